What follows belongs to an exercise in optimizing a design on an open flow for small area; a production flow would make more cautious choices.
Only simulation tests tie the RTL to the original design; equivalence was not proved.
Order is by start time. A run may have started before the one above it ended, and the first run may already hold edits.
Some runs may be left out. An edit can pass the tests and still lose a function that they never use.
The flow treats the clock pin as an ideal source. Dropping or thinning the clock tree relies on that and would not hold on a real chip.
No activity file was given, so power comes from the tool's default toggle rates.

==> flow/design.v <==
module LIT
#(
parameter LIT_IN = 9,
parameter LIT_OUT = 16
)
(
input [LIT_IN - 1 : 0] LIT_in,
input clk,
input rst,
output reg [LIT_OUT - 1: 0] LIT_out
);
parameter const0_6     = 9'b0_10011001;
parameter const0_64444 = 9'b0_10100100;
parameter const0_68889 = 9'b0_10110000;
parameter const0_73333 = 9'b0_10111011;
parameter const0_77778 = 9'b0_11000111;
parameter const0_82222 = 9'b0_11010010;
parameter const0_86667 = 9'b0_11011101;
parameter const0_91111 = 9'b0_11101001;
parameter const0_95556 = 9'b0_11110100;
parameter const1       = 9'b1_00000000;
parameter const0_36     = 19'b000_0101110000101000;
parameter const0_180625 = 19'b000_0010111000111101;
parameter const0_520625 = 19'b000_1000010101000111;
parameter const0_284375 = 19'b000_0100100011001100;
parameter const0_75375  = 19'b000_1100000011110101;
parameter const0_957    = 19'b000_1111010011111101;
parameter const0_445    = 19'b000_0111000111101011;
parameter const1_09125  = 19'b001_0001011101011100;
parameter const0_6925   = 19'b000_1011000101000111;
parameter const1_57875  = 19'b001_1001010000101000;
parameter const1_0725   = 19'b001_0001001010001111;
parameter const2_285625 = 19'b010_0100100100011110;
parameter const1_65375  = 19'b001_1010011101011100;
parameter const3_3075   = 19'b011_0100111010111000;
parameter const2_540625 = 19'b010_1000101001100110;
parameter const4_786875 = 19'b100_1100100101110000;
parameter const3_89     = 19'b011_1110001111010111;
parameter const6_94     = 19'b110_1111000010100011;
parameter const5_949375 = 19'b101_1111001100001010;
reg [18:0] mult_r;
reg [18:0] sub_r;
wire [16:0] before_sft;
wire [16:0] after_sft;
wire [15:0] after_sft_16b;
wire [27:0] mult_28b;
wire [18:0] mult_19b;
wire [18:0] sub_result;
wire [15:0] sub_result_16b;
assign before_sft = {LIT_in,{8{1'd0}}};
assign after_sft = (before_sft >> 4);
assign after_sft_16b = after_sft[15:0];
assign mult_28b = LIT_in * mult_r;
assign mult_19b = mult_28b[26:8];
assign sub_result = mult_19b - sub_r;
assign sub_result_16b = sub_result[15:0];
always@(*)begin
    if(LIT_in < const0_64444)begin
        mult_r = const0_36;
        sub_r = const0_180625;
    end
    else if(LIT_in < const0_68889)begin
        mult_r = const0_520625;
        sub_r = const0_284375;
    end
    else if(LIT_in < const0_73333)begin
        mult_r = const0_75375;
        sub_r = const0_445;
    end
    else if(LIT_in < const0_77778)begin
        mult_r = const1_09125;
        sub_r = const0_6925;
    end
    else if(LIT_in < const0_82222)begin
        mult_r = const1_57875;
        sub_r = const1_0725;
    end
    else if(LIT_in < const0_86667)begin
        mult_r = const2_285625;
        sub_r = const1_65375;
    end
    else if(LIT_in < const0_91111)begin
        mult_r = const3_3075;
        sub_r = const2_540625;
    end
    else if(LIT_in < const0_95556)begin
        mult_r = const4_786875;
        sub_r = const3_89;
    end
    else begin
        mult_r = const6_94;
        sub_r = const5_949375;
    end
end
always@(posedge clk or posedge rst)begin
    if(rst) LIT_out <= 'd0;
    else LIT_out <= (LIT_in < const0_6)? after_sft_16b : sub_result_16b;
end
endmodule
==> flow/run.sh <==
#!/bin/bash
# synth_recipe.tcl (not shown) runs the flow's synth.tcl, then flattens the netlist and writes it again
# the make line also repeats each setting of config.mk as NAME=value (left out here)
make -C /OpenROAD-flow-scripts/flow DESIGN_CONFIG=/design/flow/config.mk WORK_HOME=/design/flow/orfs CLKGATE_MAP_FILE= SYNTH_SCRIPT=/design/flow/synth_recipe.tcl finish
==> flow/config.mk <==
export PLATFORM = sky130hd
export DESIGN_NAME = LIT
export DESIGN_NICKNAME = LIT
export VERILOG_FILES = /design/flow/design.v
export SDC_FILE = /design/flow/constraint.sdc
export NUM_CORES = 4
export LEC_CHECK = 0
export CAP_MARGIN = 20
export CORE_MARGIN = 2
export CORE_UTILIZATION = 40
export SLEW_MARGIN = 20
==> flow/constraint.sdc <==
create_clock -name core_clock -period 11.0 [get_ports {clk}]
set_input_delay 2.2000 -clock core_clock [delete_from_list [all_inputs] [get_ports {clk}]]
set_output_delay 2.2000 -clock core_clock [all_outputs]
set_load 0.01 [all_outputs]
==> flow_summary.toml, run 1 <==
[cts]
clk_pin_slew_ns = 0.05
clock_path_buffers = 2
root_buffer = "clkbuf_16"
cts_setup_buffers = 0
clock-sinks = 16
cts_made_buffers = 3
htreeDepth = 1
cts_tree = "done"
cts.repair.resized = 0
postCtsHoldBufs = 0

[timing]
timing.slew.headroom = 0.306
min_period_ns = 10.40
max_freq_mhz = 96.1
setup_tns_ns = 0
period_share = 0.946
worst-slew-pin-transition_ns = 1.04
rsz0062_at_grt = "no"
finalSetupViolCount = 0
hold_viol = 0
report.final.slew_viol_count = 0

[floorplan]
core-area_sq_um = 15300
dieArea_sq_um = 16800
row_count = 45
io_pins = 27
initial_core_util = 0.412
die_y_um = 130
fp.dieW_um = 130

[detailed_routing]
routed_via_density = 5.12
wire_per_inst_um = 16.3
wl_um = 16200
route.detailed.drc = 0
drt_iter0_drc = 339
num_vias = 5107
drtPass1Iterations = 5
drtAntennaViolNets = 0

[cells_and_area]
layout_commonest_cell = "inv_1"
seqCellArea_sq_um = 400
layout_common_cells = "141 x inv_1, 115 x fa_1, 97 x nand2_1"
nets = 961
fillers = 1552
diodes = 0
multiInputGateArea_sq_um = 5240
largest_register = "LIT_out"
reg_top3 = "LIT_out (16)"
drive_gt1_frac = 0.0559
syn2layout_area_growth_pct = 10.2
largest_reg_flops = 16

[yosys]
synth_edf_count = 0
synthArstFlopShare = 1.00
yosysSeqAreaShare = 0.0635
syn_area_sq_um = 6310
synthCells = 765
ys_types = 66
yosysWarnings = 1
synthFlopType = "dfrtp_1"
syn_area_per_cell_sq_um = 8.25
synth_seq_cells = 16

[worst_setup_path]
crit_slowest_cell = "clkdlybuf4s50_1"
cp_common_cell = "fa_1"
cp.arrival_ns = 10.59
end_kind = "register"
worstSetupPathType = "primary input to register"
critPathMaxStageDelay_ns = 0.75
critPathBufInv = 4
start_kind = "primary input"
critPathTopFamily = "compound AO/OA/AOI/OAI gates"
cp_max_fo = 13
critPathRequiredTime_ns = 11.19

[place]
dp_hpwl_um = 13300
gp_congestion = 0.884
io_buffers = 26

[global_route]
grt_overflow = 0
grt_pass1_vias = 5203
grt_first_pass_wirelength_um = 27000
antenna_found_initial = 0
grt_max_degree = 33
grt.total_usage = 0.209

[worst_hold_path]
min_path_type = "primary input to asynchronous set/reset pin"

[run]
cap_viol_max_count = 0

[status]
status = "timing/DRC/antenna clean"
[final cells by class]
type,count,share of cell area
Clock buffer,3,0.0108
Multi-Input combinational cell,577,0.753
Tap cell,211,0.0380
Inverter,142,0.0766
Timing Repair Buffer,49,0.0641
Sequential cell,16,0.0576
[synthesized netlist by cell type, types with 4 or more instances]
library cell  count  area, sq um
a31oi_1           5         31.3
nand2_1          97          364
a21oi_1          29          145
nor2b_1           9         56.3
dfrtp_1          16          400
ha_1             46          576
o21ai_0          24          120
xnor2_1          17          149
fa_1            115         2300
nor2_1           52          195
xor2_1            9         78.8
o21a_1            9         67.6
inv_1           141          529
clkbuf_1         27          101
nor3_1           11         55.1
nand3_1           5         25.0
buf_2             7         35.0
or2_2             4         25.0
and2_1           74          463
[layer usage]
layer | wire length [um] | track usage | up-vias | share of wire
met1 | 7150 | 0.285 | 2525 | 0.44
met4 | 496 | 0.0620 | 0 | 0.031
met2 | 7930 | 0.357 | 132 | 0.49
li1 | - | - | 2416 | -
met3 | 660 | 0.0182 | 34 | 0.041
met5 | 0 | 0 | - | 0
[worst max-delay path by stage]
| stage | startpoint | endpoint | slack (ns) | cells past startpoint |
|---|---|---|---|---|
| floorplan | LIT_in[7] | LIT_out[15] | 2.00 | 35 |
| global placement | LIT_in[2] | LIT_out[15] | 0.33 | 31 |
| detailed placement | LIT_in[2] | LIT_out[15] | 0.42 | 31 |
| CTS | LIT_in[2] | LIT_out[15] | 0.64 | 31 |
| global route | LIT_in[4] | LIT_out[15] | 0.17 | 34 |
| finish | LIT_in[2] | LIT_out[15] | 0.60 | 31 |
[through the flow]
stage / instances / setup slack (ns) / utilization / hold slack, ns / instance area [sq um]
after global placement: 995 / 0.330 / 0.449 / 2.60 / 6880
final: 998 / 0.597 / 0.454 / 2.32 / 6950
after CTS: 998 / 0.637 / 0.454 / 2.34 / 6950
after detailed placement: 995 / 0.419 / 0.449 / 2.60 / 6880
after global routing: 998 / 0.169 / 0.454 / 2.40 / 6950
after floorplan: 772 / 2.00 / - / 2.11 / 6340
[kinds of logic (layout without fill, tap and decap cells)]
group / count (synthesis) / after routing / share of synthesized area
DFF: 16 / 16 / 0.0635
and+or+nand+nor: 272 / 272 / 0.212
adders and majority gates: 161 / 161 / 0.456
AOI/OAI and AO/OA: 110 / 110 / 0.121
xor gates and xnor gates: 26 / 26 / 0.0361
buffers and inverters: 179 / 194 / 0.111
other: 1 / 8 / 0.000594
Power of run 1 is left out: the tool's default activity adds up to more than one toggle a clock period on the data nets, which glitch-free logic cannot reach.
==> run 2, diff against run 1 <==
==> flow/design.v (replaced) <==
module LIT(input [8:0] LIT_in, input clk, input rst, output [15:0] LIT_out);
reg [15:0] y;
reg [8:0] x;
always @(posedge clk or posedge rst) if (rst) x <= 9'd0; else x <= LIT_in;
always @(*) begin
 case (x)
  9'd0: y = 16'h0000;
  9'd1: y = 16'h0010;
  9'd2: y = 16'h0020;
  9'd3: y = 16'h0030;
  9'd4: y = 16'h0040;
  9'd5: y = 16'h0050;
  9'd6: y = 16'h0060;
  9'd7: y = 16'h0070;
  9'd8: y = 16'h0080;
  9'd9: y = 16'h0090;
  9'd10: y = 16'h00a0;
  9'd11: y = 16'h00b0;
  9'd12: y = 16'h00c0;
  9'd13: y = 16'h00d0;
  9'd14: y = 16'h00e0;
  9'd15: y = 16'h00f0;
  9'd16: y = 16'h0100;
  9'd17: y = 16'h0110;
  9'd18: y = 16'h0120;
  9'd19: y = 16'h0130;
  9'd20: y = 16'h0140;
  9'd21: y = 16'h0150;
  9'd22: y = 16'h0160;
  9'd23: y = 16'h0170;
  9'd24: y = 16'h0180;
  9'd25: y = 16'h0190;
  9'd26: y = 16'h01a0;
  9'd27: y = 16'h01b0;
  9'd28: y = 16'h01c0;
  9'd29: y = 16'h01d0;
  9'd30: y = 16'h01e0;
  9'd31: y = 16'h01f0;
  9'd32: y = 16'h0200;
  9'd33: y = 16'h0210;
  9'd34: y = 16'h0220;
  9'd35: y = 16'h0230;
  9'd36: y = 16'h0240;
  9'd37: y = 16'h0250;
  9'd38: y = 16'h0260;
  9'd39: y = 16'h0270;
  9'd40: y = 16'h0280;
  9'd41: y = 16'h0290;
  9'd42: y = 16'h02a0;
  9'd43: y = 16'h02b0;
  9'd44: y = 16'h02c0;
  9'd45: y = 16'h02d0;
  9'd46: y = 16'h02e0;
  9'd47: y = 16'h02f0;
  9'd48: y = 16'h0300;
  9'd49: y = 16'h0310;
  9'd50: y = 16'h0320;
  9'd51: y = 16'h0330;
  9'd52: y = 16'h0340;
  9'd53: y = 16'h0350;
  9'd54: y = 16'h0360;
  9'd55: y = 16'h0370;
  9'd56: y = 16'h0380;
  9'd57: y = 16'h0390;
  9'd58: y = 16'h03a0;
  9'd59: y = 16'h03b0;
  9'd60: y = 16'h03c0;
  9'd61: y = 16'h03d0;
  9'd62: y = 16'h03e0;
  9'd63: y = 16'h03f0;
  9'd64: y = 16'h0400;
  9'd65: y = 16'h0410;
  9'd66: y = 16'h0420;
  9'd67: y = 16'h0430;
  9'd68: y = 16'h0440;
  9'd69: y = 16'h0450;
  9'd70: y = 16'h0460;
  9'd71: y = 16'h0470;
  9'd72: y = 16'h0480;
  9'd73: y = 16'h0490;
  9'd74: y = 16'h04a0;
  9'd75: y = 16'h04b0;
  9'd76: y = 16'h04c0;
  9'd77: y = 16'h04d0;
  9'd78: y = 16'h04e0;
  9'd79: y = 16'h04f0;
  9'd80: y = 16'h0500;
  9'd81: y = 16'h0510;
  9'd82: y = 16'h0520;
  9'd83: y = 16'h0530;
  9'd84: y = 16'h0540;
  9'd85: y = 16'h0550;
  9'd86: y = 16'h0560;
  9'd87: y = 16'h0570;
  9'd88: y = 16'h0580;
  9'd89: y = 16'h0590;
  9'd90: y = 16'h05a0;
  9'd91: y = 16'h05b0;
  9'd92: y = 16'h05c0;
  9'd93: y = 16'h05d0;
  9'd94: y = 16'h05e0;
  9'd95: y = 16'h05f0;
  9'd96: y = 16'h0600;
  9'd97: y = 16'h0610;
  9'd98: y = 16'h0620;
  9'd99: y = 16'h0630;
  9'd100: y = 16'h0640;
  9'd101: y = 16'h0650;
  9'd102: y = 16'h0660;
  9'd103: y = 16'h0670;
  9'd104: y = 16'h0680;
  9'd105: y = 16'h0690;
  9'd106: y = 16'h06a0;
  9'd107: y = 16'h06b0;
  9'd108: y = 16'h06c0;
  9'd109: y = 16'h06d0;
  9'd110: y = 16'h06e0;
  9'd111: y = 16'h06f0;
  9'd112: y = 16'h0700;
  9'd113: y = 16'h0710;
  9'd114: y = 16'h0720;
  9'd115: y = 16'h0730;
  9'd116: y = 16'h0740;
  9'd117: y = 16'h0750;
  9'd118: y = 16'h0760;
  9'd119: y = 16'h0770;
  9'd120: y = 16'h0780;
  9'd121: y = 16'h0790;
  9'd122: y = 16'h07a0;
  9'd123: y = 16'h07b0;
  9'd124: y = 16'h07c0;
  9'd125: y = 16'h07d0;
  9'd126: y = 16'h07e0;
  9'd127: y = 16'h07f0;
  9'd128: y = 16'h0800;
  9'd129: y = 16'h0810;
  9'd130: y = 16'h0820;
  9'd131: y = 16'h0830;
  9'd132: y = 16'h0840;
  9'd133: y = 16'h0850;
  9'd134: y = 16'h0860;
  9'd135: y = 16'h0870;
  9'd136: y = 16'h0880;
  9'd137: y = 16'h0890;
  9'd138: y = 16'h08a0;
  9'd139: y = 16'h08b0;
  9'd140: y = 16'h08c0;
  9'd141: y = 16'h08d0;
  9'd142: y = 16'h08e0;
  9'd143: y = 16'h08f0;
  9'd144: y = 16'h0900;
  9'd145: y = 16'h0910;
  9'd146: y = 16'h0920;
  9'd147: y = 16'h0930;
  9'd148: y = 16'h0940;
  9'd149: y = 16'h0950;
  9'd150: y = 16'h0960;
  9'd151: y = 16'h0970;
  9'd152: y = 16'h0980;
  9'd153: y = 16'h08d6;
  9'd154: y = 16'h0933;
  9'd155: y = 16'h098f;
  9'd156: y = 16'h09eb;
  9'd157: y = 16'h0a47;
  9'd158: y = 16'h0aa3;
  9'd159: y = 16'h0aff;
  9'd160: y = 16'h0b5c;
  9'd161: y = 16'h0bb8;
  9'd162: y = 16'h0c14;
  9'd163: y = 16'h0c70;
  9'd164: y = 16'h0c95;
  9'd165: y = 16'h0d1a;
  9'd166: y = 16'h0da0;
  9'd167: y = 16'h0e25;
  9'd168: y = 16'h0eaa;
  9'd169: y = 16'h0f2f;
  9'd170: y = 16'h0fb5;
  9'd171: y = 16'h103a;
  9'd172: y = 16'h10bf;
  9'd173: y = 16'h1144;
  9'd174: y = 16'h11ca;
  9'd175: y = 16'h124f;
  9'd176: y = 16'h12bd;
  9'd177: y = 16'h137e;
  9'd178: y = 16'h143f;
  9'd179: y = 16'h1500;
  9'd180: y = 16'h15c1;
  9'd181: y = 16'h1682;
  9'd182: y = 16'h1743;
  9'd183: y = 16'h1804;
  9'd184: y = 16'h18c5;
  9'd185: y = 16'h1986;
  9'd186: y = 16'h1a47;
  9'd187: y = 16'h1ac9;
  9'd188: y = 16'h1be0;
  9'd189: y = 16'h1cf7;
  9'd190: y = 16'h1e0f;
  9'd191: y = 16'h1f26;
  9'd192: y = 16'h203e;
  9'd193: y = 16'h2155;
  9'd194: y = 16'h226c;
  9'd195: y = 16'h2384;
  9'd196: y = 16'h249b;
  9'd197: y = 16'h25b2;
  9'd198: y = 16'h26ca;
  9'd199: y = 16'h279c;
  9'd200: y = 16'h2930;
  9'd201: y = 16'h2ac4;
  9'd202: y = 16'h2c58;
  9'd203: y = 16'h2dec;
  9'd204: y = 16'h2f80;
  9'd205: y = 16'h3115;
  9'd206: y = 16'h32a9;
  9'd207: y = 16'h343d;
  9'd208: y = 16'h35d1;
  9'd209: y = 16'h3765;
  9'd210: y = 16'h389e;
  9'd211: y = 16'h3ae7;
  9'd212: y = 16'h3d30;
  9'd213: y = 16'h3f79;
  9'd214: y = 16'h41c3;
  9'd215: y = 16'h440c;
  9'd216: y = 16'h4655;
  9'd217: y = 16'h489e;
  9'd218: y = 16'h4ae7;
  9'd219: y = 16'h4d30;
  9'd220: y = 16'h4f79;
  9'd221: y = 16'h508e;
  9'd222: y = 16'h53dd;
  9'd223: y = 16'h572c;
  9'd224: y = 16'h5a7b;
  9'd225: y = 16'h5dc9;
  9'd226: y = 16'h6118;
  9'd227: y = 16'h6467;
  9'd228: y = 16'h67b5;
  9'd229: y = 16'h6b04;
  9'd230: y = 16'h6e53;
  9'd231: y = 16'h71a2;
  9'd232: y = 16'h74f0;
  9'd233: y = 16'h777f;
  9'd234: y = 16'h7c49;
  9'd235: y = 16'h8112;
  9'd236: y = 16'h85dc;
  9'd237: y = 16'h8aa5;
  9'd238: y = 16'h8f6f;
  9'd239: y = 16'h9438;
  9'd240: y = 16'h9902;
  9'd241: y = 16'h9dcb;
  9'd242: y = 16'ha294;
  9'd243: y = 16'ha75e;
  9'd244: y = 16'haa51;
  9'd245: y = 16'hb141;
  9'd246: y = 16'hb832;
  9'd247: y = 16'hbf23;
  9'd248: y = 16'hc613;
  9'd249: y = 16'hcd04;
  9'd250: y = 16'hd3f5;
  9'd251: y = 16'hdae5;
  9'd252: y = 16'he1d6;
  9'd253: y = 16'he8c7;
  9'd254: y = 16'hefb7;
  9'd255: y = 16'hf6a8;
  9'd256: y = 16'hfd99;
  default: y = 16'hxxxx;
 endcase
end
assign LIT_out = y;
endmodule
==> run 2 against run 1 <==
  * The run now fails in 1_2_yosys
==> flow_summary.toml, run 2 <==
[status]
status = "aborted with a tool error"
failed_stage = "1_2_yosys"
error = "ERROR: TCL interpreter returned an error: Source files actually used in the design:"

[yosys]
yosysWarnings = 1
==> run 3, diff against run 2 <==
==> flow/design.v (replaced) <==
module LIT
#(
parameter LIT_IN = 9,
parameter LIT_OUT = 16
)
(
input [LIT_IN - 1 : 0] LIT_in,
input clk,
input rst,
output [LIT_OUT - 1: 0] LIT_out
);
reg [8:0] x_r;
always@(posedge clk or posedge rst)begin
    if(rst) x_r <= 9'd0;
    else x_r <= LIT_in;
end
LIT_rom u_rom (
    .pi0(x_r[8]), .pi1(x_r[7]), .pi2(x_r[6]), .pi3(x_r[5]), .pi4(x_r[4]),
    .pi5(x_r[3]), .pi6(x_r[2]), .pi7(x_r[1]), .pi8(x_r[0]),
    .po00(LIT_out[15]),
    .po01(LIT_out[14]),
    .po02(LIT_out[13]),
    .po03(LIT_out[12]),
    .po04(LIT_out[11]),
    .po05(LIT_out[10]),
    .po06(LIT_out[9]),
    .po07(LIT_out[8]),
    .po08(LIT_out[7]),
    .po09(LIT_out[6]),
    .po10(LIT_out[5]),
    .po11(LIT_out[4]),
    .po12(LIT_out[3]),
    .po13(LIT_out[2]),
    .po14(LIT_out[1]),
    .po15(LIT_out[0])
);
endmodule
module LIT_rom ( 
    pi0, pi1, pi2, pi3, pi4, pi5, pi6, pi7, pi8,
    po00, po01, po02, po03, po04, po05, po06, po07, po08, po09, po10, po11,
    po12, po13, po14, po15  );
  input  pi0, pi1, pi2, pi3, pi4, pi5, pi6, pi7, pi8;
  output po00, po01, po02, po03, po04, po05, po06, po07, po08, po09, po10,
    po11, po12, po13, po14, po15;
  wire new_n26, new_n27, new_n28, new_n29, new_n30, new_n31, new_n32,
    new_n33, new_n34, new_n35, new_n36, new_n37, new_n39, new_n40, new_n41,
    new_n42, new_n43, new_n44, new_n45, new_n46, new_n47, new_n49, new_n50,
    new_n51, new_n52, new_n53, new_n54, new_n55, new_n57, new_n58, new_n59,
    new_n60, new_n61, new_n62, new_n63, new_n64, new_n65, new_n66, new_n67,
    new_n68, new_n69, new_n70, new_n71, new_n72, new_n73, new_n74, new_n75,
    new_n76, new_n77, new_n78, new_n79, new_n80, new_n81, new_n82, new_n83,
    new_n84, new_n85, new_n86, new_n87, new_n88, new_n89, new_n91, new_n92,
    new_n93, new_n94, new_n95, new_n96, new_n97, new_n98, new_n99,
    new_n100, new_n101, new_n102, new_n103, new_n104, new_n105, new_n106,
    new_n107, new_n108, new_n109, new_n110, new_n111, new_n112, new_n113,
    new_n114, new_n115, new_n116, new_n117, new_n118, new_n119, new_n120,
    new_n121, new_n122, new_n123, new_n124, new_n125, new_n126, new_n127,
    new_n128, new_n129, new_n130, new_n131, new_n133, new_n134, new_n135,
    new_n136, new_n137, new_n138, new_n139, new_n140, new_n141, new_n142,
    new_n143, new_n144, new_n145, new_n146, new_n147, new_n148, new_n149,
    new_n150, new_n151, new_n152, new_n153, new_n154, new_n155, new_n156,
    new_n157, new_n158, new_n159, new_n160, new_n161, new_n162, new_n163,
    new_n164, new_n165, new_n166, new_n168, new_n169, new_n170, new_n171,
    new_n172, new_n173, new_n174, new_n175, new_n176, new_n177, new_n178,
    new_n179, new_n180, new_n181, new_n182, new_n183, new_n184, new_n185,
    new_n186, new_n187, new_n188, new_n189, new_n190, new_n191, new_n192,
    new_n193, new_n194, new_n195, new_n196, new_n197, new_n198, new_n199,
    new_n201, new_n202, new_n203, new_n204, new_n205, new_n206, new_n207,
    new_n208, new_n209, new_n210, new_n211, new_n212, new_n213, new_n214,
    new_n215, new_n216, new_n217, new_n218, new_n219, new_n220, new_n221,
    new_n222, new_n223, new_n224, new_n225, new_n226, new_n227, new_n228,
    new_n229, new_n230, new_n231, new_n232, new_n233, new_n234, new_n235,
    new_n236, new_n237, new_n238, new_n239, new_n240, new_n241, new_n242,
    new_n243, new_n244, new_n245, new_n246, new_n247, new_n248, new_n249,
    new_n250, new_n251, new_n252, new_n253, new_n255, new_n256, new_n257,
    new_n258, new_n259, new_n260, new_n261, new_n262, new_n263, new_n264,
    new_n265, new_n266, new_n267, new_n268, new_n269, new_n270, new_n271,
    new_n272, new_n273, new_n274, new_n275, new_n276, new_n277, new_n278,
    new_n279, new_n280, new_n281, new_n282, new_n283, new_n284, new_n285,
    new_n286, new_n287, new_n288, new_n289, new_n290, new_n291, new_n292,
    new_n294, new_n295, new_n296, new_n297, new_n298, new_n299, new_n300,
    new_n301, new_n302, new_n303, new_n304, new_n305, new_n306, new_n307,
    new_n308, new_n309, new_n310, new_n311, new_n312, new_n313, new_n314,
    new_n315, new_n316, new_n317, new_n318, new_n319, new_n320, new_n321,
    new_n322, new_n323, new_n324, new_n325, new_n326, new_n327, new_n328,
    new_n329, new_n330, new_n331, new_n332, new_n333, new_n335, new_n336,
    new_n337, new_n338, new_n339, new_n340, new_n341, new_n342, new_n343,
    new_n344, new_n345, new_n346, new_n347, new_n348, new_n349, new_n350,
    new_n351, new_n352, new_n353, new_n354, new_n355, new_n356, new_n357,
    new_n358, new_n359, new_n360, new_n361, new_n362, new_n363, new_n364,
    new_n365, new_n366, new_n367, new_n368, new_n369, new_n370, new_n371,
    new_n372, new_n373, new_n374, new_n376, new_n377, new_n378, new_n379,
    new_n380, new_n381, new_n382, new_n383, new_n384, new_n385, new_n386,
    new_n387, new_n388, new_n389, new_n390, new_n391, new_n392, new_n393,
    new_n394, new_n395, new_n396, new_n397, new_n398, new_n399, new_n400,
    new_n401, new_n402, new_n403, new_n404, new_n405, new_n406, new_n407,
    new_n408, new_n409, new_n410, new_n411, new_n412, new_n413, new_n414,
    new_n416, new_n417, new_n418, new_n419, new_n420, new_n421, new_n422,
    new_n423, new_n424, new_n425, new_n426, new_n427, new_n428, new_n429,
    new_n430, new_n431, new_n432, new_n433, new_n434, new_n435, new_n436,
    new_n437, new_n438, new_n439, new_n440, new_n441, new_n442, new_n443,
    new_n444, new_n445, new_n446, new_n447, new_n448, new_n450, new_n451,
    new_n452, new_n453, new_n454, new_n455, new_n456, new_n457, new_n458,
    new_n459, new_n460, new_n461, new_n462, new_n463, new_n464, new_n465,
    new_n466, new_n467, new_n468, new_n469, new_n470, new_n472, new_n473,
    new_n474, new_n475, new_n476, new_n477, new_n478, new_n479, new_n480,
    new_n481, new_n482, new_n483, new_n484, new_n485, new_n486, new_n487,
    new_n488, new_n489, new_n490, new_n492, new_n493, new_n494, new_n495,
    new_n496, new_n497, new_n498, new_n499, new_n500, new_n501, new_n502,
    new_n503, new_n504, new_n505, new_n506, new_n507, new_n508, new_n509,
    new_n510, new_n511, new_n512, new_n513, new_n514, new_n515, new_n516,
    new_n517, new_n518;
  assign new_n26 = ~pi4 & pi5;
  assign new_n27 = pi3 & new_n26;
  assign new_n28 = ~pi5 & pi6;
  assign new_n29 = ~pi6 & ~pi7;
  assign new_n30 = ~pi6 & ~pi8;
  assign new_n31 = ~new_n29 & ~new_n30;
  assign new_n32 = ~new_n28 & new_n31;
  assign new_n33 = new_n27 & new_n32;
  assign new_n34 = pi3 & pi4;
  assign new_n35 = ~new_n33 & ~new_n34;
  assign new_n36 = pi1 & pi2;
  assign new_n37 = ~new_n35 & new_n36;
  assign po00 = pi0 | new_n37;
  assign new_n39 = ~new_n33 & new_n36;
  assign new_n40 = pi4 & pi5;
  assign new_n41 = ~pi3 & pi7;
  assign new_n42 = pi4 & pi6;
  assign new_n43 = new_n41 & new_n42;
  assign new_n44 = ~new_n40 & ~new_n43;
  assign new_n45 = pi3 & ~pi4;
  assign new_n46 = new_n44 & ~new_n45;
  assign new_n47 = new_n39 & ~new_n46;
  assign po01 = pi0 | new_n47;
  assign new_n49 = pi3 & ~pi5;
  assign new_n50 = pi3 & pi6;
  assign new_n51 = ~new_n49 & ~new_n50;
  assign new_n52 = ~new_n44 & new_n51;
  assign new_n53 = new_n29 & new_n49;
  assign new_n54 = ~new_n52 & ~new_n53;
  assign new_n55 = new_n39 & new_n54;
  assign po02 = pi0 | new_n55;
  assign new_n57 = pi4 & pi8;
  assign new_n58 = ~new_n30 & ~new_n57;
  assign new_n59 = pi3 & pi7;
  assign new_n60 = pi5 & new_n59;
  assign new_n61 = ~new_n58 & new_n60;
  assign new_n62 = ~pi3 & ~pi4;
  assign new_n63 = ~pi6 & ~new_n62;
  assign new_n64 = ~pi7 & ~new_n40;
  assign new_n65 = new_n63 & new_n64;
  assign new_n66 = ~pi6 & pi7;
  assign new_n67 = ~pi7 & ~pi8;
  assign new_n68 = ~new_n66 & ~new_n67;
  assign new_n69 = pi4 & ~pi5;
  assign new_n70 = pi7 & pi8;
  assign new_n71 = ~new_n69 & ~new_n70;
  assign new_n72 = new_n68 & ~new_n71;
  assign new_n73 = ~new_n65 & ~new_n72;
  assign new_n74 = ~new_n61 & new_n73;
  assign new_n75 = ~pi7 & pi8;
  assign new_n76 = pi7 & ~pi8;
  assign new_n77 = ~new_n75 & ~new_n76;
  assign new_n78 = pi5 & pi6;
  assign new_n79 = ~pi3 & new_n78;
  assign new_n80 = ~new_n77 & new_n79;
  assign new_n81 = ~pi3 & new_n69;
  assign new_n82 = pi2 & ~new_n81;
  assign new_n83 = ~new_n80 & new_n82;
  assign new_n84 = new_n74 & new_n83;
  assign new_n85 = ~pi2 & new_n35;
  assign new_n86 = new_n28 & new_n41;
  assign new_n87 = pi1 & ~new_n86;
  assign new_n88 = ~new_n85 & new_n87;
  assign new_n89 = ~new_n84 & new_n88;
  assign po03 = pi0 | new_n89;
  assign new_n91 = new_n42 & new_n49;
  assign new_n92 = new_n70 & new_n91;
  assign new_n93 = ~pi5 & ~pi7;
  assign new_n94 = new_n42 & new_n93;
  assign new_n95 = pi2 & ~new_n53;
  assign new_n96 = ~new_n94 & new_n95;
  assign new_n97 = new_n50 & ~new_n77;
  assign new_n98 = pi7 & new_n30;
  assign new_n99 = new_n26 & new_n98;
  assign new_n100 = ~new_n97 & ~new_n99;
  assign new_n101 = ~pi6 & pi8;
  assign new_n102 = new_n40 & new_n101;
  assign new_n103 = ~pi3 & pi4;
  assign new_n104 = new_n66 & new_n103;
  assign new_n105 = ~new_n102 & ~new_n104;
  assign new_n106 = ~pi6 & new_n26;
  assign new_n107 = ~pi3 & new_n106;
  assign new_n108 = new_n105 & ~new_n107;
  assign new_n109 = new_n100 & new_n108;
  assign new_n110 = new_n96 & new_n109;
  assign new_n111 = pi8 & new_n28;
  assign new_n112 = pi2 & ~new_n111;
  assign new_n113 = ~new_n40 & ~new_n112;
  assign new_n114 = ~new_n35 & new_n113;
  assign new_n115 = ~new_n110 & ~new_n114;
  assign new_n116 = ~new_n92 & ~new_n115;
  assign new_n117 = pi1 & ~new_n116;
  assign new_n118 = pi6 & ~pi7;
  assign new_n119 = pi5 & pi8;
  assign new_n120 = new_n32 & ~new_n119;
  assign new_n121 = ~new_n69 & ~new_n106;
  assign new_n122 = new_n75 & ~new_n121;
  assign new_n123 = ~new_n26 & ~new_n69;
  assign new_n124 = ~new_n57 & ~new_n93;
  assign new_n125 = new_n123 & new_n124;
  assign new_n126 = ~new_n122 & ~new_n125;
  assign new_n127 = ~new_n120 & new_n126;
  assign new_n128 = new_n36 & new_n51;
  assign new_n129 = ~new_n127 & new_n128;
  assign new_n130 = new_n118 & new_n129;
  assign new_n131 = ~pi0 & ~new_n130;
  assign po04 = new_n117 | ~new_n131;
  assign new_n133 = pi1 & pi3;
  assign new_n134 = ~new_n92 & new_n133;
  assign new_n135 = new_n54 & new_n134;
  assign new_n136 = ~pi2 & ~new_n135;
  assign new_n137 = pi6 & pi7;
  assign new_n138 = new_n69 & new_n137;
  assign new_n139 = new_n118 & new_n119;
  assign new_n140 = ~new_n138 & ~new_n139;
  assign new_n141 = new_n29 & new_n62;
  assign new_n142 = new_n34 & new_n118;
  assign new_n143 = ~new_n141 & ~new_n142;
  assign new_n144 = new_n140 & new_n143;
  assign new_n145 = ~pi3 & pi5;
  assign new_n146 = ~new_n49 & new_n66;
  assign new_n147 = ~new_n145 & new_n146;
  assign new_n148 = ~new_n77 & new_n145;
  assign new_n149 = pi6 & pi8;
  assign new_n150 = ~new_n30 & ~new_n149;
  assign new_n151 = new_n49 & ~new_n150;
  assign new_n152 = ~new_n148 & ~new_n151;
  assign new_n153 = ~new_n147 & new_n152;
  assign new_n154 = new_n144 & new_n153;
  assign new_n155 = ~pi2 & ~new_n77;
  assign new_n156 = new_n42 & new_n70;
  assign new_n157 = ~pi2 & ~pi5;
  assign new_n158 = pi1 & ~new_n157;
  assign new_n159 = ~new_n156 & new_n158;
  assign new_n160 = ~new_n99 & new_n159;
  assign new_n161 = ~new_n155 & new_n160;
  assign new_n162 = ~new_n154 & new_n161;
  assign new_n163 = ~pi2 & pi6;
  assign new_n164 = new_n26 & new_n163;
  assign new_n165 = ~new_n162 & ~new_n164;
  assign new_n166 = ~new_n136 & new_n165;
  assign po05 = pi0 | new_n166;
  assign new_n168 = ~new_n74 & ~new_n156;
  assign new_n169 = ~pi2 & ~new_n168;
  assign new_n170 = pi2 & ~new_n98;
  assign new_n171 = ~pi4 & new_n149;
  assign new_n172 = ~new_n70 & ~new_n171;
  assign new_n173 = new_n170 & new_n172;
  assign new_n174 = pi2 & pi7;
  assign new_n175 = ~pi4 & new_n174;
  assign new_n176 = ~new_n173 & ~new_n175;
  assign new_n177 = ~new_n169 & new_n176;
  assign new_n178 = pi4 & new_n29;
  assign new_n179 = new_n93 & ~new_n178;
  assign new_n180 = pi2 & ~pi8;
  assign new_n181 = new_n179 & new_n180;
  assign new_n182 = pi1 & ~new_n181;
  assign new_n183 = ~new_n177 & new_n182;
  assign new_n184 = pi3 & ~new_n183;
  assign new_n185 = ~new_n129 & ~new_n184;
  assign new_n186 = ~pi0 & ~new_n185;
  assign new_n187 = ~pi4 & ~new_n180;
  assign new_n188 = pi7 & ~new_n187;
  assign new_n189 = ~pi2 & pi3;
  assign new_n190 = new_n57 & new_n189;
  assign new_n191 = ~pi2 & pi4;
  assign new_n192 = ~pi3 & ~pi8;
  assign new_n193 = new_n191 & ~new_n192;
  assign new_n194 = ~new_n190 & new_n193;
  assign new_n195 = ~new_n188 & ~new_n194;
  assign new_n196 = ~pi0 & pi1;
  assign new_n197 = pi6 & ~new_n69;
  assign new_n198 = new_n196 & new_n197;
  assign new_n199 = ~new_n195 & new_n198;
  assign po06 = new_n186 | new_n199;
  assign new_n201 = ~pi2 & ~pi3;
  assign new_n202 = ~new_n163 & ~new_n201;
  assign new_n203 = ~new_n68 & ~new_n202;
  assign new_n204 = pi1 & ~new_n203;
  assign new_n205 = ~pi4 & ~new_n204;
  assign new_n206 = ~new_n66 & ~new_n118;
  assign new_n207 = pi5 & new_n206;
  assign new_n208 = ~new_n57 & new_n163;
  assign new_n209 = pi3 & ~new_n208;
  assign new_n210 = ~new_n207 & new_n209;
  assign new_n211 = pi3 & ~new_n191;
  assign new_n212 = ~new_n77 & new_n211;
  assign new_n213 = new_n69 & ~new_n174;
  assign new_n214 = ~new_n190 & ~new_n213;
  assign new_n215 = ~new_n212 & new_n214;
  assign new_n216 = ~new_n210 & ~new_n215;
  assign new_n217 = ~pi4 & ~pi8;
  assign new_n218 = ~new_n206 & new_n217;
  assign new_n219 = ~new_n178 & ~new_n218;
  assign new_n220 = pi2 & ~pi5;
  assign new_n221 = pi3 & new_n220;
  assign new_n222 = ~new_n219 & new_n221;
  assign new_n223 = new_n45 & new_n66;
  assign new_n224 = ~pi5 & pi8;
  assign new_n225 = ~new_n103 & new_n224;
  assign new_n226 = new_n202 & new_n225;
  assign new_n227 = ~new_n223 & new_n226;
  assign new_n228 = ~new_n222 & ~new_n227;
  assign new_n229 = ~new_n216 & new_n228;
  assign new_n230 = ~pi3 & ~pi7;
  assign new_n231 = ~pi8 & ~new_n50;
  assign new_n232 = ~new_n230 & new_n231;
  assign new_n233 = pi5 & ~new_n232;
  assign new_n234 = ~pi4 & ~new_n233;
  assign new_n235 = ~pi4 & ~new_n50;
  assign new_n236 = ~new_n206 & new_n235;
  assign new_n237 = ~pi8 & ~new_n49;
  assign new_n238 = new_n40 & new_n41;
  assign new_n239 = ~new_n237 & ~new_n238;
  assign new_n240 = ~new_n236 & new_n239;
  assign new_n241 = pi2 & ~new_n240;
  assign new_n242 = ~new_n234 & new_n241;
  assign new_n243 = new_n30 & new_n103;
  assign new_n244 = ~new_n178 & ~new_n243;
  assign new_n245 = new_n242 & new_n244;
  assign new_n246 = new_n229 & ~new_n245;
  assign new_n247 = ~pi4 & ~pi5;
  assign new_n248 = new_n67 & new_n247;
  assign new_n249 = ~new_n99 & ~new_n248;
  assign new_n250 = ~pi2 & ~new_n249;
  assign new_n251 = new_n204 & ~new_n250;
  assign new_n252 = new_n246 & new_n251;
  assign new_n253 = ~new_n205 & ~new_n252;
  assign po07 = pi0 | new_n253;
  assign new_n255 = pi4 & new_n155;
  assign new_n256 = ~new_n206 & new_n255;
  assign new_n257 = new_n136 & new_n256;
  assign new_n258 = ~pi3 & ~new_n105;
  assign new_n259 = new_n78 & new_n103;
  assign new_n260 = ~new_n258 & ~new_n259;
  assign new_n261 = new_n246 & ~new_n260;
  assign new_n262 = pi2 & ~pi7;
  assign new_n263 = new_n50 & new_n262;
  assign new_n264 = ~new_n136 & ~new_n263;
  assign new_n265 = ~new_n261 & new_n264;
  assign new_n266 = ~new_n257 & ~new_n265;
  assign new_n267 = new_n62 & new_n101;
  assign new_n268 = pi1 & ~new_n267;
  assign new_n269 = ~new_n266 & new_n268;
  assign new_n270 = pi5 & ~new_n269;
  assign new_n271 = ~new_n30 & ~new_n171;
  assign new_n272 = ~pi5 & ~new_n271;
  assign new_n273 = ~new_n40 & ~new_n272;
  assign new_n274 = new_n174 & ~new_n273;
  assign new_n275 = ~pi5 & new_n101;
  assign new_n276 = new_n211 & ~new_n275;
  assign new_n277 = ~new_n59 & ~new_n276;
  assign new_n278 = ~new_n174 & new_n217;
  assign new_n279 = ~new_n277 & ~new_n278;
  assign new_n280 = ~new_n274 & new_n279;
  assign new_n281 = new_n42 & ~new_n76;
  assign new_n282 = new_n36 & ~new_n119;
  assign new_n283 = ~new_n281 & new_n282;
  assign new_n284 = ~new_n133 & ~new_n283;
  assign new_n285 = ~pi5 & ~new_n75;
  assign new_n286 = ~pi6 & ~new_n211;
  assign new_n287 = ~new_n285 & new_n286;
  assign new_n288 = new_n30 & new_n247;
  assign new_n289 = ~new_n287 & ~new_n288;
  assign new_n290 = ~new_n284 & new_n289;
  assign new_n291 = ~new_n280 & new_n290;
  assign new_n292 = ~pi0 & ~new_n291;
  assign po08 = new_n270 | ~new_n292;
  assign new_n294 = pi4 & ~pi7;
  assign new_n295 = ~new_n242 & ~new_n294;
  assign new_n296 = new_n40 & ~new_n41;
  assign new_n297 = ~new_n195 & new_n296;
  assign new_n298 = pi2 & pi8;
  assign new_n299 = pi3 & new_n75;
  assign new_n300 = ~new_n298 & ~new_n299;
  assign new_n301 = new_n69 & ~new_n300;
  assign new_n302 = pi3 & new_n77;
  assign new_n303 = new_n247 & new_n302;
  assign new_n304 = ~new_n301 & ~new_n303;
  assign new_n305 = ~new_n297 & new_n304;
  assign new_n306 = pi3 & new_n305;
  assign new_n307 = ~new_n295 & new_n306;
  assign new_n308 = pi1 & ~new_n307;
  assign new_n309 = ~pi6 & ~new_n305;
  assign new_n310 = pi5 & ~new_n67;
  assign new_n311 = new_n45 & ~new_n310;
  assign new_n312 = new_n40 & new_n76;
  assign new_n313 = new_n163 & ~new_n190;
  assign new_n314 = ~new_n312 & new_n313;
  assign new_n315 = ~new_n311 & new_n314;
  assign new_n316 = ~new_n63 & ~new_n77;
  assign new_n317 = ~pi5 & ~new_n29;
  assign new_n318 = ~new_n316 & new_n317;
  assign new_n319 = ~new_n103 & new_n137;
  assign new_n320 = ~new_n247 & new_n319;
  assign new_n321 = pi2 & ~new_n320;
  assign new_n322 = ~pi4 & pi6;
  assign new_n323 = ~new_n40 & ~new_n322;
  assign new_n324 = pi8 & ~new_n323;
  assign new_n325 = new_n217 & new_n230;
  assign new_n326 = ~new_n324 & ~new_n325;
  assign new_n327 = new_n321 & new_n326;
  assign new_n328 = ~new_n318 & new_n327;
  assign new_n329 = ~new_n315 & ~new_n328;
  assign new_n330 = ~new_n309 & new_n329;
  assign new_n331 = new_n308 & new_n330;
  assign new_n332 = ~pi6 & ~new_n308;
  assign new_n333 = ~pi0 & ~new_n332;
  assign po09 = ~new_n331 & new_n333;
  assign new_n335 = ~new_n28 & new_n57;
  assign new_n336 = pi2 & ~new_n106;
  assign new_n337 = ~new_n335 & new_n336;
  assign new_n338 = ~new_n30 & ~new_n102;
  assign new_n339 = ~new_n337 & new_n338;
  assign new_n340 = new_n35 & new_n339;
  assign new_n341 = pi1 & ~new_n340;
  assign new_n342 = pi7 & ~new_n341;
  assign new_n343 = new_n40 & new_n66;
  assign new_n344 = new_n29 & new_n217;
  assign new_n345 = ~new_n343 & ~new_n344;
  assign new_n346 = ~new_n303 & new_n345;
  assign new_n347 = ~new_n118 & ~new_n288;
  assign new_n348 = ~pi3 & ~new_n347;
  assign new_n349 = ~pi7 & ~new_n34;
  assign new_n350 = ~new_n247 & new_n349;
  assign new_n351 = pi8 & new_n350;
  assign new_n352 = new_n321 & ~new_n351;
  assign new_n353 = ~new_n348 & new_n352;
  assign new_n354 = new_n346 & new_n353;
  assign new_n355 = ~pi8 & new_n322;
  assign new_n356 = ~new_n119 & ~new_n355;
  assign new_n357 = ~pi3 & ~new_n356;
  assign new_n358 = pi1 & ~new_n357;
  assign new_n359 = ~new_n174 & ~new_n358;
  assign new_n360 = ~new_n57 & ~new_n67;
  assign new_n361 = new_n78 & ~new_n360;
  assign new_n362 = ~pi7 & new_n275;
  assign new_n363 = ~pi5 & ~pi6;
  assign new_n364 = pi4 & ~pi8;
  assign new_n365 = new_n363 & new_n364;
  assign new_n366 = new_n189 & ~new_n365;
  assign new_n367 = ~new_n362 & new_n366;
  assign new_n368 = ~new_n106 & new_n367;
  assign new_n369 = ~pi2 & new_n230;
  assign new_n370 = ~new_n368 & ~new_n369;
  assign new_n371 = ~new_n361 & ~new_n370;
  assign new_n372 = ~new_n359 & ~new_n371;
  assign new_n373 = ~new_n354 & new_n372;
  assign new_n374 = ~new_n342 & ~new_n373;
  assign po10 = ~pi0 & ~new_n374;
  assign new_n376 = new_n27 & new_n174;
  assign new_n377 = ~new_n40 & new_n201;
  assign new_n378 = pi1 & ~new_n377;
  assign new_n379 = ~new_n376 & new_n378;
  assign new_n380 = ~new_n26 & ~new_n262;
  assign new_n381 = ~pi8 & ~new_n380;
  assign new_n382 = ~new_n155 & ~new_n381;
  assign new_n383 = ~pi6 & ~new_n382;
  assign new_n384 = pi6 & ~pi8;
  assign new_n385 = ~new_n26 & ~new_n384;
  assign new_n386 = pi2 & new_n40;
  assign new_n387 = ~new_n385 & new_n386;
  assign new_n388 = new_n70 & new_n163;
  assign new_n389 = ~new_n365 & ~new_n388;
  assign new_n390 = ~new_n179 & new_n389;
  assign new_n391 = ~new_n387 & new_n390;
  assign new_n392 = ~new_n383 & new_n391;
  assign new_n393 = ~new_n221 & ~new_n367;
  assign new_n394 = ~new_n392 & new_n393;
  assign new_n395 = new_n229 & new_n298;
  assign new_n396 = new_n66 & ~new_n191;
  assign new_n397 = ~new_n218 & ~new_n396;
  assign new_n398 = ~pi4 & new_n93;
  assign new_n399 = ~new_n298 & new_n398;
  assign new_n400 = pi2 & ~new_n385;
  assign new_n401 = pi4 & new_n139;
  assign new_n402 = ~new_n400 & ~new_n401;
  assign new_n403 = ~new_n399 & new_n402;
  assign new_n404 = new_n397 & new_n403;
  assign new_n405 = pi3 & ~new_n404;
  assign new_n406 = ~new_n395 & new_n405;
  assign new_n407 = ~new_n394 & ~new_n406;
  assign new_n408 = new_n379 & ~new_n407;
  assign new_n409 = pi2 & new_n102;
  assign new_n410 = ~new_n171 & ~new_n409;
  assign new_n411 = ~pi3 & ~new_n410;
  assign new_n412 = pi8 & ~new_n379;
  assign new_n413 = ~pi0 & ~new_n412;
  assign new_n414 = ~new_n411 & new_n413;
  assign po11 = new_n408 | ~new_n414;
  assign new_n416 = pi2 & ~new_n363;
  assign new_n417 = ~new_n150 & new_n416;
  assign new_n418 = new_n64 & ~new_n417;
  assign new_n419 = ~pi2 & ~new_n364;
  assign new_n420 = new_n356 & new_n419;
  assign new_n421 = pi7 & ~new_n420;
  assign new_n422 = ~new_n418 & ~new_n421;
  assign new_n423 = new_n101 & new_n175;
  assign new_n424 = new_n133 & ~new_n139;
  assign new_n425 = ~new_n423 & new_n424;
  assign new_n426 = ~pi2 & ~new_n57;
  assign new_n427 = ~new_n163 & ~new_n364;
  assign new_n428 = ~new_n426 & ~new_n427;
  assign new_n429 = pi6 & new_n285;
  assign new_n430 = ~new_n428 & ~new_n429;
  assign new_n431 = new_n425 & new_n430;
  assign new_n432 = ~new_n422 & new_n431;
  assign new_n433 = ~new_n187 & ~new_n213;
  assign new_n434 = ~new_n298 & ~new_n433;
  assign new_n435 = pi1 & ~pi3;
  assign new_n436 = ~new_n434 & new_n435;
  assign new_n437 = pi5 & ~pi7;
  assign new_n438 = ~new_n75 & ~new_n437;
  assign new_n439 = ~pi4 & ~new_n438;
  assign new_n440 = ~new_n155 & ~new_n275;
  assign new_n441 = ~new_n439 & new_n440;
  assign new_n442 = new_n436 & new_n441;
  assign new_n443 = ~new_n432 & ~new_n442;
  assign new_n444 = pi2 & new_n343;
  assign new_n445 = ~new_n78 & ~new_n363;
  assign new_n446 = new_n364 & new_n445;
  assign new_n447 = ~new_n444 & ~new_n446;
  assign new_n448 = ~new_n443 & new_n447;
  assign po12 = pi0 | new_n448;
  assign new_n450 = pi4 & new_n66;
  assign new_n451 = ~new_n120 & ~new_n450;
  assign new_n452 = pi2 & ~new_n451;
  assign new_n453 = ~pi2 & ~new_n219;
  assign new_n454 = ~pi7 & ~new_n356;
  assign new_n455 = ~new_n312 & ~new_n388;
  assign new_n456 = new_n30 & new_n157;
  assign new_n457 = new_n262 & new_n322;
  assign new_n458 = ~new_n456 & ~new_n457;
  assign new_n459 = new_n455 & new_n458;
  assign new_n460 = ~new_n454 & new_n459;
  assign new_n461 = ~new_n453 & new_n460;
  assign new_n462 = ~new_n452 & new_n461;
  assign new_n463 = new_n133 & ~new_n462;
  assign new_n464 = new_n166 & ~new_n462;
  assign new_n465 = ~new_n70 & ~new_n119;
  assign new_n466 = ~new_n363 & new_n465;
  assign new_n467 = ~new_n386 & new_n466;
  assign new_n468 = new_n436 & ~new_n467;
  assign new_n469 = ~new_n464 & new_n468;
  assign new_n470 = ~new_n463 & ~new_n469;
  assign po13 = ~pi0 & ~new_n470;
  assign new_n472 = new_n163 & ~new_n437;
  assign new_n473 = ~new_n285 & new_n472;
  assign new_n474 = new_n26 & ~new_n76;
  assign new_n475 = ~new_n149 & ~new_n180;
  assign new_n476 = new_n474 & new_n475;
  assign new_n477 = ~new_n473 & ~new_n476;
  assign new_n478 = ~new_n255 & new_n477;
  assign new_n479 = pi3 & ~new_n478;
  assign new_n480 = new_n49 & new_n118;
  assign new_n481 = ~new_n145 & ~new_n480;
  assign new_n482 = new_n170 & new_n481;
  assign new_n483 = pi8 & ~new_n49;
  assign new_n484 = ~new_n118 & new_n483;
  assign new_n485 = ~pi4 & new_n299;
  assign new_n486 = ~new_n350 & ~new_n485;
  assign new_n487 = ~new_n484 & new_n486;
  assign new_n488 = new_n482 & new_n487;
  assign new_n489 = ~new_n479 & ~new_n488;
  assign new_n490 = ~new_n261 & new_n489;
  assign po14 = new_n196 & ~new_n490;
  assign new_n492 = new_n363 & new_n395;
  assign new_n493 = ~new_n118 & ~new_n201;
  assign new_n494 = new_n364 & new_n493;
  assign new_n495 = ~new_n259 & ~new_n343;
  assign new_n496 = ~new_n401 & new_n495;
  assign new_n497 = ~new_n494 & new_n496;
  assign new_n498 = ~pi3 & new_n298;
  assign new_n499 = ~pi3 & ~new_n66;
  assign new_n500 = new_n220 & ~new_n499;
  assign new_n501 = ~new_n498 & ~new_n500;
  assign new_n502 = ~new_n497 & new_n501;
  assign new_n503 = ~new_n272 & new_n427;
  assign new_n504 = ~new_n302 & ~new_n503;
  assign new_n505 = pi4 & ~new_n224;
  assign new_n506 = pi3 & ~new_n70;
  assign new_n507 = ~new_n93 & ~new_n163;
  assign new_n508 = ~new_n79 & new_n507;
  assign new_n509 = ~new_n506 & new_n508;
  assign new_n510 = ~new_n505 & ~new_n509;
  assign new_n511 = ~new_n91 & ~new_n510;
  assign new_n512 = ~new_n208 & ~new_n220;
  assign new_n513 = ~new_n310 & new_n512;
  assign new_n514 = ~new_n511 & ~new_n513;
  assign new_n515 = ~new_n504 & new_n514;
  assign new_n516 = ~new_n502 & ~new_n515;
  assign new_n517 = ~new_n492 & new_n516;
  assign new_n518 = pi1 & ~new_n517;
  assign po15 = pi0 | new_n518;
endmodule
--- a/flow/config.mk
+++ b/flow/config.mk
@@ -5,6 +5,7 @@
 export SDC_FILE = /design/flow/constraint.sdc
 export NUM_CORES = 4
 export LEC_CHECK = 0
+export ABC_AREA = 1
 export CAP_MARGIN = 20
 export CORE_MARGIN = 2
 export CORE_UTILIZATION = 40
==> run 3 against run 2 <==
  * The run now finishes clean
==> flow_summary.toml, run 3 <==
[status]
status = "timing/DRC/antenna clean"

[floorplan]
io_pins = 27
row_count = 28
die_y_um = 82.3
core-area_sq_um = 5920
dieArea_sq_um = 6770
initial_core_util = 0.414
fp.dieW_um = 82.3

[cells_and_area]
syn2layout_area_growth_pct = 7.55
fin_cells = 508
drive_gt1_frac = 0.0693
diodes = 0
reg_top3 = "x_r (9)"
fillers = 677
largest_reg_flops = 9
largest_register = "x_r"
layout_common_cells = "133 x nand2_1, 38 x inv_1, 36 x nor2_1"
layout_commonest_cell = "nand2_1"
seqCellArea_sq_um = 225
multiInputGateArea_sq_um = 1810
nets = 467

[global_route]
grt_first_pass_wirelength_um = 16600
grt_pass1_vias = 3029
grt_max_degree = 23
grt_overflow = 0
antenna_found_initial = 0
grt.total_usage = 0.334

[worst_setup_path]
cp_max_fo = 15
worstSetupPathType = "register to primary output"
start_kind = "register"
crit_path_start = "x_r[0]"
cp.arrival_ns = 3.77
critPathRequiredTime_ns = 8.80
end_kind = "primary output"

[timing]
worst-slew-pin-transition_ns = 0.942
rsz0062_at_grt = "no"
setup_ws_ns = 5.03
max_freq_mhz = 168
period_share = 0.543
min_period_ns = 5.97
finalSetupViolCount = 0
hold_viol = 0
setup_tns_ns = 0
report.final.slew_viol_count = 0
timing.slew.headroom = 0.372

[run]
cap_viol_max_count = 0

[power_and_ir_drop]
p_leak_nw = 1.30
peakVddDrop_mv = 0.0833
powerDensity_nw_per_um2 = 70.6

[yosys]
ys_types = 37
yosysSeqAreaShare = 0.0919
synthTopCellsByArea = "nand2_1 20%, ha_1 11%, dfrtp_1 9.2%"
yosys.area.top_type_share = 0.204
synthCells = 432
synth_edf_count = 0
synth_seq_cells = 9
synthArstFlopShare = 1.00
synth_most_common_cell = "nand2_1"
synthFlopType = "dfrtp_1"
yosysWarnings = 1
syn_area_sq_um = 2450
syn_area_per_cell_sq_um = 5.67
yosys.area.top_type = "nand2_1"
ys_top_cells_by_count = "133 x nand2_1, 38 x inv_1, 36 x nor2_1, 31 x o21ai_0, 29 x nand3_1"

[cts]
root_buffer = "clkbuf_8"
cts_made_buffers = 3
postCtsHoldBufs = 0
cts_tree = "done"
htreeDepth = 1
clock_path_buffers = 2
clk_pin_slew_ns = 0.04
cts.repair.resized = 0
cts_setup_buffers = 0
clock-sinks = 9

[place]
pre_cts_ws_ns = 5.45
dp_hpwl_um = 8080
gp_congestion = 1.04
io_buffers = 26
dp.cells = 504

[detailed_routing]
route.detailed.drc = 0
drtPass1Iterations = 6
wl_um = 10800
wire_per_inst_um = 21.3
drtAntennaViolNets = 0
num_vias = 3220
routed_via_density = 6.34
drt_iter0_drc = 645

[worst_hold_path]
min_path_type = "primary input to asynchronous set/reset pin"
[run 3: worst max-delay path: stages, from the launching register on]
cell and delay [ns]:
dfrtp_1 0.79, inv_1 0.54, ha_1 0.59, nor3_1 0.38
or2_1 0.16, inv_1 0.04, nand2_1 0.08, nor2_1 0.04
nand2_1 0.07, nand2_1 0.06, nand2_1 0.08, nand2_1 0.05
nor2_1 0.11, clkdlybuf4s50_1 0.54
[run 3: how the worst max path moves through the flow]
| stage | endpoint | slack [ns] | cells past startpoint |
|---|---|---|---|
| global route | LIT_out[6] | 4.82 | 13 |
| CTS | LIT_out[6] | 5.19 | 13 |
| finish | LIT_out[6] | 5.03 | 13 |
| global placement | LIT_out[6] | 5.31 | 9 |
| detailed placement | LIT_out[6] | 5.45 | 13 |
| floorplan | LIT_out[11] | 6.87 | 11 |
[run 3: power breakdown]
| group | switching (mW) | internal (mW) | total (mW) |
|---|---|---|---|
| logic | 0.0694 | 0.0370 | 0.106 |
| clock network | 0.0118 | 0.0251 | 0.0369 |
| registers | 0.00792 | 0.0348 | 0.0427 |
[run 3: area by class of cell]
cell class	instances	share of cell area
clock buffer	4	0.0171
inverter	49	0.0698
timing repair buffer	28	0.104
sequential	9	0.0854
tap	75	0.0356
multi-input combinational	343	0.688
[run 3: layer usage]
layer / routed length, um / track usage
met5: 0 / 0
met4: 983 / 0.258
met3: 1390 / 0.0478
met2: 4400 / 0.492
met1: 4060 / 0.435
[run 3: metrics by stage]
stage               cell area [sq um]  hold slack (ns)  total power [mW]  utilization
finish                           2640             2.22             0.186        0.445
global route                     2640             2.25             0.198        0.445
CTS                              2640             2.22             0.182        0.445
detailed placement               2590             2.47             0.144        0.438
global placement                 2590             2.47             0.148        0.438
floorplan                        2450             2.03             0.114            -
[run 3: cells by family after synthesis]
group,synth area share
compound gates,0.211
flops,0.0919
buf+inv,0.168
fa+ha+maj,0.112
simple gates,0.417
==> run 4, diff against run 3 <==
==> flow/design.v (replaced) <==
module LIT
#(
parameter LIT_IN = 9,
parameter LIT_OUT = 16
)
(
input [LIT_IN - 1 : 0] LIT_in,
input clk,
input rst,
output [LIT_OUT - 1: 0] LIT_out
);
reg [8:0] x_r;
always@(posedge clk or posedge rst)begin
    if(rst) x_r <= 9'd0;
    else x_r <= LIT_in;
end
LIT_rom u_rom (
    .pi0(x_r[8]), .pi1(x_r[7]), .pi2(x_r[6]), .pi3(x_r[5]), .pi4(x_r[4]),
    .pi5(x_r[3]), .pi6(x_r[2]), .pi7(x_r[1]), .pi8(x_r[0]),
    .po00(LIT_out[15]),
    .po01(LIT_out[14]),
    .po02(LIT_out[13]),
    .po03(LIT_out[12]),
    .po04(LIT_out[11]),
    .po05(LIT_out[10]),
    .po06(LIT_out[9]),
    .po07(LIT_out[8]),
    .po08(LIT_out[7]),
    .po09(LIT_out[6]),
    .po10(LIT_out[5]),
    .po11(LIT_out[4]),
    .po12(LIT_out[3]),
    .po13(LIT_out[2]),
    .po14(LIT_out[1]),
    .po15(LIT_out[0])
);
endmodule
module LIT_rom ( 
    pi0, pi1, pi2, pi3, pi4, pi5, pi6, pi7, pi8,
    po00, po01, po02, po03, po04, po05, po06, po07, po08, po09, po10, po11,
    po12, po13, po14, po15  );
  input  pi0, pi1, pi2, pi3, pi4, pi5, pi6, pi7, pi8;
  output po00, po01, po02, po03, po04, po05, po06, po07, po08, po09, po10,
    po11, po12, po13, po14, po15;
  wire new_n26, new_n27, new_n28, new_n29, new_n30, new_n31, new_n32,
    new_n33, new_n34, new_n35, new_n36, new_n37, new_n38, new_n40, new_n41,
    new_n42, new_n44, new_n45, new_n46, new_n47, new_n48, new_n49, new_n50,
    new_n51, new_n52, new_n54, new_n55, new_n56, new_n57, new_n58, new_n59,
    new_n60, new_n61, new_n62, new_n63, new_n64, new_n65, new_n66, new_n67,
    new_n68, new_n69, new_n70, new_n71, new_n72, new_n73, new_n74, new_n75,
    new_n76, new_n77, new_n78, new_n79, new_n80, new_n81, new_n82, new_n83,
    new_n84, new_n85, new_n86, new_n87, new_n88, new_n89, new_n90, new_n91,
    new_n92, new_n93, new_n94, new_n95, new_n96, new_n97, new_n98, new_n99,
    new_n100, new_n101, new_n102, new_n103, new_n104, new_n105, new_n106,
    new_n107, new_n108, new_n109, new_n110, new_n111, new_n112, new_n113,
    new_n114, new_n115, new_n116, new_n117, new_n118, new_n119, new_n120,
    new_n122, new_n123, new_n124, new_n125, new_n126, new_n127, new_n128,
    new_n129, new_n130, new_n131, new_n132, new_n133, new_n134, new_n135,
    new_n136, new_n137, new_n138, new_n139, new_n140, new_n141, new_n142,
    new_n143, new_n144, new_n146, new_n147, new_n148, new_n149, new_n150,
    new_n151, new_n152, new_n153, new_n154, new_n155, new_n156, new_n157,
    new_n158, new_n159, new_n160, new_n161, new_n162, new_n163, new_n164,
    new_n165, new_n166, new_n167, new_n168, new_n169, new_n170, new_n171,
    new_n172, new_n173, new_n174, new_n175, new_n176, new_n177, new_n178,
    new_n179, new_n180, new_n181, new_n182, new_n183, new_n184, new_n185,
    new_n186, new_n187, new_n188, new_n189, new_n190, new_n192, new_n193,
    new_n194, new_n195, new_n196, new_n197, new_n198, new_n199, new_n200,
    new_n201, new_n202, new_n203, new_n204, new_n205, new_n206, new_n207,
    new_n208, new_n209, new_n210, new_n211, new_n212, new_n213, new_n214,
    new_n215, new_n216, new_n217, new_n218, new_n219, new_n220, new_n221,
    new_n222, new_n223, new_n224, new_n225, new_n226, new_n227, new_n228,
    new_n229, new_n230, new_n231, new_n232, new_n233, new_n234, new_n235,
    new_n236, new_n237, new_n238, new_n239, new_n240, new_n241, new_n242,
    new_n243, new_n244, new_n245, new_n246, new_n247, new_n248, new_n249,
    new_n250, new_n252, new_n253, new_n254, new_n255, new_n256, new_n257,
    new_n258, new_n259, new_n260, new_n262, new_n263, new_n264, new_n265,
    new_n266, new_n267, new_n268, new_n269, new_n270, new_n271, new_n272,
    new_n273, new_n274, new_n275, new_n276, new_n277, new_n278, new_n279,
    new_n280, new_n281, new_n282, new_n283, new_n284, new_n285, new_n286,
    new_n287, new_n288, new_n289, new_n290, new_n291, new_n292, new_n293,
    new_n294, new_n295, new_n296, new_n297, new_n298, new_n299, new_n300,
    new_n302, new_n303, new_n304, new_n305, new_n306, new_n307, new_n308,
    new_n309, new_n310, new_n311, new_n312, new_n313, new_n314, new_n315,
    new_n316, new_n317, new_n318, new_n319, new_n320, new_n321, new_n322,
    new_n323, new_n324, new_n325, new_n326, new_n327, new_n328, new_n329,
    new_n330, new_n331, new_n332, new_n333, new_n334, new_n336, new_n337,
    new_n338, new_n339, new_n340, new_n341, new_n342, new_n343, new_n344,
    new_n345, new_n346, new_n347, new_n348, new_n349, new_n350, new_n351,
    new_n352, new_n354, new_n355, new_n356, new_n357, new_n358, new_n359,
    new_n360, new_n361, new_n362, new_n363, new_n364, new_n365, new_n366,
    new_n367, new_n368, new_n369, new_n370, new_n371, new_n372, new_n373,
    new_n374, new_n375, new_n376, new_n377, new_n378, new_n379, new_n380,
    new_n381, new_n382, new_n383, new_n384, new_n385, new_n386, new_n387,
    new_n388, new_n389, new_n391, new_n392, new_n393, new_n394, new_n395,
    new_n396, new_n397, new_n398, new_n399, new_n400, new_n401, new_n402,
    new_n403, new_n404, new_n405, new_n406, new_n407, new_n408, new_n409,
    new_n410, new_n411, new_n412, new_n413, new_n414, new_n415, new_n417,
    new_n418, new_n419, new_n420, new_n421, new_n422, new_n423, new_n424,
    new_n425, new_n426, new_n427, new_n428, new_n429, new_n430, new_n431,
    new_n432, new_n433, new_n434, new_n435, new_n436, new_n437, new_n439,
    new_n440, new_n441, new_n442, new_n443, new_n444, new_n445, new_n446,
    new_n447, new_n448, new_n449, new_n450, new_n451, new_n452, new_n453,
    new_n454, new_n455, new_n456, new_n457, new_n458, new_n459, new_n460,
    new_n461, new_n462, new_n463, new_n464, new_n465, new_n467, new_n468,
    new_n469, new_n470, new_n471, new_n472, new_n473, new_n474, new_n475,
    new_n476, new_n477, new_n478, new_n479, new_n480, new_n481, new_n482,
    new_n483, new_n484, new_n485, new_n486, new_n487, new_n488, new_n489;
  assign new_n26 = pi1 & pi2;
  assign new_n27 = pi6 & pi7;
  assign new_n28 = ~pi5 & ~new_n27;
  assign new_n29 = pi4 & ~new_n28;
  assign new_n30 = ~pi3 & ~new_n29;
  assign new_n31 = pi3 & pi4;
  assign new_n32 = ~new_n30 & ~new_n31;
  assign new_n33 = pi7 & pi8;
  assign new_n34 = ~pi6 & ~new_n33;
  assign new_n35 = pi5 & ~new_n34;
  assign new_n36 = new_n32 & ~new_n35;
  assign new_n37 = pi3 & ~new_n36;
  assign new_n38 = new_n26 & new_n37;
  assign po00 = pi0 | new_n38;
  assign new_n40 = pi4 & pi5;
  assign new_n41 = ~new_n36 & ~new_n40;
  assign new_n42 = new_n26 & ~new_n41;
  assign po01 = pi0 | new_n42;
  assign new_n44 = new_n26 & ~new_n32;
  assign new_n45 = ~po01 & ~new_n44;
  assign new_n46 = ~pi3 & new_n29;
  assign new_n47 = ~pi5 & pi7;
  assign new_n48 = ~pi4 & pi5;
  assign new_n49 = pi3 & ~pi6;
  assign new_n50 = ~new_n48 & new_n49;
  assign new_n51 = ~new_n47 & new_n50;
  assign new_n52 = ~new_n46 & ~new_n51;
  assign po02 = ~new_n45 & new_n52;
  assign new_n54 = ~pi3 & pi5;
  assign new_n55 = ~pi4 & ~pi5;
  assign new_n56 = pi5 & pi8;
  assign new_n57 = ~pi7 & ~new_n56;
  assign new_n58 = pi6 & ~new_n57;
  assign new_n59 = ~new_n55 & ~new_n58;
  assign new_n60 = pi6 & new_n40;
  assign new_n61 = ~pi2 & ~new_n48;
  assign new_n62 = ~pi7 & new_n61;
  assign new_n63 = ~pi5 & pi8;
  assign new_n64 = pi2 & ~pi5;
  assign new_n65 = ~new_n33 & ~new_n64;
  assign new_n66 = ~new_n63 & ~new_n65;
  assign new_n67 = ~new_n62 & ~new_n66;
  assign new_n68 = new_n60 & ~new_n67;
  assign new_n69 = ~new_n60 & ~new_n64;
  assign new_n70 = ~pi4 & ~pi6;
  assign new_n71 = pi2 & pi7;
  assign new_n72 = ~new_n70 & new_n71;
  assign new_n73 = new_n69 & new_n72;
  assign new_n74 = ~new_n68 & ~new_n73;
  assign new_n75 = ~pi2 & ~pi3;
  assign new_n76 = pi2 & ~pi8;
  assign new_n77 = ~new_n54 & new_n76;
  assign new_n78 = ~new_n75 & ~new_n77;
  assign new_n79 = new_n74 & new_n78;
  assign new_n80 = pi3 & pi6;
  assign new_n81 = ~pi7 & ~pi8;
  assign new_n82 = ~new_n33 & ~new_n81;
  assign new_n83 = new_n80 & new_n82;
  assign new_n84 = ~pi6 & ~pi7;
  assign new_n85 = new_n56 & new_n84;
  assign new_n86 = ~new_n83 & ~new_n85;
  assign new_n87 = new_n79 & new_n86;
  assign new_n88 = ~pi2 & ~new_n87;
  assign new_n89 = ~new_n59 & ~new_n88;
  assign new_n90 = new_n54 & ~new_n89;
  assign new_n91 = ~pi6 & pi7;
  assign new_n92 = pi7 & new_n40;
  assign new_n93 = ~pi4 & ~pi8;
  assign new_n94 = pi2 & new_n93;
  assign new_n95 = ~new_n92 & ~new_n94;
  assign new_n96 = new_n80 & ~new_n95;
  assign new_n97 = pi4 & pi8;
  assign new_n98 = pi5 & ~new_n97;
  assign new_n99 = ~pi2 & new_n80;
  assign new_n100 = pi7 & new_n97;
  assign new_n101 = new_n99 & ~new_n100;
  assign new_n102 = ~new_n98 & new_n101;
  assign new_n103 = ~new_n96 & ~new_n102;
  assign new_n104 = ~new_n91 & new_n103;
  assign new_n105 = ~pi8 & ~new_n104;
  assign new_n106 = pi3 & ~new_n105;
  assign new_n107 = ~new_n54 & ~new_n106;
  assign new_n108 = new_n89 & new_n107;
  assign new_n109 = ~new_n90 & ~new_n108;
  assign new_n110 = ~pi2 & ~new_n37;
  assign new_n111 = ~new_n34 & ~new_n97;
  assign new_n112 = ~pi7 & new_n40;
  assign new_n113 = ~new_n47 & ~new_n112;
  assign new_n114 = ~new_n111 & new_n113;
  assign new_n115 = pi2 & pi3;
  assign new_n116 = ~new_n27 & new_n115;
  assign new_n117 = ~new_n114 & new_n116;
  assign new_n118 = pi1 & ~new_n117;
  assign new_n119 = ~new_n110 & new_n118;
  assign new_n120 = new_n109 & new_n119;
  assign po03 = pi0 | new_n120;
  assign new_n122 = ~pi0 & ~pi1;
  assign new_n123 = ~pi4 & pi8;
  assign new_n124 = pi4 & ~pi8;
  assign new_n125 = ~new_n123 & ~new_n124;
  assign new_n126 = pi6 & new_n125;
  assign new_n127 = pi2 & ~pi7;
  assign new_n128 = pi5 & ~new_n127;
  assign new_n129 = new_n125 & new_n128;
  assign new_n130 = pi3 & ~pi5;
  assign new_n131 = new_n127 & new_n130;
  assign new_n132 = ~new_n129 & ~new_n131;
  assign new_n133 = ~new_n126 & ~new_n132;
  assign new_n134 = pi2 & pi4;
  assign new_n135 = new_n84 & new_n134;
  assign new_n136 = ~new_n89 & ~new_n135;
  assign new_n137 = pi3 & new_n136;
  assign new_n138 = ~pi5 & new_n31;
  assign new_n139 = new_n86 & ~new_n138;
  assign new_n140 = ~new_n136 & new_n139;
  assign new_n141 = ~new_n137 & ~new_n140;
  assign new_n142 = ~new_n133 & ~new_n141;
  assign new_n143 = ~pi2 & ~new_n41;
  assign new_n144 = new_n142 & ~new_n143;
  assign po04 = ~new_n122 & ~new_n144;
  assign new_n146 = ~pi2 & new_n122;
  assign new_n147 = pi4 & new_n91;
  assign new_n148 = pi3 & ~pi7;
  assign new_n149 = pi2 & ~new_n148;
  assign new_n150 = ~pi3 & pi6;
  assign new_n151 = ~pi4 & ~new_n150;
  assign new_n152 = new_n149 & new_n151;
  assign new_n153 = ~new_n147 & ~new_n152;
  assign new_n154 = ~pi5 & ~new_n153;
  assign new_n155 = ~new_n63 & ~new_n93;
  assign new_n156 = new_n82 & new_n155;
  assign new_n157 = ~new_n49 & new_n149;
  assign new_n158 = ~new_n156 & new_n157;
  assign new_n159 = ~new_n154 & new_n158;
  assign new_n160 = ~pi8 & ~new_n153;
  assign new_n161 = new_n56 & new_n142;
  assign new_n162 = ~new_n160 & ~new_n161;
  assign new_n163 = ~new_n59 & ~new_n162;
  assign new_n164 = ~pi2 & pi3;
  assign new_n165 = ~new_n34 & new_n164;
  assign new_n166 = ~new_n27 & ~new_n84;
  assign new_n167 = new_n130 & new_n166;
  assign new_n168 = ~new_n165 & ~new_n167;
  assign new_n169 = ~new_n87 & ~new_n168;
  assign new_n170 = ~new_n76 & ~new_n84;
  assign new_n171 = new_n128 & ~new_n170;
  assign new_n172 = new_n168 & ~new_n171;
  assign new_n173 = new_n87 & new_n172;
  assign new_n174 = ~new_n169 & ~new_n173;
  assign new_n175 = ~new_n105 & new_n109;
  assign new_n176 = new_n174 & ~new_n175;
  assign new_n177 = ~new_n105 & ~new_n174;
  assign new_n178 = ~pi4 & ~new_n177;
  assign new_n179 = ~new_n176 & new_n178;
  assign new_n180 = ~new_n163 & new_n179;
  assign new_n181 = new_n84 & ~new_n162;
  assign new_n182 = new_n27 & new_n110;
  assign new_n183 = ~new_n181 & ~new_n182;
  assign new_n184 = ~new_n180 & new_n183;
  assign new_n185 = new_n159 & new_n184;
  assign new_n186 = new_n49 & ~new_n92;
  assign new_n187 = new_n67 & new_n186;
  assign new_n188 = pi1 & new_n103;
  assign new_n189 = ~new_n187 & new_n188;
  assign new_n190 = ~new_n185 & new_n189;
  assign po05 = ~new_n146 & ~new_n190;
  assign new_n192 = pi5 & ~pi6;
  assign new_n193 = new_n124 & new_n192;
  assign new_n194 = ~pi3 & new_n33;
  assign new_n195 = new_n64 & new_n194;
  assign new_n196 = new_n127 & new_n192;
  assign new_n197 = ~pi6 & new_n164;
  assign new_n198 = ~pi7 & new_n56;
  assign new_n199 = ~new_n197 & ~new_n198;
  assign new_n200 = ~new_n196 & new_n199;
  assign new_n201 = ~new_n195 & new_n200;
  assign new_n202 = ~pi2 & pi8;
  assign new_n203 = ~new_n76 & ~new_n202;
  assign new_n204 = ~pi6 & new_n81;
  assign new_n205 = new_n130 & ~new_n204;
  assign new_n206 = ~new_n203 & new_n205;
  assign new_n207 = pi7 & ~pi8;
  assign new_n208 = ~pi3 & ~pi6;
  assign new_n209 = pi2 & new_n208;
  assign new_n210 = ~pi2 & pi6;
  assign new_n211 = pi5 & new_n210;
  assign new_n212 = ~new_n209 & ~new_n211;
  assign new_n213 = new_n207 & ~new_n212;
  assign new_n214 = ~pi2 & new_n150;
  assign new_n215 = ~new_n115 & ~new_n214;
  assign new_n216 = new_n56 & ~new_n215;
  assign new_n217 = ~new_n213 & ~new_n216;
  assign new_n218 = ~new_n206 & new_n217;
  assign new_n219 = new_n201 & new_n218;
  assign new_n220 = ~new_n93 & new_n219;
  assign new_n221 = new_n131 & ~new_n220;
  assign new_n222 = ~new_n86 & new_n134;
  assign new_n223 = pi8 & new_n134;
  assign new_n224 = new_n86 & ~new_n223;
  assign new_n225 = new_n52 & ~new_n224;
  assign new_n226 = ~new_n222 & new_n225;
  assign new_n227 = pi6 & ~new_n56;
  assign new_n228 = new_n54 & new_n227;
  assign new_n229 = ~pi4 & ~new_n54;
  assign new_n230 = ~new_n115 & new_n229;
  assign new_n231 = pi4 & new_n49;
  assign new_n232 = ~new_n60 & ~new_n231;
  assign new_n233 = ~new_n230 & new_n232;
  assign new_n234 = ~new_n127 & ~new_n233;
  assign new_n235 = ~new_n228 & ~new_n234;
  assign new_n236 = ~new_n226 & new_n235;
  assign new_n237 = ~new_n221 & new_n236;
  assign new_n238 = ~new_n193 & new_n237;
  assign new_n239 = ~new_n33 & ~new_n124;
  assign new_n240 = new_n80 & ~new_n239;
  assign new_n241 = ~pi3 & pi8;
  assign new_n242 = ~new_n27 & ~new_n241;
  assign new_n243 = pi4 & ~new_n242;
  assign new_n244 = ~pi2 & ~new_n243;
  assign new_n245 = ~new_n240 & new_n244;
  assign new_n246 = pi1 & ~new_n245;
  assign new_n247 = ~new_n238 & new_n246;
  assign new_n248 = pi1 & ~new_n114;
  assign new_n249 = pi3 & ~new_n248;
  assign new_n250 = ~new_n246 & new_n249;
  assign po06 = new_n247 | new_n250;
  assign new_n252 = ~pi4 & ~new_n174;
  assign new_n253 = pi8 & new_n49;
  assign new_n254 = ~new_n111 & new_n253;
  assign new_n255 = ~new_n252 & ~new_n254;
  assign new_n256 = ~new_n92 & ~new_n255;
  assign new_n257 = pi1 & new_n256;
  assign new_n258 = ~pi4 & ~po00;
  assign new_n259 = pi1 & ~new_n219;
  assign new_n260 = ~new_n258 & ~new_n259;
  assign po07 = new_n257 | new_n260;
  assign new_n262 = ~pi5 & new_n122;
  assign new_n263 = ~pi3 & ~pi4;
  assign new_n264 = ~new_n81 & ~new_n263;
  assign new_n265 = ~new_n84 & ~new_n264;
  assign new_n266 = new_n27 & new_n123;
  assign new_n267 = ~pi3 & new_n124;
  assign new_n268 = ~new_n266 & ~new_n267;
  assign new_n269 = ~new_n265 & new_n268;
  assign new_n270 = ~new_n254 & new_n269;
  assign new_n271 = ~new_n75 & new_n270;
  assign new_n272 = new_n136 & new_n271;
  assign new_n273 = ~new_n136 & ~new_n270;
  assign new_n274 = ~pi5 & ~new_n273;
  assign new_n275 = ~new_n272 & new_n274;
  assign new_n276 = pi6 & ~pi7;
  assign new_n277 = new_n270 & new_n276;
  assign new_n278 = ~new_n89 & new_n277;
  assign new_n279 = ~new_n275 & ~new_n278;
  assign new_n280 = ~new_n99 & new_n279;
  assign new_n281 = new_n162 & ~new_n280;
  assign new_n282 = ~new_n134 & ~new_n162;
  assign new_n283 = ~pi4 & ~pi7;
  assign new_n284 = ~pi5 & ~new_n80;
  assign new_n285 = ~new_n283 & new_n284;
  assign new_n286 = pi6 & new_n55;
  assign new_n287 = ~new_n285 & new_n286;
  assign new_n288 = ~new_n46 & ~new_n287;
  assign new_n289 = pi2 & ~new_n288;
  assign new_n290 = ~new_n135 & ~new_n289;
  assign new_n291 = ~pi3 & new_n82;
  assign new_n292 = pi5 & ~new_n291;
  assign new_n293 = ~new_n290 & new_n292;
  assign new_n294 = ~new_n282 & ~new_n293;
  assign new_n295 = ~new_n281 & new_n294;
  assign new_n296 = pi4 & ~pi7;
  assign new_n297 = ~new_n93 & ~new_n296;
  assign new_n298 = new_n99 & ~new_n297;
  assign new_n299 = pi1 & ~new_n298;
  assign new_n300 = ~new_n295 & new_n299;
  assign po08 = ~new_n262 & ~new_n300;
  assign new_n302 = ~pi2 & new_n130;
  assign new_n303 = ~new_n81 & ~new_n302;
  assign new_n304 = ~new_n124 & ~new_n303;
  assign new_n305 = ~new_n92 & ~new_n304;
  assign new_n306 = pi1 & ~new_n305;
  assign new_n307 = ~new_n54 & ~new_n297;
  assign new_n308 = ~new_n267 & new_n307;
  assign new_n309 = new_n26 & ~new_n308;
  assign new_n310 = pi6 & ~new_n309;
  assign new_n311 = ~new_n306 & new_n310;
  assign new_n312 = new_n54 & new_n62;
  assign new_n313 = ~pi2 & ~new_n148;
  assign new_n314 = ~pi6 & ~new_n40;
  assign new_n315 = ~new_n313 & new_n314;
  assign new_n316 = ~new_n214 & ~new_n315;
  assign new_n317 = ~new_n312 & new_n316;
  assign new_n318 = ~pi3 & new_n93;
  assign new_n319 = ~new_n127 & new_n318;
  assign new_n320 = ~pi4 & ~new_n127;
  assign new_n321 = pi8 & ~new_n320;
  assign new_n322 = ~new_n319 & ~new_n321;
  assign new_n323 = ~new_n185 & new_n322;
  assign new_n324 = ~new_n317 & ~new_n323;
  assign new_n325 = ~new_n55 & new_n76;
  assign new_n326 = new_n32 & new_n325;
  assign new_n327 = pi4 & ~new_n128;
  assign new_n328 = pi8 & new_n148;
  assign new_n329 = new_n50 & ~new_n328;
  assign new_n330 = ~new_n327 & new_n329;
  assign new_n331 = new_n109 & new_n330;
  assign new_n332 = ~new_n326 & ~new_n331;
  assign new_n333 = ~new_n324 & new_n332;
  assign new_n334 = pi1 & ~new_n333;
  assign po09 = new_n311 | new_n334;
  assign new_n336 = pi4 & ~new_n82;
  assign new_n337 = new_n75 & ~new_n336;
  assign new_n338 = pi1 & ~new_n337;
  assign new_n339 = ~pi7 & ~new_n338;
  assign new_n340 = new_n159 & new_n166;
  assign new_n341 = ~new_n33 & new_n302;
  assign new_n342 = pi3 & new_n27;
  assign new_n343 = ~new_n341 & ~new_n342;
  assign new_n344 = ~new_n340 & new_n343;
  assign new_n345 = ~new_n93 & ~new_n344;
  assign new_n346 = ~new_n210 & new_n345;
  assign new_n347 = ~pi5 & new_n208;
  assign new_n348 = new_n125 & new_n347;
  assign new_n349 = new_n338 & ~new_n348;
  assign new_n350 = new_n74 & new_n349;
  assign new_n351 = ~new_n346 & new_n350;
  assign new_n352 = new_n184 & new_n351;
  assign po10 = ~new_n339 & ~new_n352;
  assign new_n354 = pi3 & ~new_n171;
  assign new_n355 = ~new_n220 & new_n354;
  assign new_n356 = ~new_n134 & ~new_n241;
  assign new_n357 = ~new_n355 & new_n356;
  assign new_n358 = ~new_n208 & ~new_n342;
  assign new_n359 = new_n79 & ~new_n358;
  assign new_n360 = ~new_n49 & ~new_n71;
  assign new_n361 = new_n33 & ~new_n150;
  assign new_n362 = ~new_n360 & new_n361;
  assign new_n363 = new_n206 & new_n362;
  assign new_n364 = ~new_n83 & ~new_n363;
  assign new_n365 = new_n41 & ~new_n364;
  assign new_n366 = new_n40 & new_n150;
  assign new_n367 = ~new_n55 & ~new_n91;
  assign new_n368 = ~new_n366 & new_n367;
  assign new_n369 = new_n40 & ~new_n368;
  assign new_n370 = ~new_n27 & new_n369;
  assign new_n371 = ~new_n27 & ~new_n148;
  assign new_n372 = new_n134 & ~new_n371;
  assign new_n373 = ~new_n370 & ~new_n372;
  assign new_n374 = ~new_n365 & new_n373;
  assign new_n375 = ~new_n359 & new_n374;
  assign new_n376 = ~new_n357 & new_n375;
  assign new_n377 = ~new_n48 & new_n209;
  assign new_n378 = ~new_n76 & ~new_n377;
  assign new_n379 = new_n48 & ~new_n209;
  assign new_n380 = ~new_n285 & ~new_n379;
  assign new_n381 = ~new_n378 & new_n380;
  assign new_n382 = pi1 & ~new_n381;
  assign new_n383 = ~new_n376 & new_n382;
  assign new_n384 = pi4 & ~new_n109;
  assign new_n385 = ~new_n162 & new_n384;
  assign new_n386 = new_n383 & ~new_n385;
  assign new_n387 = ~pi8 & new_n122;
  assign new_n388 = ~new_n383 & new_n385;
  assign new_n389 = ~new_n387 & ~new_n388;
  assign po11 = ~new_n386 & new_n389;
  assign new_n391 = ~pi3 & ~new_n340;
  assign new_n392 = new_n324 & ~new_n391;
  assign new_n393 = ~new_n203 & ~new_n252;
  assign new_n394 = ~pi3 & new_n296;
  assign new_n395 = ~new_n27 & ~new_n394;
  assign new_n396 = ~new_n345 & new_n395;
  assign new_n397 = ~new_n219 & ~new_n396;
  assign new_n398 = ~new_n393 & new_n397;
  assign new_n399 = ~new_n130 & ~new_n368;
  assign new_n400 = pi3 & ~pi8;
  assign new_n401 = ~pi7 & ~new_n400;
  assign new_n402 = new_n48 & ~new_n401;
  assign new_n403 = ~new_n70 & ~new_n402;
  assign new_n404 = ~new_n399 & new_n403;
  assign new_n405 = new_n91 & new_n203;
  assign new_n406 = ~new_n63 & ~new_n193;
  assign new_n407 = ~new_n196 & new_n406;
  assign new_n408 = ~new_n405 & new_n407;
  assign new_n409 = ~new_n404 & new_n408;
  assign new_n410 = new_n404 & ~new_n408;
  assign new_n411 = new_n340 & new_n410;
  assign new_n412 = ~new_n409 & ~new_n411;
  assign new_n413 = ~new_n398 & new_n412;
  assign new_n414 = ~new_n392 & new_n413;
  assign new_n415 = ~pi0 & ~new_n338;
  assign po12 = ~new_n414 & ~new_n415;
  assign new_n417 = ~new_n142 & new_n252;
  assign new_n418 = pi2 & pi5;
  assign new_n419 = ~new_n82 & ~new_n296;
  assign new_n420 = ~new_n418 & ~new_n419;
  assign new_n421 = new_n80 & ~new_n420;
  assign new_n422 = ~new_n56 & ~new_n421;
  assign new_n423 = ~new_n123 & ~new_n422;
  assign new_n424 = ~new_n142 & ~new_n423;
  assign new_n425 = ~new_n362 & ~new_n424;
  assign new_n426 = ~new_n417 & ~new_n425;
  assign new_n427 = ~pi2 & ~pi6;
  assign new_n428 = ~new_n123 & new_n427;
  assign new_n429 = ~new_n92 & ~new_n428;
  assign new_n430 = new_n422 & new_n429;
  assign new_n431 = pi1 & ~new_n430;
  assign new_n432 = ~new_n426 & new_n431;
  assign new_n433 = new_n238 & new_n279;
  assign new_n434 = ~new_n208 & ~new_n297;
  assign new_n435 = new_n26 & ~new_n342;
  assign new_n436 = ~new_n434 & new_n435;
  assign new_n437 = ~new_n433 & new_n436;
  assign po13 = new_n432 | new_n437;
  assign new_n439 = ~new_n192 & ~new_n227;
  assign new_n440 = new_n252 & new_n439;
  assign new_n441 = pi3 & new_n283;
  assign new_n442 = new_n237 & new_n441;
  assign new_n443 = pi6 & new_n131;
  assign new_n444 = ~new_n61 & ~new_n394;
  assign new_n445 = ~new_n328 & ~new_n444;
  assign new_n446 = ~new_n443 & ~new_n445;
  assign new_n447 = new_n31 & new_n207;
  assign new_n448 = ~new_n446 & ~new_n447;
  assign new_n449 = ~new_n56 & new_n209;
  assign new_n450 = ~new_n164 & ~new_n449;
  assign new_n451 = pi4 & ~new_n450;
  assign new_n452 = ~new_n70 & new_n216;
  assign new_n453 = ~pi6 & new_n207;
  assign new_n454 = ~new_n54 & ~new_n194;
  assign new_n455 = ~new_n453 & new_n454;
  assign new_n456 = ~new_n452 & new_n455;
  assign new_n457 = ~new_n451 & ~new_n456;
  assign new_n458 = ~new_n448 & ~new_n457;
  assign new_n459 = ~new_n442 & new_n458;
  assign new_n460 = ~new_n440 & new_n459;
  assign new_n461 = new_n75 & ~new_n84;
  assign new_n462 = ~pi8 & ~new_n461;
  assign new_n463 = new_n40 & new_n360;
  assign new_n464 = ~new_n462 & new_n463;
  assign new_n465 = ~new_n460 & ~new_n464;
  assign po14 = pi1 & ~new_n465;
  assign new_n467 = ~new_n150 & ~new_n256;
  assign new_n468 = ~new_n114 & ~new_n467;
  assign new_n469 = pi4 & ~pi6;
  assign new_n470 = pi5 & ~new_n469;
  assign new_n471 = new_n82 & new_n470;
  assign new_n472 = ~pi4 & new_n210;
  assign new_n473 = new_n64 & ~new_n207;
  assign new_n474 = ~new_n472 & ~new_n473;
  assign new_n475 = ~new_n471 & new_n474;
  assign new_n476 = ~new_n31 & ~new_n263;
  assign new_n477 = ~pi6 & ~new_n476;
  assign new_n478 = ~new_n256 & new_n477;
  assign new_n479 = ~new_n475 & ~new_n478;
  assign new_n480 = ~new_n468 & new_n479;
  assign new_n481 = pi3 & ~new_n124;
  assign new_n482 = new_n69 & ~new_n481;
  assign new_n483 = new_n142 & new_n482;
  assign new_n484 = ~pi8 & new_n289;
  assign new_n485 = pi1 & ~new_n369;
  assign new_n486 = ~new_n289 & ~new_n485;
  assign new_n487 = ~new_n484 & ~new_n486;
  assign new_n488 = ~new_n483 & new_n487;
  assign new_n489 = ~new_n480 & new_n488;
  assign po15 = ~new_n122 & ~new_n489;
endmodule
==> flow/flow/run.sh (new file) <==
#!/bin/bash
# Own layout flow: the standard layout (standard.sh), except that the final
# ABC technology mapping in synthesis uses flow/abc.script (area-only mapping,
# no delay-driven buffering/upsizing) instead of ORFS's abc_area.script,
# and the two make settings below.
# Everything else (registers, flattening, renaming, floorplan to finish) is
# the standard flow. Each tool's output goes to a log file in the work folder.
set -euo pipefail
W=$(pwd)
F=$W/flow
# Synthesis script: the standard flow's own, with the abc command redirected to our script.
{
  printf 'proc abc {args} {\n'
  printf '  set i [lsearch -exact $args -script]\n'
  printf '  if {$i >= 0} { set args [lreplace $args [expr {$i + 1}] [expr {$i + 1}] %s] }\n' "$F/abc.script"
  printf '  yosys abc {*}$args\n'
  printf '}\n'
  # the coarse synth pass skips its quick abc run: the design is already an
  # optimised gate network, and the one abc call below maps it
  sed -e 's/yosys synth -nofsm -noshare /yosys synth -nofsm -noshare -noabc /' "$W/synth_recipe.tcl"
} > "$W/own_synth.tcl"
# Also: no adder extraction (it turns plain XOR/AND logic into half-adder
# cells), and port buffers of the smallest buffer cell.
sed -e "s#SYNTH_SCRIPT=[^ ]*#SYNTH_SCRIPT=$W/own_synth.tcl ADDER_MAP_FILE= 'BUFFER_PORTS_ARGS=-buffer_cell sky130_fd_sc_hd__buf_1'#" \
  "$W/standard.sh" > "$W/own_standard.sh"
grep -q "SYNTH_SCRIPT=$W/own_synth.tcl" "$W/own_standard.sh"
grep -q -- "-noshare -noabc" "$W/own_synth.tcl"
bash "$W/own_standard.sh" finish > "$W/own_flow_make.log" 2>&1
test -f "$W/out/final.def"
==> flow/flow/abc.script (new file) <==
strash
dch
amap
==> flow/standard.sh (new file) <==
#!/bin/bash
# synth_recipe.tcl (not shown) runs the flow's synth.tcl, then flattens the netlist and writes it again
# the make line also repeats each setting of config.mk as NAME=value (left out here)
make -C /OpenROAD-flow-scripts/flow DESIGN_CONFIG=/design/flow/config.mk WORK_HOME=/design/flow/orfs CLKGATE_MAP_FILE= SYNTH_SCRIPT=/design/flow/synth_recipe.tcl "${@:-finish}"
--- a/flow/config.mk
+++ b/flow/config.mk
@@ -5,8 +5,8 @@
 export SDC_FILE = /design/flow/constraint.sdc
 export NUM_CORES = 4
 export LEC_CHECK = 0
-export ABC_AREA = 1
 export CAP_MARGIN = 20
 export CORE_MARGIN = 2
 export CORE_UTILIZATION = 40
+export CTS_BUF_LIST = sky130_fd_sc_hd__clkbuf_2
 export SLEW_MARGIN = 20
removed: flow/run.sh
==> run 4 against run 3 <==
  * Still clean on timing, DRC and antenna
  * Non-clock buffer count increased by 2
  * Setup slack got worse by 2.4 ns
  * Total power decreased by 14%
  * Critical endpoint is now LIT_out[3]
==> flow_summary.toml, run 4 <==
[status]
status = "timing/DRC/antenna clean"

[timing]
report.final.slew_viol_count = 0
min_period_ns = 8.35
setup_ws_ns = 2.65
rsz0062_at_grt = "no"
setup_tns_ns = 0
finalSetupViolCount = 0
period_share = 0.759
hold_viol = 0
timing.slew.headroom = 0.438
max_freq_mhz = 120
holdWs_ns = 1.83
worst-slew-pin-transition_ns = 0.840

[cells_and_area]
layout_common_cells = "98 x nor2_1, 46 x clkinv_1, 26 x buf_1"
layout_commonest_cell = "nor2_1"
final_area_sq_um = 1940
drive_gt1_frac = 0.0236
largest_register = "x_r"
fin_cells = 391
fillers = 511
largest_reg_flops = 9
nets = 351
reg_top3 = "x_r (9)"
diodes = 0
syn2layout_area_growth_pct = 5.02

[worst_setup_path]
crit_chain = "clkinv_1 -> nor2_1 -> clkinv_1 -> nor2_1 -> nor2_1 -> a32o_1 -> a211o_1 -> nor2_1 -> o21ai_0 -> clkinv_1 -> nor2_1 -> a21oi_1 -> o21ai_0 -> o22ai_1 -> clkinv_1 -> o221ai_1 -> nor2_1 -> o21a_1 -> o21a_1 -> o32a_1 -> buf_1"
cp_common_cell = "nor2_1"
crit_slowest_cell = "dfrtp_1"
critPathBufInv = 5
critPathMaxStageDelay_ns = 0.85
end_kind = "primary output"
worstSetupPathType = "register to primary output"
start_kind = "register"
cp.arrival_ns = 6.15
critPathTopFamily = "compound AO/OA/AOI/OAI gates"
cp_max_fo = 21
critPathRequiredTime_ns = 8.80

[yosys]
synthCells = 321
synth_fa_ha_area_frac = 0
yosys.area_share.simple = 0.306
muxShareOfSynthArea = 0
ys_top_cells_by_count = "98 x nor2_1, 46 x clkinv_1, 24 x o21ai_0, 18 x a21oi_1"
syn_area_per_cell_sq_um = 5.75
synth_compound_area_frac = 0.413
synth_edf_count = 0
yosysSeqAreaShare = 0.122
syn_area_sq_um = 1850
yosys.area.top_type = "nor2_1"
synthTopCellsByArea = "nor2_1 20%, dfrtp_1 12%, clkinv_1 9.4%"
ys_types = 37
yosysWarnings = 1
yosys.area.top_type_share = 0.199
synthFlopType = "dfrtp_1"
synth_seq_cells = 9
synth_most_common_cell = "nor2_1"
synthArstFlopShare = 1.00
synth_top_family_by_area = "compound AO/OA/AOI/OAI gates"
synthXorXnorAreaFrac = 0

[global_route]
grt.total_usage = 0.346
grt_pass1_vias = 2473
grt_overflow = 0
grt_max_degree = 22
grt_first_pass_wirelength_um = 13700
antenna_found_initial = 0

[cts]
cts_tree = "done"
root_buffer = "clkbuf_2"
clock_path_buffers = 2
clock-sinks = 9
cts.repair.resized = 0
htreeDepth = 1
cts_setup_buffers = 0
postCtsHoldBufs = 0
cts_made_buffers = 3
clk_pin_slew_ns = 0.08

[worst_hold_path]
min_path_type = "primary input to asynchronous set/reset pin"

[floorplan]
core-area_sq_um = 4410
die_y_um = 71.9
row_count = 24
io_pins = 27
initial_core_util = 0.418
dieArea_sq_um = 5170
fp.dieW_um = 71.9

[detailed_routing]
drtPass1Iterations = 6
route.detailed.drc = 0
drt_iter0_drc = 491
routed_via_density = 6.99
wl_um = 8820
drtAntennaViolNets = 0
wire_per_inst_um = 22.5
num_vias = 2735

[place]
dp_hpwl_um = 6720
dpl-instance-area_sq_um = 1920
dp.cells = 387
io_buffers = 26
gp_congestion = 1.12
pre_cts_ws_ns = 3.23

[power_and_ir_drop]
powerDensity_nw_per_um2 = 82.3
peakVddDrop_mv = 0.0660
p_leak_nw = 0.651

[run]
cap_viol_max_count = 0
run 4: layer usage:
metal / wire, um / GRT usage
met1: 3170 / 0.464
met2: 3650 / 0.509
met3: 1290 / 0.0667
met4: 703 / 0.220
met5: 0 / 0
run 4: worst max path at each step:
stage,slack (ns),cells past startpoint,start,end
after global placement,2.90,21,x_r[4],LIT_out[3]
after global routing,2.35,21,x_r[4],LIT_out[3]
after floorplan,4.62,21,x_r[4],LIT_out[3]
after detailed placement,3.23,21,x_r[4],LIT_out[3]
final,2.65,21,x_r[4],LIT_out[3]
after CTS,2.94,21,x_r[4],LIT_out[3]
run 4: cells by family (layout without fill, tap and decap cells):
| family | Yosys count | after routing |
|---|---|---|
| and+or+nand+nor | 140 | 140 |
| AOI/OAI and AO/OA | 110 | 110 |
| DFF | 9 | 9 |
| buffers and inverters | 62 | 80 |
run 4: layout make-up:
type | count | area [sq um] | share of cell area
inverters | 46 | 173 | 0.0891
multi-input cells | 250 | 1330 | 0.685
flip-flops and latches | 9 | 225 | 0.116
repair buffers | 30 | 128 | 0.0658
well taps | 52 | 65.1 | 0.0336
clock buffers | 4 | 20.0 | 0.0103
run 4: per-stage QoR:
stage	power [mW]	utilization
floorplan	0.112	-
global placement	0.138	0.435
detailed placement	0.135	0.435
CTS	0.155	0.439
global route	0.169	0.439
finish	0.159	0.439
run 4: power by group:
group          internal (mW)  total, mW  switching (mW)
Combinational         0.0306     0.0998          0.0692
Sequential            0.0347     0.0397         0.00505
Clock                0.00967     0.0199          0.0103
Total                 0.0749      0.159          0.0845
==> run 5, diff against run 4 <==
==> flow/design.v (replaced) <==
module LIT
#(
parameter LIT_IN = 9,
parameter LIT_OUT = 16
)
(
input [LIT_IN - 1 : 0] LIT_in,
input clk,
input rst,
output [LIT_OUT - 1: 0] LIT_out
);
reg [8:0] x_r;
always@(posedge clk or posedge rst)begin
    if(rst) x_r <= 9'd0;
    else x_r <= LIT_in;
end
  wire new_n26, new_n27, new_n28, new_n29, new_n30, new_n31, new_n32,
    new_n33, new_n34, new_n35, new_n37, new_n38, new_n39, new_n40, new_n41,
    new_n42, new_n43, new_n44, new_n46, new_n47, new_n48, new_n49, new_n50,
    new_n51, new_n52, new_n53, new_n55, new_n56, new_n57, new_n58, new_n59,
    new_n60, new_n61, new_n62, new_n63, new_n64, new_n65, new_n66, new_n67,
    new_n68, new_n69, new_n70, new_n71, new_n72, new_n73, new_n74, new_n75,
    new_n76, new_n77, new_n78, new_n79, new_n80, new_n81, new_n82, new_n83,
    new_n84, new_n85, new_n86, new_n87, new_n88, new_n89, new_n90, new_n91,
    new_n92, new_n93, new_n94, new_n95, new_n96, new_n97, new_n98, new_n99,
    new_n100, new_n101, new_n102, new_n103, new_n104, new_n105, new_n106,
    new_n107, new_n108, new_n109, new_n110, new_n111, new_n112, new_n113,
    new_n114, new_n115, new_n116, new_n118, new_n119, new_n120, new_n121,
    new_n122, new_n123, new_n124, new_n125, new_n126, new_n127, new_n128,
    new_n129, new_n130, new_n131, new_n132, new_n133, new_n134, new_n135,
    new_n136, new_n137, new_n138, new_n139, new_n140, new_n141, new_n142,
    new_n143, new_n144, new_n145, new_n146, new_n147, new_n148, new_n149,
    new_n150, new_n151, new_n152, new_n153, new_n154, new_n155, new_n156,
    new_n157, new_n159, new_n160, new_n161, new_n162, new_n163, new_n164,
    new_n165, new_n166, new_n167, new_n168, new_n169, new_n170, new_n171,
    new_n172, new_n173, new_n174, new_n175, new_n176, new_n177, new_n178,
    new_n179, new_n180, new_n181, new_n182, new_n183, new_n184, new_n185,
    new_n186, new_n187, new_n188, new_n189, new_n190, new_n191, new_n192,
    new_n193, new_n194, new_n195, new_n196, new_n197, new_n198, new_n199,
    new_n200, new_n201, new_n202, new_n203, new_n204, new_n205, new_n206,
    new_n207, new_n208, new_n209, new_n210, new_n211, new_n212, new_n213,
    new_n214, new_n215, new_n217, new_n218, new_n219, new_n220, new_n221,
    new_n222, new_n223, new_n224, new_n225, new_n226, new_n227, new_n228,
    new_n229, new_n230, new_n231, new_n232, new_n233, new_n234, new_n235,
    new_n237, new_n238, new_n239, new_n240, new_n241, new_n242, new_n243,
    new_n244, new_n245, new_n246, new_n247, new_n248, new_n249, new_n250,
    new_n251, new_n252, new_n253, new_n254, new_n255, new_n256, new_n257,
    new_n258, new_n259, new_n260, new_n261, new_n262, new_n263, new_n264,
    new_n265, new_n266, new_n267, new_n268, new_n269, new_n270, new_n271,
    new_n273, new_n274, new_n275, new_n276, new_n277, new_n278, new_n279,
    new_n280, new_n281, new_n282, new_n283, new_n284, new_n285, new_n286,
    new_n287, new_n288, new_n289, new_n290, new_n291, new_n292, new_n293,
    new_n294, new_n295, new_n296, new_n297, new_n299, new_n300, new_n301,
    new_n302, new_n303, new_n304, new_n305, new_n306, new_n307, new_n308,
    new_n309, new_n310, new_n311, new_n312, new_n313, new_n314, new_n315,
    new_n316, new_n317, new_n318, new_n319, new_n320, new_n321, new_n322,
    new_n323, new_n324, new_n325, new_n326, new_n327, new_n328, new_n330,
    new_n331, new_n332, new_n333, new_n334, new_n335, new_n336, new_n337,
    new_n338, new_n339, new_n340, new_n341, new_n342, new_n343, new_n344,
    new_n345, new_n346, new_n347, new_n348, new_n349, new_n350, new_n351,
    new_n352, new_n353, new_n354, new_n355, new_n356, new_n357, new_n358,
    new_n359, new_n360, new_n361, new_n362, new_n363, new_n364, new_n365,
    new_n367, new_n368, new_n369, new_n370, new_n371, new_n372, new_n373,
    new_n374, new_n375, new_n376, new_n377, new_n378, new_n379, new_n380,
    new_n381, new_n382, new_n383, new_n384, new_n385, new_n386, new_n387,
    new_n388, new_n389, new_n390, new_n391, new_n392, new_n393, new_n394,
    new_n395, new_n396, new_n397, new_n398, new_n400, new_n401, new_n402,
    new_n403, new_n404, new_n405, new_n406, new_n407, new_n408, new_n409,
    new_n410, new_n411, new_n412, new_n413, new_n414, new_n415, new_n416,
    new_n417, new_n418, new_n419, new_n420, new_n421, new_n422, new_n424,
    new_n425, new_n426, new_n427, new_n428, new_n429, new_n430, new_n431,
    new_n432, new_n433, new_n434, new_n435, new_n436, new_n437, new_n438,
    new_n439, new_n440, new_n441, new_n442, new_n443, new_n444, new_n446,
    new_n447, new_n448, new_n449, new_n450, new_n451, new_n452, new_n453,
    new_n454, new_n455, new_n456, new_n457, new_n458, new_n459, new_n460,
    new_n461, new_n462, new_n463, new_n464, new_n465, new_n466, new_n468,
    new_n469, new_n470, new_n471, new_n472, new_n473, new_n474, new_n475,
    new_n476, new_n477, new_n478, new_n479, new_n480, new_n481, new_n482,
    new_n483;
  assign new_n26 = x_r[5] & x_r[4];
  assign new_n27 = x_r[5] & ~x_r[4];
  assign new_n28 = x_r[3] & new_n27;
  assign new_n29 = ~x_r[2] & ~x_r[0];
  assign new_n30 = ~x_r[2] & ~x_r[1];
  assign new_n31 = ~new_n29 & ~new_n30;
  assign new_n32 = new_n28 & new_n31;
  assign new_n33 = ~new_n26 & ~new_n32;
  assign new_n34 = x_r[7] & x_r[6];
  assign new_n35 = ~new_n33 & new_n34;
  assign LIT_out[15] = x_r[8] | new_n35;
  assign new_n37 = x_r[4] & x_r[2];
  assign new_n38 = ~x_r[5] & x_r[1];
  assign new_n39 = new_n37 & new_n38;
  assign new_n40 = x_r[4] & x_r[3];
  assign new_n41 = ~new_n39 & ~new_n40;
  assign new_n42 = new_n27 & ~new_n32;
  assign new_n43 = new_n41 & ~new_n42;
  assign new_n44 = new_n34 & ~new_n43;
  assign LIT_out[14] = x_r[8] | new_n44;
  assign new_n46 = x_r[5] & x_r[2];
  assign new_n47 = ~new_n41 & ~new_n46;
  assign new_n48 = x_r[5] & ~x_r[1];
  assign new_n49 = ~x_r[3] & ~x_r[2];
  assign new_n50 = new_n48 & new_n49;
  assign new_n51 = ~new_n32 & ~new_n50;
  assign new_n52 = ~new_n47 & new_n51;
  assign new_n53 = new_n34 & new_n52;
  assign LIT_out[13] = x_r[8] | new_n53;
  assign new_n55 = x_r[1] & ~x_r[0];
  assign new_n56 = x_r[6] & x_r[3];
  assign new_n57 = new_n55 & ~new_n56;
  assign new_n58 = ~new_n30 & new_n40;
  assign new_n59 = ~new_n57 & new_n58;
  assign new_n60 = x_r[2] & ~x_r[0];
  assign new_n61 = ~x_r[2] & x_r[0];
  assign new_n62 = ~new_n60 & ~new_n61;
  assign new_n63 = x_r[6] & ~x_r[5];
  assign new_n64 = ~new_n62 & new_n63;
  assign new_n65 = ~new_n59 & ~new_n64;
  assign new_n66 = x_r[5] & ~x_r[2];
  assign new_n67 = x_r[3] & ~new_n66;
  assign new_n68 = x_r[4] & ~x_r[2];
  assign new_n69 = x_r[4] & ~x_r[1];
  assign new_n70 = ~new_n68 & ~new_n69;
  assign new_n71 = ~new_n67 & ~new_n70;
  assign new_n72 = ~new_n65 & new_n71;
  assign new_n73 = x_r[6] & ~x_r[3];
  assign new_n74 = ~new_n55 & ~new_n73;
  assign new_n75 = ~new_n57 & new_n66;
  assign new_n76 = ~new_n74 & new_n75;
  assign new_n77 = ~x_r[4] & ~new_n76;
  assign new_n78 = x_r[3] & x_r[2];
  assign new_n79 = x_r[0] & ~new_n56;
  assign new_n80 = ~new_n78 & ~new_n79;
  assign new_n81 = ~x_r[6] & x_r[5];
  assign new_n82 = new_n80 & new_n81;
  assign new_n83 = ~x_r[1] & x_r[0];
  assign new_n84 = new_n73 & new_n83;
  assign new_n85 = x_r[4] & ~new_n84;
  assign new_n86 = ~new_n82 & new_n85;
  assign new_n87 = ~new_n77 & ~new_n86;
  assign new_n88 = ~new_n72 & ~new_n87;
  assign new_n89 = ~x_r[6] & ~new_n33;
  assign new_n90 = x_r[3] & x_r[0];
  assign new_n91 = x_r[2] & ~x_r[1];
  assign new_n92 = ~new_n90 & new_n91;
  assign new_n93 = x_r[4] & new_n90;
  assign new_n94 = ~x_r[2] & new_n93;
  assign new_n95 = x_r[6] & ~new_n94;
  assign new_n96 = ~new_n92 & new_n95;
  assign new_n97 = ~new_n55 & ~new_n83;
  assign new_n98 = new_n46 & ~new_n97;
  assign new_n99 = x_r[2] & ~new_n98;
  assign new_n100 = ~x_r[4] & ~x_r[1];
  assign new_n101 = new_n66 & new_n100;
  assign new_n102 = x_r[4] & ~x_r[3];
  assign new_n103 = ~x_r[2] & x_r[1];
  assign new_n104 = x_r[5] & new_n103;
  assign new_n105 = new_n102 & ~new_n104;
  assign new_n106 = ~new_n101 & ~new_n105;
  assign new_n107 = ~new_n99 & new_n106;
  assign new_n108 = new_n96 & ~new_n107;
  assign new_n109 = ~new_n89 & ~new_n108;
  assign new_n110 = ~x_r[5] & ~x_r[3];
  assign new_n111 = x_r[2] & new_n110;
  assign new_n112 = ~new_n109 & ~new_n111;
  assign new_n113 = new_n88 & ~new_n112;
  assign new_n114 = new_n49 & new_n109;
  assign new_n115 = ~new_n113 & ~new_n114;
  assign new_n116 = x_r[7] & new_n115;
  assign LIT_out[12] = x_r[8] | new_n116;
  assign new_n118 = x_r[1] & x_r[0];
  assign new_n119 = ~x_r[6] & new_n102;
  assign new_n120 = new_n118 & new_n119;
  assign new_n121 = ~x_r[4] & x_r[2];
  assign new_n122 = ~new_n68 & ~new_n121;
  assign new_n123 = ~x_r[4] & ~x_r[0];
  assign new_n124 = new_n46 & new_n123;
  assign new_n125 = new_n73 & ~new_n124;
  assign new_n126 = ~new_n122 & new_n125;
  assign new_n127 = ~new_n120 & ~new_n126;
  assign new_n128 = x_r[2] & ~new_n127;
  assign new_n129 = ~new_n91 & ~new_n103;
  assign new_n130 = ~x_r[6] & x_r[0];
  assign new_n131 = x_r[3] & ~new_n123;
  assign new_n132 = ~new_n130 & new_n131;
  assign new_n133 = ~new_n129 & new_n132;
  assign new_n134 = ~x_r[3] & ~x_r[0];
  assign new_n135 = x_r[6] & ~new_n121;
  assign new_n136 = new_n134 & new_n135;
  assign new_n137 = x_r[5] & ~new_n136;
  assign new_n138 = ~new_n133 & new_n137;
  assign new_n139 = ~new_n128 & new_n138;
  assign new_n140 = new_n43 & ~new_n96;
  assign new_n141 = new_n139 & new_n140;
  assign new_n142 = ~x_r[5] & x_r[3];
  assign new_n143 = new_n92 & new_n142;
  assign new_n144 = new_n37 & new_n41;
  assign new_n145 = ~x_r[4] & ~x_r[2];
  assign new_n146 = x_r[3] & new_n145;
  assign new_n147 = x_r[5] & ~new_n55;
  assign new_n148 = new_n146 & ~new_n147;
  assign new_n149 = ~new_n50 & ~new_n98;
  assign new_n150 = ~new_n148 & new_n149;
  assign new_n151 = ~new_n144 & new_n150;
  assign new_n152 = ~new_n143 & new_n151;
  assign new_n153 = new_n38 & new_n68;
  assign new_n154 = new_n95 & ~new_n153;
  assign new_n155 = new_n152 & new_n154;
  assign new_n156 = ~x_r[8] & ~x_r[7];
  assign new_n157 = ~new_n155 & ~new_n156;
  assign LIT_out[11] = ~new_n141 & new_n157;
  assign new_n159 = ~x_r[1] & new_n90;
  assign new_n160 = ~x_r[6] & x_r[2];
  assign new_n161 = ~x_r[1] & new_n134;
  assign new_n162 = new_n160 & new_n161;
  assign new_n163 = ~new_n60 & new_n69;
  assign new_n164 = ~x_r[6] & ~x_r[3];
  assign new_n165 = x_r[6] & ~x_r[0];
  assign new_n166 = ~new_n164 & ~new_n165;
  assign new_n167 = new_n163 & new_n166;
  assign new_n168 = x_r[6] & x_r[1];
  assign new_n169 = new_n145 & new_n168;
  assign new_n170 = ~new_n120 & ~new_n169;
  assign new_n171 = ~new_n167 & new_n170;
  assign new_n172 = x_r[1] & ~new_n102;
  assign new_n173 = ~x_r[3] & ~x_r[1];
  assign new_n174 = ~new_n68 & new_n165;
  assign new_n175 = ~new_n173 & new_n174;
  assign new_n176 = ~new_n172 & new_n175;
  assign new_n177 = ~x_r[6] & x_r[1];
  assign new_n178 = x_r[6] & ~x_r[1];
  assign new_n179 = ~new_n123 & new_n178;
  assign new_n180 = ~new_n177 & ~new_n179;
  assign new_n181 = new_n49 & ~new_n180;
  assign new_n182 = new_n118 & new_n160;
  assign new_n183 = ~new_n118 & ~new_n160;
  assign new_n184 = ~x_r[4] & ~new_n183;
  assign new_n185 = ~new_n182 & new_n184;
  assign new_n186 = ~new_n181 & ~new_n185;
  assign new_n187 = ~new_n176 & new_n186;
  assign new_n188 = new_n171 & new_n187;
  assign new_n189 = ~new_n162 & new_n188;
  assign new_n190 = new_n56 & new_n121;
  assign new_n191 = x_r[4] & new_n142;
  assign new_n192 = x_r[3] & ~x_r[2];
  assign new_n193 = ~new_n46 & ~new_n192;
  assign new_n194 = x_r[6] & x_r[4];
  assign new_n195 = ~new_n193 & new_n194;
  assign new_n196 = ~new_n191 & ~new_n195;
  assign new_n197 = ~new_n56 & ~new_n196;
  assign new_n198 = ~new_n190 & ~new_n197;
  assign new_n199 = new_n189 & ~new_n198;
  assign new_n200 = ~new_n49 & new_n55;
  assign new_n201 = ~new_n164 & new_n200;
  assign new_n202 = ~new_n43 & new_n201;
  assign new_n203 = ~new_n199 & ~new_n202;
  assign new_n204 = ~new_n145 & new_n178;
  assign new_n205 = ~new_n49 & new_n168;
  assign new_n206 = ~new_n204 & ~new_n205;
  assign new_n207 = ~x_r[5] & ~new_n206;
  assign new_n208 = new_n203 & new_n207;
  assign new_n209 = ~new_n159 & new_n208;
  assign new_n210 = x_r[7] & ~new_n139;
  assign new_n211 = ~new_n209 & new_n210;
  assign new_n212 = new_n53 & new_n141;
  assign new_n213 = new_n52 & ~new_n156;
  assign new_n214 = ~x_r[6] & ~new_n213;
  assign new_n215 = ~new_n212 & ~new_n214;
  assign LIT_out[10] = ~new_n211 & new_n215;
  assign new_n217 = ~x_r[4] & x_r[1];
  assign new_n218 = new_n73 & new_n217;
  assign new_n219 = ~new_n88 & ~new_n134;
  assign new_n220 = ~new_n218 & ~new_n219;
  assign new_n221 = ~new_n83 & new_n208;
  assign new_n222 = ~new_n65 & ~new_n221;
  assign new_n223 = ~new_n130 & new_n222;
  assign new_n224 = new_n37 & ~new_n223;
  assign new_n225 = ~new_n145 & new_n165;
  assign new_n226 = ~new_n224 & ~new_n225;
  assign new_n227 = x_r[3] & ~new_n226;
  assign new_n228 = new_n220 & ~new_n227;
  assign new_n229 = x_r[7] & ~x_r[5];
  assign new_n230 = ~new_n228 & new_n229;
  assign new_n231 = x_r[7] & ~new_n189;
  assign new_n232 = x_r[5] & ~new_n231;
  assign new_n233 = new_n34 & new_n189;
  assign new_n234 = new_n222 & new_n233;
  assign new_n235 = ~new_n232 & ~new_n234;
  assign LIT_out[9] = new_n230 | ~new_n235;
  assign new_n237 = ~x_r[4] & new_n156;
  assign new_n238 = new_n81 & ~new_n152;
  assign new_n239 = x_r[5] & new_n151;
  assign new_n240 = new_n134 & ~new_n239;
  assign new_n241 = new_n48 & ~new_n92;
  assign new_n242 = x_r[6] & ~new_n241;
  assign new_n243 = ~new_n240 & new_n242;
  assign new_n244 = ~new_n238 & ~new_n243;
  assign new_n245 = new_n90 & new_n129;
  assign new_n246 = new_n77 & ~new_n245;
  assign new_n247 = ~new_n244 & new_n246;
  assign new_n248 = ~x_r[5] & new_n55;
  assign new_n249 = new_n247 & ~new_n248;
  assign new_n250 = new_n66 & new_n83;
  assign new_n251 = x_r[7] & ~new_n250;
  assign new_n252 = ~new_n249 & new_n251;
  assign new_n253 = ~new_n237 & ~new_n252;
  assign new_n254 = new_n165 & new_n222;
  assign new_n255 = ~x_r[6] & ~new_n217;
  assign new_n256 = ~new_n66 & new_n255;
  assign new_n257 = ~new_n165 & ~new_n222;
  assign new_n258 = ~new_n256 & ~new_n257;
  assign new_n259 = ~new_n254 & new_n258;
  assign new_n260 = x_r[1] & new_n259;
  assign new_n261 = ~new_n168 & ~new_n203;
  assign new_n262 = ~new_n226 & new_n261;
  assign new_n263 = ~new_n260 & ~new_n262;
  assign new_n264 = ~x_r[6] & ~new_n78;
  assign new_n265 = ~new_n115 & new_n264;
  assign new_n266 = new_n115 & ~new_n264;
  assign new_n267 = new_n62 & ~new_n266;
  assign new_n268 = ~new_n265 & new_n267;
  assign new_n269 = x_r[4] & ~new_n159;
  assign new_n270 = ~new_n268 & new_n269;
  assign new_n271 = new_n263 & new_n270;
  assign LIT_out[8] = new_n253 | new_n271;
  assign new_n273 = ~x_r[3] & new_n156;
  assign new_n274 = ~new_n160 & ~new_n173;
  assign new_n275 = new_n222 & new_n274;
  assign new_n276 = x_r[4] & ~new_n129;
  assign new_n277 = new_n142 & ~new_n276;
  assign new_n278 = ~new_n124 & ~new_n277;
  assign new_n279 = ~new_n96 & ~new_n278;
  assign new_n280 = x_r[0] & new_n49;
  assign new_n281 = ~new_n49 & ~new_n78;
  assign new_n282 = new_n123 & new_n281;
  assign new_n283 = ~x_r[6] & x_r[4];
  assign new_n284 = new_n48 & ~new_n283;
  assign new_n285 = ~new_n282 & new_n284;
  assign new_n286 = new_n280 & ~new_n285;
  assign new_n287 = ~new_n48 & ~new_n126;
  assign new_n288 = ~new_n280 & new_n285;
  assign new_n289 = ~new_n287 & ~new_n288;
  assign new_n290 = ~new_n286 & new_n289;
  assign new_n291 = x_r[7] & ~new_n290;
  assign new_n292 = ~new_n279 & new_n291;
  assign new_n293 = ~new_n275 & new_n292;
  assign new_n294 = ~new_n273 & ~new_n293;
  assign new_n295 = x_r[3] & new_n109;
  assign new_n296 = ~new_n152 & new_n295;
  assign new_n297 = ~new_n259 & new_n296;
  assign LIT_out[7] = new_n294 | new_n297;
  assign new_n299 = ~x_r[7] & ~x_r[2];
  assign new_n300 = ~new_n83 & ~new_n208;
  assign new_n301 = ~new_n147 & new_n300;
  assign new_n302 = ~x_r[2] & ~new_n255;
  assign new_n303 = new_n52 & new_n302;
  assign new_n304 = ~new_n301 & new_n303;
  assign new_n305 = x_r[4] & new_n46;
  assign new_n306 = new_n26 & ~new_n281;
  assign new_n307 = ~new_n191 & ~new_n306;
  assign new_n308 = ~x_r[0] & ~new_n199;
  assign new_n309 = ~new_n307 & ~new_n308;
  assign new_n310 = ~new_n305 & ~new_n309;
  assign new_n311 = new_n102 & new_n160;
  assign new_n312 = ~new_n26 & ~new_n256;
  assign new_n313 = ~new_n52 & new_n312;
  assign new_n314 = ~new_n311 & ~new_n313;
  assign new_n315 = ~x_r[1] & new_n314;
  assign new_n316 = ~new_n310 & new_n315;
  assign new_n317 = ~new_n220 & ~new_n247;
  assign new_n318 = ~x_r[0] & ~new_n314;
  assign new_n319 = x_r[5] & ~new_n90;
  assign new_n320 = ~x_r[5] & x_r[0];
  assign new_n321 = x_r[4] & ~new_n320;
  assign new_n322 = ~new_n319 & ~new_n321;
  assign new_n323 = new_n160 & new_n322;
  assign new_n324 = x_r[7] & ~new_n323;
  assign new_n325 = ~new_n318 & new_n324;
  assign new_n326 = ~new_n317 & new_n325;
  assign new_n327 = ~new_n316 & new_n326;
  assign new_n328 = ~new_n304 & new_n327;
  assign LIT_out[6] = ~new_n299 & ~new_n328;
  assign new_n330 = ~new_n52 & new_n199;
  assign new_n331 = ~new_n81 & ~new_n330;
  assign new_n332 = x_r[7] & ~new_n331;
  assign new_n333 = new_n72 & ~new_n332;
  assign new_n334 = ~x_r[1] & new_n189;
  assign new_n335 = x_r[1] & ~new_n188;
  assign new_n336 = ~new_n334 & ~new_n335;
  assign new_n337 = ~new_n66 & new_n134;
  assign new_n338 = new_n206 & new_n337;
  assign new_n339 = ~new_n336 & new_n338;
  assign new_n340 = new_n61 & new_n334;
  assign new_n341 = new_n29 & new_n141;
  assign new_n342 = ~x_r[5] & ~new_n90;
  assign new_n343 = ~new_n146 & ~new_n342;
  assign new_n344 = ~x_r[6] & ~new_n343;
  assign new_n345 = ~new_n27 & ~new_n68;
  assign new_n346 = new_n90 & new_n345;
  assign new_n347 = x_r[7] & ~new_n190;
  assign new_n348 = ~new_n195 & new_n347;
  assign new_n349 = ~new_n346 & new_n348;
  assign new_n350 = ~new_n344 & new_n349;
  assign new_n351 = ~new_n165 & ~new_n217;
  assign new_n352 = ~new_n55 & ~new_n351;
  assign new_n353 = ~new_n43 & new_n352;
  assign new_n354 = ~x_r[1] & ~x_r[0];
  assign new_n355 = new_n67 & new_n354;
  assign new_n356 = new_n91 & new_n320;
  assign new_n357 = ~new_n355 & ~new_n356;
  assign new_n358 = ~new_n353 & new_n357;
  assign new_n359 = new_n350 & new_n358;
  assign new_n360 = ~new_n341 & new_n359;
  assign new_n361 = ~new_n340 & new_n360;
  assign new_n362 = ~new_n339 & new_n361;
  assign new_n363 = ~new_n333 & new_n362;
  assign new_n364 = ~x_r[1] & ~new_n350;
  assign new_n365 = ~new_n332 & new_n364;
  assign LIT_out[5] = ~new_n363 & ~new_n365;
  assign new_n367 = ~new_n78 & ~new_n96;
  assign new_n368 = ~new_n199 & new_n367;
  assign new_n369 = ~new_n121 & ~new_n368;
  assign new_n370 = new_n320 & ~new_n369;
  assign new_n371 = ~x_r[0] & new_n156;
  assign new_n372 = new_n62 & new_n199;
  assign new_n373 = new_n100 & ~new_n192;
  assign new_n374 = ~new_n322 & new_n373;
  assign new_n375 = new_n159 & new_n305;
  assign new_n376 = ~x_r[3] & ~new_n118;
  assign new_n377 = ~new_n217 & ~new_n376;
  assign new_n378 = new_n66 & ~new_n377;
  assign new_n379 = ~new_n375 & ~new_n378;
  assign new_n380 = ~new_n374 & new_n379;
  assign new_n381 = ~new_n372 & new_n380;
  assign new_n382 = ~x_r[6] & ~new_n381;
  assign new_n383 = ~x_r[3] & new_n26;
  assign new_n384 = ~new_n28 & ~new_n100;
  assign new_n385 = ~new_n383 & new_n384;
  assign new_n386 = new_n155 & ~new_n385;
  assign new_n387 = ~x_r[5] & x_r[4];
  assign new_n388 = ~new_n27 & ~new_n387;
  assign new_n389 = new_n193 & new_n388;
  assign new_n390 = new_n38 & ~new_n145;
  assign new_n391 = new_n281 & new_n390;
  assign new_n392 = ~new_n28 & new_n165;
  assign new_n393 = ~new_n391 & new_n392;
  assign new_n394 = ~new_n389 & new_n393;
  assign new_n395 = x_r[7] & ~new_n394;
  assign new_n396 = ~new_n386 & new_n395;
  assign new_n397 = ~new_n382 & new_n396;
  assign new_n398 = ~new_n371 & ~new_n397;
  assign LIT_out[4] = new_n370 | new_n398;
  assign new_n400 = new_n78 & ~new_n263;
  assign new_n401 = ~x_r[6] & new_n211;
  assign new_n402 = new_n189 & new_n320;
  assign new_n403 = new_n33 & ~new_n402;
  assign new_n404 = new_n56 & ~new_n217;
  assign new_n405 = ~new_n37 & ~new_n69;
  assign new_n406 = ~new_n160 & new_n405;
  assign new_n407 = ~new_n404 & new_n406;
  assign new_n408 = ~x_r[0] & ~new_n407;
  assign new_n409 = new_n46 & new_n407;
  assign new_n410 = ~new_n280 & ~new_n409;
  assign new_n411 = ~new_n408 & new_n410;
  assign new_n412 = new_n403 & new_n411;
  assign new_n413 = ~new_n401 & new_n412;
  assign new_n414 = new_n73 & new_n309;
  assign new_n415 = ~new_n52 & ~new_n80;
  assign new_n416 = ~new_n341 & ~new_n415;
  assign new_n417 = ~new_n159 & ~new_n416;
  assign new_n418 = ~new_n414 & ~new_n417;
  assign new_n419 = ~new_n413 & new_n418;
  assign new_n420 = ~new_n400 & new_n419;
  assign new_n421 = new_n177 & new_n403;
  assign new_n422 = ~new_n156 & ~new_n421;
  assign LIT_out[3] = ~new_n420 & new_n422;
  assign new_n424 = new_n93 & new_n211;
  assign new_n425 = ~new_n101 & ~new_n204;
  assign new_n426 = ~new_n205 & ~new_n247;
  assign new_n427 = new_n425 & ~new_n426;
  assign new_n428 = ~new_n247 & ~new_n425;
  assign new_n429 = new_n37 & ~new_n118;
  assign new_n430 = new_n130 & new_n406;
  assign new_n431 = ~new_n429 & ~new_n430;
  assign new_n432 = ~new_n428 & new_n431;
  assign new_n433 = ~new_n427 & new_n432;
  assign new_n434 = x_r[5] & new_n189;
  assign new_n435 = new_n55 & new_n434;
  assign new_n436 = x_r[4] & ~new_n434;
  assign new_n437 = ~new_n83 & ~new_n436;
  assign new_n438 = ~new_n435 & new_n437;
  assign new_n439 = x_r[3] & ~new_n438;
  assign new_n440 = ~new_n320 & ~new_n439;
  assign new_n441 = ~new_n433 & new_n440;
  assign new_n442 = ~x_r[5] & ~new_n96;
  assign new_n443 = x_r[7] & ~new_n442;
  assign new_n444 = ~new_n441 & new_n443;
  assign LIT_out[2] = new_n424 | new_n444;
  assign new_n446 = new_n56 & ~new_n113;
  assign new_n447 = new_n26 & ~new_n55;
  assign new_n448 = ~new_n113 & ~new_n447;
  assign new_n449 = ~new_n40 & ~new_n49;
  assign new_n450 = new_n178 & ~new_n449;
  assign new_n451 = ~new_n205 & ~new_n450;
  assign new_n452 = ~new_n448 & new_n451;
  assign new_n453 = ~new_n446 & ~new_n452;
  assign new_n454 = new_n300 & new_n453;
  assign new_n455 = new_n113 & new_n376;
  assign new_n456 = new_n208 & new_n455;
  assign new_n457 = ~new_n56 & ~new_n164;
  assign new_n458 = x_r[1] & ~new_n457;
  assign new_n459 = new_n309 & ~new_n458;
  assign new_n460 = new_n146 & ~new_n165;
  assign new_n461 = new_n130 & new_n281;
  assign new_n462 = ~new_n460 & ~new_n461;
  assign new_n463 = new_n48 & ~new_n462;
  assign new_n464 = ~new_n459 & ~new_n463;
  assign new_n465 = ~new_n456 & new_n464;
  assign new_n466 = ~new_n454 & new_n465;
  assign LIT_out[1] = x_r[7] & ~new_n466;
  assign new_n468 = ~x_r[1] & new_n293;
  assign new_n469 = new_n46 & new_n159;
  assign new_n470 = ~new_n161 & ~new_n469;
  assign new_n471 = ~new_n468 & new_n470;
  assign new_n472 = ~new_n222 & new_n291;
  assign new_n473 = new_n228 & new_n472;
  assign new_n474 = ~new_n471 & ~new_n473;
  assign new_n475 = ~new_n160 & new_n300;
  assign new_n476 = ~x_r[5] & ~new_n56;
  assign new_n477 = ~x_r[4] & ~new_n476;
  assign new_n478 = ~new_n475 & new_n477;
  assign new_n479 = ~new_n72 & ~new_n478;
  assign new_n480 = new_n152 & ~new_n479;
  assign new_n481 = ~new_n87 & new_n203;
  assign new_n482 = ~new_n480 & new_n481;
  assign new_n483 = ~new_n474 & new_n482;
  assign LIT_out[0] = ~new_n156 & ~new_n483;
endmodule
--- a/flow/flow/run.sh
+++ b/flow/flow/run.sh
@@ -20,8 +20,10 @@
   sed -e 's/yosys synth -nofsm -noshare /yosys synth -nofsm -noshare -noabc /' "$W/synth_recipe.tcl"
 } > "$W/own_synth.tcl"
 # Also: no adder extraction (it turns plain XOR/AND logic into half-adder
-# cells), and port buffers of the smallest buffer cell.
-sed -e "s#SYNTH_SCRIPT=[^ ]*#SYNTH_SCRIPT=$W/own_synth.tcl ADDER_MAP_FILE= 'BUFFER_PORTS_ARGS=-buffer_cell sky130_fd_sc_hd__buf_1'#" \
+# cells), port buffers of the smallest buffer cell, and a clock tree of
+# clkbuf_2 cells without dummy loads (9 flip-flops only).
+CTS='-sink_clustering_enable -repair_clock_nets -root_buf sky130_fd_sc_hd__clkbuf_2 -tree_buf sky130_fd_sc_hd__clkbuf_2 -buf_list sky130_fd_sc_hd__clkbuf_2 -dont_use_dummy_load'
+sed -e "s#SYNTH_SCRIPT=[^ ]*#SYNTH_SCRIPT=$W/own_synth.tcl ADDER_MAP_FILE= 'BUFFER_PORTS_ARGS=-buffer_cell sky130_fd_sc_hd__buf_1' 'CTS_ARGS=$CTS'#" \
   "$W/standard.sh" > "$W/own_standard.sh"
 grep -q "SYNTH_SCRIPT=$W/own_synth.tcl" "$W/own_standard.sh"
 grep -q -- "-noshare -noabc" "$W/own_synth.tcl"
--- a/flow/config.mk
+++ b/flow/config.mk
@@ -8,5 +8,5 @@
 export CAP_MARGIN = 20
 export CORE_MARGIN = 2
 export CORE_UTILIZATION = 40
-export CTS_BUF_LIST = sky130_fd_sc_hd__clkbuf_2
+export GPL_TIMING_DRIVEN = 0
 export SLEW_MARGIN = 20
==> run 5 against run 4 <==
  * Via count is 1.8% lower
  * Utilization is 2.3 points higher
  * Sequential power increased by 5%
  * Flip-flop and latch count unchanged
  * First-iteration DRC count rose by 23%
  * Area after synthesis is 7.9% lower
  * Routed wire length is 7.0% lower
  * Synthesized cell count is 6.5% lower
  * Hold slack improved by 0.012 ns
  * Critical endpoint unchanged
  * Largest cell class unchanged
  * Largest power group unchanged
==> flow_summary.toml, run 5 <==
[worst_setup_path]
critPathRequiredTime_ns = 8.80
cp.arrival_ns = 6.34
crit_chain = "clkinv_1 -> nor2_1 -> clkinv_1 -> nor4_1 -> a31oi_1 -> o21ai_0 -> nor4_1 -> o21ai_0 -> o21bai_1 -> o41ai_1 -> or3_1 -> o21ai_0 -> clkinv_1 -> a221oi_1 -> a21oi_1 -> nor2_1 -> o221a_1 -> buf_1"
worstSetupPathType = "register to primary output"
critPathMaxStageDelay_ns = 0.79
crit_slowest_cell = "dfrtp_1"
end_kind = "primary output"
start_kind = "register"
cp_max_fo = 17

[yosys]
synthArstFlopShare = 1.00
yosys.area.top_type = "nor2_1"
syn_area_sq_um = 1700
synthTopCellsByArea = "nor2_1 19%, dfrtp_1 13%, clkinv_1 9.5%"
synth_edf_count = 0
synthCells = 300
synthFlopType = "dfrtp_1"
muxShareOfSynthArea = 0
ys_types = 38
yosysSeqAreaShare = 0.133
yosys.area_share.simple = 0.348
synth_fa_ha_area_frac = 0
yosys.area.top_type_share = 0.188
ys_top_cells_by_count = "85 x nor2_1, 43 x clkinv_1, 29 x o21ai_0, 21 x nand2_1, 17 x a21oi_1"
synth_top_family_by_area = "compound AO/OA/AOI/OAI gates"
synth_most_common_cell = "nor2_1"
synth_compound_area_frac = 0.425
synth_seq_cells = 9
syn_area_per_cell_sq_um = 5.66
yosysWarnings = 1
synthXorXnorAreaFrac = 0

[cells_and_area]
largest_register = "x_r"
syn2layout_area_growth_pct = 10.3
layout_commonest_cell = "nor2_1"
layout_common_cells = "85 x nor2_1, 43 x clkinv_1, 29 x o21ai_0"
diodes = 0
drive_gt1_frac = 0.00912
largest_reg_flops = 9
fin_cells = 379
reg_top3 = "x_r (9)"
nets = 342

[timing]
hold_viol = 0
setup_tns_ns = 0
max_freq_mhz = 117
period_share = 0.776
timing.slew.headroom = 0.269
report.final.slew_viol_count = 0
rsz0062_at_grt = "no"
finalSetupViolCount = 0
worst-slew-pin-transition_ns = 1.09
holdWs_ns = 1.84
min_period_ns = 8.54

[power_and_ir_drop]
p_leak_nw = 0.621
powerDensity_nw_per_um2 = 78.4
peakVddDrop_mv = 0.0519

[detailed_routing]
num_vias = 2685
drt_iter0_drc = 604
wire_per_inst_um = 21.6
wl_um = 8200
routed_via_density = 7.08
route.detailed.drc = 0
drtPass1Iterations = 7
drtAntennaViolNets = 0

[global_route]
grt_max_degree = 20
grt_pass1_vias = 2423
grt_overflow = 0
antenna_found_initial = 0
grt.total_usage = 0.330
grt_first_pass_wirelength_um = 12600

[cts]
cts_made_buffers = 3
clock-sinks = 9
root_buffer = "clkbuf_2"
cts_setup_buffers = 0
cts.repair.resized = 0
postCtsHoldBufs = 0
htreeDepth = 1
clock_path_buffers = 2
cts_tree = "done"
clk_pin_slew_ns = 0.07

[floorplan]
fp.dieW_um = 69.2
core-area_sq_um = 4060
dieArea_sq_um = 4790
initial_core_util = 0.419
die_y_um = 69.2
row_count = 23
io_pins = 27

[worst_hold_path]
min_path_type = "primary input to asynchronous set/reset pin"

[place]
io_buffers = 26
dp_hpwl_um = 6170
dp.cells = 376
gp_congestion = 1.08

[status]
status = "timing/DRC/antenna clean"

[run]
cap_viol_max_count = 0
[run 5: cell types whose count changed after synthesis, sizes merged, moves of 3 or more]
cell	delta
o32ai	-4
a211oi	+4
nand3	-4
nor2	-13
o21ai	+5
o221ai	-4
or2	+3
nand2	+5
o211ai	-3
nor4	+7
buf	-16
clkinv	-3
[run 5: path summary, 6_finish.rpt]
path,from,endpoint
setup / recovery,x_r[1],LIT_out[3]
hold / removal,rst,x_r[4]
max in group asynchronous,rst,x_r[8]
min in group core_clock,LIT_in[4],x_r[4]
[run 5: layout make-up]
cell class,instances,area [sq um]
fillers,443,2180
inverters,43,161
clock buffers,3,15.0
flip-flops and latches,9,225
repair buffers,26,97.6
well taps,50,62.6
multi-input cells,248,1310
[run 5: critical path, delay by kind of cell, from the launching register on]
| kind | cells | cell delay [ns] |
|---|---|---|
| AOI/OAI and AO/OA | 9 | 2.59 |
| buffers and inverters | 4 | 1.12 |
| DFF | 1 | 0.79 |
| and+or+nand+nor | 5 | 1.62 |
[run 5: logic make-up (layout without fill, tap and decap cells)]
| group | count (synthesis) | after routing |
|---|---|---|
| compound gates | 108 | 108 |
| buf+inv | 43 | 72 |
| simple gates | 140 | 140 |
| flops | 9 | 9 |
[run 5: report_power, final]
part / total (mW) / switching, mW / internal, mW
clock: 0.0167 / 0.00921 / 0.00744
sequential: 0.0416 / 0.00694 / 0.0346
combinational: 0.0887 / 0.0622 / 0.0265
total: 0.147 / 0.0784 / 0.0686
[run 5: metal layers]
layer  vias up  routed length [um]  track usage
li1       1169                   -            -
met1      1145                2890        0.419
met2       296                3230        0.481
met3        75                1400        0.100
met4         0                 682        0.216
met5         -                   0            0
[run 5: stage by stage]
stage | cell area (sq um) | power, mW | utilization | setup slack (ns)
after floorplan | 1700 | 0.0969 | - | 4.86
after global placement | 1860 | 0.128 | 0.458 | 2.81
after detailed placement | 1860 | 0.126 | 0.458 | 3.15
after CTS | 1870 | 0.143 | 0.462 | 2.85
after global routing | 1870 | 0.156 | 0.462 | 2.20
final | 1870 | 0.147 | 0.462 | 2.46
==> run 6: too many edits to list; what changed since run 5 <==
flow/design.v: 539 -> 539 lines; modules unchanged: 0
  LIT: edited, 539 -> 539 lines, shown in part
==> module LIT, changes in run 6, first 26 of 1011 lines <==
@@ -16,8 +16,8 @@
 end
   wire new_n26, new_n27, new_n28, new_n29, new_n30, new_n31, new_n32,
     new_n33, new_n34, new_n35, new_n37, new_n38, new_n39, new_n40, new_n41,
-    new_n42, new_n43, new_n44, new_n46, new_n47, new_n48, new_n49, new_n50,
-    new_n51, new_n52, new_n53, new_n55, new_n56, new_n57, new_n58, new_n59,
+    new_n42, new_n43, new_n44, new_n45, new_n47, new_n48, new_n49, new_n50,
+    new_n51, new_n52, new_n53, new_n54, new_n55, new_n57, new_n58, new_n59,
     new_n60, new_n61, new_n62, new_n63, new_n64, new_n65, new_n66, new_n67,
     new_n68, new_n69, new_n70, new_n71, new_n72, new_n73, new_n74, new_n75,
     new_n76, new_n77, new_n78, new_n79, new_n80, new_n81, new_n82, new_n83,
@@ -25,32 +25,32 @@
     new_n92, new_n93, new_n94, new_n95, new_n96, new_n97, new_n98, new_n99,
     new_n100, new_n101, new_n102, new_n103, new_n104, new_n105, new_n106,
     new_n107, new_n108, new_n109, new_n110, new_n111, new_n112, new_n113,
-    new_n114, new_n115, new_n116, new_n118, new_n119, new_n120, new_n121,
-    new_n122, new_n123, new_n124, new_n125, new_n126, new_n127, new_n128,
-    new_n129, new_n130, new_n131, new_n132, new_n133, new_n134, new_n135,
-    new_n136, new_n137, new_n138, new_n139, new_n140, new_n141, new_n142,
+    new_n114, new_n115, new_n116, new_n117, new_n118, new_n119, new_n120,
+    new_n121, new_n122, new_n123, new_n124, new_n125, new_n126, new_n127,
+    new_n128, new_n129, new_n130, new_n131, new_n132, new_n133, new_n134,
+    new_n135, new_n136, new_n137, new_n138, new_n139, new_n141, new_n142,
     new_n143, new_n144, new_n145, new_n146, new_n147, new_n148, new_n149,
     new_n150, new_n151, new_n152, new_n153, new_n154, new_n155, new_n156,
-    new_n157, new_n159, new_n160, new_n161, new_n162, new_n163, new_n164,
new, not shown: flow/flow/rom.v
==> flow/flow/run.sh (replaced) <==
#!/bin/bash
# Own layout flow: the standard layout (standard.sh) with these changes:
#  - synthesis maps with flow/abc.script (area-only amap, no delay-driven
#    buffering/upsizing), skips yosys's quick abc pass and ORFS's adder
#    extraction; the flip-flops come out exactly as in the standard synthesis;
#  - the logic that drives LIT_out in the synthesized netlist is then replaced
#    by flow/rom.v, a premapped cell netlist of the same and-inverter graph as
#    rtl/LIT.v (flow/subst.py; the flip-flops and their reset inverter stay);
#  - port buffers are buf_1, the clock tree uses clkbuf_2 without dummy loads.
# Each tool's output goes to a log file of its own in the work folder.
set -euo pipefail
W=$(pwd)
F=$W/flow
{
  printf 'proc abc {args} {\n'
  printf '  set i [lsearch -exact $args -script]\n'
  printf '  if {$i >= 0} { set args [lreplace $args [expr {$i + 1}] [expr {$i + 1}] %s] }\n' "$F/abc.script"
  printf '  yosys abc {*}$args\n'
  printf '}\n'
  sed -e 's/yosys synth -nofsm -noshare /yosys synth -nofsm -noshare -noabc /' "$W/synth_recipe.tcl"
} > "$W/own_synth.tcl"
CTS='-sink_clustering_enable -repair_clock_nets -root_buf sky130_fd_sc_hd__clkbuf_2 -tree_buf sky130_fd_sc_hd__clkbuf_2 -buf_list sky130_fd_sc_hd__clkbuf_2 -dont_use_dummy_load'
sed -e "s#SYNTH_SCRIPT=[^ ]*#SYNTH_SCRIPT=$W/own_synth.tcl ADDER_MAP_FILE= 'BUFFER_PORTS_ARGS=-buffer_cell sky130_fd_sc_hd__buf_1' 'CTS_ARGS=$CTS'#" \
  "$W/standard.sh" > "$W/own_standard.sh"
grep -q "SYNTH_SCRIPT=$W/own_synth.tcl" "$W/own_standard.sh"
grep -q -- "-noshare -noabc" "$W/own_synth.tcl"
bash "$W/own_standard.sh" synth > "$W/own_flow_synth.log" 2>&1
RES=$(ls -d "$W"/orfs/results/*/LIT/base)
cp "$RES/1_2_yosys.v" "$W/synth_before_subst.v"
if python3 "$F/subst.py" "$RES/1_2_yosys.v" "$F/rom.v" > "$W/own_flow_subst.log" 2>&1; then
  rm -f "$RES/1_synth.odb" "$RES/1_synth.sdc"
else
  cp "$W/synth_before_subst.v" "$RES/1_2_yosys.v"
fi
bash "$W/own_standard.sh" finish > "$W/own_flow_make.log" 2>&1
test -f "$W/out/final.def"
==> flow/flow/abc.script (replaced) <==
strash
dch
amap -m
==> flow/flow/subst.py (new file) <==
#!/usr/bin/env python3
"""Replace the combinational logic that drives LIT_out in the synthesized netlist
(ORFS results 1_2_yosys.v) by the premapped netlist rom.v, a cell-level mapping
of the same and-inverter graph that rtl/LIT.v holds. The flip-flops, their
names and cells, and the logic feeding them are kept as synthesis made them.
usage: subst.py NETLIST ROM  (rewrites NETLIST in place)"""
import re, sys

net_path, rom_path = sys.argv[1], sys.argv[2]
src = open(net_path).read()
OUTPINS = {'X', 'Y', 'Q', 'Q_N', 'HI', 'LO', 'SUM', 'COUT'}
CELL = re.compile(r'^\s*(sky130_fd_sc_hd__\w+)\s+(\\\S+\s|\S+)\s*\((.*?)\);\s*$', re.M | re.S)
PIN = re.compile(r'\.(\w+)\(\s*([^()]*?)\s*\)')

head = src[:src.index('module')]
mod = src[src.index('module'):src.rindex('endmodule')]
if re.search(r'^\s*assign\b', mod, re.M):
    sys.exit('netlist has assign statements')
cells = []
for m in CELL.finditer(mod):
    pins = {p: n.strip() for p, n in PIN.findall(m.group(3))}
    cells.append((m.group(1), m.group(2).strip(), pins))
decl_end = CELL.search(mod).start()
decls = mod[:decl_end]
ports = re.search(r'module\s+LIT\s*\(([^)]*)\);', decls).group(0)
port_decls = [l for l in decls.splitlines() if re.match(r'\s*(input|output)\b', l)]
port_wires = [l for l in decls.splitlines()
              if re.match(r'\s*wire\s*\[\d+:0\]\s*(LIT_in|LIT_out)\s*;', l) or re.match(r'\s*wire\s+(clk|rst)\s*;', l)]

driver = {}
for i, (t, n, pins) in enumerate(cells):
    for p, net in pins.items():
        if p in OUTPINS:
            driver[net] = i
flops = [i for i, (t, n, p) in enumerate(cells) if '__df' in t]
if len(flops) != 9:
    sys.exit('expected 9 flip-flops, found %d' % len(flops))
keep = set(flops)
todo = [net for i in flops for p, net in cells[i][2].items() if p not in OUTPINS]
while todo:
    net = todo.pop()
    i = driver.get(net)
    if i is not None and i not in keep:
        keep.add(i)
        todo += [nn for p, nn in cells[i][2].items() if p not in OUTPINS]
drop = [i for i in range(len(cells)) if i not in keep]
# every LIT_out bit must be driven by dropped logic, and the dropped logic may
# only drive dropped logic or LIT_out
for k in range(16):
    if driver.get('LIT_out[%d]' % k) not in drop:
        sys.exit('LIT_out[%d] not driven by the logic being replaced' % k)
dropped_out = {net for i in drop for p, net in cells[i][2].items() if p in OUTPINS}
for i in keep:
    for p, net in cells[i][2].items():
        if p not in OUTPINS and net in dropped_out:
            sys.exit('kept cell %s reads replaced net %s' % (cells[i][1], net))

qnet = {}
for i in flops:
    m = re.match(r'\\?x_r\[(\d)\]', cells[i][1])
    if not m:
        sys.exit('unexpected flip-flop name %s' % cells[i][1])
    qnet[int(m.group(1))] = cells[i][2]['Q']

rom = open(rom_path).read()
def rn(net):
    m = re.fullmatch(r'pi(\d+)', net)
    if m:
        return qnet[8 - int(m.group(1))]
    m = re.fullmatch(r'po(\d+)', net)
    if m:
        return 'LIT_out[%d]' % (15 - int(m.group(1)))
    if re.fullmatch(r'new_n\d+', net):
        return 'rom_' + net
    sys.exit('unexpected net %s in rom' % net)
body = rom[rom.index(');') + 2: rom.rindex('endmodule')]
if re.search(r'^\s*assign\b', body, re.M):
    sys.exit('rom has assign statements')
new = []
for t, n, conn in re.findall(r'^\s*(sky130_fd_sc_hd__\w+)\s+(\w+)\s*\((.*?)\);', body, re.M | re.S):
    new.append((t, 'rom_' + n, {p: rn(x.strip()) for p, x in PIN.findall(conn)}))
if not new:
    sys.exit('empty rom')

out = [c for i, c in enumerate(cells) if i in keep] + new
nets = set()
for t, n, pins in out:
    nets.update(pins.values())
def isport(net):
    return net in ('clk', 'rst') or re.fullmatch(r'(LIT_in|LIT_out)\[\d+\]', net)
lines = [head + ports] + port_decls + port_wires
for net in sorted(nets):
    if not isport(net):
        lines.append('  wire %s%s;' % (net, ' ' if net.startswith('\\') else ''))
for t, n, pins in out:
    conns = ',\n'.join('    .%s(%s%s)' % (p, x, ' ' if x.startswith('\\') else '') for p, x in pins.items())
    lines.append('  %s %s%s (\n%s\n  );' % (t, n, ' ' if n.startswith('\\') else '', conns))
lines.append('endmodule')
open(net_path, 'w').write('\n'.join(lines) + '\n')
print('subst: kept %d cells, replaced %d by %d' % (len(keep), len(drop), len(new)))
==> run 6 against run 5 <==
  * Still clean on timing, DRC and antenna
  * Count of clock-buffer cells in the layout did not move
  * First-iteration DRC count rose by 6.8%
  * Die area fell by 1.6%
  * Clock power barely moved
  * Largest power group unchanged
  * Critical path type unchanged
  * Non-clock buffer count rose by 1
  * Sequential share of layout area rose by 0.11 points
  * Design area fell by 0.87%
  * Routed wire length rose by 0.66%
==> flow_summary.toml, run 6 <==
[cells_and_area]
layout_commonest_cell = "nor2_1"
multiInputGateArea_sq_um = 1310
final_area_sq_um = 1860
drive_gt1_frac = 0.0154
layout_common_cells = "92 x nor2_1, 37 x clkinv_1, 26 x buf_1"
nets = 337
syn2layout_area_growth_pct = 11.2
largest_register = "x_r"
fillers = 449
reg_top3 = "x_r (9)"
largest_reg_flops = 9
diodes = 0
seqCellArea_sq_um = 225

[timing]
hold_viol = 0
rsz0062_at_grt = "no"
worst-slew-pin-transition_ns = 0.902
min_period_ns = 10.37
period_share = 0.942
report.final.slew_viol_count = 0
max_freq_mhz = 96.5
timing.slew.headroom = 0.383
setup_tns_ns = 0
finalSetupViolCount = 0

[floorplan]
core-area_sq_um = 4000
row_count = 23
dieArea_sq_um = 4710
die_y_um = 68.6
io_pins = 27
initial_core_util = 0.418
fp.dieW_um = 68.6

[worst_hold_path]
min_path_type = "primary input to asynchronous set/reset pin"

[cts]
cts_tree = "done"
cts.repair.resized = 0
clock_path_buffers = 2
postCtsHoldBufs = 0
cts_setup_buffers = 0
cts_made_buffers = 3
clock-sinks = 9
htreeDepth = 1
clk_pin_slew_ns = 0.09
root_buffer = "clkbuf_2"

[power_and_ir_drop]
peakVddDrop_mv = 0.0826
powerDensity_nw_per_um2 = 84.7
p_leak_nw = 0.634

[detailed_routing]
routed_via_density = 7.08
wire_per_inst_um = 22.1
num_vias = 2647
route.detailed.drc = 0
wl_um = 8260
drt_iter0_drc = 645
drtAntennaViolNets = 0
drtPass1Iterations = 6

[worst_setup_path]
end_kind = "primary output"
cp.arrival_ns = 8.17
worstSetupPathType = "register to primary output"
start_kind = "register"
critPathRequiredTime_ns = 8.80
cp_max_fo = 15

[status]
status = "timing/DRC/antenna clean"

[global_route]
antenna_found_initial = 0
grt_first_pass_wirelength_um = 12900
grt_max_degree = 20
grt_overflow = 0
grt_pass1_vias = 2474
grt.total_usage = 0.378

[place]
dp_hpwl_um = 6200
gp_congestion = 1.06
dpl-instance-area_sq_um = 1840
io_buffers = 26

[yosys]
syn_area_per_cell_sq_um = 5.68
syn_area_sq_um = 1670
synthCells = 294
yosysWarnings = 1

[run]
cap_viol_max_count = 0
run 6: cell count changes in the layout (fill, tap and decap cells not counted), sizes merged, moves of 4 or more:
cell / previous run / this run
nor2: 85 / 92
clkinv: 43 / 37
o21ai: 29 / 23
a211oi: 8 / 3
a31oi: 6 / 11
nor4: 10 / 5
o32ai: 1 / 6
o21a: 5 / 9
run 6: layout make-up:
class	instances	area share
Sequential cell	9	0.121
Multi-Input combinational cell	248	0.707
Inverter	37	0.0747
Tap cell	50	0.0337
Timing Repair Buffer	27	0.0552
Clock buffer	3	0.00808
run 6: final timing paths:
path | from | to | slack, ns | depth (start not counted)
min | rst | x_r[5] | 1.83 | 2
min in group core_clock | LIT_in[2] | x_r[2] | 2.05 | 1
max | x_r[1] | LIT_out[4] | 0.63 | 23
max in group asynchronous | rst | x_r[6] | 8.95 | 2
run 6: metal layers:
metal / vias up / share of wire / global-route usage
li1: 1154 / - / -
met1: 1122 / 0.36 / 0.474
met2: 288 / 0.41 / 0.567
met3: 83 / 0.14 / 0.0909
met4: 0 / 0.087 / 0.260
met5: - / 0 / 0
run 6: critical path: stages, from the launching register on:
cell	delay, ns
dfrtp_1	0.75
clkinv_1	0.58
nor2_1	0.45
nor2_1	0.12
clkinv_1	0.13
nor2_1	0.07
a221oi_1	0.64
clkinv_1	0.24
a21oi_1	0.51
o311ai_0	0.40
a22o_1	0.37
o32ai_1	0.36
o21a_1	0.24
a31oi_1	0.10
o41ai_2	0.15
buf_2	0.27
clkinv_1	0.16
o21ai_0	0.53
o32ai_1	0.23
a2111oi_0	0.75
o211ai_1	0.28
a31oi_1	0.27
o32a_1	0.16
buf_1	0.15
run 6: stage by stage:
stage / total power, mW / instances / util / setup WS [ns] / hold slack, ns
after floorplan: 0.103 / 294 / - / 3.68 / 1.99
after global placement: 0.138 / 370 / 0.458 / 0.320 / 2.09
after detailed placement: 0.136 / 371 / 0.461 / 1.40 / 2.09
after CTS: 0.153 / 374 / 0.464 / 1.11 / 1.82
after global routing: 0.167 / 374 / 0.464 / 0.387 / 1.83
final: 0.157 / 374 / 0.464 / 0.633 / 1.83
run 6: where the power goes:
part | switching, mW | internal, mW
combinational | 0.0681 | 0.0304
sequential | 0.00771 | 0.0346
clock | 0.00903 | 0.00741
total | 0.0849 | 0.0724
## Run 7: large edit since run 6, in outline
changed, not shown: flow/flow/rom.v
==> flow/design.v (replaced) <==
module LIT
#(
parameter LIT_IN = 9,
parameter LIT_OUT = 16
)
(
input [LIT_IN - 1 : 0] LIT_in,
input clk,
input rst,
output [LIT_OUT - 1: 0] LIT_out
);
reg [8:0] x_r;
always@(posedge clk or posedge rst)begin
    if(rst) x_r <= 9'd0;
    else x_r <= LIT_in;
end
  wire new_n26, new_n27, new_n28, new_n29, new_n30, new_n31, new_n32,
    new_n33, new_n35, new_n36, new_n37, new_n38, new_n39, new_n40, new_n41,
    new_n42, new_n43, new_n44, new_n46, new_n47, new_n48, new_n49, new_n50,
    new_n51, new_n52, new_n53, new_n54, new_n56, new_n57, new_n58, new_n59,
    new_n60, new_n61, new_n62, new_n63, new_n64, new_n65, new_n66, new_n67,
    new_n68, new_n69, new_n70, new_n71, new_n72, new_n73, new_n74, new_n75,
    new_n76, new_n77, new_n78, new_n79, new_n80, new_n81, new_n82, new_n83,
    new_n84, new_n85, new_n86, new_n87, new_n88, new_n89, new_n90, new_n91,
    new_n92, new_n93, new_n94, new_n95, new_n96, new_n98, new_n99,
    new_n100, new_n101, new_n102, new_n103, new_n104, new_n105, new_n106,
    new_n107, new_n108, new_n109, new_n110, new_n111, new_n112, new_n113,
    new_n114, new_n115, new_n116, new_n117, new_n118, new_n119, new_n120,
    new_n121, new_n122, new_n123, new_n124, new_n125, new_n126, new_n127,
    new_n128, new_n129, new_n130, new_n131, new_n132, new_n133, new_n134,
    new_n135, new_n136, new_n137, new_n138, new_n139, new_n140, new_n141,
    new_n142, new_n143, new_n144, new_n145, new_n146, new_n147, new_n148,
    new_n149, new_n150, new_n151, new_n152, new_n153, new_n154, new_n155,
    new_n156, new_n157, new_n158, new_n159, new_n160, new_n161, new_n162,
    new_n163, new_n164, new_n165, new_n166, new_n167, new_n168, new_n169,
    new_n170, new_n171, new_n172, new_n173, new_n174, new_n175, new_n176,
    new_n177, new_n178, new_n179, new_n180, new_n181, new_n182, new_n183,
    new_n184, new_n185, new_n186, new_n187, new_n188, new_n189, new_n190,
    new_n191, new_n192, new_n193, new_n195, new_n196, new_n197, new_n198,
    new_n199, new_n200, new_n201, new_n202, new_n203, new_n204, new_n205,
    new_n206, new_n207, new_n208, new_n209, new_n210, new_n211, new_n212,
    new_n213, new_n214, new_n215, new_n216, new_n217, new_n218, new_n219,
    new_n220, new_n221, new_n222, new_n223, new_n225, new_n226, new_n227,
    new_n228, new_n229, new_n230, new_n231, new_n232, new_n233, new_n234,
    new_n235, new_n236, new_n237, new_n238, new_n239, new_n240, new_n241,
    new_n242, new_n243, new_n244, new_n245, new_n246, new_n247, new_n248,
    new_n249, new_n250, new_n251, new_n252, new_n253, new_n254, new_n255,
    new_n256, new_n257, new_n258, new_n259, new_n260, new_n261, new_n262,
    new_n263, new_n264, new_n265, new_n267, new_n268, new_n269, new_n271,
    new_n272, new_n273, new_n274, new_n275, new_n276, new_n277, new_n278,
    new_n279, new_n280, new_n281, new_n282, new_n283, new_n285, new_n286,
    new_n287, new_n288, new_n289, new_n290, new_n291, new_n292, new_n293,
    new_n294, new_n295, new_n296, new_n297, new_n298, new_n299, new_n300,
    new_n301, new_n302, new_n303, new_n304, new_n305, new_n306, new_n307,
    new_n308, new_n309, new_n310, new_n311, new_n312, new_n313, new_n314,
    new_n315, new_n316, new_n317, new_n318, new_n319, new_n320, new_n321,
    new_n323, new_n324, new_n325, new_n326, new_n327, new_n328, new_n329,
    new_n330, new_n331, new_n332, new_n333, new_n334, new_n335, new_n336,
    new_n337, new_n338, new_n339, new_n340, new_n341, new_n342, new_n343,
    new_n344, new_n345, new_n346, new_n347, new_n348, new_n349, new_n350,
    new_n351, new_n352, new_n353, new_n354, new_n355, new_n357, new_n358,
    new_n359, new_n360, new_n361, new_n362, new_n363, new_n364, new_n365,
    new_n366, new_n367, new_n368, new_n369, new_n370, new_n371, new_n372,
    new_n373, new_n374, new_n375, new_n376, new_n377, new_n378, new_n379,
    new_n380, new_n381, new_n382, new_n383, new_n384, new_n385, new_n386,
    new_n387, new_n388, new_n389, new_n391, new_n392, new_n393, new_n394,
    new_n395, new_n396, new_n397, new_n398, new_n399, new_n400, new_n401,
    new_n402, new_n403, new_n404, new_n405, new_n406, new_n407, new_n408,
    new_n409, new_n410, new_n411, new_n412, new_n413, new_n414, new_n416,
    new_n417, new_n418, new_n419, new_n420, new_n421, new_n422, new_n423,
    new_n424, new_n425, new_n426, new_n427, new_n428, new_n429, new_n430,
    new_n431, new_n432, new_n433, new_n434, new_n436, new_n437, new_n438,
    new_n439, new_n440, new_n441, new_n442, new_n443, new_n444, new_n445,
    new_n446, new_n447, new_n448, new_n449, new_n450, new_n451, new_n452,
    new_n453, new_n454, new_n455, new_n456, new_n457, new_n459, new_n460,
    new_n461, new_n462, new_n463, new_n464, new_n465, new_n466, new_n467,
    new_n468, new_n469, new_n470, new_n471, new_n472, new_n473, new_n474,
    new_n475, new_n476, new_n477;
  assign new_n26 = x_r[1] & x_r[0];
  assign new_n27 = ~x_r[4] & ~x_r[2];
  assign new_n28 = ~new_n26 & new_n27;
  assign new_n29 = x_r[3] & ~new_n28;
  assign new_n30 = ~x_r[4] & ~new_n29;
  assign new_n31 = x_r[5] & ~new_n30;
  assign new_n32 = x_r[6] & new_n31;
  assign new_n33 = x_r[7] & new_n32;
  assign LIT_out[15] = x_r[8] | new_n33;
  assign new_n35 = x_r[7] & x_r[6];
  assign new_n36 = ~x_r[3] & ~x_r[2];
  assign new_n37 = x_r[4] & x_r[3];
  assign new_n38 = x_r[4] & x_r[1];
  assign new_n39 = ~new_n37 & ~new_n38;
  assign new_n40 = ~new_n36 & ~new_n39;
  assign new_n41 = ~x_r[5] & ~new_n40;
  assign new_n42 = new_n31 & ~new_n37;
  assign new_n43 = ~new_n41 & ~new_n42;
  assign new_n44 = new_n35 & new_n43;
  assign LIT_out[14] = x_r[8] | new_n44;
  assign new_n46 = ~x_r[3] & ~x_r[1];
  assign new_n47 = ~x_r[2] & new_n46;
  assign new_n48 = x_r[5] & ~new_n47;
  assign new_n49 = x_r[4] & x_r[2];
  assign new_n50 = new_n29 & ~new_n49;
  assign new_n51 = new_n48 & ~new_n50;
  assign new_n52 = ~new_n41 & ~new_n51;
  assign new_n53 = x_r[6] & ~new_n52;
  assign new_n54 = x_r[7] & new_n53;
  assign LIT_out[13] = x_r[8] | new_n54;
  assign new_n56 = x_r[3] & x_r[1];
  assign new_n57 = x_r[5] & x_r[2];
  assign new_n58 = ~new_n39 & new_n57;
  assign new_n59 = ~new_n56 & new_n58;
  assign new_n60 = x_r[6] & x_r[3];
  assign new_n61 = x_r[6] & new_n48;
  assign new_n62 = ~new_n60 & ~new_n61;
  assign new_n63 = ~new_n59 & ~new_n62;
  assign new_n64 = ~x_r[2] & new_n38;
  assign new_n65 = x_r[2] & x_r[0];
  assign new_n66 = x_r[2] & x_r[1];
  assign new_n67 = ~new_n65 & ~new_n66;
  assign new_n68 = ~new_n28 & new_n67;
  assign new_n69 = ~new_n64 & new_n68;
  assign new_n70 = x_r[6] & x_r[5];
  assign new_n71 = ~x_r[4] & x_r[3];
  assign new_n72 = ~new_n38 & ~new_n71;
  assign new_n73 = ~new_n49 & new_n72;
  assign new_n74 = ~new_n66 & ~new_n73;
  assign new_n75 = ~new_n65 & new_n74;
  assign new_n76 = x_r[6] & ~new_n75;
  assign new_n77 = ~new_n42 & ~new_n76;
  assign new_n78 = ~new_n70 & ~new_n77;
  assign new_n79 = x_r[1] & ~x_r[0];
  assign new_n80 = ~x_r[1] & x_r[0];
  assign new_n81 = ~new_n79 & ~new_n80;
  assign new_n82 = x_r[4] & x_r[0];
  assign new_n83 = x_r[2] & ~new_n82;
  assign new_n84 = ~new_n81 & new_n83;
  assign new_n85 = new_n61 & ~new_n84;
  assign new_n86 = ~new_n78 & ~new_n85;
  assign new_n87 = ~new_n69 & ~new_n86;
  assign new_n88 = ~new_n36 & new_n87;
  assign new_n89 = new_n63 & ~new_n88;
  assign new_n90 = ~x_r[6] & ~x_r[5];
  assign new_n91 = x_r[7] & ~new_n90;
  assign new_n92 = ~new_n30 & new_n91;
  assign new_n93 = ~LIT_out[14] & ~new_n92;
  assign new_n94 = LIT_out[14] & new_n92;
  assign new_n95 = ~new_n63 & new_n94;
  assign new_n96 = ~new_n93 & ~new_n95;
  assign LIT_out[12] = ~new_n89 & new_n96;
  assign new_n98 = ~x_r[8] & ~x_r[7];
  assign new_n99 = new_n41 & new_n49;
  assign new_n100 = x_r[3] & x_r[0];
  assign new_n101 = ~x_r[2] & new_n100;
  assign new_n102 = x_r[4] & new_n101;
  assign new_n103 = ~new_n99 & ~new_n102;
  assign new_n104 = ~x_r[3] & ~x_r[0];
  assign new_n105 = ~new_n46 & ~new_n57;
  assign new_n106 = ~new_n104 & ~new_n105;
  assign new_n107 = ~new_n100 & new_n106;
  assign new_n108 = x_r[3] & new_n38;
  assign new_n109 = ~x_r[5] & new_n108;
  assign new_n110 = ~x_r[5] & ~x_r[0];
  assign new_n111 = x_r[2] & new_n110;
  assign new_n112 = ~new_n47 & ~new_n111;
  assign new_n113 = x_r[4] & new_n112;
  assign new_n114 = ~x_r[5] & ~new_n56;
  assign new_n115 = ~new_n104 & new_n114;
  assign new_n116 = new_n46 & new_n57;
  assign new_n117 = ~new_n115 & ~new_n116;
  assign new_n118 = ~new_n101 & new_n117;
  assign new_n119 = ~x_r[4] & new_n118;
  assign new_n120 = ~new_n113 & ~new_n119;
  assign new_n121 = x_r[5] & ~x_r[1];
  assign new_n122 = ~x_r[5] & x_r[4];
  assign new_n123 = x_r[5] & ~x_r[4];
  assign new_n124 = ~new_n122 & ~new_n123;
  assign new_n125 = ~x_r[2] & ~new_n124;
  assign new_n126 = ~new_n121 & new_n125;
  assign new_n127 = new_n48 & new_n104;
  assign new_n128 = new_n126 & new_n127;
  assign new_n129 = ~new_n120 & ~new_n128;
  assign new_n130 = ~new_n109 & new_n129;
  assign new_n131 = ~new_n107 & new_n130;
  assign new_n132 = ~new_n27 & ~new_n100;
  assign new_n133 = new_n114 & ~new_n132;
  assign new_n134 = ~x_r[5] & x_r[1];
  assign new_n135 = ~new_n100 & new_n134;
  assign new_n136 = ~new_n30 & new_n135;
  assign new_n137 = ~x_r[4] & ~new_n36;
  assign new_n138 = ~x_r[0] & new_n137;
  assign new_n139 = ~x_r[2] & ~x_r[1];
  assign new_n140 = ~new_n66 & ~new_n139;
  assign new_n141 = x_r[3] & ~new_n140;
  assign new_n142 = ~new_n138 & ~new_n141;
  assign new_n143 = x_r[5] & new_n142;
  assign new_n144 = ~new_n136 & ~new_n143;
  assign new_n145 = ~new_n133 & new_n144;
  assign new_n146 = x_r[4] & ~x_r[0];
  assign new_n147 = ~new_n80 & ~new_n146;
  assign new_n148 = x_r[6] & ~x_r[2];
  assign new_n149 = x_r[3] & new_n148;
  assign new_n150 = ~new_n147 & new_n149;
  assign new_n151 = ~new_n82 & new_n150;
  assign new_n152 = ~new_n145 & new_n151;
  assign new_n153 = ~new_n131 & new_n152;
  assign new_n154 = ~x_r[3] & ~new_n27;
  assign new_n155 = ~new_n82 & ~new_n86;
  assign new_n156 = new_n154 & new_n155;
  assign new_n157 = ~new_n138 & ~new_n156;
  assign new_n158 = ~x_r[4] & ~x_r[1];
  assign new_n159 = new_n157 & ~new_n158;
  assign new_n160 = ~x_r[4] & x_r[1];
  assign new_n161 = ~new_n157 & ~new_n160;
  assign new_n162 = ~new_n49 & new_n161;
  assign new_n163 = ~new_n159 & ~new_n162;
  assign new_n164 = x_r[5] & new_n163;
  assign new_n165 = x_r[3] & x_r[2];
  assign new_n166 = ~new_n100 & ~new_n165;
  assign new_n167 = new_n122 & new_n166;
  assign new_n168 = ~x_r[6] & ~new_n167;
  assign new_n169 = ~new_n164 & new_n168;
  assign new_n170 = new_n81 & ~new_n134;
  assign new_n171 = new_n165 & new_n170;
  assign new_n172 = x_r[4] & new_n171;
  assign new_n173 = new_n169 & ~new_n172;
  assign new_n174 = new_n131 & ~new_n152;
  assign new_n175 = x_r[6] & new_n174;
  assign new_n176 = ~new_n173 & ~new_n175;
  assign new_n177 = ~new_n153 & new_n176;
  assign new_n178 = x_r[6] & ~x_r[1];
  assign new_n179 = x_r[6] & x_r[0];
  assign new_n180 = ~x_r[6] & ~x_r[0];
  assign new_n181 = ~new_n179 & ~new_n180;
  assign new_n182 = x_r[1] & ~new_n181;
  assign new_n183 = new_n147 & ~new_n182;
  assign new_n184 = ~new_n178 & ~new_n183;
  assign new_n185 = ~new_n164 & new_n184;
  assign new_n186 = new_n177 & ~new_n185;
  assign new_n187 = x_r[4] & new_n57;
  assign new_n188 = ~new_n164 & ~new_n187;
  assign new_n189 = ~new_n177 & new_n184;
  assign new_n190 = ~new_n188 & ~new_n189;
  assign new_n191 = ~new_n186 & new_n190;
  assign new_n192 = new_n103 & ~new_n191;
  assign new_n193 = ~new_n86 & new_n192;
  assign LIT_out[11] = ~new_n98 & ~new_n193;
  assign new_n195 = ~x_r[8] & ~x_r[6];
  assign new_n196 = ~x_r[2] & x_r[0];
  assign new_n197 = x_r[5] & new_n56;
  assign new_n198 = new_n196 & ~new_n197;
  assign new_n199 = ~new_n114 & new_n198;
  assign new_n200 = x_r[7] & ~new_n199;
  assign new_n201 = new_n66 & new_n82;
  assign new_n202 = new_n200 & ~new_n201;
  assign new_n203 = ~new_n145 & new_n202;
  assign new_n204 = ~new_n195 & ~new_n203;
  assign new_n205 = new_n70 & ~new_n139;
  assign new_n206 = ~new_n160 & new_n205;
  assign new_n207 = ~x_r[6] & x_r[4];
  assign new_n208 = ~new_n79 & new_n207;
  assign new_n209 = ~new_n65 & new_n208;
  assign new_n210 = x_r[4] & ~new_n66;
  assign new_n211 = ~new_n148 & ~new_n179;
  assign new_n212 = ~new_n196 & ~new_n211;
  assign new_n213 = ~new_n210 & ~new_n212;
  assign new_n214 = ~x_r[5] & new_n213;
  assign new_n215 = x_r[7] & ~new_n214;
  assign new_n216 = ~new_n209 & new_n215;
  assign new_n217 = ~new_n206 & new_n216;
  assign new_n218 = ~x_r[8] & ~x_r[3];
  assign new_n219 = ~new_n217 & ~new_n218;
  assign new_n220 = ~x_r[6] & new_n51;
  assign new_n221 = ~new_n191 & new_n220;
  assign new_n222 = ~new_n219 & new_n221;
  assign new_n223 = x_r[7] & new_n222;
  assign LIT_out[10] = new_n204 | new_n223;
  assign new_n225 = ~x_r[6] & new_n47;
  assign new_n226 = ~new_n108 & ~new_n225;
  assign new_n227 = x_r[7] & new_n226;
  assign new_n228 = x_r[5] & ~new_n227;
  assign new_n229 = ~x_r[4] & ~new_n138;
  assign new_n230 = x_r[5] & ~x_r[2];
  assign new_n231 = ~new_n229 & new_n230;
  assign new_n232 = new_n184 & new_n231;
  assign new_n233 = new_n57 & ~new_n184;
  assign new_n234 = ~new_n232 & ~new_n233;
  assign new_n235 = ~x_r[1] & ~new_n86;
  assign new_n236 = ~new_n234 & ~new_n235;
  assign new_n237 = ~new_n173 & new_n236;
  assign new_n238 = x_r[6] & ~x_r[3];
  assign new_n239 = ~new_n146 & ~new_n158;
  assign new_n240 = new_n238 & new_n239;
  assign new_n241 = new_n41 & new_n240;
  assign new_n242 = new_n39 & ~new_n158;
  assign new_n243 = new_n181 & ~new_n242;
  assign new_n244 = ~new_n38 & ~new_n181;
  assign new_n245 = ~new_n243 & ~new_n244;
  assign new_n246 = x_r[5] & new_n245;
  assign new_n247 = ~new_n108 & ~new_n246;
  assign new_n248 = x_r[4] & ~new_n110;
  assign new_n249 = ~x_r[6] & ~new_n248;
  assign new_n250 = x_r[0] & ~new_n90;
  assign new_n251 = ~new_n249 & ~new_n250;
  assign new_n252 = x_r[3] & ~new_n70;
  assign new_n253 = new_n251 & new_n252;
  assign new_n254 = new_n247 & ~new_n253;
  assign new_n255 = x_r[2] & ~new_n254;
  assign new_n256 = ~new_n241 & ~new_n255;
  assign new_n257 = ~new_n151 & new_n256;
  assign new_n258 = x_r[7] & ~new_n257;
  assign new_n259 = ~new_n237 & ~new_n258;
  assign new_n260 = ~new_n228 & new_n259;
  assign new_n261 = ~x_r[4] & ~new_n60;
  assign new_n262 = ~x_r[6] & x_r[2];
  assign new_n263 = new_n121 & ~new_n262;
  assign new_n264 = ~new_n179 & new_n263;
  assign new_n265 = new_n261 & new_n264;
  assign LIT_out[9] = ~new_n260 | new_n265;
  assign new_n267 = x_r[7] & new_n177;
  assign new_n268 = ~x_r[8] & ~x_r[4];
  assign new_n269 = ~new_n200 & ~new_n268;
  assign LIT_out[8] = new_n267 | new_n269;
  assign new_n271 = ~x_r[3] & x_r[0];
  assign new_n272 = ~x_r[2] & new_n271;
  assign new_n273 = ~new_n169 & new_n272;
  assign new_n274 = new_n169 & ~new_n272;
  assign new_n275 = ~new_n273 & ~new_n274;
  assign new_n276 = ~new_n121 & ~new_n134;
  assign new_n277 = ~new_n275 & ~new_n276;
  assign new_n278 = ~new_n157 & new_n254;
  assign new_n279 = new_n122 & ~new_n271;
  assign new_n280 = ~new_n81 & new_n279;
  assign new_n281 = ~new_n278 & ~new_n280;
  assign new_n282 = ~new_n277 & new_n281;
  assign new_n283 = new_n91 & ~new_n282;
  assign LIT_out[7] = new_n219 | new_n283;
  assign new_n285 = ~x_r[6] & ~new_n146;
  assign new_n286 = new_n277 & new_n285;
  assign new_n287 = new_n56 & ~new_n145;
  assign new_n288 = ~x_r[4] & new_n287;
  assign new_n289 = x_r[7] & ~new_n65;
  assign new_n290 = ~new_n127 & new_n289;
  assign new_n291 = ~new_n288 & new_n290;
  assign new_n292 = new_n78 & new_n146;
  assign new_n293 = ~x_r[4] & new_n271;
  assign new_n294 = ~new_n80 & ~new_n160;
  assign new_n295 = ~x_r[6] & ~x_r[3];
  assign new_n296 = ~new_n294 & ~new_n295;
  assign new_n297 = ~new_n293 & new_n296;
  assign new_n298 = ~new_n60 & new_n297;
  assign new_n299 = x_r[0] & new_n90;
  assign new_n300 = x_r[7] & ~new_n299;
  assign new_n301 = x_r[4] & new_n121;
  assign new_n302 = x_r[6] & new_n301;
  assign new_n303 = new_n300 & ~new_n302;
  assign new_n304 = ~new_n298 & new_n303;
  assign new_n305 = ~new_n292 & new_n304;
  assign new_n306 = x_r[5] & new_n305;
  assign new_n307 = new_n81 & ~new_n100;
  assign new_n308 = ~new_n122 & new_n307;
  assign new_n309 = x_r[6] & ~new_n103;
  assign new_n310 = ~x_r[6] & new_n103;
  assign new_n311 = ~new_n309 & ~new_n310;
  assign new_n312 = ~new_n308 & new_n311;
  assign new_n313 = ~new_n306 & ~new_n312;
  assign new_n314 = new_n291 & ~new_n313;
  assign new_n315 = ~new_n145 & ~new_n260;
  assign new_n316 = new_n38 & ~new_n315;
  assign new_n317 = new_n314 & ~new_n316;
  assign new_n318 = ~new_n286 & new_n317;
  assign new_n319 = ~new_n56 & new_n90;
  assign new_n320 = new_n305 & ~new_n319;
  assign new_n321 = x_r[2] & ~new_n320;
  assign LIT_out[6] = new_n318 | new_n321;
  assign new_n323 = x_r[7] & x_r[3];
  assign new_n324 = ~new_n111 & new_n323;
  assign new_n325 = new_n134 & ~new_n183;
  assign new_n326 = x_r[6] & new_n66;
  assign new_n327 = ~new_n325 & ~new_n326;
  assign new_n328 = new_n324 & new_n327;
  assign new_n329 = x_r[2] & new_n277;
  assign new_n330 = ~new_n27 & ~new_n329;
  assign new_n331 = x_r[6] & new_n158;
  assign new_n332 = ~x_r[3] & ~new_n331;
  assign new_n333 = ~new_n271 & ~new_n332;
  assign new_n334 = new_n26 & new_n123;
  assign new_n335 = ~new_n147 & new_n230;
  assign new_n336 = new_n66 & ~new_n123;
  assign new_n337 = ~x_r[6] & ~new_n66;
  assign new_n338 = ~x_r[2] & new_n146;
  assign new_n339 = ~new_n337 & ~new_n338;
  assign new_n340 = ~new_n336 & new_n339;
  assign new_n341 = ~new_n335 & ~new_n340;
  assign new_n342 = ~new_n70 & ~new_n341;
  assign new_n343 = ~new_n334 & ~new_n342;
  assign new_n344 = ~new_n333 & new_n343;
  assign new_n345 = new_n215 & ~new_n344;
  assign new_n346 = x_r[1] & ~new_n91;
  assign new_n347 = ~new_n71 & ~new_n187;
  assign new_n348 = x_r[6] & x_r[1];
  assign new_n349 = ~new_n347 & new_n348;
  assign new_n350 = ~new_n346 & ~new_n349;
  assign new_n351 = new_n345 & ~new_n350;
  assign new_n352 = ~new_n330 & ~new_n351;
  assign new_n353 = new_n328 & ~new_n352;
  assign new_n354 = ~new_n237 & new_n353;
  assign new_n355 = ~new_n345 & new_n350;
  assign LIT_out[5] = ~new_n354 & ~new_n355;
  assign new_n357 = ~new_n187 & new_n254;
  assign new_n358 = ~new_n27 & ~new_n254;
  assign new_n359 = ~new_n357 & ~new_n358;
  assign new_n360 = new_n86 & new_n359;
  assign new_n361 = ~new_n300 & ~new_n345;
  assign new_n362 = ~new_n46 & ~new_n348;
  assign new_n363 = new_n123 & ~new_n362;
  assign new_n364 = ~new_n126 & ~new_n363;
  assign new_n365 = ~new_n100 & ~new_n104;
  assign new_n366 = x_r[6] & new_n365;
  assign new_n367 = ~new_n207 & ~new_n366;
  assign new_n368 = ~new_n81 & ~new_n348;
  assign new_n369 = x_r[3] & new_n368;
  assign new_n370 = ~new_n367 & ~new_n369;
  assign new_n371 = ~new_n364 & ~new_n370;
  assign new_n372 = ~new_n361 & ~new_n371;
  assign new_n373 = new_n41 & new_n65;
  assign new_n374 = new_n372 & ~new_n373;
  assign new_n375 = ~new_n360 & new_n374;
  assign new_n376 = new_n36 & ~new_n160;
  assign new_n377 = new_n158 & new_n365;
  assign new_n378 = ~x_r[6] & new_n377;
  assign new_n379 = ~new_n376 & ~new_n378;
  assign new_n380 = ~new_n79 & ~new_n121;
  assign new_n381 = ~new_n70 & new_n380;
  assign new_n382 = ~new_n379 & ~new_n381;
  assign new_n383 = ~new_n60 & ~new_n178;
  assign new_n384 = ~new_n239 & ~new_n383;
  assign new_n385 = ~new_n382 & ~new_n384;
  assign new_n386 = ~new_n49 & new_n86;
  assign new_n387 = ~new_n385 & ~new_n386;
  assign new_n388 = new_n375 & ~new_n387;
  assign new_n389 = ~x_r[0] & new_n98;
  assign LIT_out[4] = ~new_n388 & ~new_n389;
  assign new_n391 = new_n79 & new_n90;
  assign new_n392 = x_r[1] & ~new_n57;
  assign new_n393 = new_n207 & ~new_n392;
  assign new_n394 = x_r[0] & new_n393;
  assign new_n395 = ~new_n146 & ~new_n272;
  assign new_n396 = ~new_n165 & ~new_n395;
  assign new_n397 = ~new_n57 & new_n348;
  assign new_n398 = ~new_n210 & new_n397;
  assign new_n399 = ~new_n42 & new_n398;
  assign new_n400 = new_n65 & new_n158;
  assign new_n401 = new_n100 & ~new_n348;
  assign new_n402 = ~new_n165 & ~new_n401;
  assign new_n403 = ~new_n41 & ~new_n402;
  assign new_n404 = ~new_n78 & ~new_n403;
  assign new_n405 = ~new_n301 & ~new_n404;
  assign new_n406 = ~new_n400 & new_n405;
  assign new_n407 = ~new_n399 & ~new_n406;
  assign new_n408 = ~new_n396 & ~new_n407;
  assign new_n409 = ~new_n394 & new_n408;
  assign new_n410 = ~new_n382 & ~new_n409;
  assign new_n411 = new_n70 & new_n146;
  assign new_n412 = ~new_n410 & ~new_n411;
  assign new_n413 = ~new_n391 & new_n412;
  assign new_n414 = x_r[7] & new_n413;
  assign LIT_out[3] = x_r[8] | new_n414;
  assign new_n416 = ~x_r[1] & new_n365;
  assign new_n417 = ~new_n238 & ~new_n416;
  assign new_n418 = ~new_n90 & new_n417;
  assign new_n419 = ~new_n26 & new_n418;
  assign new_n420 = new_n100 & ~new_n207;
  assign new_n421 = ~new_n100 & ~new_n148;
  assign new_n422 = ~new_n420 & ~new_n421;
  assign new_n423 = ~x_r[5] & new_n422;
  assign new_n424 = ~new_n419 & ~new_n423;
  assign new_n425 = new_n157 & ~new_n424;
  assign new_n426 = x_r[0] & ~new_n400;
  assign new_n427 = ~x_r[1] & new_n426;
  assign new_n428 = ~new_n191 & ~new_n427;
  assign new_n429 = x_r[6] & ~new_n428;
  assign new_n430 = ~x_r[3] & new_n429;
  assign new_n431 = x_r[0] & new_n399;
  assign new_n432 = new_n234 & ~new_n431;
  assign new_n433 = ~new_n430 & ~new_n432;
  assign new_n434 = ~new_n425 & ~new_n433;
  assign LIT_out[2] = x_r[7] & ~new_n434;
  assign new_n436 = new_n147 & ~new_n238;
  assign new_n437 = ~x_r[2] & ~new_n70;
  assign new_n438 = ~new_n434 & ~new_n437;
  assign new_n439 = ~new_n27 & ~new_n438;
  assign new_n440 = ~new_n170 & ~new_n439;
  assign new_n441 = ~new_n122 & ~new_n180;
  assign new_n442 = ~x_r[1] & ~new_n441;
  assign new_n443 = ~new_n440 & ~new_n442;
  assign new_n444 = new_n57 & new_n178;
  assign new_n445 = new_n443 & ~new_n444;
  assign new_n446 = ~new_n436 & new_n445;
  assign new_n447 = new_n91 & new_n446;
  assign new_n448 = ~new_n57 & new_n124;
  assign new_n449 = ~new_n66 & ~new_n158;
  assign new_n450 = ~new_n81 & ~new_n449;
  assign new_n451 = ~new_n262 & ~new_n450;
  assign new_n452 = new_n145 & ~new_n451;
  assign new_n453 = ~new_n173 & ~new_n452;
  assign new_n454 = ~new_n145 & new_n451;
  assign new_n455 = new_n453 & ~new_n454;
  assign new_n456 = ~new_n448 & ~new_n455;
  assign new_n457 = new_n323 & new_n456;
  assign LIT_out[1] = new_n447 | new_n457;
  assign new_n459 = ~x_r[4] & ~new_n432;
  assign new_n460 = new_n64 & ~new_n118;
  assign new_n461 = ~new_n459 & ~new_n460;
  assign new_n462 = ~new_n177 & ~new_n461;
  assign new_n463 = ~x_r[4] & new_n262;
  assign new_n464 = ~x_r[2] & ~new_n38;
  assign new_n465 = ~x_r[5] & new_n464;
  assign new_n466 = ~new_n463 & ~new_n465;
  assign new_n467 = ~new_n332 & new_n466;
  assign new_n468 = ~x_r[1] & ~new_n347;
  assign new_n469 = ~new_n90 & ~new_n468;
  assign new_n470 = x_r[0] & new_n469;
  assign new_n471 = ~x_r[0] & new_n468;
  assign new_n472 = ~new_n470 & ~new_n471;
  assign new_n473 = new_n467 & new_n472;
  assign new_n474 = ~new_n292 & ~new_n473;
  assign new_n475 = ~new_n462 & new_n474;
  assign new_n476 = ~new_n430 & new_n475;
  assign new_n477 = ~x_r[8] & new_n476;
  assign LIT_out[0] = ~new_n98 & ~new_n477;
endmodule
==> run 7 against run 6 <==
  * Still clean on timing, DRC and antenna
  * Flip-flop and latch count unchanged
  * Total power fell by 8.1%
  * Routed wire length down 8.4%
  * Die area fell by 2.9%
  * Global-route usage is 4.3 points lower
  * Design area down 3.4%
  * Utilization decreased by 0.94 points
  * First-iteration DRC count down 2.6%
  * Clock power about the same
  * Area after synthesis down 3.1%
  * Count of clock-buffer cells in the layout stayed put
  * Critical endpoint is now LIT_out[1]
  * Largest cell class unchanged
==> flow_summary.toml, run 7 <==
[status]
status = "timing/DRC/antenna clean"

[floorplan]
die_y_um = 67.6
dieArea_sq_um = 4570
core-area_sq_um = 3940
row_count = 23
io_pins = 27
fp.dieW_um = 67.6
initial_core_util = 0.411

[timing]
hold_viol = 0
timing.slew.headroom = 0.248
report.final.slew_viol_count = 0
max_freq_mhz = 105
setup_tns_ns = 0
min_period_ns = 9.51
worst-slew-pin-transition_ns = 1.11
finalSetupViolCount = 0
period_share = 0.865
rsz0062_at_grt = "no"

[cts]
htreeDepth = 1
cts_setup_buffers = 0
postCtsHoldBufs = 0
root_buffer = "clkbuf_2"
cts.repair.resized = 0
clk_pin_slew_ns = 0.08
cts_tree = "done"
clock_path_buffers = 2
clock-sinks = 9
cts_made_buffers = 3

[global_route]
antenna_found_initial = 0
grt_first_pass_wirelength_um = 11500
grt_max_degree = 26
grt_pass1_vias = 2262
grt_overflow = 0
grt.total_usage = 0.336

[cells_and_area]
layout_commonest_cell = "nor2_1"
nets = 329
largest_reg_flops = 9
reg_top3 = "x_r (9)"
layout_common_cells = "92 x nor2_1, 32 x clkinv_1, 26 x buf_1"
largest_register = "x_r"
drive_gt1_frac = 0.00949
fillers = 439
syn2layout_area_growth_pct = 10.8
diodes = 0

[detailed_routing]
drtAntennaViolNets = 0
routed_via_density = 7.17
route.detailed.drc = 0
drt_iter0_drc = 628
drtPass1Iterations = 6
wire_per_inst_um = 20.7
num_vias = 2623
wl_um = 7570

[worst_setup_path]
crit_slowest_cell = "clkinv_1"
crit_chain = "clkinv_1 -> nor2_1 -> clkinv_1 -> o21ai_0 -> nand2_1 -> a41oi_1 -> nor2_1 -> a221oi_1 -> a311o_1 -> a31oi_1 -> a311oi_1 -> o221ai_1 -> o31a_1 -> nor3_1 -> o22ai_1 -> o21a_1 -> nor2_1 -> o22ai_1 -> a2111oi_0 -> a41o_1 -> buf_1"
end_kind = "primary output"
critPathTopFamily = "compound AO/OA/AOI/OAI gates"
cp_common_cell = "nor2_1"
cp.arrival_ns = 7.31
critPathBufInv = 3
crit_path_start = "x_r[6]"
critPathMaxStageDelay_ns = 0.80
start_kind = "register"
critPathRequiredTime_ns = 8.80
cp_max_fo = 25
worstSetupPathType = "register to primary output"

[yosys]
syn_area_sq_um = 1620
syn_area_per_cell_sq_um = 5.64
yosysWarnings = 1
synthCells = 287

[power_and_ir_drop]
power_mw = 0.144
p_leak_nw = 0.600
peakVddDrop_mv = 0.0623
powerDensity_nw_per_um2 = 80.5

[place]
dp_hpwl_um = 5460
gp_congestion = 1.08
io_buffers = 26

[worst_hold_path]
min_path_type = "primary input to asynchronous set/reset pin"

[run]
cap_viol_max_count = 0
## run 7: stage by stage
step	cells	hold WS, ns	worst slack, ns	cell area, sq um	util
4_1_cts	366	1.83	1.94	1790	0.455
6_report	366	1.83	1.49	1790	0.455
3_3_place_gp	363	2.09	2.18	1780	0.451
3_5_place_dp	363	2.10	2.26	1780	0.451
5_1_grt	366	1.84	1.27	1790	0.455
2_1_floorplan	287	1.99	4.24	1620	-
## run 7: metal layers
| layer | GRT usage | wire (um) |
|---|---|---|
| met1 | 0.439 | 2620 |
| met5 | 0 | 0 |
| met4 | 0.217 | 708 |
| met3 | 0.0783 | 1250 |
| met2 | 0.489 | 2990 |
## run 7: final cells by class
cell class	instances	area (sq um)	area share
well taps	50	62.6	0.0349
multi-input cells	246	1270	0.710
clock buffers	3	15.0	0.00837
repair buffers	26	97.6	0.0544
inverters	32	120	0.0669
flip-flops and latches	9	225	0.126
## run 7: how the worst max path moves through the flow
stage	endpoint	slack [ns]	cells past startpoint
floorplan	LIT_out[1]	4.24	21
global placement	LIT_out[1]	2.18	21
detailed placement	LIT_out[1]	2.26	21
CTS	LIT_out[1]	1.94	21
global route	LIT_out[1]	1.27	21
finish	LIT_out[1]	1.49	21
## run 7: power by group
| part | internal, mW | switching [mW] | total [mW] |
|---|---|---|---|
| Clock | 0.00741 | 0.00896 | 0.0164 |
| Combinational | 0.0267 | 0.0588 | 0.0855 |
| Sequential | 0.0346 | 0.00799 | 0.0426 |
| Total | 0.0687 | 0.0758 | 0.144 |
==> run 8, diff against run 7 <==
--- a/flow/flow/run.sh
+++ b/flow/flow/run.sh
@@ -6,7 +6,8 @@
 #  - the logic that drives LIT_out in the synthesized netlist is then replaced
 #    by flow/rom.v, a premapped cell netlist of the same and-inverter graph as
 #    rtl/LIT.v (flow/subst.py; the flip-flops and their reset inverter stay);
-#  - port buffers are buf_1, the clock tree uses clkbuf_2 without dummy loads.
+#  - port buffers are buf_1; the clock tree is built with clkbuf_2 without
+#    dummy loads and then reduced to a single clkbuf_4 (flow/post_cts.tcl).
 # Each tool's output goes to a log file of its own in the work folder.
 set -euo pipefail
 W=$(pwd)
@@ -20,7 +21,7 @@
   sed -e 's/yosys synth -nofsm -noshare /yosys synth -nofsm -noshare -noabc /' "$W/synth_recipe.tcl"
 } > "$W/own_synth.tcl"
 CTS='-sink_clustering_enable -repair_clock_nets -root_buf sky130_fd_sc_hd__clkbuf_2 -tree_buf sky130_fd_sc_hd__clkbuf_2 -buf_list sky130_fd_sc_hd__clkbuf_2 -dont_use_dummy_load'
-sed -e "s#SYNTH_SCRIPT=[^ ]*#SYNTH_SCRIPT=$W/own_synth.tcl ADDER_MAP_FILE= 'BUFFER_PORTS_ARGS=-buffer_cell sky130_fd_sc_hd__buf_1' 'CTS_ARGS=$CTS'#" \
+sed -e "s#SYNTH_SCRIPT=[^ ]*#SYNTH_SCRIPT=$W/own_synth.tcl ADDER_MAP_FILE= 'BUFFER_PORTS_ARGS=-buffer_cell sky130_fd_sc_hd__buf_1' 'CTS_ARGS=$CTS' POST_CTS_TCL=$F/post_cts.tcl#" \
   "$W/standard.sh" > "$W/own_standard.sh"
 grep -q "SYNTH_SCRIPT=$W/own_synth.tcl" "$W/own_standard.sh"
 grep -q -- "-noshare -noabc" "$W/own_synth.tcl"
==> flow/flow/post_cts.tcl (new file) <==
# Sourced by ORFS's cts.tcl after clock tree synthesis (POST_CTS_TCL).
# With only 9 flip-flops the tree is one root buffer and two leaf buffers. The
# leaf buffers are removed and the root buffer, resized to clkbuf_4, drives all
# flip-flop clock pins itself: one buffer between the clock port and every
# register, so all registers' clocks arrive together.
set block [ord::get_db_block]
set clk_net [$block findNet clk]
set root ""
foreach it [$clk_net getITerms] {
  set inst [$it getInst]
  if { [string match "sky130_fd_sc_hd__clkbuf_*" [[$inst getMaster] getName]] } { set root $inst }
}
if { $root eq "" } { error "post_cts: no root clock buffer on net clk" }
set root_net [[$root findITerm X] getNet]
set leaves {}
foreach it [$root_net getITerms] {
  set inst [$it getInst]
  if { $inst ne $root && [string match "sky130_fd_sc_hd__clkbuf_*" [[$inst getMaster] getName]] } {
    lappend leaves $inst
  }
}
foreach leaf $leaves {
  set out_net [[$leaf findITerm X] getNet]
  foreach it [$out_net getITerms] {
    if { [$it getInst] ne $leaf } {
      $it disconnect
      $it connect $root_net
    }
  }
  odb::dbInst_destroy $leaf
  odb::dbNet_destroy $out_net
}
replace_cell [$root getName] sky130_fd_sc_hd__clkbuf_4
detailed_placement
puts "post_cts: removed [llength $leaves] leaf clock buffers, root [$root getName] is clkbuf_4"
==> run 8 against run 7 <==
  * Design area is 0.42% lower
  * Critical endpoint unchanged
  * Sequential power hardly changed
  * Count of clock-buffer cells in the layout shrank 2
  * Critical path type unchanged
  * Still clean
  * Highest routed layer unchanged
  * Cell count is 0.55% lower
  * Largest cell class unchanged
  * Flip-flop and latch count stayed put
==> flow_summary.toml, run 8 <==
[run]
cap_viol_max_count = 0

[cells_and_area]
largest_register = "x_r"
multiInputGateArea_sq_um = 1270
final_area_sq_um = 1790
reg_top3 = "x_r (9)"
fillers = 439
diodes = 0
syn2layout_area_growth_pct = 10.4
seqCellArea_sq_um = 225
nets = 327
layout_common_cells = "92 x nor2_1, 32 x clkinv_1, 26 x buf_1"
largest_reg_flops = 9
drive_gt1_frac = 0.00318
layout_commonest_cell = "nor2_1"

[global_route]
antenna_found_initial = 0
grt_pass1_vias = 2248
grt.total_usage = 0.337
grt_first_pass_wirelength_um = 11500
grt_overflow = 0
grt_max_degree = 26

[timing]
timing.slew.headroom = 0.282
max_freq_mhz = 106
report.final.slew_viol_count = 0
worst-slew-pin-transition_ns = 1.06
rsz0062_at_grt = "no"
period_share = 0.854
setup_tns_ns = 0
min_period_ns = 9.40
hold_viol = 0
finalSetupViolCount = 0

[worst_setup_path]
cp_max_fo = 25
worstSetupPathType = "register to primary output"
cp_common_cell = "nor2_1"
critPathTopFamily = "compound AO/OA/AOI/OAI gates"
critPathMaxStageDelay_ns = 0.78
start_kind = "register"
crit_chain = "clkinv_1 -> nor2_1 -> clkinv_1 -> o21ai_0 -> nand2_1 -> a41oi_1 -> nor2_1 -> a221oi_1 -> a311o_1 -> a31oi_1 -> a311oi_1 -> o221ai_1 -> o31a_1 -> nor3_1 -> o22ai_1 -> o21a_1 -> nor2_1 -> o22ai_1 -> a2111oi_0 -> a41o_1 -> buf_1"
critPathRequiredTime_ns = 8.80
critPathBufInv = 3
end_kind = "primary output"
crit_slowest_cell = "clkinv_1"
cp.arrival_ns = 7.20

[floorplan]
initial_core_util = 0.411
io_pins = 27
core-area_sq_um = 3940
row_count = 23
fp.dieW_um = 67.6
dieArea_sq_um = 4570
die_y_um = 67.6

[worst_hold_path]
min_path_type = "primary input to asynchronous set/reset pin"

[detailed_routing]
num_vias = 2599
routed_via_density = 7.14
wl_um = 7450
drt_iter0_drc = 613
drtPass1Iterations = 6
drtAntennaViolNets = 0
wire_per_inst_um = 20.5
route.detailed.drc = 0

[power_and_ir_drop]
p_leak_nw = 0.592
powerDensity_nw_per_um2 = 77.8
peakVddDrop_mv = 0.0746

[place]
io_buffers = 26
gp_congestion = 1.08
dp_hpwl_um = 5460
dpl-instance-area_sq_um = 1780

[cts]
clock-sinks = 9
clk_pin_slew_ns = 0.08

[yosys]
yosysWarnings = 1
synthCells = 287
syn_area_per_cell_sq_um = 5.64
syn_area_sq_um = 1620

[status]
status = "timing/DRC/antenna clean"
[run 8: area by class of cell]
class	instances	share of cell area
clock buffer	1	0.00420
inverter	32	0.0672
multi-input combinational	246	0.713
sequential	9	0.126
tap	50	0.0350
timing repair buffer	26	0.0546
[run 8: how the worst max path moves through the flow]
stage	startpoint	end	slack, ns	cells past startpoint
after floorplan	x_r[4]	LIT_out[1]	4.24	21
final	x_r[6]	LIT_out[1]	1.60	21
after detailed placement	x_r[6]	LIT_out[1]	2.26	21
after global placement	x_r[6]	LIT_out[1]	2.18	21
after global routing	x_r[6]	LIT_out[1]	1.36	21
[run 8: through the flow]
step	std cells	utilization	power, mW	hold slack [ns]	setup slack [ns]
3_5_place_dp	363	0.451	0.123	2.10	2.26
5_1_grt	364	0.453	0.147	1.93	1.36
3_3_place_gp	363	0.451	0.125	2.09	2.18
2_1_floorplan	287	-	0.0965	1.99	4.24
6_report	364	0.453	0.139	1.92	1.60
[run 8: metal layers]
layer | wire length (um) | share of wire | up-vias | global-route usage
met5 | 0 | 0 | - | 0
met4 | 674 | 0.090 | 0 | 0.202
met3 | 1230 | 0.17 | 94 | 0.0733
met2 | 2960 | 0.40 | 295 | 0.498
met1 | 2590 | 0.35 | 1080 | 0.446
li1 | - | - | 1130 | -
[run 8: power by group]
part | leakage (nW) | internal (mW) | switching (mW)
Combinational | 0.482 | 0.0267 | 0.0585
Clock | 0.00460 | 0.00435 | 0.00706
Sequential | 0.105 | 0.0346 | 0.00785
## Run 9: large edit since run 8, in outline
changed, not shown: flow/flow/rom.v
==> flow/design.v (replaced) <==
module LIT
#(
parameter LIT_IN = 9,
parameter LIT_OUT = 16
)
(
input [LIT_IN - 1 : 0] LIT_in,
input clk,
input rst,
output [LIT_OUT - 1: 0] LIT_out
);
reg [8:0] x_r;
always@(posedge clk or posedge rst)begin
    if(rst) x_r <= 9'd0;
    else x_r <= LIT_in;
end
  wire new_n26, new_n27, new_n28, new_n29, new_n30, new_n31, new_n32,
    new_n33, new_n35, new_n36, new_n37, new_n38, new_n39, new_n40, new_n41,
    new_n42, new_n43, new_n45, new_n46, new_n47, new_n48, new_n49, new_n50,
    new_n51, new_n52, new_n54, new_n55, new_n56, new_n57, new_n58, new_n59,
    new_n60, new_n61, new_n62, new_n63, new_n64, new_n65, new_n66, new_n67,
    new_n68, new_n69, new_n70, new_n71, new_n72, new_n73, new_n74, new_n75,
    new_n76, new_n77, new_n78, new_n79, new_n80, new_n81, new_n82, new_n83,
    new_n84, new_n85, new_n86, new_n87, new_n88, new_n89, new_n90, new_n91,
    new_n92, new_n93, new_n95, new_n96, new_n97, new_n98, new_n99,
    new_n100, new_n101, new_n102, new_n103, new_n104, new_n105, new_n106,
    new_n107, new_n108, new_n109, new_n110, new_n111, new_n112, new_n113,
    new_n114, new_n115, new_n116, new_n117, new_n118, new_n119, new_n120,
    new_n121, new_n122, new_n123, new_n124, new_n125, new_n126, new_n127,
    new_n128, new_n129, new_n130, new_n131, new_n132, new_n133, new_n134,
    new_n135, new_n136, new_n137, new_n138, new_n139, new_n140, new_n141,
    new_n142, new_n143, new_n144, new_n145, new_n146, new_n147, new_n148,
    new_n149, new_n150, new_n151, new_n152, new_n153, new_n154, new_n155,
    new_n156, new_n157, new_n158, new_n159, new_n160, new_n161, new_n162,
    new_n163, new_n164, new_n165, new_n166, new_n167, new_n168, new_n169,
    new_n170, new_n171, new_n172, new_n173, new_n174, new_n175, new_n176,
    new_n177, new_n178, new_n179, new_n180, new_n181, new_n182, new_n183,
    new_n184, new_n185, new_n186, new_n187, new_n188, new_n189, new_n191,
    new_n192, new_n193, new_n194, new_n195, new_n196, new_n197, new_n198,
    new_n199, new_n200, new_n201, new_n202, new_n203, new_n204, new_n205,
    new_n206, new_n207, new_n208, new_n209, new_n210, new_n211, new_n212,
    new_n213, new_n214, new_n215, new_n216, new_n217, new_n218, new_n219,
    new_n220, new_n221, new_n223, new_n224, new_n225, new_n226, new_n227,
    new_n228, new_n229, new_n230, new_n231, new_n232, new_n233, new_n234,
    new_n235, new_n236, new_n237, new_n238, new_n239, new_n240, new_n241,
    new_n242, new_n243, new_n244, new_n245, new_n246, new_n247, new_n248,
    new_n249, new_n250, new_n251, new_n252, new_n253, new_n254, new_n255,
    new_n256, new_n257, new_n258, new_n259, new_n260, new_n261, new_n262,
    new_n263, new_n264, new_n266, new_n267, new_n268, new_n270, new_n271,
    new_n272, new_n273, new_n274, new_n275, new_n276, new_n277, new_n278,
    new_n279, new_n280, new_n281, new_n283, new_n284, new_n285, new_n286,
    new_n287, new_n288, new_n289, new_n290, new_n291, new_n292, new_n293,
    new_n294, new_n295, new_n296, new_n297, new_n298, new_n299, new_n300,
    new_n301, new_n302, new_n303, new_n304, new_n305, new_n306, new_n307,
    new_n308, new_n309, new_n310, new_n311, new_n312, new_n313, new_n314,
    new_n315, new_n316, new_n317, new_n318, new_n319, new_n320, new_n321,
    new_n322, new_n324, new_n325, new_n326, new_n327, new_n328, new_n329,
    new_n330, new_n331, new_n332, new_n333, new_n334, new_n335, new_n336,
    new_n337, new_n338, new_n339, new_n340, new_n341, new_n342, new_n343,
    new_n344, new_n345, new_n346, new_n347, new_n348, new_n349, new_n350,
    new_n351, new_n352, new_n353, new_n354, new_n355, new_n356, new_n357,
    new_n359, new_n360, new_n361, new_n362, new_n363, new_n364, new_n365,
    new_n366, new_n367, new_n368, new_n369, new_n370, new_n371, new_n372,
    new_n373, new_n374, new_n375, new_n376, new_n377, new_n378, new_n379,
    new_n380, new_n381, new_n382, new_n383, new_n385, new_n386, new_n387,
    new_n388, new_n389, new_n390, new_n391, new_n392, new_n393, new_n394,
    new_n395, new_n396, new_n397, new_n398, new_n399, new_n400, new_n401,
    new_n402, new_n403, new_n404, new_n405, new_n406, new_n407, new_n409,
    new_n410, new_n411, new_n412, new_n413, new_n414, new_n415, new_n416,
    new_n417, new_n418, new_n419, new_n420, new_n421, new_n422, new_n423,
    new_n424, new_n425, new_n426, new_n427, new_n429, new_n430, new_n431,
    new_n432, new_n433, new_n434, new_n435, new_n436, new_n437, new_n438,
    new_n439, new_n440, new_n441, new_n442, new_n443, new_n444, new_n445,
    new_n446, new_n447, new_n449, new_n450, new_n451, new_n452, new_n453,
    new_n454, new_n455, new_n456, new_n457, new_n458, new_n459, new_n460,
    new_n461, new_n462, new_n463, new_n464, new_n465;
  assign new_n26 = x_r[7] & x_r[6];
  assign new_n27 = x_r[1] & x_r[0];
  assign new_n28 = ~x_r[4] & ~x_r[2];
  assign new_n29 = ~new_n27 & new_n28;
  assign new_n30 = ~x_r[4] & ~x_r[3];
  assign new_n31 = ~new_n29 & ~new_n30;
  assign new_n32 = x_r[5] & new_n31;
  assign new_n33 = new_n26 & new_n32;
  assign LIT_out[15] = x_r[8] | new_n33;
  assign new_n35 = ~x_r[3] & ~x_r[2];
  assign new_n36 = ~x_r[3] & ~x_r[1];
  assign new_n37 = x_r[4] & ~new_n36;
  assign new_n38 = ~new_n35 & new_n37;
  assign new_n39 = ~x_r[5] & ~new_n38;
  assign new_n40 = x_r[4] & x_r[3];
  assign new_n41 = new_n32 & ~new_n40;
  assign new_n42 = ~new_n39 & ~new_n41;
  assign new_n43 = new_n26 & new_n42;
  assign LIT_out[14] = x_r[8] | new_n43;
  assign new_n45 = ~x_r[2] & new_n36;
  assign new_n46 = x_r[5] & ~new_n45;
  assign new_n47 = x_r[4] & x_r[2];
  assign new_n48 = ~new_n29 & ~new_n47;
  assign new_n49 = x_r[3] & new_n48;
  assign new_n50 = new_n46 & ~new_n49;
  assign new_n51 = ~new_n39 & ~new_n50;
  assign new_n52 = new_n26 & ~new_n51;
  assign LIT_out[13] = x_r[8] | new_n52;
  assign new_n54 = ~x_r[3] & ~new_n46;
  assign new_n55 = x_r[5] & x_r[2];
  assign new_n56 = x_r[3] & x_r[1];
  assign new_n57 = new_n37 & ~new_n56;
  assign new_n58 = new_n55 & new_n57;
  assign new_n59 = x_r[6] & ~new_n58;
  assign new_n60 = ~new_n54 & new_n59;
  assign new_n61 = ~x_r[6] & ~x_r[5];
  assign new_n62 = x_r[7] & ~new_n61;
  assign new_n63 = new_n31 & new_n62;
  assign new_n64 = ~new_n60 & new_n63;
  assign new_n65 = LIT_out[14] & new_n64;
  assign new_n66 = x_r[6] & x_r[5];
  assign new_n67 = x_r[4] & ~x_r[2];
  assign new_n68 = x_r[1] & new_n67;
  assign new_n69 = ~x_r[1] & ~x_r[0];
  assign new_n70 = x_r[4] & x_r[1];
  assign new_n71 = ~x_r[2] & ~new_n70;
  assign new_n72 = ~new_n69 & ~new_n71;
  assign new_n73 = ~new_n67 & ~new_n72;
  assign new_n74 = ~new_n30 & new_n73;
  assign new_n75 = ~new_n68 & ~new_n74;
  assign new_n76 = x_r[6] & new_n75;
  assign new_n77 = ~new_n41 & ~new_n76;
  assign new_n78 = ~new_n66 & ~new_n77;
  assign new_n79 = ~new_n27 & ~new_n69;
  assign new_n80 = ~x_r[4] & ~x_r[1];
  assign new_n81 = x_r[2] & x_r[1];
  assign new_n82 = ~new_n80 & ~new_n81;
  assign new_n83 = new_n79 & ~new_n82;
  assign new_n84 = x_r[2] & new_n83;
  assign new_n85 = new_n46 & ~new_n84;
  assign new_n86 = x_r[6] & new_n85;
  assign new_n87 = ~new_n78 & ~new_n86;
  assign new_n88 = ~new_n29 & ~new_n72;
  assign new_n89 = ~new_n35 & ~new_n88;
  assign new_n90 = ~new_n87 & new_n89;
  assign new_n91 = new_n60 & ~new_n90;
  assign new_n92 = ~LIT_out[14] & ~new_n63;
  assign new_n93 = ~new_n91 & ~new_n92;
  assign LIT_out[12] = ~new_n65 & new_n93;
  assign new_n95 = ~x_r[8] & ~x_r[7];
  assign new_n96 = new_n39 & new_n47;
  assign new_n97 = x_r[3] & x_r[0];
  assign new_n98 = new_n67 & new_n97;
  assign new_n99 = ~new_n96 & ~new_n98;
  assign new_n100 = x_r[6] & ~x_r[1];
  assign new_n101 = ~x_r[4] & ~x_r[0];
  assign new_n102 = ~new_n27 & ~new_n101;
  assign new_n103 = ~x_r[6] & ~x_r[0];
  assign new_n104 = x_r[6] & x_r[0];
  assign new_n105 = ~new_n103 & ~new_n104;
  assign new_n106 = x_r[1] & ~new_n105;
  assign new_n107 = ~new_n102 & ~new_n106;
  assign new_n108 = ~new_n100 & ~new_n107;
  assign new_n109 = ~x_r[4] & ~new_n35;
  assign new_n110 = ~x_r[0] & new_n109;
  assign new_n111 = ~x_r[3] & ~x_r[0];
  assign new_n112 = ~new_n30 & ~new_n111;
  assign new_n113 = ~new_n28 & ~new_n112;
  assign new_n114 = ~new_n87 & new_n113;
  assign new_n115 = ~new_n110 & ~new_n114;
  assign new_n116 = ~new_n80 & ~new_n115;
  assign new_n117 = new_n80 & new_n115;
  assign new_n118 = ~new_n116 & ~new_n117;
  assign new_n119 = x_r[5] & ~new_n67;
  assign new_n120 = ~new_n118 & new_n119;
  assign new_n121 = ~x_r[5] & x_r[4];
  assign new_n122 = x_r[3] & x_r[2];
  assign new_n123 = ~new_n97 & ~new_n122;
  assign new_n124 = new_n121 & new_n123;
  assign new_n125 = ~x_r[6] & ~new_n124;
  assign new_n126 = ~new_n120 & new_n125;
  assign new_n127 = ~x_r[5] & x_r[1];
  assign new_n128 = ~new_n79 & ~new_n127;
  assign new_n129 = new_n122 & new_n128;
  assign new_n130 = x_r[4] & new_n129;
  assign new_n131 = new_n126 & ~new_n130;
  assign new_n132 = x_r[2] & ~x_r[0];
  assign new_n133 = ~new_n56 & ~new_n132;
  assign new_n134 = new_n121 & ~new_n133;
  assign new_n135 = ~new_n97 & ~new_n111;
  assign new_n136 = ~new_n67 & ~new_n135;
  assign new_n137 = ~new_n36 & ~new_n55;
  assign new_n138 = ~new_n136 & ~new_n137;
  assign new_n139 = new_n36 & new_n55;
  assign new_n140 = ~x_r[5] & ~new_n56;
  assign new_n141 = ~new_n111 & new_n140;
  assign new_n142 = ~x_r[2] & x_r[0];
  assign new_n143 = x_r[3] & new_n142;
  assign new_n144 = ~new_n141 & ~new_n143;
  assign new_n145 = ~new_n139 & new_n144;
  assign new_n146 = ~x_r[4] & ~new_n145;
  assign new_n147 = new_n46 & new_n111;
  assign new_n148 = x_r[5] & ~x_r[1];
  assign new_n149 = ~new_n119 & ~new_n121;
  assign new_n150 = ~x_r[2] & ~new_n149;
  assign new_n151 = ~new_n148 & new_n150;
  assign new_n152 = new_n147 & new_n151;
  assign new_n153 = ~new_n146 & ~new_n152;
  assign new_n154 = ~new_n138 & new_n153;
  assign new_n155 = ~new_n134 & new_n154;
  assign new_n156 = ~new_n97 & new_n127;
  assign new_n157 = new_n31 & new_n156;
  assign new_n158 = ~x_r[2] & ~x_r[1];
  assign new_n159 = ~new_n81 & ~new_n158;
  assign new_n160 = x_r[3] & ~new_n159;
  assign new_n161 = x_r[5] & ~new_n110;
  assign new_n162 = ~new_n160 & new_n161;
  assign new_n163 = ~new_n28 & ~new_n97;
  assign new_n164 = new_n140 & ~new_n163;
  assign new_n165 = ~new_n162 & ~new_n164;
  assign new_n166 = ~new_n157 & new_n165;
  assign new_n167 = x_r[4] & ~x_r[0];
  assign new_n168 = ~new_n80 & ~new_n167;
  assign new_n169 = x_r[6] & new_n135;
  assign new_n170 = ~new_n100 & ~new_n169;
  assign new_n171 = ~new_n168 & ~new_n170;
  assign new_n172 = ~new_n40 & ~new_n97;
  assign new_n173 = new_n171 & ~new_n172;
  assign new_n174 = ~x_r[2] & new_n173;
  assign new_n175 = ~new_n166 & new_n174;
  assign new_n176 = ~new_n155 & new_n175;
  assign new_n177 = new_n155 & ~new_n175;
  assign new_n178 = x_r[6] & new_n177;
  assign new_n179 = ~new_n176 & ~new_n178;
  assign new_n180 = ~new_n131 & new_n179;
  assign new_n181 = ~new_n120 & new_n180;
  assign new_n182 = new_n108 & ~new_n181;
  assign new_n183 = x_r[4] & new_n55;
  assign new_n184 = ~new_n120 & ~new_n183;
  assign new_n185 = ~new_n108 & new_n180;
  assign new_n186 = ~new_n184 & ~new_n185;
  assign new_n187 = ~new_n182 & new_n186;
  assign new_n188 = new_n99 & ~new_n187;
  assign new_n189 = ~new_n87 & new_n188;
  assign LIT_out[11] = ~new_n95 & ~new_n189;
  assign new_n191 = ~x_r[8] & ~x_r[6];
  assign new_n192 = x_r[5] & new_n56;
  assign new_n193 = new_n142 & ~new_n192;
  assign new_n194 = ~new_n140 & new_n193;
  assign new_n195 = x_r[7] & ~new_n194;
  assign new_n196 = x_r[2] & x_r[0];
  assign new_n197 = new_n70 & new_n196;
  assign new_n198 = new_n195 & ~new_n197;
  assign new_n199 = ~new_n166 & new_n198;
  assign new_n200 = ~new_n191 & ~new_n199;
  assign new_n201 = x_r[1] & ~x_r[0];
  assign new_n202 = ~x_r[6] & x_r[4];
  assign new_n203 = ~new_n201 & new_n202;
  assign new_n204 = ~new_n196 & new_n203;
  assign new_n205 = ~x_r[4] & x_r[1];
  assign new_n206 = new_n66 & ~new_n205;
  assign new_n207 = ~new_n158 & new_n206;
  assign new_n208 = ~new_n132 & ~new_n142;
  assign new_n209 = new_n26 & new_n208;
  assign new_n210 = x_r[4] & ~new_n81;
  assign new_n211 = ~x_r[5] & ~new_n210;
  assign new_n212 = x_r[7] & ~new_n211;
  assign new_n213 = ~new_n209 & ~new_n212;
  assign new_n214 = ~new_n207 & ~new_n213;
  assign new_n215 = ~new_n204 & new_n214;
  assign new_n216 = ~x_r[8] & ~x_r[3];
  assign new_n217 = ~new_n215 & ~new_n216;
  assign new_n218 = ~x_r[6] & new_n50;
  assign new_n219 = ~new_n187 & new_n218;
  assign new_n220 = ~new_n217 & new_n219;
  assign new_n221 = x_r[7] & new_n220;
  assign LIT_out[10] = new_n200 | new_n221;
  assign new_n223 = x_r[6] & ~x_r[3];
  assign new_n224 = new_n168 & new_n223;
  assign new_n225 = new_n39 & new_n224;
  assign new_n226 = ~new_n174 & ~new_n225;
  assign new_n227 = x_r[3] & new_n70;
  assign new_n228 = ~new_n80 & new_n105;
  assign new_n229 = ~new_n70 & ~new_n228;
  assign new_n230 = ~new_n36 & new_n105;
  assign new_n231 = x_r[4] & new_n230;
  assign new_n232 = ~new_n229 & ~new_n231;
  assign new_n233 = x_r[5] & new_n232;
  assign new_n234 = x_r[0] & new_n61;
  assign new_n235 = ~x_r[0] & ~new_n61;
  assign new_n236 = ~new_n234 & ~new_n235;
  assign new_n237 = ~x_r[6] & ~x_r[4];
  assign new_n238 = x_r[3] & ~new_n66;
  assign new_n239 = ~new_n237 & new_n238;
  assign new_n240 = ~new_n236 & new_n239;
  assign new_n241 = ~new_n233 & ~new_n240;
  assign new_n242 = ~new_n227 & new_n241;
  assign new_n243 = x_r[2] & ~new_n242;
  assign new_n244 = new_n226 & ~new_n243;
  assign new_n245 = x_r[7] & ~new_n244;
  assign new_n246 = ~new_n55 & ~new_n108;
  assign new_n247 = x_r[5] & ~x_r[2];
  assign new_n248 = ~x_r[4] & ~new_n110;
  assign new_n249 = new_n247 & ~new_n248;
  assign new_n250 = new_n108 & ~new_n249;
  assign new_n251 = ~new_n246 & ~new_n250;
  assign new_n252 = ~x_r[1] & ~new_n87;
  assign new_n253 = ~new_n131 & ~new_n252;
  assign new_n254 = new_n251 & new_n253;
  assign new_n255 = ~x_r[6] & new_n45;
  assign new_n256 = x_r[7] & ~new_n227;
  assign new_n257 = ~new_n255 & new_n256;
  assign new_n258 = x_r[5] & ~new_n257;
  assign new_n259 = ~new_n254 & ~new_n258;
  assign new_n260 = ~new_n245 & new_n259;
  assign new_n261 = x_r[5] & ~x_r[4];
  assign new_n262 = ~new_n100 & ~new_n158;
  assign new_n263 = ~new_n169 & ~new_n262;
  assign new_n264 = new_n261 & new_n263;
  assign LIT_out[9] = ~new_n260 | new_n264;
  assign new_n266 = ~x_r[8] & ~x_r[4];
  assign new_n267 = ~new_n195 & ~new_n266;
  assign new_n268 = x_r[7] & new_n180;
  assign LIT_out[8] = new_n267 | new_n268;
  assign new_n270 = ~x_r[3] & new_n142;
  assign new_n271 = new_n126 & ~new_n270;
  assign new_n272 = ~new_n126 & new_n270;
  assign new_n273 = ~new_n271 & ~new_n272;
  assign new_n274 = ~new_n127 & ~new_n148;
  assign new_n275 = ~new_n273 & ~new_n274;
  assign new_n276 = ~new_n115 & new_n242;
  assign new_n277 = new_n79 & new_n121;
  assign new_n278 = ~new_n36 & new_n277;
  assign new_n279 = ~new_n276 & ~new_n278;
  assign new_n280 = ~new_n275 & new_n279;
  assign new_n281 = new_n62 & ~new_n280;
  assign LIT_out[7] = new_n217 | new_n281;
  assign new_n283 = x_r[7] & ~new_n234;
  assign new_n284 = ~x_r[6] & x_r[3];
  assign new_n285 = ~new_n223 & ~new_n284;
  assign new_n286 = x_r[0] & new_n30;
  assign new_n287 = ~new_n285 & ~new_n286;
  assign new_n288 = ~new_n70 & new_n287;
  assign new_n289 = ~new_n69 & new_n288;
  assign new_n290 = new_n78 & new_n167;
  assign new_n291 = x_r[4] & new_n148;
  assign new_n292 = x_r[6] & new_n291;
  assign new_n293 = ~new_n290 & ~new_n292;
  assign new_n294 = ~new_n289 & new_n293;
  assign new_n295 = new_n283 & new_n294;
  assign new_n296 = ~new_n56 & new_n61;
  assign new_n297 = new_n295 & ~new_n296;
  assign new_n298 = x_r[2] & ~new_n297;
  assign new_n299 = x_r[5] & new_n295;
  assign new_n300 = ~new_n56 & ~new_n79;
  assign new_n301 = ~new_n121 & new_n300;
  assign new_n302 = ~x_r[6] & new_n99;
  assign new_n303 = x_r[6] & ~new_n99;
  assign new_n304 = ~new_n302 & ~new_n303;
  assign new_n305 = ~new_n301 & new_n304;
  assign new_n306 = ~new_n299 & ~new_n305;
  assign new_n307 = new_n56 & ~new_n166;
  assign new_n308 = ~x_r[4] & new_n307;
  assign new_n309 = x_r[7] & ~new_n308;
  assign new_n310 = x_r[6] & x_r[1];
  assign new_n311 = new_n79 & ~new_n310;
  assign new_n312 = x_r[3] & new_n311;
  assign new_n313 = ~new_n169 & ~new_n202;
  assign new_n314 = ~new_n312 & ~new_n313;
  assign new_n315 = new_n275 & ~new_n314;
  assign new_n316 = new_n309 & ~new_n315;
  assign new_n317 = ~new_n196 & new_n316;
  assign new_n318 = ~new_n147 & new_n317;
  assign new_n319 = ~new_n166 & ~new_n260;
  assign new_n320 = new_n70 & ~new_n319;
  assign new_n321 = new_n318 & ~new_n320;
  assign new_n322 = ~new_n306 & new_n321;
  assign LIT_out[6] = new_n298 | new_n322;
  assign new_n324 = x_r[7] & x_r[3];
  assign new_n325 = ~x_r[5] & new_n132;
  assign new_n326 = new_n324 & ~new_n325;
  assign new_n327 = x_r[6] & new_n81;
  assign new_n328 = new_n326 & ~new_n327;
  assign new_n329 = ~new_n107 & new_n127;
  assign new_n330 = new_n328 & ~new_n329;
  assign new_n331 = x_r[1] & ~new_n62;
  assign new_n332 = ~new_n30 & ~new_n67;
  assign new_n333 = ~new_n121 & new_n332;
  assign new_n334 = new_n310 & new_n333;
  assign new_n335 = ~new_n331 & ~new_n334;
  assign new_n336 = ~x_r[2] & new_n335;
  assign new_n337 = ~new_n275 & ~new_n336;
  assign new_n338 = ~new_n67 & ~new_n337;
  assign new_n339 = new_n330 & ~new_n338;
  assign new_n340 = ~new_n254 & new_n339;
  assign new_n341 = ~x_r[0] & new_n67;
  assign new_n342 = ~new_n81 & ~new_n341;
  assign new_n343 = x_r[6] & new_n342;
  assign new_n344 = new_n102 & new_n247;
  assign new_n345 = ~new_n343 & ~new_n344;
  assign new_n346 = ~new_n66 & ~new_n345;
  assign new_n347 = ~x_r[3] & x_r[0];
  assign new_n348 = x_r[6] & new_n80;
  assign new_n349 = ~x_r[3] & ~new_n348;
  assign new_n350 = ~new_n347 & ~new_n349;
  assign new_n351 = ~new_n66 & new_n81;
  assign new_n352 = ~new_n27 & ~new_n351;
  assign new_n353 = new_n261 & ~new_n352;
  assign new_n354 = ~new_n350 & ~new_n353;
  assign new_n355 = ~new_n346 & new_n354;
  assign new_n356 = ~new_n213 & ~new_n355;
  assign new_n357 = new_n335 & ~new_n356;
  assign LIT_out[5] = ~new_n340 & ~new_n357;
  assign new_n359 = new_n35 & ~new_n205;
  assign new_n360 = ~x_r[1] & new_n135;
  assign new_n361 = new_n237 & new_n360;
  assign new_n362 = ~new_n359 & ~new_n361;
  assign new_n363 = ~new_n148 & ~new_n201;
  assign new_n364 = ~new_n66 & new_n363;
  assign new_n365 = ~new_n362 & ~new_n364;
  assign new_n366 = ~new_n171 & ~new_n365;
  assign new_n367 = ~new_n47 & new_n87;
  assign new_n368 = ~new_n366 & ~new_n367;
  assign new_n369 = ~new_n36 & ~new_n310;
  assign new_n370 = new_n261 & ~new_n369;
  assign new_n371 = ~new_n151 & ~new_n370;
  assign new_n372 = ~new_n314 & ~new_n371;
  assign new_n373 = new_n39 & new_n196;
  assign new_n374 = ~new_n372 & ~new_n373;
  assign new_n375 = ~new_n283 & ~new_n356;
  assign new_n376 = ~new_n28 & ~new_n242;
  assign new_n377 = ~new_n183 & new_n242;
  assign new_n378 = ~new_n376 & ~new_n377;
  assign new_n379 = new_n87 & new_n378;
  assign new_n380 = ~new_n375 & ~new_n379;
  assign new_n381 = new_n374 & new_n380;
  assign new_n382 = ~new_n368 & new_n381;
  assign new_n383 = ~x_r[0] & new_n95;
  assign LIT_out[4] = ~new_n382 & ~new_n383;
  assign new_n385 = new_n66 & new_n167;
  assign new_n386 = x_r[7] & ~new_n385;
  assign new_n387 = new_n61 & new_n201;
  assign new_n388 = ~new_n167 & ~new_n270;
  assign new_n389 = ~new_n122 & ~new_n388;
  assign new_n390 = ~new_n55 & ~new_n67;
  assign new_n391 = new_n310 & new_n390;
  assign new_n392 = ~new_n41 & new_n391;
  assign new_n393 = new_n80 & new_n196;
  assign new_n394 = new_n97 & ~new_n310;
  assign new_n395 = ~new_n122 & ~new_n394;
  assign new_n396 = ~new_n39 & ~new_n395;
  assign new_n397 = ~new_n78 & ~new_n396;
  assign new_n398 = ~new_n393 & ~new_n397;
  assign new_n399 = ~new_n291 & new_n398;
  assign new_n400 = ~new_n392 & ~new_n399;
  assign new_n401 = new_n202 & ~new_n246;
  assign new_n402 = x_r[0] & new_n401;
  assign new_n403 = ~new_n400 & ~new_n402;
  assign new_n404 = ~new_n389 & new_n403;
  assign new_n405 = ~new_n365 & ~new_n404;
  assign new_n406 = ~new_n387 & ~new_n405;
  assign new_n407 = new_n386 & new_n406;
  assign LIT_out[3] = x_r[8] | new_n407;
  assign new_n409 = ~x_r[1] & x_r[0];
  assign new_n410 = ~new_n393 & new_n409;
  assign new_n411 = ~new_n187 & ~new_n410;
  assign new_n412 = ~x_r[3] & ~new_n411;
  assign new_n413 = x_r[6] & new_n412;
  assign new_n414 = x_r[0] & new_n392;
  assign new_n415 = ~new_n251 & ~new_n414;
  assign new_n416 = ~new_n413 & ~new_n415;
  assign new_n417 = ~x_r[2] & ~new_n66;
  assign new_n418 = x_r[6] & ~new_n97;
  assign new_n419 = new_n417 & new_n418;
  assign new_n420 = ~new_n27 & ~new_n61;
  assign new_n421 = ~new_n223 & new_n420;
  assign new_n422 = ~new_n360 & new_n421;
  assign new_n423 = new_n40 & new_n234;
  assign new_n424 = ~new_n422 & ~new_n423;
  assign new_n425 = ~new_n419 & new_n424;
  assign new_n426 = new_n115 & ~new_n425;
  assign new_n427 = ~new_n416 & ~new_n426;
  assign LIT_out[2] = x_r[7] & ~new_n427;
  assign new_n429 = ~x_r[6] & x_r[2];
  assign new_n430 = ~new_n83 & ~new_n429;
  assign new_n431 = new_n166 & ~new_n430;
  assign new_n432 = ~new_n166 & new_n430;
  assign new_n433 = ~new_n431 & ~new_n432;
  assign new_n434 = ~new_n131 & new_n433;
  assign new_n435 = ~new_n149 & ~new_n434;
  assign new_n436 = new_n324 & new_n435;
  assign new_n437 = ~new_n417 & ~new_n427;
  assign new_n438 = ~new_n28 & ~new_n437;
  assign new_n439 = ~new_n128 & ~new_n438;
  assign new_n440 = new_n55 & new_n100;
  assign new_n441 = ~new_n103 & ~new_n121;
  assign new_n442 = ~x_r[1] & ~new_n441;
  assign new_n443 = ~new_n102 & ~new_n223;
  assign new_n444 = ~new_n442 & ~new_n443;
  assign new_n445 = ~new_n440 & new_n444;
  assign new_n446 = new_n62 & new_n445;
  assign new_n447 = ~new_n439 & new_n446;
  assign LIT_out[1] = new_n436 | new_n447;
  assign new_n449 = ~x_r[1] & new_n333;
  assign new_n450 = x_r[0] & ~new_n61;
  assign new_n451 = ~new_n449 & new_n450;
  assign new_n452 = ~new_n71 & ~new_n237;
  assign new_n453 = ~new_n247 & ~new_n452;
  assign new_n454 = ~new_n349 & ~new_n453;
  assign new_n455 = ~new_n451 & new_n454;
  assign new_n456 = new_n69 & new_n333;
  assign new_n457 = new_n455 & ~new_n456;
  assign new_n458 = ~x_r[8] & ~new_n457;
  assign new_n459 = ~new_n290 & new_n458;
  assign new_n460 = new_n68 & ~new_n145;
  assign new_n461 = ~x_r[4] & ~new_n415;
  assign new_n462 = ~new_n460 & ~new_n461;
  assign new_n463 = ~new_n180 & ~new_n462;
  assign new_n464 = ~new_n413 & ~new_n463;
  assign new_n465 = new_n459 & new_n464;
  assign LIT_out[0] = ~new_n95 & ~new_n465;
endmodule
==> run 9 against run 8 <==
  * Still clean on timing, DRC and antenna
  * Global-route usage rose by 0.94 points
  * Critical path type unchanged
  * Sequential share of layout area rose by 0.12 points
  * Cell count rose by 0.55%
  * Total power rose by 1.0%
  * Hold slack got worse by 0.0035 ns
  * Area after synthesis fell by 1.0%
==> flow_summary.toml, run 9 <==
[status]
status = "timing/DRC/antenna clean"

[worst_setup_path]
worstSetupPathType = "register to primary output"
end_kind = "primary output"
start_kind = "register"
crit_chain = "clkinv_1 -> nor2_1 -> nor2_1 -> o21ai_0 -> nor2_1 -> o31ai_1 -> a21oi_1 -> nor2_1 -> a21oi_1 -> nor3_1 -> nor3_1 -> o21ai_0 -> o221ai_1 -> o21ai_0 -> o221ai_1 -> a211oi_1 -> nor2_1 -> a21oi_1 -> nor2_1 -> nor2_1 -> nor2_1 -> o21ai_0 -> buf_1"
cp_max_fo = 15
critPathRequiredTime_ns = 8.80
cp.arrival_ns = 6.55
critPathMaxStageDelay_ns = 0.69
cp_common_cell = "nor2_1"
crit_slowest_cell = "dfrtp_1"

[cells_and_area]
diodes = 0
largest_register = "x_r"
syn2layout_area_growth_pct = 10.5
nets = 329
layout_commonest_cell = "nor2_1"
reg_top3 = "x_r (9)"
drive_gt1_frac = 0.00316
layout_common_cells = "88 x nor2_1, 35 x clkinv_1, 26 x buf_1"
largest_reg_flops = 9

[timing]
holdWs_ns = 1.91
finalSetupViolCount = 0
setup_tns_ns = 0
setup_ws_ns = 2.25
period_share = 0.795
report.final.slew_viol_count = 0
hold_viol = 0
min_period_ns = 8.75
max_freq_mhz = 114
rsz0062_at_grt = "no"
timing.slew.headroom = 0.442
worst-slew-pin-transition_ns = 0.830

[detailed_routing]
wl_met2_um = 3110
m1WireLength_um = 2570
routed_via_density = 6.92
num_vias = 2531
route.detailed.drc = 0
wire_per_inst_um = 20.4
drtPass1Iterations = 6
wl_um = 7460
drt_iter0_drc = 532
routed.top_layer = "met4"
drtAntennaViolNets = 0
dr_wl_met3_um = 1160

[floorplan]
row_count = 23
die_y_um = 67.3
core-area_sq_um = 3910
fp.dieW_um = 67.3
initial_core_util = 0.410
dieArea_sq_um = 4530
io_pins = 27

[place]
io_buffers = 26
dp_hpwl_um = 5690
gp_congestion = 1.07
pre_cts_ws_ns = 2.82

[power_and_ir_drop]
p_leak_nw = 0.608
peakVddDrop_mv = 0.0604
powerDensity_nw_per_um2 = 79.3
power_mw = 0.140

[yosys]
synthCells = 289
syn_area_sq_um = 1600
syn_area_per_cell_sq_um = 5.55
yosysWarnings = 1

[worst_hold_path]
min_path_type = "primary input to asynchronous set/reset pin"

[global_route]
grt_pass1_vias = 2275
grt.total_usage = 0.347
antenna_found_initial = 0
grt_max_degree = 19
grt_first_pass_wirelength_um = 11500
grt_overflow = 0

[run]
cap_viol_max_count = 0

[cts]
clk_pin_slew_ns = 0.09
clock-sinks = 9
run 9: report_power, final:
part | switching, mW | internal [mW]
combinational | 0.0606 | 0.0266
clock | 0.00722 | 0.00435
sequential | 0.00698 | 0.0346
run 9: worst max-delay path by stage:
stage	from	end	slack (ns)	cells past startpoint
floorplan	x_r[4]	LIT_out[1]	4.73	21
global placement	x_r[4]	LIT_out[1]	2.68	22
detailed placement	x_r[4]	LIT_out[1]	2.82	22
global route	x_r[4]	LIT_out[1]	1.86	22
finish	x_r[0]	LIT_out[1]	2.25	23
run 9: area by class of cell:
cell class,instances,area [sq um]
repair buffers,26,97.6
fillers,440,2140
multi-input cells,245,1250
clock buffers,1,7.51
inverters,35,131
flip-flops and latches,9,225
well taps,50,62.6
run 9: per-layer routing:
metal / track usage / vias to the layer above
met5: 0 / -
met4: 0.222 / 0
met3: 0.0700 / 77
met2: 0.543 / 277
met1: 0.432 / 1064
li1: - / 1113
run 9: stage by stage:
| stage | instances | util | area [sq um] |
|---|---|---|---|
| after detailed placement | 365 | 0.450 | 1760 |
| after global routing | 366 | 0.452 | 1770 |
| after global placement | 365 | 0.450 | 1760 |
| after floorplan | 289 | - | 1600 |
| final | 366 | 0.452 | 1770 |
run 9: critical path, delay by kind of cell (launching register included):
family,cells,cell delay (ns)
AND/OR/NAND/NOR,10,1.77
flip-flops,1,0.69
AO/OA/AOI/OAI,11,3.21
buffers and inverters,2,0.72
==> run 10, diff against run 9 <==
==> flow/design.v (replaced) <==
module LIT
#(
parameter LIT_IN = 9,
parameter LIT_OUT = 16
)
(
input [LIT_IN - 1 : 0] LIT_in,
input clk,
input rst,
output [LIT_OUT - 1: 0] LIT_out
);
reg [8:0] x_r;
always@(posedge clk or posedge rst)begin
    if(rst) x_r <= 9'd0;
    else x_r <= LIT_in;
end
  wire new_n26, new_n27, new_n28, new_n29, new_n30, new_n31, new_n32,
    new_n33, new_n35, new_n36, new_n37, new_n38, new_n39, new_n40, new_n41,
    new_n42, new_n43, new_n45, new_n46, new_n47, new_n48, new_n49, new_n50,
    new_n51, new_n52, new_n53, new_n55, new_n56, new_n57, new_n58, new_n59,
    new_n60, new_n61, new_n62, new_n63, new_n64, new_n65, new_n66, new_n67,
    new_n68, new_n69, new_n70, new_n71, new_n72, new_n73, new_n74, new_n75,
    new_n76, new_n77, new_n78, new_n79, new_n80, new_n81, new_n82, new_n83,
    new_n84, new_n85, new_n86, new_n87, new_n88, new_n89, new_n90, new_n91,
    new_n92, new_n93, new_n94, new_n96, new_n97, new_n98, new_n99,
    new_n100, new_n101, new_n102, new_n103, new_n104, new_n105, new_n106,
    new_n107, new_n108, new_n109, new_n110, new_n111, new_n112, new_n113,
    new_n114, new_n115, new_n116, new_n117, new_n118, new_n119, new_n120,
    new_n121, new_n122, new_n123, new_n124, new_n125, new_n126, new_n127,
    new_n128, new_n129, new_n130, new_n131, new_n132, new_n133, new_n134,
    new_n135, new_n136, new_n137, new_n138, new_n139, new_n140, new_n141,
    new_n142, new_n143, new_n144, new_n145, new_n146, new_n147, new_n148,
    new_n149, new_n150, new_n151, new_n152, new_n153, new_n154, new_n155,
    new_n156, new_n157, new_n158, new_n159, new_n160, new_n161, new_n162,
    new_n163, new_n164, new_n165, new_n166, new_n167, new_n168, new_n169,
    new_n170, new_n171, new_n172, new_n173, new_n174, new_n175, new_n176,
    new_n177, new_n178, new_n179, new_n180, new_n181, new_n182, new_n183,
    new_n184, new_n185, new_n186, new_n187, new_n188, new_n190, new_n191,
    new_n192, new_n193, new_n194, new_n195, new_n196, new_n197, new_n198,
    new_n199, new_n200, new_n201, new_n202, new_n203, new_n204, new_n205,
    new_n206, new_n207, new_n208, new_n209, new_n210, new_n211, new_n212,
    new_n213, new_n214, new_n215, new_n216, new_n217, new_n218, new_n219,
    new_n220, new_n222, new_n223, new_n224, new_n225, new_n226, new_n227,
    new_n228, new_n229, new_n230, new_n231, new_n232, new_n233, new_n234,
    new_n235, new_n236, new_n237, new_n238, new_n239, new_n240, new_n241,
    new_n242, new_n243, new_n244, new_n245, new_n246, new_n247, new_n248,
    new_n249, new_n250, new_n251, new_n252, new_n253, new_n254, new_n255,
    new_n256, new_n257, new_n258, new_n259, new_n260, new_n261, new_n263,
    new_n264, new_n265, new_n267, new_n268, new_n269, new_n270, new_n271,
    new_n272, new_n273, new_n274, new_n275, new_n276, new_n277, new_n278,
    new_n280, new_n281, new_n282, new_n283, new_n284, new_n285, new_n286,
    new_n287, new_n288, new_n289, new_n290, new_n291, new_n292, new_n293,
    new_n294, new_n295, new_n296, new_n297, new_n298, new_n299, new_n300,
    new_n301, new_n302, new_n303, new_n304, new_n305, new_n306, new_n307,
    new_n308, new_n309, new_n310, new_n311, new_n312, new_n313, new_n314,
    new_n315, new_n316, new_n317, new_n318, new_n319, new_n320, new_n322,
    new_n323, new_n324, new_n325, new_n326, new_n327, new_n328, new_n329,
    new_n330, new_n331, new_n332, new_n333, new_n334, new_n335, new_n336,
    new_n337, new_n338, new_n339, new_n340, new_n341, new_n342, new_n343,
    new_n344, new_n345, new_n346, new_n347, new_n348, new_n349, new_n350,
    new_n351, new_n352, new_n353, new_n354, new_n356, new_n357, new_n358,
    new_n359, new_n360, new_n361, new_n362, new_n363, new_n364, new_n365,
    new_n366, new_n367, new_n368, new_n369, new_n370, new_n371, new_n372,
    new_n373, new_n374, new_n375, new_n376, new_n377, new_n378, new_n379,
    new_n380, new_n382, new_n383, new_n384, new_n385, new_n386, new_n387,
    new_n388, new_n389, new_n390, new_n391, new_n392, new_n393, new_n394,
    new_n395, new_n396, new_n397, new_n398, new_n399, new_n400, new_n401,
    new_n402, new_n403, new_n404, new_n406, new_n407, new_n408, new_n409,
    new_n410, new_n411, new_n412, new_n413, new_n414, new_n415, new_n416,
    new_n417, new_n418, new_n419, new_n420, new_n421, new_n422, new_n423,
    new_n425, new_n426, new_n427, new_n428, new_n429, new_n430, new_n431,
    new_n432, new_n433, new_n434, new_n435, new_n436, new_n437, new_n438,
    new_n439, new_n440, new_n441, new_n443, new_n444, new_n445, new_n446,
    new_n447, new_n448, new_n449, new_n450, new_n451, new_n452, new_n453,
    new_n454, new_n455, new_n456, new_n457, new_n458, new_n459;
  assign new_n26 = x_r[7] & x_r[6];
  assign new_n27 = x_r[1] & x_r[0];
  assign new_n28 = ~x_r[4] & ~x_r[2];
  assign new_n29 = ~new_n27 & new_n28;
  assign new_n30 = ~x_r[4] & ~x_r[3];
  assign new_n31 = ~new_n29 & ~new_n30;
  assign new_n32 = x_r[5] & new_n31;
  assign new_n33 = new_n26 & new_n32;
  assign LIT_out[15] = x_r[8] | new_n33;
  assign new_n35 = ~x_r[3] & ~x_r[2];
  assign new_n36 = x_r[4] & x_r[3];
  assign new_n37 = x_r[4] & x_r[1];
  assign new_n38 = ~new_n36 & ~new_n37;
  assign new_n39 = ~new_n35 & ~new_n38;
  assign new_n40 = ~x_r[5] & ~new_n39;
  assign new_n41 = new_n32 & ~new_n36;
  assign new_n42 = ~new_n40 & ~new_n41;
  assign new_n43 = new_n26 & new_n42;
  assign LIT_out[14] = x_r[8] | new_n43;
  assign new_n45 = ~x_r[3] & ~x_r[1];
  assign new_n46 = ~x_r[2] & new_n45;
  assign new_n47 = x_r[5] & ~new_n46;
  assign new_n48 = x_r[4] & x_r[2];
  assign new_n49 = ~new_n29 & ~new_n48;
  assign new_n50 = x_r[3] & new_n49;
  assign new_n51 = new_n47 & ~new_n50;
  assign new_n52 = ~new_n40 & ~new_n51;
  assign new_n53 = new_n26 & ~new_n52;
  assign LIT_out[13] = x_r[8] | new_n53;
  assign new_n55 = ~x_r[3] & ~new_n47;
  assign new_n56 = x_r[3] & x_r[1];
  assign new_n57 = x_r[5] & x_r[2];
  assign new_n58 = x_r[4] & new_n57;
  assign new_n59 = ~new_n56 & new_n58;
  assign new_n60 = ~new_n45 & new_n59;
  assign new_n61 = x_r[6] & ~new_n60;
  assign new_n62 = ~new_n55 & new_n61;
  assign new_n63 = ~x_r[6] & ~x_r[5];
  assign new_n64 = x_r[7] & ~new_n63;
  assign new_n65 = new_n31 & new_n64;
  assign new_n66 = ~new_n62 & new_n65;
  assign new_n67 = LIT_out[14] & new_n66;
  assign new_n68 = x_r[6] & x_r[5];
  assign new_n69 = ~x_r[2] & new_n37;
  assign new_n70 = ~x_r[1] & ~x_r[0];
  assign new_n71 = ~x_r[2] & ~new_n37;
  assign new_n72 = ~new_n70 & ~new_n71;
  assign new_n73 = x_r[4] & ~x_r[2];
  assign new_n74 = ~new_n72 & ~new_n73;
  assign new_n75 = ~new_n30 & new_n74;
  assign new_n76 = ~new_n69 & ~new_n75;
  assign new_n77 = x_r[6] & new_n76;
  assign new_n78 = ~new_n41 & ~new_n77;
  assign new_n79 = ~new_n68 & ~new_n78;
  assign new_n80 = ~new_n27 & ~new_n70;
  assign new_n81 = ~x_r[4] & ~x_r[1];
  assign new_n82 = x_r[2] & x_r[1];
  assign new_n83 = ~new_n81 & ~new_n82;
  assign new_n84 = new_n80 & ~new_n83;
  assign new_n85 = x_r[2] & new_n84;
  assign new_n86 = new_n47 & ~new_n85;
  assign new_n87 = x_r[6] & new_n86;
  assign new_n88 = ~new_n79 & ~new_n87;
  assign new_n89 = ~new_n29 & ~new_n72;
  assign new_n90 = ~new_n35 & ~new_n89;
  assign new_n91 = ~new_n88 & new_n90;
  assign new_n92 = new_n62 & ~new_n91;
  assign new_n93 = ~LIT_out[14] & ~new_n65;
  assign new_n94 = ~new_n92 & ~new_n93;
  assign LIT_out[12] = ~new_n67 & new_n94;
  assign new_n96 = ~x_r[8] & ~x_r[7];
  assign new_n97 = ~x_r[5] & x_r[4];
  assign new_n98 = x_r[2] & ~x_r[0];
  assign new_n99 = ~new_n56 & ~new_n98;
  assign new_n100 = new_n97 & ~new_n99;
  assign new_n101 = ~new_n45 & ~new_n57;
  assign new_n102 = x_r[3] & x_r[0];
  assign new_n103 = ~x_r[3] & ~x_r[0];
  assign new_n104 = ~new_n102 & ~new_n103;
  assign new_n105 = ~new_n73 & ~new_n104;
  assign new_n106 = ~new_n101 & ~new_n105;
  assign new_n107 = ~new_n100 & ~new_n106;
  assign new_n108 = ~x_r[5] & ~new_n56;
  assign new_n109 = ~new_n103 & new_n108;
  assign new_n110 = ~x_r[2] & x_r[0];
  assign new_n111 = x_r[3] & new_n110;
  assign new_n112 = new_n45 & new_n57;
  assign new_n113 = ~new_n111 & ~new_n112;
  assign new_n114 = ~new_n109 & new_n113;
  assign new_n115 = ~x_r[4] & ~new_n114;
  assign new_n116 = new_n47 & new_n103;
  assign new_n117 = x_r[5] & ~x_r[1];
  assign new_n118 = x_r[5] & ~new_n73;
  assign new_n119 = ~new_n97 & ~new_n118;
  assign new_n120 = ~x_r[2] & ~new_n119;
  assign new_n121 = ~new_n117 & new_n120;
  assign new_n122 = new_n116 & new_n121;
  assign new_n123 = ~new_n115 & ~new_n122;
  assign new_n124 = new_n107 & new_n123;
  assign new_n125 = ~x_r[5] & x_r[1];
  assign new_n126 = ~new_n102 & new_n125;
  assign new_n127 = new_n31 & new_n126;
  assign new_n128 = ~x_r[2] & ~x_r[1];
  assign new_n129 = ~new_n82 & ~new_n128;
  assign new_n130 = x_r[3] & ~new_n129;
  assign new_n131 = ~x_r[4] & ~x_r[0];
  assign new_n132 = ~new_n35 & new_n131;
  assign new_n133 = x_r[5] & ~new_n132;
  assign new_n134 = ~new_n130 & new_n133;
  assign new_n135 = ~new_n28 & ~new_n102;
  assign new_n136 = new_n108 & ~new_n135;
  assign new_n137 = ~new_n134 & ~new_n136;
  assign new_n138 = ~new_n127 & new_n137;
  assign new_n139 = x_r[6] & ~x_r[1];
  assign new_n140 = x_r[6] & new_n104;
  assign new_n141 = ~new_n139 & ~new_n140;
  assign new_n142 = x_r[4] & ~x_r[0];
  assign new_n143 = ~new_n81 & ~new_n142;
  assign new_n144 = ~new_n141 & ~new_n143;
  assign new_n145 = ~x_r[2] & ~new_n131;
  assign new_n146 = x_r[3] & new_n145;
  assign new_n147 = new_n144 & new_n146;
  assign new_n148 = ~new_n138 & new_n147;
  assign new_n149 = ~new_n124 & new_n148;
  assign new_n150 = ~new_n30 & ~new_n103;
  assign new_n151 = ~new_n28 & ~new_n150;
  assign new_n152 = ~new_n88 & new_n151;
  assign new_n153 = ~new_n132 & ~new_n152;
  assign new_n154 = new_n81 & ~new_n153;
  assign new_n155 = ~new_n81 & new_n153;
  assign new_n156 = ~new_n154 & ~new_n155;
  assign new_n157 = new_n118 & new_n156;
  assign new_n158 = x_r[3] & x_r[2];
  assign new_n159 = ~new_n102 & ~new_n158;
  assign new_n160 = new_n97 & new_n159;
  assign new_n161 = ~x_r[6] & ~new_n160;
  assign new_n162 = ~new_n157 & new_n161;
  assign new_n163 = ~new_n80 & ~new_n125;
  assign new_n164 = new_n158 & new_n163;
  assign new_n165 = x_r[4] & new_n164;
  assign new_n166 = new_n162 & ~new_n165;
  assign new_n167 = new_n124 & ~new_n148;
  assign new_n168 = x_r[6] & new_n167;
  assign new_n169 = ~new_n166 & ~new_n168;
  assign new_n170 = ~new_n149 & new_n169;
  assign new_n171 = ~new_n27 & ~new_n131;
  assign new_n172 = ~x_r[6] & ~x_r[0];
  assign new_n173 = x_r[6] & x_r[0];
  assign new_n174 = ~new_n172 & ~new_n173;
  assign new_n175 = x_r[1] & ~new_n174;
  assign new_n176 = ~new_n171 & ~new_n175;
  assign new_n177 = ~new_n139 & ~new_n176;
  assign new_n178 = ~new_n157 & new_n177;
  assign new_n179 = new_n170 & ~new_n178;
  assign new_n180 = ~new_n170 & new_n177;
  assign new_n181 = ~new_n179 & ~new_n180;
  assign new_n182 = ~new_n58 & ~new_n157;
  assign new_n183 = new_n181 & ~new_n182;
  assign new_n184 = new_n40 & new_n48;
  assign new_n185 = new_n73 & new_n102;
  assign new_n186 = ~new_n184 & ~new_n185;
  assign new_n187 = ~new_n88 & new_n186;
  assign new_n188 = ~new_n183 & new_n187;
  assign LIT_out[11] = ~new_n96 & ~new_n188;
  assign new_n190 = ~x_r[8] & ~x_r[6];
  assign new_n191 = x_r[5] & new_n56;
  assign new_n192 = new_n110 & ~new_n191;
  assign new_n193 = ~new_n108 & new_n192;
  assign new_n194 = x_r[7] & ~new_n193;
  assign new_n195 = x_r[2] & x_r[0];
  assign new_n196 = new_n37 & new_n195;
  assign new_n197 = new_n194 & ~new_n196;
  assign new_n198 = ~new_n138 & new_n197;
  assign new_n199 = ~new_n190 & ~new_n198;
  assign new_n200 = ~x_r[8] & ~x_r[3];
  assign new_n201 = x_r[4] & ~new_n82;
  assign new_n202 = x_r[6] & ~new_n110;
  assign new_n203 = ~new_n98 & new_n202;
  assign new_n204 = ~new_n201 & ~new_n203;
  assign new_n205 = ~x_r[5] & new_n204;
  assign new_n206 = x_r[7] & ~new_n205;
  assign new_n207 = ~x_r[6] & x_r[4];
  assign new_n208 = x_r[1] & ~x_r[0];
  assign new_n209 = new_n207 & ~new_n208;
  assign new_n210 = ~new_n195 & new_n209;
  assign new_n211 = new_n68 & ~new_n128;
  assign new_n212 = ~x_r[4] & x_r[1];
  assign new_n213 = new_n211 & ~new_n212;
  assign new_n214 = ~new_n210 & ~new_n213;
  assign new_n215 = new_n206 & new_n214;
  assign new_n216 = ~new_n200 & ~new_n215;
  assign new_n217 = x_r[7] & ~x_r[6];
  assign new_n218 = new_n51 & new_n217;
  assign new_n219 = ~new_n216 & new_n218;
  assign new_n220 = ~new_n183 & new_n219;
  assign LIT_out[10] = new_n199 | new_n220;
  assign new_n222 = ~x_r[6] & ~x_r[4];
  assign new_n223 = x_r[5] & ~new_n172;
  assign new_n224 = ~new_n222 & ~new_n223;
  assign new_n225 = x_r[3] & new_n224;
  assign new_n226 = ~x_r[5] & ~new_n174;
  assign new_n227 = new_n225 & ~new_n226;
  assign new_n228 = x_r[3] & new_n37;
  assign new_n229 = ~new_n38 & new_n174;
  assign new_n230 = ~new_n37 & ~new_n174;
  assign new_n231 = ~new_n229 & ~new_n230;
  assign new_n232 = ~new_n81 & new_n231;
  assign new_n233 = x_r[5] & new_n232;
  assign new_n234 = ~new_n228 & ~new_n233;
  assign new_n235 = ~new_n227 & new_n234;
  assign new_n236 = x_r[2] & ~new_n235;
  assign new_n237 = x_r[6] & ~x_r[3];
  assign new_n238 = new_n143 & new_n237;
  assign new_n239 = new_n40 & new_n238;
  assign new_n240 = ~new_n236 & ~new_n239;
  assign new_n241 = ~new_n147 & new_n240;
  assign new_n242 = x_r[7] & ~new_n241;
  assign new_n243 = ~x_r[4] & ~new_n132;
  assign new_n244 = ~x_r[2] & ~new_n243;
  assign new_n245 = x_r[5] & new_n244;
  assign new_n246 = new_n177 & ~new_n245;
  assign new_n247 = ~new_n57 & ~new_n177;
  assign new_n248 = ~new_n246 & ~new_n247;
  assign new_n249 = ~x_r[1] & ~new_n88;
  assign new_n250 = ~new_n166 & ~new_n249;
  assign new_n251 = new_n248 & new_n250;
  assign new_n252 = ~x_r[6] & new_n46;
  assign new_n253 = x_r[7] & ~new_n228;
  assign new_n254 = ~new_n252 & new_n253;
  assign new_n255 = x_r[5] & ~new_n254;
  assign new_n256 = ~new_n251 & ~new_n255;
  assign new_n257 = ~new_n242 & new_n256;
  assign new_n258 = x_r[5] & new_n81;
  assign new_n259 = ~x_r[6] & x_r[2];
  assign new_n260 = ~new_n140 & ~new_n259;
  assign new_n261 = new_n258 & new_n260;
  assign LIT_out[9] = ~new_n257 | new_n261;
  assign new_n263 = ~x_r[8] & ~x_r[4];
  assign new_n264 = ~new_n194 & ~new_n263;
  assign new_n265 = x_r[7] & new_n170;
  assign LIT_out[8] = new_n264 | new_n265;
  assign new_n267 = x_r[0] & new_n35;
  assign new_n268 = new_n162 & new_n267;
  assign new_n269 = ~new_n117 & ~new_n125;
  assign new_n270 = ~new_n162 & ~new_n267;
  assign new_n271 = ~new_n269 & ~new_n270;
  assign new_n272 = ~new_n268 & new_n271;
  assign new_n273 = ~new_n153 & new_n235;
  assign new_n274 = new_n80 & new_n97;
  assign new_n275 = ~new_n45 & new_n274;
  assign new_n276 = ~new_n273 & ~new_n275;
  assign new_n277 = ~new_n272 & new_n276;
  assign new_n278 = new_n64 & ~new_n277;
  assign LIT_out[7] = new_n216 | new_n278;
  assign new_n280 = new_n56 & ~new_n138;
  assign new_n281 = ~x_r[4] & new_n280;
  assign new_n282 = x_r[7] & ~new_n281;
  assign new_n283 = x_r[6] & x_r[1];
  assign new_n284 = new_n80 & ~new_n283;
  assign new_n285 = x_r[3] & new_n284;
  assign new_n286 = ~new_n140 & ~new_n207;
  assign new_n287 = ~new_n285 & ~new_n286;
  assign new_n288 = new_n272 & ~new_n287;
  assign new_n289 = new_n282 & ~new_n288;
  assign new_n290 = ~new_n195 & new_n289;
  assign new_n291 = ~new_n116 & new_n290;
  assign new_n292 = new_n79 & new_n142;
  assign new_n293 = ~x_r[6] & x_r[3];
  assign new_n294 = ~new_n237 & ~new_n293;
  assign new_n295 = x_r[0] & new_n30;
  assign new_n296 = ~new_n294 & ~new_n295;
  assign new_n297 = ~new_n70 & new_n296;
  assign new_n298 = ~new_n37 & new_n297;
  assign new_n299 = x_r[0] & new_n63;
  assign new_n300 = x_r[7] & ~new_n299;
  assign new_n301 = ~new_n298 & new_n300;
  assign new_n302 = ~new_n292 & new_n301;
  assign new_n303 = x_r[4] & new_n117;
  assign new_n304 = x_r[6] & new_n303;
  assign new_n305 = new_n302 & ~new_n304;
  assign new_n306 = x_r[5] & new_n305;
  assign new_n307 = ~new_n56 & ~new_n80;
  assign new_n308 = ~new_n97 & new_n307;
  assign new_n309 = ~x_r[6] & new_n186;
  assign new_n310 = x_r[6] & ~new_n186;
  assign new_n311 = ~new_n309 & ~new_n310;
  assign new_n312 = ~new_n308 & new_n311;
  assign new_n313 = ~new_n306 & ~new_n312;
  assign new_n314 = ~new_n138 & ~new_n257;
  assign new_n315 = new_n37 & ~new_n314;
  assign new_n316 = ~new_n313 & ~new_n315;
  assign new_n317 = new_n291 & new_n316;
  assign new_n318 = ~new_n56 & new_n63;
  assign new_n319 = new_n305 & ~new_n318;
  assign new_n320 = x_r[2] & ~new_n319;
  assign LIT_out[6] = new_n317 | new_n320;
  assign new_n322 = new_n131 & new_n139;
  assign new_n323 = x_r[5] & ~x_r[4];
  assign new_n324 = new_n27 & new_n323;
  assign new_n325 = ~new_n322 & ~new_n324;
  assign new_n326 = ~x_r[3] & new_n325;
  assign new_n327 = ~x_r[2] & new_n142;
  assign new_n328 = x_r[6] & ~new_n82;
  assign new_n329 = ~new_n327 & new_n328;
  assign new_n330 = x_r[5] & ~x_r[2];
  assign new_n331 = new_n171 & new_n330;
  assign new_n332 = new_n57 & new_n212;
  assign new_n333 = ~new_n331 & ~new_n332;
  assign new_n334 = ~new_n329 & new_n333;
  assign new_n335 = ~new_n68 & ~new_n334;
  assign new_n336 = new_n326 & ~new_n335;
  assign new_n337 = new_n206 & ~new_n336;
  assign new_n338 = x_r[1] & ~new_n64;
  assign new_n339 = ~new_n30 & ~new_n73;
  assign new_n340 = ~new_n97 & new_n339;
  assign new_n341 = new_n283 & new_n340;
  assign new_n342 = ~new_n338 & ~new_n341;
  assign new_n343 = ~new_n337 & new_n342;
  assign new_n344 = ~x_r[2] & new_n342;
  assign new_n345 = ~new_n100 & ~new_n344;
  assign new_n346 = ~new_n272 & new_n345;
  assign new_n347 = ~new_n73 & ~new_n346;
  assign new_n348 = x_r[7] & x_r[3];
  assign new_n349 = new_n125 & ~new_n176;
  assign new_n350 = x_r[6] & new_n82;
  assign new_n351 = ~new_n251 & ~new_n350;
  assign new_n352 = ~new_n349 & new_n351;
  assign new_n353 = new_n348 & new_n352;
  assign new_n354 = ~new_n347 & new_n353;
  assign LIT_out[5] = ~new_n343 & ~new_n354;
  assign new_n356 = ~new_n58 & new_n235;
  assign new_n357 = ~new_n28 & ~new_n235;
  assign new_n358 = ~new_n356 & ~new_n357;
  assign new_n359 = new_n88 & new_n358;
  assign new_n360 = ~new_n300 & ~new_n337;
  assign new_n361 = new_n40 & new_n195;
  assign new_n362 = ~new_n360 & ~new_n361;
  assign new_n363 = ~new_n48 & new_n88;
  assign new_n364 = new_n35 & ~new_n212;
  assign new_n365 = ~x_r[1] & new_n104;
  assign new_n366 = new_n222 & new_n365;
  assign new_n367 = ~new_n364 & ~new_n366;
  assign new_n368 = ~new_n117 & ~new_n208;
  assign new_n369 = ~new_n68 & new_n368;
  assign new_n370 = ~new_n367 & ~new_n369;
  assign new_n371 = ~new_n144 & ~new_n370;
  assign new_n372 = ~new_n363 & ~new_n371;
  assign new_n373 = ~new_n45 & ~new_n283;
  assign new_n374 = new_n323 & ~new_n373;
  assign new_n375 = ~new_n121 & ~new_n374;
  assign new_n376 = ~new_n287 & ~new_n375;
  assign new_n377 = ~new_n372 & ~new_n376;
  assign new_n378 = new_n362 & new_n377;
  assign new_n379 = ~new_n359 & new_n378;
  assign new_n380 = ~x_r[0] & new_n96;
  assign LIT_out[4] = ~new_n379 & ~new_n380;
  assign new_n382 = new_n68 & new_n142;
  assign new_n383 = x_r[7] & ~new_n382;
  assign new_n384 = new_n63 & new_n208;
  assign new_n385 = new_n207 & ~new_n247;
  assign new_n386 = x_r[0] & new_n385;
  assign new_n387 = new_n142 & ~new_n158;
  assign new_n388 = ~new_n386 & ~new_n387;
  assign new_n389 = ~new_n57 & ~new_n73;
  assign new_n390 = new_n283 & new_n389;
  assign new_n391 = ~new_n41 & new_n390;
  assign new_n392 = new_n81 & new_n195;
  assign new_n393 = new_n102 & ~new_n283;
  assign new_n394 = ~new_n158 & ~new_n393;
  assign new_n395 = ~new_n40 & ~new_n394;
  assign new_n396 = ~new_n79 & ~new_n395;
  assign new_n397 = ~new_n303 & ~new_n396;
  assign new_n398 = ~new_n392 & new_n397;
  assign new_n399 = ~new_n391 & ~new_n398;
  assign new_n400 = new_n388 & ~new_n399;
  assign new_n401 = ~new_n267 & new_n400;
  assign new_n402 = ~new_n370 & ~new_n401;
  assign new_n403 = ~new_n384 & ~new_n402;
  assign new_n404 = new_n383 & new_n403;
  assign LIT_out[3] = x_r[8] | new_n404;
  assign new_n406 = new_n36 & new_n299;
  assign new_n407 = ~new_n27 & ~new_n63;
  assign new_n408 = ~new_n237 & new_n407;
  assign new_n409 = ~new_n365 & new_n408;
  assign new_n410 = ~x_r[2] & ~new_n68;
  assign new_n411 = x_r[6] & ~new_n102;
  assign new_n412 = new_n410 & new_n411;
  assign new_n413 = ~new_n409 & ~new_n412;
  assign new_n414 = ~new_n406 & new_n413;
  assign new_n415 = new_n153 & ~new_n414;
  assign new_n416 = ~x_r[1] & x_r[0];
  assign new_n417 = ~new_n392 & new_n416;
  assign new_n418 = ~new_n183 & ~new_n417;
  assign new_n419 = new_n237 & ~new_n418;
  assign new_n420 = x_r[0] & new_n391;
  assign new_n421 = ~new_n248 & ~new_n420;
  assign new_n422 = ~new_n419 & ~new_n421;
  assign new_n423 = ~new_n415 & ~new_n422;
  assign LIT_out[2] = x_r[7] & ~new_n423;
  assign new_n425 = ~new_n410 & ~new_n423;
  assign new_n426 = ~new_n28 & ~new_n425;
  assign new_n427 = ~new_n163 & ~new_n426;
  assign new_n428 = ~new_n97 & ~new_n172;
  assign new_n429 = ~new_n211 & new_n428;
  assign new_n430 = ~x_r[1] & ~new_n429;
  assign new_n431 = ~new_n171 & ~new_n237;
  assign new_n432 = ~new_n430 & ~new_n431;
  assign new_n433 = new_n64 & new_n432;
  assign new_n434 = ~new_n427 & new_n433;
  assign new_n435 = ~new_n84 & ~new_n259;
  assign new_n436 = ~new_n138 & new_n435;
  assign new_n437 = new_n138 & ~new_n435;
  assign new_n438 = ~new_n166 & ~new_n437;
  assign new_n439 = ~new_n436 & new_n438;
  assign new_n440 = new_n348 & ~new_n439;
  assign new_n441 = ~new_n119 & new_n440;
  assign LIT_out[1] = new_n434 | new_n441;
  assign new_n443 = new_n69 & ~new_n114;
  assign new_n444 = ~x_r[4] & ~new_n421;
  assign new_n445 = ~new_n443 & ~new_n444;
  assign new_n446 = ~new_n170 & ~new_n445;
  assign new_n447 = ~new_n71 & ~new_n222;
  assign new_n448 = ~new_n330 & ~new_n447;
  assign new_n449 = ~x_r[1] & new_n340;
  assign new_n450 = x_r[0] & ~new_n63;
  assign new_n451 = ~new_n449 & new_n450;
  assign new_n452 = ~x_r[0] & new_n449;
  assign new_n453 = ~new_n451 & ~new_n452;
  assign new_n454 = ~new_n448 & new_n453;
  assign new_n455 = ~new_n326 & new_n454;
  assign new_n456 = ~new_n292 & ~new_n455;
  assign new_n457 = ~new_n446 & new_n456;
  assign new_n458 = ~new_n419 & new_n457;
  assign new_n459 = ~x_r[8] & new_n458;
  assign LIT_out[0] = ~new_n96 & ~new_n459;
endmodule
==> flow/flow/rom.v (replaced) <==

module ms_d2_q41 ( 
 pi0, pi1, pi2, pi3, pi4, pi5, pi6, pi7, pi8,
 po00, po01, po02, po03, po04, po05, po06, po07, po08, po09, po10, po11,
 po12, po13, po14, po15 );
 input pi0, pi1, pi2, pi3, pi4, pi5, pi6, pi7, pi8;
 output po00, po01, po02, po03, po04, po05, po06, po07, po08, po09, po10,
 po11, po12, po13, po14, po15;
 wire new_n26, new_n27, new_n28, new_n29, new_n30, new_n31, new_n32,
 new_n33, new_n34, new_n35, new_n36, new_n37, new_n38, new_n39, new_n40,
 new_n41, new_n42, new_n43, new_n44, new_n46, new_n47, new_n48, new_n49,
 new_n50, new_n51, new_n52, new_n53, new_n55, new_n56, new_n57, new_n58,
 new_n59, new_n60, new_n62, new_n63, new_n64, new_n65, new_n66, new_n67,
 new_n68, new_n69, new_n70, new_n71, new_n72, new_n73, new_n74, new_n75,
 new_n76, new_n77, new_n78, new_n79, new_n80, new_n81, new_n82, new_n83,
 new_n84, new_n85, new_n86, new_n87, new_n88, new_n89, new_n90, new_n91,
 new_n92, new_n93, new_n94, new_n96, new_n97, new_n98, new_n99,
 new_n100, new_n101, new_n102, new_n103, new_n104, new_n105, new_n106,
 new_n107, new_n108, new_n109, new_n110, new_n111, new_n112, new_n113,
 new_n114, new_n115, new_n116, new_n117, new_n118, new_n119, new_n120,
 new_n121, new_n122, new_n123, new_n124, new_n125, new_n126, new_n127,
 new_n128, new_n129, new_n130, new_n131, new_n132, new_n133, new_n134,
 new_n135, new_n136, new_n137, new_n138, new_n139, new_n140, new_n141,
 new_n142, new_n143, new_n144, new_n145, new_n146, new_n147, new_n148,
 new_n149, new_n150, new_n151, new_n152, new_n153, new_n154, new_n155,
 new_n156, new_n157, new_n158, new_n159, new_n161, new_n162, new_n163,
 new_n164, new_n165, new_n166, new_n167, new_n168, new_n169, new_n170,
 new_n171, new_n172, new_n173, new_n174, new_n175, new_n176, new_n177,
 new_n178, new_n180, new_n181, new_n182, new_n183, new_n184, new_n185,
 new_n186, new_n187, new_n188, new_n189, new_n190, new_n191, new_n192,
 new_n193, new_n194, new_n195, new_n196, new_n197, new_n198, new_n199,
 new_n200, new_n201, new_n202, new_n204, new_n206, new_n207, new_n208,
 new_n209, new_n210, new_n212, new_n213, new_n214, new_n215, new_n216,
 new_n217, new_n218, new_n219, new_n220, new_n221, new_n222, new_n223,
 new_n224, new_n225, new_n226, new_n227, new_n228, new_n229, new_n230,
 new_n231, new_n233, new_n234, new_n235, new_n236, new_n237, new_n238,
 new_n239, new_n240, new_n241, new_n242, new_n243, new_n244, new_n245,
 new_n246, new_n247, new_n249, new_n250, new_n251, new_n252, new_n253,
 new_n254, new_n255, new_n256, new_n257, new_n258, new_n259, new_n261,
 new_n262, new_n263, new_n264, new_n265, new_n266, new_n267, new_n268,
 new_n269, new_n270, new_n272, new_n273, new_n274, new_n275, new_n276,
 new_n277, new_n278, new_n279, new_n280, new_n282, new_n283, new_n284,
 new_n285, new_n286, new_n287, new_n288, new_n289, new_n290, new_n291,
 new_n293, new_n294, new_n295, new_n296, new_n297, new_n298, new_n299,
 new_n300, new_n301;
 sky130_fd_sc_hd__clkinv_1 g000(.A(pi0), .Y(new_n26));
 sky130_fd_sc_hd__clkinv_1 g001(.A(pi1), .Y(new_n27));
 sky130_fd_sc_hd__clkinv_1 g002(.A(pi2), .Y(new_n28));
 sky130_fd_sc_hd__clkinv_1 g003(.A(pi3), .Y(new_n29));
 sky130_fd_sc_hd__clkinv_1 g004(.A(pi4), .Y(new_n30));
 sky130_fd_sc_hd__clkinv_1 g005(.A(pi5), .Y(new_n31));
 sky130_fd_sc_hd__clkinv_1 g006(.A(pi6), .Y(new_n32));
 sky130_fd_sc_hd__clkinv_1 g007(.A(pi7), .Y(new_n33));
 sky130_fd_sc_hd__clkinv_1 g008(.A(pi8), .Y(new_n34));
 sky130_fd_sc_hd__nand2_1 g009(.A(pi1), .B(pi2), .Y(new_n35));
 sky130_fd_sc_hd__nor2_1 g010(.A(new_n33), .B(new_n34), .Y(new_n36));
 sky130_fd_sc_hd__nor2_1 g011(.A(pi4), .B(pi6), .Y(new_n37));
 sky130_fd_sc_hd__clkinv_1 g012(.A(new_n37), .Y(new_n38));
 sky130_fd_sc_hd__nor2_1 g013(.A(new_n36), .B(new_n38), .Y(new_n39));
 sky130_fd_sc_hd__clkinv_1 g014(.A(new_n39), .Y(new_n40));
 sky130_fd_sc_hd__nor2_1 g015(.A(pi4), .B(pi5), .Y(new_n41));
 sky130_fd_sc_hd__clkinv_1 g016(.A(new_n41), .Y(new_n42));
 sky130_fd_sc_hd__nand2_1 g017(.A(new_n40), .B(new_n42), .Y(new_n43));
 sky130_fd_sc_hd__nand3_1 g018(.A(new_n40), .B(new_n42), .C(pi3), .Y(new_n44));
 sky130_fd_sc_hd__o21ai_0 g019(.A1(new_n35), .A2(new_n44), .B1(new_n26), .Y(po00));
 sky130_fd_sc_hd__nor2_1 g020(.A(new_n30), .B(new_n31), .Y(new_n46));
 sky130_fd_sc_hd__nor2_1 g021(.A(new_n44), .B(new_n46), .Y(new_n47));
 sky130_fd_sc_hd__nor2_1 g022(.A(pi5), .B(pi6), .Y(new_n48));
 sky130_fd_sc_hd__nor2_1 g023(.A(new_n30), .B(new_n33), .Y(new_n49));
 sky130_fd_sc_hd__clkinv_1 g024(.A(new_n49), .Y(new_n50));
 sky130_fd_sc_hd__nor2_1 g025(.A(new_n46), .B(new_n49), .Y(new_n51));
 sky130_fd_sc_hd__o21ai_0 g026(.A1(new_n48), .A2(new_n51), .B1(new_n29), .Y(new_n52));
 sky130_fd_sc_hd__clkinv_1 g027(.A(new_n52), .Y(new_n53));
 sky130_fd_sc_hd__o31ai_1 g028(.A1(new_n35), .A2(new_n53), .A3(new_n47), .B1(new_n26), .Y(po01));
 sky130_fd_sc_hd__nor2_1 g029(.A(pi5), .B(pi7), .Y(new_n55));
 sky130_fd_sc_hd__clkinv_1 g030(.A(new_n55), .Y(new_n56));
 sky130_fd_sc_hd__o21ai_0 g031(.A1(pi6), .A2(new_n56), .B1(pi3), .Y(new_n57));
 sky130_fd_sc_hd__nand2_1 g032(.A(pi4), .B(pi6), .Y(new_n58));
 sky130_fd_sc_hd__a31oi_1 g033(.A1(pi5), .A2(new_n58), .A3(new_n40), .B1(new_n57), .Y(new_n59));
 sky130_fd_sc_hd__nor2_1 g034(.A(new_n53), .B(new_n59), .Y(new_n60));
 sky130_fd_sc_hd__o21ai_0 g035(.A1(new_n35), .A2(new_n60), .B1(new_n26), .Y(po02));
 sky130_fd_sc_hd__nand2_1 g036(.A(new_n31), .B(new_n57), .Y(new_n62));
 sky130_fd_sc_hd__nor2_1 g037(.A(new_n29), .B(new_n32), .Y(new_n63));
 sky130_fd_sc_hd__nand2_1 g038(.A(pi4), .B(new_n63), .Y(new_n64));
 sky130_fd_sc_hd__nor2_1 g039(.A(new_n31), .B(new_n33), .Y(new_n65));
 sky130_fd_sc_hd__clkinv_1 g040(.A(new_n65), .Y(new_n66));
 sky130_fd_sc_hd__o311ai_0 g041(.A1(new_n55), .A2(new_n65), .A3(new_n64), .B1(pi2), .C1(new_n62), .Y(new_n67));
 sky130_fd_sc_hd__nor2_1 g042(.A(new_n28), .B(new_n29), .Y(new_n68));
 sky130_fd_sc_hd__clkinv_1 g043(.A(new_n68), .Y(new_n69));
 sky130_fd_sc_hd__nor2_1 g044(.A(pi7), .B(pi8), .Y(new_n70));
 sky130_fd_sc_hd__nor2_1 g045(.A(pi6), .B(new_n49), .Y(new_n71));
 sky130_fd_sc_hd__nor2_1 g046(.A(new_n70), .B(new_n71), .Y(new_n72));
 sky130_fd_sc_hd__nor2_1 g047(.A(new_n30), .B(pi6), .Y(new_n73));
 sky130_fd_sc_hd__clkinv_1 g048(.A(new_n73), .Y(new_n74));
 sky130_fd_sc_hd__nand2_1 g049(.A(new_n32), .B(new_n49), .Y(new_n75));
 sky130_fd_sc_hd__o311a_1 g050(.A1(new_n41), .A2(new_n73), .A3(new_n72), .B1(pi2), .C1(new_n75), .X(new_n76));
 sky130_fd_sc_hd__o21ai_0 g051(.A1(new_n47), .A2(new_n76), .B1(new_n69), .Y(new_n77));
 sky130_fd_sc_hd__nor2_1 g052(.A(pi4), .B(pi7), .Y(new_n78));
 sky130_fd_sc_hd__clkinv_1 g053(.A(new_n78), .Y(new_n79));
 sky130_fd_sc_hd__nor2_1 g054(.A(new_n32), .B(pi8), .Y(new_n80));
 sky130_fd_sc_hd__nor2_1 g055(.A(new_n36), .B(new_n70), .Y(new_n81));
 sky130_fd_sc_hd__nor2_1 g056(.A(new_n32), .B(new_n33), .Y(new_n82));
 sky130_fd_sc_hd__o21ai_0 g057(.A1(new_n78), .A2(new_n82), .B1(new_n81), .Y(new_n83));
 sky130_fd_sc_hd__nor2_1 g058(.A(new_n32), .B(new_n83), .Y(new_n84));
 sky130_fd_sc_hd__o31ai_1 g059(.A1(new_n28), .A2(new_n57), .A3(new_n84), .B1(new_n77), .Y(new_n85));
 sky130_fd_sc_hd__clkinv_1 g060(.A(new_n85), .Y(new_n86));
 sky130_fd_sc_hd__nor2_1 g061(.A(new_n39), .B(new_n72), .Y(new_n87));
 sky130_fd_sc_hd__nor3_1 g062(.A(new_n48), .B(new_n87), .C(new_n86), .Y(new_n88));
 sky130_fd_sc_hd__nor2_1 g063(.A(pi2), .B(pi3), .Y(new_n89));
 sky130_fd_sc_hd__clkinv_1 g064(.A(new_n89), .Y(new_n90));
 sky130_fd_sc_hd__nor2_1 g065(.A(new_n27), .B(new_n89), .Y(new_n91));
 sky130_fd_sc_hd__clkinv_1 g066(.A(new_n91), .Y(new_n92));
 sky130_fd_sc_hd__nor2_1 g067(.A(new_n43), .B(new_n92), .Y(new_n93));
 sky130_fd_sc_hd__nand3_1 g068(.A(new_n67), .B(new_n93), .C(po01), .Y(new_n94));
 sky130_fd_sc_hd__o221a_1 g069(.A1(new_n67), .A2(new_n88), .B1(po01), .B2(new_n93), .C1(new_n94), .X(po03));
 sky130_fd_sc_hd__nor2_1 g070(.A(pi0), .B(pi1), .Y(new_n96));
 sky130_fd_sc_hd__nor2_1 g071(.A(new_n29), .B(pi4), .Y(new_n97));
 sky130_fd_sc_hd__nor2_1 g072(.A(new_n29), .B(new_n73), .Y(new_n98));
 sky130_fd_sc_hd__nor2_1 g073(.A(pi4), .B(pi8), .Y(new_n99));
 sky130_fd_sc_hd__clkinv_1 g074(.A(new_n99), .Y(new_n100));
 sky130_fd_sc_hd__nor2_1 g075(.A(new_n48), .B(new_n100), .Y(new_n101));
 sky130_fd_sc_hd__nor2_1 g076(.A(pi5), .B(pi8), .Y(new_n102));
 sky130_fd_sc_hd__o21ai_0 g077(.A1(new_n41), .A2(new_n102), .B1(new_n38), .Y(new_n103));
 sky130_fd_sc_hd__o22ai_1 g078(.A1(new_n48), .A2(new_n100), .B1(new_n86), .B2(new_n103), .Y(new_n104));
 sky130_fd_sc_hd__clkinv_1 g079(.A(new_n104), .Y(new_n105));
 sky130_fd_sc_hd__o221ai_1 g080(.A1(new_n79), .A2(new_n105), .B1(new_n78), .B2(new_n104), .C1(new_n98), .Y(new_n106));
 sky130_fd_sc_hd__nor2_1 g081(.A(pi3), .B(new_n30), .Y(new_n107));
 sky130_fd_sc_hd__clkinv_1 g082(.A(new_n107), .Y(new_n108));
 sky130_fd_sc_hd__nor2_1 g083(.A(new_n31), .B(new_n32), .Y(new_n109));
 sky130_fd_sc_hd__nor2_1 g084(.A(new_n31), .B(new_n34), .Y(new_n110));
 sky130_fd_sc_hd__clkinv_1 g085(.A(new_n110), .Y(new_n111));
 sky130_fd_sc_hd__o311ai_0 g086(.A1(new_n108), .A2(new_n110), .A3(new_n109), .B1(new_n28), .C1(new_n106), .Y(new_n112));
 sky130_fd_sc_hd__nor2_1 g087(.A(pi3), .B(new_n33), .Y(new_n113));
 sky130_fd_sc_hd__clkinv_1 g088(.A(new_n113), .Y(new_n114));
 sky130_fd_sc_hd__nor2_1 g089(.A(new_n81), .B(new_n113), .Y(new_n115));
 sky130_fd_sc_hd__a31oi_1 g090(.A1(pi4), .A2(new_n109), .A3(new_n115), .B1(new_n112), .Y(new_n116));
 sky130_fd_sc_hd__a21oi_1 g091(.A1(new_n32), .A2(new_n33), .B1(new_n82), .Y(new_n117));
 sky130_fd_sc_hd__nor2_1 g092(.A(new_n31), .B(new_n117), .Y(new_n118));
 sky130_fd_sc_hd__nor3_1 g093(.A(new_n29), .B(new_n101), .C(new_n118), .Y(new_n119));
 sky130_fd_sc_hd__nor3_1 g094(.A(new_n110), .B(new_n114), .C(new_n43), .Y(new_n120));
 sky130_fd_sc_hd__nand2_1 g095(.A(new_n29), .B(new_n66), .Y(new_n121));
 sky130_fd_sc_hd__a21oi_1 g096(.A1(new_n38), .A2(new_n111), .B1(new_n121), .Y(new_n122));
 sky130_fd_sc_hd__nor3_1 g097(.A(new_n119), .B(new_n122), .C(new_n120), .Y(new_n123));
 sky130_fd_sc_hd__nor2_1 g098(.A(new_n28), .B(pi7), .Y(new_n124));
 sky130_fd_sc_hd__nor2_1 g099(.A(new_n102), .B(new_n110), .Y(new_n125));
 sky130_fd_sc_hd__clkinv_1 g100(.A(new_n125), .Y(new_n126));
 sky130_fd_sc_hd__nor2_1 g101(.A(new_n28), .B(new_n126), .Y(new_n127));
 sky130_fd_sc_hd__nor2_1 g102(.A(new_n30), .B(pi8), .Y(new_n128));
 sky130_fd_sc_hd__clkinv_1 g103(.A(new_n128), .Y(new_n129));
 sky130_fd_sc_hd__nor2_1 g104(.A(new_n78), .B(new_n128), .Y(new_n130));
 sky130_fd_sc_hd__o22ai_1 g105(.A1(new_n124), .A2(new_n127), .B1(new_n78), .B2(new_n128), .Y(new_n131));
 sky130_fd_sc_hd__nor4_1 g106(.A(pi6), .B(new_n99), .C(new_n31), .D(new_n131), .Y(new_n132));
 sky130_fd_sc_hd__nand2b_1 g107(.A_N(new_n123), .B(new_n132), .Y(new_n133));
 sky130_fd_sc_hd__nor3_1 g108(.A(pi5), .B(pi8), .C(new_n57), .Y(new_n134));
 sky130_fd_sc_hd__nor2_1 g109(.A(new_n98), .B(new_n107), .Y(new_n135));
 sky130_fd_sc_hd__nor2_1 g110(.A(new_n29), .B(pi7), .Y(new_n136));
 sky130_fd_sc_hd__clkinv_1 g111(.A(new_n136), .Y(new_n137));
 sky130_fd_sc_hd__nor3_1 g112(.A(pi6), .B(new_n135), .C(new_n136), .Y(new_n138));
 sky130_fd_sc_hd__nor2_1 g113(.A(new_n102), .B(new_n121), .Y(new_n139));
 sky130_fd_sc_hd__nor2_1 g114(.A(pi6), .B(new_n34), .Y(new_n140));
 sky130_fd_sc_hd__a221oi_1 g115(.A1(pi5), .A2(new_n140), .B1(new_n55), .B2(new_n63), .C1(new_n139), .Y(new_n141));
 sky130_fd_sc_hd__nor2_1 g116(.A(pi4), .B(new_n141), .Y(new_n142));
 sky130_fd_sc_hd__o21ai_0 g117(.A1(new_n65), .A2(new_n80), .B1(new_n107), .Y(new_n143));
 sky130_fd_sc_hd__nor2_1 g118(.A(new_n55), .B(new_n63), .Y(new_n144));
 sky130_fd_sc_hd__nor2_1 g119(.A(new_n73), .B(new_n125), .Y(new_n145));
 sky130_fd_sc_hd__o21ai_0 g120(.A1(new_n144), .A2(new_n145), .B1(new_n143), .Y(new_n146));
 sky130_fd_sc_hd__a211oi_1 g121(.A1(new_n134), .A2(new_n138), .B1(new_n146), .C1(new_n142), .Y(new_n147));
 sky130_fd_sc_hd__nor2_1 g122(.A(new_n133), .B(new_n147), .Y(new_n148));
 sky130_fd_sc_hd__a311oi_1 g123(.A1(pi2), .A2(new_n147), .A3(new_n133), .B1(new_n148), .C1(new_n116), .Y(new_n149));
 sky130_fd_sc_hd__clkinv_1 g124(.A(new_n149), .Y(new_n150));
 sky130_fd_sc_hd__nand2_1 g125(.A(new_n28), .B(new_n34), .Y(new_n151));
 sky130_fd_sc_hd__o21ai_0 g126(.A1(new_n28), .A2(new_n34), .B1(new_n151), .Y(new_n152));
 sky130_fd_sc_hd__nor2_1 g127(.A(new_n36), .B(new_n99), .Y(new_n153));
 sky130_fd_sc_hd__a21oi_1 g128(.A1(pi7), .A2(new_n152), .B1(new_n153), .Y(new_n154));
 sky130_fd_sc_hd__nor2_1 g129(.A(new_n124), .B(new_n154), .Y(new_n155));
 sky130_fd_sc_hd__nand2_1 g130(.A(new_n106), .B(new_n155), .Y(new_n156));
 sky130_fd_sc_hd__a222oi_1 g131(.A1(new_n149), .A2(new_n156), .B1(new_n150), .B2(new_n155), .C1(new_n64), .C2(new_n106), .Y(new_n157));
 sky130_fd_sc_hd__o22ai_1 g132(.A1(new_n52), .A2(new_n58), .B1(new_n74), .B2(new_n111), .Y(new_n158));
 sky130_fd_sc_hd__nor3_1 g133(.A(new_n86), .B(new_n158), .C(new_n157), .Y(new_n159));
 sky130_fd_sc_hd__nor2_1 g134(.A(new_n96), .B(new_n159), .Y(po04));
 sky130_fd_sc_hd__nor2_1 g135(.A(new_n32), .B(new_n34), .Y(new_n161));
 sky130_fd_sc_hd__clkinv_1 g136(.A(new_n161), .Y(new_n162));
 sky130_fd_sc_hd__nand2_1 g137(.A(pi3), .B(new_n65), .Y(new_n163));
 sky130_fd_sc_hd__a31oi_1 g138(.A1(new_n121), .A2(new_n140), .A3(new_n163), .B1(new_n27), .Y(new_n164));
 sky130_fd_sc_hd__o21ai_0 g139(.A1(new_n50), .A2(new_n162), .B1(new_n164), .Y(new_n165));
 sky130_fd_sc_hd__o22ai_1 g140(.A1(pi0), .A2(pi2), .B1(new_n123), .B2(new_n165), .Y(new_n166));
 sky130_fd_sc_hd__nor2_1 g141(.A(new_n30), .B(new_n82), .Y(new_n167));
 sky130_fd_sc_hd__nor3_1 g142(.A(new_n28), .B(new_n140), .C(new_n80), .Y(new_n168));
 sky130_fd_sc_hd__o31ai_1 g143(.A1(pi3), .A2(new_n167), .A3(new_n168), .B1(pi1), .Y(new_n169));
 sky130_fd_sc_hd__o21ai_0 g144(.A1(pi6), .A2(pi7), .B1(new_n68), .Y(new_n170));
 sky130_fd_sc_hd__nor2_1 g145(.A(pi4), .B(new_n33), .Y(new_n171));
 sky130_fd_sc_hd__nor2_1 g146(.A(new_n33), .B(pi8), .Y(new_n172));
 sky130_fd_sc_hd__clkinv_1 g147(.A(new_n172), .Y(new_n173));
 sky130_fd_sc_hd__nor2_1 g148(.A(pi2), .B(new_n30), .Y(new_n174));
 sky130_fd_sc_hd__clkinv_1 g149(.A(new_n174), .Y(new_n175));
 sky130_fd_sc_hd__o32ai_1 g150(.A1(new_n161), .A2(new_n175), .A3(new_n172), .B1(new_n170), .B2(new_n171), .Y(new_n176));
 sky130_fd_sc_hd__o22ai_1 g151(.A1(pi0), .A2(pi5), .B1(new_n169), .B2(new_n176), .Y(new_n177));
 sky130_fd_sc_hd__nand4_1 g152(.A(pi1), .B(new_n28), .C(new_n59), .D(new_n177), .Y(new_n178));
 sky130_fd_sc_hd__o21ai_0 g153(.A1(new_n157), .A2(new_n178), .B1(new_n166), .Y(po05));
 sky130_fd_sc_hd__nor2_1 g154(.A(new_n29), .B(pi6), .Y(new_n180));
 sky130_fd_sc_hd__nor2_1 g155(.A(pi4), .B(new_n101), .Y(new_n181));
 sky130_fd_sc_hd__o31ai_1 g156(.A1(new_n29), .A2(pi6), .A3(new_n181), .B1(new_n155), .Y(new_n182));
 sky130_fd_sc_hd__nor2_1 g157(.A(new_n63), .B(new_n155), .Y(new_n183));
 sky130_fd_sc_hd__o21ai_0 g158(.A1(new_n63), .A2(new_n155), .B1(new_n182), .Y(new_n184));
 sky130_fd_sc_hd__a211oi_1 g159(.A1(new_n33), .A2(new_n85), .B1(new_n184), .C1(new_n116), .Y(new_n185));
 sky130_fd_sc_hd__nor2_1 g160(.A(new_n51), .B(new_n152), .Y(new_n186));
 sky130_fd_sc_hd__a21oi_1 g161(.A1(new_n50), .A2(new_n152), .B1(new_n186), .Y(new_n187));
 sky130_fd_sc_hd__nor2_1 g162(.A(new_n31), .B(new_n50), .Y(new_n188));
 sky130_fd_sc_hd__nor2_1 g163(.A(pi2), .B(pi4), .Y(new_n189));
 sky130_fd_sc_hd__a211o_1 g164(.A1(pi3), .A2(new_n151), .B1(new_n31), .C1(new_n189), .X(new_n190));
 sky130_fd_sc_hd__a21oi_1 g165(.A1(new_n29), .A2(new_n152), .B1(new_n190), .Y(new_n191));
 sky130_fd_sc_hd__a311oi_1 g166(.A1(pi3), .A2(new_n79), .A3(new_n187), .B1(new_n191), .C1(new_n188), .Y(new_n192));
 sky130_fd_sc_hd__clkinv_1 g167(.A(new_n192), .Y(new_n193));
 sky130_fd_sc_hd__nor2_1 g168(.A(new_n32), .B(new_n192), .Y(new_n194));
 sky130_fd_sc_hd__nor2_1 g169(.A(new_n28), .B(pi5), .Y(new_n195));
 sky130_fd_sc_hd__a311oi_1 g170(.A1(new_n53), .A2(new_n195), .A3(new_n130), .B1(new_n132), .C1(new_n194), .Y(new_n196));
 sky130_fd_sc_hd__nor2_1 g171(.A(new_n27), .B(new_n196), .Y(new_n197));
 sky130_fd_sc_hd__nand3_1 g172(.A(new_n32), .B(new_n55), .C(new_n28), .Y(new_n198));
 sky130_fd_sc_hd__nor2_1 g173(.A(new_n27), .B(new_n188), .Y(new_n199));
 sky130_fd_sc_hd__a21oi_1 g174(.A1(new_n198), .A2(new_n199), .B1(new_n29), .Y(new_n200));
 sky130_fd_sc_hd__nor3_1 g175(.A(new_n185), .B(new_n200), .C(new_n197), .Y(new_n201));
 sky130_fd_sc_hd__nor2_1 g176(.A(pi2), .B(new_n32), .Y(new_n202));
 sky130_fd_sc_hd__o41ai_1 g177(.A1(new_n29), .A2(new_n79), .A3(new_n202), .A4(new_n127), .B1(new_n201), .Y(po06));
 sky130_fd_sc_hd__nor2_1 g178(.A(pi0), .B(pi4), .Y(new_n204));
 sky130_fd_sc_hd__o22ai_1 g179(.A1(new_n164), .A2(new_n204), .B1(new_n27), .B2(new_n150), .Y(po07));
 sky130_fd_sc_hd__nand2_1 g180(.A(pi8), .B(new_n48), .Y(new_n206));
 sky130_fd_sc_hd__nor2_1 g181(.A(new_n112), .B(new_n206), .Y(new_n207));
 sky130_fd_sc_hd__a221oi_1 g182(.A1(new_n114), .A2(new_n137), .B1(new_n112), .B2(new_n206), .C1(new_n207), .Y(new_n208));
 sky130_fd_sc_hd__nor2_1 g183(.A(new_n105), .B(new_n193), .Y(new_n209));
 sky130_fd_sc_hd__a311oi_1 g184(.A1(new_n56), .A2(new_n107), .A3(new_n81), .B1(new_n208), .C1(new_n209), .Y(new_n210));
 sky130_fd_sc_hd__o21ai_0 g185(.A1(new_n92), .A2(new_n210), .B1(new_n177), .Y(po08));
 sky130_fd_sc_hd__nor2_1 g186(.A(new_n77), .B(new_n129), .Y(new_n212));
 sky130_fd_sc_hd__a21oi_1 g187(.A1(new_n28), .A2(pi5), .B1(new_n195), .Y(new_n213));
 sky130_fd_sc_hd__a2111oi_0 g188(.A1(pi8), .A2(new_n41), .B1(new_n49), .C1(new_n70), .D1(new_n213), .Y(new_n214));
 sky130_fd_sc_hd__nand2_1 g189(.A(pi4), .B(new_n136), .Y(new_n215));
 sky130_fd_sc_hd__o21ai_0 g190(.A1(new_n34), .A2(new_n90), .B1(pi1), .Y(new_n216));
 sky130_fd_sc_hd__clkinv_1 g191(.A(new_n216), .Y(new_n217));
 sky130_fd_sc_hd__nor3_1 g192(.A(new_n214), .B(new_n216), .C(new_n212), .Y(new_n218));
 sky130_fd_sc_hd__o21ai_0 g193(.A1(new_n28), .A2(new_n215), .B1(new_n218), .Y(new_n219));
 sky130_fd_sc_hd__a21oi_1 g194(.A1(new_n66), .A2(new_n89), .B1(new_n219), .Y(new_n220));
 sky130_fd_sc_hd__nor2_1 g195(.A(new_n123), .B(new_n201), .Y(new_n221));
 sky130_fd_sc_hd__nand2_1 g196(.A(pi2), .B(pi7), .Y(new_n222));
 sky130_fd_sc_hd__nand3_1 g197(.A(new_n81), .B(new_n222), .C(pi5), .Y(new_n223));
 sky130_fd_sc_hd__o21ai_0 g198(.A1(new_n127), .A2(new_n174), .B1(new_n223), .Y(new_n224));
 sky130_fd_sc_hd__nor2_1 g199(.A(new_n29), .B(new_n219), .Y(new_n225));
 sky130_fd_sc_hd__nor3_1 g200(.A(new_n65), .B(new_n81), .C(new_n107), .Y(new_n226));
 sky130_fd_sc_hd__nor2_1 g201(.A(pi2), .B(new_n158), .Y(new_n227));
 sky130_fd_sc_hd__a211oi_1 g202(.A1(pi2), .A2(new_n158), .B1(new_n226), .C1(new_n227), .Y(new_n228));
 sky130_fd_sc_hd__o31ai_1 g203(.A1(pi4), .A2(new_n66), .A3(new_n123), .B1(pi1), .Y(new_n229));
 sky130_fd_sc_hd__a2111oi_0 g204(.A1(new_n208), .A2(new_n224), .B1(new_n134), .C1(new_n161), .D1(new_n229), .Y(new_n230));
 sky130_fd_sc_hd__o221ai_1 g205(.A1(new_n225), .A2(new_n228), .B1(new_n50), .B2(new_n221), .C1(new_n230), .Y(new_n231));
 sky130_fd_sc_hd__o21ai_0 g206(.A1(new_n32), .A2(new_n220), .B1(new_n231), .Y(po09));
 sky130_fd_sc_hd__a221oi_1 g207(.A1(new_n99), .A2(new_n124), .B1(new_n36), .B2(new_n97), .C1(pi5), .Y(new_n233));
 sky130_fd_sc_hd__nor2_1 g208(.A(pi6), .B(new_n129), .Y(new_n234));
 sky130_fd_sc_hd__nor3_1 g209(.A(new_n28), .B(new_n82), .C(new_n234), .Y(new_n235));
 sky130_fd_sc_hd__a221o_1 g210(.A1(new_n153), .A2(new_n180), .B1(new_n63), .B2(new_n171), .C1(new_n235), .X(new_n236));
 sky130_fd_sc_hd__nand2_1 g211(.A(new_n69), .B(new_n236), .Y(new_n237));
 sky130_fd_sc_hd__a21oi_1 g212(.A1(new_n233), .A2(new_n237), .B1(new_n169), .Y(new_n238));
 sky130_fd_sc_hd__nand3_1 g213(.A(new_n42), .B(new_n74), .C(new_n108), .Y(new_n239));
 sky130_fd_sc_hd__o22ai_1 g214(.A1(new_n33), .A2(new_n91), .B1(new_n222), .B2(new_n239), .Y(new_n240));
 sky130_fd_sc_hd__o21ai_0 g215(.A1(pi6), .A2(new_n240), .B1(new_n143), .Y(new_n241));
 sky130_fd_sc_hd__nor2_1 g216(.A(new_n208), .B(new_n241), .Y(new_n242));
 sky130_fd_sc_hd__nor2_1 g217(.A(new_n73), .B(new_n242), .Y(new_n243));
 sky130_fd_sc_hd__nor2_1 g218(.A(new_n114), .B(new_n154), .Y(new_n244));
 sky130_fd_sc_hd__nor2_1 g219(.A(new_n27), .B(new_n31), .Y(new_n245));
 sky130_fd_sc_hd__a211oi_1 g220(.A1(pi2), .A2(new_n82), .B1(new_n244), .C1(new_n185), .Y(new_n246));
 sky130_fd_sc_hd__nand2_1 g221(.A(new_n245), .B(new_n246), .Y(new_n247));
 sky130_fd_sc_hd__o22a_1 g222(.A1(new_n238), .A2(new_n240), .B1(new_n243), .B2(new_n247), .X(po10));
 sky130_fd_sc_hd__nor3_1 g223(.A(pi5), .B(pi6), .C(new_n171), .Y(new_n249));
 sky130_fd_sc_hd__nor2_1 g224(.A(pi7), .B(new_n126), .Y(new_n250));
 sky130_fd_sc_hd__a21oi_1 g225(.A1(new_n189), .A2(new_n250), .B1(new_n249), .Y(new_n251));
 sky130_fd_sc_hd__a31oi_1 g226(.A1(new_n69), .A2(new_n137), .A3(new_n173), .B1(new_n251), .Y(new_n252));
 sky130_fd_sc_hd__clkinv_1 g227(.A(new_n252), .Y(new_n253));
 sky130_fd_sc_hd__a22oi_1 g228(.A1(new_n58), .A2(new_n86), .B1(new_n131), .B2(new_n253), .Y(new_n254));
 sky130_fd_sc_hd__a221oi_1 g229(.A1(new_n64), .A2(new_n192), .B1(new_n38), .B2(new_n193), .C1(new_n85), .Y(new_n255));
 sky130_fd_sc_hd__nand2_1 g230(.A(new_n56), .B(new_n222), .Y(new_n256));
 sky130_fd_sc_hd__a21o_1 g231(.A1(new_n97), .A2(new_n256), .B1(new_n138), .X(new_n257));
 sky130_fd_sc_hd__o22ai_1 g232(.A1(new_n217), .A2(new_n238), .B1(new_n52), .B2(new_n162), .Y(new_n258));
 sky130_fd_sc_hd__a2111oi_0 g233(.A1(new_n224), .A2(new_n257), .B1(new_n255), .C1(new_n258), .D1(new_n254), .Y(new_n259));
 sky130_fd_sc_hd__a21oi_1 g234(.A1(new_n34), .A2(new_n96), .B1(new_n259), .Y(po11));
 sky130_fd_sc_hd__or4_1 g235(.A(new_n63), .B(new_n73), .C(new_n222), .D(new_n47), .X(new_n261));
 sky130_fd_sc_hd__a21oi_1 g236(.A1(new_n110), .A2(new_n222), .B1(new_n109), .Y(new_n262));
 sky130_fd_sc_hd__o21ai_0 g237(.A1(new_n53), .A2(new_n262), .B1(new_n77), .Y(new_n263));
 sky130_fd_sc_hd__nor2_1 g238(.A(new_n79), .B(new_n162), .Y(new_n264));
 sky130_fd_sc_hd__nand2_1 g239(.A(new_n215), .B(new_n263), .Y(new_n265));
 sky130_fd_sc_hd__o21ai_0 g240(.A1(new_n264), .A2(new_n265), .B1(new_n261), .Y(new_n266));
 sky130_fd_sc_hd__o32a_1 g241(.A1(new_n34), .A2(new_n175), .A3(new_n183), .B1(new_n109), .B2(new_n129), .X(new_n267));
 sky130_fd_sc_hd__a31oi_1 g242(.A1(new_n206), .A2(new_n267), .A3(new_n266), .B1(new_n252), .Y(new_n268));
 sky130_fd_sc_hd__nor2_1 g243(.A(new_n90), .B(new_n173), .Y(new_n269));
 sky130_fd_sc_hd__nor2_1 g244(.A(new_n69), .B(new_n129), .Y(new_n270));
 sky130_fd_sc_hd__o41ai_1 g245(.A1(new_n27), .A2(new_n270), .A3(new_n269), .A4(new_n268), .B1(new_n26), .Y(po12));
 sky130_fd_sc_hd__or4_1 g246(.A(new_n36), .B(new_n89), .C(new_n195), .D(new_n250), .X(new_n272));
 sky130_fd_sc_hd__nand3_1 g247(.A(pi8), .B(new_n89), .C(new_n46), .Y(new_n273));
 sky130_fd_sc_hd__nor2_1 g248(.A(pi6), .B(new_n68), .Y(new_n274));
 sky130_fd_sc_hd__nand3_1 g249(.A(pi2), .B(new_n111), .C(new_n274), .Y(new_n275));
 sky130_fd_sc_hd__nand3_1 g250(.A(new_n272), .B(new_n275), .C(new_n273), .Y(new_n276));
 sky130_fd_sc_hd__nor3_1 g251(.A(pi7), .B(new_n34), .C(new_n264), .Y(new_n277));
 sky130_fd_sc_hd__o21ai_0 g252(.A1(new_n157), .A2(new_n277), .B1(new_n195), .Y(new_n278));
 sky130_fd_sc_hd__o21ai_0 g253(.A1(new_n34), .A2(new_n261), .B1(new_n184), .Y(new_n279));
 sky130_fd_sc_hd__a22oi_1 g254(.A1(new_n105), .A2(new_n276), .B1(new_n278), .B2(new_n279), .Y(new_n280));
 sky130_fd_sc_hd__nor2_1 g255(.A(new_n27), .B(new_n280), .Y(po13));
 sky130_fd_sc_hd__nor2_1 g256(.A(new_n274), .B(new_n280), .Y(new_n282));
 sky130_fd_sc_hd__nor2_1 g257(.A(new_n37), .B(new_n282), .Y(new_n283));
 sky130_fd_sc_hd__nor2_1 g258(.A(new_n115), .B(new_n283), .Y(new_n284));
 sky130_fd_sc_hd__nand3_1 g259(.A(new_n108), .B(new_n151), .C(new_n170), .Y(new_n285));
 sky130_fd_sc_hd__nand2_1 g260(.A(new_n33), .B(new_n285), .Y(new_n286));
 sky130_fd_sc_hd__o211ai_1 g261(.A1(new_n153), .A2(new_n195), .B1(new_n91), .C1(new_n286), .Y(new_n287));
 sky130_fd_sc_hd__o21ai_0 g262(.A1(pi2), .A2(new_n32), .B1(new_n83), .Y(new_n288));
 sky130_fd_sc_hd__nor2_1 g263(.A(new_n123), .B(new_n288), .Y(new_n289));
 sky130_fd_sc_hd__a211o_1 g264(.A1(new_n123), .A2(new_n288), .B1(new_n289), .C1(new_n116), .X(new_n290));
 sky130_fd_sc_hd__nand2_1 g265(.A(new_n245), .B(new_n290), .Y(new_n291));
 sky130_fd_sc_hd__o22ai_1 g266(.A1(new_n284), .A2(new_n287), .B1(new_n135), .B2(new_n291), .Y(po14));
 sky130_fd_sc_hd__nor2_1 g267(.A(new_n75), .B(new_n141), .Y(new_n293));
 sky130_fd_sc_hd__a21oi_1 g268(.A1(new_n30), .A2(new_n279), .B1(new_n293), .Y(new_n294));
 sky130_fd_sc_hd__nor2_1 g269(.A(new_n149), .B(new_n294), .Y(new_n295));
 sky130_fd_sc_hd__nor2_1 g270(.A(pi7), .B(new_n239), .Y(new_n296));
 sky130_fd_sc_hd__nor3_1 g271(.A(new_n34), .B(new_n89), .C(new_n296), .Y(new_n297));
 sky130_fd_sc_hd__nor2_1 g272(.A(new_n71), .B(new_n189), .Y(new_n298));
 sky130_fd_sc_hd__nor2_1 g273(.A(new_n180), .B(new_n298), .Y(new_n299));
 sky130_fd_sc_hd__a2111oi_0 g274(.A1(new_n34), .A2(new_n296), .B1(new_n233), .C1(new_n299), .D1(new_n297), .Y(new_n300));
 sky130_fd_sc_hd__nor3_1 g275(.A(new_n212), .B(new_n300), .C(new_n295), .Y(new_n301));
 sky130_fd_sc_hd__a31oi_1 g276(.A1(new_n26), .A2(new_n301), .A3(new_n278), .B1(new_n96), .Y(po15));
endmodule


==> run 10 against run 9 <==
  * Utilization increased by 1.7 points
  * Combinational power barely moved
  * Non-clock buffer count unchanged
  * Area after synthesis down 0.70%
  * Sequential power grew 1%
  * Via count fell by 1.3%
  * Largest power group unchanged
  * Critical path type unchanged
  * Design area down 0.78%
  * Fmax down 4.7%
  * Total power increased by 0.22%
  * Count of clock-buffer cells in the layout did not move
  * Synthesized cell count decreased by 0.69%
==> flow_summary.toml, run 10 <==
[yosys]
syn_area_sq_um = 1590
synthCells = 287
yosysWarnings = 1
syn_area_per_cell_sq_um = 5.55

[floorplan]
die_y_um = 67.1
dieArea_sq_um = 4500
io_pins = 27
row_count = 22
fp.dieW_um = 67.1
core-area_sq_um = 3740
initial_core_util = 0.425

[global_route]
antenna_found_initial = 0
grt_overflow = 0
grt_first_pass_wirelength_um = 12100
grt.total_usage = 0.370
grt_pass1_vias = 2299
grt_max_degree = 18

[cells_and_area]
largest_reg_flops = 9
final_util = 0.469
syn2layout_area_growth_pct = 10.4
largest_register = "x_r"
reg_top3 = "x_r (9)"
nets = 327
diodes = 0
layout_common_cells = "98 x nor2_1, 38 x clkinv_1, 26 x buf_1"
drive_gt1_frac = 0.00318
layout_commonest_cell = "nor2_1"

[detailed_routing]
wl_met2_um = 3120
dr_wl_met3_um = 1180
drtPass1Iterations = 6
routed.top_layer = "met4"
m1WireLength_um = 2820
wl_um = 7750
wire_per_inst_um = 21.4
routed_via_density = 6.90
route.detailed.drc = 0
drtAntennaViolNets = 0
num_vias = 2499
drt_iter0_drc = 430

[timing]
timing.slew.headroom = 0.405
period_share = 0.834
report.final.slew_viol_count = 0
worst-slew-pin-transition_ns = 0.892
hold_viol = 0
max_freq_mhz = 109
min_period_ns = 9.18
rsz0062_at_grt = "no"
holdWs_ns = 1.91
setup_ws_ns = 1.82
setup_tns_ns = 0
finalSetupViolCount = 0

[worst_setup_path]
start_kind = "register"
cp_max_fo = 12
crit_path_start = "x_r[1]"
cp.arrival_ns = 6.98
worstSetupPathType = "register to primary output"
end_kind = "primary output"
critPathRequiredTime_ns = 8.80
endpoint = "LIT_out[1]"

[place]
gp_congestion = 1.08
io_buffers = 26
dp_hpwl_um = 5880
pre_cts_ws_ns = 2.63

[status]
status = "timing/DRC/antenna clean"

[power_and_ir_drop]
p_leak_nw = 0.609
peakVddDrop_mv = 0.0607
power_mw = 0.141
powerDensity_nw_per_um2 = 80.1

[worst_hold_path]
min_path_type = "primary input to asynchronous set/reset pin"

[cts]
clock-sinks = 9
clk_pin_slew_ns = 0.09

[run]
cap_viol_max_count = 0
-- run 10: cell count changes in the layout (fill, tap and decap cells not counted), moves of 2 or more --
cell       change
o21a_1         -4
a21oi_1       -10
or3_1          -2
o2111ai_1      -3
o22ai_1        -2
a2111oi_0      +2
nand3_1        -2
clkinv_1       +3
a221oi_1       +4
a311oi_1       +3
a211o_1        +2
nand2_1        -4
nor2_1        +10
-- run 10: how the worst min path moves through the flow --
| stage | startpoint | to | slack, ns | cells past startpoint |
|---|---|---|---|---|
| final | rst | x_r[2] | 1.91 | 2 |
| after global routing | rst | x_r[0] | 1.94 | 2 |
| after detailed placement | rst | x_r[2] | 2.09 | 2 |
| after global placement | rst | x_r[2] | 2.09 | 2 |
| after floorplan | rst | x_r[0] | 1.99 | 1 |
-- run 10: metal layers --
layer  global-route usage  vias to the layer above
met4                0.219                        0
met5                    0                        -
met2                0.537                      266
met3               0.0811                       71
met1                0.496                     1059
li1                     -                     1103
-- run 10: metrics by stage --
stage               std cells  instance area [sq um]
floorplan                 287                   1590
global placement          361                   1750
detailed placement        361                   1750
global route              362                   1760
finish                    362                   1760
-- run 10: where the power goes --
group	leakage [nW]	switching, mW	internal (mW)
combinational	0.500	0.0607	0.0261
sequential	0.105	0.00736	0.0346
clock	0.00460	0.00753	0.00435
-- run 10: final cells by class --
| class | instances | area [sq um] |
|---|---|---|
| Clock buffer | 1 | 7.51 |
| Fill cell | 456 | 1990 |
| Inverter | 38 | 143 |
| Multi-Input combinational cell | 240 | 1220 |
| Sequential cell | 9 | 225 |
| Tap cell | 48 | 60.1 |
| Timing Repair Buffer | 26 | 97.6 |
-- run 10: critical path: stages, from the launching register on --
cell and delay (ns):
dfrtp_1 0.67, clkinv_1 0.53, nor2_1 0.42, nor2_1 0.13, clkinv_1 0.09, nand3_1 0.09
nor2_1 0.24, o21ai_0 0.31, o31ai_1 0.24, clkinv_1 0.26, o22ai_1 0.25, clkinv_1 0.17
o221ai_1 0.42, o311ai_0 0.32, a31oi_1 0.43, a311oi_1 0.20, a222oi_1 0.86, o21ai_0 0.35
a22oi_1 0.29, nor2_1 0.07, nor2_1 0.11, nor2_1 0.05, o22ai_1 0.16, buf_1 0.17
==> run 11, diff against run 10 <==
==> flow/design.v (replaced) <==
module LIT
#(
parameter LIT_IN = 9,
parameter LIT_OUT = 16
)
(
input [LIT_IN - 1 : 0] LIT_in,
input clk,
input rst,
output [LIT_OUT - 1: 0] LIT_out
);
reg [8:0] x_r;
always@(posedge clk or posedge rst)begin
    if(rst) x_r <= 9'd0;
    else x_r <= LIT_in;
end
  wire new_n26, new_n27, new_n28, new_n29, new_n30, new_n31, new_n32,
    new_n33, new_n35, new_n36, new_n37, new_n38, new_n39, new_n40, new_n41,
    new_n42, new_n43, new_n45, new_n46, new_n47, new_n48, new_n49, new_n50,
    new_n51, new_n52, new_n54, new_n55, new_n56, new_n57, new_n58, new_n59,
    new_n60, new_n61, new_n62, new_n63, new_n64, new_n65, new_n66, new_n67,
    new_n68, new_n69, new_n70, new_n71, new_n72, new_n73, new_n74, new_n75,
    new_n76, new_n77, new_n78, new_n79, new_n80, new_n81, new_n82, new_n83,
    new_n84, new_n85, new_n86, new_n87, new_n88, new_n89, new_n90, new_n91,
    new_n92, new_n93, new_n95, new_n96, new_n97, new_n98, new_n99,
    new_n100, new_n101, new_n102, new_n103, new_n104, new_n105, new_n106,
    new_n107, new_n108, new_n109, new_n110, new_n111, new_n112, new_n113,
    new_n114, new_n115, new_n116, new_n117, new_n118, new_n119, new_n120,
    new_n121, new_n122, new_n123, new_n124, new_n125, new_n126, new_n127,
    new_n128, new_n129, new_n130, new_n131, new_n132, new_n133, new_n134,
    new_n135, new_n136, new_n137, new_n138, new_n139, new_n140, new_n141,
    new_n142, new_n143, new_n144, new_n145, new_n146, new_n147, new_n148,
    new_n149, new_n150, new_n151, new_n152, new_n153, new_n154, new_n155,
    new_n156, new_n157, new_n158, new_n159, new_n160, new_n161, new_n162,
    new_n163, new_n164, new_n165, new_n166, new_n167, new_n168, new_n169,
    new_n170, new_n171, new_n172, new_n173, new_n174, new_n175, new_n176,
    new_n177, new_n178, new_n179, new_n180, new_n181, new_n182, new_n183,
    new_n184, new_n185, new_n186, new_n187, new_n189, new_n190, new_n191,
    new_n192, new_n193, new_n194, new_n195, new_n196, new_n197, new_n198,
    new_n199, new_n200, new_n201, new_n202, new_n203, new_n204, new_n205,
    new_n206, new_n207, new_n208, new_n209, new_n210, new_n211, new_n212,
    new_n213, new_n214, new_n215, new_n216, new_n217, new_n218, new_n219,
    new_n220, new_n222, new_n223, new_n224, new_n225, new_n226, new_n227,
    new_n228, new_n229, new_n230, new_n231, new_n232, new_n233, new_n234,
    new_n235, new_n236, new_n237, new_n238, new_n239, new_n240, new_n241,
    new_n242, new_n243, new_n244, new_n245, new_n246, new_n247, new_n248,
    new_n249, new_n250, new_n251, new_n252, new_n253, new_n254, new_n255,
    new_n256, new_n257, new_n258, new_n259, new_n260, new_n261, new_n263,
    new_n264, new_n265, new_n267, new_n268, new_n269, new_n270, new_n271,
    new_n272, new_n273, new_n274, new_n275, new_n276, new_n277, new_n278,
    new_n279, new_n281, new_n282, new_n283, new_n284, new_n285, new_n286,
    new_n287, new_n288, new_n289, new_n290, new_n291, new_n292, new_n293,
    new_n294, new_n295, new_n296, new_n297, new_n298, new_n299, new_n300,
    new_n301, new_n302, new_n303, new_n304, new_n305, new_n306, new_n307,
    new_n308, new_n309, new_n310, new_n311, new_n312, new_n313, new_n314,
    new_n315, new_n316, new_n317, new_n318, new_n319, new_n320, new_n321,
    new_n322, new_n324, new_n325, new_n326, new_n327, new_n328, new_n329,
    new_n330, new_n331, new_n332, new_n333, new_n334, new_n335, new_n336,
    new_n337, new_n338, new_n339, new_n340, new_n341, new_n342, new_n343,
    new_n344, new_n345, new_n346, new_n347, new_n348, new_n349, new_n350,
    new_n351, new_n352, new_n353, new_n355, new_n356, new_n357, new_n358,
    new_n359, new_n360, new_n361, new_n362, new_n363, new_n364, new_n365,
    new_n366, new_n367, new_n368, new_n369, new_n370, new_n371, new_n372,
    new_n373, new_n374, new_n375, new_n376, new_n377, new_n378, new_n379,
    new_n381, new_n382, new_n383, new_n384, new_n385, new_n386, new_n387,
    new_n388, new_n389, new_n390, new_n391, new_n392, new_n393, new_n394,
    new_n395, new_n396, new_n397, new_n398, new_n399, new_n400, new_n401,
    new_n402, new_n403, new_n405, new_n406, new_n407, new_n408, new_n409,
    new_n410, new_n411, new_n412, new_n413, new_n414, new_n415, new_n416,
    new_n417, new_n418, new_n419, new_n420, new_n421, new_n422, new_n423,
    new_n424, new_n426, new_n427, new_n428, new_n429, new_n430, new_n431,
    new_n432, new_n433, new_n434, new_n435, new_n436, new_n437, new_n438,
    new_n439, new_n440, new_n441, new_n442, new_n443, new_n445, new_n446,
    new_n447, new_n448, new_n449, new_n450, new_n451, new_n452, new_n453,
    new_n454, new_n455, new_n456, new_n457, new_n458, new_n459, new_n460,
    new_n461, new_n462;
  assign new_n26 = x_r[7] & x_r[6];
  assign new_n27 = x_r[1] & x_r[0];
  assign new_n28 = ~x_r[4] & ~x_r[2];
  assign new_n29 = ~new_n27 & new_n28;
  assign new_n30 = ~x_r[4] & ~x_r[3];
  assign new_n31 = ~new_n29 & ~new_n30;
  assign new_n32 = x_r[5] & new_n31;
  assign new_n33 = new_n26 & new_n32;
  assign LIT_out[15] = x_r[8] | new_n33;
  assign new_n35 = ~x_r[3] & ~x_r[2];
  assign new_n36 = x_r[4] & x_r[1];
  assign new_n37 = x_r[4] & x_r[3];
  assign new_n38 = ~new_n36 & ~new_n37;
  assign new_n39 = ~new_n35 & ~new_n38;
  assign new_n40 = ~x_r[5] & ~new_n39;
  assign new_n41 = new_n32 & ~new_n37;
  assign new_n42 = ~new_n40 & ~new_n41;
  assign new_n43 = new_n26 & new_n42;
  assign LIT_out[14] = x_r[8] | new_n43;
  assign new_n45 = ~x_r[1] & new_n35;
  assign new_n46 = x_r[5] & ~new_n45;
  assign new_n47 = x_r[4] & x_r[2];
  assign new_n48 = ~new_n29 & ~new_n47;
  assign new_n49 = x_r[3] & new_n48;
  assign new_n50 = new_n46 & ~new_n49;
  assign new_n51 = ~new_n40 & ~new_n50;
  assign new_n52 = new_n26 & ~new_n51;
  assign LIT_out[13] = x_r[8] | new_n52;
  assign new_n54 = ~x_r[3] & ~new_n46;
  assign new_n55 = x_r[6] & ~new_n54;
  assign new_n56 = x_r[3] & x_r[1];
  assign new_n57 = x_r[5] & x_r[2];
  assign new_n58 = ~new_n38 & new_n57;
  assign new_n59 = ~new_n56 & new_n58;
  assign new_n60 = new_n55 & ~new_n59;
  assign new_n61 = ~x_r[1] & ~x_r[0];
  assign new_n62 = ~x_r[2] & ~new_n36;
  assign new_n63 = ~new_n61 & ~new_n62;
  assign new_n64 = ~new_n29 & ~new_n63;
  assign new_n65 = x_r[6] & x_r[5];
  assign new_n66 = x_r[4] & ~x_r[2];
  assign new_n67 = ~new_n63 & ~new_n66;
  assign new_n68 = ~new_n30 & new_n67;
  assign new_n69 = x_r[6] & ~x_r[1];
  assign new_n70 = x_r[6] & ~new_n66;
  assign new_n71 = ~new_n69 & ~new_n70;
  assign new_n72 = ~new_n68 & ~new_n71;
  assign new_n73 = ~new_n41 & ~new_n72;
  assign new_n74 = ~new_n65 & ~new_n73;
  assign new_n75 = ~new_n27 & ~new_n61;
  assign new_n76 = ~x_r[4] & ~x_r[1];
  assign new_n77 = x_r[2] & x_r[1];
  assign new_n78 = ~new_n76 & ~new_n77;
  assign new_n79 = new_n75 & ~new_n78;
  assign new_n80 = x_r[2] & new_n79;
  assign new_n81 = new_n46 & ~new_n80;
  assign new_n82 = x_r[6] & new_n81;
  assign new_n83 = ~new_n74 & ~new_n82;
  assign new_n84 = ~new_n64 & ~new_n83;
  assign new_n85 = ~new_n35 & new_n84;
  assign new_n86 = new_n60 & ~new_n85;
  assign new_n87 = ~x_r[6] & ~x_r[5];
  assign new_n88 = x_r[7] & ~new_n87;
  assign new_n89 = new_n31 & new_n88;
  assign new_n90 = ~LIT_out[14] & ~new_n89;
  assign new_n91 = ~new_n60 & new_n89;
  assign new_n92 = LIT_out[14] & new_n91;
  assign new_n93 = ~new_n90 & ~new_n92;
  assign LIT_out[12] = ~new_n86 & new_n93;
  assign new_n95 = ~x_r[8] & ~x_r[7];
  assign new_n96 = new_n40 & new_n47;
  assign new_n97 = x_r[3] & x_r[0];
  assign new_n98 = new_n66 & new_n97;
  assign new_n99 = ~new_n96 & ~new_n98;
  assign new_n100 = ~x_r[4] & ~x_r[0];
  assign new_n101 = ~new_n27 & ~new_n100;
  assign new_n102 = ~x_r[6] & ~x_r[0];
  assign new_n103 = x_r[6] & x_r[0];
  assign new_n104 = ~new_n102 & ~new_n103;
  assign new_n105 = x_r[1] & ~new_n104;
  assign new_n106 = ~new_n101 & ~new_n105;
  assign new_n107 = ~new_n69 & ~new_n106;
  assign new_n108 = ~new_n35 & new_n100;
  assign new_n109 = ~x_r[3] & ~x_r[0];
  assign new_n110 = ~new_n30 & ~new_n109;
  assign new_n111 = ~new_n28 & ~new_n110;
  assign new_n112 = ~new_n83 & new_n111;
  assign new_n113 = ~new_n108 & ~new_n112;
  assign new_n114 = ~new_n76 & ~new_n113;
  assign new_n115 = new_n76 & new_n113;
  assign new_n116 = ~new_n114 & ~new_n115;
  assign new_n117 = x_r[5] & ~new_n66;
  assign new_n118 = ~new_n116 & new_n117;
  assign new_n119 = x_r[3] & x_r[2];
  assign new_n120 = ~x_r[5] & x_r[4];
  assign new_n121 = ~new_n97 & new_n120;
  assign new_n122 = ~new_n119 & new_n121;
  assign new_n123 = ~new_n118 & ~new_n122;
  assign new_n124 = ~x_r[6] & new_n123;
  assign new_n125 = ~x_r[5] & x_r[1];
  assign new_n126 = ~new_n75 & ~new_n125;
  assign new_n127 = new_n119 & new_n126;
  assign new_n128 = x_r[4] & new_n127;
  assign new_n129 = new_n124 & ~new_n128;
  assign new_n130 = x_r[2] & ~x_r[0];
  assign new_n131 = ~new_n56 & ~new_n130;
  assign new_n132 = new_n120 & ~new_n131;
  assign new_n133 = ~x_r[3] & ~x_r[1];
  assign new_n134 = ~new_n57 & ~new_n133;
  assign new_n135 = ~new_n97 & ~new_n109;
  assign new_n136 = ~new_n66 & ~new_n135;
  assign new_n137 = ~new_n134 & ~new_n136;
  assign new_n138 = ~new_n132 & ~new_n137;
  assign new_n139 = x_r[5] & ~x_r[1];
  assign new_n140 = ~new_n117 & ~new_n120;
  assign new_n141 = ~x_r[2] & ~new_n140;
  assign new_n142 = ~new_n139 & new_n141;
  assign new_n143 = new_n46 & new_n109;
  assign new_n144 = new_n142 & new_n143;
  assign new_n145 = ~x_r[5] & ~new_n56;
  assign new_n146 = ~new_n109 & new_n145;
  assign new_n147 = ~x_r[2] & new_n97;
  assign new_n148 = ~new_n146 & ~new_n147;
  assign new_n149 = new_n57 & new_n133;
  assign new_n150 = new_n148 & ~new_n149;
  assign new_n151 = ~x_r[4] & ~new_n150;
  assign new_n152 = ~new_n144 & ~new_n151;
  assign new_n153 = new_n138 & new_n152;
  assign new_n154 = ~new_n28 & ~new_n97;
  assign new_n155 = new_n145 & ~new_n154;
  assign new_n156 = ~new_n97 & new_n125;
  assign new_n157 = new_n31 & new_n156;
  assign new_n158 = ~x_r[2] & ~x_r[1];
  assign new_n159 = ~new_n77 & ~new_n158;
  assign new_n160 = x_r[3] & ~new_n159;
  assign new_n161 = x_r[5] & ~new_n108;
  assign new_n162 = ~new_n160 & new_n161;
  assign new_n163 = ~new_n157 & ~new_n162;
  assign new_n164 = ~new_n155 & new_n163;
  assign new_n165 = x_r[6] & new_n135;
  assign new_n166 = ~new_n69 & ~new_n165;
  assign new_n167 = x_r[4] & ~x_r[0];
  assign new_n168 = ~new_n76 & ~new_n167;
  assign new_n169 = ~new_n166 & ~new_n168;
  assign new_n170 = ~x_r[2] & ~new_n100;
  assign new_n171 = x_r[3] & new_n170;
  assign new_n172 = new_n169 & new_n171;
  assign new_n173 = ~new_n164 & new_n172;
  assign new_n174 = ~new_n153 & new_n173;
  assign new_n175 = new_n153 & ~new_n173;
  assign new_n176 = x_r[6] & new_n175;
  assign new_n177 = ~new_n174 & ~new_n176;
  assign new_n178 = ~new_n129 & new_n177;
  assign new_n179 = ~new_n118 & new_n178;
  assign new_n180 = new_n107 & ~new_n179;
  assign new_n181 = x_r[4] & new_n57;
  assign new_n182 = ~new_n118 & ~new_n181;
  assign new_n183 = ~new_n107 & new_n178;
  assign new_n184 = ~new_n182 & ~new_n183;
  assign new_n185 = ~new_n180 & new_n184;
  assign new_n186 = new_n99 & ~new_n185;
  assign new_n187 = ~new_n83 & new_n186;
  assign LIT_out[11] = ~new_n95 & ~new_n187;
  assign new_n189 = ~x_r[2] & x_r[0];
  assign new_n190 = x_r[5] & new_n56;
  assign new_n191 = new_n189 & ~new_n190;
  assign new_n192 = ~new_n145 & new_n191;
  assign new_n193 = x_r[7] & ~new_n192;
  assign new_n194 = x_r[2] & x_r[0];
  assign new_n195 = new_n36 & new_n194;
  assign new_n196 = ~new_n164 & ~new_n195;
  assign new_n197 = new_n193 & new_n196;
  assign new_n198 = ~x_r[8] & ~x_r[6];
  assign new_n199 = ~new_n197 & ~new_n198;
  assign new_n200 = x_r[7] & ~x_r[6];
  assign new_n201 = new_n50 & new_n200;
  assign new_n202 = ~x_r[8] & ~x_r[3];
  assign new_n203 = ~new_n130 & ~new_n189;
  assign new_n204 = new_n26 & new_n203;
  assign new_n205 = x_r[4] & ~new_n77;
  assign new_n206 = ~x_r[5] & ~new_n205;
  assign new_n207 = x_r[7] & ~new_n206;
  assign new_n208 = ~new_n204 & ~new_n207;
  assign new_n209 = x_r[1] & ~x_r[0];
  assign new_n210 = ~x_r[6] & x_r[4];
  assign new_n211 = ~new_n209 & new_n210;
  assign new_n212 = ~new_n194 & new_n211;
  assign new_n213 = new_n65 & ~new_n158;
  assign new_n214 = ~x_r[4] & x_r[1];
  assign new_n215 = new_n213 & ~new_n214;
  assign new_n216 = ~new_n212 & ~new_n215;
  assign new_n217 = ~new_n208 & new_n216;
  assign new_n218 = ~new_n202 & ~new_n217;
  assign new_n219 = ~new_n185 & ~new_n218;
  assign new_n220 = new_n201 & new_n219;
  assign LIT_out[10] = new_n199 | new_n220;
  assign new_n222 = ~new_n57 & ~new_n107;
  assign new_n223 = x_r[5] & ~x_r[2];
  assign new_n224 = ~x_r[4] & ~new_n108;
  assign new_n225 = new_n223 & ~new_n224;
  assign new_n226 = new_n107 & ~new_n225;
  assign new_n227 = ~new_n222 & ~new_n226;
  assign new_n228 = ~x_r[1] & ~new_n83;
  assign new_n229 = new_n227 & ~new_n228;
  assign new_n230 = ~new_n129 & new_n229;
  assign new_n231 = ~new_n76 & new_n104;
  assign new_n232 = new_n38 & new_n231;
  assign new_n233 = new_n36 & ~new_n104;
  assign new_n234 = ~new_n232 & ~new_n233;
  assign new_n235 = x_r[5] & ~new_n234;
  assign new_n236 = x_r[1] & new_n37;
  assign new_n237 = ~new_n235 & ~new_n236;
  assign new_n238 = ~x_r[6] & ~x_r[4];
  assign new_n239 = ~x_r[5] & ~new_n104;
  assign new_n240 = ~new_n238 & ~new_n239;
  assign new_n241 = x_r[5] & ~new_n102;
  assign new_n242 = new_n240 & ~new_n241;
  assign new_n243 = x_r[3] & new_n242;
  assign new_n244 = new_n237 & ~new_n243;
  assign new_n245 = x_r[2] & ~new_n244;
  assign new_n246 = x_r[6] & ~x_r[3];
  assign new_n247 = new_n40 & new_n246;
  assign new_n248 = new_n168 & new_n247;
  assign new_n249 = ~new_n172 & ~new_n248;
  assign new_n250 = ~new_n245 & new_n249;
  assign new_n251 = x_r[7] & ~new_n250;
  assign new_n252 = ~x_r[6] & new_n45;
  assign new_n253 = ~new_n236 & ~new_n252;
  assign new_n254 = x_r[7] & new_n253;
  assign new_n255 = x_r[5] & ~new_n254;
  assign new_n256 = ~new_n251 & ~new_n255;
  assign new_n257 = ~new_n230 & new_n256;
  assign new_n258 = ~new_n69 & ~new_n158;
  assign new_n259 = x_r[5] & ~x_r[4];
  assign new_n260 = ~new_n258 & new_n259;
  assign new_n261 = ~new_n165 & new_n260;
  assign LIT_out[9] = ~new_n257 | new_n261;
  assign new_n263 = ~x_r[8] & ~x_r[4];
  assign new_n264 = ~new_n193 & ~new_n263;
  assign new_n265 = x_r[7] & new_n178;
  assign LIT_out[8] = new_n264 | new_n265;
  assign new_n267 = x_r[0] & new_n35;
  assign new_n268 = ~new_n124 & new_n267;
  assign new_n269 = new_n124 & ~new_n267;
  assign new_n270 = ~new_n268 & ~new_n269;
  assign new_n271 = ~new_n125 & ~new_n139;
  assign new_n272 = ~new_n270 & ~new_n271;
  assign new_n273 = new_n120 & ~new_n133;
  assign new_n274 = new_n75 & new_n273;
  assign new_n275 = ~new_n113 & new_n244;
  assign new_n276 = ~new_n274 & ~new_n275;
  assign new_n277 = ~new_n272 & new_n276;
  assign new_n278 = ~new_n87 & ~new_n277;
  assign new_n279 = x_r[7] & new_n278;
  assign LIT_out[7] = new_n218 | new_n279;
  assign new_n281 = x_r[0] & new_n30;
  assign new_n282 = ~x_r[6] & x_r[3];
  assign new_n283 = ~new_n246 & ~new_n282;
  assign new_n284 = ~x_r[1] & x_r[0];
  assign new_n285 = ~new_n214 & ~new_n284;
  assign new_n286 = ~new_n283 & ~new_n285;
  assign new_n287 = ~new_n281 & new_n286;
  assign new_n288 = x_r[0] & new_n87;
  assign new_n289 = x_r[7] & ~new_n288;
  assign new_n290 = new_n74 & new_n167;
  assign new_n291 = x_r[4] & new_n139;
  assign new_n292 = x_r[6] & new_n291;
  assign new_n293 = ~new_n290 & ~new_n292;
  assign new_n294 = new_n289 & new_n293;
  assign new_n295 = ~new_n287 & new_n294;
  assign new_n296 = ~new_n56 & new_n87;
  assign new_n297 = new_n295 & ~new_n296;
  assign new_n298 = x_r[2] & ~new_n297;
  assign new_n299 = ~new_n164 & ~new_n257;
  assign new_n300 = new_n36 & ~new_n299;
  assign new_n301 = new_n56 & ~new_n164;
  assign new_n302 = ~x_r[4] & new_n301;
  assign new_n303 = x_r[7] & ~new_n194;
  assign new_n304 = ~new_n143 & new_n303;
  assign new_n305 = ~new_n302 & new_n304;
  assign new_n306 = x_r[5] & new_n295;
  assign new_n307 = ~new_n75 & ~new_n120;
  assign new_n308 = ~new_n56 & new_n307;
  assign new_n309 = x_r[6] & ~new_n99;
  assign new_n310 = ~new_n308 & ~new_n309;
  assign new_n311 = ~x_r[6] & new_n99;
  assign new_n312 = new_n310 & ~new_n311;
  assign new_n313 = ~new_n306 & ~new_n312;
  assign new_n314 = ~new_n165 & ~new_n210;
  assign new_n315 = x_r[6] & x_r[1];
  assign new_n316 = new_n75 & ~new_n315;
  assign new_n317 = x_r[3] & new_n316;
  assign new_n318 = ~new_n314 & ~new_n317;
  assign new_n319 = new_n272 & ~new_n318;
  assign new_n320 = ~new_n313 & ~new_n319;
  assign new_n321 = new_n305 & new_n320;
  assign new_n322 = ~new_n300 & new_n321;
  assign LIT_out[6] = new_n298 | new_n322;
  assign new_n324 = ~new_n30 & ~new_n66;
  assign new_n325 = ~new_n120 & new_n324;
  assign new_n326 = new_n315 & new_n325;
  assign new_n327 = x_r[1] & ~new_n88;
  assign new_n328 = ~new_n326 & ~new_n327;
  assign new_n329 = new_n27 & new_n259;
  assign new_n330 = new_n69 & new_n100;
  assign new_n331 = ~new_n329 & ~new_n330;
  assign new_n332 = ~x_r[3] & new_n331;
  assign new_n333 = new_n101 & new_n223;
  assign new_n334 = new_n77 & ~new_n259;
  assign new_n335 = ~new_n77 & ~new_n103;
  assign new_n336 = ~new_n70 & new_n335;
  assign new_n337 = ~new_n334 & ~new_n336;
  assign new_n338 = ~new_n333 & ~new_n337;
  assign new_n339 = ~new_n65 & ~new_n338;
  assign new_n340 = new_n332 & ~new_n339;
  assign new_n341 = ~new_n208 & ~new_n340;
  assign new_n342 = new_n328 & ~new_n341;
  assign new_n343 = x_r[7] & x_r[3];
  assign new_n344 = ~new_n106 & new_n125;
  assign new_n345 = x_r[6] & new_n77;
  assign new_n346 = ~new_n344 & ~new_n345;
  assign new_n347 = new_n343 & new_n346;
  assign new_n348 = ~x_r[2] & new_n328;
  assign new_n349 = ~new_n132 & ~new_n348;
  assign new_n350 = ~new_n272 & new_n349;
  assign new_n351 = ~new_n66 & ~new_n350;
  assign new_n352 = new_n347 & ~new_n351;
  assign new_n353 = ~new_n230 & new_n352;
  assign LIT_out[5] = ~new_n342 & ~new_n353;
  assign new_n355 = ~new_n47 & new_n83;
  assign new_n356 = ~new_n139 & ~new_n209;
  assign new_n357 = ~new_n65 & new_n356;
  assign new_n358 = new_n35 & ~new_n214;
  assign new_n359 = ~x_r[1] & new_n238;
  assign new_n360 = new_n135 & new_n359;
  assign new_n361 = ~new_n358 & ~new_n360;
  assign new_n362 = ~new_n357 & ~new_n361;
  assign new_n363 = ~new_n169 & ~new_n362;
  assign new_n364 = ~new_n355 & ~new_n363;
  assign new_n365 = ~new_n289 & ~new_n341;
  assign new_n366 = ~new_n133 & ~new_n315;
  assign new_n367 = new_n259 & ~new_n366;
  assign new_n368 = ~new_n142 & ~new_n367;
  assign new_n369 = ~new_n318 & ~new_n368;
  assign new_n370 = ~new_n365 & ~new_n369;
  assign new_n371 = ~new_n28 & ~new_n244;
  assign new_n372 = new_n83 & ~new_n371;
  assign new_n373 = ~new_n181 & new_n244;
  assign new_n374 = new_n372 & ~new_n373;
  assign new_n375 = new_n40 & new_n194;
  assign new_n376 = ~new_n374 & ~new_n375;
  assign new_n377 = new_n370 & new_n376;
  assign new_n378 = ~new_n364 & new_n377;
  assign new_n379 = ~x_r[0] & new_n95;
  assign LIT_out[4] = ~new_n378 & ~new_n379;
  assign new_n381 = new_n102 & new_n125;
  assign new_n382 = x_r[7] & ~new_n381;
  assign new_n383 = ~new_n119 & new_n167;
  assign new_n384 = ~new_n267 & ~new_n383;
  assign new_n385 = x_r[0] & ~new_n222;
  assign new_n386 = new_n210 & new_n385;
  assign new_n387 = ~new_n57 & ~new_n66;
  assign new_n388 = new_n315 & new_n387;
  assign new_n389 = ~new_n41 & new_n388;
  assign new_n390 = new_n76 & new_n194;
  assign new_n391 = new_n97 & ~new_n315;
  assign new_n392 = ~new_n119 & ~new_n391;
  assign new_n393 = ~new_n40 & ~new_n392;
  assign new_n394 = ~new_n74 & ~new_n393;
  assign new_n395 = ~new_n390 & ~new_n394;
  assign new_n396 = ~new_n291 & new_n395;
  assign new_n397 = ~new_n389 & ~new_n396;
  assign new_n398 = ~new_n386 & ~new_n397;
  assign new_n399 = new_n384 & new_n398;
  assign new_n400 = ~new_n362 & ~new_n399;
  assign new_n401 = new_n65 & new_n167;
  assign new_n402 = ~new_n400 & ~new_n401;
  assign new_n403 = new_n382 & new_n402;
  assign LIT_out[3] = x_r[8] | new_n403;
  assign new_n405 = ~x_r[1] & new_n135;
  assign new_n406 = ~new_n246 & ~new_n405;
  assign new_n407 = ~new_n87 & new_n406;
  assign new_n408 = ~new_n27 & new_n407;
  assign new_n409 = new_n37 & new_n87;
  assign new_n410 = x_r[0] & new_n409;
  assign new_n411 = x_r[6] & ~new_n97;
  assign new_n412 = ~x_r[2] & ~new_n65;
  assign new_n413 = new_n411 & new_n412;
  assign new_n414 = ~new_n410 & ~new_n413;
  assign new_n415 = ~new_n408 & new_n414;
  assign new_n416 = new_n113 & ~new_n415;
  assign new_n417 = x_r[0] & new_n389;
  assign new_n418 = ~new_n227 & ~new_n417;
  assign new_n419 = new_n284 & ~new_n390;
  assign new_n420 = ~new_n185 & ~new_n419;
  assign new_n421 = ~x_r[3] & ~new_n420;
  assign new_n422 = x_r[6] & new_n421;
  assign new_n423 = ~new_n418 & ~new_n422;
  assign new_n424 = ~new_n416 & ~new_n423;
  assign LIT_out[2] = x_r[7] & ~new_n424;
  assign new_n426 = ~new_n101 & ~new_n246;
  assign new_n427 = new_n88 & ~new_n426;
  assign new_n428 = ~new_n120 & ~new_n213;
  assign new_n429 = ~new_n102 & new_n428;
  assign new_n430 = ~x_r[1] & ~new_n429;
  assign new_n431 = ~new_n412 & ~new_n424;
  assign new_n432 = ~new_n28 & ~new_n431;
  assign new_n433 = ~new_n126 & ~new_n432;
  assign new_n434 = ~new_n430 & ~new_n433;
  assign new_n435 = new_n427 & new_n434;
  assign new_n436 = ~x_r[6] & x_r[2];
  assign new_n437 = ~new_n79 & ~new_n436;
  assign new_n438 = ~new_n164 & new_n437;
  assign new_n439 = new_n164 & ~new_n437;
  assign new_n440 = ~new_n129 & ~new_n439;
  assign new_n441 = ~new_n438 & new_n440;
  assign new_n442 = ~new_n140 & ~new_n441;
  assign new_n443 = new_n343 & new_n442;
  assign LIT_out[1] = new_n435 | new_n443;
  assign new_n445 = ~x_r[4] & ~new_n418;
  assign new_n446 = new_n66 & ~new_n148;
  assign new_n447 = x_r[1] & new_n446;
  assign new_n448 = ~new_n445 & ~new_n447;
  assign new_n449 = ~new_n178 & ~new_n448;
  assign new_n450 = ~new_n62 & ~new_n238;
  assign new_n451 = ~new_n223 & ~new_n450;
  assign new_n452 = ~new_n332 & ~new_n451;
  assign new_n453 = ~x_r[1] & new_n325;
  assign new_n454 = ~new_n87 & ~new_n453;
  assign new_n455 = x_r[0] & new_n454;
  assign new_n456 = new_n61 & new_n325;
  assign new_n457 = ~new_n455 & ~new_n456;
  assign new_n458 = new_n452 & new_n457;
  assign new_n459 = ~x_r[8] & ~new_n458;
  assign new_n460 = ~new_n290 & new_n459;
  assign new_n461 = ~new_n449 & new_n460;
  assign new_n462 = ~new_n422 & new_n461;
  assign LIT_out[0] = ~new_n95 & ~new_n462;
endmodule
==> flow/flow/rom.v (replaced) <==

module ms_d3_q41 ( 
 pi0, pi1, pi2, pi3, pi4, pi5, pi6, pi7, pi8,
 po00, po01, po02, po03, po04, po05, po06, po07, po08, po09, po10, po11,
 po12, po13, po14, po15 );
 input pi0, pi1, pi2, pi3, pi4, pi5, pi6, pi7, pi8;
 output po00, po01, po02, po03, po04, po05, po06, po07, po08, po09, po10,
 po11, po12, po13, po14, po15;
 wire new_n26, new_n27, new_n28, new_n29, new_n30, new_n31, new_n32,
 new_n33, new_n34, new_n35, new_n36, new_n37, new_n38, new_n39, new_n40,
 new_n41, new_n43, new_n44, new_n45, new_n46, new_n47, new_n48, new_n49,
 new_n50, new_n52, new_n53, new_n54, new_n55, new_n56, new_n57, new_n58,
 new_n59, new_n60, new_n62, new_n63, new_n64, new_n65, new_n66, new_n67,
 new_n68, new_n69, new_n70, new_n71, new_n72, new_n73, new_n74, new_n75,
 new_n76, new_n77, new_n78, new_n79, new_n80, new_n81, new_n82, new_n83,
 new_n84, new_n85, new_n86, new_n87, new_n88, new_n89, new_n90, new_n91,
 new_n92, new_n93, new_n94, new_n96, new_n97, new_n98, new_n99,
 new_n100, new_n101, new_n102, new_n103, new_n104, new_n105, new_n106,
 new_n107, new_n108, new_n109, new_n110, new_n111, new_n112, new_n113,
 new_n114, new_n115, new_n116, new_n117, new_n118, new_n119, new_n120,
 new_n121, new_n122, new_n123, new_n124, new_n125, new_n126, new_n127,
 new_n128, new_n129, new_n130, new_n131, new_n132, new_n133, new_n134,
 new_n135, new_n136, new_n137, new_n138, new_n139, new_n140, new_n141,
 new_n142, new_n143, new_n144, new_n145, new_n146, new_n147, new_n148,
 new_n149, new_n150, new_n151, new_n152, new_n153, new_n154, new_n155,
 new_n156, new_n157, new_n158, new_n160, new_n161, new_n162, new_n163,
 new_n164, new_n165, new_n166, new_n167, new_n168, new_n169, new_n170,
 new_n171, new_n172, new_n173, new_n174, new_n176, new_n177, new_n178,
 new_n179, new_n180, new_n181, new_n182, new_n183, new_n184, new_n185,
 new_n186, new_n187, new_n188, new_n189, new_n191, new_n193, new_n194,
 new_n195, new_n196, new_n197, new_n198, new_n199, new_n201, new_n202,
 new_n203, new_n204, new_n205, new_n206, new_n207, new_n208, new_n209,
 new_n210, new_n211, new_n212, new_n213, new_n214, new_n215, new_n216,
 new_n217, new_n218, new_n219, new_n220, new_n221, new_n223, new_n224,
 new_n225, new_n226, new_n227, new_n228, new_n229, new_n230, new_n231,
 new_n232, new_n233, new_n234, new_n235, new_n236, new_n237, new_n238,
 new_n240, new_n241, new_n242, new_n243, new_n244, new_n245, new_n246,
 new_n247, new_n248, new_n249, new_n250, new_n251, new_n253, new_n254,
 new_n255, new_n256, new_n257, new_n258, new_n259, new_n260, new_n261,
 new_n262, new_n264, new_n265, new_n266, new_n267, new_n268, new_n269,
 new_n270, new_n271, new_n273, new_n274, new_n275, new_n276, new_n277,
 new_n278, new_n279, new_n280, new_n281, new_n283, new_n284, new_n285,
 new_n286, new_n287, new_n288, new_n289, new_n290, new_n291;
 sky130_fd_sc_hd__clkinv_1 g000(.A(pi0), .Y(new_n26));
 sky130_fd_sc_hd__clkinv_1 g001(.A(pi1), .Y(new_n27));
 sky130_fd_sc_hd__clkinv_1 g002(.A(pi2), .Y(new_n28));
 sky130_fd_sc_hd__clkinv_1 g003(.A(pi3), .Y(new_n29));
 sky130_fd_sc_hd__clkinv_1 g004(.A(pi4), .Y(new_n30));
 sky130_fd_sc_hd__clkinv_1 g005(.A(pi5), .Y(new_n31));
 sky130_fd_sc_hd__clkinv_1 g006(.A(pi6), .Y(new_n32));
 sky130_fd_sc_hd__clkinv_1 g007(.A(pi7), .Y(new_n33));
 sky130_fd_sc_hd__clkinv_1 g008(.A(pi8), .Y(new_n34));
 sky130_fd_sc_hd__nand2_1 g009(.A(pi1), .B(pi2), .Y(new_n35));
 sky130_fd_sc_hd__nor2_1 g010(.A(new_n33), .B(new_n34), .Y(new_n36));
 sky130_fd_sc_hd__nor2_1 g011(.A(pi4), .B(pi6), .Y(new_n37));
 sky130_fd_sc_hd__nor3_1 g012(.A(pi4), .B(pi6), .C(new_n36), .Y(new_n38));
 sky130_fd_sc_hd__nor2_1 g013(.A(pi4), .B(pi5), .Y(new_n39));
 sky130_fd_sc_hd__nor2_1 g014(.A(new_n38), .B(new_n39), .Y(new_n40));
 sky130_fd_sc_hd__nand2_1 g015(.A(pi3), .B(new_n40), .Y(new_n41));
 sky130_fd_sc_hd__o21ai_0 g016(.A1(new_n35), .A2(new_n41), .B1(new_n26), .Y(po00));
 sky130_fd_sc_hd__nor2_1 g017(.A(new_n30), .B(new_n31), .Y(new_n43));
 sky130_fd_sc_hd__nor2_1 g018(.A(new_n41), .B(new_n43), .Y(new_n44));
 sky130_fd_sc_hd__nor2_1 g019(.A(pi5), .B(pi6), .Y(new_n45));
 sky130_fd_sc_hd__clkinv_1 g020(.A(new_n45), .Y(new_n46));
 sky130_fd_sc_hd__nor2_1 g021(.A(new_n30), .B(new_n33), .Y(new_n47));
 sky130_fd_sc_hd__clkinv_1 g022(.A(new_n47), .Y(new_n48));
 sky130_fd_sc_hd__o21ai_0 g023(.A1(new_n30), .A2(new_n31), .B1(new_n48), .Y(new_n49));
 sky130_fd_sc_hd__a21oi_1 g024(.A1(new_n46), .A2(new_n49), .B1(pi3), .Y(new_n50));
 sky130_fd_sc_hd__o31ai_1 g025(.A1(new_n35), .A2(new_n50), .A3(new_n44), .B1(new_n26), .Y(po01));
 sky130_fd_sc_hd__clkinv_1 g026(.A(po01), .Y(new_n52));
 sky130_fd_sc_hd__nor2_1 g027(.A(pi5), .B(pi7), .Y(new_n53));
 sky130_fd_sc_hd__nor2_1 g028(.A(pi7), .B(new_n46), .Y(new_n54));
 sky130_fd_sc_hd__nor2_1 g029(.A(new_n29), .B(new_n54), .Y(new_n55));
 sky130_fd_sc_hd__clkinv_1 g030(.A(new_n55), .Y(new_n56));
 sky130_fd_sc_hd__nor2_1 g031(.A(new_n30), .B(new_n32), .Y(new_n57));
 sky130_fd_sc_hd__nor2_1 g032(.A(new_n38), .B(new_n57), .Y(new_n58));
 sky130_fd_sc_hd__a21oi_1 g033(.A1(pi5), .A2(new_n58), .B1(new_n56), .Y(new_n59));
 sky130_fd_sc_hd__nor2_1 g034(.A(new_n50), .B(new_n59), .Y(new_n60));
 sky130_fd_sc_hd__o21ai_0 g035(.A1(new_n35), .A2(new_n60), .B1(new_n26), .Y(po02));
 sky130_fd_sc_hd__nor2_1 g036(.A(new_n31), .B(new_n33), .Y(new_n62));
 sky130_fd_sc_hd__clkinv_1 g037(.A(new_n62), .Y(new_n63));
 sky130_fd_sc_hd__nor2_1 g038(.A(new_n29), .B(new_n32), .Y(new_n64));
 sky130_fd_sc_hd__nand2_1 g039(.A(pi4), .B(new_n64), .Y(new_n65));
 sky130_fd_sc_hd__clkinv_1 g040(.A(new_n65), .Y(new_n66));
 sky130_fd_sc_hd__o21ai_0 g041(.A1(pi5), .A2(new_n55), .B1(pi2), .Y(new_n67));
 sky130_fd_sc_hd__a31oi_1 g042(.A1(new_n63), .A2(new_n64), .A3(new_n49), .B1(new_n67), .Y(new_n68));
 sky130_fd_sc_hd__nor2_1 g043(.A(new_n28), .B(new_n29), .Y(new_n69));
 sky130_fd_sc_hd__clkinv_1 g044(.A(new_n69), .Y(new_n70));
 sky130_fd_sc_hd__nor2_1 g045(.A(pi7), .B(pi8), .Y(new_n71));
 sky130_fd_sc_hd__nor2_1 g046(.A(pi6), .B(pi7), .Y(new_n72));
 sky130_fd_sc_hd__a21oi_1 g047(.A1(new_n32), .A2(new_n48), .B1(new_n71), .Y(new_n73));
 sky130_fd_sc_hd__nor2_1 g048(.A(new_n30), .B(pi6), .Y(new_n74));
 sky130_fd_sc_hd__clkinv_1 g049(.A(new_n74), .Y(new_n75));
 sky130_fd_sc_hd__nor2_1 g050(.A(new_n28), .B(pi7), .Y(new_n76));
 sky130_fd_sc_hd__nor2_1 g051(.A(new_n28), .B(new_n74), .Y(new_n77));
 sky130_fd_sc_hd__o32a_1 g052(.A1(new_n39), .A2(new_n74), .A3(new_n73), .B1(new_n76), .B2(new_n77), .X(new_n78));
 sky130_fd_sc_hd__o21ai_0 g053(.A1(new_n44), .A2(new_n78), .B1(new_n70), .Y(new_n79));
 sky130_fd_sc_hd__nor2_1 g054(.A(new_n36), .B(new_n71), .Y(new_n80));
 sky130_fd_sc_hd__nor2_1 g055(.A(pi4), .B(pi7), .Y(new_n81));
 sky130_fd_sc_hd__nor2_1 g056(.A(new_n32), .B(new_n33), .Y(new_n82));
 sky130_fd_sc_hd__clkinv_1 g057(.A(new_n82), .Y(new_n83));
 sky130_fd_sc_hd__nor2_1 g058(.A(new_n32), .B(pi8), .Y(new_n84));
 sky130_fd_sc_hd__o21ai_0 g059(.A1(new_n81), .A2(new_n82), .B1(new_n80), .Y(new_n85));
 sky130_fd_sc_hd__o21ai_0 g060(.A1(new_n32), .A2(new_n85), .B1(new_n55), .Y(new_n86));
 sky130_fd_sc_hd__o21ai_0 g061(.A1(new_n28), .A2(new_n86), .B1(new_n79), .Y(new_n87));
 sky130_fd_sc_hd__clkinv_1 g062(.A(new_n87), .Y(new_n88));
 sky130_fd_sc_hd__nor2_1 g063(.A(new_n38), .B(new_n73), .Y(new_n89));
 sky130_fd_sc_hd__o31a_1 g064(.A1(new_n45), .A2(new_n89), .A3(new_n88), .B1(new_n68), .X(new_n90));
 sky130_fd_sc_hd__nor2_1 g065(.A(pi2), .B(pi3), .Y(new_n91));
 sky130_fd_sc_hd__nor2_1 g066(.A(new_n27), .B(new_n91), .Y(new_n92));
 sky130_fd_sc_hd__nand2_1 g067(.A(new_n40), .B(new_n92), .Y(new_n93));
 sky130_fd_sc_hd__nor2_1 g068(.A(new_n68), .B(new_n93), .Y(new_n94));
 sky130_fd_sc_hd__a221oi_1 g069(.A1(new_n52), .A2(new_n93), .B1(po01), .B2(new_n94), .C1(new_n90), .Y(po03));
 sky130_fd_sc_hd__nor2_1 g070(.A(pi0), .B(pi1), .Y(new_n96));
 sky130_fd_sc_hd__nand2_1 g071(.A(new_n28), .B(new_n34), .Y(new_n97));
 sky130_fd_sc_hd__o21ai_0 g072(.A1(new_n28), .A2(new_n34), .B1(new_n97), .Y(new_n98));
 sky130_fd_sc_hd__clkinv_1 g073(.A(new_n98), .Y(new_n99));
 sky130_fd_sc_hd__nor2_1 g074(.A(pi4), .B(pi8), .Y(new_n100));
 sky130_fd_sc_hd__nor2_1 g075(.A(new_n30), .B(pi8), .Y(new_n101));
 sky130_fd_sc_hd__clkinv_1 g076(.A(new_n101), .Y(new_n102));
 sky130_fd_sc_hd__nor2_1 g077(.A(pi7), .B(new_n34), .Y(new_n103));
 sky130_fd_sc_hd__nor2_1 g078(.A(new_n36), .B(new_n100), .Y(new_n104));
 sky130_fd_sc_hd__a21oi_1 g079(.A1(pi7), .A2(new_n98), .B1(new_n104), .Y(new_n105));
 sky130_fd_sc_hd__nor2_1 g080(.A(new_n76), .B(new_n105), .Y(new_n106));
 sky130_fd_sc_hd__nor2_1 g081(.A(new_n29), .B(pi4), .Y(new_n107));
 sky130_fd_sc_hd__clkinv_1 g082(.A(new_n107), .Y(new_n108));
 sky130_fd_sc_hd__nor3_1 g083(.A(pi4), .B(pi8), .C(new_n45), .Y(new_n109));
 sky130_fd_sc_hd__nor2_1 g084(.A(pi5), .B(pi8), .Y(new_n110));
 sky130_fd_sc_hd__clkinv_1 g085(.A(new_n110), .Y(new_n111));
 sky130_fd_sc_hd__nor2_1 g086(.A(new_n39), .B(new_n110), .Y(new_n112));
 sky130_fd_sc_hd__nor2_1 g087(.A(new_n37), .B(new_n112), .Y(new_n113));
 sky130_fd_sc_hd__a21oi_1 g088(.A1(new_n87), .A2(new_n113), .B1(new_n109), .Y(new_n114));
 sky130_fd_sc_hd__clkinv_1 g089(.A(new_n114), .Y(new_n115));
 sky130_fd_sc_hd__nor2_1 g090(.A(new_n81), .B(new_n114), .Y(new_n116));
 sky130_fd_sc_hd__a21oi_1 g091(.A1(new_n81), .A2(new_n114), .B1(new_n116), .Y(new_n117));
 sky130_fd_sc_hd__nor3_1 g092(.A(new_n29), .B(new_n74), .C(new_n117), .Y(new_n118));
 sky130_fd_sc_hd__nor2_1 g093(.A(pi3), .B(new_n30), .Y(new_n119));
 sky130_fd_sc_hd__clkinv_1 g094(.A(new_n119), .Y(new_n120));
 sky130_fd_sc_hd__nor2_1 g095(.A(new_n31), .B(new_n32), .Y(new_n121));
 sky130_fd_sc_hd__nor2_1 g096(.A(new_n31), .B(new_n34), .Y(new_n122));
 sky130_fd_sc_hd__nor3_1 g097(.A(new_n120), .B(new_n122), .C(new_n121), .Y(new_n123));
 sky130_fd_sc_hd__or3_1 g098(.A(new_n118), .B(new_n123), .C(pi2), .X(new_n124));
 sky130_fd_sc_hd__nor2_1 g099(.A(pi3), .B(new_n33), .Y(new_n125));
 sky130_fd_sc_hd__clkinv_1 g100(.A(new_n125), .Y(new_n126));
 sky130_fd_sc_hd__nor2_1 g101(.A(new_n80), .B(new_n125), .Y(new_n127));
 sky130_fd_sc_hd__a31o_1 g102(.A1(pi4), .A2(new_n121), .A3(new_n127), .B1(new_n124), .X(new_n128));
 sky130_fd_sc_hd__nor2_1 g103(.A(pi3), .B(new_n62), .Y(new_n129));
 sky130_fd_sc_hd__nor2_1 g104(.A(pi6), .B(new_n34), .Y(new_n130));
 sky130_fd_sc_hd__a22oi_1 g105(.A1(new_n111), .A2(new_n129), .B1(new_n32), .B2(new_n122), .Y(new_n131));
 sky130_fd_sc_hd__nand2_1 g106(.A(new_n53), .B(new_n64), .Y(new_n132));
 sky130_fd_sc_hd__nand2_1 g107(.A(new_n131), .B(new_n132), .Y(new_n133));
 sky130_fd_sc_hd__a21oi_1 g108(.A1(pi3), .A2(new_n75), .B1(new_n119), .Y(new_n134));
 sky130_fd_sc_hd__nor2_1 g109(.A(new_n29), .B(pi7), .Y(new_n135));
 sky130_fd_sc_hd__nor3_1 g110(.A(pi6), .B(new_n134), .C(new_n135), .Y(new_n136));
 sky130_fd_sc_hd__nor2_1 g111(.A(new_n56), .B(new_n111), .Y(new_n137));
 sky130_fd_sc_hd__o21ai_0 g112(.A1(new_n62), .A2(new_n84), .B1(new_n119), .Y(new_n138));
 sky130_fd_sc_hd__nor2_1 g113(.A(new_n110), .B(new_n122), .Y(new_n139));
 sky130_fd_sc_hd__clkinv_1 g114(.A(new_n139), .Y(new_n140));
 sky130_fd_sc_hd__o22ai_1 g115(.A1(new_n53), .A2(new_n64), .B1(new_n74), .B2(new_n139), .Y(new_n141));
 sky130_fd_sc_hd__nand2_1 g116(.A(new_n138), .B(new_n141), .Y(new_n142));
 sky130_fd_sc_hd__a221oi_1 g117(.A1(new_n136), .A2(new_n137), .B1(new_n30), .B2(new_n133), .C1(new_n142), .Y(new_n143));
 sky130_fd_sc_hd__nor2_1 g118(.A(new_n122), .B(new_n126), .Y(new_n144));
 sky130_fd_sc_hd__o21ai_0 g119(.A1(new_n72), .A2(new_n82), .B1(pi5), .Y(new_n145));
 sky130_fd_sc_hd__nor2_1 g120(.A(new_n29), .B(new_n109), .Y(new_n146));
 sky130_fd_sc_hd__o21a_1 g121(.A1(new_n37), .A2(new_n122), .B1(new_n129), .X(new_n147));
 sky130_fd_sc_hd__a221oi_1 g122(.A1(new_n40), .A2(new_n144), .B1(new_n145), .B2(new_n146), .C1(new_n147), .Y(new_n148));
 sky130_fd_sc_hd__nor2_1 g123(.A(new_n28), .B(new_n140), .Y(new_n149));
 sky130_fd_sc_hd__nor2_1 g124(.A(new_n81), .B(new_n101), .Y(new_n150));
 sky130_fd_sc_hd__o22ai_1 g125(.A1(new_n76), .A2(new_n149), .B1(new_n81), .B2(new_n101), .Y(new_n151));
 sky130_fd_sc_hd__nor4_1 g126(.A(pi6), .B(new_n100), .C(new_n31), .D(new_n151), .Y(new_n152));
 sky130_fd_sc_hd__nand2b_1 g127(.A_N(new_n148), .B(new_n152), .Y(new_n153));
 sky130_fd_sc_hd__nand2_1 g128(.A(new_n143), .B(new_n153), .Y(new_n154));
 sky130_fd_sc_hd__o221ai_1 g129(.A1(new_n143), .A2(new_n153), .B1(new_n28), .B2(new_n154), .C1(new_n128), .Y(new_n155));
 sky130_fd_sc_hd__o21ai_0 g130(.A1(new_n118), .A2(new_n155), .B1(new_n106), .Y(new_n156));
 sky130_fd_sc_hd__o221ai_1 g131(.A1(new_n66), .A2(new_n118), .B1(new_n106), .B2(new_n155), .C1(new_n156), .Y(new_n157));
 sky130_fd_sc_hd__a22oi_1 g132(.A1(new_n50), .A2(new_n57), .B1(new_n74), .B2(new_n122), .Y(new_n158));
 sky130_fd_sc_hd__a31oi_1 g133(.A1(new_n87), .A2(new_n158), .A3(new_n157), .B1(new_n96), .Y(po04));
 sky130_fd_sc_hd__o21ai_0 g134(.A1(new_n29), .A2(new_n63), .B1(new_n130), .Y(new_n160));
 sky130_fd_sc_hd__o21ai_0 g135(.A1(new_n129), .A2(new_n160), .B1(pi1), .Y(new_n161));
 sky130_fd_sc_hd__nor2_1 g136(.A(new_n32), .B(new_n34), .Y(new_n162));
 sky130_fd_sc_hd__a211oi_1 g137(.A1(new_n47), .A2(new_n162), .B1(new_n161), .C1(new_n148), .Y(new_n163));
 sky130_fd_sc_hd__a21oi_1 g138(.A1(new_n26), .A2(new_n28), .B1(new_n163), .Y(new_n164));
 sky130_fd_sc_hd__a21oi_1 g139(.A1(pi4), .A2(new_n83), .B1(pi3), .Y(new_n165));
 sky130_fd_sc_hd__o32a_1 g140(.A1(new_n35), .A2(new_n130), .A3(new_n84), .B1(new_n27), .B2(new_n165), .X(new_n166));
 sky130_fd_sc_hd__o21ai_0 g141(.A1(pi6), .A2(pi7), .B1(new_n69), .Y(new_n167));
 sky130_fd_sc_hd__nor2_1 g142(.A(pi4), .B(new_n33), .Y(new_n168));
 sky130_fd_sc_hd__nor2_1 g143(.A(pi2), .B(new_n30), .Y(new_n169));
 sky130_fd_sc_hd__clkinv_1 g144(.A(new_n169), .Y(new_n170));
 sky130_fd_sc_hd__nor2_1 g145(.A(new_n33), .B(pi8), .Y(new_n171));
 sky130_fd_sc_hd__o32ai_1 g146(.A1(new_n162), .A2(new_n171), .A3(new_n170), .B1(new_n167), .B2(new_n168), .Y(new_n172));
 sky130_fd_sc_hd__o22ai_1 g147(.A1(pi0), .A2(pi5), .B1(new_n166), .B2(new_n172), .Y(new_n173));
 sky130_fd_sc_hd__nor2_1 g148(.A(new_n27), .B(pi2), .Y(new_n174));
 sky130_fd_sc_hd__a41o_1 g149(.A1(new_n59), .A2(new_n174), .A3(new_n173), .A4(new_n157), .B1(new_n164), .X(po05));
 sky130_fd_sc_hd__nor2_1 g150(.A(new_n64), .B(new_n106), .Y(new_n176));
 sky130_fd_sc_hd__nor2_1 g151(.A(new_n29), .B(pi6), .Y(new_n177));
 sky130_fd_sc_hd__o21ai_0 g152(.A1(pi4), .A2(new_n109), .B1(new_n177), .Y(new_n178));
 sky130_fd_sc_hd__a21oi_1 g153(.A1(new_n106), .A2(new_n178), .B1(new_n176), .Y(new_n179));
 sky130_fd_sc_hd__o211ai_1 g154(.A1(pi7), .A2(new_n88), .B1(new_n128), .C1(new_n179), .Y(new_n180));
 sky130_fd_sc_hd__o32ai_1 g155(.A1(new_n49), .A2(new_n98), .A3(new_n81), .B1(new_n48), .B2(new_n99), .Y(new_n181));
 sky130_fd_sc_hd__a222oi_1 g156(.A1(new_n28), .A2(new_n30), .B1(new_n29), .B2(new_n98), .C1(pi3), .C2(new_n97), .Y(new_n182));
 sky130_fd_sc_hd__a222oi_1 g157(.A1(pi3), .A2(new_n181), .B1(pi7), .B2(new_n43), .C1(pi5), .C2(new_n182), .Y(new_n183));
 sky130_fd_sc_hd__nor2_1 g158(.A(new_n32), .B(new_n183), .Y(new_n184));
 sky130_fd_sc_hd__nor2_1 g159(.A(new_n28), .B(pi5), .Y(new_n185));
 sky130_fd_sc_hd__a311oi_1 g160(.A1(new_n150), .A2(new_n185), .A3(new_n50), .B1(new_n184), .C1(new_n152), .Y(new_n186));
 sky130_fd_sc_hd__a221oi_1 g161(.A1(pi7), .A2(new_n43), .B1(new_n28), .B2(new_n54), .C1(new_n27), .Y(new_n187));
 sky130_fd_sc_hd__o221a_1 g162(.A1(new_n27), .A2(new_n186), .B1(new_n29), .B2(new_n187), .C1(new_n180), .X(new_n188));
 sky130_fd_sc_hd__nor2_1 g163(.A(new_n72), .B(new_n76), .Y(new_n189));
 sky130_fd_sc_hd__o31ai_1 g164(.A1(new_n149), .A2(new_n189), .A3(new_n108), .B1(new_n188), .Y(po06));
 sky130_fd_sc_hd__o21ai_0 g165(.A1(pi0), .A2(pi4), .B1(new_n161), .Y(new_n191));
 sky130_fd_sc_hd__o21ai_0 g166(.A1(new_n27), .A2(new_n155), .B1(new_n191), .Y(po07));
 sky130_fd_sc_hd__nor2_1 g167(.A(new_n34), .B(new_n46), .Y(new_n193));
 sky130_fd_sc_hd__nand2_1 g168(.A(new_n124), .B(new_n193), .Y(new_n194));
 sky130_fd_sc_hd__o21ai_0 g169(.A1(new_n124), .A2(new_n193), .B1(new_n194), .Y(new_n195));
 sky130_fd_sc_hd__o21ai_0 g170(.A1(new_n125), .A2(new_n135), .B1(new_n195), .Y(new_n196));
 sky130_fd_sc_hd__clkinv_1 g171(.A(new_n196), .Y(new_n197));
 sky130_fd_sc_hd__nor2_1 g172(.A(new_n53), .B(new_n120), .Y(new_n198));
 sky130_fd_sc_hd__a221oi_1 g173(.A1(new_n80), .A2(new_n198), .B1(new_n115), .B2(new_n183), .C1(new_n197), .Y(new_n199));
 sky130_fd_sc_hd__o31ai_1 g174(.A1(new_n27), .A2(new_n91), .A3(new_n199), .B1(new_n173), .Y(po08));
 sky130_fd_sc_hd__nor2_1 g175(.A(new_n79), .B(new_n102), .Y(new_n201));
 sky130_fd_sc_hd__clkinv_1 g176(.A(new_n201), .Y(new_n202));
 sky130_fd_sc_hd__a21oi_1 g177(.A1(pi8), .A2(new_n91), .B1(new_n27), .Y(new_n203));
 sky130_fd_sc_hd__nand2_1 g178(.A(pi4), .B(new_n135), .Y(new_n204));
 sky130_fd_sc_hd__nand2_1 g179(.A(pi8), .B(new_n39), .Y(new_n205));
 sky130_fd_sc_hd__nor2_1 g180(.A(pi2), .B(new_n31), .Y(new_n206));
 sky130_fd_sc_hd__o221ai_1 g181(.A1(new_n185), .A2(new_n206), .B1(new_n103), .B2(new_n168), .C1(new_n205), .Y(new_n207));
 sky130_fd_sc_hd__o2111ai_1 g182(.A1(new_n28), .A2(new_n204), .B1(new_n207), .C1(new_n203), .D1(new_n202), .Y(new_n208));
 sky130_fd_sc_hd__a21oi_1 g183(.A1(new_n63), .A2(new_n91), .B1(new_n208), .Y(new_n209));
 sky130_fd_sc_hd__nor2_1 g184(.A(new_n148), .B(new_n188), .Y(new_n210));
 sky130_fd_sc_hd__nor2_1 g185(.A(new_n48), .B(new_n210), .Y(new_n211));
 sky130_fd_sc_hd__nor2_1 g186(.A(new_n149), .B(new_n169), .Y(new_n212));
 sky130_fd_sc_hd__nor2_1 g187(.A(new_n28), .B(new_n33), .Y(new_n213));
 sky130_fd_sc_hd__clkinv_1 g188(.A(new_n213), .Y(new_n214));
 sky130_fd_sc_hd__a31oi_1 g189(.A1(pi5), .A2(new_n214), .A3(new_n80), .B1(new_n212), .Y(new_n215));
 sky130_fd_sc_hd__nor2_1 g190(.A(new_n29), .B(new_n208), .Y(new_n216));
 sky130_fd_sc_hd__o32ai_1 g191(.A1(new_n62), .A2(new_n119), .A3(new_n80), .B1(new_n28), .B2(new_n158), .Y(new_n217));
 sky130_fd_sc_hd__a21oi_1 g192(.A1(new_n28), .A2(new_n158), .B1(new_n217), .Y(new_n218));
 sky130_fd_sc_hd__nor3_1 g193(.A(new_n63), .B(new_n148), .C(pi4), .Y(new_n219));
 sky130_fd_sc_hd__nor4_1 g194(.A(new_n27), .B(new_n162), .C(new_n137), .D(new_n219), .Y(new_n220));
 sky130_fd_sc_hd__o221ai_1 g195(.A1(new_n216), .A2(new_n218), .B1(new_n196), .B2(new_n215), .C1(new_n220), .Y(new_n221));
 sky130_fd_sc_hd__o22ai_1 g196(.A1(new_n32), .A2(new_n209), .B1(new_n211), .B2(new_n221), .Y(po09));
 sky130_fd_sc_hd__a221o_1 g197(.A1(new_n36), .A2(new_n107), .B1(new_n76), .B2(new_n100), .C1(pi5), .X(new_n223));
 sky130_fd_sc_hd__nand2_1 g198(.A(new_n104), .B(new_n177), .Y(new_n224));
 sky130_fd_sc_hd__o21ai_0 g199(.A1(new_n28), .A2(new_n34), .B1(new_n83), .Y(new_n225));
 sky130_fd_sc_hd__o22ai_1 g200(.A1(new_n83), .A2(new_n107), .B1(new_n77), .B2(new_n225), .Y(new_n226));
 sky130_fd_sc_hd__nand2_1 g201(.A(new_n224), .B(new_n226), .Y(new_n227));
 sky130_fd_sc_hd__a21oi_1 g202(.A1(new_n70), .A2(new_n227), .B1(new_n223), .Y(new_n228));
 sky130_fd_sc_hd__nor2_1 g203(.A(new_n166), .B(new_n228), .Y(new_n229));
 sky130_fd_sc_hd__nor3_1 g204(.A(new_n39), .B(new_n74), .C(new_n119), .Y(new_n230));
 sky130_fd_sc_hd__nand2_1 g205(.A(new_n213), .B(new_n230), .Y(new_n231));
 sky130_fd_sc_hd__o21ai_0 g206(.A1(new_n33), .A2(new_n92), .B1(new_n231), .Y(new_n232));
 sky130_fd_sc_hd__nor2_1 g207(.A(new_n229), .B(new_n232), .Y(new_n233));
 sky130_fd_sc_hd__o21ai_0 g208(.A1(pi6), .A2(new_n232), .B1(new_n138), .Y(new_n234));
 sky130_fd_sc_hd__o21ai_0 g209(.A1(new_n197), .A2(new_n234), .B1(new_n75), .Y(new_n235));
 sky130_fd_sc_hd__nor2_1 g210(.A(new_n105), .B(new_n126), .Y(new_n236));
 sky130_fd_sc_hd__nand2_1 g211(.A(pi1), .B(pi5), .Y(new_n237));
 sky130_fd_sc_hd__a211oi_1 g212(.A1(pi2), .A2(new_n82), .B1(new_n237), .C1(new_n236), .Y(new_n238));
 sky130_fd_sc_hd__a31oi_1 g213(.A1(new_n180), .A2(new_n238), .A3(new_n235), .B1(new_n233), .Y(po10));
 sky130_fd_sc_hd__nor2_1 g214(.A(new_n57), .B(new_n87), .Y(new_n240));
 sky130_fd_sc_hd__nor2_1 g215(.A(new_n46), .B(new_n168), .Y(new_n241));
 sky130_fd_sc_hd__nor4_1 g216(.A(pi2), .B(pi4), .C(pi7), .D(new_n140), .Y(new_n242));
 sky130_fd_sc_hd__o32ai_1 g217(.A1(new_n69), .A2(new_n135), .A3(new_n171), .B1(new_n241), .B2(new_n242), .Y(new_n243));
 sky130_fd_sc_hd__a21oi_1 g218(.A1(new_n151), .A2(new_n243), .B1(new_n240), .Y(new_n244));
 sky130_fd_sc_hd__o21ai_0 g219(.A1(new_n37), .A2(new_n183), .B1(new_n88), .Y(new_n245));
 sky130_fd_sc_hd__a21oi_1 g220(.A1(new_n65), .A2(new_n183), .B1(new_n245), .Y(new_n246));
 sky130_fd_sc_hd__nor2_1 g221(.A(new_n53), .B(new_n213), .Y(new_n247));
 sky130_fd_sc_hd__nor2_1 g222(.A(new_n108), .B(new_n247), .Y(new_n248));
 sky130_fd_sc_hd__nor2_1 g223(.A(new_n136), .B(new_n248), .Y(new_n249));
 sky130_fd_sc_hd__o22ai_1 g224(.A1(new_n203), .A2(new_n229), .B1(new_n215), .B2(new_n249), .Y(new_n250));
 sky130_fd_sc_hd__a2111oi_0 g225(.A1(new_n50), .A2(new_n162), .B1(new_n244), .C1(new_n250), .D1(new_n246), .Y(new_n251));
 sky130_fd_sc_hd__a21oi_1 g226(.A1(new_n34), .A2(new_n96), .B1(new_n251), .Y(po11));
 sky130_fd_sc_hd__nor4_1 g227(.A(new_n64), .B(new_n74), .C(new_n214), .D(new_n44), .Y(new_n253));
 sky130_fd_sc_hd__a21oi_1 g228(.A1(new_n122), .A2(new_n214), .B1(new_n121), .Y(new_n254));
 sky130_fd_sc_hd__o21ai_0 g229(.A1(new_n50), .A2(new_n254), .B1(new_n79), .Y(new_n255));
 sky130_fd_sc_hd__nand2_1 g230(.A(new_n81), .B(new_n162), .Y(new_n256));
 sky130_fd_sc_hd__a31oi_1 g231(.A1(new_n204), .A2(new_n256), .A3(new_n255), .B1(new_n253), .Y(new_n257));
 sky130_fd_sc_hd__nor3_1 g232(.A(new_n34), .B(new_n176), .C(new_n170), .Y(new_n258));
 sky130_fd_sc_hd__nor2_1 g233(.A(new_n102), .B(new_n121), .Y(new_n259));
 sky130_fd_sc_hd__o41ai_1 g234(.A1(new_n193), .A2(new_n259), .A3(new_n258), .A4(new_n257), .B1(new_n243), .Y(new_n260));
 sky130_fd_sc_hd__o21ai_0 g235(.A1(new_n97), .A2(new_n126), .B1(pi1), .Y(new_n261));
 sky130_fd_sc_hd__o21ai_0 g236(.A1(new_n70), .A2(new_n102), .B1(new_n260), .Y(new_n262));
 sky130_fd_sc_hd__o21ai_0 g237(.A1(new_n261), .A2(new_n262), .B1(new_n26), .Y(po12));
 sky130_fd_sc_hd__a21oi_1 g238(.A1(pi8), .A2(new_n253), .B1(new_n179), .Y(new_n264));
 sky130_fd_sc_hd__nand2_1 g239(.A(new_n103), .B(new_n256), .Y(new_n265));
 sky130_fd_sc_hd__a211oi_1 g240(.A1(new_n157), .A2(new_n265), .B1(new_n28), .C1(pi5), .Y(new_n266));
 sky130_fd_sc_hd__a2111oi_0 g241(.A1(new_n33), .A2(new_n139), .B1(new_n36), .C1(new_n91), .D1(new_n185), .Y(new_n267));
 sky130_fd_sc_hd__nand3_1 g242(.A(new_n43), .B(new_n91), .C(pi8), .Y(new_n268));
 sky130_fd_sc_hd__o41ai_1 g243(.A1(new_n28), .A2(new_n122), .A3(pi6), .A4(new_n69), .B1(new_n268), .Y(new_n269));
 sky130_fd_sc_hd__o21ai_0 g244(.A1(new_n267), .A2(new_n269), .B1(new_n114), .Y(new_n270));
 sky130_fd_sc_hd__o21ai_0 g245(.A1(new_n264), .A2(new_n266), .B1(new_n270), .Y(new_n271));
 sky130_fd_sc_hd__nor2b_1 g246(.A(new_n27), .B_N(new_n271), .Y(po13));
 sky130_fd_sc_hd__o21a_1 g247(.A1(pi6), .A2(new_n69), .B1(new_n271), .X(new_n273));
 sky130_fd_sc_hd__nor2_1 g248(.A(new_n37), .B(new_n273), .Y(new_n274));
 sky130_fd_sc_hd__nor2_1 g249(.A(new_n127), .B(new_n274), .Y(new_n275));
 sky130_fd_sc_hd__o21ai_0 g250(.A1(new_n104), .A2(new_n185), .B1(new_n92), .Y(new_n276));
 sky130_fd_sc_hd__a31oi_1 g251(.A1(new_n97), .A2(new_n120), .A3(new_n167), .B1(pi7), .Y(new_n277));
 sky130_fd_sc_hd__o21ai_0 g252(.A1(pi2), .A2(new_n32), .B1(new_n85), .Y(new_n278));
 sky130_fd_sc_hd__or2_0 g253(.A(new_n148), .B(new_n278), .X(new_n279));
 sky130_fd_sc_hd__nand2_1 g254(.A(new_n148), .B(new_n278), .Y(new_n280));
 sky130_fd_sc_hd__a31o_1 g255(.A1(new_n279), .A2(new_n280), .A3(new_n128), .B1(new_n134), .X(new_n281));
 sky130_fd_sc_hd__o32ai_1 g256(.A1(new_n276), .A2(new_n277), .A3(new_n275), .B1(new_n237), .B2(new_n281), .Y(po14));
 sky130_fd_sc_hd__nor2_1 g257(.A(pi4), .B(new_n264), .Y(new_n283));
 sky130_fd_sc_hd__nor3_1 g258(.A(new_n75), .B(new_n131), .C(new_n33), .Y(new_n284));
 sky130_fd_sc_hd__o21a_1 g259(.A1(new_n283), .A2(new_n284), .B1(new_n155), .X(new_n285));
 sky130_fd_sc_hd__a21oi_1 g260(.A1(new_n33), .A2(new_n230), .B1(new_n91), .Y(new_n286));
 sky130_fd_sc_hd__a22oi_1 g261(.A1(new_n32), .A2(new_n48), .B1(new_n28), .B2(new_n30), .Y(new_n287));
 sky130_fd_sc_hd__o21ai_0 g262(.A1(new_n177), .A2(new_n287), .B1(new_n223), .Y(new_n288));
 sky130_fd_sc_hd__a221oi_1 g263(.A1(pi8), .A2(new_n286), .B1(new_n71), .B2(new_n230), .C1(new_n288), .Y(new_n289));
 sky130_fd_sc_hd__or4_1 g264(.A(pi0), .B(new_n289), .C(new_n201), .D(new_n285), .X(new_n290));
 sky130_fd_sc_hd__nor2_1 g265(.A(new_n266), .B(new_n290), .Y(new_n291));
 sky130_fd_sc_hd__nor2_1 g266(.A(new_n96), .B(new_n291), .Y(po15));
endmodule


==> run 11 against run 10 <==
  * Routed wire length shrank 7.1%
  * Setup slack gained 0.57 ns
  * Die area decreased by 0.73%
  * Fmax increased by 6.6%
  * Utilization hardly changed
  * Sequential share of layout area is 0.092 points higher
  * Via count increased by 0.28%
  * Cell count decreased by 2.8%
  * Sequential power barely moved
  * Clock power decreased by 5%
  * Critical endpoint unchanged
  * Largest power group unchanged
==> flow_summary.toml, run 11 <==
[place]
io_buffers = 26
dp.cells = 351
gp_congestion = 1.05
dp_hpwl_um = 5410

[yosys]
yosysWarnings = 1
synthCells = 277
syn_area_per_cell_sq_um = 5.70
syn_area_sq_um = 1580

[timing]
period_share = 0.783
max_freq_mhz = 116
worst-slew-pin-transition_ns = 0.900
finalSetupViolCount = 0
timing.slew.headroom = 0.400
report.final.slew_viol_count = 0
hold_viol = 0
rsz0062_at_grt = "no"
setup_tns_ns = 0
min_period_ns = 8.61
holdWs_ns = 1.91

[worst_setup_path]
crit_slowest_cell = "dfrtp_1"
end_kind = "primary output"
worstSetupPathType = "register to primary output"
critPathRequiredTime_ns = 8.80
cp.arrival_ns = 6.41
start_kind = "register"
cp_max_fo = 18
critPathMaxStageDelay_ns = 0.79
endpoint = "LIT_out[1]"
crit_chain = "clkinv_1 -> nor2_1 -> nor2_1 -> o32a_1 -> o21ai_0 -> o21ai_0 -> a21oi_1 -> a21oi_1 -> nor3_1 -> or3_1 -> a31o_1 -> o221ai_1 -> o21ai_0 -> o221ai_1 -> a211oi_1 -> o21ai_0 -> o21a_1 -> nor2_1 -> nor2_1 -> o32ai_1 -> buf_1"
critPathBufInv = 2
crit_path_start = "x_r[4]"
crit_cells = 21
critPathTopFamily = "compound AO/OA/AOI/OAI gates"

[floorplan]
initial_core_util = 0.425
die_y_um = 66.8
dieArea_sq_um = 4470
io_pins = 27
fp.dieW_um = 66.8
core-area_sq_um = 3720
row_count = 22

[detailed_routing]
wire_per_inst_um = 20.5
drt_iter0_drc = 748
drtAntennaViolNets = 0
num_vias = 2506
wl_um = 7210
routed_via_density = 7.12
drtPass1Iterations = 8
route.detailed.drc = 0

[cells_and_area]
syn2layout_area_growth_pct = 10.5
nets = 317
layout_commonest_cell = "nor2_1"
layout_common_cells = "88 x nor2_1, 34 x o21ai_0, 32 x clkinv_1"
largest_reg_flops = 9
drive_gt1_frac = 0.00329
fin_cells = 352
largest_register = "x_r"
reg_top3 = "x_r (9)"
diodes = 0

[run]
cap_viol_max_count = 0

[worst_hold_path]
min_path_type = "primary input to asynchronous set/reset pin"

[global_route]
grt_max_degree = 21
grt_pass1_vias = 2272
grt_first_pass_wirelength_um = 11700
grt.total_usage = 0.350
grt_overflow = 0
antenna_found_initial = 0

[status]
status = "timing/DRC/antenna clean"

[power_and_ir_drop]
p_leak_nw = 0.579
p_int_mw = 0.0658
p_sw_mw = 0.0733
power_mw = 0.139
seqPwrFrac = 0.300
power_frac_comb = 0.619
peakVddDrop_mv = 0.0935
switching_share = 0.527
power_frac_clock = 0.082
powerDensity_nw_per_um2 = 79.8

[cts]
clk_pin_slew_ns = 0.08
clock-sinks = 9
==> run 11: area by class of cell <==
type	instances	area (sq um)
multi-input combinational	236	1230
sequential	9	225
inverter	32	120
timing repair buffer	26	97.6
clock buffer	1	7.51
fill	443	1970
tap	48	60.1
==> run 11: through the flow <==
stage               cell area (sq um)  setup slack (ns)  utilization
global placement                 1740              2.73        0.467
floorplan                        1580              4.54            -
detailed placement               1740              2.97        0.467
global route                     1740              2.10        0.469
finish                           1740              2.39        0.469
==> run 11: power groups by stage <==
stage | clock, mW | combinational [mW] | sequential, mW
6_report | 0.0113 | 0.0860 | 0.0417
5_1_grt | 0.0126 | 0.0929 | 0.0419
3_5_place_dp | 0 | 0.0813 | 0.0418
3_3_place_gp | 0 | 0.0839 | 0.0421
2_1_floorplan | 0 | 0.0573 | 0.0393
==> run 11: worst min-delay path by stage <==
stage / to / cells after the start / slack, ns / from
final: x_r[3] / 2 / 1.91 / rst
after global routing: x_r[0] / 2 / 1.92 / rst
after detailed placement: x_r[3] / 2 / 2.09 / rst
after global placement: x_r[3] / 2 / 2.09 / rst
after floorplan: x_r[0] / 1 / 1.99 / rst
==> run 11: layer usage <==
metal | wire length (um) | part of all wire | GRT usage
met5 | 0 | 0 | 0
met4 | 686 | 0.095 | 0.224
met2 | 2700 | 0.37 | 0.514
met1 | 2570 | 0.36 | 0.452
met3 | 1240 | 0.17 | 0.0895
==> run 12, diff against run 11 <==
==> flow/design.v (replaced) <==
module LIT
#(
parameter LIT_IN = 9,
parameter LIT_OUT = 16
)
(
input [LIT_IN - 1 : 0] LIT_in,
input clk,
input rst,
output [LIT_OUT - 1: 0] LIT_out
);
reg [8:0] x_r;
always@(posedge clk or posedge rst)begin
    if(rst) x_r <= 9'd0;
    else x_r <= LIT_in;
end
  wire new_n26, new_n27, new_n28, new_n29, new_n30, new_n31, new_n32,
    new_n33, new_n35, new_n36, new_n37, new_n38, new_n39, new_n40, new_n41,
    new_n42, new_n43, new_n45, new_n46, new_n47, new_n48, new_n49, new_n50,
    new_n51, new_n52, new_n53, new_n55, new_n56, new_n57, new_n58, new_n59,
    new_n60, new_n61, new_n62, new_n63, new_n64, new_n65, new_n66, new_n67,
    new_n68, new_n69, new_n70, new_n71, new_n72, new_n73, new_n74, new_n75,
    new_n76, new_n77, new_n78, new_n79, new_n80, new_n81, new_n82, new_n83,
    new_n84, new_n85, new_n86, new_n87, new_n88, new_n89, new_n90, new_n91,
    new_n92, new_n93, new_n94, new_n96, new_n97, new_n98, new_n99,
    new_n100, new_n101, new_n102, new_n103, new_n104, new_n105, new_n106,
    new_n107, new_n108, new_n109, new_n110, new_n111, new_n112, new_n113,
    new_n114, new_n115, new_n116, new_n117, new_n118, new_n119, new_n120,
    new_n121, new_n122, new_n123, new_n124, new_n125, new_n126, new_n127,
    new_n128, new_n129, new_n130, new_n131, new_n132, new_n133, new_n134,
    new_n135, new_n136, new_n137, new_n138, new_n139, new_n140, new_n141,
    new_n142, new_n143, new_n144, new_n145, new_n146, new_n147, new_n148,
    new_n149, new_n150, new_n151, new_n152, new_n153, new_n154, new_n155,
    new_n156, new_n157, new_n158, new_n159, new_n160, new_n161, new_n162,
    new_n163, new_n164, new_n165, new_n166, new_n167, new_n168, new_n169,
    new_n170, new_n171, new_n172, new_n173, new_n174, new_n175, new_n176,
    new_n177, new_n178, new_n179, new_n180, new_n181, new_n182, new_n183,
    new_n184, new_n185, new_n186, new_n187, new_n188, new_n189, new_n191,
    new_n192, new_n193, new_n194, new_n195, new_n196, new_n197, new_n198,
    new_n199, new_n200, new_n201, new_n202, new_n203, new_n204, new_n205,
    new_n206, new_n207, new_n208, new_n209, new_n210, new_n211, new_n212,
    new_n213, new_n214, new_n215, new_n216, new_n217, new_n218, new_n219,
    new_n220, new_n221, new_n222, new_n224, new_n225, new_n226, new_n227,
    new_n228, new_n229, new_n230, new_n231, new_n232, new_n233, new_n234,
    new_n235, new_n236, new_n237, new_n238, new_n239, new_n240, new_n241,
    new_n242, new_n243, new_n244, new_n245, new_n246, new_n247, new_n248,
    new_n249, new_n250, new_n251, new_n252, new_n253, new_n254, new_n255,
    new_n256, new_n257, new_n258, new_n259, new_n260, new_n261, new_n262,
    new_n263, new_n265, new_n266, new_n267, new_n269, new_n270, new_n271,
    new_n272, new_n273, new_n274, new_n275, new_n276, new_n277, new_n278,
    new_n279, new_n280, new_n281, new_n283, new_n284, new_n285, new_n286,
    new_n287, new_n288, new_n289, new_n290, new_n291, new_n292, new_n293,
    new_n294, new_n295, new_n296, new_n297, new_n298, new_n299, new_n300,
    new_n301, new_n302, new_n303, new_n304, new_n305, new_n306, new_n307,
    new_n308, new_n309, new_n310, new_n311, new_n312, new_n313, new_n314,
    new_n315, new_n316, new_n317, new_n318, new_n319, new_n320, new_n321,
    new_n322, new_n323, new_n324, new_n326, new_n327, new_n328, new_n329,
    new_n330, new_n331, new_n332, new_n333, new_n334, new_n335, new_n336,
    new_n337, new_n338, new_n339, new_n340, new_n341, new_n342, new_n343,
    new_n344, new_n345, new_n346, new_n347, new_n348, new_n349, new_n350,
    new_n351, new_n352, new_n353, new_n354, new_n355, new_n356, new_n358,
    new_n359, new_n360, new_n361, new_n362, new_n363, new_n364, new_n365,
    new_n366, new_n367, new_n368, new_n369, new_n370, new_n371, new_n372,
    new_n373, new_n374, new_n375, new_n376, new_n377, new_n378, new_n379,
    new_n380, new_n381, new_n382, new_n383, new_n384, new_n386, new_n387,
    new_n388, new_n389, new_n390, new_n391, new_n392, new_n393, new_n394,
    new_n395, new_n396, new_n397, new_n398, new_n399, new_n400, new_n401,
    new_n402, new_n403, new_n404, new_n405, new_n406, new_n407, new_n408,
    new_n410, new_n411, new_n412, new_n413, new_n414, new_n415, new_n416,
    new_n417, new_n418, new_n419, new_n420, new_n421, new_n422, new_n423,
    new_n424, new_n425, new_n426, new_n427, new_n429, new_n430, new_n431,
    new_n432, new_n433, new_n434, new_n435, new_n436, new_n437, new_n438,
    new_n439, new_n440, new_n441, new_n442, new_n443, new_n444, new_n445,
    new_n446, new_n448, new_n449, new_n450, new_n451, new_n452, new_n453,
    new_n454, new_n455, new_n456, new_n457, new_n458, new_n459, new_n460,
    new_n461, new_n462, new_n463, new_n464, new_n465;
  assign new_n26 = x_r[7] & x_r[6];
  assign new_n27 = ~x_r[4] & ~x_r[2];
  assign new_n28 = x_r[1] & x_r[0];
  assign new_n29 = new_n27 & ~new_n28;
  assign new_n30 = ~x_r[4] & ~x_r[3];
  assign new_n31 = ~new_n29 & ~new_n30;
  assign new_n32 = x_r[5] & new_n31;
  assign new_n33 = new_n26 & new_n32;
  assign LIT_out[15] = x_r[8] | new_n33;
  assign new_n35 = ~x_r[3] & ~x_r[2];
  assign new_n36 = x_r[4] & x_r[3];
  assign new_n37 = x_r[4] & x_r[1];
  assign new_n38 = ~new_n36 & ~new_n37;
  assign new_n39 = ~new_n35 & ~new_n38;
  assign new_n40 = ~x_r[5] & ~new_n39;
  assign new_n41 = new_n32 & ~new_n36;
  assign new_n42 = ~new_n40 & ~new_n41;
  assign new_n43 = new_n26 & new_n42;
  assign LIT_out[14] = x_r[8] | new_n43;
  assign new_n45 = ~x_r[3] & ~x_r[1];
  assign new_n46 = ~x_r[2] & new_n45;
  assign new_n47 = x_r[5] & ~new_n46;
  assign new_n48 = x_r[4] & x_r[2];
  assign new_n49 = x_r[3] & ~new_n48;
  assign new_n50 = ~new_n29 & new_n49;
  assign new_n51 = new_n47 & ~new_n50;
  assign new_n52 = ~new_n40 & ~new_n51;
  assign new_n53 = new_n26 & ~new_n52;
  assign LIT_out[13] = x_r[8] | new_n53;
  assign new_n55 = ~x_r[3] & ~new_n47;
  assign new_n56 = x_r[6] & ~new_n55;
  assign new_n57 = x_r[3] & x_r[1];
  assign new_n58 = x_r[5] & x_r[2];
  assign new_n59 = ~new_n38 & new_n58;
  assign new_n60 = ~new_n57 & new_n59;
  assign new_n61 = new_n56 & ~new_n60;
  assign new_n62 = ~x_r[1] & ~x_r[0];
  assign new_n63 = ~x_r[2] & ~new_n37;
  assign new_n64 = ~new_n62 & ~new_n63;
  assign new_n65 = ~new_n29 & ~new_n64;
  assign new_n66 = x_r[6] & x_r[5];
  assign new_n67 = x_r[4] & ~x_r[2];
  assign new_n68 = ~new_n64 & ~new_n67;
  assign new_n69 = ~new_n30 & new_n68;
  assign new_n70 = x_r[6] & ~x_r[1];
  assign new_n71 = x_r[6] & ~new_n67;
  assign new_n72 = ~new_n70 & ~new_n71;
  assign new_n73 = ~new_n69 & ~new_n72;
  assign new_n74 = ~new_n41 & ~new_n73;
  assign new_n75 = ~new_n66 & ~new_n74;
  assign new_n76 = ~new_n28 & ~new_n62;
  assign new_n77 = ~x_r[4] & ~x_r[1];
  assign new_n78 = x_r[2] & x_r[1];
  assign new_n79 = ~new_n77 & ~new_n78;
  assign new_n80 = new_n76 & ~new_n79;
  assign new_n81 = x_r[2] & new_n80;
  assign new_n82 = new_n47 & ~new_n81;
  assign new_n83 = x_r[6] & new_n82;
  assign new_n84 = ~new_n75 & ~new_n83;
  assign new_n85 = ~new_n65 & ~new_n84;
  assign new_n86 = ~new_n35 & new_n85;
  assign new_n87 = new_n61 & ~new_n86;
  assign new_n88 = ~x_r[6] & ~x_r[5];
  assign new_n89 = x_r[7] & ~new_n88;
  assign new_n90 = new_n31 & new_n89;
  assign new_n91 = ~LIT_out[14] & ~new_n90;
  assign new_n92 = ~new_n61 & new_n90;
  assign new_n93 = LIT_out[14] & new_n92;
  assign new_n94 = ~new_n91 & ~new_n93;
  assign LIT_out[12] = ~new_n87 & new_n94;
  assign new_n96 = ~x_r[8] & ~x_r[7];
  assign new_n97 = x_r[4] & new_n58;
  assign new_n98 = x_r[5] & ~x_r[4];
  assign new_n99 = ~new_n58 & ~new_n98;
  assign new_n100 = ~x_r[4] & ~x_r[0];
  assign new_n101 = ~new_n35 & new_n100;
  assign new_n102 = ~x_r[3] & ~x_r[0];
  assign new_n103 = ~new_n30 & ~new_n102;
  assign new_n104 = ~new_n27 & ~new_n103;
  assign new_n105 = ~new_n84 & new_n104;
  assign new_n106 = ~new_n101 & ~new_n105;
  assign new_n107 = new_n77 & new_n106;
  assign new_n108 = ~new_n77 & ~new_n106;
  assign new_n109 = ~new_n107 & ~new_n108;
  assign new_n110 = ~new_n99 & ~new_n109;
  assign new_n111 = ~new_n97 & ~new_n110;
  assign new_n112 = ~new_n45 & ~new_n58;
  assign new_n113 = x_r[3] & x_r[0];
  assign new_n114 = ~new_n102 & ~new_n113;
  assign new_n115 = ~new_n67 & ~new_n114;
  assign new_n116 = ~new_n112 & ~new_n115;
  assign new_n117 = ~x_r[5] & x_r[4];
  assign new_n118 = x_r[2] & ~x_r[0];
  assign new_n119 = ~new_n57 & ~new_n118;
  assign new_n120 = new_n117 & ~new_n119;
  assign new_n121 = ~x_r[5] & ~new_n57;
  assign new_n122 = ~new_n102 & new_n121;
  assign new_n123 = ~x_r[2] & new_n113;
  assign new_n124 = new_n45 & new_n58;
  assign new_n125 = ~new_n123 & ~new_n124;
  assign new_n126 = ~new_n122 & new_n125;
  assign new_n127 = ~x_r[4] & ~new_n126;
  assign new_n128 = ~new_n120 & ~new_n127;
  assign new_n129 = ~new_n116 & new_n128;
  assign new_n130 = x_r[5] & ~x_r[1];
  assign new_n131 = x_r[5] & ~new_n67;
  assign new_n132 = ~new_n117 & ~new_n131;
  assign new_n133 = ~x_r[2] & ~new_n132;
  assign new_n134 = ~new_n130 & new_n133;
  assign new_n135 = new_n102 & new_n134;
  assign new_n136 = new_n47 & new_n135;
  assign new_n137 = new_n129 & ~new_n136;
  assign new_n138 = ~x_r[5] & x_r[1];
  assign new_n139 = new_n31 & ~new_n113;
  assign new_n140 = new_n138 & new_n139;
  assign new_n141 = ~new_n27 & ~new_n113;
  assign new_n142 = new_n121 & ~new_n141;
  assign new_n143 = ~new_n140 & ~new_n142;
  assign new_n144 = ~x_r[2] & ~x_r[1];
  assign new_n145 = ~new_n78 & ~new_n144;
  assign new_n146 = x_r[3] & ~new_n145;
  assign new_n147 = ~new_n101 & ~new_n146;
  assign new_n148 = x_r[5] & new_n147;
  assign new_n149 = new_n143 & ~new_n148;
  assign new_n150 = x_r[4] & ~x_r[0];
  assign new_n151 = ~new_n77 & ~new_n150;
  assign new_n152 = x_r[6] & new_n114;
  assign new_n153 = ~new_n70 & ~new_n152;
  assign new_n154 = ~new_n151 & ~new_n153;
  assign new_n155 = x_r[3] & ~x_r[2];
  assign new_n156 = ~new_n100 & new_n155;
  assign new_n157 = new_n154 & new_n156;
  assign new_n158 = ~new_n149 & new_n157;
  assign new_n159 = ~new_n137 & new_n158;
  assign new_n160 = x_r[3] & x_r[2];
  assign new_n161 = ~new_n113 & new_n117;
  assign new_n162 = ~new_n160 & new_n161;
  assign new_n163 = ~x_r[6] & ~new_n162;
  assign new_n164 = ~new_n110 & new_n163;
  assign new_n165 = ~new_n76 & ~new_n138;
  assign new_n166 = new_n160 & new_n165;
  assign new_n167 = x_r[4] & new_n166;
  assign new_n168 = new_n164 & ~new_n167;
  assign new_n169 = new_n137 & ~new_n158;
  assign new_n170 = x_r[6] & new_n169;
  assign new_n171 = ~new_n168 & ~new_n170;
  assign new_n172 = ~new_n159 & new_n171;
  assign new_n173 = ~new_n28 & ~new_n100;
  assign new_n174 = ~x_r[6] & ~x_r[0];
  assign new_n175 = x_r[6] & x_r[0];
  assign new_n176 = ~new_n174 & ~new_n175;
  assign new_n177 = x_r[1] & ~new_n176;
  assign new_n178 = ~new_n173 & ~new_n177;
  assign new_n179 = ~new_n70 & ~new_n178;
  assign new_n180 = new_n172 & ~new_n179;
  assign new_n181 = ~new_n111 & ~new_n180;
  assign new_n182 = ~new_n110 & new_n172;
  assign new_n183 = new_n179 & ~new_n182;
  assign new_n184 = new_n181 & ~new_n183;
  assign new_n185 = new_n40 & new_n48;
  assign new_n186 = new_n67 & new_n113;
  assign new_n187 = ~new_n185 & ~new_n186;
  assign new_n188 = ~new_n84 & new_n187;
  assign new_n189 = ~new_n184 & new_n188;
  assign LIT_out[11] = ~new_n96 & ~new_n189;
  assign new_n191 = ~x_r[8] & ~x_r[6];
  assign new_n192 = ~x_r[2] & x_r[0];
  assign new_n193 = x_r[5] & new_n57;
  assign new_n194 = new_n192 & ~new_n193;
  assign new_n195 = ~new_n121 & new_n194;
  assign new_n196 = x_r[7] & ~new_n195;
  assign new_n197 = x_r[2] & x_r[0];
  assign new_n198 = new_n37 & new_n197;
  assign new_n199 = new_n196 & ~new_n198;
  assign new_n200 = ~new_n149 & new_n199;
  assign new_n201 = ~new_n191 & ~new_n200;
  assign new_n202 = ~x_r[8] & ~x_r[3];
  assign new_n203 = ~new_n118 & ~new_n192;
  assign new_n204 = new_n26 & new_n203;
  assign new_n205 = x_r[4] & ~new_n78;
  assign new_n206 = ~x_r[5] & ~new_n205;
  assign new_n207 = x_r[7] & ~new_n206;
  assign new_n208 = ~new_n204 & ~new_n207;
  assign new_n209 = x_r[1] & ~x_r[0];
  assign new_n210 = ~x_r[6] & x_r[4];
  assign new_n211 = ~new_n209 & new_n210;
  assign new_n212 = ~new_n197 & new_n211;
  assign new_n213 = new_n66 & ~new_n144;
  assign new_n214 = ~x_r[4] & x_r[1];
  assign new_n215 = new_n213 & ~new_n214;
  assign new_n216 = ~new_n212 & ~new_n215;
  assign new_n217 = ~new_n208 & new_n216;
  assign new_n218 = ~new_n202 & ~new_n217;
  assign new_n219 = x_r[7] & ~x_r[6];
  assign new_n220 = new_n51 & new_n219;
  assign new_n221 = ~new_n218 & new_n220;
  assign new_n222 = ~new_n184 & new_n221;
  assign LIT_out[10] = new_n201 | new_n222;
  assign new_n224 = ~x_r[4] & ~new_n101;
  assign new_n225 = ~x_r[2] & ~new_n224;
  assign new_n226 = x_r[5] & new_n225;
  assign new_n227 = new_n179 & ~new_n226;
  assign new_n228 = ~new_n58 & ~new_n179;
  assign new_n229 = ~new_n227 & ~new_n228;
  assign new_n230 = ~x_r[1] & ~new_n84;
  assign new_n231 = ~new_n168 & ~new_n230;
  assign new_n232 = new_n229 & new_n231;
  assign new_n233 = x_r[3] & new_n37;
  assign new_n234 = ~x_r[6] & ~x_r[4];
  assign new_n235 = x_r[3] & ~new_n234;
  assign new_n236 = x_r[5] & ~new_n174;
  assign new_n237 = ~x_r[5] & ~new_n176;
  assign new_n238 = ~new_n236 & ~new_n237;
  assign new_n239 = new_n235 & new_n238;
  assign new_n240 = ~new_n233 & ~new_n239;
  assign new_n241 = new_n38 & ~new_n77;
  assign new_n242 = new_n176 & new_n241;
  assign new_n243 = new_n37 & ~new_n176;
  assign new_n244 = ~new_n242 & ~new_n243;
  assign new_n245 = x_r[5] & ~new_n244;
  assign new_n246 = new_n240 & ~new_n245;
  assign new_n247 = x_r[2] & ~new_n246;
  assign new_n248 = x_r[6] & ~x_r[3];
  assign new_n249 = new_n151 & new_n248;
  assign new_n250 = new_n40 & new_n249;
  assign new_n251 = ~new_n247 & ~new_n250;
  assign new_n252 = ~new_n157 & new_n251;
  assign new_n253 = x_r[7] & ~new_n252;
  assign new_n254 = ~x_r[6] & new_n45;
  assign new_n255 = ~x_r[2] & new_n254;
  assign new_n256 = ~new_n233 & ~new_n255;
  assign new_n257 = x_r[7] & new_n256;
  assign new_n258 = x_r[5] & ~new_n257;
  assign new_n259 = ~new_n253 & ~new_n258;
  assign new_n260 = ~new_n232 & new_n259;
  assign new_n261 = ~new_n70 & ~new_n144;
  assign new_n262 = new_n98 & ~new_n261;
  assign new_n263 = ~new_n152 & new_n262;
  assign LIT_out[9] = ~new_n260 | new_n263;
  assign new_n265 = x_r[7] & new_n172;
  assign new_n266 = ~x_r[8] & ~x_r[4];
  assign new_n267 = ~new_n196 & ~new_n266;
  assign LIT_out[8] = new_n265 | new_n267;
  assign new_n269 = ~x_r[3] & new_n192;
  assign new_n270 = new_n164 & ~new_n269;
  assign new_n271 = ~new_n164 & new_n269;
  assign new_n272 = ~new_n270 & ~new_n271;
  assign new_n273 = ~new_n130 & ~new_n138;
  assign new_n274 = ~new_n272 & ~new_n273;
  assign new_n275 = ~new_n106 & new_n246;
  assign new_n276 = new_n76 & new_n117;
  assign new_n277 = ~new_n45 & new_n276;
  assign new_n278 = ~new_n275 & ~new_n277;
  assign new_n279 = ~new_n274 & new_n278;
  assign new_n280 = ~new_n88 & ~new_n279;
  assign new_n281 = x_r[7] & new_n280;
  assign LIT_out[7] = new_n218 | new_n281;
  assign new_n283 = new_n75 & new_n150;
  assign new_n284 = x_r[0] & new_n88;
  assign new_n285 = x_r[7] & ~new_n284;
  assign new_n286 = x_r[4] & new_n130;
  assign new_n287 = x_r[6] & new_n286;
  assign new_n288 = new_n285 & ~new_n287;
  assign new_n289 = ~x_r[4] & x_r[0];
  assign new_n290 = new_n248 & ~new_n289;
  assign new_n291 = ~x_r[6] & x_r[3];
  assign new_n292 = ~new_n290 & ~new_n291;
  assign new_n293 = ~new_n62 & ~new_n292;
  assign new_n294 = ~new_n37 & new_n293;
  assign new_n295 = new_n288 & ~new_n294;
  assign new_n296 = ~new_n283 & new_n295;
  assign new_n297 = ~new_n57 & new_n88;
  assign new_n298 = new_n296 & ~new_n297;
  assign new_n299 = x_r[2] & ~new_n298;
  assign new_n300 = x_r[5] & new_n296;
  assign new_n301 = ~new_n57 & ~new_n76;
  assign new_n302 = ~new_n117 & new_n301;
  assign new_n303 = ~x_r[6] & new_n187;
  assign new_n304 = x_r[6] & ~new_n187;
  assign new_n305 = ~new_n303 & ~new_n304;
  assign new_n306 = ~new_n302 & new_n305;
  assign new_n307 = ~new_n300 & ~new_n306;
  assign new_n308 = new_n57 & ~new_n149;
  assign new_n309 = ~x_r[4] & new_n308;
  assign new_n310 = x_r[7] & ~new_n309;
  assign new_n311 = new_n47 & new_n102;
  assign new_n312 = ~new_n197 & ~new_n311;
  assign new_n313 = new_n310 & new_n312;
  assign new_n314 = x_r[6] & x_r[1];
  assign new_n315 = new_n76 & ~new_n314;
  assign new_n316 = x_r[3] & new_n315;
  assign new_n317 = ~new_n152 & ~new_n210;
  assign new_n318 = ~new_n316 & ~new_n317;
  assign new_n319 = new_n274 & ~new_n318;
  assign new_n320 = new_n313 & ~new_n319;
  assign new_n321 = ~new_n149 & ~new_n260;
  assign new_n322 = new_n37 & ~new_n321;
  assign new_n323 = new_n320 & ~new_n322;
  assign new_n324 = ~new_n307 & new_n323;
  assign LIT_out[6] = new_n299 | new_n324;
  assign new_n326 = x_r[1] & ~new_n89;
  assign new_n327 = ~new_n30 & ~new_n67;
  assign new_n328 = ~new_n117 & new_n327;
  assign new_n329 = new_n314 & new_n328;
  assign new_n330 = ~new_n326 & ~new_n329;
  assign new_n331 = new_n70 & new_n100;
  assign new_n332 = new_n28 & new_n98;
  assign new_n333 = ~new_n331 & ~new_n332;
  assign new_n334 = ~x_r[3] & new_n333;
  assign new_n335 = x_r[5] & ~x_r[2];
  assign new_n336 = new_n173 & new_n335;
  assign new_n337 = new_n58 & new_n214;
  assign new_n338 = ~new_n336 & ~new_n337;
  assign new_n339 = ~new_n71 & ~new_n175;
  assign new_n340 = ~new_n78 & ~new_n339;
  assign new_n341 = new_n338 & ~new_n340;
  assign new_n342 = ~new_n66 & ~new_n341;
  assign new_n343 = new_n334 & ~new_n342;
  assign new_n344 = ~new_n208 & ~new_n343;
  assign new_n345 = new_n330 & ~new_n344;
  assign new_n346 = x_r[7] & x_r[3];
  assign new_n347 = new_n138 & ~new_n178;
  assign new_n348 = x_r[6] & new_n78;
  assign new_n349 = ~new_n347 & ~new_n348;
  assign new_n350 = ~new_n232 & new_n349;
  assign new_n351 = ~x_r[2] & new_n330;
  assign new_n352 = ~new_n120 & ~new_n351;
  assign new_n353 = ~new_n274 & new_n352;
  assign new_n354 = ~new_n67 & ~new_n353;
  assign new_n355 = new_n350 & ~new_n354;
  assign new_n356 = new_n346 & new_n355;
  assign LIT_out[5] = ~new_n345 & ~new_n356;
  assign new_n358 = ~new_n97 & new_n246;
  assign new_n359 = ~new_n27 & ~new_n246;
  assign new_n360 = ~new_n358 & ~new_n359;
  assign new_n361 = new_n84 & new_n360;
  assign new_n362 = ~new_n45 & ~new_n314;
  assign new_n363 = ~x_r[4] & ~new_n362;
  assign new_n364 = x_r[5] & new_n363;
  assign new_n365 = ~new_n134 & ~new_n364;
  assign new_n366 = ~new_n318 & ~new_n365;
  assign new_n367 = ~new_n285 & ~new_n344;
  assign new_n368 = ~new_n366 & ~new_n367;
  assign new_n369 = ~new_n48 & new_n84;
  assign new_n370 = ~x_r[1] & new_n114;
  assign new_n371 = ~x_r[4] & new_n370;
  assign new_n372 = ~x_r[6] & new_n371;
  assign new_n373 = new_n35 & ~new_n214;
  assign new_n374 = ~new_n372 & ~new_n373;
  assign new_n375 = ~new_n130 & ~new_n209;
  assign new_n376 = ~new_n66 & new_n375;
  assign new_n377 = ~new_n374 & ~new_n376;
  assign new_n378 = ~new_n154 & ~new_n377;
  assign new_n379 = ~new_n369 & ~new_n378;
  assign new_n380 = new_n40 & new_n197;
  assign new_n381 = ~new_n379 & ~new_n380;
  assign new_n382 = new_n368 & new_n381;
  assign new_n383 = ~new_n361 & new_n382;
  assign new_n384 = ~x_r[0] & new_n96;
  assign LIT_out[4] = ~new_n383 & ~new_n384;
  assign new_n386 = new_n210 & ~new_n228;
  assign new_n387 = x_r[0] & new_n386;
  assign new_n388 = new_n150 & ~new_n160;
  assign new_n389 = ~new_n269 & ~new_n388;
  assign new_n390 = ~new_n58 & ~new_n67;
  assign new_n391 = new_n314 & new_n390;
  assign new_n392 = ~new_n41 & new_n391;
  assign new_n393 = new_n77 & new_n197;
  assign new_n394 = new_n113 & ~new_n314;
  assign new_n395 = ~new_n160 & ~new_n394;
  assign new_n396 = ~new_n40 & ~new_n395;
  assign new_n397 = ~new_n75 & ~new_n396;
  assign new_n398 = ~new_n286 & ~new_n397;
  assign new_n399 = ~new_n393 & new_n398;
  assign new_n400 = ~new_n392 & ~new_n399;
  assign new_n401 = new_n389 & ~new_n400;
  assign new_n402 = ~new_n387 & new_n401;
  assign new_n403 = ~new_n377 & ~new_n402;
  assign new_n404 = new_n88 & new_n209;
  assign new_n405 = new_n66 & new_n150;
  assign new_n406 = ~new_n404 & ~new_n405;
  assign new_n407 = x_r[7] & new_n406;
  assign new_n408 = ~new_n403 & new_n407;
  assign LIT_out[3] = x_r[8] | new_n408;
  assign new_n410 = ~new_n28 & ~new_n88;
  assign new_n411 = ~new_n248 & new_n410;
  assign new_n412 = ~new_n370 & new_n411;
  assign new_n413 = x_r[6] & ~new_n113;
  assign new_n414 = ~x_r[2] & ~new_n66;
  assign new_n415 = new_n413 & new_n414;
  assign new_n416 = new_n36 & new_n284;
  assign new_n417 = ~new_n415 & ~new_n416;
  assign new_n418 = ~new_n412 & new_n417;
  assign new_n419 = new_n106 & ~new_n418;
  assign new_n420 = ~x_r[1] & x_r[0];
  assign new_n421 = ~new_n393 & new_n420;
  assign new_n422 = ~new_n184 & ~new_n421;
  assign new_n423 = new_n248 & ~new_n422;
  assign new_n424 = x_r[0] & new_n392;
  assign new_n425 = ~new_n229 & ~new_n424;
  assign new_n426 = ~new_n423 & ~new_n425;
  assign new_n427 = ~new_n419 & ~new_n426;
  assign LIT_out[2] = x_r[7] & ~new_n427;
  assign new_n429 = ~new_n174 & ~new_n213;
  assign new_n430 = ~new_n117 & new_n429;
  assign new_n431 = ~x_r[1] & ~new_n430;
  assign new_n432 = ~new_n173 & ~new_n248;
  assign new_n433 = ~new_n414 & ~new_n427;
  assign new_n434 = ~new_n27 & ~new_n433;
  assign new_n435 = ~new_n165 & ~new_n434;
  assign new_n436 = ~new_n432 & ~new_n435;
  assign new_n437 = new_n89 & new_n436;
  assign new_n438 = ~new_n431 & new_n437;
  assign new_n439 = ~x_r[6] & x_r[2];
  assign new_n440 = ~new_n80 & ~new_n439;
  assign new_n441 = new_n149 & new_n440;
  assign new_n442 = ~new_n149 & ~new_n440;
  assign new_n443 = ~new_n441 & ~new_n442;
  assign new_n444 = ~new_n168 & ~new_n443;
  assign new_n445 = new_n346 & ~new_n444;
  assign new_n446 = ~new_n132 & new_n445;
  assign LIT_out[1] = new_n438 | new_n446;
  assign new_n448 = new_n62 & new_n328;
  assign new_n449 = ~new_n63 & ~new_n234;
  assign new_n450 = ~new_n335 & ~new_n449;
  assign new_n451 = ~new_n448 & ~new_n450;
  assign new_n452 = ~new_n334 & new_n451;
  assign new_n453 = ~x_r[1] & new_n328;
  assign new_n454 = x_r[0] & ~new_n453;
  assign new_n455 = ~new_n88 & new_n454;
  assign new_n456 = new_n452 & ~new_n455;
  assign new_n457 = ~x_r[8] & ~new_n283;
  assign new_n458 = new_n67 & ~new_n126;
  assign new_n459 = x_r[1] & new_n458;
  assign new_n460 = ~x_r[4] & ~new_n425;
  assign new_n461 = ~new_n459 & ~new_n460;
  assign new_n462 = ~new_n172 & ~new_n461;
  assign new_n463 = ~new_n423 & ~new_n462;
  assign new_n464 = new_n457 & new_n463;
  assign new_n465 = ~new_n456 & new_n464;
  assign LIT_out[0] = ~new_n96 & ~new_n465;
endmodule
==> flow/flow/rom.v (replaced) <==

module ms_f_d3b ( 
 pi0, pi1, pi2, pi3, pi4, pi5, pi6, pi7, pi8,
 po00, po01, po02, po03, po04, po05, po06, po07, po08, po09, po10, po11,
 po12, po13, po14, po15 );
 input pi0, pi1, pi2, pi3, pi4, pi5, pi6, pi7, pi8;
 output po00, po01, po02, po03, po04, po05, po06, po07, po08, po09, po10,
 po11, po12, po13, po14, po15;
 wire new_n26, new_n27, new_n28, new_n29, new_n30, new_n31, new_n32,
 new_n33, new_n34, new_n35, new_n36, new_n37, new_n38, new_n39, new_n40,
 new_n41, new_n42, new_n44, new_n45, new_n46, new_n47, new_n48, new_n49,
 new_n50, new_n51, new_n52, new_n54, new_n55, new_n56, new_n57, new_n58,
 new_n59, new_n60, new_n61, new_n62, new_n64, new_n65, new_n66, new_n67,
 new_n68, new_n69, new_n70, new_n71, new_n72, new_n73, new_n74, new_n75,
 new_n76, new_n77, new_n78, new_n79, new_n80, new_n81, new_n82, new_n83,
 new_n84, new_n85, new_n86, new_n87, new_n88, new_n89, new_n90, new_n91,
 new_n92, new_n93, new_n94, new_n95, new_n96, new_n97, new_n99,
 new_n100, new_n101, new_n102, new_n103, new_n104, new_n105, new_n106,
 new_n107, new_n108, new_n109, new_n110, new_n111, new_n112, new_n113,
 new_n114, new_n115, new_n116, new_n117, new_n118, new_n119, new_n120,
 new_n121, new_n122, new_n123, new_n124, new_n125, new_n126, new_n127,
 new_n128, new_n129, new_n130, new_n131, new_n132, new_n133, new_n134,
 new_n135, new_n136, new_n137, new_n138, new_n139, new_n140, new_n141,
 new_n142, new_n143, new_n144, new_n145, new_n146, new_n147, new_n148,
 new_n149, new_n150, new_n151, new_n152, new_n153, new_n154, new_n155,
 new_n156, new_n157, new_n158, new_n160, new_n161, new_n162, new_n163,
 new_n164, new_n165, new_n166, new_n167, new_n168, new_n169, new_n170,
 new_n171, new_n172, new_n173, new_n174, new_n175, new_n176, new_n177,
 new_n178, new_n179, new_n181, new_n182, new_n183, new_n184, new_n185,
 new_n186, new_n187, new_n188, new_n189, new_n190, new_n191, new_n192,
 new_n193, new_n194, new_n195, new_n196, new_n197, new_n198, new_n199,
 new_n201, new_n202, new_n204, new_n205, new_n206, new_n207, new_n208,
 new_n210, new_n211, new_n212, new_n213, new_n214, new_n215, new_n216,
 new_n217, new_n218, new_n219, new_n220, new_n221, new_n222, new_n223,
 new_n224, new_n225, new_n226, new_n227, new_n228, new_n229, new_n231,
 new_n232, new_n233, new_n234, new_n235, new_n236, new_n237, new_n238,
 new_n239, new_n240, new_n241, new_n242, new_n243, new_n245, new_n246,
 new_n247, new_n248, new_n249, new_n250, new_n251, new_n252, new_n253,
 new_n254, new_n255, new_n256, new_n258, new_n259, new_n260, new_n261,
 new_n262, new_n263, new_n264, new_n265, new_n266, new_n267, new_n269,
 new_n270, new_n271, new_n272, new_n273, new_n274, new_n275, new_n276,
 new_n278, new_n279, new_n280, new_n281, new_n282, new_n283, new_n284,
 new_n285, new_n287, new_n288, new_n289, new_n290, new_n291, new_n292,
 new_n293, new_n294, new_n295;
 sky130_fd_sc_hd__clkinv_1 g000(.A(pi0), .Y(new_n26));
 sky130_fd_sc_hd__clkinv_1 g001(.A(pi1), .Y(new_n27));
 sky130_fd_sc_hd__clkinv_1 g002(.A(pi2), .Y(new_n28));
 sky130_fd_sc_hd__clkinv_1 g003(.A(pi3), .Y(new_n29));
 sky130_fd_sc_hd__clkinv_1 g004(.A(pi4), .Y(new_n30));
 sky130_fd_sc_hd__clkinv_1 g005(.A(pi5), .Y(new_n31));
 sky130_fd_sc_hd__clkinv_1 g006(.A(pi6), .Y(new_n32));
 sky130_fd_sc_hd__clkinv_1 g007(.A(pi7), .Y(new_n33));
 sky130_fd_sc_hd__clkinv_1 g008(.A(pi8), .Y(new_n34));
 sky130_fd_sc_hd__nand2_1 g009(.A(pi1), .B(pi2), .Y(new_n35));
 sky130_fd_sc_hd__nor2_1 g010(.A(pi4), .B(pi6), .Y(new_n36));
 sky130_fd_sc_hd__clkinv_1 g011(.A(new_n36), .Y(new_n37));
 sky130_fd_sc_hd__nor2_1 g012(.A(new_n33), .B(new_n34), .Y(new_n38));
 sky130_fd_sc_hd__nor2_1 g013(.A(new_n37), .B(new_n38), .Y(new_n39));
 sky130_fd_sc_hd__nor2_1 g014(.A(pi4), .B(pi5), .Y(new_n40));
 sky130_fd_sc_hd__nor2_1 g015(.A(new_n39), .B(new_n40), .Y(new_n41));
 sky130_fd_sc_hd__nand2_1 g016(.A(pi3), .B(new_n41), .Y(new_n42));
 sky130_fd_sc_hd__o21ai_0 g017(.A1(new_n35), .A2(new_n42), .B1(new_n26), .Y(po00));
 sky130_fd_sc_hd__nor2_1 g018(.A(new_n30), .B(new_n31), .Y(new_n44));
 sky130_fd_sc_hd__nor2_1 g019(.A(new_n42), .B(new_n44), .Y(new_n45));
 sky130_fd_sc_hd__nor2_1 g020(.A(pi5), .B(pi6), .Y(new_n46));
 sky130_fd_sc_hd__nor2_1 g021(.A(new_n30), .B(new_n33), .Y(new_n47));
 sky130_fd_sc_hd__clkinv_1 g022(.A(new_n47), .Y(new_n48));
 sky130_fd_sc_hd__nor2_1 g023(.A(new_n44), .B(new_n47), .Y(new_n49));
 sky130_fd_sc_hd__clkinv_1 g024(.A(new_n49), .Y(new_n50));
 sky130_fd_sc_hd__nor2_1 g025(.A(new_n46), .B(new_n49), .Y(new_n51));
 sky130_fd_sc_hd__nor2_1 g026(.A(pi3), .B(new_n51), .Y(new_n52));
 sky130_fd_sc_hd__o31ai_1 g027(.A1(new_n35), .A2(new_n52), .A3(new_n45), .B1(new_n26), .Y(po01));
 sky130_fd_sc_hd__clkinv_1 g028(.A(po01), .Y(new_n54));
 sky130_fd_sc_hd__nor2_1 g029(.A(pi5), .B(pi7), .Y(new_n55));
 sky130_fd_sc_hd__clkinv_1 g030(.A(new_n55), .Y(new_n56));
 sky130_fd_sc_hd__o21ai_0 g031(.A1(pi6), .A2(new_n56), .B1(pi3), .Y(new_n57));
 sky130_fd_sc_hd__clkinv_1 g032(.A(new_n57), .Y(new_n58));
 sky130_fd_sc_hd__nor2_1 g033(.A(new_n30), .B(new_n32), .Y(new_n59));
 sky130_fd_sc_hd__nor3_1 g034(.A(new_n31), .B(new_n59), .C(new_n39), .Y(new_n60));
 sky130_fd_sc_hd__nor2_1 g035(.A(new_n57), .B(new_n60), .Y(new_n61));
 sky130_fd_sc_hd__nor2_1 g036(.A(new_n52), .B(new_n61), .Y(new_n62));
 sky130_fd_sc_hd__o21ai_0 g037(.A1(new_n35), .A2(new_n62), .B1(new_n26), .Y(po02));
 sky130_fd_sc_hd__nor2_1 g038(.A(new_n31), .B(new_n33), .Y(new_n64));
 sky130_fd_sc_hd__clkinv_1 g039(.A(new_n64), .Y(new_n65));
 sky130_fd_sc_hd__nor2_1 g040(.A(new_n29), .B(new_n32), .Y(new_n66));
 sky130_fd_sc_hd__nand2_1 g041(.A(pi4), .B(new_n66), .Y(new_n67));
 sky130_fd_sc_hd__o21ai_0 g042(.A1(pi5), .A2(new_n58), .B1(pi2), .Y(new_n68));
 sky130_fd_sc_hd__a31oi_1 g043(.A1(new_n65), .A2(new_n66), .A3(new_n50), .B1(new_n68), .Y(new_n69));
 sky130_fd_sc_hd__nor2_1 g044(.A(new_n28), .B(new_n29), .Y(new_n70));
 sky130_fd_sc_hd__clkinv_1 g045(.A(new_n70), .Y(new_n71));
 sky130_fd_sc_hd__nor2_1 g046(.A(pi7), .B(pi8), .Y(new_n72));
 sky130_fd_sc_hd__clkinv_1 g047(.A(new_n72), .Y(new_n73));
 sky130_fd_sc_hd__nor2_1 g048(.A(pi6), .B(pi7), .Y(new_n74));
 sky130_fd_sc_hd__a21oi_1 g049(.A1(new_n32), .A2(new_n48), .B1(new_n72), .Y(new_n75));
 sky130_fd_sc_hd__nor2_1 g050(.A(new_n30), .B(pi6), .Y(new_n76));
 sky130_fd_sc_hd__clkinv_1 g051(.A(new_n76), .Y(new_n77));
 sky130_fd_sc_hd__nor2_1 g052(.A(new_n28), .B(pi7), .Y(new_n78));
 sky130_fd_sc_hd__nor2_1 g053(.A(new_n28), .B(new_n76), .Y(new_n79));
 sky130_fd_sc_hd__o32a_1 g054(.A1(new_n40), .A2(new_n76), .A3(new_n75), .B1(new_n78), .B2(new_n79), .X(new_n80));
 sky130_fd_sc_hd__o21ai_0 g055(.A1(new_n45), .A2(new_n80), .B1(new_n71), .Y(new_n81));
 sky130_fd_sc_hd__nor2_1 g056(.A(pi4), .B(pi7), .Y(new_n82));
 sky130_fd_sc_hd__clkinv_1 g057(.A(new_n82), .Y(new_n83));
 sky130_fd_sc_hd__nor2_1 g058(.A(new_n32), .B(pi8), .Y(new_n84));
 sky130_fd_sc_hd__nor2_1 g059(.A(new_n38), .B(new_n72), .Y(new_n85));
 sky130_fd_sc_hd__nor2_1 g060(.A(new_n32), .B(new_n33), .Y(new_n86));
 sky130_fd_sc_hd__o21ai_0 g061(.A1(new_n82), .A2(new_n86), .B1(new_n85), .Y(new_n87));
 sky130_fd_sc_hd__o21ai_0 g062(.A1(new_n32), .A2(new_n87), .B1(new_n58), .Y(new_n88));
 sky130_fd_sc_hd__o21ai_0 g063(.A1(new_n28), .A2(new_n88), .B1(new_n81), .Y(new_n89));
 sky130_fd_sc_hd__clkinv_1 g064(.A(new_n89), .Y(new_n90));
 sky130_fd_sc_hd__nor2_1 g065(.A(new_n39), .B(new_n75), .Y(new_n91));
 sky130_fd_sc_hd__o31a_1 g066(.A1(new_n46), .A2(new_n91), .A3(new_n90), .B1(new_n69), .X(new_n92));
 sky130_fd_sc_hd__nor2_1 g067(.A(pi2), .B(pi3), .Y(new_n93));
 sky130_fd_sc_hd__clkinv_1 g068(.A(new_n93), .Y(new_n94));
 sky130_fd_sc_hd__nor2_1 g069(.A(new_n27), .B(new_n93), .Y(new_n95));
 sky130_fd_sc_hd__nand2_1 g070(.A(new_n41), .B(new_n95), .Y(new_n96));
 sky130_fd_sc_hd__nor2_1 g071(.A(new_n69), .B(new_n96), .Y(new_n97));
 sky130_fd_sc_hd__a221oi_1 g072(.A1(new_n54), .A2(new_n96), .B1(po01), .B2(new_n97), .C1(new_n92), .Y(po03));
 sky130_fd_sc_hd__nor2_1 g073(.A(pi0), .B(pi1), .Y(new_n99));
 sky130_fd_sc_hd__nor2_1 g074(.A(new_n29), .B(pi4), .Y(new_n100));
 sky130_fd_sc_hd__nor2_1 g075(.A(pi4), .B(pi8), .Y(new_n101));
 sky130_fd_sc_hd__o21ai_0 g076(.A1(pi5), .A2(pi6), .B1(new_n101), .Y(new_n102));
 sky130_fd_sc_hd__nor2_1 g077(.A(pi5), .B(pi8), .Y(new_n103));
 sky130_fd_sc_hd__o21ai_0 g078(.A1(new_n40), .A2(new_n103), .B1(new_n37), .Y(new_n104));
 sky130_fd_sc_hd__o21ai_0 g079(.A1(new_n90), .A2(new_n104), .B1(new_n102), .Y(new_n105));
 sky130_fd_sc_hd__clkinv_1 g080(.A(new_n105), .Y(new_n106));
 sky130_fd_sc_hd__nor2_1 g081(.A(new_n83), .B(new_n105), .Y(new_n107));
 sky130_fd_sc_hd__nor2_1 g082(.A(new_n82), .B(new_n106), .Y(new_n108));
 sky130_fd_sc_hd__o22ai_1 g083(.A1(new_n66), .A2(new_n100), .B1(new_n107), .B2(new_n108), .Y(new_n109));
 sky130_fd_sc_hd__nor2_1 g084(.A(pi3), .B(new_n30), .Y(new_n110));
 sky130_fd_sc_hd__clkinv_1 g085(.A(new_n110), .Y(new_n111));
 sky130_fd_sc_hd__nor2_1 g086(.A(new_n31), .B(new_n32), .Y(new_n112));
 sky130_fd_sc_hd__nor2_1 g087(.A(new_n31), .B(new_n34), .Y(new_n113));
 sky130_fd_sc_hd__o311ai_0 g088(.A1(new_n112), .A2(new_n113), .A3(new_n111), .B1(new_n28), .C1(new_n109), .Y(new_n114));
 sky130_fd_sc_hd__nor2_1 g089(.A(pi3), .B(new_n33), .Y(new_n115));
 sky130_fd_sc_hd__nor2_1 g090(.A(new_n85), .B(new_n115), .Y(new_n116));
 sky130_fd_sc_hd__a31oi_1 g091(.A1(pi4), .A2(new_n112), .A3(new_n116), .B1(new_n114), .Y(new_n117));
 sky130_fd_sc_hd__a21oi_1 g092(.A1(pi3), .A2(new_n77), .B1(new_n110), .Y(new_n118));
 sky130_fd_sc_hd__nor2_1 g093(.A(new_n29), .B(pi7), .Y(new_n119));
 sky130_fd_sc_hd__nor3_1 g094(.A(pi6), .B(new_n118), .C(new_n119), .Y(new_n120));
 sky130_fd_sc_hd__nand2_1 g095(.A(new_n58), .B(new_n103), .Y(new_n121));
 sky130_fd_sc_hd__nand2_1 g096(.A(new_n29), .B(new_n65), .Y(new_n122));
 sky130_fd_sc_hd__nor2_1 g097(.A(new_n103), .B(new_n122), .Y(new_n123));
 sky130_fd_sc_hd__nor2_1 g098(.A(pi6), .B(new_n34), .Y(new_n124));
 sky130_fd_sc_hd__a221oi_1 g099(.A1(new_n32), .A2(new_n113), .B1(new_n55), .B2(new_n66), .C1(new_n123), .Y(new_n125));
 sky130_fd_sc_hd__nor2_1 g100(.A(new_n103), .B(new_n113), .Y(new_n126));
 sky130_fd_sc_hd__clkinv_1 g101(.A(new_n126), .Y(new_n127));
 sky130_fd_sc_hd__o22ai_1 g102(.A1(new_n55), .A2(new_n66), .B1(new_n76), .B2(new_n126), .Y(new_n128));
 sky130_fd_sc_hd__o21ai_0 g103(.A1(new_n64), .A2(new_n84), .B1(new_n110), .Y(new_n129));
 sky130_fd_sc_hd__o211ai_1 g104(.A1(pi4), .A2(new_n125), .B1(new_n128), .C1(new_n129), .Y(new_n130));
 sky130_fd_sc_hd__a31oi_1 g105(.A1(new_n58), .A2(new_n103), .A3(new_n120), .B1(new_n130), .Y(new_n131));
 sky130_fd_sc_hd__o211ai_1 g106(.A1(new_n31), .A2(new_n34), .B1(new_n115), .C1(new_n41), .Y(new_n132));
 sky130_fd_sc_hd__o21ai_0 g107(.A1(new_n74), .A2(new_n86), .B1(pi5), .Y(new_n133));
 sky130_fd_sc_hd__nor2_1 g108(.A(new_n36), .B(new_n113), .Y(new_n134));
 sky130_fd_sc_hd__o21ai_0 g109(.A1(new_n122), .A2(new_n134), .B1(new_n132), .Y(new_n135));
 sky130_fd_sc_hd__a31oi_1 g110(.A1(pi3), .A2(new_n133), .A3(new_n102), .B1(new_n135), .Y(new_n136));
 sky130_fd_sc_hd__clkinv_1 g111(.A(new_n136), .Y(new_n137));
 sky130_fd_sc_hd__nor2_1 g112(.A(new_n28), .B(new_n113), .Y(new_n138));
 sky130_fd_sc_hd__nor2_1 g113(.A(new_n28), .B(new_n127), .Y(new_n139));
 sky130_fd_sc_hd__nand2_1 g114(.A(pi4), .B(new_n34), .Y(new_n140));
 sky130_fd_sc_hd__nand2_1 g115(.A(new_n83), .B(new_n140), .Y(new_n141));
 sky130_fd_sc_hd__o21ai_0 g116(.A1(new_n78), .A2(new_n139), .B1(new_n141), .Y(new_n142));
 sky130_fd_sc_hd__nor4_1 g117(.A(new_n31), .B(pi6), .C(new_n101), .D(new_n142), .Y(new_n143));
 sky130_fd_sc_hd__nand2_1 g118(.A(new_n137), .B(new_n143), .Y(new_n144));
 sky130_fd_sc_hd__nor2_1 g119(.A(new_n131), .B(new_n144), .Y(new_n145));
 sky130_fd_sc_hd__a311oi_1 g120(.A1(pi2), .A2(new_n131), .A3(new_n144), .B1(new_n145), .C1(new_n117), .Y(new_n146));
 sky130_fd_sc_hd__nand2_1 g121(.A(new_n28), .B(new_n34), .Y(new_n147));
 sky130_fd_sc_hd__o21ai_0 g122(.A1(new_n28), .A2(new_n34), .B1(new_n147), .Y(new_n148));
 sky130_fd_sc_hd__nor2_1 g123(.A(new_n38), .B(new_n101), .Y(new_n149));
 sky130_fd_sc_hd__a21oi_1 g124(.A1(pi7), .A2(new_n148), .B1(new_n149), .Y(new_n150));
 sky130_fd_sc_hd__clkinv_1 g125(.A(new_n150), .Y(new_n151));
 sky130_fd_sc_hd__nor2_1 g126(.A(new_n78), .B(new_n150), .Y(new_n152));
 sky130_fd_sc_hd__clkinv_1 g127(.A(new_n152), .Y(new_n153));
 sky130_fd_sc_hd__nand2_1 g128(.A(new_n109), .B(new_n146), .Y(new_n154));
 sky130_fd_sc_hd__a222oi_1 g129(.A1(new_n67), .A2(new_n109), .B1(new_n146), .B2(new_n153), .C1(new_n152), .C2(new_n154), .Y(new_n155));
 sky130_fd_sc_hd__a22oi_1 g130(.A1(new_n52), .A2(new_n59), .B1(new_n76), .B2(new_n113), .Y(new_n156));
 sky130_fd_sc_hd__clkinv_1 g131(.A(new_n156), .Y(new_n157));
 sky130_fd_sc_hd__nor3_1 g132(.A(new_n90), .B(new_n157), .C(new_n155), .Y(new_n158));
 sky130_fd_sc_hd__nor2_1 g133(.A(new_n99), .B(new_n158), .Y(po04));
 sky130_fd_sc_hd__nor2_1 g134(.A(pi0), .B(pi2), .Y(new_n160));
 sky130_fd_sc_hd__nor2_1 g135(.A(new_n32), .B(new_n34), .Y(new_n161));
 sky130_fd_sc_hd__clkinv_1 g136(.A(new_n161), .Y(new_n162));
 sky130_fd_sc_hd__nand2_1 g137(.A(pi3), .B(new_n64), .Y(new_n163));
 sky130_fd_sc_hd__a31oi_1 g138(.A1(new_n122), .A2(new_n124), .A3(new_n163), .B1(new_n27), .Y(new_n164));
 sky130_fd_sc_hd__o21ai_0 g139(.A1(new_n48), .A2(new_n162), .B1(new_n164), .Y(new_n165));
 sky130_fd_sc_hd__nor2_1 g140(.A(new_n136), .B(new_n165), .Y(new_n166));
 sky130_fd_sc_hd__nor2_1 g141(.A(new_n30), .B(new_n86), .Y(new_n167));
 sky130_fd_sc_hd__nor2_1 g142(.A(pi3), .B(new_n167), .Y(new_n168));
 sky130_fd_sc_hd__o32a_1 g143(.A1(new_n35), .A2(new_n84), .A3(new_n124), .B1(new_n27), .B2(new_n168), .X(new_n169));
 sky130_fd_sc_hd__o21ai_0 g144(.A1(pi6), .A2(pi7), .B1(new_n70), .Y(new_n170));
 sky130_fd_sc_hd__nor2_1 g145(.A(pi4), .B(new_n33), .Y(new_n171));
 sky130_fd_sc_hd__clkinv_1 g146(.A(new_n171), .Y(new_n172));
 sky130_fd_sc_hd__nor2_1 g147(.A(new_n33), .B(pi8), .Y(new_n173));
 sky130_fd_sc_hd__clkinv_1 g148(.A(new_n173), .Y(new_n174));
 sky130_fd_sc_hd__nor2_1 g149(.A(pi2), .B(new_n30), .Y(new_n175));
 sky130_fd_sc_hd__nand3_1 g150(.A(new_n174), .B(new_n175), .C(new_n162), .Y(new_n176));
 sky130_fd_sc_hd__o21ai_0 g151(.A1(new_n170), .A2(new_n171), .B1(new_n176), .Y(new_n177));
 sky130_fd_sc_hd__o22ai_1 g152(.A1(pi0), .A2(pi5), .B1(new_n169), .B2(new_n177), .Y(new_n178));
 sky130_fd_sc_hd__nand4_1 g153(.A(pi1), .B(new_n28), .C(new_n61), .D(new_n178), .Y(new_n179));
 sky130_fd_sc_hd__o22ai_1 g154(.A1(new_n160), .A2(new_n166), .B1(new_n155), .B2(new_n179), .Y(po05));
 sky130_fd_sc_hd__nor2_1 g155(.A(new_n29), .B(pi6), .Y(new_n181));
 sky130_fd_sc_hd__a211oi_1 g156(.A1(new_n30), .A2(new_n102), .B1(new_n29), .C1(pi6), .Y(new_n182));
 sky130_fd_sc_hd__o22ai_1 g157(.A1(new_n153), .A2(new_n182), .B1(new_n66), .B2(new_n152), .Y(new_n183));
 sky130_fd_sc_hd__a211oi_1 g158(.A1(new_n33), .A2(new_n89), .B1(new_n183), .C1(new_n117), .Y(new_n184));
 sky130_fd_sc_hd__nor3_1 g159(.A(new_n50), .B(new_n82), .C(new_n148), .Y(new_n185));
 sky130_fd_sc_hd__a21oi_1 g160(.A1(new_n47), .A2(new_n148), .B1(new_n185), .Y(new_n186));
 sky130_fd_sc_hd__nor2_1 g161(.A(new_n31), .B(new_n48), .Y(new_n187));
 sky130_fd_sc_hd__o21ai_0 g162(.A1(pi2), .A2(pi4), .B1(pi5), .Y(new_n188));
 sky130_fd_sc_hd__a221oi_1 g163(.A1(pi3), .A2(new_n147), .B1(new_n29), .B2(new_n148), .C1(new_n188), .Y(new_n189));
 sky130_fd_sc_hd__nor2_1 g164(.A(new_n187), .B(new_n189), .Y(new_n190));
 sky130_fd_sc_hd__o21ai_0 g165(.A1(new_n29), .A2(new_n186), .B1(new_n190), .Y(new_n191));
 sky130_fd_sc_hd__clkinv_1 g166(.A(new_n191), .Y(new_n192));
 sky130_fd_sc_hd__nor2_1 g167(.A(new_n28), .B(pi5), .Y(new_n193));
 sky130_fd_sc_hd__nor3_1 g168(.A(new_n28), .B(pi5), .C(new_n141), .Y(new_n194));
 sky130_fd_sc_hd__a221oi_1 g169(.A1(pi6), .A2(new_n191), .B1(new_n52), .B2(new_n194), .C1(new_n143), .Y(new_n195));
 sky130_fd_sc_hd__a311oi_1 g170(.A1(new_n32), .A2(new_n55), .A3(new_n28), .B1(new_n27), .C1(new_n187), .Y(new_n196));
 sky130_fd_sc_hd__o22ai_1 g171(.A1(new_n27), .A2(new_n195), .B1(new_n29), .B2(new_n196), .Y(new_n197));
 sky130_fd_sc_hd__nor2_1 g172(.A(new_n184), .B(new_n197), .Y(new_n198));
 sky130_fd_sc_hd__o21ai_0 g173(.A1(new_n74), .A2(new_n78), .B1(new_n100), .Y(new_n199));
 sky130_fd_sc_hd__o21ai_0 g174(.A1(new_n139), .A2(new_n199), .B1(new_n198), .Y(po06));
 sky130_fd_sc_hd__nor2_1 g175(.A(pi0), .B(pi4), .Y(new_n201));
 sky130_fd_sc_hd__nand2_1 g176(.A(pi1), .B(new_n146), .Y(new_n202));
 sky130_fd_sc_hd__o21ai_0 g177(.A1(new_n164), .A2(new_n201), .B1(new_n202), .Y(po07));
 sky130_fd_sc_hd__nand2_1 g178(.A(new_n31), .B(new_n124), .Y(new_n204));
 sky130_fd_sc_hd__xor2_1 g179(.A(new_n114), .B(new_n204), .X(new_n205));
 sky130_fd_sc_hd__o21a_1 g180(.A1(new_n115), .A2(new_n119), .B1(new_n205), .X(new_n206));
 sky130_fd_sc_hd__nor2_1 g181(.A(new_n106), .B(new_n191), .Y(new_n207));
 sky130_fd_sc_hd__a311oi_1 g182(.A1(new_n56), .A2(new_n110), .A3(new_n85), .B1(new_n206), .C1(new_n207), .Y(new_n208));
 sky130_fd_sc_hd__o31ai_1 g183(.A1(new_n27), .A2(new_n93), .A3(new_n208), .B1(new_n178), .Y(po08));
 sky130_fd_sc_hd__nor2_1 g184(.A(new_n81), .B(new_n140), .Y(new_n210));
 sky130_fd_sc_hd__o21ai_0 g185(.A1(pi4), .A2(new_n34), .B1(new_n193), .Y(new_n211));
 sky130_fd_sc_hd__o21ai_0 g186(.A1(pi2), .A2(new_n31), .B1(new_n211), .Y(new_n212));
 sky130_fd_sc_hd__nand2_1 g187(.A(pi4), .B(new_n119), .Y(new_n213));
 sky130_fd_sc_hd__nor2_1 g188(.A(new_n34), .B(new_n94), .Y(new_n214));
 sky130_fd_sc_hd__nor2_1 g189(.A(new_n27), .B(new_n214), .Y(new_n215));
 sky130_fd_sc_hd__o21ai_0 g190(.A1(new_n28), .A2(new_n213), .B1(new_n215), .Y(new_n216));
 sky130_fd_sc_hd__a311o_1 g191(.A1(new_n48), .A2(new_n73), .A3(new_n212), .B1(new_n216), .C1(new_n210), .X(new_n217));
 sky130_fd_sc_hd__a21oi_1 g192(.A1(new_n65), .A2(new_n93), .B1(new_n217), .Y(new_n218));
 sky130_fd_sc_hd__nor2_1 g193(.A(new_n136), .B(new_n198), .Y(new_n219));
 sky130_fd_sc_hd__nand2_1 g194(.A(pi2), .B(pi7), .Y(new_n220));
 sky130_fd_sc_hd__nand3_1 g195(.A(new_n85), .B(new_n220), .C(pi5), .Y(new_n221));
 sky130_fd_sc_hd__o21ai_0 g196(.A1(new_n139), .A2(new_n175), .B1(new_n221), .Y(new_n222));
 sky130_fd_sc_hd__nor3_1 g197(.A(new_n64), .B(new_n85), .C(new_n110), .Y(new_n223));
 sky130_fd_sc_hd__o22ai_1 g198(.A1(pi2), .A2(new_n157), .B1(new_n28), .B2(new_n156), .Y(new_n224));
 sky130_fd_sc_hd__o22a_1 g199(.A1(new_n29), .A2(new_n217), .B1(new_n223), .B2(new_n224), .X(new_n225));
 sky130_fd_sc_hd__a31oi_1 g200(.A1(new_n30), .A2(new_n64), .A3(new_n137), .B1(new_n27), .Y(new_n226));
 sky130_fd_sc_hd__nand3_1 g201(.A(new_n121), .B(new_n162), .C(new_n226), .Y(new_n227));
 sky130_fd_sc_hd__a21oi_1 g202(.A1(new_n206), .A2(new_n222), .B1(new_n227), .Y(new_n228));
 sky130_fd_sc_hd__o21ai_0 g203(.A1(new_n48), .A2(new_n219), .B1(new_n228), .Y(new_n229));
 sky130_fd_sc_hd__o22ai_1 g204(.A1(new_n32), .A2(new_n218), .B1(new_n225), .B2(new_n229), .Y(po09));
 sky130_fd_sc_hd__a221oi_1 g205(.A1(new_n78), .A2(new_n101), .B1(new_n38), .B2(new_n100), .C1(pi5), .Y(new_n231));
 sky130_fd_sc_hd__a21oi_1 g206(.A1(pi2), .A2(pi8), .B1(new_n79), .Y(new_n232));
 sky130_fd_sc_hd__a22oi_1 g207(.A1(new_n149), .A2(new_n181), .B1(new_n66), .B2(new_n171), .Y(new_n233));
 sky130_fd_sc_hd__o21ai_0 g208(.A1(new_n86), .A2(new_n232), .B1(new_n233), .Y(new_n234));
 sky130_fd_sc_hd__nand2_1 g209(.A(new_n71), .B(new_n234), .Y(new_n235));
 sky130_fd_sc_hd__a21oi_1 g210(.A1(new_n231), .A2(new_n235), .B1(new_n169), .Y(new_n236));
 sky130_fd_sc_hd__or3_1 g211(.A(new_n40), .B(new_n76), .C(new_n110), .X(new_n237));
 sky130_fd_sc_hd__o22ai_1 g212(.A1(new_n33), .A2(new_n95), .B1(new_n220), .B2(new_n237), .Y(new_n238));
 sky130_fd_sc_hd__nor2_1 g213(.A(new_n236), .B(new_n238), .Y(new_n239));
 sky130_fd_sc_hd__o21ai_0 g214(.A1(pi6), .A2(new_n238), .B1(new_n129), .Y(new_n240));
 sky130_fd_sc_hd__o21ai_0 g215(.A1(new_n206), .A2(new_n240), .B1(new_n77), .Y(new_n241));
 sky130_fd_sc_hd__nor2_1 g216(.A(new_n27), .B(new_n31), .Y(new_n242));
 sky130_fd_sc_hd__a221oi_1 g217(.A1(new_n115), .A2(new_n151), .B1(pi2), .B2(new_n86), .C1(new_n184), .Y(new_n243));
 sky130_fd_sc_hd__a31oi_1 g218(.A1(new_n242), .A2(new_n243), .A3(new_n241), .B1(new_n239), .Y(po10));
 sky130_fd_sc_hd__nor2_1 g219(.A(pi7), .B(new_n127), .Y(new_n245));
 sky130_fd_sc_hd__a32oi_1 g220(.A1(new_n28), .A2(new_n30), .A3(new_n245), .B1(new_n46), .B2(new_n172), .Y(new_n246));
 sky130_fd_sc_hd__nor2_1 g221(.A(new_n119), .B(new_n173), .Y(new_n247));
 sky130_fd_sc_hd__a21oi_1 g222(.A1(new_n71), .A2(new_n247), .B1(new_n246), .Y(new_n248));
 sky130_fd_sc_hd__clkinv_1 g223(.A(new_n248), .Y(new_n249));
 sky130_fd_sc_hd__nor2_1 g224(.A(new_n59), .B(new_n89), .Y(new_n250));
 sky130_fd_sc_hd__a21oi_1 g225(.A1(new_n142), .A2(new_n249), .B1(new_n250), .Y(new_n251));
 sky130_fd_sc_hd__a221oi_1 g226(.A1(new_n67), .A2(new_n192), .B1(new_n37), .B2(new_n191), .C1(new_n89), .Y(new_n252));
 sky130_fd_sc_hd__a211oi_1 g227(.A1(new_n56), .A2(new_n220), .B1(new_n29), .C1(pi4), .Y(new_n253));
 sky130_fd_sc_hd__o21ai_0 g228(.A1(new_n120), .A2(new_n253), .B1(new_n222), .Y(new_n254));
 sky130_fd_sc_hd__o21ai_0 g229(.A1(new_n215), .A2(new_n236), .B1(new_n254), .Y(new_n255));
 sky130_fd_sc_hd__a2111oi_0 g230(.A1(new_n52), .A2(new_n161), .B1(new_n252), .C1(new_n255), .D1(new_n251), .Y(new_n256));
 sky130_fd_sc_hd__a21oi_1 g231(.A1(new_n34), .A2(new_n99), .B1(new_n256), .Y(po11));
 sky130_fd_sc_hd__or4_1 g232(.A(new_n66), .B(new_n76), .C(new_n220), .D(new_n45), .X(new_n258));
 sky130_fd_sc_hd__a21oi_1 g233(.A1(new_n113), .A2(new_n220), .B1(new_n112), .Y(new_n259));
 sky130_fd_sc_hd__o21ai_0 g234(.A1(new_n52), .A2(new_n259), .B1(new_n81), .Y(new_n260));
 sky130_fd_sc_hd__nor2_1 g235(.A(new_n83), .B(new_n162), .Y(new_n261));
 sky130_fd_sc_hd__nand2_1 g236(.A(new_n213), .B(new_n260), .Y(new_n262));
 sky130_fd_sc_hd__o21ai_0 g237(.A1(new_n261), .A2(new_n262), .B1(new_n258), .Y(new_n263));
 sky130_fd_sc_hd__o211ai_1 g238(.A1(new_n66), .A2(new_n152), .B1(pi8), .C1(new_n175), .Y(new_n264));
 sky130_fd_sc_hd__o21a_1 g239(.A1(new_n112), .A2(new_n140), .B1(new_n204), .X(new_n265));
 sky130_fd_sc_hd__a31oi_1 g240(.A1(new_n264), .A2(new_n265), .A3(new_n263), .B1(new_n248), .Y(new_n266));
 sky130_fd_sc_hd__o221ai_1 g241(.A1(new_n94), .A2(new_n174), .B1(new_n71), .B2(new_n140), .C1(pi1), .Y(new_n267));
 sky130_fd_sc_hd__o21ai_0 g242(.A1(new_n266), .A2(new_n267), .B1(new_n26), .Y(po12));
 sky130_fd_sc_hd__nor4_1 g243(.A(new_n38), .B(new_n93), .C(new_n193), .D(new_n245), .Y(new_n269));
 sky130_fd_sc_hd__nor2_1 g244(.A(pi6), .B(new_n70), .Y(new_n270));
 sky130_fd_sc_hd__a221oi_1 g245(.A1(new_n138), .A2(new_n270), .B1(new_n44), .B2(new_n214), .C1(new_n269), .Y(new_n271));
 sky130_fd_sc_hd__nor2_1 g246(.A(new_n105), .B(new_n271), .Y(new_n272));
 sky130_fd_sc_hd__nor3_1 g247(.A(pi7), .B(new_n34), .C(new_n261), .Y(new_n273));
 sky130_fd_sc_hd__o21ai_0 g248(.A1(new_n155), .A2(new_n273), .B1(new_n193), .Y(new_n274));
 sky130_fd_sc_hd__o21ai_0 g249(.A1(new_n34), .A2(new_n258), .B1(new_n183), .Y(new_n275));
 sky130_fd_sc_hd__a21oi_1 g250(.A1(new_n274), .A2(new_n275), .B1(new_n272), .Y(new_n276));
 sky130_fd_sc_hd__nor2_1 g251(.A(new_n27), .B(new_n276), .Y(po13));
 sky130_fd_sc_hd__nor2_1 g252(.A(new_n270), .B(new_n276), .Y(new_n278));
 sky130_fd_sc_hd__nor2_1 g253(.A(new_n36), .B(new_n278), .Y(new_n279));
 sky130_fd_sc_hd__a31oi_1 g254(.A1(new_n111), .A2(new_n147), .A3(new_n170), .B1(pi7), .Y(new_n280));
 sky130_fd_sc_hd__o221ai_1 g255(.A1(new_n149), .A2(new_n193), .B1(new_n116), .B2(new_n279), .C1(new_n95), .Y(new_n281));
 sky130_fd_sc_hd__o21ai_0 g256(.A1(pi2), .A2(new_n32), .B1(new_n87), .Y(new_n282));
 sky130_fd_sc_hd__nor2_1 g257(.A(new_n137), .B(new_n282), .Y(new_n283));
 sky130_fd_sc_hd__a21oi_1 g258(.A1(new_n137), .A2(new_n282), .B1(new_n283), .Y(new_n284));
 sky130_fd_sc_hd__o21ai_0 g259(.A1(new_n117), .A2(new_n284), .B1(new_n242), .Y(new_n285));
 sky130_fd_sc_hd__o22ai_1 g260(.A1(new_n280), .A2(new_n281), .B1(new_n118), .B2(new_n285), .Y(po14));
 sky130_fd_sc_hd__nor3_1 g261(.A(new_n77), .B(new_n125), .C(new_n33), .Y(new_n287));
 sky130_fd_sc_hd__a21oi_1 g262(.A1(new_n30), .A2(new_n275), .B1(new_n287), .Y(new_n288));
 sky130_fd_sc_hd__o21ai_0 g263(.A1(pi7), .A2(new_n237), .B1(pi8), .Y(new_n289));
 sky130_fd_sc_hd__a22oi_1 g264(.A1(new_n32), .A2(new_n48), .B1(new_n28), .B2(new_n30), .Y(new_n290));
 sky130_fd_sc_hd__o22ai_1 g265(.A1(new_n73), .A2(new_n237), .B1(new_n181), .B2(new_n290), .Y(new_n291));
 sky130_fd_sc_hd__nor2_1 g266(.A(new_n231), .B(new_n291), .Y(new_n292));
 sky130_fd_sc_hd__o21ai_0 g267(.A1(new_n93), .A2(new_n289), .B1(new_n292), .Y(new_n293));
 sky130_fd_sc_hd__nor2_1 g268(.A(pi0), .B(new_n210), .Y(new_n294));
 sky130_fd_sc_hd__o2111ai_1 g269(.A1(new_n146), .A2(new_n288), .B1(new_n293), .C1(new_n294), .D1(new_n274), .Y(new_n295));
 sky130_fd_sc_hd__nor2b_1 g270(.A(new_n99), .B_N(new_n295), .Y(po15));
endmodule


==> run 12 against run 11 <==
  * Still clean on timing, DRC and antenna
  * Sequential share of layout area is essentially flat
  * Setup slack lost 0.88 ns
  * Flip-flop and latch count is the same
  * Area after synthesis shrank 0.40%
  * Synthesized cell count grew 1.4%
  * Critical path depth grew 3
  * Sequential power is essentially flat
  * Fmax shrank 9.3%
  * Cell count grew 1.1%
  * Critical path type unchanged
  * Largest cell class unchanged
==> flow_summary.toml, run 12 <==
[cells_and_area]
nets = 321
seqCellArea_sq_um = 225
syn2layout_area_growth_pct = 10.5
layout_commonest_cell = "nor2_1"
largest_reg_flops = 9
multiInputGateArea_sq_um = 1220
drive_gt1_frac = 0.00325
reg_top3 = "x_r (9)"
diodes = 0
largest_register = "x_r"
fillers = 425
layout_common_cells = "87 x nor2_1, 43 x o21ai_0, 35 x clkinv_1"

[detailed_routing]
drtAntennaViolNets = 0
route.detailed.drc = 0
drt_iter0_drc = 658
num_vias = 2562
routed_via_density = 7.20
wire_per_inst_um = 20.1
wl_um = 7150
drtPass1Iterations = 7

[timing]
rsz0062_at_grt = "no"
holdWs_ns = 1.91
period_share = 0.863
setup_ws_ns = 1.51
timing.slew.headroom = 0.436
finalSetupViolCount = 0
max_freq_mhz = 105
setup_tns_ns = 0
worst-slew-pin-transition_ns = 0.841
report.final.slew_viol_count = 0
min_period_ns = 9.49
hold_viol = 0

[run]
cap_viol_max_count = 0

[floorplan]
io_pins = 27
initial_core_util = 0.423
dieArea_sq_um = 4450
core-area_sq_um = 3720
row_count = 22
fp.dieW_um = 66.7
die_y_um = 66.7

[power_and_ir_drop]
powerDensity_nw_per_um2 = 80.2
p_leak_nw = 0.569
peakVddDrop_mv = 0.0848

[global_route]
grt_overflow = 0
grt.total_usage = 0.340
grt_max_degree = 18
grt_pass1_vias = 2237
antenna_found_initial = 0
grt_first_pass_wirelength_um = 11200

[place]
io_buffers = 26
dp_hpwl_um = 5360
gp_congestion = 1.06
pre_cts_ws_ns = 2.35

[worst_setup_path]
critPathMaxStageDelay_ns = 0.80
critPathTopFamily = "compound AO/OA/AOI/OAI gates"
crit_chain = "clkinv_1 -> nor2_1 -> clkinv_1 -> a21oi_1 -> o32a_1 -> o21ai_0 -> o21ai_0 -> clkinv_1 -> o21ai_0 -> clkinv_1 -> nor2_1 -> o22ai_1 -> o311ai_0 -> a31oi_1 -> a311oi_1 -> nand2_1 -> a222oi_1 -> o21ai_0 -> a21oi_1 -> nor2_1 -> nor2_1 -> o221ai_1 -> o22ai_1 -> buf_1"
critPathRequiredTime_ns = 8.80
crit_slowest_cell = "dfrtp_1"
end_kind = "primary output"
cp_max_fo = 16
cp.arrival_ns = 7.29
worstSetupPathType = "register to primary output"
start_kind = "register"
critPathBufInv = 5

[status]
status = "timing/DRC/antenna clean"

[yosys]
synthCells = 281
yosysWarnings = 1
syn_area_per_cell_sq_um = 5.60
syn_area_sq_um = 1570

[cts]
clk_pin_slew_ns = 0.09
clock-sinks = 9

[worst_hold_path]
min_path_type = "primary input to asynchronous set/reset pin"
run 12: cell count changes in the layout (fill, tap and decap cells not counted), sizes merged, moves of 3 or more:
cell and change:
a21oi -5, a31oi +3, clkinv +3, o21ai +9
o22ai +5, o32ai -5
run 12: stage by stage:
step	area [sq um]	instances	total power, mW	util
global route	1740	356	0.147	0.468
floorplan	1570	281	0.0964	-
detailed placement	1730	355	0.122	0.466
global placement	1730	355	0.125	0.466
finish	1740	356	0.139	0.468
run 12: power breakdown:
part / total [mW] / leakage, nW / internal (mW) / switching (mW)
sequential: 0.0418 / 0.105 / 0.0346 / 0.00715
clock: 0.0117 / 0.00460 / 0.00435 / 0.00736
combinational: 0.0859 / 0.460 / 0.0262 / 0.0597
total: 0.139 / 0.569 / 0.0652 / 0.0742
run 12: worst paths after layout:
path,startpoint,endpoint,slack (ns),depth (start not counted)
hold / removal,rst,x_r[6],1.91,2
max in group asynchronous,rst,x_r[1],8.91,2
min in group core_clock,LIT_in[7],x_r[7],2.14,1
setup / recovery,x_r[4],LIT_out[1],1.51,24
run 12: cell type report:
cell class                 instances  area share
timing repair buffer              26      0.0562
clock buffer                       1     0.00432
sequential                         9       0.130
tap                               48      0.0346
multi-input combinational        237       0.700
inverter                          35      0.0756
run 12: layer usage:
metal  up-vias  track usage  share of wire
met2       312        0.521           0.41
met3        86       0.0709           0.16
met4         0        0.204          0.080
met1      1074        0.434           0.35
met5         -            0              0
li1       1090            -              -

## static timing again, ports no longer ideal
In the flow no input, the clock included, has a driving cell. The finished layouts below were timed again as built, in two steps.
Step 1, drivers: a clkbuf_16 drives clk and a buf_2 each remaining input, both assumed.
Step 2 adds t to the input delays and takes it off the output delays; t is the mean of the earliest and latest rising clock arrival at the registers after step 1. Input paths then give back, and output paths get back, about the clock's delay inside the block.
Slacks: ideal ports / drivers / drivers and shift; pairs: ideal ports / drivers.
run | t, ns | slack for setup (ns) | worst hold slack (ns)
run 1 | 0.278 | 0.597 / 0.609 / 0.332 | 2.321 / 2.311 / 2.589
run 3 | 0.246 | 5.031 / 5.011 / 5.258 | 2.216 / 2.218 / 2.464
run 4 | 0.247 | 2.650 / 2.636 / 2.883 | 1.832 / 1.838 / 2.085
run 5 | 0.238 | 2.463 / 2.447 / 2.685 | 1.845 / 1.849 / 2.088
run 6 | 0.239 | 0.633 / 0.615 / 0.855 | 1.833 / 1.834 / 2.074
run 7 | 0.235 | 1.487 / 1.472 / 1.708 | 1.834 / 1.839 / 2.075
run 8 | 0.163 | 1.605 / 1.590 / 1.753 | 1.918 / 1.922 / 2.085
run 9 | 0.164 | 2.251 / 2.236 / 2.400 | 1.914 / 1.919 / 2.083
run 10 | 0.166 | 1.822 / 1.807 / 1.973 | 1.911 / 1.919 / 2.084
run 11 | 0.164 | 2.389 / 2.372 / 2.536 | 1.912 / 1.914 / 2.078
run 12 | 0.165 | 1.509 / 1.493 / 1.658 | 1.913 / 1.917 / 2.082
After both steps setup and hold are still met in every run listed. For run 1, which loses most, drivers alone change the setup slack by +0.012 ns; drivers and shift together by -0.265 ns.
